Source: an optimization exercise on an open RTL-to-GDS flow (aim: small area, a short achievable clock period and few clock cycles). Production flows keep margins and buffers that such runs may drop. At most, simulation tests tie the RTL to the original design; equivalence was not proved. Runs are listed by start time; runs that overlapped did not see each other's results, and the first one shown may already differ from the original design. The series may have gaps, and a smaller design here may also do less where the tests do not look. For runs 4 to 6, 10 to 18, 21, 27 to 31, 34 to 36, 38, 43 and 45, only the layout was checked, not whether the RTL still works. The clock cells of runs 14 to 45 come from the design's own scripts or RTL, not from TritonCTS. The clock port is modelled as an ideal driver, which makes a skipped or thinned clock tree look cheaper than it is; a real chip needs a root buffer or a tree.

<file path="flow/design.v">
module fifo_axi #(
    parameter DATA_WIDTH = 32,   
    parameter ADDR_WIDTH = 4     
)(
    input  wire                  clk,     
    input  wire                  rst_n,   
    input  wire [DATA_WIDTH-1:0] din,     
    input  wire                  wr_en,   
    output wire                  full,    
    output wire [DATA_WIDTH-1:0] dout,    
    input  wire                  rd_en,   
    output wire                  empty    
);
  localparam DEPTH = (1 << ADDR_WIDTH);
  reg [DATA_WIDTH-1:0] fifo_mem [0:DEPTH-1];
  reg [ADDR_WIDTH:0] wr_ptr; 
  reg [ADDR_WIDTH:0] rd_ptr;
  wire [ADDR_WIDTH-1:0] wr_addr = wr_ptr[ADDR_WIDTH-1:0];
  wire [ADDR_WIDTH-1:0] rd_addr = rd_ptr[ADDR_WIDTH-1:0];
  assign empty = (wr_ptr == rd_ptr);
  assign full  = ((wr_ptr[ADDR_WIDTH] != rd_ptr[ADDR_WIDTH]) &&
                  (wr_ptr[ADDR_WIDTH-1:0] == rd_ptr[ADDR_WIDTH-1:0]));
  assign dout = fifo_mem[rd_addr];
  always @(posedge clk or negedge rst_n) begin
    if (!rst_n) begin
      wr_ptr <= 0;
      rd_ptr <= 0;
    end else begin
      if (wr_en && !full) begin
        fifo_mem[wr_addr] <= din;
        wr_ptr <= wr_ptr + 1;
      end
      if (rd_en && !empty) begin
        rd_ptr <= rd_ptr + 1;
      end
    end
  end
endmodule
module axi_pcie_fifo_accel #(
    parameter DATA_WIDTH  = 32,
    parameter ADDR_WIDTH  = 4,
    parameter ADDR_LSB    = 2       
)(
    input  wire         s_axi_aclk,      
    input  wire         s_axi_aresetn,   
    input  wire [31:0]  s_axi_awaddr,
    input  wire         s_axi_awvalid,
    output reg          s_axi_awready,
    input  wire [31:0]  s_axi_wdata,
    input  wire [3:0]   s_axi_wstrb,
    input  wire         s_axi_wvalid,
    output reg          s_axi_wready,
    output reg [1:0]    s_axi_bresp,
    output reg          s_axi_bvalid,
    input  wire         s_axi_bready,
    input  wire [31:0]  s_axi_araddr,
    input  wire         s_axi_arvalid,
    output reg          s_axi_arready,
    output reg [31:0]   s_axi_rdata,
    output reg [1:0]    s_axi_rresp,
    output reg          s_axi_rvalid,
    input  wire         s_axi_rready
);
  wire fifo_full;
  wire fifo_empty;
  wire [DATA_WIDTH-1:0] fifo_dout;
  reg  [DATA_WIDTH-1:0] fifo_din;
  reg fifo_wr_en, fifo_rd_en;
  fifo_axi #(
      .DATA_WIDTH(DATA_WIDTH),
      .ADDR_WIDTH(ADDR_WIDTH)
  ) fifo_inst (
      .clk(s_axi_aclk),
      .rst_n(s_axi_aresetn),
      .din(fifo_din),
      .wr_en(fifo_wr_en),
      .full(fifo_full),
      .dout(fifo_dout),
      .rd_en(fifo_rd_en),
      .empty(fifo_empty)
  );
  reg [31:0] axi_awaddr_reg;
  reg        write_active;
  always @(posedge s_axi_aclk) begin
    if (!s_axi_aresetn) begin
      s_axi_awready   <= 0;
      s_axi_wready    <= 0;
      write_active    <= 0;
      axi_awaddr_reg  <= 32'd0;
      fifo_wr_en      <= 0;
      s_axi_bresp     <= 2'b00;
      s_axi_bvalid    <= 0;
    end else begin
      if (!write_active && s_axi_awvalid && s_axi_wvalid &&
          (!s_axi_bvalid || s_axi_bready)) begin
        axi_awaddr_reg <= s_axi_awaddr;
        s_axi_awready  <= 1;
        s_axi_wready   <= 1;
        write_active   <= 1;
      end else begin
        s_axi_awready  <= 0;
        s_axi_wready   <= 0;
      end
      if (write_active) begin
        case (axi_awaddr_reg[ADDR_LSB+1:ADDR_LSB])
          2'b00: begin
            if (!fifo_full) begin
              fifo_din  <= s_axi_wdata;
              fifo_wr_en <= 1;
            end else begin
              fifo_wr_en <= 0;
            end
          end
          default: begin
            fifo_wr_en <= 0;
          end
        endcase
      end else begin
        fifo_wr_en <= 0;
      end
      if (write_active) begin
        s_axi_bresp  <= 2'b00;
        s_axi_bvalid <= 1;
        write_active <= 0;   
      end else if (s_axi_bvalid && s_axi_bready) begin
        s_axi_bvalid <= 0;
      end
    end
  end
  always @(posedge s_axi_aclk) begin
    if (!s_axi_aresetn) begin
      s_axi_arready <= 0;
      s_axi_rvalid  <= 0;
      s_axi_rresp   <= 2'b00;
      fifo_rd_en    <= 0;
      s_axi_rdata   <= 32'd0;
    end else begin
      fifo_rd_en <= 0;
      if (s_axi_arvalid && !s_axi_arready &&
          (!s_axi_rvalid || s_axi_rready)) begin
        s_axi_arready <= 1;
      end else begin
        s_axi_arready <= 0;
      end
      if (s_axi_arready && s_axi_arvalid) begin
        case (s_axi_araddr[ADDR_LSB+1:ADDR_LSB])
          2'b01: begin
            if (!fifo_empty) begin
              fifo_rd_en  <= 1;
              s_axi_rdata <= fifo_dout;
            end else begin
              fifo_rd_en  <= 0;
              s_axi_rdata <= 32'hDEAD_DEAD;  
            end
          end
          2'b10: begin
            s_axi_rdata <= {30'd0, fifo_full, fifo_empty};
          end
          default: begin
            s_axi_rdata <= 32'd0;
          end
        endcase
        s_axi_rresp  <= 2'b00;   
        s_axi_rvalid <= 1;
      end else if (s_axi_rvalid && s_axi_rready) begin
        s_axi_rvalid <= 0;
      end
    end
  end
endmodule
module accelerator_mod #(
   parameter DATA_W = 32,
   parameter ADDR_W = 4
)(
   input  wire            pcie_clk,           
   input  wire            pcie_rstn,
   input  wire [31:0]     pcie_axi_awaddr,
   input  wire            pcie_axi_awvalid,
   output wire            pcie_axi_awready,
   input  wire [31:0]     pcie_axi_wdata,
   input  wire [3:0]      pcie_axi_wstrb,
   input  wire            pcie_axi_wvalid,
   output wire            pcie_axi_wready,
   output wire [1:0]      pcie_axi_bresp,
   output wire            pcie_axi_bvalid,
   input  wire            pcie_axi_bready,
   input  wire [31:0]     pcie_axi_araddr,
   input  wire            pcie_axi_arvalid,
   output wire            pcie_axi_arready,
   output wire [31:0]     pcie_axi_rdata,
   output wire [1:0]      pcie_axi_rresp,
   output wire            pcie_axi_rvalid,
   input  wire            pcie_axi_rready
);
   axi_pcie_fifo_accel #(
      .DATA_WIDTH (DATA_W),
      .ADDR_WIDTH (ADDR_W)
   ) u_fifo_accel (
      .s_axi_aclk   (pcie_clk),
      .s_axi_aresetn(pcie_rstn),
      .s_axi_awaddr (pcie_axi_awaddr),
      .s_axi_awvalid(pcie_axi_awvalid),
      .s_axi_awready(pcie_axi_awready),
      .s_axi_wdata  (pcie_axi_wdata),
      .s_axi_wstrb  (pcie_axi_wstrb),
      .s_axi_wvalid (pcie_axi_wvalid),
      .s_axi_wready (pcie_axi_wready),
      .s_axi_bresp  (pcie_axi_bresp),
      .s_axi_bvalid (pcie_axi_bvalid),
      .s_axi_bready (pcie_axi_bready),
      .s_axi_araddr (pcie_axi_araddr),
      .s_axi_arvalid(pcie_axi_arvalid),
      .s_axi_arready(pcie_axi_arready),
      .s_axi_rdata  (pcie_axi_rdata),
      .s_axi_rresp  (pcie_axi_rresp),
      .s_axi_rvalid (pcie_axi_rvalid),
      .s_axi_rready (pcie_axi_rready)
   );
endmodule
</file>
<file path="flow/run.sh">
#!/bin/bash
# synth_recipe.tcl (not shown) runs the flow's synth.tcl, then flattens the netlist and writes it again
# the make line also repeats each setting of config.mk as NAME=value (left out here)
make -C /OpenROAD-flow-scripts/flow DESIGN_CONFIG=/design/flow/config.mk WORK_HOME=/design/flow/orfs CLKGATE_MAP_FILE= SYNTH_SCRIPT=/design/flow/synth_recipe.tcl finish
</file>
<file path="flow/config.mk">
export PLATFORM = sky130hd
export DESIGN_NAME = accelerator_mod
export DESIGN_NICKNAME = accelerator_mod
export VERILOG_FILES = /design/flow/design.v
export SDC_FILE = /design/flow/constraint.sdc
export NUM_CORES = 4
export LEC_CHECK = 0
export CAP_MARGIN = 20
export CORE_MARGIN = 2
export CORE_UTILIZATION = 40
export PLACE_DENSITY = 0.6
export SLEW_MARGIN = 20
</file>
<file path="flow/constraint.sdc">
create_clock -name core_clock -period 2.8 [get_ports {pcie_clk}]
set_input_delay 0.5600 -clock core_clock [delete_from_list [all_inputs] [get_ports {pcie_clk}]]
set_output_delay 0.5600 -clock core_clock [all_outputs]
set_load 0.01 [all_outputs]
</file>
==> metrics.yaml, run 1 <==
worst_ep_arrival_time_ps: 3210
end_kind: "flop"
cts_resized: 0
drive_above_1_share_pct: 15.03
yosysWarnings: 3
postSynthCellCount: 1357
reg_top3: "u_fifo_accel.fifo_inst.fifo_mem x512, u_fifo_accel.fifo_din x32, u_fifo_accel.s_axi_rdata x32"
dpl_cell_area_um2: 25080
cts_buffers: 59
portBuffers: 79
io_pins: 148
finalCritPeriodShare_pct: 96.15
synth-seq-cells: 595
drc_errors: 0
holdBufCountCts: 0
fmax_ghz: 0.3714
synthToLayoutAreaGrowth_pct: 20.68
antenna_cells: 0
dp_hpwl_um: 35970
avgSynthCellArea_um2: 16.60
grt.total_usage_pct: 21.18
cts_tree: "yes"
wirelength_um: 61390
ant_nets: 0
path_clk_slew_ps: 60
ys.flop_type: "edfxtp_1"
critPathMaxFanout: 13
antenna_found_initial: 0
clockBufferDepth: 3
syn_area_um2: 22520
largest_reg_flops: 512
cp.required_ps: 3320
synthArstFlopShare_pct: 1.681
yosys.area.top_type_share_pct: 72.53
synth.distinct_cells: 62
setup_viol: 0
drv_slew: 0
synth-edff-count: 544
drt_iter0_drc: 1521
design_area_um2: 27180
start_util_pct: 40.64
yosysTopAreaCell: "edfxtp_1"
cap_violations: 0
yosys-top-cells-area: "edfxtp_1 73%, dfxtp_1 3.6%, a22oi_1 2.2%"
grt_pass1_wl_um: 88760
grt_max_degree: 42
hold_class: "in2async"
overflow: 0
tightest_slew_ps: 640.8
die_y_um: 241.3
finalHoldViolations: 0
core-area_um2: 55420
rsz0062_at_grt: "false"
vias: 13350
grt_pass1_vias: 13140
regMostFlops: "u_fifo_accel.fifo_inst.fifo_mem"
nets: 1618
dr.pass1.iters: 6
wl_per_cell_um: 26.71
insertion_delay_ps: 630
fin_skew_ps: 15.85
clock-sinks: 595
place_congestion: 0.7998
cts-root-buf: "clkbuf_16"
yosysSeqAreaShare_pct: 77.28
status: "timing/DRC/antenna clean"
period_needed_ps: 2692
cp-start-kind: "flop"
htree_levels: 2
path_class: "reg2reg"
relSlewSlack_pct: 57.28
die_w_um: 241.3
rows: 86
die_area_um2: 58220
viasPerCell: 5.808
worst max-delay path: stages (launching register included):
cell and delay, ps:
dfrtp_1 480, inv_1 190, ha_4 430, nor3_4 80, and2_1 300, a2111oi_0 550, nand3_1 330, o2bb2ai_1 210
stage by stage:
step / hold WS (ps) / utilization, % / cells / TNS, ps / setup WS [ps]
after floorplan: 264.4 / - / 1360 / -108820 / -245.8
after global placement: 469.9 / 45.26 / 2187 / 0 / 66.27
after detailed placement: 477.0 / 45.26 / 2187 / 0 / 59.86
after CTS: 322.2 / 49.02 / 2297 / 0 / 54.81
after global routing: 335.6 / 49.05 / 2298 / 0 / 4.452
final: 340.3 / 49.05 / 2298 / 0 / 107.7
layout by cell type, fill, tap and decap left out, types with 9 or more instances in the layout:
cell	instances
edfxtp_1	544
clkdlybuf4s50_1	79
nand2_1	74
buf_4	71
a22oi_1	65
a21oi_1	61
clkbuf_16	59
o21ai_0	46
dfxtp_1	41
nand3_1	39
a221oi_1	39
a22o_1	34
buf_12	32
a222oi_1	29
nor2_1	28
mux2i_1	23
o22ai_1	18
a31oi_1	14
clkinv_1	14
a32o_1	13
a32oi_1	13
bufinv_16	13
nor2_4	12
a211oi_1	12
clkbuf_1	10
inv_1	9
xnor2_1	9
logic make-up (layout without fill, tap and decap cells):
group | count (synthesis) | count (layout) | share of synthesized area, %
adders and majority gates | 10 | 10 | 0.5555
and+or+nand+nor | 205 | 205 | 4.350
AOI/OAI and AO/OA | 385 | 385 | 12.72
muxes | 34 | 34 | 1.822
xor gates and xnor gates | 14 | 14 | 0.5444
buffers and inverters | 113 | 303 | 2.711
other | 1 | 4 | 0.01665
DFF | 595 | 595 | 77.28
path summary, 6_finish.rpt:
check	startpoint	end	slack [ps]	cells after the start
worst max-delay path	u_fifo_accel.fifo_inst.rd_ptr[1]	u_fifo_accel.s_axi_rdata[0]	110	7
worst min-delay path	pcie_rstn	u_fifo_accel.fifo_inst.wr_ptr[4]	340	2
worst max register to register	u_fifo_accel.fifo_inst.rd_ptr[1]	u_fifo_accel.s_axi_rdata[0]	110	7
max in group asynchronous	pcie_rstn	u_fifo_accel.fifo_inst.rd_ptr[3]	2250	2
min in group core_clock	pcie_axi_wdata[23]	u_fifo_accel.fifo_din[23]	480	1
worst min register to register	u_fifo_accel.s_axi_rdata[11]	u_fifo_accel.s_axi_rdata[11]	490	1
cell usage after synthesis, types with 18 or more instances:
cell type / n
a222oi_1: 29
a21oi_1: 61
a221oi_1: 39
o22ai_1: 18
nand2_1: 74
a22o_1: 34
buf_2: 64
edfxtp_1: 544
nor2_1: 40
nand3_1: 39
a22oi_1: 65
dfxtp_1: 41
o21ai_0: 46
mux2i_1: 23
repair_timing:
item | CTS | global route
setup buffers | 0 | 1
setup endpoints to repair | 0 | 1
hold endpoints to repair | 0 | 0
layer usage:
layer / global-route usage, % / routed length [um] / vias to the layer above
li1: - / - / 5810
met5: 0 / 0 / -
met1: 29.65 / 25770 / 6840
met3: 4.239 / 5175 / 90
met4: 5.518 / 1235 / 0
met2: 34.01 / 29210 / 607
final cells by class:
class                   instances  area (um^2)
clock buffers                  70         1528
clock inverters                40        554.3
fillers                      4543        28240
inverters                      10        37.54
multi-input cells             652         4731
flip-flops and latches        595        17410
well taps                     748        935.9
repair buffers                183         1979
Testbench counts, summed over its fixed seeds: cycles 11,122.
Power of run 1 is not shown: the default activity estimate is doubtful for this run.
==> inputs of run 2 (changes only) <==
==> flow/design.v (replaced) <==
module fifo_axi #(
    parameter DATA_WIDTH = 32,   
    parameter ADDR_WIDTH = 4     
)(
    input  wire                  clk,
    input  wire                  rst_n,
    input  wire [DATA_WIDTH-1:0] din,       
    input  wire                  wr_stage,  
    input  wire                  push,      
    output reg                   full,
    output wire [DATA_WIDTH-1:0] dout,      
    input  wire                  pop,
    output reg                   empty
);
  localparam DEPTH = (1 << ADDR_WIDTH);
  reg [DATA_WIDTH-1:0] fifo_mem [0:DEPTH-1];
  reg [ADDR_WIDTH-1:0] wr_ptr;
  reg [ADDR_WIDTH-1:0] rd_ptr;
  wire do_push = push && !full;
  wire do_pop  = pop && !empty;
  wire [ADDR_WIDTH-1:0] wr_nxt = wr_ptr + 1'b1;
  wire [ADDR_WIDTH-1:0] rd_nxt = rd_ptr + 1'b1;
  assign dout = fifo_mem[rd_ptr];
  always @(posedge clk) begin
    if (wr_stage && !full)
      fifo_mem[wr_ptr] <= din;
  end
  always @(posedge clk or negedge rst_n) begin
    if (!rst_n) begin
      wr_ptr <= 0;
      rd_ptr <= 0;
      full   <= 1'b0;
      empty  <= 1'b1;
    end else begin
      if (do_push) wr_ptr <= wr_nxt;
      if (do_pop)  rd_ptr <= rd_nxt;
      if (do_push && !do_pop) begin
        empty <= 1'b0;
        full  <= (wr_nxt == rd_ptr);
      end else if (do_pop && !do_push) begin
        full  <= 1'b0;
        empty <= (rd_nxt == wr_ptr);
      end
    end
  end
endmodule
module axi_pcie_fifo_accel #(
    parameter DATA_WIDTH  = 32,
    parameter ADDR_WIDTH  = 4,
    parameter ADDR_LSB    = 2       
)(
    input  wire         s_axi_aclk,
    input  wire         s_axi_aresetn,
    input  wire [31:0]  s_axi_awaddr,
    input  wire         s_axi_awvalid,
    output reg          s_axi_awready,
    input  wire [31:0]  s_axi_wdata,
    input  wire [3:0]   s_axi_wstrb,
    input  wire         s_axi_wvalid,
    output reg          s_axi_wready,
    output wire [1:0]   s_axi_bresp,
    output reg          s_axi_bvalid,
    input  wire         s_axi_bready,
    input  wire [31:0]  s_axi_araddr,
    input  wire         s_axi_arvalid,
    output reg          s_axi_arready,
    output reg  [31:0]  s_axi_rdata,
    output wire [1:0]   s_axi_rresp,
    output reg          s_axi_rvalid,
    input  wire         s_axi_rready
);
  assign s_axi_bresp = 2'b00;
  assign s_axi_rresp = 2'b00;
  wire fifo_full;
  wire fifo_empty;
  wire [DATA_WIDTH-1:0] fifo_dout;
  reg aw_pend;      
  reg aw_push;      
  reg w_pend;       
  reg b_two;        
  wire aw_hs   = s_axi_awvalid && s_axi_awready;
  wire w_hs    = s_axi_wvalid && s_axi_wready;
  wire aw_have = aw_hs || aw_pend;
  wire w_have  = w_hs || w_pend;
  wire wr_done = aw_have && w_have;
  wire is_push = aw_hs ? (s_axi_awaddr[ADDR_LSB+1:ADDR_LSB] == 2'b00) : aw_push;
  wire b_hs    = s_axi_bvalid && s_axi_bready;
  wire aw_pend_n = aw_have && !w_have;
  wire w_pend_n  = w_have && !aw_have;
  wire b_one_n   = wr_done ? (!b_hs || s_axi_bvalid) : (s_axi_bvalid && !b_hs) || b_two;
  wire b_two_n   = wr_done ? (s_axi_bvalid && !b_hs) || b_two : (b_two && !b_hs);
  always @(posedge s_axi_aclk or negedge s_axi_aresetn) begin
    if (!s_axi_aresetn) begin
      aw_pend       <= 1'b0;
      aw_push       <= 1'b0;
      w_pend        <= 1'b0;
      b_two         <= 1'b0;
      s_axi_bvalid  <= 1'b0;
      s_axi_awready <= 1'b1;
      s_axi_wready  <= 1'b1;
    end else begin
      aw_pend       <= aw_pend_n;
      w_pend        <= w_pend_n;
      if (aw_hs) aw_push <= is_push;
      s_axi_bvalid  <= b_one_n;
      b_two         <= b_two_n;
      s_axi_awready <= !aw_pend_n && !b_two_n;
      s_axi_wready  <= !w_pend_n && !b_two_n;
    end
  end
  reg [1:0] skid_t;    
  wire ar_hs  = s_axi_arvalid && s_axi_arready;
  wire r_free = !s_axi_rvalid || s_axi_rready;
  wire skid_v = !s_axi_arready;
  wire r_load = r_free && (skid_v || ar_hs);
  wire [1:0] r_t = skid_v ? skid_t : s_axi_araddr[ADDR_LSB+1:ADDR_LSB];
  wire fifo_pop = r_load && (r_t == 2'b01);
  always @(posedge s_axi_aclk or negedge s_axi_aresetn) begin
    if (!s_axi_aresetn) begin
      s_axi_rvalid  <= 1'b0;
      s_axi_arready <= 1'b1;
      skid_t        <= 2'b00;
    end else begin
      s_axi_rvalid  <= r_load || !r_free;
      s_axi_arready <= skid_v ? r_free : !(ar_hs && !r_free);
      if (ar_hs) skid_t <= s_axi_araddr[ADDR_LSB+1:ADDR_LSB];
    end
  end
  always @(posedge s_axi_aclk) begin
    if (r_load) begin
      case (r_t)
        2'b01:   s_axi_rdata <= fifo_empty ? 32'hDEAD_DEAD : fifo_dout;
        2'b10:   s_axi_rdata <= {30'd0, fifo_full, fifo_empty};
        default: s_axi_rdata <= 32'd0;
      endcase
    end
  end
  fifo_axi #(
      .DATA_WIDTH(DATA_WIDTH),
      .ADDR_WIDTH(ADDR_WIDTH)
  ) fifo_inst (
      .clk(s_axi_aclk),
      .rst_n(s_axi_aresetn),
      .din(s_axi_wdata),
      .wr_stage(!w_pend),
      .push(wr_done && is_push),
      .full(fifo_full),
      .dout(fifo_dout),
      .pop(fifo_pop),
      .empty(fifo_empty)
  );
endmodule
module accelerator_mod #(
   parameter DATA_W = 32,
   parameter ADDR_W = 4
)(
   input  wire            pcie_clk,           
   input  wire            pcie_rstn,
   input  wire [31:0]     pcie_axi_awaddr,
   input  wire            pcie_axi_awvalid,
   output wire            pcie_axi_awready,
   input  wire [31:0]     pcie_axi_wdata,
   input  wire [3:0]      pcie_axi_wstrb,
   input  wire            pcie_axi_wvalid,
   output wire            pcie_axi_wready,
   output wire [1:0]      pcie_axi_bresp,
   output wire            pcie_axi_bvalid,
   input  wire            pcie_axi_bready,
   input  wire [31:0]     pcie_axi_araddr,
   input  wire            pcie_axi_arvalid,
   output wire            pcie_axi_arready,
   output wire [31:0]     pcie_axi_rdata,
   output wire [1:0]      pcie_axi_rresp,
   output wire            pcie_axi_rvalid,
   input  wire            pcie_axi_rready
);
   axi_pcie_fifo_accel #(
      .DATA_WIDTH (DATA_W),
      .ADDR_WIDTH (ADDR_W)
   ) u_fifo_accel (
      .s_axi_aclk   (pcie_clk),
      .s_axi_aresetn(pcie_rstn),
      .s_axi_awaddr (pcie_axi_awaddr),
      .s_axi_awvalid(pcie_axi_awvalid),
      .s_axi_awready(pcie_axi_awready),
      .s_axi_wdata  (pcie_axi_wdata),
      .s_axi_wstrb  (pcie_axi_wstrb),
      .s_axi_wvalid (pcie_axi_wvalid),
      .s_axi_wready (pcie_axi_wready),
      .s_axi_bresp  (pcie_axi_bresp),
      .s_axi_bvalid (pcie_axi_bvalid),
      .s_axi_bready (pcie_axi_bready),
      .s_axi_araddr (pcie_axi_araddr),
      .s_axi_arvalid(pcie_axi_arvalid),
      .s_axi_arready(pcie_axi_arready),
      .s_axi_rdata  (pcie_axi_rdata),
      .s_axi_rresp  (pcie_axi_rresp),
      .s_axi_rvalid (pcie_axi_rvalid),
      .s_axi_rready (pcie_axi_rready)
   );
endmodule
==> metrics.yaml, run 2 <==
path_clk_slew_ps: 60
setup_viol: 0
layout_commonest_cell: "edfxtp_1"
tightest_slew_ps: 682.1
cts_buffers: 57
met1_usage_pct: 23.38
synth.distinct_cells: 50
busiest_layer: "met2"
fmax_ghz: 0.3965
cts_resized: 0
design_area_um2: 25690
critPathMaxFanout: 5
nets: 1323
yosys.area.top_type_share_pct: 74.67
yosysTopAreaCell: "edfxtp_1"
place_congestion: 0.7574
setup_ws_ps: 277.9
synth-edff-count: 544
yosysMostFrequentCell: "edfxtp_1"
largest_reg_flops: 512
cpMostUsedCell: "ha_1"
netlist_top_cells_count: "544 x edfxtp_1, 112 x mux2i_1, 81 x mux4_2"
wirelength_um: 47720
holdBufCountCts: 0
crit_chain: "mux2i_1 -> ha_1 -> nand2b_1 -> or3_1 -> ha_1 -> nor4_1 -> a32o_1"
drc_errors: 0
rsz0062_at_grt: "false"
avgSynthCellArea_um2: 20.56
cts_setup_buffers: 0
synthArstFlopShare_pct: 3.717
dp_hpwl_um: 26370
drv_slew: 0
path_delay_family: "simple AND/OR/NAND/NOR gates"
cp.required_ps: 3350
start_util_pct: 40.58
die_w_um: 237.9
synth-seq-cells: 565
portBuffers: 79
status: "timing/DRC/antenna clean"
finalHoldViolations: 0
fin_skew_ps: 14.68
clock-sinks: 565
io_pins: 148
grt_use_met2_pct: 28.15
yosysSeqAreaShare_pct: 77.09
htree_levels: 2
grt_max_degree: 46
regMostFlops: "u_fifo_accel.fifo_inst.fifo_mem"
ys.flop_type: "edfxtp_1"
cpPeakStageDelay_ps: 580
crit_slowest_cell: "dfstp_2"
final_cell_mix: "544 x edfxtp_1, 112 x mux2i_1, 81 x mux4_2"
crit_buf_inv: 0
drive_above_1_share_pct: 21.02
die_area_um2: 56580
grt_pass1_wl_um: 70760
grt_pass1_vias: 10930
antenna_found_initial: 1
worst_ep_arrival_time_ps: 3070
grt.total_usage_pct: 17.08
reg_top3: "u_fifo_accel.fifo_inst.fifo_mem x512, u_fifo_accel.s_axi_rdata x32"
pre_cts_ws_ps: -108.5
period_needed_ps: 2522
ant_nets: 0
die_y_um: 237.9
vias: 10520
rows: 85
clockBufferDepth: 3
antenna_cells: 0
path_class: "reg2reg"
wl_per_cell_um: 24.51
end_kind: "flop"
overflow: 0
dpl_cell_area_um2: 23910
syn_area_um2: 21880
yosys-top-cells-area: "edfxtp_1 75%, mux4_2 8.3%, mux2i_1 5.1%"
cts-root-buf: "clkbuf_16"
ff2ff_setup_slack_ps: 280
viasPerCell: 5.403
cp-start-kind: "flop"
yosysWarnings: 2
finalCritPeriodShare_pct: 90.08
grt_util_met3_pct: 3.343
relSlewSlack_pct: 54.39
core-area_um2: 53920
cap_violations: 0
synthToLayoutAreaGrowth_pct: 17.43
nFillCells: 4438
dr.pass1.iters: 5
insertion_delay_ps: 610
hold_class: "in2async"
postSynthCellCount: 1064
cts_tree: "yes"
drt_iter0_drc: 889
## run 2: cell types whose count changed after synthesis, sizes merged, moves of 25 or more
cell | previous run | this run
nor2 | 40 | 15
a22o | 34 | 0
dfxtp | 41 | 0
a221oi | 39 | 1
nand2 | 74 | 10
mux2i | 23 | 112
nand3 | 39 | 3
buf | 90 | 35
a22oi | 65 | 24
mux4 | 5 | 81
## run 2: path summary, 6_finish.rpt
path	startpoint	endpoint	depth (start not counted)
max in group asynchronous	pcie_rstn	u_fifo_accel.s_axi_awready	2
min in group core_clock	u_fifo_accel.b_two	u_fifo_accel.s_axi_bvalid	2
max reg2reg	u_fifo_accel.s_axi_arready	u_fifo_accel.fifo_inst.empty	7
max	u_fifo_accel.s_axi_arready	u_fifo_accel.fifo_inst.empty	7
min reg2reg	u_fifo_accel.b_two	u_fifo_accel.s_axi_bvalid	2
min	pcie_rstn	u_fifo_accel.fifo_inst.rd_ptr[1]	1
## run 2: layer usage
metal | share of wire (%) | vias to the layer above
li1 | - | 4688
met5 | 0.027 | -
met2 | 49 | 240
met3 | 4.8 | 68
met4 | 2.1 | 2
met1 | 44 | 5521
## run 2: cells by family (layout without fill, tap and decap cells)
group	after synthesis	count (layout)	synth area share, %
buffers and inverters	70	254	2.167
and+or+nand+nor	70	70	1.790
muxes	196	196	13.62
other	1	4	0.01714
xor gates and xnor gates	15	15	0.6005
DFF	565	565	77.09
adders and majority gates	8	8	0.4575
AOI/OAI and AO/OA	139	139	4.261
## run 2: layout make-up
type	instances	area, um^2	area share [%]
multi-input combinational	432	4639	18.06
tap	696	870.8	3.390
timing repair buffer	145	1499	5.834
inverter	7	26.28	0.1023
clock buffer	74	1521	5.922
clock inverter	28	260.3	1.013
sequential	565	16870	65.68
## run 2: worst register-to-register path: stages (launching register included)
cell,delay (ps)
dfstp_2,580
mux2i_1,320
ha_1,240
nand2b_1,80
or3_1,430
ha_1,340
nor4_1,290
a32o_1,200
## run 2: through the flow
| step | hold WS, ps | instances | setup TNS, ps | util (%) |
|---|---|---|---|---|
| CTS | 363.8 | 1947 | 0 | 47.65 |
| finish | 369.9 | 1947 | 0 | 47.65 |
| floorplan | 264.4 | 1067 | -28840 | - |
| global placement | 482.0 | 1845 | -15.36 | 44.34 |
| detailed placement | 488.9 | 1845 | -160.3 | 44.34 |
| global route | 405.7 | 1947 | 0 | 47.65 |
Testbench counts for the RTL of run 2, summed over its fixed seeds: cycles 5,881.
Power of run 2 is not shown: the default activity estimate is doubtful for this run.
==> inputs of run 3 (changes only) <==
--- a/flow/config.mk
+++ b/flow/config.mk
@@ -11,2 +11,3 @@
 export PLACE_DENSITY = 0.6
+export SETUP_SLACK_MARGIN = 1.2
 export SLEW_MARGIN = 20
==> metrics.yaml, run 3 <==
worst_ep_arrival_time_ps: 2870
nets: 1466
crit_buf_inv: 4
period_needed_ps: 2455
netlist_top_cells_count: "544 x edfxtp_1, 112 x mux2i_1, 81 x mux4_2"
fmax_ghz: 0.4073
viasPerCell: 5.633
start_util_pct: 40.58
reg_top3: "u_fifo_accel.fifo_inst.fifo_mem x512, u_fifo_accel.s_axi_rdata x32"
clockBufferDepth: 3
rows: 85
die_area_um2: 56580
grt.total_usage_pct: 19.85
final_cell_mix: "544 x edfxtp_1, 108 x mux2i_1, 81 x mux4_2"
yosysWarnings: 2
yosysSeqAreaShare_pct: 77.09
drv_slew: 0
vias: 11790
rsz0062_at_grt: "true"
synth_xor_area_share_pct: 0.6005
cts-root-buf: "clkbuf_16"
dr.pass1.iters: 7
synth_fa_ha_area_share_pct: 0.4575
cp.required_ps: 3220
insertion_delay_ps: 620
grt_pass1_vias: 11770
core-area_um2: 53920
holdBufCountCts: 0
crit_chain: "buf_12 -> mux2i_4 -> ha_4 -> buf_6 -> nand3b_1 -> buf_6 -> clkbuf_16 -> a21oi_4 -> a21oi_2 -> o21ai_2"
wl_per_cell_um: 28.12
wirelength_um: 58860
syn_area_um2: 21880
synth_simple_gate_area_share_pct: 1.790
r2r_cells: 10
met1_usage_pct: 27.81
synthToLayoutAreaGrowth_pct: 30.47
ys.flop_type: "edfxtp_1"
setup_viol: 0
path_depth: 10
cts_tree: "yes"
cpPeakStageDelay_ps: 580
overflow: 0
drt_iter0_drc: 1302
finalHoldViolations: 0
die_y_um: 237.9
synthArstFlopShare_pct: 3.717
postSynthCellCount: 1064
place_congestion: 0.7307
fin_skew_ps: 15.13
hold_class: "in2async"
drive_above_1_share_pct: 37.94
grt_pass1_wl_um: 80530
cp-start-kind: "flop"
cpMostUsedCell: "buf_6"
drc_errors: 0
grt_use_met2_pct: 31.33
htree_levels: 2
layout_commonest_cell: "edfxtp_1"
status: "timing/DRC/antenna clean"
clock-sinks: 565
synth.distinct_cells: 50
grt_util_met3_pct: 4.246
tightest_slew_ps: 845.0
path_class: "reg2reg"
ant_nets: 0
cts_buffers: 56
finalCritPeriodShare_pct: 87.68
relSlewSlack_pct: 43.49
grt_max_degree: 62
end_kind: "flop"
synth-edff-count: 544
io_pins: 148
synth_compound_area_share_pct: 4.261
synth_mux_area_share_pct: 13.62
yosys.area.top_type_share_pct: 74.67
portBuffers: 79
path_clk_slew_ps: 60
antenna_found_initial: 1
cap_violations: 0
dp_hpwl_um: 25100
busiest_layer: "met2"
yosysMostFrequentCell: "edfxtp_1"
antenna_cells: 0
critPathMaxFanout: 6
die_w_um: 237.9
avgSynthCellArea_um2: 20.56
crit_slowest_cell: "dfstp_2"
path_delay_family: "buffers and inverters"
synth-seq-cells: 565
utilization_pct: 52.94
regMostFlops: "u_fifo_accel.fifo_inst.fifo_mem"
synth_top_family_by_area: "multiplexers"
yosysTopAreaCell: "edfxtp_1"
largest_reg_flops: 512
yosys-top-cells-area: "edfxtp_1 75%, mux4_2 8.3%, mux2i_1 5.1%"
[run 3: cell counts after synthesis]
No cell type changed its count.
[run 3: metrics by stage]
step                std cells  setup TNS (ps)  hold slack, ps  cell area (um^2)  setup slack [ps]
CTS                      2057               0           423.8             27730             425.7
detailed placement       1829          -94.64           493.6             23840            -57.22
global route             2093               0           474.6             28540             300.5
global placement         1829          -55.78           486.0             23840            -39.48
floorplan                1067               0           264.4             22110             501.9
finish                   2093               0           431.9             28540             344.9
[run 3: area by class of cell]
| type | instances | area [um^2] |
|---|---|---|
| clock buffer | 75 | 1525 |
| clock inverter | 29 | 275.3 |
| fill | 4067 | 25380 |
| inverter | 7 | 28.78 |
| multi-input combinational | 443 | 5386 |
| sequential | 565 | 16880 |
| tap | 696 | 870.8 |
| timing repair buffer | 278 | 3576 |
[run 3: logic make-up after synthesis]
| group | after synthesis |
|---|---|
| flip-flops | 565 |
| AO/OA/AOI/OAI | 139 |
| other | 1 |
| adder cells (fa/ha/maj) | 8 |
| AND/OR/NAND/NOR | 70 |
| XOR/XNOR | 15 |
| buffers and inverters | 70 |
| multiplexers | 196 |
[run 3: path summary, 6_finish.rpt]
kind,from,to,slack [ps]
hold reg to reg,u_fifo_accel.b_two,u_fifo_accel.s_axi_bvalid,530
max in group asynchronous,pcie_rstn,u_fifo_accel.s_axi_wready,1670
setup reg to reg,u_fifo_accel.s_axi_arready,u_fifo_accel.s_axi_rdata[30],340
min in group core_clock,pcie_axi_awvalid,u_fifo_accel.aw_push,480
hold / removal,pcie_rstn,u_fifo_accel.w_pend,430
setup / recovery,u_fifo_accel.s_axi_arready,u_fifo_accel.s_axi_rdata[30],340
[run 3: timing repair]
item	4_1_cts	5_1_grt
cloned	21	9
pin swaps	35	28
setup endpoints to repair	591	619
setup buffers	103	27
gates resized for setup	279	95
[run 3: per-layer routing]
| metal | part of all wire [%] | vias up |
|---|---|---|
| met5 | 0.014 | - |
| met4 | 2.8 | 2 |
| met3 | 7.0 | 98 |
| met2 | 48 | 431 |
| met1 | 42 | 6241 |
| li1 | - | 5017 |
Power of run 3 is not shown: the default activity estimate is doubtful for this run.
==> inputs of run 4 (changes only) <==
--- a/flow/design.v
+++ b/flow/design.v
@@ -22,2 +22,4 @@
   wire [ADDR_WIDTH-1:0] rd_nxt = rd_ptr + 1'b1;
+  wire one_left  = (rd_nxt == wr_ptr);
+  wire one_free  = (wr_nxt == rd_ptr);
   assign dout = fifo_mem[rd_ptr];
@@ -27,3 +29,3 @@
   end
-  always @(posedge clk or negedge rst_n) begin
+  always @(posedge clk) begin
     if (!rst_n) begin
@@ -38,6 +40,6 @@
         empty <= 1'b0;
-        full  <= (wr_nxt == rd_ptr);
+        full  <= one_free;
       end else if (do_pop && !do_push) begin
         full  <= 1'b0;
-        empty <= (rd_nxt == wr_ptr);
+        empty <= one_left;
       end
@@ -89,8 +91,7 @@
   wire w_pend_n  = w_have && !aw_have;
-  wire b_one_n   = wr_done ? (!b_hs || s_axi_bvalid) : (s_axi_bvalid && !b_hs) || b_two;
+  wire b_one_n   = wr_done || (s_axi_bvalid && !b_hs) || b_two;
   wire b_two_n   = wr_done ? (s_axi_bvalid && !b_hs) || b_two : (b_two && !b_hs);
-  always @(posedge s_axi_aclk or negedge s_axi_aresetn) begin
+  always @(posedge s_axi_aclk) begin
     if (!s_axi_aresetn) begin
       aw_pend       <= 1'b0;
-      aw_push       <= 1'b0;
       w_pend        <= 1'b0;
@@ -103,3 +104,2 @@
       w_pend        <= w_pend_n;
-      if (aw_hs) aw_push <= is_push;
       s_axi_bvalid  <= b_one_n;
@@ -110,10 +110,16 @@
   end
-  reg [1:0] skid_t;    
+  always @(posedge s_axi_aclk) begin
+    if (aw_hs) aw_push <= is_push;
+  end
+  reg       skid_v;    
+  reg [1:0] skid_t;
   wire ar_hs  = s_axi_arvalid && s_axi_arready;
   wire r_free = !s_axi_rvalid || s_axi_rready;
-  wire skid_v = !s_axi_arready;
   wire r_load = r_free && (skid_v || ar_hs);
   wire [1:0] r_t = skid_v ? skid_t : s_axi_araddr[ADDR_LSB+1:ADDR_LSB];
-  wire fifo_pop = r_load && (r_t == 2'b01);
-  always @(posedge s_axi_aclk or negedge s_axi_aresetn) begin
+  wire t_pop  = (r_t == 2'b01);
+  wire t_stat = (r_t == 2'b10);
+  wire fifo_pop = r_load && t_pop;
+  wire skid_v_n = skid_v ? !r_free : (ar_hs && !r_free);
+  always @(posedge s_axi_aclk) begin
     if (!s_axi_aresetn) begin
@@ -121,7 +127,7 @@
       s_axi_arready <= 1'b1;
-      skid_t        <= 2'b00;
+      skid_v        <= 1'b0;
     end else begin
       s_axi_rvalid  <= r_load || !r_free;
-      s_axi_arready <= skid_v ? r_free : !(ar_hs && !r_free);
-      if (ar_hs) skid_t <= s_axi_araddr[ADDR_LSB+1:ADDR_LSB];
+      s_axi_arready <= !skid_v_n;
+      skid_v        <= skid_v_n;
     end
@@ -129,9 +135,11 @@
   always @(posedge s_axi_aclk) begin
-    if (r_load) begin
-      case (r_t)
-        2'b01:   s_axi_rdata <= fifo_empty ? 32'hDEAD_DEAD : fifo_dout;
-        2'b10:   s_axi_rdata <= {30'd0, fifo_full, fifo_empty};
-        default: s_axi_rdata <= 32'd0;
-      endcase
-    end
+    if (ar_hs) skid_t <= s_axi_araddr[ADDR_LSB+1:ADDR_LSB];
+  end
+  wire sel_head = t_pop && !fifo_empty;
+  wire sel_dead = t_pop && fifo_empty;
+  wire [31:0] r_val = ({32{sel_head}} & fifo_dout)
+                    | ({32{sel_dead}} & 32'hDEAD_DEAD)
+                    | {30'd0, t_stat && fifo_full, t_stat && fifo_empty};
+  always @(posedge s_axi_aclk) begin
+    if (r_load) s_axi_rdata <= r_val;
   end
--- a/flow/config.mk
+++ b/flow/config.mk
@@ -11,3 +11,3 @@
 export PLACE_DENSITY = 0.6
-export SETUP_SLACK_MARGIN = 1.2
+export SETUP_SLACK_MARGIN = 0.8
 export SLEW_MARGIN = 20
==> metrics.yaml, run 4 <==
status: "timing/DRC/antenna clean"
yosys-top-cells-area: "edfxtp_1 76%, mux4_2 11%, mux2i_1 3.2%"
rsz0062_at_grt: "true"
finalCritPeriodShare_pct: 71.45
io_pins: 148
ys.flop_type: "edfxtp_1"
ant_nets: 0
yosysWarnings: 2
synth.distinct_cells: 50
cp.required_ps: 3100
synth-edff-count: 547
final_cell_mix: "547 x edfxtp_1, 106 x mux4_2, 70 x mux2i_1"
antenna_found_initial: 0
synthArstFlopShare_pct: 0
path_clk_slew_ps: 60
layout_commonest_cell: "edfxtp_1"
die_w_um: 237.1
cts_tree: "yes"
end_kind: "flop"
die_area_um2: 56200
synth_mux_area_share_pct: 14.21
cts-root-buf: "clkbuf_16"
drv_slew: 0
met2_length_um: 22780
hold_class: "in2reg"
start_util_pct: 40.45
hold-worst-slack_ps: 221.2
synthToLayoutAreaGrowth_pct: 18.84
grt_max_degree: 38
place_congestion: 0.7024
r2r_cells: 4
grt_pass1_vias: 10900
antenna_cells: 0
cp-start-kind: "flop"
cts_buffers: 56
yosysTopAreaCell: "edfxtp_1"
utilization_pct: 48.07
largest_reg_flops: 512
netlist_top_cells_count: "547 x edfxtp_1, 106 x mux4_2, 70 x mux2i_1"
clock-sinks: 570
fin_skew_ps: 14.05
min_path_cells: 1
portBuffers: 79
fmax_ghz: 0.4998
setup_tns_ps: 0
worst_ep_arrival_time_ps: 2310
wirelength_um: 47730
postSynthCellCount: 1024
synth_fa_ha_area_share_pct: 0.3455
htree_levels: 2
dr_wl_met3_um: 2145
yosysSeqAreaShare_pct: 77.72
overflow: 0
tightest_slew_ps: 819.1
path_class: "reg2reg"
grt.total_usage_pct: 17.14
synth-seq-cells: 570
highest_layer: "met4"
holdBufCountCts: 0
synth_simple_gate_area_share_pct: 2.154
core-area_um2: 53710
dp_hpwl_um: 25250
nets: 1298
dr.pass1.iters: 5
viasPerCell: 5.440
setup_viol: 0
clockBufferDepth: 3
yosysMostFrequentCell: "edfxtp_1"
synth_xor_area_share_pct: 0.4434
synth_compound_area_share_pct: 3.853
regMostFlops: "u_fifo_accel.fifo_inst.fifo_mem"
drive_above_1_share_pct: 23.77
drt_iter0_drc: 958
syn_area_um2: 21730
wl_met1_um: 21640
finalHoldViolations: 0
cap_violations: 0
insertion_delay_ps: 610
grt_pass1_wl_um: 70510
die_y_um: 237.1
wl_per_cell_um: 24.86
critPathMaxFanout: 17
avgSynthCellArea_um2: 21.22
synth_top_family_by_area: "multiplexers"
pre_cts_ws_ps: 194.5
rows: 85
reg_top3: "u_fifo_accel.fifo_inst.fifo_mem x512, u_fifo_accel.s_axi_rdata x32"
period_needed_ps: 2001
setup_ws_ps: 799.4
relSlewSlack_pct: 45.39
yosys.area.top_type_share_pct: 75.60
vias: 10440
drc_errors: 0
run 4: path summary, 6_finish.rpt:
path,startpoint,endpoint,slack (ps)
setup / recovery,flop,u_fifo_accel.s_axi_rdata[2],800
hold reg to reg,u_fifo_accel.fifo_inst.rd_ptr[3],u_fifo_accel.fifo_inst.rd_ptr[3],520
hold / removal,pcie_axi_araddr[2],u_fifo_accel.skid_t[0],220
setup reg to reg,flop,u_fifo_accel.s_axi_rdata[2],800
run 4: logic make-up after synthesis:
family | Yosys count
mux | 176
flops | 570
simple gates | 80
buf+inv | 61
fa+ha+maj | 6
xor+xnor | 11
compound gates | 119
other cells | 1
run 4: stage by stage:
step / std cells / area [um^2]
3_3_place_gp: 1802 / 23840
6_report: 1920 / 25820
4_1_cts: 1912 / 25680
5_1_grt: 1920 / 25820
3_5_place_dp: 1802 / 23840
2_1_floorplan: 1027 / 21770
run 4: area by class of cell:
cell class,instances,area (um^2)
fillers,4324,27890
flip-flops and latches,570,16900
multi-input cells,396,4697
repair buffers,155,1699
clock buffers,74,1469
well taps,696,870.8
clock inverters,23,163.9
inverters,6,22.52
run 4: routing by layer:
layer / track usage, % / vias up
li1: - / 4586
met1: 24.55 / 5524
met2: 27.41 / 259
met3: 2.343 / 75
met4: 5.451 / 0
met5: 0 / -
run 4: what timing repair did:
item                                    in CTS  in global routing
endpoints found under the setup margin     225                267
buffers inserted                            11                  6
resized for setup                           54                 15
hold endpoints to repair                     0                  0
pin swaps                                    0                  2
gates cloned                                 2                  2
run 4: critical path: stages, from the launching register on:
cell	delay, ps
dfxtp_4	480
buf_16	220
mux4_2	510
a211oi_1	340
a21oi_2	140
Power of run 4 is not shown: the default activity estimate is doubtful for this run.
==> inputs of run 5 (changes only) <==
--- a/flow/config.mk
+++ b/flow/config.mk
@@ -11,3 +11,2 @@
 export PLACE_DENSITY = 0.6
-export SETUP_SLACK_MARGIN = 0.8
 export SLEW_MARGIN = 20
==> metrics.yaml, run 5 <==
regMostFlops: "u_fifo_accel.fifo_inst.fifo_mem"
timing.rr.end: "u_fifo_accel.fifo_inst.fifo_mem[2][28]"
start_util_pct: 40.45
dpl_cell_area_um2: 23960
drc_errors: 0
ff2ff_setup_slack_ps: 560
cts_resized: 0
vias: 10450
die_area_um2: 56200
synthToLayoutAreaGrowth_pct: 18.54
grt.total_usage_pct: 17.21
ant_nets: 0
netlist_top_cells_count: "547 x edfxtp_1, 106 x mux4_2, 70 x mux2i_1"
portBuffers: 79
holdBufCountCts: 0
cap_violations: 0
finalCritPeriodShare_pct: 80.18
cts_setup_buffers: 0
layout_commonest_cell: "edfxtp_1"
synth.distinct_cells: 50
nets: 1288
cts_tree: "yes"
cts-root-buf: "clkbuf_16"
insertion_delay_ps: 630
yosysWarnings: 2
avgSynthCellArea_um2: 21.22
core-area_um2: 53710
finalHoldViolations: 0
synth-edff-count: 547
yosysSeqAreaShare_pct: 77.72
cp-start-kind: "flop"
final_cell_mix: "547 x edfxtp_1, 106 x mux4_2, 79 x clkdlybuf4s50_1"
grt_max_degree: 35
die_y_um: 237.1
yosysTopAreaCell: "edfxtp_1"
htree_levels: 2
worstSetupStartpoint: "u_fifo_accel.fifo_inst.full"
rsz0062_at_grt: "false"
synthArstFlopShare_pct: 0
multi_input_area_um2: 4612
relSlewSlack_pct: 48.00
antenna_found_initial: 0
ys.flop_type: "edfxtp_1"
hold_class: "reg2reg"
crit_path_end: "u_fifo_accel.fifo_inst.fifo_mem[2][28]"
drt_iter0_drc: 891
drive_above_1_share_pct: 22.28
yosysMostFrequentCell: "edfxtp_1"
dp_hpwl_um: 27810
grt_pass1_wl_um: 70760
wl_per_cell_um: 24.90
seq_area_um2: 16900
die_w_um: 237.1
clock-sinks: 570
grt_pass1_vias: 10750
synth-seq-cells: 570
critPathMaxFanout: 14
rows: 85
reg_top3: "u_fifo_accel.fifo_inst.fifo_mem x512, u_fifo_accel.s_axi_rdata x32"
cts_buffers: 59
setup_viol: 0
worst_ep_arrival_time_ps: 2530
viasPerCell: 5.453
drv_slew: 0
yosys-top-cells-area: "edfxtp_1 76%, mux4_2 11%, mux2i_1 3.2%"
dr.pass1.iters: 5
overflow: 0
crit_slowest_cell: "nor4_1"
antenna_cells: 0
timing.rr.start: "u_fifo_accel.fifo_inst.full"
yosys.area.top_type_share_pct: 75.60
cpPeakStageDelay_ps: 590
clockBufferDepth: 3
design_area_um2: 25750
largest_reg_flops: 512
status: "timing/DRC/antenna clean"
tightest_slew_ps: 777.6
cp.required_ps: 3080
period_needed_ps: 2245
wirelength_um: 47730
path_clk_slew_ps: 60
syn_area_um2: 21730
fmax_ghz: 0.4454
r2r_cells: 3
path_class: "reg2reg"
place_congestion: 0.7167
nFillCells: 4363
io_pins: 148
crit_chain: "nor4_1 -> and2_2 -> buf_4"
postSynthCellCount: 1024
fin_skew_ps: 29.79
end_kind: "flop"
[run 5: cell counts after synthesis]
Identical to the previous run, type by type.
[run 5: per-layer routing]
layer  track usage, %  wire, um  vias to the layer above
li1                 -         -                     4578
met1            24.23     21110                     5532
met2            28.08     23460                      273
met3            2.530      2183                       70
met4            5.012       975                        0
met5                0         0                        -
[run 5: kinds of logic after synthesis]
group	share of synthesized area [%]
muxes	14.21
buffers and inverters	1.250
AOI/OAI and AO/OA	3.853
and+or+nand+nor	2.154
xor gates and xnor gates	0.4435
DFF	77.72
other	0.01726
adders and majority gates	0.3455
[run 5: through the flow]
stage,util [%],worst slack (ps),TNS [ps],hold WS [ps],cells
2_1_floorplan,-,330.2,0,481.4,1027
6_report,47.95,555.0,0,526.6,1917
3_3_place_gp,44.58,-8.207,-74.17,495.9,1809
5_1_grt,47.95,388.0,0,561.1,1917
4_1_cts,47.95,496.4,0,524.9,1917
3_5_place_dp,44.62,-13.52,-13.52,513.2,1810
[run 5: cell type report]
class,instances,area share [%]
multi-input cells,396,17.91
repair buffers,142,6.073
clock inverters,27,0.8697
well taps,696,3.381
flip-flops and latches,570,65.60
inverters,6,0.08745
clock buffers,80,6.078
[run 5: how the worst min path moves through the flow]
stage                                     startpoint                               end  slack, ps  cells past startpoint
global placement    u_fifo_accel.fifo_inst.rd_ptr[3]  u_fifo_accel.fifo_inst.rd_ptr[3]        500                      2
CTS                 u_fifo_accel.fifo_inst.rd_ptr[3]                              flop        520                      2
global route        u_fifo_accel.fifo_inst.rd_ptr[3]  u_fifo_accel.fifo_inst.rd_ptr[3]        560                      2
detailed placement  u_fifo_accel.fifo_inst.rd_ptr[3]                              flop        510                      2
floorplan           u_fifo_accel.fifo_inst.rd_ptr[3]                              flop        480                      2
finish              u_fifo_accel.fifo_inst.rd_ptr[3]  u_fifo_accel.fifo_inst.rd_ptr[3]        530                      2
[run 5: critical path, delay by kind of cell (launching register included)]
kind / cells / cell delay (ps)
AND/OR/NAND/NOR: 2 / 1110
flip-flops: 1 / 420
buffers and inverters: 1 / 370
Power of run 5 is not shown: the default activity estimate is doubtful for this run.
==> inputs of run 6 (changes only) <==
--- a/flow/config.mk
+++ b/flow/config.mk
@@ -10,3 +10,6 @@
 export CORE_UTILIZATION = 40
+export CTS_CLUSTER_DIAMETER = 80
+export CTS_CLUSTER_SIZE = 30
 export PLACE_DENSITY = 0.6
+export SETUP_SLACK_MARGIN = 0.8
 export SLEW_MARGIN = 20
==> metrics.yaml, run 6 <==
tightest_slew_ps: 764.5
crit_chain: "buf_4 -> buf_8 -> or3_4 -> buf_4 -> o22ai_2 -> a211oi_2 -> a21oi_2"
insertion_delay_ps: 590
portBuffers: 79
fmax_ghz: 0.5042
nFillCells: 4359
crit_slowest_cell: "or3_4"
postSynthCellCount: 1024
wirelength_um: 47690
finalHoldViolations: 0
synthArstFlopShare_pct: 0
netlist_top_cells_count: "547 x edfxtp_1, 106 x mux4_2, 70 x mux2i_1"
drv_slew: 0
wl_per_cell_um: 25.41
setup_ws_ps: 816.6
final_cell_mix: "547 x edfxtp_1, 106 x mux4_2, 70 x mux2i_1"
grt_pass1_wl_um: 69150
grt.total_usage_pct: 16.69
synth.distinct_cells: 50
yosysTopAreaCell: "edfxtp_1"
cts_tree: "yes"
yosysWarnings: 2
pre_cts_ws_ps: 194.5
dp_hpwl_um: 25250
timing.rr.end: "u_fifo_accel.s_axi_rdata[2]"
reg_top3: "u_fifo_accel.fifo_inst.fifo_mem x512, u_fifo_accel.s_axi_rdata x32"
cp-start-kind: "flop"
hold_start: "pcie_axi_araddr[2]"
synth-seq-cells: 570
dp.cells: 1802
path_class: "reg2reg"
relSlewSlack_pct: 48.87
rows: 85
core-area_um2: 53710
finalCritPeriodShare_pct: 70.84
avgSynthCellArea_um2: 21.22
antenna_found_initial: 0
clockBufferDepth: 3
min_path_cells: 1
yosys-top-cells-area: "edfxtp_1 76%, mux4_2 11%, mux2i_1 3.2%"
setup_viol: 0
start_util_pct: 40.45
syn_area_um2: 21730
vias: 10350
critPathMaxFanout: 9
setup_tns_ps: 0
clock-sinks: 570
cpPeakStageDelay_ps: 480
ant_nets: 0
whs_endpoint: "u_fifo_accel.skid_t[0]"
die_y_um: 237.1
period_needed_ps: 1983
drt_iter0_drc: 1035
grt_max_degree: 38
status: "timing/DRC/antenna clean"
yosysMostFrequentCell: "edfxtp_1"
drive_above_1_share_pct: 24.39
nets: 1278
cts-root-buf: "clkbuf_16"
ff2ff_setup_slack_ps: 820
die_area_um2: 56200
ys.flop_type: "edfxtp_1"
antenna_cells: 0
r2r_cells: 7
cap_violations: 0
end_kind: "flop"
holdBufCountCts: 0
overflow: 0
layout.cells.non_filler: 1877
io_pins: 148
cts_buffers: 27
htree_levels: 1
path_delay_family: "buffers and inverters"
synthToLayoutAreaGrowth_pct: 16.47
synth-edff-count: 547
layout_commonest_cell: "edfxtp_1"
yosys.area.top_type_share_pct: 75.60
die_w_um: 237.1
dr.pass1.iters: 7
viasPerCell: 5.513
yosysSeqAreaShare_pct: 77.72
rsz0062_at_grt: "true"
path_clk_slew_ps: 110
crit_buf_inv: 3
grt_pass1_vias: 10540
regMostFlops: "u_fifo_accel.fifo_inst.fifo_mem"
fin_skew_ps: 20.59
worst_ep_arrival_time_ps: 2390
drc_errors: 0
cpMostUsedCell: "buf_4"
place_congestion: 0.7024
largest_reg_flops: 512
cp.required_ps: 3210
hold_class: "in2reg"
-- run 6: worst max-delay path by stage --
stage | cells after the start | slack (ps) | from | endpoint
detailed placement | 8 | 190 | pcie_axi_araddr[2] | u_fifo_accel.fifo_inst.full
global placement | 8 | 210 | pcie_axi_araddr[2] | u_fifo_accel.fifo_inst.full
global route | 7 | 730 | pcie_axi_awvalid | u_fifo_accel.fifo_inst.full
finish | 7 | 820 | flop | u_fifo_accel.s_axi_rdata[2]
floorplan | 7 | 660 | pcie_axi_araddr[3] | u_fifo_accel.fifo_inst.full
CTS | 4 | 770 | flop | u_fifo_accel.s_axi_rdata[21]
-- run 6: timing repair --
action / in CTS / in global routing
gates resized for setup: 57 / 33
cloned: 2 / 7
setup endpoints to repair: 189 / 235
setup buffers: 10 / 11
pin swaps: 1 / 4
-- run 6: cells by family (layout without fill, tap and decap cells) --
logic type / after synthesis / after routing / share of synthesized area [%]
compound gates: 119 / 119 / 3.853
xor+xnor: 11 / 11 / 0.4435
fa+ha+maj: 6 / 6 / 0.3455
buf+inv: 61 / 215 / 1.250
flops: 570 / 570 / 77.72
mux: 176 / 176 / 14.21
other cells: 1 / 4 / 0.01726
simple gates: 80 / 80 / 2.154
-- run 6: final cells by class --
cell class,instances,area (um^2),area share [%]
flip-flops and latches,570,16900,66.78
multi-input cells,396,4766,18.83
repair buffers,164,1876,7.412
well taps,696,870.8,3.441
clock buffers,28,679.4,2.685
clock inverters,17,192.7,0.7615
inverters,6,22.52,0.08900
-- run 6: per-layer routing --
layer  vias up  track usage (%)  wire [um]
li1       4518                -          -
met1      5482            24.63      21300
met2       306            27.11      22890
met3        42            1.772       2738
met4         0            3.488        758
met5         -                0          0
-- run 6: through the flow --
stage / hold slack [ps] / area (um^2) / util [%]
after floorplan: 481.4 / 21770 / -
after global placement: 500.6 / 23840 / 44.40
after detailed placement: 515.4 / 23840 / 44.40
after CTS: 531.0 / 24880 / 46.33
after global routing: 214.3 / 25300 / 47.11
final: 222.3 / 25300 / 47.11
Power of run 6 is not shown: the default activity estimate is doubtful for this run.
==> inputs of run 7 (changes only) <==
--- a/flow/design.v
+++ b/flow/design.v
@@ -7,3 +7,3 @@
     input  wire [DATA_WIDTH-1:0] din,       
-    input  wire                  wr_stage,  
+    input  wire                  hold,      
     input  wire                  push,      
@@ -16,24 +16,36 @@
   reg [DATA_WIDTH-1:0] fifo_mem [0:DEPTH-1];
-  reg [ADDR_WIDTH-1:0] wr_ptr;
-  reg [ADDR_WIDTH-1:0] rd_ptr;
+  reg [DEPTH-1:0] tail;    
+  reg [DEPTH-1:0] head;    
   wire do_push = push && !full;
   wire do_pop  = pop && !empty;
-  wire [ADDR_WIDTH-1:0] wr_nxt = wr_ptr + 1'b1;
-  wire [ADDR_WIDTH-1:0] rd_nxt = rd_ptr + 1'b1;
-  wire one_left  = (rd_nxt == wr_ptr);
-  wire one_free  = (wr_nxt == rd_ptr);
-  assign dout = fifo_mem[rd_ptr];
-  always @(posedge clk) begin
-    if (wr_stage && !full)
-      fifo_mem[wr_ptr] <= din;
-  end
+  wire [DEPTH-1:0] tail_nxt = {tail[DEPTH-2:0], tail[DEPTH-1]};
+  wire [DEPTH-1:0] head_nxt = {head[DEPTH-2:0], head[DEPTH-1]};
+  wire one_left = |(head_nxt & tail);
+  wire one_free = |(tail_nxt & head);
+  reg [DATA_WIDTH-1:0] rd_or;
+  integer i;
+  always @(*) begin
+    rd_or = {DATA_WIDTH{1'b0}};
+    for (i = 0; i < DEPTH; i = i + 1)
+      rd_or = rd_or | ({DATA_WIDTH{head[i]}} & fifo_mem[i]);
+  end
+  assign dout = rd_or;
+  genvar g;
+  generate
+    for (g = 0; g < DEPTH; g = g + 1) begin : g_row
+      always @(posedge clk) begin
+        if (tail[g] && !hold && !full)
+          fifo_mem[g] <= din;
+      end
+    end
+  endgenerate
   always @(posedge clk) begin
     if (!rst_n) begin
-      wr_ptr <= 0;
-      rd_ptr <= 0;
-      full   <= 1'b0;
-      empty  <= 1'b1;
+      tail  <= {{(DEPTH-1){1'b0}}, 1'b1};
+      head  <= {{(DEPTH-1){1'b0}}, 1'b1};
+      full  <= 1'b0;
+      empty <= 1'b1;
     end else begin
-      if (do_push) wr_ptr <= wr_nxt;
-      if (do_pop)  rd_ptr <= rd_nxt;
+      if (do_push) tail <= tail_nxt;
+      if (do_pop)  head <= head_nxt;
       if (do_push && !do_pop) begin
@@ -152,3 +164,3 @@
       .din(s_axi_wdata),
-      .wr_stage(!w_pend),
+      .hold(w_pend),
       .push(wr_done && is_push),
==> metrics.yaml, run 7 <==
largest_reg_flops: 512
crit_slowest_cell: "or3b_4"
hold_class: "in2reg"
hold-worst-slack_ps: 322.9
path_class: "reg2reg"
die_y_um: 234.5
finalHoldViolations: 0
ys.flop_type: "edfxtp_1"
yosys.area.top_type_share_pct: 77.29
path_clk_slew_ps: 100
crit_chain: "or3b_4 -> a2111oi_4 -> inv_2 -> ha_4 -> and3b_1 -> a32o_1"
netlist_top_cells_count: "547 x edfxtp_1, 152 x a22oi_1, 69 x clkbuf_1"
synth-edff-count: 547
met2_length_um: 26690
grt_pass1_wl_um: 80230
cts-root-buf: "clkbuf_16"
nets: 1375
portBuffers: 79
synthToLayoutAreaGrowth_pct: 14.21
syn_area_um2: 21250
synth.distinct_cells: 48
fmax_ghz: 0.5016
tightest_slew_ps: 817.3
grt_pass1_vias: 11430
rows: 84
die_w_um: 234.5
core-area_um2: 52550
htree_levels: 1
yosysWarnings: 3
final_cell_mix: "547 x edfxtp_1, 152 x a22oi_1, 45 x nand3_1"
yosysSeqAreaShare_pct: 81.34
fin_skew_ps: 27.47
relSlewSlack_pct: 45.52
die_area_um2: 54990
setup_viol: 0
r2r_cells: 6
rsz0062_at_grt: "true"
viasPerCell: 6.014
min_path_cells: 1
layout_commonest_cell: "edfxtp_1"
cpPeakStageDelay_ps: 400
highest_layer: "met4"
cts_tree: "yes"
finalCritPeriodShare_pct: 71.20
worst_ep_arrival_time_ps: 2490
clockBufferDepth: 3
io_pins: 148
grt.total_usage_pct: 20.33
avgSynthCellArea_um2: 17.92
vias: 11840
wl_met1_um: 24410
critPathMaxFanout: 6
drt_iter0_drc: 1590
timing.rr.start: "u_fifo_accel.skid_v"
dp_hpwl_um: 28020
wl_per_cell_um: 28.86
regMostFlops: "u_fifo_accel.fifo_inst.fifo_mem"
dr_wl_met3_um: 4666
antenna_found_initial: 2
yosysMostFrequentCell: "edfxtp_1"
utilization_pct: 46.19
cap_violations: 0
clock-sinks: 590
synth-seq-cells: 590
grt_max_degree: 49
path_delay_family: "simple AND/OR/NAND/NOR gates"
drc_errors: 0
hold_start: "pcie_axi_araddr[2]"
synthArstFlopShare_pct: 0
period_needed_ps: 1994
insertion_delay_ps: 610
setup_tns_ps: 0
reg_top3: "u_fifo_accel.fifo_inst.fifo_mem x512, u_fifo_accel.s_axi_rdata x32"
overflow: 0
end_kind: "flop"
timing.rr.end: "u_fifo_accel.fifo_inst.full"
status: "timing/DRC/antenna clean"
drv_slew: 0
cp.required_ps: 3290
ant_nets: 0
wirelength_um: 56830
yosysTopAreaCell: "edfxtp_1"
whs_endpoint: "u_fifo_accel.skid_t[0]"
crit_buf_inv: 1
ff2ff_setup_slack_ps: 810
dr.pass1.iters: 5
place_congestion: 0.8029
cts_buffers: 27
drive_above_1_share_pct: 11.41
postSynthCellCount: 1186
start_util_pct: 40.44
cp-start-kind: "flop"
yosys-top-cells-area: "edfxtp_1 77%, a22oi_1 5.4%, dfxtp_1 4.1%"
## run 7: what timing repair did
| action | CTS | global route |
|---|---|---|
| setup buffers | 2 | 3 |
| setup endpoints to repair | 58 | 18 |
| endpoints found under the hold margin | 0 | 0 |
| pin swaps | 1 | 2 |
| gates resized for setup | 61 | 11 |
| hold buffers | 0 | 0 |
## run 7: worst reg2reg max path: stages, from the launching register on
cell       delay [ps]
dfxtp_1           360
or3b_4            400
a2111oi_4         370
inv_2             100
ha_4              290
and3b_1           170
a32o_1            210
## run 7: routing by layer
| metal | vias to the layer above | GRT usage (%) |
|---|---|---|
| li1 | 5070 | - |
| met1 | 6180 | 29.22 |
| met2 | 523 | 33.21 |
| met3 | 69 | 3.064 |
| met4 | 0 | 3.911 |
| met5 | - | 0 |
## run 7: worst max-delay path by stage
| stage | start | depth (start not counted) | endpoint | slack (ps) |
|---|---|---|---|---|
| final | u_fifo_accel.skid_v | 6 | u_fifo_accel.fifo_inst.full | 810 |
| after CTS | u_fifo_accel.skid_v | 6 | u_fifo_accel.fifo_inst.full | 810 |
| after global routing | u_fifo_accel.skid_v | 6 | u_fifo_accel.fifo_inst.full | 720 |
| after floorplan | pcie_axi_araddr[3] | 6 | u_fifo_accel.fifo_inst.full | 530 |
| after detailed placement | pcie_axi_araddr[2] | 6 | u_fifo_accel.s_axi_rdata[17] | 60 |
| after global placement | pcie_axi_araddr[2] | 7 | u_fifo_accel.fifo_inst.full | 90 |
## run 7: final cells by class
type | instances | area [um^2]
inverter | 4 | 15.01
multi-input combinational | 508 | 3641
tap | 688 | 860.8
clock buffer | 27 | 675.6
sequential | 590 | 17350
antenna | 1 | 2.502
clock inverter | 15 | 251.5
timing repair buffer | 136 | 1479
fill | 4475 | 28280
## run 7: metrics by stage
| stage | std cells | setup WS (ps) | area (um^2) |
|---|---|---|---|
| finish | 1969 | 806.3 | 24270 |
| floorplan | 1189 | 527.7 | 21280 |
| global placement | 1921 | 92.38 | 23220 |
| global route | 1968 | 721.4 | 24270 |
| CTS | 1965 | 810.0 | 24170 |
| detailed placement | 1921 | 64.77 | 23220 |
## run 7: cell families after synthesis
family / Yosys count / synth area share (%)
flops: 590 / 81.34
buf+inv: 91 / 1.966
other cells: 1 / 0.01764
compound gates: 329 / 12.25
simple gates: 172 / 4.274
mux: 2 / 0.09420
fa+ha+maj: 1 / 0.05886
Testbench counts for the RTL of run 7, summed over its fixed seeds: cycles 5,881.
Power of run 7 is not shown: the default activity estimate is doubtful for this run.
==> inputs of run 8 (changes only) <==
--- a/flow/config.mk
+++ b/flow/config.mk
@@ -13,3 +13,3 @@
 export PLACE_DENSITY = 0.6
-export SETUP_SLACK_MARGIN = 0.8
+export SETUP_SLACK_MARGIN = 1.3
 export SLEW_MARGIN = 20
==> metrics.yaml, run 8 <==
status: "timing/DRC/antenna clean"
syn_area_um2: 21250
path_depth: 6
yosysWarnings: 3
overflow: 0
cts-root-buf: "clkbuf_16"
layout_commonest_cell: "edfxtp_1"
grt.total_usage_pct: 25.82
drc_errors: 0
yosysMostFrequentCell: "edfxtp_1"
crit_chain: "or3b_4 -> a2111oi_4 -> inv_2 -> ha_4 -> and3b_1 -> a32o_1"
largest_reg_flops: 512
cp-start-kind: "flop"
path_clk_slew_ps: 100
final_cell_mix: "547 x edfxtp_1, 129 x a22oi_1, 79 x buf_4"
regMostFlops: "u_fifo_accel.fifo_inst.fifo_mem"
yosys.area.top_type_share_pct: 77.29
synth-edff-count: 547
die_area_um2: 54990
end_kind: "flop"
rows: 84
synthArstFlopShare_pct: 0
nets: 1548
synth.distinct_cells: 48
clock-sinks: 590
drv_slew: 0
rsz0062_at_grt: "true"
cap_violations: 0
wirelength_um: 71310
crit_buf_inv: 1
setup_tns_ps: 0
cts_tree: "yes"
nFillCells: 4128
die_y_um: 234.5
yosys-top-cells-area: "edfxtp_1 77%, a22oi_1 5.4%, dfxtp_1 4.1%"
crit_slowest_cell: "or3b_4"
wl_per_cell_um: 33.27
setup_viol: 0
hold_class: "in2reg"
synthToLayoutAreaGrowth_pct: 29.61
dp_hpwl_um: 29390
cts_buffers: 29
yosysTopAreaCell: "edfxtp_1"
relSlewSlack_pct: 32.58
insertion_delay_ps: 620
min_path_cells: 1
grt_max_degree: 50
tightest_slew_ps: 1011
reg_top3: "u_fifo_accel.fifo_inst.fifo_mem x512, u_fifo_accel.s_axi_rdata x32"
avgSynthCellArea_um2: 17.92
postSynthCellCount: 1186
path_class: "reg2reg"
yosysSeqAreaShare_pct: 81.34
io_pins: 148
cp.required_ps: 3310
antenna_cells: 0
netlist_top_cells_count: "547 x edfxtp_1, 152 x a22oi_1, 69 x clkbuf_1"
antenna_found_initial: 3
vias: 13520
synth-seq-cells: 590
die_w_um: 234.5
path_delay_family: "simple AND/OR/NAND/NOR gates"
drt_iter0_drc: 2408
r2r_cells: 6
critPathMaxFanout: 3
portBuffers: 79
fin_skew_ps: 28.36
worst_ep_arrival_time_ps: 2450
core-area_um2: 52550
drive_above_1_share_pct: 32.10
start_util_pct: 40.44
clockBufferDepth: 3
fmax_ghz: 0.5169
cpPeakStageDelay_ps: 390
period_needed_ps: 1935
dr.pass1.iters: 6
viasPerCell: 6.310
grt_pass1_wl_um: 98680
finalHoldViolations: 0
grt_pass1_vias: 13090
holdBufCountCts: 0
place_congestion: 0.7370
htree_levels: 1
ys.flop_type: "edfxtp_1"
finalCritPeriodShare_pct: 69.10
ant_nets: 0
==> run 8: cell counts after synthesis <==
Identical to the previous run, type by type.
==> run 8: final cells by class <==
cell class,count,area (um^2),area share (%)
multi-input combinational,519,4522,16.42
sequential,590,17360,63.02
inverter,4,15.01,0.05451
tap,688,860.8,3.125
clock inverter,17,217.7,0.7903
timing repair buffer,296,3846,13.96
clock buffer,29,725.7,2.634
==> run 8: routing by layer <==
metal,routed length [um],track usage [%]
met1,26350,34.53
met2,33380,41.31
met3,8553,6.093
met4,2993,9.355
met5,31,0
==> run 8: path summary, 6_finish.rpt <==
path                             from  slack [ps]                          end
setup / recovery  u_fifo_accel.skid_v         870  u_fifo_accel.fifo_inst.full
hold / removal     pcie_axi_araddr[2]         290       u_fifo_accel.skid_t[0]
setup reg to reg  u_fifo_accel.skid_v         870  u_fifo_accel.fifo_inst.full
hold reg to reg    u_fifo_accel.b_two         490    u_fifo_accel.s_axi_bvalid
==> run 8: cell families (layout without fill, tap and decap cells) <==
logic type	after synthesis	after routing	synth area share (%)
and+or+nand+nor	172	183	4.274
AOI/OAI and AO/OA	329	329	12.25
DFF	590	590	81.34
other	1	4	0.01764
buffers and inverters	91	346	1.966
muxes	2	2	0.09420
adders and majority gates	1	1	0.05886
==> run 8: metrics by stage <==
stage               setup slack, ps  cell area [um^2]  hold WS [ps]  instances  util, %
floorplan                     527.7             21610         462.6       1189        -
global placement              96.36             23230         477.8       1915    44.20
detailed placement            97.84             23230         489.0       1915    44.20
CTS                           808.8             27150         271.6       2132    51.67
global route                  759.1             27550         284.6       2143    52.42
finish                        865.3             27550         294.4       2143    52.42
==> run 8: what timing repair did <==
action,CTS,global route
buffers inserted,149,10
pin swaps,73,64
gates cloned,22,1
resized for setup,337,54
setup endpoints to repair,601,390
Power of run 8 is not shown: the default activity estimate is doubtful for this run.
==> inputs of run 9 (changes only) <==
==> flow/flow/run.sh (new file) <==
#!/bin/bash
# Standard layout, with the port buffers made from plain buffers.
set -o pipefail
echo 'export BUFFER_PORTS_ARGS = -buffer_cell sky130_fd_sc_hd__buf_2' >> config.mk
bash standard.sh > standard.log 2>&1
==> flow/standard.sh (new file) <==
#!/bin/bash
# synth_recipe.tcl (not shown) runs the flow's synth.tcl, then flattens the netlist and writes it again
# the make line also repeats each setting of config.mk as NAME=value (left out here)
make -C /OpenROAD-flow-scripts/flow DESIGN_CONFIG=/design/flow/config.mk WORK_HOME=/design/flow/orfs CLKGATE_MAP_FILE= SYNTH_SCRIPT=/design/flow/synth_recipe.tcl "${@:-finish}"
--- a/flow/config.mk
+++ b/flow/config.mk
@@ -13,3 +13,4 @@
 export PLACE_DENSITY = 0.6
-export SETUP_SLACK_MARGIN = 1.3
+export SETUP_SLACK_MARGIN = 0.8
 export SLEW_MARGIN = 20
+export BUFFER_PORTS_ARGS = -buffer_cell sky130_fd_sc_hd__buf_2
removed: flow/run.sh
==> metrics.yaml, run 9 <==
yosys-top-cells-area: "edfxtp_1 77%, a22oi_1 5.4%, dfxtp_1 4.1%"
wirelength_um: 56300
syn_area_um2: 21250
yosys.area.top_type_share_pct: 77.29
cts-root-buf: "clkbuf_16"
vias: 11860
end_kind: "flop"
io_pins: 148
worstSetupStartpoint: "u_fifo_accel.fifo_inst.head[10]"
synth-seq-cells: 590
path_class: "reg2reg"
crit_slowest_cell: "dfxtp_2"
regMostFlops: "u_fifo_accel.fifo_inst.fifo_mem"
dr.pass1.iters: 8
clock-sinks: 590
yosysSeqAreaShare_pct: 81.34
synthArstFlopShare_pct: 0
insertion_delay_ps: 600
antenna_found_initial: 6
drc_errors: 0
overflow: 0
setup_viol: 0
tightest_slew_ps: 754.7
hold_class: "in2reg"
drv_slew: 0
largest_reg_flops: 512
synthToLayoutAreaGrowth_pct: 12.04
portBuffers: 79
place_congestion: 0.7768
clockBufferDepth: 3
avgSynthCellArea_um2: 17.92
nets: 1377
dp_hpwl_um: 28620
fmax_ghz: 0.5140
timing.rr.start: "u_fifo_accel.fifo_inst.head[10]"
start_util_pct: 40.44
status: "timing/DRC/antenna clean"
cp-start-kind: "flop"
htree_levels: 1
final_cell_mix: "547 x edfxtp_1, 152 x a22oi_1, 79 x buf_2"
ant_nets: 0
path_clk_slew_ps: 110
relSlewSlack_pct: 49.68
yosysMostFrequentCell: "edfxtp_1"
die_w_um: 234.5
cp.required_ps: 3140
ys.flop_type: "edfxtp_1"
core-area_um2: 52550
grt.total_usage_pct: 20.18
die_area_um2: 54990
layout_commonest_cell: "edfxtp_1"
worst_ep_arrival_time_ps: 2290
grt_pass1_wl_um: 79830
synth-edff-count: 547
finalCritPeriodShare_pct: 69.48
drive_above_1_share_pct: 17.57
crit_chain: "buf_12 -> a22oi_1 -> nand4_1 -> a2111oi_2 -> buf_4 -> nor2_1"
rows: 84
yosysWarnings: 3
cap_violations: 0
drt_iter0_drc: 1383
grt_max_degree: 35
fin_skew_ps: 24.64
cts_tree: "yes"
synth.distinct_cells: 48
wl_per_cell_um: 28.49
cpPeakStageDelay_ps: 470
setup_tns_ps: 0
grt_pass1_vias: 11450
finalHoldViolations: 0
yosysTopAreaCell: "edfxtp_1"
die_y_um: 234.5
period_needed_ps: 1946
postSynthCellCount: 1186
hold_start: "pcie_axi_araddr[2]"
netlist_top_cells_count: "547 x edfxtp_1, 152 x a22oi_1, 69 x clkbuf_1"
reg_top3: "u_fifo_accel.fifo_inst.fifo_mem x512, u_fifo_accel.s_axi_rdata x32"
rsz0062_at_grt: "true"
viasPerCell: 6.003
critPathMaxFanout: 26
cts_buffers: 27
## run 9: cell counts after synthesis
Identical to the previous run, type by type.
## run 9: cells by family after synthesis
group	after synthesis	synth area share, %
compound gates	329	12.25
fa+ha+maj	1	0.05886
buf+inv	91	1.966
flops	590	81.34
mux	2	0.09420
other cells	1	0.01764
simple gates	172	4.274
## run 9: final timing paths
kind / end / slack [ps] / depth (start not counted)
setup / recovery: u_fifo_accel.s_axi_rdata[10] / 850 / 6
setup reg to reg: u_fifo_accel.s_axi_rdata[10] / 850 / 6
hold / removal: u_fifo_accel.skid_t[0] / 170 / 1
hold reg to reg: u_fifo_accel.fifo_inst.tail[3] / 520 / 2
## run 9: timing repair
action,in CTS,in global routing
pin swaps,3,4
endpoints found under the setup margin,22,16
setup buffers,3,2
hold endpoints to repair,0,0
hold buffers,0,0
gates resized for setup,15,15
## run 9: metal layers
layer  vias to the layer above  wire length, um  GRT usage, %
li1                       5084                -             -
met1                      6197            24060         28.77
met2                       489            26970         33.04
met3                        84             3792         2.422
met4                         8             1430         5.228
met5                         -               52             0
## run 9: cell type report
cell class                 instances  area, um^2
fill                            4521       28740
sequential                       590       17340
multi-input combinational        508        3627
timing repair buffer             138        1107
tap                              688       860.8
clock buffer                      30       686.9
clock inverter                    16       166.4
inverter                           4       15.01
antenna                            2       5.005
## run 9: worst max-delay path, delay by kind of cell, from the launching register on
kind,cells,cell delay (ps)
AO/OA/AOI/OAI,2,600
AND/OR/NAND/NOR,2,170
flip-flops,1,470
buffers and inverters,2,430
## run 9: stage by stage
stage	util (%)	area, um^2	worst slack (ps)	std cells	hold slack [ps]
6_report	45.31	23810	854.5	1976	170.8
2_1_floorplan	-	21280	527.7	1189	465.4
4_1_cts	45.16	23730	712.2	1972	150.4
3_3_place_gp	43.43	22820	411.6	1923	474.5
3_5_place_dp	43.43	22820	408.1	1923	487.1
5_1_grt	45.31	23810	761.7	1975	155.4
Power of run 9 is not shown: the default activity estimate is doubtful for this run.
==> inputs of run 10 (changes only) <==
--- a/flow/design.v
+++ b/flow/design.v
@@ -50,9 +50,4 @@
       if (do_pop)  head <= head_nxt;
-      if (do_push && !do_pop) begin
-        empty <= 1'b0;
-        full  <= one_free;
-      end else if (do_pop && !do_push) begin
-        full  <= 1'b0;
-        empty <= one_left;
-      end
+      full  <= (full && !do_pop) || (do_push && !do_pop && one_free);
+      empty <= (empty && !do_push) || (do_pop && !do_push && one_left);
     end
@@ -99,3 +94,4 @@
   wire wr_done = aw_have && w_have;
-  wire is_push = aw_hs ? (s_axi_awaddr[ADDR_LSB+1:ADDR_LSB] == 2'b00) : aw_push;
+  wire aw_is0  = (s_axi_awaddr[ADDR_LSB+1:ADDR_LSB] == 2'b00);
+  wire push    = (aw_hs && aw_is0 && w_have) || (aw_pend && aw_push && w_hs);
   wire b_hs    = s_axi_bvalid && s_axi_bready;
@@ -123,13 +119,15 @@
   always @(posedge s_axi_aclk) begin
-    if (aw_hs) aw_push <= is_push;
-  end
-  reg       skid_v;    
-  reg [1:0] skid_t;
+    if (aw_hs) aw_push <= aw_is0;
+  end
+  reg skid_v;      
+  reg skid_pop;    
+  reg skid_stat;   
   wire ar_hs  = s_axi_arvalid && s_axi_arready;
+  wire ar_pop  = (s_axi_araddr[ADDR_LSB+1:ADDR_LSB] == 2'b01);
+  wire ar_stat = (s_axi_araddr[ADDR_LSB+1:ADDR_LSB] == 2'b10);
   wire r_free = !s_axi_rvalid || s_axi_rready;
   wire r_load = r_free && (skid_v || ar_hs);
-  wire [1:0] r_t = skid_v ? skid_t : s_axi_araddr[ADDR_LSB+1:ADDR_LSB];
-  wire t_pop  = (r_t == 2'b01);
-  wire t_stat = (r_t == 2'b10);
-  wire fifo_pop = r_load && t_pop;
+  wire t_pop  = skid_v ? skid_pop : ar_pop;
+  wire t_stat = skid_v ? skid_stat : ar_stat;
+  wire fifo_pop = r_free && (skid_v ? skid_pop : (ar_hs && ar_pop));
   wire skid_v_n = skid_v ? !r_free : (ar_hs && !r_free);
@@ -147,3 +145,6 @@
   always @(posedge s_axi_aclk) begin
-    if (ar_hs) skid_t <= s_axi_araddr[ADDR_LSB+1:ADDR_LSB];
+    if (ar_hs) begin
+      skid_pop  <= ar_pop;
+      skid_stat <= ar_stat;
+    end
   end
@@ -155,3 +156,3 @@
   always @(posedge s_axi_aclk) begin
-    if (r_load) s_axi_rdata <= r_val;
+    s_axi_rdata <= ({32{r_load}} & r_val) | ({32{!r_load}} & s_axi_rdata);
   end
@@ -165,3 +166,3 @@
       .hold(w_pend),
-      .push(wr_done && is_push),
+      .push(push),
       .full(fifo_full),
==> metrics.yaml, run 10 <==
setup_tns_ps: 0
finalHoldViolations: 0
reg_top3: "u_fifo_accel.fifo_inst.fifo_mem x512, u_fifo_accel.fifo_inst.head x16, u_fifo_accel.fifo_inst.tail x16"
grt_pass1_vias: 11870
viasPerCell: 6.017
antenna_found_initial: 3
worst_ep_arrival_time_ps: 2310
start_util_pct: 40.24
nets: 1395
drive_above_1_share_pct: 19.05
drt_iter0_drc: 1507
layout.cells.non_filler: 2005
wl_per_cell_um: 28.85
status: "timing/DRC/antenna clean"
dp_hpwl_um: 31450
cts_tree: "yes"
nFillCells: 4610
cts-root-buf: "clkbuf_16"
synth-edff-count: 547
synth.distinct_cells: 53
io_pins: 148
insertion_delay_ps: 610
utilization_pct: 44.95
dp.cells: 1953
yosysTopAreaCell: "edfxtp_1"
relSlewSlack_pct: 41.13
min_path_cells: 3
avgSynthCellArea_um2: 18.05
cp.required_ps: 3160
timing.rr.start: "u_fifo_accel.fifo_inst.head[6]"
setup_viol: 0
netlist_top_cells_count: "547 x edfxtp_1, 164 x a22oi_1, 43 x dfxtp_1"
finalCritPeriodShare_pct: 69.76
vias: 12060
overflow: 0
ff2ff_setup_slack_ps: 850
dr.pass1.iters: 5
fmax_ghz: 0.5120
synthArstFlopShare_pct: 0
clockBufferDepth: 3
crit_chain: "buf_4 -> a22oi_1 -> nand4_1 -> a2111oi_0 -> nor2_1"
hold_class: "in2reg"
period_needed_ps: 1953
ant_nets: 0
r2r_cells: 5
layout_commonest_cell: "edfxtp_1"
cpPeakStageDelay_ps: 520
yosys.area.top_type_share_pct: 76.15
die_w_um: 236.2
drv_slew: 0
yosysSeqAreaShare_pct: 80.14
tightest_slew_ps: 883.1
grt_pass1_wl_um: 83510
end_kind: "flop"
cp-start-kind: "flop"
holdBufCountCts: 0
crit_buf_inv: 1
die_y_um: 236.2
rows: 85
path_class: "reg2reg"
yosysWarnings: 3
synthToLayoutAreaGrowth_pct: 11.70
postSynthCellCount: 1195
grt.total_usage_pct: 20.39
place_congestion: 0.8201
portBuffers: 79
core-area_um2: 53600
crit_slowest_cell: "dfxtp_4"
clock-sinks: 590
wirelength_um: 57850
regMostFlops: "u_fifo_accel.fifo_inst.fifo_mem"
cap_violations: 0
whs_endpoint: "u_fifo_accel.s_axi_wready"
path_clk_slew_ps: 110
cts_buffers: 29
ys.flop_type: "edfxtp_1"
syn_area_um2: 21570
yosys-top-cells-area: "edfxtp_1 76%, a22oi_1 5.7%, dfxtp_1 4.0%"
final_cell_mix: "547 x edfxtp_1, 164 x a22oi_1, 79 x buf_2"
path_delay_family: "compound AO/OA/AOI/OAI gates"
die_area_um2: 55800
grt_max_degree: 38
htree_levels: 1
rsz0062_at_grt: "true"
drc_errors: 0
critPathMaxFanout: 28
yosysMostFrequentCell: "edfxtp_1"
cts_setup_buffers: 0
hold_start: "pcie_axi_bready"
fin_skew_ps: 19.30
synth-seq-cells: 590
largest_reg_flops: 512
==> run 10: cell types whose count changed in the layout (fill, tap and decap cells not counted), sizes merged, moves of 4 or more <==
| cell | before | now |
|---|---|---|
| o21ai | 30 | 21 |
| buf | 138 | 146 |
| nand3 | 45 | 40 |
| nand2 | 28 | 23 |
| nand3b | 8 | 0 |
| inv | 11 | 18 |
| a22oi | 152 | 164 |
| nand4 | 24 | 28 |
| mux2i | 2 | 17 |
| a21boi | 1 | 16 |
| a22o | 39 | 31 |
| a221oi | 39 | 31 |
==> run 10: worst max path at each step <==
| stage | slack (ps) | startpoint | to | depth (start not counted) |
|---|---|---|---|---|
| finish | 850 | u_fifo_accel.fifo_inst.head[6] | flop | 5 |
| global route | 770 | u_fifo_accel.fifo_inst.head[9] | flop | 4 |
| CTS | 720 | u_fifo_accel.fifo_inst.head[5] | flop | 5 |
| detailed placement | 600 | u_fifo_accel.fifo_inst.head[3] | flop | 5 |
| global placement | 660 | u_fifo_accel.fifo_inst.head[3] | flop | 5 |
| floorplan | 820 | u_fifo_accel.fifo_inst.full | u_fifo_accel.fifo_inst.fifo_mem[10][0] | 3 |
==> run 10: layout make-up <==
class / instances / area, um^2 / area share [%]
sequential: 590 / 17350 / 71.99
multi-input combinational: 513 / 3796 / 15.76
timing repair buffer: 146 / 1086 / 4.508
tap: 696 / 870.8 / 3.614
clock buffer: 29 / 725.7 / 3.012
clock inverter: 21 / 231.5 / 0.9607
inverter: 8 / 32.53 / 0.1350
antenna: 2 / 5.005 / 0.02077
==> run 10: timing repair <==
item | CTS | global route
endpoints found under the hold margin | 0 | 0
gates resized for setup | 17 | 8
setup endpoints to repair | 61 | 23
pin swaps | 1 | 0
==> run 10: per-stage QoR <==
stage                     worst slack [ps]  hold WS (ps)  instance area [um^2]
final                                846.8         229.3                 24090
after global routing                 770.3         231.9                 24090
after CTS                            715.8         213.4                 24070
after detailed placement             599.5         489.4                 23070
after global placement               657.6         488.5                 23070
after floorplan                      815.1         460.8                 21600
==> run 10: worst reg2reg max path, cell delays in order, from the launching register on <==
cell	delay, ps
dfxtp_4	520
buf_4	290
a22oi_1	190
nand4_1	100
a2111oi_0	510
nor2_1	90
==> run 10: routing by layer <==
metal  GRT usage, %  part of all wire [%]  up-vias
met5              0                 0.024        -
met4          3.606                   1.4        2
met3          3.183                   7.8       53
met2          34.50                    49      503
met1          28.28                    42     6371
li1               -                     -     5135
==> run 10: cells by family (layout without fill, tap and decap cells) <==
logic type / Yosys count / in the layout / share of synthesized area, %
AO/OA/AOI/OAI: 335 / 335 / 12.56
other: 1 / 6 / 0.01739
flip-flops: 590 / 590 / 80.14
AND/OR/NAND/NOR: 157 / 157 / 3.898
multiplexers: 17 / 17 / 0.7889
buffers and inverters: 95 / 204 / 2.587
Power of run 10 is not shown: the default activity estimate is doubtful for this run.
==> inputs of run 11 (changes only) <==
--- a/flow/config.mk
+++ b/flow/config.mk
@@ -9,6 +9,6 @@
 export CORE_MARGIN = 2
-export CORE_UTILIZATION = 40
+export CORE_UTILIZATION = 65
 export CTS_CLUSTER_DIAMETER = 80
 export CTS_CLUSTER_SIZE = 30
-export PLACE_DENSITY = 0.6
+export PLACE_DENSITY = 0.75
 export SETUP_SLACK_MARGIN = 0.8
==> metrics.yaml, run 11 <==
hold_class: "in2reg"
dpl_cell_area_um2: 22600
io_pins: 148
fmax_ghz: 0.4994
synthToLayoutAreaGrowth_pct: 9.003
yosysWarnings: 3
syn_area_um2: 21570
grt_max_degree: 37
cp.required_ps: 3100
grt.total_usage_pct: 31.02
nFillCells: 1953
synth_compound_area_share_pct: 12.56
yosysMostFrequentCell: "edfxtp_1"
die_w_um: 186.2
portBuffers: 79
netlist_top_cells_count: "547 x edfxtp_1, 164 x a22oi_1, 43 x dfxtp_1"
wl_per_cell_um: 30.98
design_area_um2: 23510
yosys-top-cells-area: "edfxtp_1 76%, a22oi_1 5.7%, dfxtp_1 4.0%"
synth-edff-count: 547
drc_errors: 0
synthArstFlopShare_pct: 0
relSlewSlack_pct: 38.31
grt_pass1_wl_um: 75850
rows: 66
nets: 1383
grt_pass1_vias: 11750
grt_util_met3_pct: 4.537
viasPerCell: 7.194
synth_simple_gate_area_share_pct: 3.898
core-area_um2: 32620
status: "timing/DRC/antenna clean"
cts_tree: "yes"
fin_skew_ps: 25.63
die_area_um2: 34660
critPathMaxFanout: 36
grt_use_met2_pct: 49.61
final_cell_mix: "547 x edfxtp_1, 164 x a22oi_1, 79 x buf_2"
synth_mux_area_share_pct: 0.7889
setup_viol: 0
rsz0062_at_grt: "true"
path_clk_slew_ps: 110
worst_ep_arrival_time_ps: 2300
yosysSeqAreaShare_pct: 80.14
pre_cts_ws_ps: 652.0
cts_buffers: 24
insertion_delay_ps: 570
drv_slew: 0
vias: 12500
die_y_um: 186.2
avgSynthCellArea_um2: 18.05
finalHoldViolations: 0
cap_violations: 0
synth_xor_area_share_pct: 0
drt_iter0_drc: 2143
postSynthCellCount: 1195
synth_fa_ha_area_share_pct: 0
overflow: 0
crit_slowest_cell: "dfxtp_4"
cpPeakStageDelay_ps: 560
synth-seq-cells: 590
met1_usage_pct: 45.10
regMostFlops: "u_fifo_accel.fifo_inst.fifo_mem"
yosys.area.top_type_share_pct: 76.15
layout_commonest_cell: "edfxtp_1"
cts-root-buf: "clkbuf_16"
setup_ws_ps: 797.5
ant_nets: 0
largest_reg_flops: 512
setup_tns_ps: 0
synth.distinct_cells: 53
start_util_pct: 66.13
antenna_found_initial: 3
clock-sinks: 590
period_needed_ps: 2003
drive_above_1_share_pct: 17.31
synth_top_family_by_area: "compound AO/OA/AOI/OAI gates"
tightest_slew_ps: 925.3
cp-start-kind: "flop"
crit_chain: "a222oi_1 -> nand3_1 -> a2111oi_1 -> nor2_1"
dr.pass1.iters: 6
busiest_layer: "met2"
end_kind: "flop"
wirelength_um: 53840
htree_levels: 1
clockBufferDepth: 3
finalCritPeriodShare_pct: 71.52
path_class: "reg2reg"
reg_top3: "u_fifo_accel.fifo_inst.fifo_mem x512, u_fifo_accel.fifo_inst.head x16, u_fifo_accel.fifo_inst.tail x16"
dp_hpwl_um: 28250
yosysTopAreaCell: "edfxtp_1"
place_congestion: 0.8655
ys.flop_type: "edfxtp_1"
run 11: cell counts after synthesis:
Identical to the previous run, type by type.
run 11: critical path: cells and delay by family, from the launching register on:
family,cells,cell delay [ps]
AOI/OAI and AO/OA,2,860
DFF,1,560
and+or+nand+nor,2,320
run 11: layout make-up:
type / instances / area [um^2] / area share [%]
inverter: 8 / 32.53 / 0.1384
timing repair buffer: 139 / 1033 / 4.396
clock inverter: 5 / 47.55 / 0.2022
antenna: 2 / 5.005 / 0.02129
sequential: 590 / 17350 / 73.79
clock buffer: 39 / 678.2 / 2.884
tap: 442 / 553.0 / 2.352
multi-input combinational: 513 / 3814 / 16.22
run 11: what timing repair did:
action | 4_1_cts | 5_1_grt
hold buffers | 0 | 0
setup buffers | 0 | 5
pin swaps | 0 | 1
gates resized for setup | 14 | 20
endpoints found under the setup margin | 44 | 53
run 11: through the flow:
stage                     util [%]  hold WS [ps]  cells
after CTS                    71.62         248.0   1731
after detailed placement     69.29         511.5   1687
after global routing         72.06         282.3   1736
final                        72.08         260.7   1738
after global placement       69.29         497.1   1687
after floorplan                  -         460.8   1198
run 11: metal layers:
layer	wire [um]	vias up
met5	21	-
met4	1710	4
met3	6881	137
met2	25760	979
met1	19460	6272
li1	-	5112
run 11: logic make-up after synthesis:
logic type | after synthesis
buffers and inverters | 95
AOI/OAI and AO/OA | 335
muxes | 17
other | 1
and+or+nand+nor | 157
DFF | 590
run 11: path summary, 6_finish.rpt:
kind / cells past startpoint / slack (ps) / startpoint / to
max: 4 / 800 / u_fifo_accel.fifo_inst.head[7] / flop
min: 3 / 260 / pcie_axi_bready / u_fifo_accel.s_axi_awready
max reg2reg: 4 / 800 / u_fifo_accel.fifo_inst.head[7] / flop
min reg2reg: 2 / 530 / u_fifo_accel.fifo_inst.tail[6] / u_fifo_accel.fifo_inst.tail[6]
Power of run 11 is not shown: the default activity estimate is doubtful for this run.
==> inputs of run 12 (changes only) <==
--- a/flow/design.v
+++ b/flow/design.v
@@ -44,3 +44,3 @@
       tail  <= {{(DEPTH-1){1'b0}}, 1'b1};
-      head  <= {{(DEPTH-1){1'b0}}, 1'b1};
+      head  <= {DEPTH{1'b0}};
       full  <= 1'b0;
@@ -49,3 +49,6 @@
       if (do_push) tail <= tail_nxt;
-      if (do_pop)  head <= head_nxt;
+      if (do_push && empty)
+        head <= tail;
+      else if (do_pop)
+        head <= (one_left && !do_push) ? {DEPTH{1'b0}} : head_nxt;
       full  <= (full && !do_pop) || (do_push && !do_pop && one_free);
@@ -150,9 +153,7 @@
   end
-  wire sel_head = t_pop && !fifo_empty;
-  wire sel_dead = t_pop && fifo_empty;
-  wire [31:0] r_val = ({32{sel_head}} & fifo_dout)
-                    | ({32{sel_dead}} & 32'hDEAD_DEAD)
-                    | {30'd0, t_stat && fifo_full, t_stat && fifo_empty};
-  always @(posedge s_axi_aclk) begin
-    s_axi_rdata <= ({32{r_load}} & r_val) | ({32{!r_load}} & s_axi_rdata);
+  wire [31:0] pop_val = fifo_dout | ({32{fifo_empty}} & 32'hDEAD_DEAD);
+  wire [31:0] r_val = t_pop ? pop_val
+                            : {30'd0, t_stat && fifo_full, t_stat && fifo_empty};
+  always @(posedge s_axi_aclk) begin
+    if (r_load) s_axi_rdata <= r_val;
   end
--- a/flow/config.mk
+++ b/flow/config.mk
@@ -9,6 +9,6 @@
 export CORE_MARGIN = 2
-export CORE_UTILIZATION = 65
+export CORE_UTILIZATION = 40
 export CTS_CLUSTER_DIAMETER = 80
 export CTS_CLUSTER_SIZE = 30
-export PLACE_DENSITY = 0.75
+export PLACE_DENSITY = 0.6
 export SETUP_SLACK_MARGIN = 0.8
==> metrics.yaml, run 12 <==
status: "timing/DRC/antenna clean"
cts_tree: "yes"
ys.flop_type: "edfxtp_1"
drive_above_1_share_pct: 20.47
overflow: 0
clockBufferDepth: 3
path_delay_family: "compound AO/OA/AOI/OAI gates"
antenna_found_initial: 5
cp-start-kind: "flop"
synth.distinct_cells: 40
die_w_um: 234.8
synthToLayoutAreaGrowth_pct: 14.43
r2r_cells: 6
portBuffers: 79
grt_pass1_vias: 12040
synthArstFlopShare_pct: 0
crit_chain: "a22o_1 -> a221oi_1 -> nand4_1 -> a211oi_4 -> buf_6 -> o2bb2ai_1"
yosysTopAreaCell: "edfxtp_1"
core-area_um2: 52660
grt.total_usage_pct: 20.38
timing.rr.end: "u_fifo_accel.fifo_inst.head[14]"
tightest_slew_ps: 596.5
finalHoldViolations: 0
grt_max_degree: 36
start_util_pct: 40.45
vias: 12300
synth-seq-cells: 590
yosys-top-cells-area: "edfxtp_1 77%, a22oi_1 6.0%, dfxtp_1 4.0%"
crit_buf_inv: 1
path_depth: 6
netlist_top_cells_count: "547 x edfxtp_1, 170 x a22oi_1, 73 x clkbuf_1"
syn_area_um2: 21300
finalCritPeriodShare_pct: 70.75
timing.rr.start: "u_fifo_accel.fifo_inst.head[12]"
hold_start: "pcie_rstn"
yosys.area.top_type_share_pct: 77.11
fmax_ghz: 0.5048
worst_ep_arrival_time_ps: 2490
rsz0062_at_grt: "false"
yosysWarnings: 3
insertion_delay_ps: 620
final_cell_mix: "547 x edfxtp_1, 170 x a22oi_1, 79 x buf_2"
path_clk_slew_ps: 100
reg_top3: "u_fifo_accel.fifo_inst.fifo_mem x512, u_fifo_accel.s_axi_rdata x32"
drt_iter0_drc: 1584
viasPerCell: 6.111
hold_class: "in2reg"
die_y_um: 234.8
setup_tns_ps: 0
avgSynthCellArea_um2: 18.05
fin_skew_ps: 36.04
synth-edff-count: 547
dr.pass1.iters: 7
place_congestion: 0.7902
io_pins: 148
rows: 84
postSynthCellCount: 1180
nets: 1419
path_class: "reg2reg"
htree_levels: 1
largest_reg_flops: 512
end_kind: "flop"
clock-sinks: 590
holdBufCountCts: 0
cts-root-buf: "clkbuf_16"
yosysMostFrequentCell: "edfxtp_1"
relSlewSlack_pct: 59.21
layout_commonest_cell: "edfxtp_1"
dp_hpwl_um: 30880
drc_errors: 0
yosysSeqAreaShare_pct: 81.16
setup_viol: 0
drv_slew: 0
critPathMaxFanout: 13
grt_pass1_wl_um: 83440
cap_violations: 0
crit_slowest_cell: "dfxtp_4"
period_needed_ps: 1981
ff2ff_setup_slack_ps: 820
die_area_um2: 55110
wl_per_cell_um: 29.21
cpPeakStageDelay_ps: 460
cp.required_ps: 3310
whs_endpoint: "u_fifo_accel.fifo_inst.tail[0]"
cts_buffers: 27
regMostFlops: "u_fifo_accel.fifo_inst.fifo_mem"
wirelength_um: 58810
ant_nets: 0
min_path_cells: 2
==> run 12: area by class of cell <==
class	instances	area (um^2)
timing repair buffer	184	1536
fill	4446	28280
clock buffer	27	675.6
tap	688	860.8
antenna	1	2.502
sequential	590	17350
inverter	3	11.26
clock inverter	14	188.9
multi-input combinational	506	3751
==> run 12: per-stage QoR <==
step                      hold slack, ps  setup slack (ps)  utilization (%)  cell area [um^2]  instances
after floorplan                    444.4             716.0                -             21330       1183
after global placement             462.0             625.9            43.69             23000       1938
after detailed placement           458.7             578.4            43.69             23000       1938
after CTS                          190.6             769.5            45.51             23960       1984
after global routing               225.2             749.9            46.29             24370       2012
final                              215.6             819.0            46.29             24370       2013
==> run 12: cell families after synthesis <==
kind of cell / after synthesis / synth area share, %
flip-flops: 590 / 81.16
AO/OA/AOI/OAI: 332 / 12.56
AND/OR/NAND/NOR: 153 / 3.777
buffers and inverters: 87 / 1.686
multiplexers: 17 / 0.8047
other: 1 / 0.01761
==> run 12: worst max path at each step <==
stage,startpoint,endpoint,slack [ps]
finish,u_fifo_accel.fifo_inst.head[12],u_fifo_accel.fifo_inst.head[14],820
global placement,pcie_axi_awaddr[2],u_fifo_accel.fifo_inst.head[6],630
global route,u_fifo_accel.fifo_inst.head[12],u_fifo_accel.fifo_inst.head[14],750
floorplan,pcie_axi_awaddr[2],u_fifo_accel.fifo_inst.head[12],720
CTS,u_fifo_accel.fifo_inst.head[9],u_fifo_accel.s_axi_rdata[11],770
detailed placement,u_fifo_accel.fifo_inst.head[5],u_fifo_accel.s_axi_rdata[11],580
==> run 12: repair_timing <==
| item | 4_1_cts | 5_1_grt |
|---|---|---|
| gates resized for setup | 19 | 20 |
| endpoints found under the hold margin | 0 | 0 |
| pin swaps | 0 | 5 |
| endpoints found under the setup margin | 40 | 33 |
| setup buffers | 5 | 27 |
| cloned | 0 | 1 |
==> run 12: worst register-to-register path: stages, from the launching register on <==
cell and delay (ps):
dfxtp_4 460, a22o_1 250, a221oi_1 240, nand4_1 260, a211oi_4 350, buf_6 210
o2bb2ai_1 140
==> run 12: layer usage <==
| metal | GRT usage [%] | up-vias | wire (um) |
|---|---|---|---|
| met5 | 0 | - | 29 |
| met4 | 4.104 | 4 | 1372 |
| met3 | 2.643 | 105 | 5173 |
| met2 | 33.85 | 630 | 27850 |
| met1 | 28.99 | 6380 | 24380 |
| li1 | - | 5182 | - |
Power of run 12 is not shown: the default activity estimate is doubtful for this run.
==> inputs of run 13 (changes only) <==
--- a/flow/design.v
+++ b/flow/design.v
@@ -10,3 +10,4 @@
     output reg                   full,
-    output wire [DATA_WIDTH-1:0] dout,      
+    output wire [DATA_WIDTH-1:0] dout_lo,   
+    output wire [DATA_WIDTH-1:0] dout_hi,   
     input  wire                  pop,
@@ -24,11 +25,16 @@
   wire one_free = |(tail_nxt & head);
-  reg [DATA_WIDTH-1:0] rd_or;
-  integer i;
-  always @(*) begin
-    rd_or = {DATA_WIDTH{1'b0}};
-    for (i = 0; i < DEPTH; i = i + 1)
-      rd_or = rd_or | ({DATA_WIDTH{head[i]}} & fifo_mem[i]);
-  end
-  assign dout = rd_or;
+  wire [DATA_WIDTH-1:0] pair_n [0:DEPTH/2-1];
   genvar g;
+  generate
+    for (g = 0; g < DEPTH/2; g = g + 1) begin : g_pair
+      fifo_aoi22 #(.W(DATA_WIDTH)) u_aoi (
+          .a(fifo_mem[2*g]), .sa(head[2*g]),
+          .b(fifo_mem[2*g+1]), .sb(head[2*g+1]),
+          .y(pair_n[g]));
+    end
+  endgenerate
+  fifo_nand4 #(.W(DATA_WIDTH)) u_lo (
+      .a(pair_n[0]), .b(pair_n[1]), .c(pair_n[2]), .d(pair_n[3]), .y(dout_lo));
+  fifo_nand4 #(.W(DATA_WIDTH)) u_hi (
+      .a(pair_n[4]), .b(pair_n[5]), .c(pair_n[6]), .d(pair_n[7]), .y(dout_hi));
   generate
@@ -58,2 +64,24 @@
 endmodule
+module fifo_aoi22 #(
+    parameter W = 32
+)(
+    input  wire [W-1:0] a,
+    input  wire         sa,
+    input  wire [W-1:0] b,
+    input  wire         sb,
+    output wire [W-1:0] y
+);
+  assign y = ~((a & {W{sa}}) | (b & {W{sb}}));
+endmodule
+module fifo_nand4 #(
+    parameter W = 32
+)(
+    input  wire [W-1:0] a,
+    input  wire [W-1:0] b,
+    input  wire [W-1:0] c,
+    input  wire [W-1:0] d,
+    output wire [W-1:0] y
+);
+  assign y = ~(a & b & c & d);
+endmodule
 module axi_pcie_fifo_accel #(
@@ -78,3 +106,3 @@
     output reg          s_axi_arready,
-    output reg  [31:0]  s_axi_rdata,
+    output wire [31:0]  s_axi_rdata,
     output wire [1:0]   s_axi_rresp,
@@ -87,3 +115,4 @@
   wire fifo_empty;
-  wire [DATA_WIDTH-1:0] fifo_dout;
+  wire [DATA_WIDTH-1:0] fifo_dout_lo;
+  wire [DATA_WIDTH-1:0] fifo_dout_hi;
   reg aw_pend;      
@@ -153,8 +182,10 @@
   end
-  wire [31:0] pop_val = fifo_dout | ({32{fifo_empty}} & 32'hDEAD_DEAD);
+  wire [31:0] pop_val = fifo_dout_lo | fifo_dout_hi | ({32{fifo_empty}} & 32'hDEAD_DEAD);
   wire [31:0] r_val = t_pop ? pop_val
                             : {30'd0, t_stat && fifo_full, t_stat && fifo_empty};
-  always @(posedge s_axi_aclk) begin
-    if (r_load) s_axi_rdata <= r_val;
-  end
+  axi_rdata_reg u_rdata (
+      .clk(s_axi_aclk),
+      .d(r_load ? r_val : s_axi_rdata),
+      .q(s_axi_rdata)
+  );
   fifo_axi #(
@@ -169,3 +200,4 @@
       .full(fifo_full),
-      .dout(fifo_dout),
+      .dout_lo(fifo_dout_lo),
+      .dout_hi(fifo_dout_hi),
       .pop(fifo_pop),
@@ -173,2 +205,9 @@
   );
+endmodule
+module axi_rdata_reg (
+    input  wire        clk,
+    input  wire [31:0] d,
+    output reg  [31:0] q
+);
+  always @(posedge clk) q <= d;
 endmodule
--- a/flow/config.mk
+++ b/flow/config.mk
@@ -15,2 +15,3 @@
 export SLEW_MARGIN = 20
+export SYNTH_HIERARCHICAL = 1
 export BUFFER_PORTS_ARGS = -buffer_cell sky130_fd_sc_hd__buf_2
==> metrics.yaml, run 13 <==
largest_reg_flops: 512
timing.rr.end: "u_fifo_accel.u_rdata.q[21]"
die_y_um: 238.3
dr.pass1.iters: 5
clock-sinks: 590
drc_errors: 0
min_path_cells: 2
ff2ff_setup_slack_ps: 860
yosysMostFrequentCell: "edfxtp_1"
cp.required_ps: 3290
wirelength_um: 55400
htree_levels: 1
utilization_pct: 45.21
cts_tree: "yes"
viasPerCell: 5.919
yosys-top-cells-area: "edfxtp_1 70%, a22oi_1 9.0%, dfxtp_1 6.8%"
nets: 1522
synth-edff-count: 515
yosys.area.top_type_share_pct: 70.46
period_needed_ps: 1936
relSlewSlack_pct: 46.27
grt_pass1_vias: 12520
regMostFlops: "u_fifo_accel.fifo_inst.fifo_mem"
yosysTopAreaCell: "edfxtp_1"
hold_class: "in2reg"
end_kind: "flop"
pre_cts_ws_ps: 264.4
synth.distinct_cells: 53
whs_endpoint: "u_fifo_accel.aw_push"
die_w_um: 238.3
status: "timing/DRC/antenna clean"
dp.cells: 2076
synth-seq-cells: 590
syn_area_um2: 21950
avgSynthCellArea_um2: 16.57
hold_start: "pcie_axi_awaddr[3]"
cp-start-kind: "flop"
finalCritPeriodShare_pct: 69.16
place_congestion: 0.7859
drt_iter0_drc: 1271
grt_pass1_wl_um: 81320
cts-root-buf: "clkbuf_16"
critPathMaxFanout: 21
die_area_um2: 56770
layout_commonest_cell: "edfxtp_1"
grt_max_degree: 65
antenna_found_initial: 3
setup_ws_ps: 863.5
path_class: "reg2reg"
nFillCells: 4719
r2r_cells: 5
postSynthCellCount: 1325
setup_tns_ps: 0
core-area_um2: 54030
dp_hpwl_um: 31600
insertion_delay_ps: 610
start_util_pct: 40.63
ant_nets: 0
rsz0062_at_grt: "true"
grt.total_usage_pct: 19.26
path_clk_slew_ps: 110
worst_ep_arrival_time_ps: 2430
layout.cells.non_filler: 2134
cap_violations: 0
fmax_ghz: 0.5164
finalHoldViolations: 0
timing.rr.start: "u_fifo_accel.fifo_inst.head[8]"
tightest_slew_ps: 806.0
netlist_top_cells_count: "515 x edfxtp_1, 262 x a22oi_1, 86 x nand2_1"
portBuffers: 79
fin_skew_ps: 29.94
drive_above_1_share_pct: 18.79
holdBufCountCts: 0
io_pins: 148
rows: 85
overflow: 0
cts_buffers: 28
clockBufferDepth: 3
reg_top3: "u_fifo_accel.fifo_inst.fifo_mem x512, u_fifo_accel.u_rdata.q x32"
setup_viol: 0
yosysSeqAreaShare_pct: 77.30
yosysWarnings: 11
drv_slew: 0
final_cell_mix: "515 x edfxtp_1, 262 x a22oi_1, 85 x nand2_1"
vias: 12630
synthArstFlopShare_pct: 0
ys.flop_type: "edfxtp_1"
wl_per_cell_um: 25.96
synthToLayoutAreaGrowth_pct: 11.27
run 13: cell types whose count changed in the layout (fill, tap and decap cells not counted), sizes merged, moves of 22 or more:
cell     previous run  this run
nor2               50        11
dfxtp              43        75
o21ai               6        56
a221oi             37         4
buf               183       139
o31ai               0        22
a2111oi            23         1
nand4              25        67
a22o               37         4
nand2              10        87
edfxtp            547       515
a22oi             170       262
run 13: cell families (layout without fill, tap and decap cells):
kind of cell / after synthesis / count (layout) / share of synthesized area, %
muxes: 2 / 2 / 0.1026
and+or+nand+nor: 251 / 252 / 6.230
DFF: 590 / 590 / 77.30
AOI/OAI and AO/OA: 396 / 396 / 13.58
other: 1 / 5 / 0.01708
buffers and inverters: 85 / 193 / 2.776
run 13: worst max-delay path by stage:
stage	startpoint	end	slack, ps
finish	u_fifo_accel.fifo_inst.head[8]	u_fifo_accel.u_rdata.q[21]	860
global route	u_fifo_accel.fifo_inst.head[8]	u_fifo_accel.u_rdata.q[29]	800
CTS	u_fifo_accel.fifo_inst.head[3]	u_fifo_accel.fifo_inst.empty	800
detailed placement	pcie_axi_awaddr[3]	u_fifo_accel.fifo_inst.head[11]	260
global placement	pcie_axi_awaddr[3]	u_fifo_accel.fifo_inst.head[10]	360
floorplan	pcie_axi_araddr[3]	u_fifo_accel.fifo_inst.head[1]	690
run 13: critical path, cell delays in order, from the launching register on:
cell and delay, ps:
dfxtp_2 550, buf_4 350, a22oi_1 210, nand4_1 110, o31ai_1 460, o21ai_1 100
run 13: timing repair:
item / CTS / global route
gates resized for setup: 7 / 9
gates cloned: 1 / 1
setup buffers: 1 / 2
pin swaps: 1 / 3
endpoints found under the setup margin: 17 / 18
run 13: per-stage QoR:
step / cell area, um^2 / hold slack (ps)
finish: 24420 / 250.7
detailed placement: 23320 / 439.3
CTS: 24340 / 222.4
global placement: 23320 / 434.4
global route: 24420 / 243.6
floorplan: 22040 / 469.5
run 13: final cells by class:
type | count | area [um^2] | share of cell area (%)
timing repair buffer | 140 | 1100 | 4.503
tap | 696 | 870.8 | 3.566
antenna | 1 | 2.502 | 0.01025
inverter | 1 | 3.754 | 0.01537
sequential | 590 | 16990 | 69.56
multi-input combinational | 654 | 4473 | 18.31
clock buffer | 39 | 794.5 | 3.253
clock inverter | 13 | 190.2 | 0.7787
run 13: layer usage:
| layer | share of wire [%] | track usage [%] | up-vias |
|---|---|---|---|
| met5 | 0.029 | 0 | - |
| met2 | 49 | 32.61 | 456 |
| met3 | 5.9 | 2.557 | 76 |
| met1 | 42 | 26.36 | 6555 |
| met4 | 2.2 | 4.924 | 2 |
| li1 | - | - | 5543 |
Power of run 13 is not shown: the default activity estimate is doubtful for this run.
==> inputs of run 14 (changes only) <==
--- a/flow/design.v
+++ b/flow/design.v
@@ -23,4 +23,9 @@
   wire [DEPTH-1:0] head_nxt = {head[DEPTH-2:0], head[DEPTH-1]};
-  wire one_left = |(head_nxt & tail);
-  wire one_free = |(tail_nxt & head);
+  reg [ADDR_WIDTH:0] count;
+  reg one_left;
+  reg one_free;
+  wire inc = do_push && !do_pop;
+  wire dec = do_pop && !do_push;
+  wire two_left = (count == 2);
+  wire two_free = (count == DEPTH-2);
   wire [DATA_WIDTH-1:0] pair_n [0:DEPTH/2-1];
@@ -49,6 +54,9 @@
     if (!rst_n) begin
-      tail  <= {{(DEPTH-1){1'b0}}, 1'b1};
-      head  <= {DEPTH{1'b0}};
-      full  <= 1'b0;
-      empty <= 1'b1;
+      tail     <= {{(DEPTH-1){1'b0}}, 1'b1};
+      head     <= {DEPTH{1'b0}};
+      count    <= 0;
+      full     <= 1'b0;
+      empty    <= 1'b1;
+      one_left <= 1'b0;
+      one_free <= 1'b0;
     end else begin
@@ -59,4 +67,15 @@
         head <= (one_left && !do_push) ? {DEPTH{1'b0}} : head_nxt;
-      full  <= (full && !do_pop) || (do_push && !do_pop && one_free);
-      empty <= (empty && !do_push) || (do_pop && !do_push && one_left);
+      if (inc) begin
+        count    <= count + 1'b1;
+        empty    <= 1'b0;
+        one_left <= empty;
+        one_free <= two_free;
+        full     <= one_free;
+      end else if (dec) begin
+        count    <= count - 1'b1;
+        full     <= 1'b0;
+        one_free <= full;
+        one_left <= two_left;
+        empty    <= one_left;
+      end
     end
==> flow/flow/run.sh (replaced) <==
#!/bin/bash
# Standard layout, with plain buffers on the ports and a two-level clock tree
# (flow/mycts.tcl) in place of TritonCTS.
set -o pipefail
here=$(pwd)
echo 'export BUFFER_PORTS_ARGS = -buffer_cell sky130_fd_sc_hd__buf_2' >> config.mk
echo "export PRE_CTS_TCL = $here/flow/pre_cts.tcl" >> config.mk
bash standard.sh > standard.log 2>&1
==> flow/flow/mycts.tcl (new file) <==
# Two-level clock tree: one root buffer fed by the clock port, driving one
# leaf buffer per cluster of flip-flops (clusters by k-means on position).
proc mycts_build {} {
  set block [ord::get_db_block]
  set db [ord::get_db]
  set clk_port [$block findBTerm pcie_clk]
  set clk_net [$clk_port getNet]
  set master [$db findMaster sky130_fd_sc_hd__clkbuf_16]
  set sinks {}
  foreach it [$clk_net getITerms] { lappend sinks $it }
  set n [llength $sinks]
  set csize [expr {[info exists ::env(MYCTS_CLUSTER)] ? $::env(MYCTS_CLUSTER) : 28}]
  set k [expr {int(ceil(double($n) / $csize))}]
  # positions
  set xs {}; set ys {}
  foreach it $sinks {
    set inst [$it getInst]
    set bb [$inst getBBox]
    lappend xs [expr {([$bb xMin] + [$bb xMax]) / 2.0}]
    lappend ys [expr {([$bb yMin] + [$bb yMax]) / 2.0}]
  }
  # init centers: grid over bounding box
  set xmin [tcl::mathfunc::min {*}$xs]; set xmax [tcl::mathfunc::max {*}$xs]
  set ymin [tcl::mathfunc::min {*}$ys]; set ymax [tcl::mathfunc::max {*}$ys]
  set g [expr {int(ceil(sqrt($k)))}]
  set cx {}; set cy {}
  for {set i 0} {$i < $k} {incr i} {
    set gx [expr {$i % $g}]; set gy [expr {$i / $g}]
    lappend cx [expr {$xmin + ($gx + 0.5) * ($xmax - $xmin) / $g}]
    lappend cy [expr {$ymin + ($gy + 0.5) * ($ymax - $ymin) / $g}]
  }
  # balanced k-means: capacity-limited greedy assignment
  set cap [expr {int(ceil(double($n) / $k)) + 2}]
  for {set iter 0} {$iter < 25} {incr iter} {
    set pairs {}
    for {set s 0} {$s < $n} {incr s} {
      set x [lindex $xs $s]; set y [lindex $ys $s]
      for {set c 0} {$c < $k} {incr c} {
        set d [expr {abs($x - [lindex $cx $c]) + abs($y - [lindex $cy $c])}]
        lappend pairs [list $d $s $c]
      }
    }
    set pairs [lsort -real -index 0 $pairs]
    set asg [lrepeat $n -1]
    set cnt [lrepeat $k 0]
    set left $n
    foreach p $pairs {
      lassign $p d s c
      if {[lindex $asg $s] >= 0} continue
      if {[lindex $cnt $c] >= $cap} continue
      lset asg $s $c
      lset cnt $c [expr {[lindex $cnt $c] + 1}]
      incr left -1
      if {$left == 0} break
    }
    set sx [lrepeat $k 0.0]; set sy [lrepeat $k 0.0]
    for {set s 0} {$s < $n} {incr s} {
      set c [lindex $asg $s]
      lset sx $c [expr {[lindex $sx $c] + [lindex $xs $s]}]
      lset sy $c [expr {[lindex $sy $c] + [lindex $ys $s]}]
    }
    for {set c 0} {$c < $k} {incr c} {
      if {[lindex $cnt $c] > 0} {
        lset cx $c [expr {[lindex $sx $c] / [lindex $cnt $c]}]
        lset cy $c [expr {[lindex $sy $c] / [lindex $cnt $c]}]
      }
    }
  }
  set nr [expr {[info exists ::env(MYCTS_ROOTS)] ? $::env(MYCTS_ROOTS) : 4}]
  set mx [expr {[tcl::mathop::+ {*}$cx] / $k}]
  set my [expr {[tcl::mathop::+ {*}$cy] / $k}]
  set rgrp {}
  for {set c 0} {$c < $k} {incr c} {
    if {$nr == 1} { lappend rgrp 0; continue }
    set q [expr {([lindex $cx $c] >= $mx ? 1 : 0) + ([lindex $cy $c] >= $my ? 2 : 0)}]
    if {$nr == 2} { set q [expr {$q & 1}] }
    lappend rgrp $q
  }
  set rnets {}
  for {set r 0} {$r < 4} {incr r} {
    set members {}
    for {set c 0} {$c < $k} {incr c} { if {[lindex $rgrp $c] == $r} { lappend members $c } }
    if {[llength $members] == 0} { lappend rnets {}; continue }
    set rx 0.0; set ry 0.0
    foreach c $members { set rx [expr {$rx + [lindex $cx $c]}]; set ry [expr {$ry + [lindex $cy $c]}] }
    set rx [expr {int($rx / [llength $members])}]; set ry [expr {int($ry / [llength $members])}]
    set root [odb::dbInst_create $block $master clkroot_$r]
    $root setLocation $rx $ry
    $root setPlacementStatus PLACED
    set rnet [odb::dbNet_create $block clknet_root_$r]
    $rnet setSigType CLOCK
    [$root findITerm A] connect $clk_net
    [$root findITerm X] connect $rnet
    lappend rnets $rnet
  }
  for {set c 0} {$c < $k} {incr c} {
    set b [odb::dbInst_create $block $master clkleaf_$c]
    $b setLocation [expr {int([lindex $cx $c])}] [expr {int([lindex $cy $c])}]
    $b setPlacementStatus PLACED
    set lnet [odb::dbNet_create $block clknet_leaf_$c]
    $lnet setSigType CLOCK
    [$b findITerm A] connect [lindex $rnets [lindex $rgrp $c]]
    [$b findITerm X] connect $lnet
    lappend leafnets $lnet
  }
  for {set s 0} {$s < $n} {incr s} {
    set it [lindex $sinks $s]
    $it disconnect
    $it connect [lindex $leafnets [lindex $asg $s]]
  }
  puts "mycts: $n sinks, $k leaf buffers, cluster cap $cap"
}
==> flow/flow/pre_cts.tcl (new file) <==
# Replaces TritonCTS with the two-level tree of mycts.tcl.
source [file join [file dirname [info script]] mycts.tcl]
proc clock_tree_synthesis {args} { mycts_build }
--- a/flow/config.mk
+++ b/flow/config.mk
@@ -10,4 +10,2 @@
 export CORE_UTILIZATION = 40
-export CTS_CLUSTER_DIAMETER = 80
-export CTS_CLUSTER_SIZE = 30
 export PLACE_DENSITY = 0.6
@@ -17 +15,2 @@
 export BUFFER_PORTS_ARGS = -buffer_cell sky130_fd_sc_hd__buf_2
+export PRE_CTS_TCL = /design/flow/flow/pre_cts.tcl
==> metrics.yaml, run 14 <==
status: "timing/DRC/antenna clean"
yosysTopAreaCell: "edfxtp_1"
timing.rr.start: "u_fifo_accel.skid_v"
relSlewSlack_pct: 41.12
drv_slew: 0
synth_xor_area_share_pct: 0.1190
synth-edff-count: 515
cp-start-kind: "primary input"
worst_ep_arrival_time_ps: 2720
postSynthCellCount: 1314
netlist_top_cells_count: "515 x edfxtp_1, 257 x a22oi_1, 82 x dfxtp_1"
synth_compound_area_share_pct: 13.00
antenna_found_initial: 3
wirelength_um: 54310
yosys-top-cells-area: "edfxtp_1 70%, a22oi_1 8.7%, dfxtp_1 7.4%"
synthToLayoutAreaGrowth_pct: 10.47
worstSetupStartpoint: "pcie_axi_araddr[3]"
yosys.area.top_type_share_pct: 70.07
crit_chain: "buf_6 -> or3b_4 -> and2_4 -> nor2_4 -> and2b_4 -> inv_4 -> ha_4 -> fa_2 -> nand3b_1 -> a211oi_2 -> a31oi_4 -> mux2i_1"
dr.pass1.iters: 5
die_w_um: 238.9
drive_above_1_share_pct: 20.06
grt_pass1_wl_um: 79700
die_area_um2: 57070
rows: 86
synth_top_family_by_area: "compound AO/OA/AOI/OAI gates"
setup_viol: 0
nets: 1531
period_needed_ps: 2518
synth.distinct_cells: 66
path_clk_slew_ps: 90
synth_fa_ha_area_share_pct: 0.3741
yosysWarnings: 11
hold_class: "reg2reg"
holdBufCountCts: 0
min_path_cells: 2
die_y_um: 238.9
regMostFlops: "u_fifo_accel.fifo_inst.fifo_mem"
cp.required_ps: 3000
grt_max_degree: 65
ant_nets: 0
avgSynthCellArea_um2: 16.80
drc_errors: 0
vias: 12320
fmax_ghz: 0.3972
overflow: 0
ys.flop_type: "edfxtp_1"
finalCritPeriodShare_pct: 89.92
ff2ff_setup_slack_ps: 300
layout_commonest_cell: "edfxtp_1"
crit_slowest_cell: "or3b_4"
cap_violations: 0
start_util_pct: 40.22
setup_tns_ps: 0
drt_iter0_drc: 1301
timing.rr.end: "u_fifo_accel.fifo_inst.count[4]"
synth_simple_gate_area_share_pct: 5.385
critPathMaxFanout: 3
final_cell_mix: "515 x edfxtp_1, 256 x a22oi_1, 78 x buf_2"
portBuffers: 79
core-area_um2: 54880
synth-seq-cells: 597
crit_path_end: "u_fifo_accel.fifo_inst.count[4]"
finalHoldViolations: 0
viasPerCell: 5.804
end_kind: "flop"
insertion_delay_ps: 370
fin_skew_ps: 59.40
rsz0062_at_grt: "true"
wl_per_cell_um: 25.58
path_class: "in2reg"
yosysSeqAreaShare_pct: 77.51
grt_pass1_vias: 12110
r2r_cells: 11
dp_hpwl_um: 30310
place_congestion: 0.7638
cpPeakStageDelay_ps: 380
synthArstFlopShare_pct: 0
largest_reg_flops: 512
grt.total_usage_pct: 18.76
reg_top3: "u_fifo_accel.fifo_inst.fifo_mem x512, u_fifo_accel.u_rdata.q x32"
yosysMostFrequentCell: "edfxtp_1"
syn_area_um2: 22070
io_pins: 148
synth_mux_area_share_pct: 0.6916
tightest_slew_ps: 883.2
## run 14: changes by cell type after synthesis, sizes merged, moves of 14 or more
cell	delta
nor2	+21
o211ai	-16
a21oi	+24
a21boi	-15
and2	-15
nor3b	-14
o21ai	-14
## run 14: metrics by stage
step           area, um^2  setup WS, ps  hold WS (ps)  cells  utilization [%]
2_1_floorplan       22140         59.51         445.0   1317                -
3_3_place_gp        23410         18.28         436.7   2079            42.66
3_5_place_dp        23410         22.59         435.9   2079            42.66
4_1_cts             24310         13.82         435.9   2117            44.31
5_1_grt             24380         223.0         467.6   2121            44.42
6_report            24380         282.2         450.8   2123            44.43
## run 14: worst min-delay path by stage
stage | from | end | slack, ps
after floorplan | u_fifo_accel.fifo_inst.tail[10] | u_fifo_accel.fifo_inst.tail[10] | 440
after global placement | u_fifo_accel.u_rdata.q[30] | u_fifo_accel.u_rdata.q[30] | 440
after detailed placement | u_fifo_accel.u_rdata.q[24] | u_fifo_accel.u_rdata.q[24] | 440
after CTS | u_fifo_accel.u_rdata.q[24] | u_fifo_accel.u_rdata.q[24] | 440
after global routing | u_fifo_accel.u_rdata.q[7] | u_fifo_accel.u_rdata.q[7] | 470
final | u_fifo_accel.u_rdata.q[9] | u_fifo_accel.u_rdata.q[9] | 450
## run 14: worst max-delay path, delay by kind of cell
kind | cells | cell delay (ps)
adder cells (fa/ha/maj) | 2 | 490
AO/OA/AOI/OAI | 2 | 400
AND/OR/NAND/NOR | 5 | 1000
buffers and inverters | 2 | 130
multiplexers | 1 | 120
## run 14: timing repair
action,in CTS,in global routing
setup endpoints to repair,36,12
gates resized for setup,24,11
gates cloned,1,0
buffers inserted,11,3
pin swaps,12,2
## run 14: cell type report
cell class / count / area [um^2]
Timing Repair Buffer: 151 / 1164
Inverter: 8 / 35.03
Multi-Input combinational cell: 634 / 4501
Buffer: 26 / 650.6
Antenna cell: 3 / 7.507
Tap cell: 704 / 880.8
Fill cell: 4765 / 30500
Sequential cell: 597 / 17140
## run 14: cell families after synthesis
group / Yosys count
flip-flops: 597
AO/OA/AOI/OAI: 383
AND/OR/NAND/NOR: 223
buffers and inverters: 86
multiplexers: 15
adder cells (fa/ha/maj): 6
XOR/XNOR: 3
other: 1
## run 14: layer usage
metal | track usage (%) | share of wire (%) | up-vias
met3 | 2.102 | 6.2 | 76
met1 | 25.44 | 42 | 6327
li1 | - | - | 5485
met4 | 4.186 | 2.4 | 2
met2 | 32.57 | 50 | 431
met5 | 0 | 0.028 | -
Power of run 14 is not shown: the default activity estimate is doubtful for this run.
==> inputs of run 15 (changes only) <==
--- a/flow/design.v
+++ b/flow/design.v
@@ -12,3 +12,3 @@
     output wire [DATA_WIDTH-1:0] dout_hi,   
-    input  wire                  pop,
+    input  wire                  pop,       
     output reg                   empty
@@ -19,7 +19,6 @@
   reg [DEPTH-1:0] head;    
-  wire do_push = push && !full;
-  wire do_pop  = pop && !empty;
+  wire do_push = push;
+  wire do_pop  = pop;
   wire [DEPTH-1:0] tail_nxt = {tail[DEPTH-2:0], tail[DEPTH-1]};
   wire [DEPTH-1:0] head_nxt = {head[DEPTH-2:0], head[DEPTH-1]};
-  reg [ADDR_WIDTH:0] count;
   reg one_left;
@@ -28,4 +27,6 @@
   wire dec = do_pop && !do_push;
-  wire two_left = (count == 2);
-  wire two_free = (count == DEPTH-2);
+  wire [DEPTH-1:0] head_nxt2 = {head[DEPTH-3:0], head[DEPTH-1:DEPTH-2]};
+  wire [DEPTH-1:0] tail_nxt2 = {tail[DEPTH-3:0], tail[DEPTH-1:DEPTH-2]};
+  wire two_left = |(head_nxt2 & tail);
+  wire two_free = |(tail_nxt2 & head);
   wire [DATA_WIDTH-1:0] pair_n [0:DEPTH/2-1];
@@ -56,3 +57,2 @@
       head     <= {DEPTH{1'b0}};
-      count    <= 0;
       full     <= 1'b0;
@@ -68,3 +68,2 @@
       if (inc) begin
-        count    <= count + 1'b1;
         empty    <= 1'b0;
@@ -74,3 +73,2 @@
       end else if (dec) begin
-        count    <= count - 1'b1;
         full     <= 1'b0;
@@ -146,3 +144,6 @@
   wire aw_is0  = (s_axi_awaddr[ADDR_LSB+1:ADDR_LSB] == 2'b00);
-  wire push    = (aw_hs && aw_is0 && w_have) || (aw_pend && aw_push && w_hs);
+  wire p_aw    = s_axi_awready && !fifo_full;
+  wire p_w     = aw_pend && aw_push && s_axi_wready && !fifo_full;
+  wire push    = (s_axi_awvalid && aw_is0 && p_aw && (w_pend || (s_axi_wvalid && s_axi_wready)))
+              || (s_axi_wvalid && p_w);
   wire b_hs    = s_axi_bvalid && s_axi_bready;
@@ -182,3 +183,6 @@
   wire t_stat = skid_v ? skid_stat : ar_stat;
-  wire fifo_pop = r_free && (skid_v ? skid_pop : (ar_hs && ar_pop));
+  wire q_skid  = skid_v && skid_pop && !fifo_empty;
+  wire q_ar    = !skid_v && !fifo_empty;
+  wire fifo_pop = (!s_axi_rvalid || s_axi_rready)
+               && (q_skid || (q_ar && s_axi_arvalid && ar_pop));
   wire skid_v_n = skid_v ? !r_free : (ar_hs && !r_free);
--- a/flow/config.mk
+++ b/flow/config.mk
@@ -11,3 +11,3 @@
 export PLACE_DENSITY = 0.6
-export SETUP_SLACK_MARGIN = 0.8
+export SETUP_SLACK_MARGIN = 1.3
 export SLEW_MARGIN = 20
==> metrics.yaml, run 15 <==
status: "timing/DRC/antenna clean"
drv_slew: 0
viasPerCell: 6.098
nets: 1611
overflow: 0
avgSynthCellArea_um2: 17.03
grt.total_usage_pct: 20.00
start_util_pct: 40.36
drt_iter0_drc: 1823
seq_area_um2: 17080
rows: 85
portBuffers: 79
yosysWarnings: 11
die_area_um2: 56070
yosys-top-cells-area: "edfxtp_1 71%, a22oi_1 9.1%, dfxtp_1 7.1%"
relSlewSlack_pct: 58.35
netlist_top_cells_count: "515 x edfxtp_1, 262 x a22oi_1, 77 x dfxtp_1"
fin_skew_ps: 86.89
grt_pass1_vias: 12110
insertion_delay_ps: 390
syn_area_um2: 21680
reg_top3: "u_fifo_accel.fifo_inst.fifo_mem x512, u_fifo_accel.u_rdata.q x32"
synthArstFlopShare_pct: 0
period_needed_ps: 2038
synth_compound_area_share_pct: 12.80
synthToLayoutAreaGrowth_pct: 20.65
drc_errors: 0
rsz0062_at_grt: "true"
critPathMaxFanout: 7
utilization_pct: 48.69
path_class: "reg2reg"
setup_tns_ps: 0
dr.pass1.iters: 6
cp.required_ps: 3100
ys.flop_type: "edfxtp_1"
setup_viol: 0
hold_class: "reg2reg"
cp-start-kind: "flop"
hold-worst-slack_ps: 445.8
core-area_um2: 53710
ant_nets: 0
worst_ep_arrival_time_ps: 2340
dp_hpwl_um: 28420
cap_violations: 0
die_w_um: 236.8
synth.distinct_cells: 48
nFillCells: 4412
dpl_cell_area_um2: 22820
yosysMostFrequentCell: "edfxtp_1"
vias: 13410
synth-edff-count: 515
synth_simple_gate_area_share_pct: 5.241
synth_top_family_by_area: "compound AO/OA/AOI/OAI gates"
wl_per_cell_um: 29.57
tightest_slew_ps: 623.1
design_area_um2: 26150
finalCritPeriodShare_pct: 72.80
fmax_ghz: 0.4906
drive_above_1_share_pct: 26.72
grt_pass1_wl_um: 83260
postSynthCellCount: 1273
io_pins: 148
synth-seq-cells: 592
end_kind: "flop"
path_clk_slew_ps: 100
layout_commonest_cell: "edfxtp_1"
yosys.area.top_type_share_pct: 71.35
die_y_um: 236.8
final_cell_mix: "515 x edfxtp_1, 261 x a22oi_1, 76 x buf_2"
place_congestion: 0.7672
finalHoldViolations: 0
regMostFlops: "u_fifo_accel.fifo_inst.fifo_mem"
yosysSeqAreaShare_pct: 78.46
synth_mux_area_share_pct: 0.7908
wirelength_um: 65030
yosysTopAreaCell: "edfxtp_1"
largest_reg_flops: 512
multi_input_area_um2: 4573
synth_fa_ha_area_share_pct: 0.05772
synth_xor_area_share_pct: 0
grt_max_degree: 38
antenna_found_initial: 3
==> run 15: cell types whose count changed in the layout (fill, tap and decap cells not counted), moves of 13 or more <==
| cell | delta |
|---|---|
| nor2_1 | +20 |
| a21oi_1 | -19 |
| buf_12 | +49 |
| and3_1 | +16 |
| buf_6 | +28 |
| a221oi_2 | +13 |
| nand2_1 | -39 |
| and2_4 | +27 |
| and2_2 | -14 |
==> run 15: area by class of cell <==
cell class                      count  area share [%]
Antenna cell                        2         0.01914
Buffer                             26           2.488
Inverter                            4         0.07177
Multi-Input combinational cell    619           17.49
Sequential cell                   592           65.31
Tap cell                          696           3.330
Timing Repair Buffer              259           11.27
Timing Repair inverter              1         0.01914
==> run 15: stage by stage <==
| step | setup WS [ps] | std cells |
|---|---|---|
| final | 761.5 | 2199 |
| after global routing | 681.2 | 2199 |
| after CTS | 373.4 | 2101 |
| after detailed placement | 354.5 | 2001 |
| after global placement | 367.4 | 2001 |
| after floorplan | 394.2 | 1276 |
==> run 15: logic make-up (layout without fill, tap and decap cells) <==
family	Yosys count	count (layout)
buf+inv	79	290
compound gates	372	373
simple gates	211	224
other cells	1	6
fa+ha+maj	1	1
flops	592	592
mux	17	17
==> run 15: worst max-delay path: stages, from the launching register on <==
cell and delay (ps):
dfxtp_4 390, or3b_4 380, and2_4 160, nor4_4 190
inv_2 90, ha_4 250, buf_6 130, a221oi_2 260
o21a_1 150
==> run 15: final timing paths <==
check | cells past startpoint | slack, ps | to | start
max | 8 | 760 | u_fifo_accel.fifo_inst.one_left | u_fifo_accel.skid_v
min | 2 | 450 | u_fifo_accel.u_rdata.q[17] | u_fifo_accel.u_rdata.q[17]
max reg2reg | 8 | 760 | u_fifo_accel.fifo_inst.one_left | u_fifo_accel.skid_v
min reg2reg | 2 | 450 | u_fifo_accel.u_rdata.q[17] | u_fifo_accel.u_rdata.q[17]
==> run 15: what timing repair did <==
action	4_1_cts	5_1_grt
endpoints found under the setup margin	583	299
pin swaps	5	28
gates resized for setup	82	71
hold buffers	0	0
cloned	16	7
endpoints found under the hold margin	0	0
buffers inserted	58	89
==> run 15: routing by layer <==
layer	up-vias	share of wire, %	track usage, %
li1	5669	-	-
met4	0	3.6	4.392
met2	766	46	32.27
met3	117	9.4	3.078
met1	6857	41	28.79
met5	-	0	0
Power of run 15 is not shown: the default activity estimate is doubtful for this run.
==> inputs of run 16 (changes only) <==
--- a/flow/config.mk
+++ b/flow/config.mk
@@ -11,3 +11,3 @@
 export PLACE_DENSITY = 0.6
-export SETUP_SLACK_MARGIN = 1.3
+export SETUP_SLACK_MARGIN = 0.8
 export SLEW_MARGIN = 20
==> metrics.yaml, run 16 <==
rows: 85
syn_area_um2: 21680
vias: 12110
path_clk_slew_ps: 110
ant_nets: 0
busiest_layer: "met2"
die_area_um2: 56070
setup_viol: 0
met1_usage_pct: 26.91
grt_pass1_vias: 11650
holdBufCountCts: 0
multi_input_area_um2: 4208
path_class: "reg2reg"
drive_above_1_share_pct: 15.55
grt_util_met3_pct: 1.935
finalCritPeriodShare_pct: 70.21
finalHoldViolations: 0
postSynthCellCount: 1273
final_cell_mix: "515 x edfxtp_1, 262 x a22oi_1, 77 x buf_2"
end_kind: "flop"
viasPerCell: 5.926
regMostFlops: "u_fifo_accel.fifo_inst.fifo_mem"
cap_violations: 0
yosysMostFrequentCell: "edfxtp_1"
worst_ep_arrival_time_ps: 2300
worstSetupStartpoint: "u_fifo_accel.skid_v"
rsz0062_at_grt: "true"
wl_per_cell_um: 25.45
drt_iter0_drc: 1181
yosys.area.top_type_share_pct: 71.35
synthArstFlopShare_pct: 0
reg_top3: "u_fifo_accel.fifo_inst.fifo_mem x512, u_fifo_accel.u_rdata.q x32"
dp_hpwl_um: 26930
netlist_top_cells_count: "515 x edfxtp_1, 262 x a22oi_1, 77 x dfxtp_1"
avgSynthCellArea_um2: 17.03
synth-seq-cells: 592
critPathMaxFanout: 6
grt.total_usage_pct: 17.90
dr.pass1.iters: 5
nFillCells: 4624
design_area_um2: 23690
portBuffers: 79
drc_errors: 0
fmax_ghz: 0.5087
synth.distinct_cells: 48
grt_max_degree: 40
place_congestion: 0.7548
antenna_found_initial: 1
core-area_um2: 53710
nets: 1454
yosys-top-cells-area: "edfxtp_1 71%, a22oi_1 9.1%, dfxtp_1 7.1%"
status: "timing/DRC/antenna clean"
grt_use_met2_pct: 28.66
yosysTopAreaCell: "edfxtp_1"
wirelength_um: 51990
synthToLayoutAreaGrowth_pct: 9.276
cp.required_ps: 3140
yosysSeqAreaShare_pct: 78.46
fin_skew_ps: 74.36
dpl_cell_area_um2: 22890
start_util_pct: 40.36
grt_pass1_wl_um: 76130
hold_start: "u_fifo_accel.u_rdata.q[27]"
yosysWarnings: 11
hold_class: "reg2reg"
insertion_delay_ps: 380
utilization_pct: 44.10
synth-edff-count: 515
die_w_um: 236.8
relSlewSlack_pct: 26.55
timing.rr.start: "u_fifo_accel.skid_v"
period_needed_ps: 1966
seq_area_um2: 17050
io_pins: 148
drv_slew: 0
layout_commonest_cell: "edfxtp_1"
tightest_slew_ps: 1102
overflow: 0
cp-start-kind: "flop"
die_y_um: 236.8
ys.flop_type: "edfxtp_1"
largest_reg_flops: 512
setup_tns_ps: 0
==> run 16: worst paths after layout <==
kind         slack [ps]  cells past startpoint                               to
max reg2reg         830                      8  u_fifo_accel.fifo_inst.one_left
min reg2reg         450                      2       u_fifo_accel.u_rdata.q[27]
min                 450                      2       u_fifo_accel.u_rdata.q[27]
max                 830                      8  u_fifo_accel.fifo_inst.one_left
==> run 16: layout make-up <==
cell class | count | area share, %
tap | 696 | 3.677
antenna | 3 | 0.03169
sequential | 592 | 71.98
multi-input combinational | 605 | 17.76
timing repair buffer | 117 | 3.735
inverter | 4 | 0.06339
buffer | 26 | 2.747
==> run 16: cell families after synthesis <==
family / count (synthesis) / synth area share [%]
flops: 592 / 78.46
compound gates: 372 / 12.80
simple gates: 211 / 5.241
buf+inv: 79 / 2.638
mux: 17 / 0.7908
fa+ha+maj: 1 / 0.05771
other cells: 1 / 0.01730
==> run 16: critical path: stages (launching register included) <==
cell and delay, ps:
dfxtp_4 370, or3b_4 370, and2_4 160, nor4_4 180, inv_2 100, ha_4 330
nor2_4 40, a221oi_2 240, o21a_1 140
==> run 16: layer usage <==
metal | wire (um) | vias up
met5 | 0 | -
met1 | 23030 | 6251
met3 | 3757 | 59
li1 | - | 5331
met2 | 24340 | 465
met4 | 857 | 0
==> run 16: metrics by stage <==
stage	hold WS [ps]	setup slack, ps	instances
2_1_floorplan	469.8	394.2	1276
3_3_place_gp	439.2	364.5	2007
3_5_place_dp	441.2	340.5	2007
4_1_cts	441.2	414.7	2037
5_1_grt	456.3	760.0	2040
6_report	449.6	834.1	2043
==> run 16: timing repair <==
action                                  in CTS  in global routing
resized for setup                            8                 16
pin swaps                                    3                  7
endpoints found under the setup margin      53                 31
setup buffers                                4                  3
Power of run 16 is not shown: the default activity estimate is doubtful for this run.
==> inputs of run 17 (changes only) <==
--- a/flow/design.v
+++ b/flow/design.v
@@ -19,10 +19,6 @@
   reg [DEPTH-1:0] head;    
-  wire do_push = push;
-  wire do_pop  = pop;
-  wire [DEPTH-1:0] tail_nxt = {tail[DEPTH-2:0], tail[DEPTH-1]};
-  wire [DEPTH-1:0] head_nxt = {head[DEPTH-2:0], head[DEPTH-1]};
-  reg one_left;
-  reg one_free;
-  wire inc = do_push && !do_pop;
-  wire dec = do_pop && !do_push;
+  reg one_left;            
+  reg one_free;            
+  wire [DEPTH-1:0] tail_nxt  = {tail[DEPTH-2:0], tail[DEPTH-1]};
+  wire [DEPTH-1:0] head_nxt  = {head[DEPTH-2:0], head[DEPTH-1]};
   wire [DEPTH-1:0] head_nxt2 = {head[DEPTH-3:0], head[DEPTH-1:DEPTH-2]};
@@ -31,2 +27,4 @@
   wire two_free = |(tail_nxt2 & head);
+  wire [DEPTH-1:0] head_push = empty ? tail : head;
+  wire [DEPTH-1:0] head_pop  = one_left ? {DEPTH{1'b0}} : head_nxt;
   wire [DATA_WIDTH-1:0] pair_n [0:DEPTH/2-1];
@@ -61,19 +59,15 @@
       one_free <= 1'b0;
-    end else begin
-      if (do_push) tail <= tail_nxt;
-      if (do_push && empty)
-        head <= tail;
-      else if (do_pop)
-        head <= (one_left && !do_push) ? {DEPTH{1'b0}} : head_nxt;
-      if (inc) begin
-        empty    <= 1'b0;
-        one_left <= empty;
-        one_free <= two_free;
-        full     <= one_free;
-      end else if (dec) begin
-        full     <= 1'b0;
-        one_free <= full;
-        one_left <= two_left;
-        empty    <= one_left;
-      end
+    end else if (push) begin
+      tail     <= tail_nxt;
+      head     <= head_push;
+      empty    <= 1'b0;
+      one_left <= empty;
+      one_free <= two_free;
+      full     <= one_free;
+    end else if (pop) begin
+      head     <= head_pop;
+      full     <= 1'b0;
+      one_free <= full;
+      one_left <= two_left;
+      empty    <= one_left;
     end
@@ -112,3 +106,3 @@
     input  wire         s_axi_awvalid,
-    output reg          s_axi_awready,
+    output wire         s_axi_awready,
     input  wire [31:0]  s_axi_wdata,
@@ -116,5 +110,5 @@
     input  wire         s_axi_wvalid,
-    output reg          s_axi_wready,
+    output wire         s_axi_wready,
     output wire [1:0]   s_axi_bresp,
-    output reg          s_axi_bvalid,
+    output wire         s_axi_bvalid,
     input  wire         s_axi_bready,
@@ -122,6 +116,6 @@
     input  wire         s_axi_arvalid,
-    output reg          s_axi_arready,
+    output wire         s_axi_arready,
     output wire [31:0]  s_axi_rdata,
     output wire [1:0]   s_axi_rresp,
-    output reg          s_axi_rvalid,
+    output wire         s_axi_rvalid,
     input  wire         s_axi_rready
@@ -134,2 +128,5 @@
   wire [DATA_WIDTH-1:0] fifo_dout_hi;
+  reg awready;      
+  reg wready;
+  reg bvalid;
   reg aw_pend;      
@@ -138,4 +135,4 @@
   reg b_two;        
-  wire aw_hs   = s_axi_awvalid && s_axi_awready;
-  wire w_hs    = s_axi_wvalid && s_axi_wready;
+  wire aw_hs   = s_axi_awvalid && awready;
+  wire w_hs    = s_axi_wvalid && wready;
   wire aw_have = aw_hs || aw_pend;
@@ -144,26 +141,28 @@
   wire aw_is0  = (s_axi_awaddr[ADDR_LSB+1:ADDR_LSB] == 2'b00);
-  wire p_aw    = s_axi_awready && !fifo_full;
-  wire p_w     = aw_pend && aw_push && s_axi_wready && !fifo_full;
-  wire push    = (s_axi_awvalid && aw_is0 && p_aw && (w_pend || (s_axi_wvalid && s_axi_wready)))
+  wire p_aw    = awready && !fifo_full;
+  wire p_w     = aw_pend && aw_push && wready && !fifo_full;
+  wire push    = (s_axi_awvalid && aw_is0 && p_aw && (w_pend || (s_axi_wvalid && wready)))
               || (s_axi_wvalid && p_w);
-  wire b_hs    = s_axi_bvalid && s_axi_bready;
+  wire b_hs    = bvalid && s_axi_bready;
   wire aw_pend_n = aw_have && !w_have;
   wire w_pend_n  = w_have && !aw_have;
-  wire b_one_n   = wr_done || (s_axi_bvalid && !b_hs) || b_two;
-  wire b_two_n   = wr_done ? (s_axi_bvalid && !b_hs) || b_two : (b_two && !b_hs);
+  wire b_one_n   = wr_done || (bvalid && !b_hs) || b_two;
+  wire b_two_n   = wr_done ? (bvalid && !b_hs) || b_two : (b_two && !b_hs);
+  wire awready_n = !aw_pend_n && !b_two_n;
+  wire wready_n  = !w_pend_n && !b_two_n;
   always @(posedge s_axi_aclk) begin
     if (!s_axi_aresetn) begin
-      aw_pend       <= 1'b0;
-      w_pend        <= 1'b0;
-      b_two         <= 1'b0;
-      s_axi_bvalid  <= 1'b0;
-      s_axi_awready <= 1'b1;
-      s_axi_wready  <= 1'b1;
+      aw_pend <= 1'b0;
+      w_pend  <= 1'b0;
+      b_two   <= 1'b0;
+      bvalid  <= 1'b0;
+      awready <= 1'b1;
+      wready  <= 1'b1;
     end else begin
-      aw_pend       <= aw_pend_n;
-      w_pend        <= w_pend_n;
-      s_axi_bvalid  <= b_one_n;
-      b_two         <= b_two_n;
-      s_axi_awready <= !aw_pend_n && !b_two_n;
-      s_axi_wready  <= !w_pend_n && !b_two_n;
+      aw_pend <= aw_pend_n;
+      w_pend  <= w_pend_n;
+      bvalid  <= b_one_n;
+      b_two   <= b_two_n;
+      awready <= awready_n;
+      wready  <= wready_n;
     end
@@ -173,2 +172,6 @@
   end
+  axi_reg1 #(.INIT(1'b1)) u_awready (.clk(s_axi_aclk), .rst_n(s_axi_aresetn), .d(awready_n), .q(s_axi_awready));
+  axi_reg1 #(.INIT(1'b1)) u_wready  (.clk(s_axi_aclk), .rst_n(s_axi_aresetn), .d(wready_n),  .q(s_axi_wready));
+  axi_reg1 #(.INIT(1'b0)) u_bvalid  (.clk(s_axi_aclk), .rst_n(s_axi_aresetn), .d(b_one_n),   .q(s_axi_bvalid));
+  reg rvalid;      
   reg skid_v;      
@@ -176,23 +179,21 @@
   reg skid_stat;   
-  wire ar_hs  = s_axi_arvalid && s_axi_arready;
+  wire ar_hs   = s_axi_arvalid && !skid_v;
   wire ar_pop  = (s_axi_araddr[ADDR_LSB+1:ADDR_LSB] == 2'b01);
   wire ar_stat = (s_axi_araddr[ADDR_LSB+1:ADDR_LSB] == 2'b10);
-  wire r_free = !s_axi_rvalid || s_axi_rready;
-  wire r_load = r_free && (skid_v || ar_hs);
-  wire t_pop  = skid_v ? skid_pop : ar_pop;
-  wire t_stat = skid_v ? skid_stat : ar_stat;
+  wire r_free  = !rvalid || s_axi_rready;
+  wire r_load  = r_free && (skid_v || ar_hs);
+  wire t_pop   = skid_v ? skid_pop : ar_pop;
+  wire t_stat  = skid_v ? skid_stat : ar_stat;
   wire q_skid  = skid_v && skid_pop && !fifo_empty;
   wire q_ar    = !skid_v && !fifo_empty;
-  wire fifo_pop = (!s_axi_rvalid || s_axi_rready)
-               && (q_skid || (q_ar && s_axi_arvalid && ar_pop));
+  wire fifo_pop = r_free && (q_skid || (q_ar && s_axi_arvalid && ar_pop));
   wire skid_v_n = skid_v ? !r_free : (ar_hs && !r_free);
+  wire rvalid_n = r_load || !r_free;
   always @(posedge s_axi_aclk) begin
     if (!s_axi_aresetn) begin
-      s_axi_rvalid  <= 1'b0;
-      s_axi_arready <= 1'b1;
-      skid_v        <= 1'b0;
+      rvalid <= 1'b0;
+      skid_v <= 1'b0;
     end else begin
-      s_axi_rvalid  <= r_load || !r_free;
-      s_axi_arready <= !skid_v_n;
-      skid_v        <= skid_v_n;
+      rvalid <= rvalid_n;
+      skid_v <= skid_v_n;
     end
@@ -205,10 +206,16 @@
   end
-  wire [31:0] pop_val = fifo_dout_lo | fifo_dout_hi | ({32{fifo_empty}} & 32'hDEAD_DEAD);
-  wire [31:0] r_val = t_pop ? pop_val
-                            : {30'd0, t_stat && fifo_full, t_stat && fifo_empty};
-  axi_rdata_reg u_rdata (
-      .clk(s_axi_aclk),
-      .d(r_load ? r_val : s_axi_rdata),
-      .q(s_axi_rdata)
-  );
+  axi_reg1 #(.INIT(1'b1)) u_arready (.clk(s_axi_aclk), .rst_n(s_axi_aresetn), .d(!skid_v_n), .q(s_axi_arready));
+  axi_reg1 #(.INIT(1'b0)) u_rvalid  (.clk(s_axi_aclk), .rst_n(s_axi_aresetn), .d(rvalid_n),  .q(s_axi_rvalid));
+  wire s_pop  = r_load && t_pop;
+  wire s_dead = r_load && t_pop && fifo_empty;
+  wire s_stat = r_load && t_stat;
+  wire [31:0] x_val = ({32{s_dead}} & 32'hDEAD_DEAD)
+                    | {30'd0, s_stat && fifo_full, s_stat && fifo_empty};
+  wire [31:0] n_lo, n_hi;
+  wire [31:0] n_qx = ~(({32{!r_load}} & s_axi_rdata) | x_val);
+  wire [31:0] rdata_d;
+  axi_nand2s u_nlo (.a(fifo_dout_lo), .s(s_pop), .y(n_lo));
+  axi_nand2s u_nhi (.a(fifo_dout_hi), .s(s_pop), .y(n_hi));
+  axi_nand3  u_d   (.a(n_lo), .b(n_hi), .c(n_qx), .y(rdata_d));
+  axi_rdata_reg u_rdata (.clk(s_axi_aclk), .d(rdata_d), .q(s_axi_rdata));
   fifo_axi #(
@@ -236,2 +243,27 @@
 endmodule
+module axi_reg1 #(
+    parameter INIT = 1'b0
+)(
+    input  wire clk,
+    input  wire rst_n,
+    input  wire d,
+    output reg  q
+);
+  always @(posedge clk) q <= rst_n ? d : INIT;
+endmodule
+module axi_nand2s (
+    input  wire [31:0] a,
+    input  wire        s,
+    output wire [31:0] y
+);
+  assign y = ~(a & {32{s}});
+endmodule
+module axi_nand3 (
+    input  wire [31:0] a,
+    input  wire [31:0] b,
+    input  wire [31:0] c,
+    output wire [31:0] y
+);
+  assign y = ~(a & b & c);
+endmodule
 module accelerator_mod #(
--- a/flow/config.mk
+++ b/flow/config.mk
@@ -11,3 +11,3 @@
 export PLACE_DENSITY = 0.6
-export SETUP_SLACK_MARGIN = 0.8
+export SETUP_SLACK_MARGIN = 1.1
 export SLEW_MARGIN = 20
==> metrics.yaml, run 17 <==
status: "timing/DRC/antenna clean"
grt_pass1_wl_um: 82360
ant_nets: 0
whs_endpoint: "u_fifo_accel.skid_pop"
tightest_slew_ps: 1071
end_kind: "flop"
setup_tns_ps: 0
hold_start: "pcie_axi_araddr[3]"
dr.pass1.iters: 5
seq_area_um2: 17110
grt_pass1_vias: 12270
synth-edff-count: 515
setup_viol: 0
postSynthCellCount: 1311
grt_util_met3_pct: 1.851
reg_top3: "u_fifo_accel.fifo_inst.fifo_mem x512, u_fifo_accel.u_rdata.q x32"
cpPeakStageDelay_ps: 380
insertion_delay_ps: 380
rows: 85
rsz0062_at_grt: "true"
dp_hpwl_um: 28890
busiest_layer: "met2"
io_pins: 148
die_w_um: 238.4
synthToLayoutAreaGrowth_pct: 15.82
drc_errors: 0
synth.distinct_cells: 47
timing.rr.start: "u_fifo_accel.skid_v"
finalCritPeriodShare_pct: 68.98
ys.flop_type: "edfxtp_1"
hold_class: "in2reg"
final_cell_mix: "515 x edfxtp_1, 262 x a22oi_1, 75 x buf_4"
wl_per_cell_um: 26.31
multi_input_area_um2: 4662
finalHoldViolations: 0
ff2ff_setup_slack_ps: 870
worst_ep_arrival_time_ps: 2220
holdBufCountCts: 0
antenna_cells: 0
yosys.area.top_type_share_pct: 70.39
syn_area_um2: 21970
grt.total_usage_pct: 19.41
place_congestion: 0.7572
overflow: 0
min_path_cells: 2
antenna_found_initial: 2
largest_reg_flops: 512
portBuffers: 79
drv_slew: 0
wirelength_um: 57120
worstSetupStartpoint: "u_fifo_accel.skid_v"
met1_usage_pct: 27.59
nFillCells: 4625
path_class: "reg2reg"
regMostFlops: "u_fifo_accel.fifo_inst.fifo_mem"
yosysSeqAreaShare_pct: 77.77
relSlewSlack_pct: 28.58
layout_commonest_cell: "edfxtp_1"
avgSynthCellArea_um2: 16.76
crit_slowest_cell: "or3b_4"
grt_use_met2_pct: 32.50
fmax_ghz: 0.5178
path_clk_slew_ps: 100
die_y_um: 238.4
drive_above_1_share_pct: 23.25
core-area_um2: 54030
grt_max_degree: 47
netlist_top_cells_count: "515 x edfxtp_1, 262 x a22oi_1, 81 x dfxtp_1, 81 x nand2_1, 67 x nand4_1"
fin_skew_ps: 40.44
cp.required_ps: 3090
cap_violations: 0
r2r_cells: 8
synthArstFlopShare_pct: 0
vias: 12680
period_needed_ps: 1931
die_area_um2: 56820
utilization_pct: 47.10
critPathMaxFanout: 6
timing.rr.end: "u_fifo_accel.u_rdata.q[23]"
crit_chain: "or3b_4 -> buf_6 -> a2111oi_4 -> buf_4 -> buf_8 -> buf_12 -> a21oi_2 -> nand3_1"
start_util_pct: 40.66
nets: 1584
synth-seq-cells: 596
cp-start-kind: "flop"
viasPerCell: 5.842
drt_iter0_drc: 1103
yosysTopAreaCell: "edfxtp_1"
yosys-top-cells-area: "edfxtp_1 70%, a22oi_1 9.0%, dfxtp_1 7.4%"
yosysWarnings: 13
yosysMostFrequentCell: "edfxtp_1"
-- run 17: cell types whose count changed after synthesis, moves of 19 or more --
cell,previous run,this run
nand2_1,39,81
o21ai_1,37,3
nand3_1,4,36
o31ai_1,22,0
nor2_1,43,24
-- run 17: what timing repair did --
action | 4_1_cts | 5_1_grt
pin swaps | 38 | 26
gates cloned | 13 | 2
gates resized for setup | 108 | 33
setup endpoints to repair | 382 | 348
buffers inserted | 19 | 56
-- run 17: per-module statistics from Yosys, one instance, submodules excluded, a selection --
| module | times used | cell area, um^2 |
|---|---|---|
| axi_rdata_reg | 1 | 640.6 |
| axi_nand3 | 1 | 160.2 |
| axi_nand2s | 2 | 153.9 |
-- run 17: how the worst max path moves through the flow --
| stage | to | slack, ps | cells past startpoint |
|---|---|---|---|
| finish | u_fifo_accel.u_rdata.q[23] | 870 | 8 |
| floorplan | u_fifo_accel.fifo_inst.head[11] | 710 | 8 |
| global placement | u_fifo_accel.fifo_inst.head[4] | 450 | 8 |
| detailed placement | u_fifo_accel.fifo_inst.head[4] | 420 | 8 |
| global route | u_fifo_accel.u_rdata.q[25] | 780 | 8 |
| CTS | u_fifo_accel.fifo_inst.head[4] | 560 | 9 |
-- run 17: layout make-up --
cell class / count / share of cell area, %
sequential: 596 / 67.26
timing repair buffer: 209 / 8.399
tap: 696 / 3.423
multi-input combinational: 641 / 18.32
inverter: 3 / 0.04426
buffer: 26 / 2.557
-- run 17: through the flow --
stage,worst slack [ps],instance area (um^2),hold slack (ps),std cells
6_report,868.6,25440,470.3,2171
5_1_grt,780.0,25440,453.0,2171
4_1_cts,555.8,24770,460.7,2112
3_5_place_dp,419.8,23180,469.8,2054
3_3_place_gp,450.1,23180,454.7,2054
2_1_floorplan,713.4,22020,474.9,1314
-- run 17: layer usage --
layer	part of all wire [%]	vias up
met5	0.032	-
met4	2.5	4
met3	5.7	60
met2	49	405
met1	43	6612
li1	-	5603
-- run 17: kinds of logic (layout without fill, tap and decap cells) --
group / count (synthesis) / in the layout / share of synthesized area [%]
multiplexers: 19 / 19 / 0.8713
AND/OR/NAND/NOR: 264 / 265 / 6.202
flip-flops: 596 / 596 / 77.77
buffers and inverters: 79 / 238 / 2.990
AO/OA/AOI/OAI: 352 / 353 / 12.15
other: 1 / 4 / 0.01707
-- run 17: worst max-delay path, delay by kind of cell, from the launching register on --
family	cells	cell delay [ps]
compound gates	2	400
buf+inv	4	610
flops	1	370
simple gates	2	470
Power of run 17 is not shown: the default activity estimate is doubtful for this run.
==> inputs of run 18 (changes only) <==
--- a/flow/config.mk
+++ b/flow/config.mk
@@ -11,3 +11,3 @@
 export PLACE_DENSITY = 0.6
-export SETUP_SLACK_MARGIN = 1.1
+export SETUP_SLACK_MARGIN = 0.8
 export SLEW_MARGIN = 20
==> metrics.yaml, run 18 <==
status: "timing/DRC/antenna clean"
die_w_um: 238.4
dp_hpwl_um: 30010
postSynthCellCount: 1311
fin_skew_ps: 64.17
dr.pass1.iters: 5
grt_pass1_vias: 12300
dp.cells: 2061
yosysTopAreaCell: "edfxtp_1"
finalCritPeriodShare_pct: 68.44
path_delay_family: "simple AND/OR/NAND/NOR gates"
seq_area_um2: 17110
overflow: 0
grt_max_degree: 47
worst_ep_arrival_time_ps: 2210
drt_iter0_drc: 1354
crit_slowest_cell: "or3b_4"
wl_per_cell_um: 26.88
drive_above_1_share_pct: 19.46
wirelength_um: 56850
synth-seq-cells: 596
grt_pass1_wl_um: 82920
crit_buf_inv: 5
crit_chain: "or3b_4 -> and2_4 -> buf_4 -> buf_6 -> nor2_4 -> buf_12 -> buf_12 -> buf_16 -> nand2_1 -> nand3_1"
cp.required_ps: 3100
regMostFlops: "u_fifo_accel.fifo_inst.fifo_mem"
antenna_found_initial: 5
path_class: "reg2reg"
period_needed_ps: 1916
vias: 12540
end_kind: "flop"
synthToLayoutAreaGrowth_pct: 11.90
setup_viol: 0
ant_nets: 0
largest_reg_flops: 512
portBuffers: 79
relSlewSlack_pct: 24.56
synth.distinct_cells: 47
synth-edff-count: 515
cpMostUsedCell: "buf_12"
viasPerCell: 5.927
tightest_slew_ps: 1132
rows: 85
finalHoldViolations: 0
drc_errors: 0
die_y_um: 238.4
path_clk_slew_ps: 100
multi_input_area_um2: 4519
syn_area_um2: 21970
rsz0062_at_grt: "false"
nFillCells: 4588
synthArstFlopShare_pct: 0
yosysMostFrequentCell: "edfxtp_1"
avgSynthCellArea_um2: 16.76
ff2ff_setup_slack_ps: 880
core-area_um2: 54030
die_area_um2: 56820
layout_commonest_cell: "edfxtp_1"
io_pins: 148
cpPeakStageDelay_ps: 370
layout.cells.non_filler: 2115
setup_tns_ps: 0
yosys.area.top_type_share_pct: 70.39
hold_class: "reg2reg"
nets: 1527
yosysWarnings: 13
final_cell_mix: "515 x edfxtp_1, 262 x a22oi_1, 77 x buf_2"
yosysSeqAreaShare_pct: 77.77
fmax_ghz: 0.5218
reg_top3: "u_fifo_accel.fifo_inst.fifo_mem x512, u_fifo_accel.u_rdata.q x32"
critPathMaxFanout: 10
ys.flop_type: "edfxtp_1"
cp-start-kind: "flop"
drv_slew: 0
place_congestion: 0.7400
cap_violations: 0
grt.total_usage_pct: 19.64
netlist_top_cells_count: "515 x edfxtp_1, 262 x a22oi_1, 81 x dfxtp_1, 81 x nand2_1, 67 x nand4_1"
yosys-top-cells-area: "edfxtp_1 70%, a22oi_1 9.0%, dfxtp_1 7.4%"
insertion_delay_ps: 390
start_util_pct: 40.66
## run 18: logic make-up after synthesis
| logic type | share of synthesized area [%] |
|---|---|
| mux | 0.8713 |
| compound gates | 12.15 |
| simple gates | 6.202 |
| flops | 77.77 |
| other cells | 0.01707 |
| buf+inv | 2.990 |
## run 18: area by class of cell
type,instances,area share [%]
Timing Repair Buffer,152,5.776
Antenna cell,1,0.01018
Sequential cell,596,69.60
Tap cell,696,3.542
Buffer,26,2.646
Multi-Input combinational cell,641,18.38
Inverter,3,0.04580
## run 18: through the flow
step | utilization [%] | setup WS, ps | area, um^2 | hold slack, ps
4_1_cts | 45.45 | 546.8 | 24550 | 456.1
6_report | 45.50 | 883.7 | 24580 | 476.9
3_3_place_gp | 42.98 | 434.7 | 23220 | 460.8
3_5_place_dp | 42.98 | 418.6 | 23220 | 452.3
5_1_grt | 45.50 | 809.3 | 24580 | 476.4
2_1_floorplan | - | 713.1 | 21990 | 474.9
## run 18: timing repair
action | in CTS | in global routing
buffers inserted | 15 | 2
pin swaps | 20 | 2
endpoints found under the setup margin | 66 | 43
hold buffers | 0 | 0
cloned | 10 | 0
gates resized for setup | 74 | 4
## run 18: modules after synthesis (local to each module, per instance), a selection
module         times used  cell area [um^2]  cells inside  flip-flops and latches
axi_nand3               1             160.2            32                       0
axi_nand2s              2             153.9            35                       0
axi_rdata_reg           1             640.6            32                      32
## run 18: final timing paths
kind / to / from / cells after the start
worst min register to register: u_fifo_accel.u_rdata.q[20] / u_fifo_accel.u_rdata.q[20] / 2
worst max-delay path: u_fifo_accel.u_rdata.q[30] / u_fifo_accel.skid_v / 10
worst min-delay path: u_fifo_accel.u_rdata.q[20] / u_fifo_accel.u_rdata.q[20] / 2
worst max register to register: u_fifo_accel.u_rdata.q[30] / u_fifo_accel.skid_v / 10
## run 18: layer usage
layer | part of all wire (%) | track usage [%] | vias to the layer above
met2 | 48 | 32.60 | 520
li1 | - | - | 5499
met1 | 42 | 27.91 | 6439
met3 | 7.5 | 2.603 | 72
met4 | 2.1 | 3.845 | 6
met5 | 0.063 | 0 | -
## run 18: worst register-to-register path: stages, from the launching register on
cell	delay (ps)
dfxtp_4	360
or3b_4	370
and2_4	180
buf_4	130
buf_6	110
nor2_4	140
buf_12	170
buf_12	140
buf_16	150
nand2_1	70
nand3_1	70
Power of run 18 is not shown: the default activity estimate is doubtful for this run.
==> inputs of run 19 (changes only) <==
--- a/flow/design.v
+++ b/flow/design.v
@@ -13,3 +13,5 @@
     input  wire                  pop,       
-    output reg                   empty
+    output reg                   empty,
+    output wire                  full_nx,
+    output wire                  empty_nx
 );
@@ -51,2 +53,8 @@
   endgenerate
+  assign full_nx  = rst_n && (push ? one_free : (!pop && full));
+  assign empty_nx = !rst_n || (push ? 1'b0 : (pop ? one_left : empty));
+  always @(posedge clk) begin
+    full  <= full_nx;
+    empty <= empty_nx;
+  end
   always @(posedge clk) begin
@@ -55,4 +63,2 @@
       head     <= {DEPTH{1'b0}};
-      full     <= 1'b0;
-      empty    <= 1'b1;
       one_left <= 1'b0;
@@ -62,12 +68,8 @@
       head     <= head_push;
-      empty    <= 1'b0;
       one_left <= empty;
       one_free <= two_free;
-      full     <= one_free;
     end else if (pop) begin
       head     <= head_pop;
-      full     <= 1'b0;
       one_free <= full;
       one_left <= two_left;
-      empty    <= one_left;
     end
@@ -126,2 +128,4 @@
   wire fifo_empty;
+  wire fifo_full_nx;
+  wire fifo_empty_nx;
   wire [DATA_WIDTH-1:0] fifo_dout_lo;
@@ -141,5 +145,6 @@
   wire aw_is0  = (s_axi_awaddr[ADDR_LSB+1:ADDR_LSB] == 2'b00);
-  wire p_aw    = awready && !fifo_full;
-  wire p_w     = aw_pend && aw_push && wready && !fifo_full;
-  wire push    = (s_axi_awvalid && aw_is0 && p_aw && (w_pend || (s_axi_wvalid && wready)))
+  reg p_aw_ws;      
+  reg p_aw_w;       
+  reg p_w;          
+  wire push    = (s_axi_awvalid && aw_is0 && (p_aw_ws || (s_axi_wvalid && p_aw_w)))
               || (s_axi_wvalid && p_w);
@@ -169,4 +174,16 @@
   end
+  wire aw_push_n = aw_hs ? aw_is0 : aw_push;
   always @(posedge s_axi_aclk) begin
-    if (aw_hs) aw_push <= aw_is0;
+    aw_push <= aw_push_n;
+  end
+  always @(posedge s_axi_aclk) begin
+    if (!s_axi_aresetn) begin
+      p_aw_ws <= 1'b0;
+      p_aw_w  <= 1'b1;
+      p_w     <= 1'b0;
+    end else begin
+      p_aw_ws <= awready_n && w_pend_n && !fifo_full_nx;
+      p_aw_w  <= awready_n && wready_n && !fifo_full_nx;
+      p_w     <= aw_pend_n && aw_push_n && wready_n && !fifo_full_nx;
+    end
   end
@@ -183,10 +200,9 @@
   wire r_free  = !rvalid || s_axi_rready;
-  wire r_load  = r_free && (skid_v || ar_hs);
   wire t_pop   = skid_v ? skid_pop : ar_pop;
   wire t_stat  = skid_v ? skid_stat : ar_stat;
-  wire q_skid  = skid_v && skid_pop && !fifo_empty;
-  wire q_ar    = !skid_v && !fifo_empty;
+  reg q_skid;       
+  reg q_ar;         
   wire fifo_pop = r_free && (q_skid || (q_ar && s_axi_arvalid && ar_pop));
   wire skid_v_n = skid_v ? !r_free : (ar_hs && !r_free);
-  wire rvalid_n = r_load || !r_free;
+  wire rvalid_n = !r_free || skid_v || s_axi_arvalid;
   always @(posedge s_axi_aclk) begin
@@ -200,6 +216,14 @@
   end
+  wire skid_pop_n = ar_hs ? ar_pop : skid_pop;
+  always @(posedge s_axi_aclk) begin
+    if (ar_hs) skid_stat <= ar_stat;
+    skid_pop <= skid_pop_n;
+  end
   always @(posedge s_axi_aclk) begin
-    if (ar_hs) begin
-      skid_pop  <= ar_pop;
-      skid_stat <= ar_stat;
+    if (!s_axi_aresetn) begin
+      q_skid <= 1'b0;
+      q_ar   <= 1'b0;
+    end else begin
+      q_skid <= skid_v_n && skid_pop_n && !fifo_empty_nx;
+      q_ar   <= !skid_v_n && !fifo_empty_nx;
     end
@@ -208,5 +232,6 @@
   axi_reg1 #(.INIT(1'b0)) u_rvalid  (.clk(s_axi_aclk), .rst_n(s_axi_aresetn), .d(rvalid_n),  .q(s_axi_rvalid));
-  wire s_pop  = r_load && t_pop;
-  wire s_dead = r_load && t_pop && fifo_empty;
-  wire s_stat = r_load && t_stat;
+  wire hold   = !r_free;
+  wire s_pop  = r_free && t_pop;
+  wire s_dead = r_free && t_pop && fifo_empty;
+  wire s_stat = r_free && t_stat;
   wire [31:0] x_val = ({32{s_dead}} & 32'hDEAD_DEAD)
@@ -214,3 +239,3 @@
   wire [31:0] n_lo, n_hi;
-  wire [31:0] n_qx = ~(({32{!r_load}} & s_axi_rdata) | x_val);
+  wire [31:0] n_qx = ~(({32{hold}} & s_axi_rdata) | x_val);
   wire [31:0] rdata_d;
@@ -233,3 +258,5 @@
       .pop(fifo_pop),
-      .empty(fifo_empty)
+      .empty(fifo_empty),
+      .full_nx(fifo_full_nx),
+      .empty_nx(fifo_empty_nx)
   );
==> metrics.yaml, run 19 <==
drv_slew: 0
grt_pass1_vias: 12180
cpPeakStageDelay_ps: 540
wl_per_cell_um: 26.23
yosysTopAreaCell: "edfxtp_1"
ant_nets: 0
die_y_um: 239.0
status: "timing/DRC/antenna clean"
yosys-top-cells-area: "edfxtp_1 70%, a22oi_1 9.0%, dfxtp_1 8.0%"
finalHoldViolations: 0
crit_slowest_cell: "and2_2"
crit_buf_inv: 2
yosysWarnings: 13
drive_above_1_share_pct: 16.55
layout_commonest_cell: "edfxtp_1"
synth_simple_gate_area_share_pct: 6.240
die_w_um: 239.0
rows: 86
dp_hpwl_um: 30610
fin_skew_ps: 69.82
rsz0062_at_grt: "false"
cp.required_ps: 2840
postSynthCellCount: 1322
drt_iter0_drc: 1078
reg_top3: "u_fifo_accel.fifo_inst.fifo_mem x512, u_fifo_accel.u_rdata.q x32"
wirelength_um: 55620
synth_xor_area_share_pct: 0
antenna_found_initial: 4
ys.flop_type: "edfxtp_1"
start_util_pct: 40.26
nets: 1523
io_pins: 148
grt.total_usage_pct: 19.13
end_kind: "flop"
fmax_ghz: 0.5537
path_class: "reg2reg"
setup_tns_ps: 0
tightest_slew_ps: 1104
portBuffers: 79
hold_class: "in2reg"
synth_fa_ha_area_share_pct: 0
drc_errors: 0
yosysSeqAreaShare_pct: 77.69
synth_top_family_by_area: "compound AO/OA/AOI/OAI gates"
netlist_top_cells_count: "513 x edfxtp_1, 264 x a22oi_1, 88 x dfxtp_1"
path_delay_family: "simple AND/OR/NAND/NOR gates"
relSlewSlack_pct: 26.41
avgSynthCellArea_um2: 16.71
finalCritPeriodShare_pct: 64.50
insertion_delay_ps: 390
setup_viol: 0
synthArstFlopShare_pct: 0
holdBufCountCts: 0
yosysMostFrequentCell: "edfxtp_1"
worst_ep_arrival_time_ps: 1850
grt_pass1_wl_um: 81050
largest_reg_flops: 512
final_cell_mix: "513 x edfxtp_1, 264 x a22oi_1, 82 x nand2_1"
period_needed_ps: 1806
cap_violations: 0
overflow: 0
synth-seq-cells: 601
synth.distinct_cells: 50
crit_chain: "nor2_1 -> buf_4 -> and2_2 -> buf_12"
syn_area_um2: 22090
regMostFlops: "u_fifo_accel.fifo_inst.fifo_mem"
critPathMaxFanout: 21
synth_mux_area_share_pct: 0.9740
cp-start-kind: "flop"
path_clk_slew_ps: 90
yosys.area.top_type_share_pct: 69.72
vias: 12360
grt_max_degree: 38
place_congestion: 0.7468
synth-edff-count: 513
dr.pass1.iters: 5
core-area_um2: 54880
synth_compound_area_share_pct: 12.18
die_area_um2: 57130
viasPerCell: 5.831
synthToLayoutAreaGrowth_pct: 9.695
## run 19: cell count changes after synthesis, moves of 3 or more
| cell | delta |
|---|---|
| a221oi_2 | +3 |
| dfxtp_1 | +7 |
| a31oi_1 | +3 |
| mux2_2 | +3 |
## run 19: worst register-to-register path, stage by stage (launching register included)
cell	delay, ps
dfxtp_1	350
nor2_1	110
buf_4	210
and2_2	540
buf_12	280
## run 19: kinds of logic after synthesis
kind of cell | Yosys count
buffers and inverters | 79
DFF | 601
and+or+nand+nor | 266
AOI/OAI and AO/OA | 354
other | 1
muxes | 21
## run 19: metrics by stage
step                area, um^2  hold WS, ps  cells  util (%)  setup slack (ps)
finish                   24240        488.6   2120     44.17             993.9
global route             24240        512.0   2120     44.17             902.2
CTS                      24230        476.8   2118     44.16             725.7
detailed placement       23410        474.0   2084     42.65             380.8
global placement         23410        465.5   2084     42.65             417.9
floorplan                22140        443.4   1325         -             679.5
## run 19: Yosys stat by module, one instance, submodules excluded, excerpt
module	cell area, um^2	cells	times used
axi_rdata_reg	640.6	32	1
axi_nand3	160.2	32	1
axi_nand2s	153.9	35	2
## run 19: routing by layer
| layer | track usage [%] | wire length (um) | up-vias |
|---|---|---|---|
| li1 | - | - | 5500 |
| met5 | 0 | 42 | - |
| met4 | 5.114 | 1682 | 6 |
| met1 | 26.41 | 23110 | 6308 |
| met3 | 2.425 | 3919 | 100 |
| met2 | 32.06 | 26860 | 447 |
## run 19: worst paths after layout
check                                                 start                                      to  slack [ps]  cells past startpoint
worst max-delay path            u_fifo_accel.fifo_inst.full  u_fifo_accel.fifo_inst.fifo_mem[11][9]         990                      4
worst min-delay path                              pcie_rstn                 u_fifo_accel.u_wready.q         490                      2
worst max register to register  u_fifo_accel.fifo_inst.full  u_fifo_accel.fifo_inst.fifo_mem[11][9]         990                      4
worst min register to register   u_fifo_accel.u_rdata.q[17]              u_fifo_accel.u_rdata.q[17]         490                      2
## run 19: layout make-up
class / count / area, um^2
Buffer: 26 / 650.6
Tap cell: 704 / 880.8
Multi-Input combinational cell: 645 / 4385
Fill cell: 4757 / 30640
Timing Repair Buffer: 139 / 1117
Inverter: 3 / 11.26
Antenna cell: 2 / 5.005
Sequential cell: 601 / 17190
## run 19: what timing repair did
item / in CTS / in global routing
setup endpoints to repair: 58 / 0
setup buffers: 7 / 0
resized for setup: 15 / 0
Testbench counts for the RTL of run 19, summed over its fixed seeds: cycles 5,881.
Power of run 19 is not shown: the default activity estimate is doubtful for this run.
==> inputs of run 20 (changes only) <==
--- a/flow/config.mk
+++ b/flow/config.mk
@@ -11,3 +11,3 @@
 export PLACE_DENSITY = 0.6
-export SETUP_SLACK_MARGIN = 0.8
+export SETUP_SLACK_MARGIN = 1.1
 export SLEW_MARGIN = 20
==> metrics.yaml, run 20 <==
synth_simple_gate_area_share_pct: 6.240
tightest_slew_ps: 836.1
rsz0062_at_grt: "true"
drv_slew: 0
ys.flop_type: "edfxtp_1"
relSlewSlack_pct: 44.26
path_class: "reg2reg"
yosysMostFrequentCell: "edfxtp_1"
period_needed_ps: 1725
finalCritPeriodShare_pct: 61.62
end_kind: "flop"
synthArstFlopShare_pct: 0
start_util_pct: 40.26
grt_pass1_wl_um: 85310
finalHoldViolations: 0
postSynthCellCount: 1322
portBuffers: 79
netlist_top_cells_count: "513 x edfxtp_1, 264 x a22oi_1, 88 x dfxtp_1"
critPathMaxFanout: 8
wl_per_cell_um: 27.49
synth-seq-cells: 601
multi_input_area_um2: 4896
die_w_um: 239.0
grt.total_usage_pct: 20.27
dp_hpwl_um: 30590
drive_above_1_share_pct: 24.46
viasPerCell: 6.018
hold_class: "reg2reg"
overflow: 0
die_y_um: 239.0
rows: 86
yosysWarnings: 13
nets: 1552
worst_ep_arrival_time_ps: 1990
synth_compound_area_share_pct: 12.18
synth.distinct_cells: 50
yosys.area.top_type_share_pct: 69.72
ff2ff_setup_slack_ps: 1070
regMostFlops: "u_fifo_accel.fifo_inst.fifo_mem"
drc_errors: 0
insertion_delay_ps: 380
cp-start-kind: "flop"
largest_reg_flops: 512
synth_fa_ha_area_share_pct: 0
yosys-top-cells-area: "edfxtp_1 70%, a22oi_1 9.0%, dfxtp_1 8.0%"
final_cell_mix: "513 x edfxtp_1, 263 x a22oi_1, 76 x buf_2"
nFillCells: 4716
synth_xor_area_share_pct: 0
synth-edff-count: 513
synth_mux_area_share_pct: 0.9740
status: "timing/DRC/antenna clean"
layout_commonest_cell: "edfxtp_1"
grt_pass1_vias: 12560
yosysSeqAreaShare_pct: 77.69
setup_tns_ps: 0
wirelength_um: 59020
yosysTopAreaCell: "edfxtp_1"
place_congestion: 0.7545
core-area_um2: 54880
path_clk_slew_ps: 100
fin_skew_ps: 52.18
dr.pass1.iters: 5
cap_violations: 0
avgSynthCellArea_um2: 16.71
syn_area_um2: 22090
grt_max_degree: 46
seq_area_um2: 17200
antenna_cells: 0
synthToLayoutAreaGrowth_pct: 14.87
antenna_found_initial: 3
io_pins: 148
setup_viol: 0
reg_top3: "u_fifo_accel.fifo_inst.fifo_mem x512, u_fifo_accel.u_rdata.q x32"
ant_nets: 0
synth_top_family_by_area: "compound AO/OA/AOI/OAI gates"
vias: 12920
cp.required_ps: 3060
die_area_um2: 57130
fmax_ghz: 0.5796
drt_iter0_drc: 1438
run 20: cell type report:
class                           count  share of cell area, %
Tap cell                          704                  3.471
Buffer                             26                  2.563
Multi-Input combinational cell    645                  19.29
Timing Repair Buffer              168                  6.862
Sequential cell                   601                  67.77
Inverter                            3                0.04437
run 20: timing repair:
action | 4_1_cts | 5_1_grt
cloned | 12 | 0
pin swaps | 39 | 4
resized for setup | 155 | 13
setup buffers | 22 | 1
endpoints found under the setup margin | 71 | 51
hold buffers | 0 | 0
run 20: layer usage:
metal	track usage (%)	wire length, um
met4	4.830	1564
met2	32.06	27310
met5	0	32
met1	29.44	25290
met3	3.268	4825
run 20: modules after synthesis (local to each module, per instance), a selection:
| module | flops+latches | cells inside | times used | area, um^2 |
|---|---|---|---|---|
| axi_rdata_reg | 32 | 32 | 1 | 640.6 |
| axi_nand3 | 0 | 32 | 1 | 160.2 |
| axi_nand2s | 0 | 35 | 2 | 153.9 |
run 20: per-stage QoR:
step | setup slack [ps] | cell area (um^2) | hold slack [ps] | cells | util [%]
floorplan | 679.9 | 22210 | 443.4 | 1325 | -
global placement | 516.8 | 23450 | 452.6 | 2086 | 42.74
detailed placement | 519.9 | 23450 | 451.0 | 2086 | 42.74
CTS | 761.5 | 25320 | 450.6 | 2146 | 46.13
global route | 1046 | 25380 | 500.7 | 2147 | 46.25
finish | 1075 | 25380 | 472.6 | 2147 | 46.25
run 20: kinds of logic (layout without fill, tap and decap cells):
logic type             count (synthesis)  count (layout)
AO/OA/AOI/OAI                        354             354
buffers and inverters                 79             197
flip-flops                           601             601
multiplexers                          21              21
other                                  1               4
AND/OR/NAND/NOR                      266             266
run 20: worst max-delay path: stages (launching register included):
cell and delay [ps]:
dfxtp_2 370, or3b_4 440, a21oi_4 180, buf_12 150, buf_12 120, buf_6 100, buf_16 130, nand2_4 50
nand3_2 70
run 20: final timing paths:
kind	to	startpoint	cells past startpoint
max reg2reg	u_fifo_accel.u_rdata.q[23]	u_fifo_accel.skid_v	8
max	u_fifo_accel.u_rdata.q[23]	u_fifo_accel.skid_v	8
min reg2reg	u_fifo_accel.u_rdata.q[29]	u_fifo_accel.u_rdata.q[29]	2
min	u_fifo_accel.u_rdata.q[29]	u_fifo_accel.u_rdata.q[29]	2
Power of run 20 is not shown: the default activity estimate is doubtful for this run.
==> inputs of run 21 (changes only) <==
--- a/flow/design.v
+++ b/flow/design.v
@@ -31,2 +31,9 @@
   wire [DEPTH-1:0] head_pop  = one_left ? {DEPTH{1'b0}} : head_nxt;
+  wire [DEPTH-1:0] head_d = !rst_n ? {DEPTH{1'b0}}
+                          : push   ? head_push
+                          : pop    ? head_pop
+                          : head;
+  wire [DEPTH-1:0] head_b;
+  fifo_sel_reg #(.W(DEPTH)) u_head_b (.clk(clk), .d(head_d), .q(head_b));
+  localparam HW = DATA_WIDTH / 2;
   wire [DATA_WIDTH-1:0] pair_n [0:DEPTH/2-1];
@@ -35,6 +42,10 @@
     for (g = 0; g < DEPTH/2; g = g + 1) begin : g_pair
-      fifo_aoi22 #(.W(DATA_WIDTH)) u_aoi (
-          .a(fifo_mem[2*g]), .sa(head[2*g]),
-          .b(fifo_mem[2*g+1]), .sb(head[2*g+1]),
-          .y(pair_n[g]));
+      fifo_aoi22 #(.W(HW)) u_aoi_l (
+          .a(fifo_mem[2*g][HW-1:0]), .sa(head[2*g]),
+          .b(fifo_mem[2*g+1][HW-1:0]), .sb(head[2*g+1]),
+          .y(pair_n[g][HW-1:0]));
+      fifo_aoi22 #(.W(DATA_WIDTH-HW)) u_aoi_h (
+          .a(fifo_mem[2*g][DATA_WIDTH-1:HW]), .sa(head_b[2*g]),
+          .b(fifo_mem[2*g+1][DATA_WIDTH-1:HW]), .sb(head_b[2*g+1]),
+          .y(pair_n[g][DATA_WIDTH-1:HW]));
     end
@@ -58,2 +69,3 @@
     empty <= empty_nx;
+    head  <= head_d;
   end
@@ -62,3 +74,2 @@
       tail     <= {{(DEPTH-1){1'b0}}, 1'b1};
-      head     <= {DEPTH{1'b0}};
       one_left <= 1'b0;
@@ -67,3 +78,2 @@
       tail     <= tail_nxt;
-      head     <= head_push;
       one_left <= empty;
@@ -71,3 +81,2 @@
     end else if (pop) begin
-      head     <= head_pop;
       one_free <= full;
@@ -99,2 +108,11 @@
 endmodule
+module fifo_sel_reg #(
+    parameter W = 16
+)(
+    input  wire         clk,
+    input  wire [W-1:0] d,
+    output reg  [W-1:0] q
+);
+  always @(posedge clk) q <= d;
+endmodule
 module axi_pcie_fifo_accel #(
==> metrics.yaml, run 21 <==
layout.cells.non_filler: 2255
viasPerCell: 5.657
synthArstFlopShare_pct: 0
largest_reg_flops: 512
die_area_um2: 61480
relSlewSlack_pct: 38.56
yosys-top-cells-area: "edfxtp_1 65%, dfxtp_1 8.7%, a22oi_2 7.6%"
synth-edff-count: 513
nets: 1590
core-area_um2: 58910
design_area_um2: 26410
yosysSeqAreaShare_pct: 73.45
fin_skew_ps: 40.25
ant_nets: 0
busiest_layer: "met2"
wirelength_um: 58270
synth.distinct_cells: 50
path_delay_family: "buffers and inverters"
setup_tns_ps: 0
place_congestion: 0.7688
critPathMaxFanout: 14
avgSynthCellArea_um2: 17.49
cp-start-kind: "primary input"
overflow: 0
vias: 12760
grt_max_degree: 33
yosys.area.top_type_share_pct: 64.71
ys.flop_type: "edfxtp_1"
die_y_um: 248.0
regMostFlops: "u_fifo_accel.fifo_inst.fifo_mem"
crit_buf_inv: 4
finalHoldViolations: 0
syn_area_um2: 23810
crit_chain: "buf_6 -> nor2_4 -> nand2_2 -> o21ai_4 -> buf_6 -> buf_4 -> buf_12 -> o21ai_1 -> nand2b_1 -> nor3b_1"
hold_class: "reg2reg"
grt_util_met3_pct: 2.011
grt_pass1_vias: 12870
dpl_cell_area_um2: 24940
status: "timing/DRC/antenna clean"
drt_iter0_drc: 1073
yosysWarnings: 14
yosysTopAreaCell: "edfxtp_1"
drc_errors: 0
worst_ep_arrival_time_ps: 1950
grt.total_usage_pct: 18.64
ff2ff_setup_slack_ps: 1150
dr.pass1.iters: 9
antenna_found_initial: 3
layout_commonest_cell: "edfxtp_1"
cpPeakStageDelay_ps: 190
dp_hpwl_um: 32840
wl_per_cell_um: 25.84
cp.required_ps: 3080
holdBufCountCts: 0
final_cell_mix: "513 x edfxtp_1, 144 x a22oi_2, 106 x a22oi_1"
setup_viol: 0
die_w_um: 248.0
synth-seq-cells: 617
drive_above_1_share_pct: 30.11
postSynthCellCount: 1361
crit_slowest_cell: "buf_4"
portBuffers: 79
met1_usage_pct: 26.61
cpMostUsedCell: "buf_6"
finalCritPeriodShare_pct: 59.76
rows: 89
fmax_ghz: 0.5976
grt_pass1_wl_um: 84690
dp.cells: 2195
tightest_slew_ps: 920.3
end_kind: "flop"
path_clk_slew_ps: 90
drv_slew: 0
path_class: "in2reg"
io_pins: 148
period_needed_ps: 1673
yosysMostFrequentCell: "edfxtp_1"
cap_violations: 0
rsz0062_at_grt: "true"
insertion_delay_ps: 370
grt_use_met2_pct: 31.26
reg_top3: "u_fifo_accel.fifo_inst.fifo_mem x512, u_fifo_accel.u_rdata.q x32"
netlist_top_cells_count: "513 x edfxtp_1, 144 x a22oi_2, 106 x a22oi_1"
start_util_pct: 40.41
synthToLayoutAreaGrowth_pct: 10.94
==> run 21: changes by cell type in the layout (fill, tap and decap cells not counted), sizes merged, moves of 2 or more <==
cell / delta
a221oi: -5
a211oi: +20
a22o: -3
inv: +2
nor2: +2
dfxtp: +16
buf: +17
o21ai: -17
a22oi: +2
nor3b: +3
mux2i: +16
nor2b: -17
==> run 21: cell families (layout without fill, tap and decap cells) <==
family,Yosys count,in the layout,synth area share (%)
multiplexers,37,37,1.577
other,1,5,0.01575
flip-flops,617,617,73.45
buffers and inverters,100,217,4.614
AO/OA/AOI/OAI,351,351,14.88
AND/OR/NAND/NOR,255,255,5.455
==> run 21: final timing paths <==
| path | from | endpoint | cells past startpoint |
|---|---|---|---|
| max | pcie_axi_awaddr[2] | u_fifo_accel.q_skid | 10 |
| min | u_fifo_accel.u_rdata.q[17] | u_fifo_accel.u_rdata.q[17] | 2 |
| max reg2reg | u_fifo_accel.skid_v | u_fifo_accel.u_rdata.q[12] | 7 |
| min reg2reg | u_fifo_accel.u_rdata.q[17] | u_fifo_accel.u_rdata.q[17] | 2 |
==> run 21: Yosys stat by module (local to each module, per instance), excerpt <==
module / cell area, um^2 / copies in the design / flip-flops and latches / cells inside
axi_nand2s: 153.9 / 2 / 0 / 35
axi_nand3: 160.2 / 1 / 0 / 32
axi_rdata_reg: 640.6 / 1 / 32 / 32
==> run 21: worst min-delay path: cells and delay by family, from the launching register on <==
kind | cells | cell delay (ps)
flops | 1 | 330
simple gates | 2 | 120
==> run 21: layout make-up <==
type | instances | area, um^2
fillers | 5071 | 32500
flip-flops and latches | 617 | 17500
multi-input cells | 647 | 5514
repair buffers | 185 | 1732
well taps | 773 | 967.2
plain buffers | 27 | 675.6
inverters | 5 | 21.27
diodes | 1 | 2.502
==> run 21: through the flow <==
step / worst slack [ps] / hold WS [ps] / utilization [%]
floorplan: 653.4 / 443.4 / -
global placement: 459.7 / 458.1 / 42.33
detailed placement: 451.9 / 457.5 / 42.33
CTS: 754.7 / 460.0 / 44.71
global route: 1038 / 505.1 / 44.83
finish: 1127 / 476.1 / 44.83
==> run 21: layer usage <==
layer  up-vias  share of wire (%)
li1       5685                  -
met3        69                5.7
met4         2                1.7
met5         -              0.027
met2       378                 49
met1      6623                 43
==> run 21: repair_timing <==
action,in CTS,in global routing
setup buffers,19,4
setup endpoints to repair,135,69
hold endpoints to repair,0,0
resized for setup,66,14
cloned,9,0
pin swaps,26,8
Power of run 21 is not shown: the default activity estimate is doubtful for this run.
==> inputs of run 22 (changes only) <==
--- a/flow/design.v
+++ b/flow/design.v
@@ -31,9 +31,2 @@
   wire [DEPTH-1:0] head_pop  = one_left ? {DEPTH{1'b0}} : head_nxt;
-  wire [DEPTH-1:0] head_d = !rst_n ? {DEPTH{1'b0}}
-                          : push   ? head_push
-                          : pop    ? head_pop
-                          : head;
-  wire [DEPTH-1:0] head_b;
-  fifo_sel_reg #(.W(DEPTH)) u_head_b (.clk(clk), .d(head_d), .q(head_b));
-  localparam HW = DATA_WIDTH / 2;
   wire [DATA_WIDTH-1:0] pair_n [0:DEPTH/2-1];
@@ -42,10 +35,6 @@
     for (g = 0; g < DEPTH/2; g = g + 1) begin : g_pair
-      fifo_aoi22 #(.W(HW)) u_aoi_l (
-          .a(fifo_mem[2*g][HW-1:0]), .sa(head[2*g]),
-          .b(fifo_mem[2*g+1][HW-1:0]), .sb(head[2*g+1]),
-          .y(pair_n[g][HW-1:0]));
-      fifo_aoi22 #(.W(DATA_WIDTH-HW)) u_aoi_h (
-          .a(fifo_mem[2*g][DATA_WIDTH-1:HW]), .sa(head_b[2*g]),
-          .b(fifo_mem[2*g+1][DATA_WIDTH-1:HW]), .sb(head_b[2*g+1]),
-          .y(pair_n[g][DATA_WIDTH-1:HW]));
+      fifo_aoi22 #(.W(DATA_WIDTH)) u_aoi (
+          .a(fifo_mem[2*g]), .sa(head[2*g]),
+          .b(fifo_mem[2*g+1]), .sb(head[2*g+1]),
+          .y(pair_n[g]));
     end
@@ -69,3 +58,2 @@
     empty <= empty_nx;
-    head  <= head_d;
   end
@@ -74,2 +62,3 @@
       tail     <= {{(DEPTH-1){1'b0}}, 1'b1};
+      head     <= {DEPTH{1'b0}};
       one_left <= 1'b0;
@@ -78,2 +67,3 @@
       tail     <= tail_nxt;
+      head     <= head_push;
       one_left <= empty;
@@ -81,2 +71,3 @@
     end else if (pop) begin
+      head     <= head_pop;
       one_free <= full;
@@ -108,11 +99,2 @@
 endmodule
-module fifo_sel_reg #(
-    parameter W = 16
-)(
-    input  wire         clk,
-    input  wire [W-1:0] d,
-    output reg  [W-1:0] q
-);
-  always @(posedge clk) q <= d;
-endmodule
 module axi_pcie_fifo_accel #(
--- a/flow/config.mk
+++ b/flow/config.mk
@@ -9,4 +9,4 @@
 export CORE_MARGIN = 2
-export CORE_UTILIZATION = 40
-export PLACE_DENSITY = 0.6
+export CORE_UTILIZATION = 75
+export PLACE_DENSITY = 0.82
 export SETUP_SLACK_MARGIN = 1.1
==> metrics.yaml, run 22 <==
io_pins: 148
synth-seq-cells: 601
dr.pass1.iters: 6
worstSetupStartpoint: "u_fifo_accel.skid_v"
final_cell_mix: "513 x edfxtp_1, 264 x a22oi_1, 76 x buf_2"
relSlewSlack_pct: 49.63
grt_max_degree: 37
regMostFlops: "u_fifo_accel.fifo_inst.fifo_mem"
grt_pass1_vias: 13770
place_congestion: 0.7781
period_needed_ps: 1692
yosysMostFrequentCell: "edfxtp_1"
synthArstFlopShare_pct: 0
dp_hpwl_um: 28020
path_class: "reg2reg"
whs_endpoint: "u_fifo_accel.skid_stat"
ys.flop_type: "edfxtp_1"
die_area_um2: 30850
grt_pass1_wl_um: 86320
hold_class: "in2reg"
worst_ep_arrival_time_ps: 1980
start_util_pct: 76.57
yosysWarnings: 13
largest_reg_flops: 512
insertion_delay_ps: 370
grt.total_usage_pct: 38.55
yosys-top-cells-area: "edfxtp_1 70%, a22oi_1 9.0%, dfxtp_1 8.0%"
nFillCells: 1147
r2r_cells: 7
drive_above_1_share_pct: 25.69
die_y_um: 175.6
core-area_um2: 28860
rsz0062_at_grt: "true"
synth.distinct_cells: 50
ff2ff_setup_slack_ps: 1110
cp-start-kind: "flop"
finalCritPeriodShare_pct: 60.43
layout_commonest_cell: "edfxtp_1"
yosysTopAreaCell: "edfxtp_1"
cap_violations: 0
antenna_cells: 0
multi_input_area_um2: 4985
fin_skew_ps: 49.32
hold_start: "pcie_axi_araddr[2]"
wirelength_um: 59910
rows: 62
timing.rr.start: "u_fifo_accel.skid_v"
postSynthCellCount: 1322
ant_nets: 0
antenna_found_initial: 1
fmax_ghz: 0.5910
synth-edff-count: 513
vias: 13990
path_clk_slew_ps: 110
drv_slew: 0
syn_area_um2: 22090
avgSynthCellArea_um2: 16.71
timing.rr.end: "u_fifo_accel.u_rdata.q[28]"
seq_area_um2: 17230
nets: 1561
setup_viol: 0
drt_iter0_drc: 2248
viasPerCell: 7.622
tightest_slew_ps: 755.6
yosysSeqAreaShare_pct: 77.69
setup_tns_ps: 0
drc_errors: 0
synthToLayoutAreaGrowth_pct: 13.49
cp.required_ps: 3090
end_kind: "flop"
min_path_cells: 2
die_w_um: 175.6
reg_top3: "u_fifo_accel.fifo_inst.fifo_mem x512, u_fifo_accel.u_rdata.q x32"
portBuffers: 79
wl_per_cell_um: 32.63
critPathMaxFanout: 8
status: "timing/DRC/antenna clean"
overflow: 0
yosys.area.top_type_share_pct: 69.72
finalHoldViolations: 0
netlist_top_cells_count: "513 x edfxtp_1, 264 x a22oi_1, 88 x dfxtp_1"
-- run 22: cell count changes after synthesis, sizes merged, moves of 2 or more --
cell    before  now
o21ai        6   23
a22o         2    5
a22oi      266  264
buf         89   71
inv          5    3
dfxtp      104   88
a221oi      16   21
a211oi      21    1
nor2        26   24
nor2b        4   21
mux2i       33   17
nor3b        5    2
-- run 22: critical path, cell delays in order (launching register included) --
cell	delay [ps]
dfxtp_4	370
or3b_4	410
a21oi_4	210
buf_6	140
buf_12	110
buf_16	180
nand2_1	100
nand3_2	80
-- run 22: what timing repair did --
action	CTS	global route
cloned	13	0
resized for setup	179	44
setup buffers	33	11
hold buffers	0	0
endpoints found under the setup margin	160	210
pin swaps	53	2
-- run 22: logic make-up (layout without fill, tap and decap cells) --
family	count (synthesis)	count (layout)	share of synthesized area, %
and+or+nand+nor	266	266	6.240
other	1	4	0.01697
muxes	21	21	0.9740
DFF	601	601	77.69
AOI/OAI and AO/OA	354	355	12.18
buffers and inverters	79	205	2.894
-- run 22: layout make-up --
class                           instances  area share (%)
Multi-Input combinational cell        646           19.88
Timing Repair Buffer                  176           6.866
Sequential cell                       601           68.70
Inverter                                3         0.04491
Buffer                                 26           2.595
Tap cell                              384           1.916
-- run 22: through the flow --
stage               setup slack (ps)  instance area (um^2)  instances  hold WS [ps]  util (%)
global route                    1035                 25080       1836         492.8     86.89
CTS                            749.0                 24880       1825         457.4     86.23
floorplan                      679.9                 22210       1325         443.4         -
detailed placement             324.9                 22900       1753         454.0     79.37
finish                          1108                 25080       1836         481.8     86.89
global placement               354.0                 22900       1753         447.9     79.37
-- run 22: Yosys stat by module (local to each module, per instance), excerpt --
module / times used / flops+latches / cells inside
axi_nand2s: 2 / 0 / 35
axi_nand3: 1 / 0 / 32
axi_rdata_reg: 1 / 32 / 32
-- run 22: how the worst max path moves through the flow --
stage	end	slack (ps)	depth (start not counted)
after CTS	u_fifo_accel.p_w	750	9
final	u_fifo_accel.u_rdata.q[28]	1110	7
after detailed placement	u_fifo_accel.u_rdata.q[12]	320	6
after floorplan	u_fifo_accel.p_w	680	9
after global routing	u_fifo_accel.fifo_inst.head[7]	1040	11
after global placement	u_fifo_accel.u_rdata.q[21]	350	6
-- run 22: routing by layer --
layer,track usage (%),vias up,wire [um]
met5,0,-,13
met4,18.46,2,2955
met3,9.113,241,8060
met2,60.74,1344,28500
met1,51.88,6836,20380
li1,-,5571,-
Testbench counts for the RTL of run 22, summed over its fixed seeds: cycles 5,881.
Power of run 22 is not shown: the default activity estimate is doubtful for this run.
==> inputs of run 23 (changes only) <==
==> flow/flow/run.sh (replaced) <==
#!/bin/bash
# Standard layout, with plain buffers on the ports, a two-level clock tree
# (flow/mycts.tcl) in place of TritonCTS, and gate sizing free to change a
# cell's footprint.
set -o pipefail
here=$(pwd)
echo 'export BUFFER_PORTS_ARGS = -buffer_cell sky130_fd_sc_hd__buf_2' >> config.mk
echo "export PRE_CTS_TCL = $here/flow/pre_cts.tcl" >> config.mk
bash standard.sh MATCH_CELL_FOOTPRINT=0 finish > standard.log 2>&1
--- a/flow/config.mk
+++ b/flow/config.mk
@@ -9,4 +9,4 @@
 export CORE_MARGIN = 2
-export CORE_UTILIZATION = 75
-export PLACE_DENSITY = 0.82
+export CORE_UTILIZATION = 60
+export PLACE_DENSITY = 0.7
 export SETUP_SLACK_MARGIN = 1.1
==> metrics.yaml, run 23 <==
status: "timing/DRC/antenna clean"
final_cell_mix: "513 x edfxtp_1, 264 x a22oi_1, 76 x buf_2"
die_area_um2: 38380
relSlewSlack_pct: 57.95
critPathMaxFanout: 23
finalCritPeriodShare_pct: 61.17
viasPerCell: 6.825
tightest_slew_ps: 630.7
overflow: 0
seq_area_um2: 17200
ys.flop_type: "edfxtp_1"
drive_above_1_share_pct: 22.43
path_clk_slew_ps: 100
netlist_top_cells_count: "513 x edfxtp_1, 264 x a22oi_1, 88 x dfxtp_1"
design_area_um2: 24610
wl_per_cell_um: 29.13
nets: 1540
rsz0062_at_grt: "true"
wirelength_um: 55350
holdBufCountCts: 0
synthArstFlopShare_pct: 0
antenna_found_initial: 2
regMostFlops: "u_fifo_accel.fifo_inst.fifo_mem"
finalHoldViolations: 0
reg_top3: "u_fifo_accel.fifo_inst.fifo_mem x512, u_fifo_accel.u_rdata.q x32"
synthToLayoutAreaGrowth_pct: 11.39
nFillCells: 2455
end_kind: "flop"
yosysWarnings: 13
cap_violations: 0
ant_nets: 0
die_w_um: 195.9
dr.pass1.iters: 5
grt_pass1_vias: 12710
postSynthCellCount: 1322
drc_errors: 0
largest_reg_flops: 512
fin_skew_ps: 49.97
drt_iter0_drc: 1493
dp_hpwl_um: 28930
period_needed_ps: 1713
syn_area_um2: 22090
yosysTopAreaCell: "edfxtp_1"
place_congestion: 0.7876
vias: 12970
cp.required_ps: 2830
grt_max_degree: 46
insertion_delay_ps: 380
rows: 70
setup_tns_ps: 0
grt_pass1_wl_um: 81520
fmax_ghz: 0.5839
drv_slew: 0
core-area_um2: 36430
cp-start-kind: "flop"
synth.distinct_cells: 50
setup_viol: 0
synth-seq-cells: 601
dpl_cell_area_um2: 23100
yosysMostFrequentCell: "edfxtp_1"
r2r_cells: 4
portBuffers: 79
yosys-top-cells-area: "edfxtp_1 70%, a22oi_1 9.0%, dfxtp_1 8.0%"
die_y_um: 195.9
synth-edff-count: 513
path_class: "reg2reg"
min_path_cells: 2
layout_commonest_cell: "edfxtp_1"
yosysSeqAreaShare_pct: 77.69
grt.total_usage_pct: 28.78
worst_ep_arrival_time_ps: 1740
hold_class: "reg2reg"
avgSynthCellArea_um2: 16.71
io_pins: 148
start_util_pct: 60.64
multi_input_area_um2: 4756
yosys.area.top_type_share_pct: 69.72
[run 23: kinds of logic (layout without fill, tap and decap cells)]
kind of cell    Yosys count  after routing  share of synthesized area [%]
flops                   601            601                          77.69
compound gates          354            354                          12.18
simple gates            266            266                          6.240
buf+inv                  79            185                          2.894
mux                      21             21                         0.9740
other cells               1              5                        0.01697
[run 23: cell type report]
| cell class | instances | share of cell area (%) |
|---|---|---|
| sequential | 601 | 69.90 |
| inverter | 3 | 0.04575 |
| timing repair buffer | 156 | 5.699 |
| multi-input combinational | 645 | 19.32 |
| buffer | 26 | 2.644 |
| antenna | 1 | 0.01017 |
| tap | 468 | 2.379 |
[run 23: per-module statistics from Yosys (local to each module, per instance), a selection]
module,copies in the design,cells
axi_nand2s,2,35
axi_nand3,1,32
axi_rdata_reg,1,32
[run 23: stage by stage]
step	cells	hold WS [ps]	utilization [%]	worst slack (ps)
6_report	1900	474.6	67.55	1087
3_5_place_dp	1846	455.4	63.41	537.6
5_1_grt	1900	490.5	67.55	1016
3_3_place_gp	1846	449.5	63.41	527.3
4_1_cts	1896	455.5	67.41	781.5
2_1_floorplan	1325	443.4	-	680.2
[run 23: per-layer routing]
metal	up-vias	share of wire (%)	track usage [%]
li1	5530	-	-
met1	6693	40	40.29
met2	648	49	48.44
met3	96	8.7	3.301
met4	0	3.1	8.418
met5	-	0	0
[run 23: path summary, 6_finish.rpt]
kind	slack, ps	endpoint	from
max reg2reg	1090	u_fifo_accel.fifo_inst.fifo_mem[7][14]	u_fifo_accel.fifo_inst.full
max	1090	u_fifo_accel.fifo_inst.fifo_mem[7][14]	u_fifo_accel.fifo_inst.full
min reg2reg	470	u_fifo_accel.u_rdata.q[17]	u_fifo_accel.u_rdata.q[17]
min	470	u_fifo_accel.u_rdata.q[17]	u_fifo_accel.u_rdata.q[17]
[run 23: timing repair]
item                                   in CTS  in global routing
setup endpoints to repair                 133                153
cloned                                     10                  0
buffers inserted                           14                  3
pin swaps                                  49                  2
endpoints found under the hold margin       0                  0
resized for setup                         118                 11
[run 23: critical path, stage by stage, from the launching register on]
cell and delay, ps:
dfxtp_1 340, nor2_1 120, buf_4 210, and2_2 420, buf_12 280
Power of run 23 is not shown: the default activity estimate is doubtful for this run.
==> inputs of run 24 (changes only) <==
==> flow/flow/run.sh (replaced) <==
#!/bin/bash
# Standard layout, with plain buffers on the ports and a two-level clock tree
# (flow/mycts.tcl) in place of TritonCTS.
set -o pipefail
here=$(pwd)
echo 'export BUFFER_PORTS_ARGS = -buffer_cell sky130_fd_sc_hd__buf_2' >> config.mk
echo "export PRE_CTS_TCL = $here/flow/pre_cts.tcl" >> config.mk
bash standard.sh > standard.log 2>&1
==> metrics.yaml, run 24 <==
drt_iter0_drc: 1271
grt_pass1_wl_um: 78440
critPathMaxFanout: 16
pre_cts_ws_ps: 389.2
synth_mux_area_share_pct: 0.9740
dpl_cell_area_um2: 23070
drv_slew: 0
status: "timing/DRC/antenna clean"
final_cell_mix: "513 x edfxtp_1, 263 x a22oi_1, 78 x nand2_1"
yosysWarnings: 13
utilization_pct: 67.08
hold_class: "reg2reg"
design_area_um2: 24440
netlist_top_cells_count: "513 x edfxtp_1, 264 x a22oi_1, 88 x dfxtp_1"
cp-start-kind: "flop"
dp_hpwl_um: 27590
portBuffers: 79
synth_top_family_by_area: "compound AO/OA/AOI/OAI gates"
fmax_ghz: 0.6046
avgSynthCellArea_um2: 16.71
synth_simple_gate_area_share_pct: 6.240
place_congestion: 0.7786
period_needed_ps: 1654
yosysTopAreaCell: "edfxtp_1"
yosysSeqAreaShare_pct: 77.69
cp.required_ps: 3100
vias: 12720
largest_reg_flops: 512
drc_errors: 0
yosys.area.top_type_share_pct: 69.72
grt_pass1_vias: 12380
crit_chain: "or3b_4 -> a21oi_4 -> buf_4 -> buf_12 -> buf_16 -> nand2_1 -> nand3_1"
nets: 1544
start_util_pct: 60.64
yosysMostFrequentCell: "edfxtp_1"
die_area_um2: 38380
nFillCells: 2434
path_class: "reg2reg"
regMostFlops: "u_fifo_accel.fifo_inst.fifo_mem"
end_kind: "flop"
setup_tns_ps: 0
worst_ep_arrival_time_ps: 1950
cap_violations: 0
finalHoldViolations: 0
insertion_delay_ps: 360
synth_compound_area_share_pct: 12.18
core-area_um2: 36430
finalCritPeriodShare_pct: 59.08
grt_max_degree: 37
crit_slowest_cell: "or3b_4"
synth-seq-cells: 601
setup_ws_ps: 1146
synthArstFlopShare_pct: 0
wirelength_um: 52960
setup_viol: 0
drive_above_1_share_pct: 19.09
rsz0062_at_grt: "true"
synthToLayoutAreaGrowth_pct: 10.62
postSynthCellCount: 1322
synth_xor_area_share_pct: 0
yosys-top-cells-area: "edfxtp_1 70%, a22oi_1 9.0%, dfxtp_1 8.0%"
die_w_um: 195.9
relSlewSlack_pct: 50.95
cpPeakStageDelay_ps: 420
antenna_found_initial: 1
tightest_slew_ps: 735.8
io_pins: 148
die_y_um: 195.9
dr.pass1.iters: 5
viasPerCell: 6.682
grt.total_usage_pct: 27.59
fin_skew_ps: 31.71
synth.distinct_cells: 50
overflow: 0
synth-edff-count: 513
reg_top3: "u_fifo_accel.fifo_inst.fifo_mem x512, u_fifo_accel.u_rdata.q x32"
path_clk_slew_ps: 100
synth_fa_ha_area_share_pct: 0
rows: 70
ant_nets: 0
layout_commonest_cell: "edfxtp_1"
ys.flop_type: "edfxtp_1"
holdBufCountCts: 0
wl_per_cell_um: 27.82
syn_area_um2: 22090
-- run 24: stage by stage --
step                      hold WS, ps  instances
final                           478.0       1904
after floorplan                 443.4       1325
after global placement          451.5       1845
after CTS                       454.0       1903
after global routing            498.9       1903
after detailed placement        456.6       1845
-- run 24: critical path: cells and delay by family, from the launching register on --
| family | cells | cell delay [ps] |
|---|---|---|
| AND/OR/NAND/NOR | 3 | 570 |
| buffers and inverters | 3 | 450 |
| flip-flops | 1 | 370 |
| AO/OA/AOI/OAI | 1 | 210 |
-- run 24: path summary, 6_finish.rpt --
kind                              start                         end  slack [ps]  cells past startpoint
max                 u_fifo_accel.skid_v  u_fifo_accel.u_rdata.q[22]        1150                      7
min          u_fifo_accel.u_rdata.q[17]  u_fifo_accel.u_rdata.q[17]         480                      2
max reg2reg         u_fifo_accel.skid_v  u_fifo_accel.u_rdata.q[22]        1150                      7
min reg2reg  u_fifo_accel.u_rdata.q[17]  u_fifo_accel.u_rdata.q[17]         480                      2
-- run 24: modules after synthesis, one instance, submodules excluded, a selection --
module / flops+latches / cell area, um^2 / cells
axi_nand3: 0 / 160.2 / 32
axi_rdata_reg: 32 / 640.6 / 32
axi_nand2s: 0 / 153.9 / 35
-- run 24: repair_timing --
item / in CTS / in global routing
buffers inserted: 24 / 0
hold endpoints to repair: 0 / 0
gates cloned: 8 / 0
pin swaps: 15 / 0
resized for setup: 62 / 10
setup endpoints to repair: 72 / 38
-- run 24: cell families after synthesis --
| group | Yosys count |
|---|---|
| multiplexers | 21 |
| other | 1 |
| buffers and inverters | 79 |
| AND/OR/NAND/NOR | 266 |
| AO/OA/AOI/OAI | 354 |
| flip-flops | 601 |
-- run 24: layer usage --
| layer | wire, um | vias up | track usage [%] |
|---|---|---|---|
| met5 | 0 | - | 0 |
| met4 | 1510 | 0 | 6.987 |
| met3 | 4056 | 103 | 3.369 |
| met2 | 26160 | 585 | 47.33 |
| met1 | 21230 | 6492 | 38.13 |
| li1 | - | 5542 | - |
-- run 24: final cells by class --
class,instances,area [um^2],area share [%]
Antenna cell,1,2.502,0.01024
Buffer,26,650.6,2.662
Inverter,3,11.26,0.04607
Multi-Input combinational cell,645,4507,18.44
Sequential cell,601,17200,70.38
Tap cell,468,585.6,2.396
Timing Repair Buffer,160,1483,6.066
Power of run 24 is not shown: the default activity estimate is doubtful for this run.
==> inputs of run 25 (changes only) <==
--- a/flow/config.mk
+++ b/flow/config.mk
@@ -11,3 +11,3 @@
 export PLACE_DENSITY = 0.7
-export SETUP_SLACK_MARGIN = 1.1
+export SETUP_SLACK_MARGIN = 1.3
 export SLEW_MARGIN = 20
==> metrics.yaml, run 25 <==
holdBufCountCts: 0
place_congestion: 0.7623
cap_violations: 0
postSynthCellCount: 1322
avgSynthCellArea_um2: 16.71
synthArstFlopShare_pct: 0
yosys-top-cells-area: "edfxtp_1 70%, a22oi_1 9.0%, dfxtp_1 8.0%"
ff2ff_setup_slack_ps: 1110
ys.flop_type: "edfxtp_1"
utilization_pct: 72.03
dr.pass1.iters: 6
synth.distinct_cells: 50
regMostFlops: "u_fifo_accel.fifo_inst.fifo_mem"
ant_nets: 0
drive_above_1_share_pct: 27.92
dp.cells: 1826
die_y_um: 195.9
tightest_slew_ps: 713.7
yosysTopAreaCell: "edfxtp_1"
r2r_cells: 6
yosysWarnings: 13
yosys.area.top_type_share_pct: 69.72
finalCritPeriodShare_pct: 61.10
met1_usage_pct: 40.73
antenna_found_initial: 2
finalHoldViolations: 0
hold_start: "u_fifo_accel.u_rdata.q[13]"
period_needed_ps: 1711
layout_commonest_cell: "edfxtp_1"
cp.required_ps: 3050
io_pins: 148
fin_skew_ps: 33.53
insertion_delay_ps: 360
drc_errors: 0
grt_pass1_wl_um: 82640
cp-start-kind: "primary input"
min_path_cells: 2
netlist_top_cells_count: "513 x edfxtp_1, 264 x a22oi_1, 88 x dfxtp_1"
drt_iter0_drc: 1753
critPathMaxFanout: 3
vias: 13710
yosysMostFrequentCell: "edfxtp_1"
grt.total_usage_pct: 29.34
nets: 1606
whs_endpoint: "u_fifo_accel.u_rdata.q[13]"
setup_viol: 0
grt_util_met3_pct: 4.848
grt_use_met2_pct: 47.46
yosysSeqAreaShare_pct: 77.69
start_util_pct: 60.64
cpMostUsedCell: "buf_4"
portBuffers: 79
wl_per_cell_um: 31.23
fmax_ghz: 0.5845
viasPerCell: 6.970
worst_ep_arrival_time_ps: 1960
grt_pass1_vias: 12650
final_cell_mix: "513 x edfxtp_1, 263 x a22oi_1, 76 x buf_2"
reg_top3: "u_fifo_accel.fifo_inst.fifo_mem x512, u_fifo_accel.u_rdata.q x32"
die_area_um2: 38380
synth-seq-cells: 601
dp_hpwl_um: 26540
core-area_um2: 36430
timing.rr.end: "u_fifo_accel.u_rdata.q[15]"
crit_chain: "buf_6 -> nor2b_4 -> a31oi_4 -> nor2_4 -> nor2_4 -> buf_4 -> buf_4 -> buf_4 -> a22o_1 -> o21ai_1 -> o21ba_1"
setup_tns_ps: 0
relSlewSlack_pct: 52.42
path_class: "in2reg"
status: "timing/DRC/antenna clean"
largest_reg_flops: 512
hold_class: "reg2reg"
path_clk_slew_ps: 100
busiest_layer: "met2"
die_w_um: 195.9
synth-edff-count: 513
worstSetupStartpoint: "pcie_axi_araddr[2]"
synthToLayoutAreaGrowth_pct: 18.78
crit_buf_inv: 4
wirelength_um: 61440
end_kind: "flop"
path_delay_family: "compound AO/OA/AOI/OAI gates"
crit_slowest_cell: "a22o_1"
timing.rr.start: "u_fifo_accel.skid_v"
cpPeakStageDelay_ps: 210
rsz0062_at_grt: "true"
layout.cells.non_filler: 1967
overflow: 0
drv_slew: 0
syn_area_um2: 22090
rows: 70
grt_max_degree: 46
## run 25: cell counts after synthesis
No cell type changed its count.
## run 25: cell families after synthesis
kind of cell | after synthesis | synth area share (%)
buffers and inverters | 79 | 2.894
DFF | 601 | 77.69
other | 1 | 0.01697
and+or+nand+nor | 266 | 6.240
muxes | 21 | 0.9740
AOI/OAI and AO/OA | 354 | 12.18
## run 25: worst max-delay path by stage
| stage | endpoint | slack [ps] | cells past startpoint |
|---|---|---|---|
| 2_1_floorplan | u_fifo_accel.p_w | 700 | 9 |
| 3_3_place_gp | u_fifo_accel.p_w | 490 | 9 |
| 3_5_place_dp | u_fifo_accel.p_w | 450 | 9 |
| 4_1_cts | u_fifo_accel.p_w | 830 | 9 |
| 5_1_grt | u_fifo_accel.p_w | 1050 | 9 |
| 6_report | u_fifo_accel.fifo_inst.one_left | 1090 | 11 |
## run 25: timing repair
| item | in CTS | in global routing |
|---|---|---|
| buffers inserted | 51 | 24 |
| setup endpoints to repair | 518 | 506 |
| resized for setup | 81 | 150 |
| gates cloned | 18 | 20 |
| pin swaps | 14 | 20 |
## run 25: cell type report
cell class,instances,area [um^2]
fill,2185,10190
buffer,26,650.6
tap,468,585.6
inverter,3,11.26
sequential,601,17230
timing repair buffer,212,2674
antenna,2,5.005
multi-input combinational,655,5091
## run 25: worst register-to-register path: stages (launching register included)
cell and delay (ps):
dfxtp_4 370, or3b_4 410, a211oi_4 310, buf_6 200, clkbuf_16 200, a21oi_2 50, nand3_2 70
## run 25: layer usage
metal  up-vias  wire length [um]  share of wire (%)
li1       5693                 -                  -
met1      6945             23120                 38
met2       909             29340                 48
met3       163              6369                 10
met4         0              2605                4.2
met5         -                 0                  0
## run 25: per-stage QoR
stage | hold slack [ps] | setup WS, ps | cell area (um^2)
global placement | 459.3 | 488.7 | 22910
CTS | 454.5 | 827.6 | 24970
floorplan | 443.4 | 695.8 | 22230
finish | 487.0 | 1089 | 26240
detailed placement | 456.5 | 446.0 | 22910
global route | 489.1 | 1048 | 26240
## run 25: modules after synthesis (local to each module, per instance), a selection
module	times used	area, um^2
axi_nand2s	2	153.9
axi_nand3	1	160.2
axi_rdata_reg	1	640.6
Power of run 25 is not shown: the default activity estimate is doubtful for this run.
==> inputs of run 26 (changes only) <==
==> flow/flow/pre_cts.tcl (replaced) <==
# Buffers high-fanout nets (at most 10 loads per driver), then replaces
# TritonCTS with the two-level tree of mycts.tcl.
source [file join [file dirname [info script]] mycts.tcl]
set_max_fanout 10 [current_design]
repair_design -verbose
proc clock_tree_synthesis {args} { mycts_build }
--- a/flow/config.mk
+++ b/flow/config.mk
@@ -11,3 +11,3 @@
 export PLACE_DENSITY = 0.7
-export SETUP_SLACK_MARGIN = 1.3
+export SETUP_SLACK_MARGIN = 1.1
 export SLEW_MARGIN = 20
==> metrics.yaml, run 26 <==
status: "timing/DRC/antenna clean"
period_needed_ps: 1816
drv_slew: 0
drive_above_1_share_pct: 30.06
pre_cts_ws_ps: 389.2
fmax_ghz: 0.5506
rows: 70
core-area_um2: 36430
final_cell_mix: "513 x edfxtp_1, 258 x a22oi_1, 101 x buf_2"
layout.cells.non_filler: 2130
wirelength_um: 64880
yosys.area.top_type_share_pct: 69.72
yosysTopAreaCell: "edfxtp_1"
timing.rr.start: "u_fifo_accel.skid_v"
grt.total_usage_pct: 32.98
portBuffers: 79
yosysSeqAreaShare_pct: 77.69
yosysWarnings: 13
antenna_found_initial: 3
dp_hpwl_um: 27590
yosysMostFrequentCell: "edfxtp_1"
reg_top3: "u_fifo_accel.fifo_inst.fifo_mem x512, u_fifo_accel.u_rdata.q x32"
dp.cells: 1845
ys.flop_type: "edfxtp_1"
synthArstFlopShare_pct: 0
insertion_delay_ps: 370
netlist_top_cells_count: "513 x edfxtp_1, 264 x a22oi_1, 88 x dfxtp_1"
hold_class: "reg2reg"
viasPerCell: 6.813
cp.required_ps: 3060
finalHoldViolations: 0
wl_per_cell_um: 30.46
die_area_um2: 38380
path_class: "in2reg"
drt_iter0_drc: 1651
die_w_um: 195.9
path_clk_slew_ps: 100
postSynthCellCount: 1322
synth.distinct_cells: 50
layout_commonest_cell: "edfxtp_1"
grt_pass1_vias: 13870
vias: 14510
drc_errors: 0
grt_pass1_wl_um: 91520
cap_violations: 0
rsz0062_at_grt: "true"
start_util_pct: 60.64
setup_viol: 0
synth-seq-cells: 601
largest_reg_flops: 512
grt_max_degree: 31
critPathMaxFanout: 4
worstSetupStartpoint: "pcie_axi_awaddr[2]"
syn_area_um2: 22090
avgSynthCellArea_um2: 16.71
worst_ep_arrival_time_ps: 2070
setup_ws_ps: 983.7
regMostFlops: "u_fifo_accel.fifo_inst.fifo_mem"
ant_nets: 0
fin_skew_ps: 34.92
overflow: 0
die_y_um: 195.9
io_pins: 148
hold_start: "u_fifo_accel.u_rdata.q[17]"
synthToLayoutAreaGrowth_pct: 22.36
dr.pass1.iters: 5
end_kind: "flop"
place_congestion: 0.7786
setup_tns_ps: 0
cp-start-kind: "primary input"
yosys-top-cells-area: "edfxtp_1 70%, a22oi_1 9.0%, dfxtp_1 8.0%"
nets: 1769
synth-edff-count: 513
finalCritPeriodShare_pct: 64.87
## run 26: cell type report
type	count	area (um^2)
flip-flops and latches	601	17200
well taps	468	585.6
repair buffers	385	3726
fillers	2183	9400
multi-input cells	645	4860
diodes	2	5.005
inverters	3	11.26
plain buffers	26	650.6
## run 26: worst max-delay path: stages
cell and delay [ps]:
buf_6 100, nor2_4 110, nand2_2 70, o21ai_4 240
buf_12 140, nor2_4 30, a22oi_2 130, nor2b_2 80
or3_4 400, nor4b_4 200
## run 26: per-module statistics from Yosys, one instance, submodules excluded, a selection
| module | cell area [um^2] | cells inside |
|---|---|---|
| axi_nand2s | 153.9 | 35 |
| axi_nand3 | 160.2 | 32 |
| axi_rdata_reg | 640.6 | 32 |
## run 26: worst paths after layout
| check | to | slack (ps) | depth (start not counted) |
|---|---|---|---|
| worst min-delay path | u_fifo_accel.u_rdata.q[17] | 480 | 2 |
| worst max register to register | u_fifo_accel.u_rdata.q[23] | 1000 | 10 |
| worst min register to register | u_fifo_accel.u_rdata.q[17] | 480 | 2 |
| worst max-delay path | u_fifo_accel.p_w | 980 | 10 |
## run 26: kinds of logic after synthesis
logic type	Yosys count	share of synthesized area [%]
buffers and inverters	79	2.894
AOI/OAI and AO/OA	354	12.18
other	1	0.01697
muxes	21	0.9740
and+or+nand+nor	266	6.240
DFF	601	77.69
## run 26: timing repair
action | 4_1_cts | 5_1_grt
buffers inserted | 31 | 11
cloned | 3 | 4
gates resized for setup | 753 | 285
hold buffers | 0 | 0
endpoints found under the setup margin | 593 | 300
pin swaps | 18 | 21
## run 26: per-layer routing
layer	track usage [%]	vias up	wire length, um
met5	0	-	9
met4	13.89	2	3325
met3	5.742	209	6896
met2	54.46	979	31180
met1	43.92	7312	23470
li1	-	6010	-
## run 26: metrics by stage
step                      hold WS, ps  area, um^2  util (%)
after floorplan                 443.4       22210         -
after global placement          451.5       23070     63.32
after detailed placement        456.6       23070     63.32
after CTS                       454.0       26620     73.07
after global routing            499.1       27030     74.19
final                           482.5       27030     74.20
Power of run 26 is not shown: the default activity estimate is doubtful for this run.
==> inputs of run 27 (changes only) <==
--- a/flow/design.v
+++ b/flow/design.v
@@ -13,5 +13,3 @@
     input  wire                  pop,       
-    output reg                   empty,
-    output wire                  full_nx,
-    output wire                  empty_nx
+    output reg                   empty
 );
@@ -23,2 +21,4 @@
   reg one_free;            
+  wire do_push = push && !full;
+  wire do_pop  = pop && !empty;
   wire [DEPTH-1:0] tail_nxt  = {tail[DEPTH-2:0], tail[DEPTH-1]};
@@ -53,4 +53,4 @@
   endgenerate
-  assign full_nx  = rst_n && (push ? one_free : (!pop && full));
-  assign empty_nx = !rst_n || (push ? 1'b0 : (pop ? one_left : empty));
+  wire full_nx  = rst_n && (do_push ? one_free : (!do_pop && full));
+  wire empty_nx = !rst_n || (do_push ? 1'b0 : (do_pop ? one_left : empty));
   always @(posedge clk) begin
@@ -65,3 +65,3 @@
       one_free <= 1'b0;
-    end else if (push) begin
+    end else if (do_push) begin
       tail     <= tail_nxt;
@@ -70,3 +70,3 @@
       one_free <= two_free;
-    end else if (pop) begin
+    end else if (do_pop) begin
       head     <= head_pop;
@@ -128,4 +128,2 @@
   wire fifo_empty;
-  wire fifo_full_nx;
-  wire fifo_empty_nx;
   wire [DATA_WIDTH-1:0] fifo_dout_lo;
@@ -184,5 +182,5 @@
     end else begin
-      p_aw_ws <= awready_n && w_pend_n && !fifo_full_nx;
-      p_aw_w  <= awready_n && wready_n && !fifo_full_nx;
-      p_w     <= aw_pend_n && aw_push_n && wready_n && !fifo_full_nx;
+      p_aw_ws <= awready_n && w_pend_n;
+      p_aw_w  <= awready_n && wready_n;
+      p_w     <= aw_pend_n && aw_push_n && wready_n;
     end
@@ -226,4 +224,4 @@
     end else begin
-      q_skid <= skid_v_n && skid_pop_n && !fifo_empty_nx;
-      q_ar   <= !skid_v_n && !fifo_empty_nx;
+      q_skid <= skid_v_n && skid_pop_n;
+      q_ar   <= !skid_v_n;
     end
@@ -258,5 +256,3 @@
       .pop(fifo_pop),
-      .empty(fifo_empty),
-      .full_nx(fifo_full_nx),
-      .empty_nx(fifo_empty_nx)
+      .empty(fifo_empty)
   );
==> flow/flow/pre_cts.tcl (replaced) <==
# Replaces TritonCTS with the two-level tree of mycts.tcl.
source [file join [file dirname [info script]] mycts.tcl]
proc clock_tree_synthesis {args} { mycts_build }
==> metrics.yaml, run 27 <==
status: "timing/DRC/antenna clean"
synth-seq-cells: 601
critPathMaxFanout: 16
end_kind: "flop"
final_cell_mix: "513 x edfxtp_1, 268 x a22oi_1, 94 x nand2_1"
die_area_um2: 38030
regMostFlops: "u_fifo_accel.fifo_inst.fifo_mem"
reg_top3: "u_fifo_accel.fifo_inst.fifo_mem x512, u_fifo_accel.u_rdata.q x32"
drv_slew: 0
multi_input_area_um2: 4756
overflow: 0
io_pins: 148
dp_hpwl_um: 28130
fmax_ghz: 0.5806
yosys-top-cells-area: "edfxtp_1 70%, a22oi_1 9.2%, dfxtp_1 8.0%"
postSynthCellCount: 1348
crit_buf_inv: 1
die_w_um: 195
cpPeakStageDelay_ps: 440
largest_reg_flops: 512
path_delay_family: "simple AND/OR/NAND/NOR gates"
dr.pass1.iters: 7
crit_slowest_cell: "and2_4"
worst_ep_arrival_time_ps: 1730
grt_pass1_wl_um: 81920
cp.required_ps: 2810
avgSynthCellArea_um2: 16.24
yosysMostFrequentCell: "edfxtp_1"
synthArstFlopShare_pct: 0
finalCritPeriodShare_pct: 61.52
viasPerCell: 6.847
synth.distinct_cells: 50
synth-edff-count: 513
finalHoldViolations: 0
cap_violations: 0
synthToLayoutAreaGrowth_pct: 13.12
relSlewSlack_pct: 49.54
yosysWarnings: 13
grt_max_degree: 36
portBuffers: 79
place_congestion: 0.8390
drive_above_1_share_pct: 22.82
nFillCells: 2292
setup_viol: 0
yosysSeqAreaShare_pct: 78.43
seq_area_um2: 17200
path_clk_slew_ps: 110
insertion_delay_ps: 360
grt.total_usage_pct: 29.41
layout_commonest_cell: "edfxtp_1"
path_class: "reg2reg"
antenna_found_initial: 3
wl_per_cell_um: 29.67
netlist_top_cells_count: "513 x edfxtp_1, 268 x a22oi_1, 135 x nand2_1"
drt_iter0_drc: 1741
grt_pass1_vias: 12730
yosysTopAreaCell: "edfxtp_1"
drc_errors: 0
crit_chain: "nor2_4 -> clkbuf_4 -> and2_4"
yosys.area.top_type_share_pct: 70.38
rsz0062_at_grt: "true"
ys.flop_type: "edfxtp_1"
vias: 13210
setup_tns_ps: 0
rows: 69
nets: 1577
hold_class: "in2reg"
ant_nets: 0
tightest_slew_ps: 756.9
fin_skew_ps: 25.91
die_y_um: 195
period_needed_ps: 1722
syn_area_um2: 21890
core-area_um2: 35740
wirelength_um: 57260
start_util_pct: 61.24
cp-start-kind: "flop"
## run 27: worst paths after layout
| path | startpoint | endpoint | slack (ps) | depth (start not counted) |
|---|---|---|---|---|
| min reg2reg | u_fifo_accel.u_rdata.q[17] | u_fifo_accel.u_rdata.q[17] | 470 | 2 |
| max reg2reg | u_fifo_accel.fifo_inst.full | u_fifo_accel.fifo_inst.fifo_mem[7][9] | 1080 | 3 |
| min | pcie_axi_araddr[2] | u_fifo_accel.skid_stat | 470 | 2 |
| max | u_fifo_accel.fifo_inst.full | u_fifo_accel.fifo_inst.fifo_mem[7][9] | 1080 | 3 |
## run 27: final cells by class
cell class	count	area share (%)
well taps	461	2.329
plain buffers	26	2.628
inverters	3	0.04548
repair buffers	156	6.311
multi-input cells	682	19.21
diodes	1	0.01011
flip-flops and latches	601	69.47
## run 27: cell families (layout without fill, tap and decap cells)
logic type,Yosys count,in the layout,share of synthesized area [%]
compound gates,372,372,12.00
buf+inv,79,185,2.795
flops,601,601,78.43
mux,3,3,0.1429
other cells,1,5,0.01713
simple gates,292,303,6.620
## run 27: modules after synthesis (local to each module, per instance), a selection
module	copies in the design	flip-flops and latches	cells
axi_nand2s	2	0	35
axi_nand3	1	0	32
axi_rdata_reg	1	32	32
## run 27: per-layer routing
metal	GRT usage (%)	share of wire, %	wire length [um]	vias up
met5	0	0.045	26	-
met3	5.406	11	6214	163
met2	46.90	47	26750	771
met4	10.21	3.8	2156	4
met1	41.43	39	22120	6655
li1	-	-	-	5621
## run 27: repair_timing
| action | in CTS | in global routing |
|---|---|---|
| cloned | 19 | 1 |
| endpoints found under the setup margin | 484 | 322 |
| setup buffers | 16 | 15 |
| gates resized for setup | 139 | 18 |
| hold buffers | 0 | 0 |
| pin swaps | 36 | 3 |
## run 27: per-stage QoR
| stage | hold WS [ps] | cells | area (um^2) | utilization (%) | setup slack, ps |
|---|---|---|---|---|---|
| global route | 476.1 | 1929 | 24760 | 69.27 | 1075 |
| finish | 465.7 | 1930 | 24760 | 69.28 | 1078 |
| detailed placement | 455.2 | 1852 | 22820 | 63.86 | 602.6 |
| global placement | 451.4 | 1852 | 22820 | 63.86 | 636.9 |
| CTS | 454.2 | 1913 | 24490 | 68.51 | 860.5 |
| floorplan | 441.1 | 1351 | 22080 | - | 1023 |
Power of run 27 is not shown: the default activity estimate is doubtful for this run.
==> inputs of run 28 (changes only) <==
--- a/flow/design.v
+++ b/flow/design.v
@@ -7,3 +7,3 @@
     input  wire [DATA_WIDTH-1:0] din,       
-    input  wire                  hold,      
+    input  wire                  hold_nx,   
     input  wire                  push,      
@@ -21,2 +21,3 @@
   reg one_free;            
+  reg stage;               
   wire do_push = push && !full;
@@ -31,2 +32,9 @@
   wire [DEPTH-1:0] head_pop  = one_left ? {DEPTH{1'b0}} : head_nxt;
+  wire [DEPTH-1:0] head_d = !rst_n  ? {DEPTH{1'b0}}
+                          : do_push ? head_push
+                          : do_pop  ? head_pop
+                          : head;
+  wire [DEPTH-1:0] head_b;
+  fifo_sel_reg #(.W(DEPTH)) u_head_b (.clk(clk), .d(head_d), .q(head_b));
+  localparam HW = DATA_WIDTH / 2;
   wire [DATA_WIDTH-1:0] pair_n [0:DEPTH/2-1];
@@ -35,6 +43,10 @@
     for (g = 0; g < DEPTH/2; g = g + 1) begin : g_pair
-      fifo_aoi22 #(.W(DATA_WIDTH)) u_aoi (
-          .a(fifo_mem[2*g]), .sa(head[2*g]),
-          .b(fifo_mem[2*g+1]), .sb(head[2*g+1]),
-          .y(pair_n[g]));
+      fifo_aoi22 #(.W(HW)) u_aoi_l (
+          .a(fifo_mem[2*g][HW-1:0]), .sa(head[2*g]),
+          .b(fifo_mem[2*g+1][HW-1:0]), .sb(head[2*g+1]),
+          .y(pair_n[g][HW-1:0]));
+      fifo_aoi22 #(.W(DATA_WIDTH-HW)) u_aoi_h (
+          .a(fifo_mem[2*g][DATA_WIDTH-1:HW]), .sa(head_b[2*g]),
+          .b(fifo_mem[2*g+1][DATA_WIDTH-1:HW]), .sb(head_b[2*g+1]),
+          .y(pair_n[g][DATA_WIDTH-1:HW]));
     end
@@ -48,3 +60,3 @@
       always @(posedge clk) begin
-        if (tail[g] && !hold && !full)
+        if (tail[g] && stage)
           fifo_mem[g] <= din;
@@ -58,2 +70,4 @@
     empty <= empty_nx;
+    stage <= !full_nx && !hold_nx;
+    head  <= head_d;
   end
@@ -62,3 +76,2 @@
       tail     <= {{(DEPTH-1){1'b0}}, 1'b1};
-      head     <= {DEPTH{1'b0}};
       one_left <= 1'b0;
@@ -67,3 +80,2 @@
       tail     <= tail_nxt;
-      head     <= head_push;
       one_left <= empty;
@@ -71,3 +83,2 @@
     end else if (do_pop) begin
-      head     <= head_pop;
       one_free <= full;
@@ -99,2 +110,11 @@
 endmodule
+module fifo_sel_reg #(
+    parameter W = 16
+)(
+    input  wire         clk,
+    input  wire [W-1:0] d,
+    output reg  [W-1:0] q
+);
+  always @(posedge clk) q <= d;
+endmodule
 module axi_pcie_fifo_accel #(
@@ -250,3 +270,3 @@
       .din(s_axi_wdata),
-      .hold(w_pend),
+      .hold_nx(w_pend_n && s_axi_aresetn),
       .push(push),
==> metrics.yaml, run 28 <==
hold_class: "reg2reg"
setup_viol: 0
grt_pass1_wl_um: 82380
die_y_um: 203.4
io_pins: 148
worst_ep_arrival_time_ps: 1960
crit_chain: "or3b_4 -> a21oi_4 -> buf_12 -> and2_4 -> buf_12 -> a21oi_2 -> nand3_1"
cp.required_ps: 3100
critPathMaxFanout: 6
antenna_found_initial: 0
vias: 13190
grt_max_degree: 38
synth.distinct_cells: 56
relSlewSlack_pct: 58.03
rsz0062_at_grt: "false"
end_kind: "flop"
die_w_um: 203.4
overflow: 0
grt.total_usage_pct: 26.93
yosysMostFrequentCell: "edfxtp_1"
status: "timing/DRC/antenna clean"
tightest_slew_ps: 628.6
postSynthCellCount: 1397
nets: 1607
netlist_top_cells_count: "513 x edfxtp_1, 144 x a22oi_2, 117 x nand2_1"
final_cell_mix: "513 x edfxtp_1, 144 x a22oi_2, 115 x nand2_1"
path_clk_slew_ps: 100
yosysTopAreaCell: "edfxtp_1"
start_util_pct: 60.44
dr.pass1.iters: 7
finalHoldViolations: 0
drc_errors: 0
yosys-top-cells-area: "edfxtp_1 65%, dfxtp_1 8.8%, a22oi_2 7.6%"
cap_violations: 0
grt_pass1_vias: 13020
synthArstFlopShare_pct: 0
ant_nets: 0
yosysSeqAreaShare_pct: 73.41
yosysWarnings: 14
drive_above_1_share_pct: 28.57
crit_slowest_cell: "or3b_4"
viasPerCell: 6.520
synth-seq-cells: 618
crit_buf_inv: 2
ys.flop_type: "edfxtp_1"
reg_top3: "u_fifo_accel.fifo_inst.fifo_mem x512, u_fifo_accel.u_rdata.q x32"
drv_slew: 0
yosys.area.top_type_share_pct: 64.60
die_area_um2: 41360
place_congestion: 0.8610
dp_hpwl_um: 31510
antenna_cells: 0
avgSynthCellArea_um2: 17.07
wirelength_um: 56330
holdBufCountCts: 0
core-area_um2: 39460
cp-start-kind: "flop"
wl_per_cell_um: 27.84
cpPeakStageDelay_ps: 420
cpMostUsedCell: "buf_12"
layout_commonest_cell: "edfxtp_1"
drt_iter0_drc: 1512
setup_tns_ps: 0
insertion_delay_ps: 370
syn_area_um2: 23850
rows: 73
utilization_pct: 65.54
period_needed_ps: 1666
fmax_ghz: 0.6003
portBuffers: 79
fin_skew_ps: 28.75
synthToLayoutAreaGrowth_pct: 8.442
synth-edff-count: 513
finalCritPeriodShare_pct: 59.50
path_class: "reg2reg"
path_delay_family: "simple AND/OR/NAND/NOR gates"
regMostFlops: "u_fifo_accel.fifo_inst.fifo_mem"
largest_reg_flops: 512
## run 28: timing repair
item / in CTS / in global routing
pin swaps: 20 / 1
endpoints found under the setup margin: 318 / 347
endpoints found under the hold margin: 0 / 0
resized for setup: 88 / 7
gates cloned: 9 / 1
buffers inserted: 20 / 0
## run 28: tightest hold or removal path, cell delays in order (launching register included)
cell	delay (ps)
dfxtp_1	350
a21oi_2	50
nand3_1	50
## run 28: kinds of logic (layout without fill, tap and decap cells)
| kind of cell | count (synthesis) | in the layout | share of synthesized area (%) |
|---|---|---|---|
| flip-flops | 618 | 618 | 73.41 |
| AO/OA/AOI/OAI | 371 | 372 | 15.37 |
| other | 1 | 4 | 0.01573 |
| multiplexers | 2 | 2 | 0.08920 |
| buffers and inverters | 96 | 188 | 4.554 |
| AND/OR/NAND/NOR | 309 | 314 | 6.559 |
## run 28: through the flow
| step | hold slack [ps] | cell area [um^2] | cells | setup WS [ps] |
|---|---|---|---|---|
| 2_1_floorplan | 441.1 | 23960 | 1400 | 1024 |
| 3_3_place_gp | 451.9 | 24520 | 1966 | 640.1 |
| 5_1_grt | 492.9 | 25860 | 2023 | 1099 |
| 3_5_place_dp | 454.9 | 24520 | 1966 | 658.6 |
| 4_1_cts | 453.1 | 25820 | 2022 | 877.1 |
| 6_report | 477.6 | 25860 | 2023 | 1134 |
## run 28: area by class of cell
type                    instances  area (um^2)
plain buffers                  27        675.6
fillers                      2725        13600
inverters                       2        7.507
multi-input cells             692         5599
flip-flops and latches        618        17510
well taps                     525        656.9
repair buffers                159         1406
## run 28: modules after synthesis, one instance, submodules excluded, a selection
module	cells inside	copies in the design	flops+latches
axi_rdata_reg	32	1	32
axi_nand2s	35	2	0
axi_nand3	32	1	0
## run 28: final timing paths
kind	from	endpoint	slack, ps	cells past startpoint
worst max-delay path	u_fifo_accel.skid_v	u_fifo_accel.u_rdata.q[2]	1130	7
worst min-delay path	u_fifo_accel.u_rdata.q[14]	u_fifo_accel.u_rdata.q[14]	480	2
worst max register to register	u_fifo_accel.skid_v	u_fifo_accel.u_rdata.q[2]	1130	7
worst min register to register	u_fifo_accel.u_rdata.q[14]	u_fifo_accel.u_rdata.q[14]	480	2
## run 28: per-layer routing
| metal | GRT usage [%] | share of wire (%) | vias up |
|---|---|---|---|
| met5 | 0 | 0 | - |
| met4 | 6.621 | 2.9 | 0 |
| li1 | - | - | 5721 |
| met3 | 3.531 | 8.0 | 106 |
| met2 | 44.82 | 48 | 575 |
| met1 | 38.18 | 41 | 6787 |
Power of run 28 is not shown: the default activity estimate is doubtful for this run.
==> inputs of run 29 (changes only) <==
--- a/flow/config.mk
+++ b/flow/config.mk
@@ -11,3 +11,3 @@
 export PLACE_DENSITY = 0.7
-export SETUP_SLACK_MARGIN = 1.1
+export SETUP_SLACK_MARGIN = 1.25
 export SLEW_MARGIN = 20
==> metrics.yaml, run 29 <==
setup_tns_ps: 0
path_clk_slew_ps: 110
hold_class: "reg2reg"
synthToLayoutAreaGrowth_pct: 10.87
worst_ep_arrival_time_ps: 1900
io_pins: 148
nets: 1637
hold-worst-slack_ps: 477.3
grt_max_degree: 35
setup_viol: 0
insertion_delay_ps: 400
syn_area_um2: 23850
finalCritPeriodShare_pct: 57.22
antenna_cells: 0
start_util_pct: 60.44
cap_violations: 0
synth-edff-count: 513
critPathMaxFanout: 6
wirelength_um: 54820
end_kind: "flop"
core-area_um2: 39460
die_w_um: 203.4
setup_ws_ps: 1198
drt_iter0_drc: 1415
worstSetupStartpoint: "pcie_axi_araddr[3]"
synth-seq-cells: 618
finalHoldViolations: 0
cp-start-kind: "primary input"
antenna_found_initial: 0
viasPerCell: 6.475
layout_commonest_cell: "edfxtp_1"
rows: 73
status: "timing/DRC/antenna clean"
reg_top3: "u_fifo_accel.fifo_inst.fifo_mem x512, u_fifo_accel.u_rdata.q x32"
wl_per_cell_um: 26.70
yosysTopAreaCell: "edfxtp_1"
r2r_cells: 7
yosysWarnings: 14
layout.cells.non_filler: 2053
synthArstFlopShare_pct: 0
die_y_um: 203.4
cp.required_ps: 3090
yosys-top-cells-area: "edfxtp_1 65%, dfxtp_1 8.8%, a22oi_2 7.6%"
synth.distinct_cells: 56
place_congestion: 0.8663
dp_hpwl_um: 31430
dp.cells: 1972
yosys.area.top_type_share_pct: 64.60
postSynthCellCount: 1397
timing.rr.end: "u_fifo_accel.u_rdata.q[23]"
regMostFlops: "u_fifo_accel.fifo_inst.fifo_mem"
rsz0062_at_grt: "true"
pre_cts_ws_ps: 684.9
timing.rr.start: "u_fifo_accel.skid_v"
portBuffers: 79
drv_slew: 0
netlist_top_cells_count: "513 x edfxtp_1, 144 x a22oi_2, 117 x nand2_1"
fin_skew_ps: 87.79
path_class: "in2reg"
nFillCells: 2627
yosysMostFrequentCell: "edfxtp_1"
largest_reg_flops: 512
dr.pass1.iters: 8
drc_errors: 0
period_needed_ps: 1602
grt_pass1_vias: 13020
fmax_ghz: 0.6241
avgSynthCellArea_um2: 17.07
vias: 13290
overflow: 0
crit_path_end: "u_fifo_accel.u_rdata.q[23]"
ff2ff_setup_slack_ps: 1200
grt.total_usage_pct: 25.48
final_cell_mix: "513 x edfxtp_1, 145 x a22oi_2, 103 x a22oi_1"
grt_pass1_wl_um: 79390
die_area_um2: 41360
drive_above_1_share_pct: 33.64
relSlewSlack_pct: 62.66
ys.flop_type: "edfxtp_1"
tightest_slew_ps: 559.4
ant_nets: 0
yosysSeqAreaShare_pct: 73.41
==> run 29: cell counts after synthesis <==
Identical to the previous run, type by type.
==> run 29: routing by layer <==
layer  up-vias  wire length (um)  track usage [%]
met3       106              3943            1.934
met2       590             26770            42.88
met4         0              1640            7.560
met1      6817             22470            36.13
li1       5781                 -                -
met5         -                 0                0
==> run 29: cell type report <==
cell class / count / area [um^2] / share of cell area (%)
Timing Repair Buffer: 187 / 1724 / 6.522
Sequential cell: 618 / 17530 / 66.32
Inverter: 2 / 7.507 / 0.02840
Tap cell: 525 / 656.9 / 2.485
Buffer: 27 / 675.6 / 2.556
Multi-Input combinational cell: 694 / 5839 / 22.09
==> run 29: cell families (layout without fill, tap and decap cells) <==
logic type	Yosys count	in the layout	share of synthesized area (%)
compound gates	371	372	15.37
buf+inv	96	216	4.554
flops	618	618	73.41
mux	2	2	0.08920
other cells	1	4	0.01573
simple gates	309	316	6.559
==> run 29: how the worst min path moves through the flow <==
| stage | startpoint | end | slack (ps) | cells after the start |
|---|---|---|---|---|
| CTS | u_fifo_accel.u_rdata.q[28] | u_fifo_accel.u_rdata.q[28] | 460 | 2 |
| detailed placement | u_fifo_accel.u_rdata.q[28] | u_fifo_accel.u_rdata.q[28] | 460 | 2 |
| global placement | u_fifo_accel.u_rdata.q[13] | u_fifo_accel.u_rdata.q[13] | 450 | 2 |
| finish | u_fifo_accel.u_rdata.q[28] | u_fifo_accel.u_rdata.q[28] | 480 | 2 |
| global route | u_fifo_accel.u_rdata.q[13] | u_fifo_accel.u_rdata.q[13] | 510 | 2 |
| floorplan | u_fifo_accel.skid_pop | u_fifo_accel.skid_pop | 440 | 2 |
==> run 29: per-stage QoR <==
stage               area [um^2]  util (%)
global route              26440     67.00
detailed placement        24550     62.23
CTS                       25870     65.56
floorplan                 24040         -
global placement          24550     62.23
finish                    26440     67.00
==> run 29: modules after synthesis, one instance, submodules excluded, a selection <==
module,area [um^2],cells inside
axi_nand2s,153.9,35
axi_rdata_reg,640.6,32
axi_nand3,160.2,32
==> run 29: what timing repair did <==
action,in CTS,in global routing
cloned,9,6
resized for setup,83,83
hold buffers,0,0
setup buffers,20,19
pin swaps,17,20
endpoints found under the setup margin,457,93
==> run 29: critical path: stages <==
cell and delay [ps]:
buf_8 100, or3b_4 410, a21oi_4 190, buf_12 180
buf_12 140, buf_16 160, nand2_1 70, nand3_1 70
Power of run 29 is not shown: the default activity estimate is doubtful for this run.
==> inputs of run 30 (changes only) <==
--- a/flow/design.v
+++ b/flow/design.v
@@ -222,2 +222,3 @@
   reg q_ar;         
+  reg q_skid_n;     
   wire fifo_pop = r_free && (q_skid || (q_ar && s_axi_arvalid && ar_pop));
@@ -241,7 +242,9 @@
     if (!s_axi_aresetn) begin
-      q_skid <= 1'b0;
-      q_ar   <= 1'b0;
+      q_skid   <= 1'b0;
+      q_skid_n <= 1'b1;
+      q_ar     <= 1'b1;
     end else begin
-      q_skid <= skid_v_n && skid_pop_n;
-      q_ar   <= !skid_v_n;
+      q_skid   <= skid_v_n && skid_pop_n;
+      q_skid_n <= !(skid_v_n && skid_pop_n);
+      q_ar     <= !skid_v_n;
     end
@@ -250,5 +253,12 @@
   axi_reg1 #(.INIT(1'b0)) u_rvalid  (.clk(s_axi_aclk), .rst_n(s_axi_aresetn), .d(rvalid_n),  .q(s_axi_rvalid));
-  wire hold   = !r_free;
-  wire s_pop  = r_free && t_pop;
-  wire s_dead = r_free && t_pop && fifo_empty;
+  wire rready_n, hold, a3_n, ar_npop, t_pop_n, s_pop;
+  axi_g_inv   u_g0 (.a(s_axi_rready), .y(rready_n));
+  axi_g_and2  u_g1 (.a(rvalid), .b(rready_n), .y(hold));
+  axi_g_inv   u_g2 (.a(s_axi_araddr[ADDR_LSB+1]), .y(a3_n));
+  axi_g_nand3 u_g3 (.a(q_ar), .b(s_axi_araddr[ADDR_LSB]), .c(a3_n), .y(ar_npop));
+  axi_g_and2  u_g4 (.a(q_skid_n), .b(ar_npop), .y(t_pop_n));
+  axi_g_nor2  u_g5 (.a(hold), .b(t_pop_n), .y(s_pop));
+  wire not_empty, s_dead;
+  axi_g_inv   u_g6 (.a(fifo_empty), .y(not_empty));
+  axi_g_nor3  u_g7 (.a(hold), .b(t_pop_n), .c(not_empty), .y(s_dead));
   wire s_stat = r_free && t_stat;
@@ -311,2 +321,17 @@
 endmodule
+module axi_g_inv (input wire a, output wire y);
+  assign y = ~a;
+endmodule
+module axi_g_and2 (input wire a, input wire b, output wire y);
+  assign y = a & b;
+endmodule
+module axi_g_nor2 (input wire a, input wire b, output wire y);
+  assign y = ~(a | b);
+endmodule
+module axi_g_nand3 (input wire a, input wire b, input wire c, output wire y);
+  assign y = ~(a & b & c);
+endmodule
+module axi_g_nor3 (input wire a, input wire b, input wire c, output wire y);
+  assign y = ~(a | b | c);
+endmodule
 module accelerator_mod #(
==> metrics.yaml, run 30 <==
cp.required_ps: 3030
yosysSeqAreaShare_pct: 73.40
start_util_pct: 60.38
drt_iter0_drc: 1306
drv_slew: 0
nets: 1649
setup_tns_ps: 0
netlist_top_cells_count: "513 x edfxtp_1, 144 x a22oi_2, 114 x nand2_1"
antenna_cells: 0
avgSynthCellArea_um2: 17.07
place_congestion: 0.8167
crit_path_end: "u_fifo_accel.fifo_inst.one_left"
worst_ep_arrival_time_ps: 1860
yosysTopAreaCell: "edfxtp_1"
timing.rr.start: "u_fifo_accel.fifo_inst.head[11]"
antenna_found_initial: 0
cp-start-kind: "flop"
grt_pass1_vias: 13160
relSlewSlack_pct: 61.01
synthArstFlopShare_pct: 0
tightest_slew_ps: 584.9
dp_hpwl_um: 31020
end_kind: "flop"
insertion_delay_ps: 380
status: "timing/DRC/antenna clean"
critPathMaxFanout: 20
dr.pass1.iters: 6
drc_errors: 0
largest_reg_flops: 512
drive_above_1_share_pct: 34.61
viasPerCell: 6.456
yosysMostFrequentCell: "edfxtp_1"
hold_class: "reg2reg"
crit_slowest_cell: "a2111oi_4"
holdBufCountCts: 0
overflow: 0
r2r_cells: 5
yosysWarnings: 14
path_clk_slew_ps: 90
synth-seq-cells: 619
ff2ff_setup_slack_ps: 1170
io_pins: 148
fin_skew_ps: 50.37
worstSetupStartpoint: "u_fifo_accel.fifo_inst.head[11]"
final_cell_mix: "513 x edfxtp_1, 144 x a22oi_2, 103 x a22oi_1"
crit_chain: "buf_4 -> a222oi_1 -> nand3_1 -> a2111oi_4 -> nor3_1"
grt_pass1_wl_um: 82320
synth.distinct_cells: 59
yosys-top-cells-area: "edfxtp_1 65%, dfxtp_1 8.9%, a22oi_2 7.5%"
vias: 13330
portBuffers: 79
rows: 73
fmax_ghz: 0.6138
grt.total_usage_pct: 26.79
wirelength_um: 56220
layout_commonest_cell: "edfxtp_1"
setup_viol: 0
regMostFlops: "u_fifo_accel.fifo_inst.fifo_mem"
design_area_um2: 26840
path_class: "reg2reg"
die_y_um: 203.5
die_w_um: 203.5
postSynthCellCount: 1399
reg_top3: "u_fifo_accel.fifo_inst.fifo_mem x512, u_fifo_accel.u_rdata.q x32"
finalHoldViolations: 0
yosys.area.top_type_share_pct: 64.51
grt_max_degree: 37
rsz0062_at_grt: "true"
timing.rr.end: "u_fifo_accel.fifo_inst.one_left"
cap_violations: 0
synthToLayoutAreaGrowth_pct: 12.42
finalCritPeriodShare_pct: 58.18
dpl_cell_area_um2: 24530
ant_nets: 0
synth-edff-count: 513
core-area_um2: 39550
wl_per_cell_um: 27.23
period_needed_ps: 1629
ys.flop_type: "edfxtp_1"
cpPeakStageDelay_ps: 370
syn_area_um2: 23880
die_area_um2: 41410
[run 30: cell count changes after synthesis, sizes merged, moves of 2 or more]
cell    previous run  this run
and3               0         4
buf               85        82
clkbuf             9        12
inv                2         6
nand2            117       114
nor3               7         3
o211ai             1         3
o21ai             10         8
[run 30: worst min-delay path by stage]
stage,start,end,slack [ps],cells after the start
floorplan,u_fifo_accel.skid_pop,u_fifo_accel.skid_pop,440,2
global placement,u_fifo_accel.aw_push,u_fifo_accel.aw_push,450,1
detailed placement,u_fifo_accel.u_rdata.q[20],u_fifo_accel.u_rdata.q[20],460,2
CTS,u_fifo_accel.aw_push,u_fifo_accel.aw_push,460,1
global route,u_fifo_accel.aw_push,u_fifo_accel.aw_push,520,1
finish,u_fifo_accel.aw_push,u_fifo_accel.aw_push,480,1
[run 30: kinds of logic after synthesis]
kind of cell	share of synthesized area [%]
AO/OA/AOI/OAI	15.44
buffers and inverters	4.553
flip-flops	73.40
multiplexers	0.08908
other	0.01570
AND/OR/NAND/NOR	6.503
[run 30: final cells by class]
cell class / instances / area [um^2]
sequential: 619 / 17540
fill: 2532 / 12700
multi-input combinational: 687 / 5917
timing repair buffer: 201 / 2031
buffer: 27 / 675.6
tap: 525 / 656.9
inverter: 6 / 22.52
[run 30: repair_timing]
action,in CTS,in global routing
setup endpoints to repair,556,97
buffers inserted,47,9
gates resized for setup,176,36
pin swaps,40,9
gates cloned,14,1
[run 30: critical path, delay by kind of cell, from the launching register on]
kind	cells	cell delay, ps
AO/OA/AOI/OAI	2	680
buffers and inverters	1	250
flip-flops	1	310
AND/OR/NAND/NOR	2	270
[run 30: metrics by stage]
step	hold WS [ps]	cells	setup slack (ps)	utilization, %
4_1_cts	459.8	2055	926.7	67.39
3_5_place_dp	458.0	1967	704.8	62.03
2_1_floorplan	437.2	1402	1127	-
6_report	481.0	2065	1171	67.88
5_1_grt	515.0	2065	1064	67.88
3_3_place_gp	453.7	1967	716.1	62.03
[run 30: per-layer routing]
layer | GRT usage [%] | vias up | wire length, um
met3 | 3.452 | 103 | 4360
met2 | 44.03 | 579 | 26890
met1 | 38.27 | 6838 | 23220
li1 | - | 5811 | -
met4 | 7.247 | 0 | 1752
met5 | 0 | - | 0
[run 30: modules after synthesis (local to each module, per instance), excerpt]
module / area, um^2 / cells inside
axi_nand2s: 153.9 / 35
axi_g_inv: 3.754 / 1
axi_g_nand3: 5.005 / 1
axi_g_nor3: 10.01 / 1
axi_g_nor2: 3.754 / 1
axi_nand3: 160.2 / 32
axi_rdata_reg: 640.6 / 32
axi_g_and2: 6.256 / 1
Power of run 30 is not shown: the default activity estimate is doubtful for this run.
==> inputs of run 31 (changes only) <==
--- a/flow/config.mk
+++ b/flow/config.mk
@@ -11,3 +11,3 @@
 export PLACE_DENSITY = 0.7
-export SETUP_SLACK_MARGIN = 1.25
+export SETUP_SLACK_MARGIN = 1.1
 export SLEW_MARGIN = 20
==> metrics.yaml, run 31 <==
synth-seq-cells: 619
grt.total_usage_pct: 27.12
regMostFlops: "u_fifo_accel.fifo_inst.fifo_mem"
wirelength_um: 56100
path_depth: 2
setup_viol: 0
nets: 1611
crit_slowest_cell: "and2_2"
dpl_cell_area_um2: 24520
cpPeakStageDelay_ps: 630
reg_top3: "u_fifo_accel.fifo_inst.fifo_mem x512, u_fifo_accel.u_rdata.q x32"
fin_skew_ps: 77.55
vias: 13240
r2r_cells: 2
final_cell_mix: "513 x edfxtp_1, 144 x a22oi_2, 113 x nand2_1"
largest_reg_flops: 512
path_delay_family: "simple AND/OR/NAND/NOR gates"
overflow: 0
die_area_um2: 41410
rows: 73
syn_area_um2: 23880
synth.distinct_cells: 59
ff2ff_setup_slack_ps: 1150
synthToLayoutAreaGrowth_pct: 8.657
yosysMostFrequentCell: "edfxtp_1"
status: "timing/DRC/antenna clean"
finalCritPeriodShare_pct: 58.93
end_kind: "flop"
drc_errors: 0
yosysTopAreaCell: "edfxtp_1"
wl_per_cell_um: 27.66
postSynthCellCount: 1399
grt_pass1_vias: 13340
whs_endpoint: "u_fifo_accel.aw_push"
crit_chain: "and2_2 -> buf_12"
drv_slew: 0
period_needed_ps: 1650
grt_max_degree: 39
start_util_pct: 60.38
relSlewSlack_pct: 48.18
design_area_um2: 25940
yosys.area.top_type_share_pct: 64.51
portBuffers: 79
ys.flop_type: "edfxtp_1"
utilization_pct: 65.60
dp_hpwl_um: 31740
synthArstFlopShare_pct: 0
layout_commonest_cell: "edfxtp_1"
timing.rr.start: "u_fifo_accel.fifo_inst.stage"
hold_class: "reg2reg"
dr.pass1.iters: 6
path_class: "reg2reg"
yosysWarnings: 14
grt_pass1_wl_um: 83560
io_pins: 148
setup_tns_ps: 0
place_congestion: 0.8259
cp.required_ps: 2870
avgSynthCellArea_um2: 17.07
hold_start: "u_fifo_accel.aw_push"
die_w_um: 203.5
die_y_um: 203.5
min_path_cells: 1
cap_violations: 0
path_clk_slew_ps: 90
tightest_slew_ps: 776.3
ant_nets: 0
crit_buf_inv: 1
drt_iter0_drc: 1681
worst_ep_arrival_time_ps: 1720
critPathMaxFanout: 17
synth-edff-count: 513
timing.rr.end: "u_fifo_accel.fifo_inst.fifo_mem[8][18]"
rsz0062_at_grt: "false"
yosys-top-cells-area: "edfxtp_1 65%, dfxtp_1 8.9%, a22oi_2 7.5%"
insertion_delay_ps: 380
hold-worst-slack_ps: 476.4
fmax_ghz: 0.6060
yosysSeqAreaShare_pct: 73.40
core-area_um2: 39550
finalHoldViolations: 0
viasPerCell: 6.529
drive_above_1_share_pct: 27.36
netlist_top_cells_count: "513 x edfxtp_1, 144 x a22oi_2, 114 x nand2_1"
antenna_found_initial: 1
cp-start-kind: "flop"
-- run 31: changes by cell type in the layout (fill, tap and decap cells not counted), sizes merged --
cell | previous run | this run
bufbuf | 0 | 1
o21ai | 9 | 8
buf | 201 | 162
nor2 | 25 | 24
diode | 0 | 1
nand3b | 2 | 4
-- run 31: logic make-up (layout without fill, tap and decap cells) --
kind of cell           Yosys count  count (layout)  synth area share [%]
flip-flops                     619             619                 73.40
AO/OA/AOI/OAI                  372             372                 15.44
multiplexers                     2               2               0.08908
buffers and inverters          100             196                 4.553
other                            1               5               0.01570
AND/OR/NAND/NOR                305             309                 6.503
-- run 31: worst max-delay path by stage --
stage                                 startpoint                                     end  slack, ps
CTS                           pcie_axi_araddr[2]   u_fifo_accel.fifo_inst.u_head_b.q[11]        920
global placement              pcie_axi_awaddr[3]         u_fifo_accel.fifo_inst.head[14]        640
floorplan                     pcie_axi_araddr[2]         u_fifo_accel.fifo_inst.head[10]       1110
global route        u_fifo_accel.fifo_inst.stage  u_fifo_accel.fifo_inst.fifo_mem[8][17]       1110
finish              u_fifo_accel.fifo_inst.stage  u_fifo_accel.fifo_inst.fifo_mem[8][18]       1150
detailed placement            pcie_axi_awaddr[3]         u_fifo_accel.fifo_inst.head[14]        620
-- run 31: per-module statistics from Yosys (local to each module, per instance), a selection --
module,cell area [um^2],flip-flops and latches
axi_g_and2,6.256,0
axi_g_inv,3.754,0
axi_g_nand3,5.005,0
axi_g_nor2,3.754,0
axi_g_nor3,10.01,0
axi_nand2s,153.9,0
axi_nand3,160.2,0
axi_rdata_reg,640.6,32
-- run 31: per-stage QoR --
stage,setup slack [ps],std cells
global route,1113,2028
detailed placement,618.1,1968
CTS,918.9,2027
floorplan,1106,1402
global placement,639.5,1968
finish,1150,2028
-- run 31: final cells by class --
type,count,area [um^2]
inverters,6,22.52
multi-input cells,687,5488
flip-flops and latches,619,17530
plain buffers,27,675.6
well taps,525,656.9
repair buffers,163,1567
diodes,1,2.502
fillers,2691,13600
-- run 31: timing repair --
item,CTS,global route
pin swaps,20,0
endpoints found under the setup margin,390,18
gates resized for setup,66,5
cloned,14,0
setup buffers,18,0
hold buffers,0,0
-- run 31: metal layers --
| metal | track usage, % | vias up | wire length, um |
|---|---|---|---|
| met5 | 0 | - | 0 |
| met4 | 8.394 | 0 | 1948 |
| met3 | 5.018 | 108 | 5148 |
| met2 | 42.82 | 670 | 26400 |
| met1 | 38.81 | 6738 | 22600 |
| li1 | - | 5724 | - |
Power of run 31 is not shown: the default activity estimate is doubtful for this run.
==> inputs of run 32 (changes only) <==
==> flow/design.v: back to that of run 19 <==
--- a/flow/config.mk
+++ b/flow/config.mk
@@ -11,3 +11,3 @@
 export PLACE_DENSITY = 0.7
-export SETUP_SLACK_MARGIN = 1.1
+export SETUP_SLACK_MARGIN = 1.25
 export SLEW_MARGIN = 20
==> metrics.yaml, run 32 <==
status: "timing/DRC/antenna clean"
final_cell_mix: "513 x edfxtp_1, 263 x a22oi_1, 75 x buf_2"
yosysTopAreaCell: "edfxtp_1"
vias: 13250
yosysSeqAreaShare_pct: 77.69
cp.required_ps: 3110
path_clk_slew_ps: 110
viasPerCell: 6.823
end_kind: "flop"
cpPeakStageDelay_ps: 410
synth-edff-count: 513
yosys.area.top_type_share_pct: 69.72
fin_skew_ps: 62.23
layout_commonest_cell: "edfxtp_1"
fmax_ghz: 0.5779
worst_ep_arrival_time_ps: 2040
cp-start-kind: "flop"
io_pins: 148
drt_iter0_drc: 1601
yosys-top-cells-area: "edfxtp_1 70%, a22oi_1 9.0%, dfxtp_1 8.0%"
hold_class: "in2reg"
synth.distinct_cells: 50
drv_slew: 0
path_delay_family: "simple AND/OR/NAND/NOR gates"
core-area_um2: 36430
cpMostUsedCell: "buf_6"
synthArstFlopShare_pct: 0
tightest_slew_ps: 675.7
synth-seq-cells: 601
nFillCells: 2237
avgSynthCellArea_um2: 16.71
portBuffers: 79
ant_nets: 0
place_congestion: 0.7502
drive_above_1_share_pct: 26.59
grt_max_degree: 43
die_area_um2: 38380
ys.flop_type: "edfxtp_1"
cap_violations: 0
holdBufCountCts: 0
grt_pass1_wl_um: 83300
rows: 70
finalCritPeriodShare_pct: 61.80
rsz0062_at_grt: "true"
wirelength_um: 59140
yosysWarnings: 13
start_util_pct: 60.64
regMostFlops: "u_fifo_accel.fifo_inst.fifo_mem"
setup_tns_ps: 0
grt.total_usage_pct: 29.86
wl_per_cell_um: 30.45
crit_buf_inv: 3
crit_slowest_cell: "or3b_4"
overflow: 0
yosysMostFrequentCell: "edfxtp_1"
relSlewSlack_pct: 54.95
grt_pass1_vias: 12770
die_y_um: 195.9
antenna_cells: 0
syn_area_um2: 22090
synthToLayoutAreaGrowth_pct: 16.76
netlist_top_cells_count: "513 x edfxtp_1, 264 x a22oi_1, 88 x dfxtp_1"
dp_hpwl_um: 26670
path_class: "reg2reg"
reg_top3: "u_fifo_accel.fifo_inst.fifo_mem x512, u_fifo_accel.u_rdata.q x32"
insertion_delay_ps: 380
largest_reg_flops: 512
nets: 1583
critPathMaxFanout: 7
finalHoldViolations: 0
antenna_found_initial: 1
postSynthCellCount: 1322
drc_errors: 0
period_needed_ps: 1730
dr.pass1.iters: 5
setup_viol: 0
die_w_um: 195.9
crit_chain: "or3b_4 -> a211oi_4 -> buf_6 -> buf_6 -> buf_16 -> a21oi_1 -> nand3_1"
run 32: cell count changes after synthesis, sizes merged, moves of 4 or more:
cell    previous run  this run
o211a             14         0
a221oi             5        21
nor2b              8        21
dfxtp            106        88
nand2            114        83
a21boi            19         1
and3               4         0
o21ai              8        23
nand2b            20         5
a21oi             41        26
buf               82        71
clkbuf            12         5
mux2i              1        17
run 32: layout make-up:
class,instances,area (um^2),area share (%)
plain buffers,26,650.6,2.522
inverters,3,11.26,0.04365
well taps,468,585.6,2.270
flip-flops and latches,601,17220,66.75
multi-input cells,655,5085,19.71
repair buffers,189,2246,8.706
run 32: worst paths after layout:
kind,startpoint,endpoint,slack (ps),depth (start not counted)
setup reg to reg,u_fifo_accel.skid_v,u_fifo_accel.u_rdata.q[25],1070,7
setup / recovery,u_fifo_accel.skid_v,u_fifo_accel.u_rdata.q[25],1070,7
hold / removal,pcie_rstn,u_fifo_accel.u_arready.q,410,2
hold reg to reg,u_fifo_accel.u_rdata.q[12],u_fifo_accel.u_rdata.q[12],480,2
run 32: kinds of logic after synthesis:
kind of cell,after synthesis,synth area share [%]
and+or+nand+nor,266,6.240
other,1,0.01697
muxes,21,0.9740
AOI/OAI and AO/OA,354,12.18
DFF,601,77.69
buffers and inverters,79,2.894
run 32: through the flow:
step / setup WS (ps) / utilization [%] / cell area, um^2 / hold slack (ps) / instances
2_1_floorplan: 695.8 / - / 22230 / 443.4 / 1325
3_3_place_gp: 411.3 / 62.85 / 22900 / 451.6 / 1824
3_5_place_dp: 410.3 / 62.85 / 22900 / 453.9 / 1824
4_1_cts: 780.3 / 68.87 / 25090 / 456.9 / 1915
5_1_grt: 1015 / 70.80 / 25800 / 404.9 / 1942
6_report: 1070 / 70.80 / 25800 / 407.0 / 1942
run 32: routing by layer:
layer	part of all wire, %	up-vias	GRT usage, %
met4	3.7	2	10.75
li1	-	5629	-
met5	0.014	-	0
met1	39	6717	41.87
met3	9.8	108	4.452
met2	48	794	48.50
run 32: timing repair:
action	CTS	global route
cloned	22	5
pin swaps	49	26
gates resized for setup	155	64
setup endpoints to repair	550	544
buffers inserted	43	22
run 32: per-module statistics from Yosys, one instance, submodules excluded, a selection:
module	times used	flip-flops and latches	cells inside
axi_nand2s	2	0	35
axi_nand3	1	0	32
axi_rdata_reg	1	32	32
Testbench counts for the RTL of run 32, summed over its fixed seeds: cycles 5,881.
Power of run 32 is not shown: the default activity estimate is doubtful for this run.
==> inputs of run 33 (changes only) <==
--- a/flow/config.mk
+++ b/flow/config.mk
@@ -9,5 +9,5 @@
 export CORE_MARGIN = 2
-export CORE_UTILIZATION = 60
-export PLACE_DENSITY = 0.7
-export SETUP_SLACK_MARGIN = 1.25
+export CORE_UTILIZATION = 65
+export PLACE_DENSITY = 0.75
+export SETUP_SLACK_MARGIN = 1.1
 export SLEW_MARGIN = 20
==> metrics.yaml, run 33 <==
status: "timing/DRC/antenna clean"
nFillCells: 1932
relSlewSlack_pct: 43.47
drt_iter0_drc: 1762
fin_skew_ps: 32.02
multi_input_area_um2: 4997
grt_use_met2_pct: 51.63
worst_ep_arrival_time_ps: 2030
dr.pass1.iters: 6
yosys-top-cells-area: "edfxtp_1 70%, a22oi_1 9.0%, dfxtp_1 8.0%"
wl_per_cell_um: 30.10
grt_pass1_vias: 12970
portBuffers: 79
ant_nets: 0
pre_cts_ws_ps: 403.6
rows: 67
die_w_um: 188.4
start_util_pct: 65.89
rsz0062_at_grt: "true"
end_kind: "flop"
viasPerCell: 7.013
period_needed_ps: 1758
dp_hpwl_um: 27790
grt_pass1_wl_um: 82660
synth-edff-count: 513
netlist_top_cells_count: "513 x edfxtp_1, 264 x a22oi_1, 88 x dfxtp_1"
yosysTopAreaCell: "edfxtp_1"
synthToLayoutAreaGrowth_pct: 13.62
wirelength_um: 56710
synth.distinct_cells: 50
drc_errors: 0
path_class: "reg2reg"
seq_area_um2: 17220
hold_class: "reg2reg"
grt.total_usage_pct: 31.54
reg_top3: "u_fifo_accel.fifo_inst.fifo_mem x512, u_fifo_accel.u_rdata.q x32"
fmax_ghz: 0.5688
die_area_um2: 35480
yosys.area.top_type_share_pct: 69.72
vias: 13210
ys.flop_type: "edfxtp_1"
die_y_um: 188.4
tightest_slew_ps: 848.0
place_congestion: 0.7793
postSynthCellCount: 1322
io_pins: 148
drv_slew: 0
largest_reg_flops: 512
finalCritPeriodShare_pct: 62.79
busiest_layer: "met2"
setup_tns_ps: 0
overflow: 0
drive_above_1_share_pct: 24.55
finalHoldViolations: 0
nets: 1543
grt_util_met3_pct: 5.457
setup_ws_ps: 1042
cp-start-kind: "flop"
insertion_delay_ps: 360
grt_max_degree: 37
regMostFlops: "u_fifo_accel.fifo_inst.fifo_mem"
path_clk_slew_ps: 90
holdBufCountCts: 0
yosysSeqAreaShare_pct: 77.69
cp.required_ps: 3070
setup_viol: 0
core-area_um2: 33530
layout_commonest_cell: "edfxtp_1"
avgSynthCellArea_um2: 16.71
yosysMostFrequentCell: "edfxtp_1"
final_cell_mix: "513 x edfxtp_1, 263 x a22oi_1, 75 x buf_2"
synth-seq-cells: 601
synthArstFlopShare_pct: 0
antenna_found_initial: 2
critPathMaxFanout: 27
met1_usage_pct: 43.09
yosysWarnings: 13
cap_violations: 0
syn_area_um2: 22090
==> run 33: changes by cell type in the layout (fill, tap and decap cells not counted), moves of 6 or more <==
cell     change
buf_12      -21
and2_4      -17
buf_6        -9
nand2_1      -7
and2_2       +6
==> run 33: Yosys stat by module, one instance, submodules excluded, a selection <==
module         cells inside  flip-flops and latches  cell area [um^2]  times used
axi_nand2s               35                       0             153.9           2
axi_rdata_reg            32                      32             640.6           1
axi_nand3                32                       0             160.2           1
==> run 33: metrics by stage <==
step	cell area [um^2]	instances	hold WS (ps)	util (%)
6_report	25100	1884	481.6	74.87
5_1_grt	25100	1883	497.5	74.86
4_1_cts	24780	1872	457.5	73.90
3_5_place_dp	23020	1815	455.8	68.65
3_3_place_gp	23020	1815	451.4	68.65
2_1_floorplan	22210	1325	443.4	-
==> run 33: logic make-up after synthesis <==
family / share of synthesized area [%]
simple gates: 6.240
flops: 77.69
compound gates: 12.18
buf+inv: 2.894
other cells: 0.01697
mux: 0.9740
==> run 33: routing by layer <==
layer	wire, um	up-vias
li1	-	5545
met1	21150	6695
met2	27450	845
met3	6119	128
met4	1989	0
met5	0	-
==> run 33: repair_timing <==
action / 4_1_cts / 5_1_grt
pin swaps: 37 / 16
cloned: 12 / 0
gates resized for setup: 141 / 55
buffers inserted: 19 / 10
endpoints found under the setup margin: 141 / 278
==> run 33: final timing paths <==
| path | startpoint | endpoint | slack [ps] | cells past startpoint |
|---|---|---|---|---|
| max | u_fifo_accel.fifo_inst.head[11] | u_fifo_accel.u_rdata.q[4] | 1040 | 5 |
| min | u_fifo_accel.u_rdata.q[24] | u_fifo_accel.u_rdata.q[24] | 480 | 2 |
| max reg2reg | u_fifo_accel.fifo_inst.head[11] | u_fifo_accel.u_rdata.q[4] | 1040 | 5 |
| min reg2reg | u_fifo_accel.u_rdata.q[24] | u_fifo_accel.u_rdata.q[24] | 480 | 2 |
==> run 33: cell type report <==
cell class / count / area share [%]
flip-flops and latches: 601 / 68.58
multi-input cells: 645 / 19.91
plain buffers: 26 / 2.592
inverters: 3 / 0.04486
diodes: 2 / 0.01994
well taps: 448 / 2.233
repair buffers: 159 / 6.629
==> run 33: critical path: stages, from the launching register on <==
cell and delay [ps]:
dfxtp_2 870, buf_4 340, a22oi_1 130, nand4_1 180
nand2_4 70, nand3_2 90
Power of run 33 is not shown: the default activity estimate is doubtful for this run.
==> inputs of run 34 (changes only) <==
--- a/flow/design.v
+++ b/flow/design.v
@@ -21,10 +21,7 @@
   reg [DEPTH-1:0] head;    
-  reg one_left;            
-  reg one_free;            
+  reg [DEPTH:0]   cnt;     
+  wire one_left = cnt[1];
+  wire one_free = cnt[DEPTH-1];
   wire [DEPTH-1:0] tail_nxt  = {tail[DEPTH-2:0], tail[DEPTH-1]};
   wire [DEPTH-1:0] head_nxt  = {head[DEPTH-2:0], head[DEPTH-1]};
-  wire [DEPTH-1:0] head_nxt2 = {head[DEPTH-3:0], head[DEPTH-1:DEPTH-2]};
-  wire [DEPTH-1:0] tail_nxt2 = {tail[DEPTH-3:0], tail[DEPTH-1:DEPTH-2]};
-  wire two_left = |(head_nxt2 & tail);
-  wire two_free = |(tail_nxt2 & head);
   wire [DEPTH-1:0] head_push = empty ? tail : head;
@@ -53,5 +50,10 @@
   endgenerate
-  assign full_nx  = rst_n && (push ? one_free : (!pop && full));
-  assign empty_nx = !rst_n || (push ? 1'b0 : (pop ? one_left : empty));
+  wire [DEPTH:0] cnt_nx = !rst_n ? {{DEPTH{1'b0}}, 1'b1}
+                       : push   ? {cnt[DEPTH-1:0], 1'b0}
+                       : pop    ? {1'b0, cnt[DEPTH:1]}
+                       : cnt;
+  assign full_nx  = cnt_nx[DEPTH];
+  assign empty_nx = cnt_nx[0];
   always @(posedge clk) begin
+    cnt   <= cnt_nx;
     full  <= full_nx;
@@ -61,15 +63,9 @@
     if (!rst_n) begin
-      tail     <= {{(DEPTH-1){1'b0}}, 1'b1};
-      head     <= {DEPTH{1'b0}};
-      one_left <= 1'b0;
-      one_free <= 1'b0;
+      tail <= {{(DEPTH-1){1'b0}}, 1'b1};
+      head <= {DEPTH{1'b0}};
     end else if (push) begin
-      tail     <= tail_nxt;
-      head     <= head_push;
-      one_left <= empty;
-      one_free <= two_free;
+      tail <= tail_nxt;
+      head <= head_push;
     end else if (pop) begin
-      head     <= head_pop;
-      one_free <= full;
-      one_left <= two_left;
+      head <= head_pop;
     end
--- a/flow/config.mk
+++ b/flow/config.mk
@@ -9,4 +9,4 @@
 export CORE_MARGIN = 2
-export CORE_UTILIZATION = 65
-export PLACE_DENSITY = 0.75
+export CORE_UTILIZATION = 60
+export PLACE_DENSITY = 0.7
 export SETUP_SLACK_MARGIN = 1.1
==> metrics.yaml, run 34 <==
status: "timing/DRC/antenna clean"
viasPerCell: 6.594
netlist_top_cells_count: "513 x edfxtp_1, 258 x a22oi_1, 101 x dfxtp_1"
yosysWarnings: 13
die_area_um2: 39150
cp-start-kind: "primary input"
end_kind: "flop"
die_y_um: 197.9
synth-seq-cells: 614
finalCritPeriodShare_pct: 61.16
ant_nets: 0
rsz0062_at_grt: "true"
setup_viol: 0
grt_pass1_vias: 12570
yosysTopAreaCell: "edfxtp_1"
synthToLayoutAreaGrowth_pct: 12.25
synth-edff-count: 513
vias: 12960
tightest_slew_ps: 1011
grt_pass1_wl_um: 79070
yosys.area.top_type_share_pct: 68.31
drv_slew: 0
core-area_um2: 37310
antenna_found_initial: 1
dp_hpwl_um: 28850
yosysSeqAreaShare_pct: 77.28
design_area_um2: 25310
dpl_cell_area_um2: 23490
holdBufCountCts: 0
largest_reg_flops: 512
critPathMaxFanout: 4
synth.distinct_cells: 45
period_needed_ps: 1713
final_cell_mix: "513 x edfxtp_1, 257 x a22oi_1, 83 x dfxtp_1"
path_class: "in2reg"
layout_commonest_cell: "edfxtp_1"
io_pins: 148
portBuffers: 79
place_congestion: 0.7596
postSynthCellCount: 1375
wl_per_cell_um: 27.74
worst_ep_arrival_time_ps: 1980
regMostFlops: "u_fifo_accel.fifo_inst.fifo_mem"
path_clk_slew_ps: 100
grt_max_degree: 51
drc_errors: 0
nets: 1599
wirelength_um: 54550
reg_top3: "u_fifo_accel.fifo_inst.fifo_mem x512, u_fifo_accel.u_rdata.q x32"
rows: 71
overflow: 0
finalHoldViolations: 0
fin_skew_ps: 20.07
drt_iter0_drc: 1354
start_util_pct: 60.44
setup_tns_ps: 0
fmax_ghz: 0.5839
yosysMostFrequentCell: "edfxtp_1"
drive_above_1_share_pct: 22.62
ys.flop_type: "edfxtp_1"
dr.pass1.iters: 5
cap_violations: 0
die_w_um: 197.9
hold_class: "reg2reg"
grt.total_usage_pct: 27.62
cp.required_ps: 3070
insertion_delay_ps: 360
synthArstFlopShare_pct: 0
yosys-top-cells-area: "edfxtp_1 68%, dfxtp_1 9.0%, a22oi_1 8.6%"
avgSynthCellArea_um2: 16.40
syn_area_um2: 22550
nFillCells: 2476
relSlewSlack_pct: 32.58
-- run 34: changes by cell type after synthesis, moves of 6 or more --
cell     change
a22oi_1      -6
and2_1      +15
dfxtp_1     +13
mux2i_1     +15
nand2_1     +14
o21ai_0     +14
-- run 34: layout make-up --
type                    instances  area [um^2]  share of cell area, %
diodes                          2        5.005                0.01977
plain buffers                  26        650.6                  2.570
inverters                       3        11.26                0.04449
multi-input cells             679         5001                  19.76
flip-flops and latches        614        17460                  68.99
well taps                     474        593.1                  2.343
repair buffers                168         1588                  6.273
-- run 34: Yosys stat by module (local to each module, per instance), excerpt --
module | area, um^2 | cells | copies in the design
axi_nand3 | 160.2 | 32 | 1
axi_nand2s | 153.9 | 35 | 2
axi_rdata_reg | 640.6 | 32 | 1
-- run 34: timing repair --
item / CTS / global route
hold endpoints to repair: 0 / 0
setup endpoints to repair: 89 / 87
gates resized for setup: 147 / 20
cloned: 11 / 0
pin swaps: 45 / 7
buffers inserted: 22 / 3
-- run 34: worst paths after layout --
path                                                  from                          to  slack, ps  depth (start not counted)
worst max-delay path                       pcie_axi_wvalid            u_fifo_accel.p_w       1090                          8
worst min-delay path            u_fifo_accel.u_rdata.q[31]  u_fifo_accel.u_rdata.q[31]        470                          2
worst max register to register         u_fifo_accel.p_aw_w            u_fifo_accel.p_w       1100                          7
worst min register to register  u_fifo_accel.u_rdata.q[31]  u_fifo_accel.u_rdata.q[31]        470                          2
-- run 34: per-stage QoR --
| step | setup slack [ps] | instances | utilization, % | hold WS (ps) |
|---|---|---|---|---|
| 2_1_floorplan | 424.4 | 1378 | - | 443.4 |
| 6_report | 1087 | 1966 | 67.84 | 472.9 |
| 4_1_cts | 744.8 | 1961 | 67.60 | 453.6 |
| 3_5_place_dp | 352.4 | 1902 | 62.97 | 459.5 |
| 5_1_grt | 1028 | 1965 | 67.84 | 492.6 |
| 3_3_place_gp | 471.1 | 1902 | 62.97 | 451.4 |
-- run 34: logic make-up after synthesis --
group / after synthesis / synth area share, %
simple gates: 290 / 6.608
flops: 614 / 77.28
buf+inv: 86 / 3.024
other cells: 1 / 0.01663
mux: 37 / 1.737
compound gates: 347 / 11.34
-- run 34: per-layer routing --
layer | wire length [um] | GRT usage [%] | share of wire, % | vias to the layer above
met4 | 1564 | 7.630 | 2.9 | 0
met1 | 21800 | 37.52 | 40 | 6632
met2 | 26610 | 46.50 | 49 | 562
met3 | 4574 | 4.854 | 8.4 | 85
li1 | - | - | - | 5684
met5 | 0 | 0 | 0 | -
-- run 34: worst max-delay path: stages --
cell and delay (ps):
buf_2 130, a21oi_2 170, o21ai_4 110, buf_6 130, a22oi_2 160, nor2b_2 70, or3_4 390, nor4b_4 260
Power of run 34 is not shown: the default activity estimate is doubtful for this run.
==> inputs of run 35 (changes only) <==
--- a/flow/design.v
+++ b/flow/design.v
@@ -7,3 +7,3 @@
     input  wire [DATA_WIDTH-1:0] din,       
-    input  wire                  hold,      
+    input  wire                  hold_nx,   
     input  wire                  push,      
@@ -22,2 +22,3 @@
   reg [DEPTH:0]   cnt;     
+  reg [DEPTH-1:0] wen;     
   wire one_left = cnt[1];
@@ -45,3 +46,3 @@
       always @(posedge clk) begin
-        if (tail[g] && !hold && !full)
+        if (wen[g])
           fifo_mem[g] <= din;
@@ -61,2 +62,8 @@
   end
+  wire [DEPTH-1:0] tail_nx = !rst_n ? {{(DEPTH-1){1'b0}}, 1'b1}
+                           : push   ? tail_nxt
+                           : tail;
+  always @(posedge clk) begin
+    wen <= tail_nx & {DEPTH{!full_nx && !(hold_nx && rst_n)}};
+  end
   always @(posedge clk) begin
@@ -196,3 +203,2 @@
   wire r_free  = !rvalid || s_axi_rready;
-  wire t_pop   = skid_v ? skid_pop : ar_pop;
   wire t_stat  = skid_v ? skid_stat : ar_stat;
@@ -200,2 +206,4 @@
   reg q_ar;         
+  reg t_skid_n;     
+  reg t_ar;         
   wire fifo_pop = r_free && (q_skid || (q_ar && s_axi_arvalid && ar_pop));
@@ -219,7 +227,11 @@
     if (!s_axi_aresetn) begin
-      q_skid <= 1'b0;
-      q_ar   <= 1'b0;
+      q_skid   <= 1'b0;
+      q_ar     <= 1'b0;
+      t_skid_n <= 1'b1;
+      t_ar     <= 1'b1;
     end else begin
-      q_skid <= skid_v_n && skid_pop_n && !fifo_empty_nx;
-      q_ar   <= !skid_v_n && !fifo_empty_nx;
+      q_skid   <= skid_v_n && skid_pop_n && !fifo_empty_nx;
+      q_ar     <= !skid_v_n && !fifo_empty_nx;
+      t_skid_n <= !(skid_v_n && skid_pop_n);
+      t_ar     <= !skid_v_n;
     end
@@ -228,5 +240,11 @@
   axi_reg1 #(.INIT(1'b0)) u_rvalid  (.clk(s_axi_aclk), .rst_n(s_axi_aresetn), .d(rvalid_n),  .q(s_axi_rvalid));
-  wire hold   = !r_free;
-  wire s_pop  = r_free && t_pop;
-  wire s_dead = r_free && t_pop && fifo_empty;
+  wire rready_n, hold, a3_n, ar_npop, t_pop_n, s_pop, not_empty, s_dead;
+  axi_g_inv   u_g0 (.a(s_axi_rready), .y(rready_n));
+  axi_g_and2  u_g1 (.a(rvalid), .b(rready_n), .y(hold));
+  axi_g_inv   u_g2 (.a(s_axi_araddr[ADDR_LSB+1]), .y(a3_n));
+  axi_g_nand3 u_g3 (.a(t_ar), .b(s_axi_araddr[ADDR_LSB]), .c(a3_n), .y(ar_npop));
+  axi_g_and2  u_g4 (.a(t_skid_n), .b(ar_npop), .y(t_pop_n));
+  axi_g_nor2  u_g5 (.a(hold), .b(t_pop_n), .y(s_pop));
+  axi_g_inv   u_g6 (.a(fifo_empty), .y(not_empty));
+  axi_g_nor3  u_g7 (.a(hold), .b(t_pop_n), .c(not_empty), .y(s_dead));
   wire s_stat = r_free && t_stat;
@@ -248,3 +266,3 @@
       .din(s_axi_wdata),
-      .hold(w_pend),
+      .hold_nx(w_pend_n),
       .push(push),
@@ -291,2 +309,17 @@
 endmodule
+module axi_g_inv (input wire a, output wire y);
+  assign y = ~a;
+endmodule
+module axi_g_and2 (input wire a, input wire b, output wire y);
+  assign y = a & b;
+endmodule
+module axi_g_nor2 (input wire a, input wire b, output wire y);
+  assign y = ~(a | b);
+endmodule
+module axi_g_nand3 (input wire a, input wire b, input wire c, output wire y);
+  assign y = ~(a & b & c);
+endmodule
+module axi_g_nor3 (input wire a, input wire b, input wire c, output wire y);
+  assign y = ~(a | b | c);
+endmodule
 module accelerator_mod #(
==> metrics.yaml, run 35 <==
overflow: 0
antenna_cells: 0
insertion_delay_ps: 390
synth_mux_area_share_pct: 1.556
setup_viol: 0
portBuffers: 79
drc_errors: 0
ys.flop_type: "edfxtp_1"
die_area_um2: 39780
yosysSeqAreaShare_pct: 77.61
yosysTopAreaCell: "edfxtp_1"
nets: 1637
regMostFlops: "u_fifo_accel.fifo_inst.fifo_mem"
cp.required_ps: 3080
yosys-top-cells-area: "edfxtp_1 67%, dfxtp_1 10%, a22oi_1 8.4%"
setup_tns_ps: 0
synth-edff-count: 513
end_kind: "flop"
grt.total_usage_pct: 28.61
status: "timing/DRC/antenna clean"
ant_nets: 0
largest_reg_flops: 512
io_pins: 148
cpPeakStageDelay_ps: 440
synth_fa_ha_area_share_pct: 0
drt_iter0_drc: 1689
syn_area_um2: 22920
path_clk_slew_ps: 110
start_util_pct: 60.85
antenna_found_initial: 2
reg_top3: "u_fifo_accel.fifo_inst.fifo_mem x512, u_fifo_accel.u_rdata.q x32"
rsz0062_at_grt: "true"
synth.distinct_cells: 43
place_congestion: 0.7982
core-area_um2: 37670
viasPerCell: 6.539
fin_skew_ps: 68.72
die_y_um: 199.4
netlist_top_cells_count: "513 x edfxtp_1, 257 x a22oi_1, 119 x dfxtp_1"
crit_chain: "buf_6 -> nor2_4 -> nand2_2 -> o21ai_4 -> nor3b_2 -> a21oi_2 -> nor2b_2 -> nor2_2 -> or4b_1 -> nand4_1"
vias: 13330
finalHoldViolations: 0
yosysWarnings: 13
worst_ep_arrival_time_ps: 1960
yosysMostFrequentCell: "edfxtp_1"
layout_commonest_cell: "edfxtp_1"
relSlewSlack_pct: 30.61
holdBufCountCts: 0
rows: 71
layout.cells.non_filler: 2039
grt_pass1_wl_um: 82500
crit_slowest_cell: "or4b_1"
grt_pass1_vias: 12940
dr.pass1.iters: 6
tightest_slew_ps: 1041
synth_xor_area_share_pct: 0
cp-start-kind: "primary input"
final_cell_mix: "513 x edfxtp_1, 257 x a22oi_1, 87 x dfxtp_1"
postSynthCellCount: 1407
period_needed_ps: 1683
drive_above_1_share_pct: 21.20
dp_hpwl_um: 30260
cap_violations: 0
avgSynthCellArea_um2: 16.29
die_w_um: 199.4
synth_top_family_by_area: "compound AO/OA/AOI/OAI gates"
synth_simple_gate_area_share_pct: 6.982
wirelength_um: 56850
grt_max_degree: 54
finalCritPeriodShare_pct: 60.11
critPathMaxFanout: 4
drv_slew: 0
nFillCells: 2556
yosys.area.top_type_share_pct: 67.21
synth_compound_area_share_pct: 11.00
synthToLayoutAreaGrowth_pct: 12.03
synth-seq-cells: 632
synthArstFlopShare_pct: 0
dp.cells: 1969
fmax_ghz: 0.5941
path_class: "in2reg"
hold_class: "reg2reg"
wl_per_cell_um: 27.88
[run 35: changes by cell type after synthesis, sizes merged, moves of 4 or more]
cell    delta
dfxtp     +18
nor3b     +14
and2      -13
clkbuf    +10
buf        -7
nand3      +4
[run 35: cells by family after synthesis]
logic type | count (synthesis)
buffers and inverters | 91
flip-flops | 632
AO/OA/AOI/OAI | 350
other | 1
multiplexers | 35
AND/OR/NAND/NOR | 298
[run 35: layer usage]
metal  GRT usage [%]  up-vias  share of wire (%)
li1                -     5798                  -
met1           41.11     6775                 40
met2           45.99      654                 47
met3           4.439      102                9.4
met4           8.395        4                3.4
met5               0        -              0.037
[run 35: worst paths after layout]
kind | start | end | slack (ps) | depth (start not counted)
max | pcie_axi_awaddr[2] | u_fifo_accel.p_aw_w | 1120 | 10
min | u_fifo_accel.u_rdata.q[23] | u_fifo_accel.u_rdata.q[23] | 490 | 2
max reg2reg | u_fifo_accel.fifo_inst.head[6] | u_fifo_accel.u_rdata.q[15] | 1160 | 5
min reg2reg | u_fifo_accel.u_rdata.q[23] | u_fifo_accel.u_rdata.q[23] | 490 | 2
[run 35: worst max-delay path, delay by kind of cell]
kind	cells	cell delay, ps
compound gates	2	350
simple gates	7	960
buf+inv	1	100
[run 35: timing repair]
action	4_1_cts	5_1_grt
resized for setup	140	11
endpoints found under the setup margin	103	15
hold endpoints to repair	0	0
setup buffers	28	1
cloned	14	0
pin swaps	43	1
[run 35: area by class of cell]
type	instances	area, um^2	area share, %
inverter	5	18.77	0.07309
buffer	27	675.6	2.631
multi-input combinational	688	4857	18.92
tap	511	639.4	2.490
timing repair buffer	176	1649	6.422
sequential	632	17840	69.47
[run 35: per-module statistics from Yosys, one instance, submodules excluded, excerpt]
| module | cells inside | flops+latches | cell area [um^2] |
|---|---|---|---|
| axi_g_inv | 1 | 0 | 3.754 |
| axi_g_and2 | 1 | 0 | 6.256 |
| axi_g_nand3 | 1 | 0 | 5.005 |
| axi_nand2s | 35 | 0 | 153.9 |
| axi_g_nor3 | 1 | 0 | 10.01 |
| axi_rdata_reg | 32 | 32 | 640.6 |
| axi_g_nor2 | 1 | 0 | 3.754 |
| axi_nand3 | 32 | 0 | 160.2 |
[run 35: stage by stage]
step                      cell area (um^2)  util, %  hold slack, ps  setup slack, ps
after floorplan                      23000        -           445.2            834.9
after global placement               23860    63.35           460.2            199.7
after detailed placement             23890    63.43           458.0            313.9
after CTS                            25630    68.06           453.9            764.2
after global routing                 25680    68.17           506.8             1055
final                                25680    68.17           485.2             1117
Power of run 35 is not shown: the default activity estimate is doubtful for this run.
==> inputs of run 36 (changes only) <==
--- a/flow/config.mk
+++ b/flow/config.mk
@@ -11,3 +11,3 @@
 export PLACE_DENSITY = 0.7
-export SETUP_SLACK_MARGIN = 1.1
+export SETUP_SLACK_MARGIN = 1.0
 export SLEW_MARGIN = 20
==> metrics.yaml, run 36 <==
status: "timing/DRC/antenna clean"
start_util_pct: 60.85
drv_slew: 0
grt_max_degree: 70
ys.flop_type: "edfxtp_1"
cp-start-kind: "flop"
path_depth: 9
layout_commonest_cell: "edfxtp_1"
period_needed_ps: 1733
fin_skew_ps: 54.48
grt_pass1_wl_um: 76670
ff2ff_setup_slack_ps: 1070
regMostFlops: "u_fifo_accel.fifo_inst.fifo_mem"
dr.pass1.iters: 7
cp.required_ps: 3080
reg_top3: "u_fifo_accel.fifo_inst.fifo_mem x512, u_fifo_accel.u_rdata.q x32"
nFillCells: 2599
rsz0062_at_grt: "true"
yosysTopAreaCell: "edfxtp_1"
worst_ep_arrival_time_ps: 2020
die_area_um2: 39780
yosysSeqAreaShare_pct: 77.61
netlist_top_cells_count: "513 x edfxtp_1, 257 x a22oi_1, 119 x dfxtp_1"
io_pins: 148
path_delay_family: "simple AND/OR/NAND/NOR gates"
viasPerCell: 6.489
place_congestion: 0.7778
synth-edff-count: 513
final_cell_mix: "513 x edfxtp_1, 257 x a22oi_1, 97 x nand2_1"
synth.distinct_cells: 43
path_class: "reg2reg"
r2r_cells: 9
ant_nets: 0
finalCritPeriodShare_pct: 61.88
largest_reg_flops: 512
drt_iter0_drc: 1581
path_clk_slew_ps: 90
yosys-top-cells-area: "edfxtp_1 67%, dfxtp_1 10%, a22oi_1 8.4%"
cap_violations: 0
holdBufCountCts: 0
overflow: 0
relSlewSlack_pct: 23.19
yosysWarnings: 13
wl_per_cell_um: 25.78
dp_hpwl_um: 27130
crit_slowest_cell: "or4b_1"
die_y_um: 199.4
timing.rr.start: "u_fifo_accel.p_aw_w"
drive_above_1_share_pct: 15.96
avgSynthCellArea_um2: 16.29
fmax_ghz: 0.5771
tightest_slew_ps: 1152
crit_chain: "a21oi_4 -> o21ai_4 -> buf_12 -> buf_8 -> a21oi_2 -> nor2b_2 -> nor2_1 -> or4b_1 -> nand4_1"
syn_area_um2: 22920
worstSetupStartpoint: "u_fifo_accel.p_aw_w"
synth-seq-cells: 632
grt_pass1_vias: 12380
grt.total_usage_pct: 26.01
antenna_found_initial: 2
insertion_delay_ps: 380
nets: 1594
setup_tns_ps: 0
wirelength_um: 51530
portBuffers: 79
critPathMaxFanout: 5
min_path_cells: 2
die_w_um: 199.4
setup_viol: 0
synthArstFlopShare_pct: 0
yosysMostFrequentCell: "edfxtp_1"
end_kind: "flop"
finalHoldViolations: 0
vias: 12970
drc_errors: 0
synthToLayoutAreaGrowth_pct: 8.593
hold_start: "u_fifo_accel.u_rdata.q[17]"
hold_class: "reg2reg"
core-area_um2: 37670
crit_buf_inv: 2
postSynthCellCount: 1407
yosys.area.top_type_share_pct: 67.21
rows: 71
cpPeakStageDelay_ps: 440
==> run 36: final cells by class <==
| class | count | area (um^2) | share of cell area [%] |
|---|---|---|---|
| Timing Repair Buffer | 133 | 1030 | 4.137 |
| Multi-Input combinational cell | 688 | 4691 | 18.85 |
| Buffer | 27 | 675.6 | 2.715 |
| Inverter | 5 | 18.77 | 0.07541 |
| Tap cell | 511 | 639.4 | 2.569 |
| Antenna cell | 3 | 7.507 | 0.03016 |
| Sequential cell | 632 | 17830 | 71.63 |
==> run 36: worst register-to-register path: stages (launching register included) <==
cell and delay [ps]:
dfxtp_1 340, a21oi_4 150, o21ai_4 90, buf_12 140, buf_8 120, a21oi_2 130, nor2b_2 60, nor2_1 110
or4b_1 440, nand4_1 100
==> run 36: metal layers <==
layer	vias to the layer above	track usage, %	share of wire [%]
li1	5720	-	-
met1	6623	38.65	42
met2	550	42.15	47
met3	78	3.139	8.4
met4	0	5.405	2.3
met5	-	0	0
==> run 36: final timing paths <==
check,end
max,u_fifo_accel.p_aw_w
min,u_fifo_accel.u_rdata.q[17]
max reg2reg,u_fifo_accel.p_aw_w
min reg2reg,u_fifo_accel.u_rdata.q[17]
==> run 36: cells by family after synthesis <==
logic type,after synthesis,share of synthesized area [%]
flip-flops,632,77.61
AO/OA/AOI/OAI,350,11.00
AND/OR/NAND/NOR,298,6.982
buffers and inverters,91,2.839
multiplexers,35,1.556
other,1,0.01636
==> run 36: through the flow <==
stage | utilization (%) | cells | instance area (um^2) | setup WS (ps) | hold slack (ps)
after floorplan | - | 1410 | 22960 | 834.9 | 445.2
after global placement | 62.89 | 1947 | 23690 | 473.9 | 464.6
after detailed placement | 62.89 | 1947 | 23690 | 456.0 | 458.0
after CTS | 66.02 | 1996 | 24870 | 717.7 | 461.1
after global routing | 66.06 | 1996 | 24880 | 968.8 | 508.8
final | 66.08 | 1999 | 24890 | 1067 | 478.8
==> run 36: what timing repair did <==
action,CTS,global route
hold endpoints to repair,0,0
cloned,5,0
pin swaps,14,0
resized for setup,60,3
setup endpoints to repair,101,9
setup buffers,17,0
==> run 36: Yosys stat by module (local to each module, per instance), a selection <==
| module | copies in the design | cells inside |
|---|---|---|
| axi_nand3 | 1 | 32 |
| axi_nand2s | 2 | 35 |
| axi_g_nor3 | 1 | 1 |
| axi_g_nor2 | 1 | 1 |
| axi_rdata_reg | 1 | 32 |
| axi_g_and2 | 2 | 1 |
Power of run 36 is not shown: the default activity estimate is doubtful for this run.
==> inputs of run 37 (changes only) <==
==> flow/design.v: back to that of run 19 <==
==> flow/flow/run.sh (replaced) <==
#!/bin/bash
# Standard layout, with plain buffers on the ports and a two-level clock tree
# (flow/mycts.tcl: clkbuf_16 roots, clkbuf_8 leaves of about 20 flip-flops)
# in place of TritonCTS.
set -o pipefail
here=$(pwd)
echo 'export BUFFER_PORTS_ARGS = -buffer_cell sky130_fd_sc_hd__buf_2' >> config.mk
echo "export PRE_CTS_TCL = $here/flow/pre_cts.tcl" >> config.mk
export MYCTS_LEAF=sky130_fd_sc_hd__clkbuf_8
export MYCTS_CLUSTER=20
bash standard.sh > standard.log 2>&1
--- a/flow/flow/mycts.tcl
+++ b/flow/flow/mycts.tcl
@@ -8,2 +8,4 @@
   set master [$db findMaster sky130_fd_sc_hd__clkbuf_16]
+  set leaf_cell [expr {[info exists ::env(MYCTS_LEAF)] ? $::env(MYCTS_LEAF) : "sky130_fd_sc_hd__clkbuf_16"}]
+  set leaf_master [$db findMaster $leaf_cell]
   set sinks {}
@@ -96,3 +98,3 @@
   for {set c 0} {$c < $k} {incr c} {
-    set b [odb::dbInst_create $block $master clkleaf_$c]
+    set b [odb::dbInst_create $block $leaf_master clkleaf_$c]
     $b setLocation [expr {int([lindex $cx $c])}] [expr {int([lindex $cy $c])}]
--- a/flow/config.mk
+++ b/flow/config.mk
@@ -11,3 +11,3 @@
 export PLACE_DENSITY = 0.7
-export SETUP_SLACK_MARGIN = 1.0
+export SETUP_SLACK_MARGIN = 1.1
 export SLEW_MARGIN = 20
==> metrics.yaml, run 37 <==
vias: 12800
finalCritPeriodShare_pct: 60.39
path_clk_slew_ps: 110
dr.pass1.iters: 6
reg_top3: "u_fifo_accel.fifo_inst.fifo_mem x512, u_fifo_accel.u_rdata.q x32"
wl_per_cell_um: 27.82
yosysTopAreaCell: "edfxtp_1"
seq_area_um2: 17200
die_y_um: 195.9
drt_iter0_drc: 1269
synthArstFlopShare_pct: 0
core-area_um2: 36430
drive_above_1_share_pct: 23.79
cp.required_ps: 3080
yosysWarnings: 13
largest_reg_flops: 512
start_util_pct: 60.64
worst_ep_arrival_time_ps: 1980
period_needed_ps: 1691
path_class: "reg2reg"
relSlewSlack_pct: 51.02
finalHoldViolations: 0
portBuffers: 79
postSynthCellCount: 1322
die_area_um2: 38380
netlist_top_cells_count: "513 x edfxtp_1, 264 x a22oi_1, 88 x dfxtp_1"
cpPeakStageDelay_ps: 430
hold_class: "reg2reg"
avgSynthCellArea_um2: 16.71
yosys.area.top_type_share_pct: 69.72
synth-seq-cells: 601
fin_skew_ps: 31.28
cap_violations: 0
place_congestion: 0.7786
drv_slew: 0
regMostFlops: "u_fifo_accel.fifo_inst.fifo_mem"
ys.flop_type: "edfxtp_1"
viasPerCell: 6.669
insertion_delay_ps: 360
final_cell_mix: "513 x edfxtp_1, 263 x a22oi_1, 75 x buf_2"
cp-start-kind: "flop"
yosys-top-cells-area: "edfxtp_1 70%, a22oi_1 9.0%, dfxtp_1 8.0%"
status: "timing/DRC/antenna clean"
synth.distinct_cells: 50
tightest_slew_ps: 734.6
multi_input_area_um2: 4783
grt_pass1_vias: 12450
crit_slowest_cell: "or3b_4"
end_kind: "flop"
drc_errors: 0
grt_pass1_wl_um: 78800
ant_nets: 0
die_w_um: 195.9
nFillCells: 2420
crit_chain: "or3b_4 -> a21oi_4 -> buf_8 -> buf_6 -> buf_16 -> nand2_2 -> nand3_2"
grt_max_degree: 37
grt.total_usage_pct: 27.79
rsz0062_at_grt: "true"
io_pins: 148
holdBufCountCts: 0
yosysMostFrequentCell: "edfxtp_1"
antenna_found_initial: 1
dp_hpwl_um: 27590
layout_commonest_cell: "edfxtp_1"
setup_viol: 0
fmax_ghz: 0.5914
yosysSeqAreaShare_pct: 77.69
syn_area_um2: 22090
wirelength_um: 53380
overflow: 0
synthToLayoutAreaGrowth_pct: 11.86
rows: 70
synth-edff-count: 513
setup_tns_ps: 0
critPathMaxFanout: 8
nets: 1559
==> run 37: cell types whose count changed after synthesis, moves of 4 or more <==
| cell | change |
|---|---|
| a221oi_1 | -8 |
| a221oi_2 | +13 |
| a22o_1 | +5 |
| a22oi_1 | +7 |
| clkbuf_1 | -13 |
| dfxtp_1 | -31 |
| mux2i_1 | -15 |
| nand2_1 | -15 |
| nor3_1 | +4 |
| nor3b_1 | -4 |
| nor3b_2 | -10 |
| o21ai_0 | -12 |
==> run 37: timing repair <==
action	CTS	global route
gates cloned	10	0
setup buffers	25	3
pin swaps	21	3
setup endpoints to repair	72	40
resized for setup	108	39
==> run 37: worst paths after layout <==
path	to	slack, ps	start	cells after the start
worst max-delay path	u_fifo_accel.u_rdata.q[24]	1110	u_fifo_accel.skid_v	7
worst min-delay path	u_fifo_accel.u_rdata.q[17]	480	u_fifo_accel.u_rdata.q[17]	2
worst max register to register	u_fifo_accel.u_rdata.q[24]	1110	u_fifo_accel.skid_v	7
worst min register to register	u_fifo_accel.u_rdata.q[17]	480	u_fifo_accel.u_rdata.q[17]	2
==> run 37: critical path, delay by kind of cell, from the launching register on <==
family          cells  cell delay [ps]
simple gates        3              570
buf+inv             3              450
flops               1              380
compound gates      1              210
==> run 37: final cells by class <==
class                   count  share of cell area [%]
multi-input cells         645                   19.35
plain buffers              35                   2.131
inverters                   3                 0.04556
diodes                      1                 0.01013
flip-flops and latches    601                   69.61
well taps                 468                   2.369
repair buffers            166                   6.480
==> run 37: kinds of logic after synthesis <==
family	after synthesis	synth area share, %
compound gates	354	12.18
buf+inv	79	2.894
flops	601	77.69
mux	21	0.9740
other cells	1	0.01697
simple gates	266	6.240
==> run 37: metal layers <==
metal  GRT usage, %  part of all wire, %  up-vias
met1          39.03                   40     6530
met2          46.83                   50      589
li1               -                    -     5566
met5              0                    0        -
met3          2.751                  7.6      112
met4          8.502                  3.0        0
==> run 37: per-stage QoR <==
step,util (%),hold WS [ps],cell area (um^2),setup slack [ps],cells
final,67.83,483.9,24720,1109,1919
after global routing,67.83,507.8,24710,1072,1918
after CTS,67.38,454.0,24550,818.2,1915
after detailed placement,63.32,456.6,23070,389.2,1845
after global placement,63.32,451.5,23070,448.0,1845
after floorplan,-,443.4,22210,679.9,1325
==> run 37: Yosys stat by module (local to each module, per instance), a selection <==
| module | area (um^2) | flip-flops and latches |
|---|---|---|
| axi_nand3 | 160.2 | 0 |
| axi_nand2s | 153.9 | 0 |
| axi_rdata_reg | 640.6 | 32 |
Testbench counts for the RTL of run 37, summed over its fixed seeds: cycles 5,881.
Power of run 37 is not shown: the default activity estimate is doubtful for this run.
==> inputs of run 38 (changes only) <==
--- a/flow/design.v
+++ b/flow/design.v
@@ -189,5 +189,5 @@
   end
-  axi_reg1 #(.INIT(1'b1)) u_awready (.clk(s_axi_aclk), .rst_n(s_axi_aresetn), .d(awready_n), .q(s_axi_awready));
-  axi_reg1 #(.INIT(1'b1)) u_wready  (.clk(s_axi_aclk), .rst_n(s_axi_aresetn), .d(wready_n),  .q(s_axi_wready));
-  axi_reg1 #(.INIT(1'b0)) u_bvalid  (.clk(s_axi_aclk), .rst_n(s_axi_aresetn), .d(b_one_n),   .q(s_axi_bvalid));
+  assign s_axi_awready = awready;
+  assign s_axi_wready  = wready;
+  assign s_axi_bvalid  = bvalid;
   reg rvalid;      
@@ -231,3 +231,3 @@
   axi_reg1 #(.INIT(1'b1)) u_arready (.clk(s_axi_aclk), .rst_n(s_axi_aresetn), .d(!skid_v_n), .q(s_axi_arready));
-  axi_reg1 #(.INIT(1'b0)) u_rvalid  (.clk(s_axi_aclk), .rst_n(s_axi_aresetn), .d(rvalid_n),  .q(s_axi_rvalid));
+  assign s_axi_rvalid = rvalid;
   wire hold   = !r_free;
==> flow/flow/run.sh (replaced) <==
#!/bin/bash
# Standard layout, with plain buffers on the ports and a two-level clock tree
# (flow/mycts.tcl) in place of TritonCTS.
set -o pipefail
here=$(pwd)
echo 'export BUFFER_PORTS_ARGS = -buffer_cell sky130_fd_sc_hd__buf_2' >> config.mk
echo "export PRE_CTS_TCL = $here/flow/pre_cts.tcl" >> config.mk
bash standard.sh > standard.log 2>&1
--- a/flow/flow/mycts.tcl
+++ b/flow/flow/mycts.tcl
@@ -8,4 +8,2 @@
   set master [$db findMaster sky130_fd_sc_hd__clkbuf_16]
-  set leaf_cell [expr {[info exists ::env(MYCTS_LEAF)] ? $::env(MYCTS_LEAF) : "sky130_fd_sc_hd__clkbuf_16"}]
-  set leaf_master [$db findMaster $leaf_cell]
   set sinks {}
@@ -98,3 +96,3 @@
   for {set c 0} {$c < $k} {incr c} {
-    set b [odb::dbInst_create $block $leaf_master clkleaf_$c]
+    set b [odb::dbInst_create $block $master clkleaf_$c]
     $b setLocation [expr {int([lindex $cx $c])}] [expr {int([lindex $cy $c])}]
==> metrics.yaml, run 38 <==
status: "timing/DRC/antenna clean"
avgSynthCellArea_um2: 16.75
core-area_um2: 36350
fmax_ghz: 0.6074
portBuffers: 79
grt.total_usage_pct: 28.16
syn_area_um2: 21960
timing.rr.start: "u_fifo_accel.fifo_inst.head[6]"
yosysWarnings: 12
finalHoldViolations: 0
wirelength_um: 54930
reg_top3: "u_fifo_accel.fifo_inst.fifo_mem x512, u_fifo_accel.u_rdata.q x32"
cap_violations: 0
start_util_pct: 60.41
whs_endpoint: "u_fifo_accel.awready"
path_delay_family: "flip-flops"
synth-edff-count: 513
hold_class: "in2reg"
nets: 1559
tightest_slew_ps: 706.0
setup_viol: 0
worst_ep_arrival_time_ps: 1930
dp_hpwl_um: 27770
drv_slew: 0
setup_tns_ps: 0
crit_buf_inv: 1
io_pins: 148
end_kind: "flop"
cp.required_ps: 3090
largest_reg_flops: 512
finalCritPeriodShare_pct: 58.80
cpPeakStageDelay_ps: 690
insertion_delay_ps: 380
yosysTopAreaCell: "edfxtp_1"
viasPerCell: 6.727
r2r_cells: 5
hold_start: "pcie_axi_bready"
cp-start-kind: "flop"
die_y_um: 195.3
ff2ff_setup_slack_ps: 1150
synthArstFlopShare_pct: 0
wl_per_cell_um: 28.62
place_congestion: 0.7595
die_area_um2: 38140
yosys-top-cells-area: "edfxtp_1 70%, a22oi_1 9.0%, dfxtp_1 7.7%"
grt_pass1_wl_um: 79160
seq_area_um2: 17120
path_class: "reg2reg"
yosys.area.top_type_share_pct: 70.16
path_clk_slew_ps: 100
holdBufCountCts: 0
ant_nets: 0
ys.flop_type: "edfxtp_1"
period_needed_ps: 1646
timing.rr.end: "u_fifo_accel.u_rdata.q[9]"
worstSetupStartpoint: "u_fifo_accel.fifo_inst.head[6]"
drt_iter0_drc: 1805
critPathMaxFanout: 19
postSynthCellCount: 1311
regMostFlops: "u_fifo_accel.fifo_inst.fifo_mem"
final_cell_mix: "513 x edfxtp_1, 263 x a22oi_1, 76 x buf_2"
multi_input_area_um2: 4638
rows: 70
yosysMostFrequentCell: "edfxtp_1"
synth-seq-cells: 597
rsz0062_at_grt: "true"
dr.pass1.iters: 7
synth.distinct_cells: 44
crit_chain: "buf_4 -> a22oi_1 -> nand4_1 -> nand2_1 -> nand3_1"
layout_commonest_cell: "edfxtp_1"
drive_above_1_share_pct: 23.31
die_w_um: 195.3
antenna_found_initial: 2
yosysSeqAreaShare_pct: 77.82
overflow: 0
nFillCells: 2337
vias: 12910
grt_pass1_vias: 12370
netlist_top_cells_count: "513 x edfxtp_1, 264 x a22oi_1, 84 x dfxtp_1"
drc_errors: 0
min_path_cells: 2
fin_skew_ps: 54.17
grt_max_degree: 42
relSlewSlack_pct: 52.93
crit_slowest_cell: "dfxtp_2"
synthToLayoutAreaGrowth_pct: 13.09
==> run 38: Yosys stat by module, one instance, submodules excluded, a selection <==
module	flops+latches	cells inside	times used	area, um^2
axi_nand2s	0	35	2	153.9
axi_nand3	0	32	1	160.2
axi_rdata_reg	32	32	1	640.6
==> run 38: worst max path at each step <==
stage | endpoint | cells past startpoint
2_1_floorplan | u_fifo_accel.u_rdata.q[10] | 6
3_3_place_gp | u_fifo_accel.p_w | 9
3_5_place_dp | u_fifo_accel.fifo_inst.head[1] | 8
4_1_cts | u_fifo_accel.u_rdata.q[14] | 7
5_1_grt | u_fifo_accel.fifo_inst.fifo_mem[9][15] | 4
6_report | u_fifo_accel.u_rdata.q[9] | 5
==> run 38: routing by layer <==
| layer | track usage [%] | wire, um | up-vias |
|---|---|---|---|
| met5 | 0 | 13 | - |
| met4 | 8.651 | 1994 | 2 |
| met3 | 4.352 | 4693 | 104 |
| met2 | 45.78 | 26050 | 631 |
| met1 | 39.91 | 22180 | 6597 |
| li1 | - | - | 5575 |
==> run 38: layout make-up <==
class | count | share of cell area [%]
inverter | 2 | 0.03023
multi-input combinational | 641 | 18.68
tap | 468 | 2.358
buffer | 26 | 2.620
antenna | 1 | 0.01008
timing repair buffer | 184 | 7.351
sequential | 597 | 68.95
==> run 38: cells by family (layout without fill, tap and decap cells) <==
logic type | Yosys count | after routing | synth area share, %
AND/OR/NAND/NOR | 259 | 260 | 6.029
flip-flops | 597 | 597 | 77.82
other | 1 | 5 | 0.01708
AO/OA/AOI/OAI | 355 | 356 | 12.27
buffers and inverters | 78 | 212 | 2.895
multiplexers | 21 | 21 | 0.9744
==> run 38: timing repair <==
action,CTS,global route
setup buffers,20,35
pin swaps,28,1
gates resized for setup,96,16
cloned,11,0
setup endpoints to repair,307,267
==> run 38: through the flow <==
step,setup slack [ps],cell area (um^2),cells,hold WS (ps),util (%)
floorplan,1025,22150,1314,442.9,-
global placement,680.6,22990,1826,454.4,63.24
detailed placement,677.8,22990,1826,456.0,63.24
CTS,887.2,24460,1883,457.5,67.30
global route,1087,24830,1918,486.1,68.31
finish,1154,24830,1919,462.3,68.32
Power of run 38 is not shown: the default activity estimate is doubtful for this run.
==> inputs of run 39 (changes only) <==
--- a/flow/design.v
+++ b/flow/design.v
@@ -189,5 +189,5 @@
   end
-  assign s_axi_awready = awready;
-  assign s_axi_wready  = wready;
-  assign s_axi_bvalid  = bvalid;
+  axi_reg1 #(.INIT(1'b1)) u_awready (.clk(s_axi_aclk), .rst_n(s_axi_aresetn), .d(awready_n), .q(s_axi_awready));
+  axi_reg1 #(.INIT(1'b1)) u_wready  (.clk(s_axi_aclk), .rst_n(s_axi_aresetn), .d(wready_n),  .q(s_axi_wready));
+  axi_reg1 #(.INIT(1'b0)) u_bvalid  (.clk(s_axi_aclk), .rst_n(s_axi_aresetn), .d(b_one_n),   .q(s_axi_bvalid));
   reg rvalid;      
@@ -231,3 +231,3 @@
   axi_reg1 #(.INIT(1'b1)) u_arready (.clk(s_axi_aclk), .rst_n(s_axi_aresetn), .d(!skid_v_n), .q(s_axi_arready));
-  assign s_axi_rvalid = rvalid;
+  axi_reg1 #(.INIT(1'b0)) u_rvalid  (.clk(s_axi_aclk), .rst_n(s_axi_aresetn), .d(rvalid_n),  .q(s_axi_rvalid));
   wire hold   = !r_free;
--- a/flow/config.mk
+++ b/flow/config.mk
@@ -7,3 +7,3 @@
 export LEC_CHECK = 0
-export CAP_MARGIN = 20
+export CAP_MARGIN = 0
 export CORE_MARGIN = 2
@@ -12,3 +12,3 @@
 export SETUP_SLACK_MARGIN = 1.1
-export SLEW_MARGIN = 20
+export SLEW_MARGIN = 0
 export SYNTH_HIERARCHICAL = 1
==> metrics.yaml, run 39 <==
status: "timing/DRC/antenna clean"
cp-start-kind: "flop"
die_area_um2: 38380
vias: 12720
grt_pass1_wl_um: 78440
dr.pass1.iters: 5
largest_reg_flops: 512
synthToLayoutAreaGrowth_pct: 10.62
wl_per_cell_um: 27.82
nets: 1544
overflow: 0
setup_viol: 0
worst_ep_arrival_time_ps: 1950
fmax_ghz: 0.6046
yosysMostFrequentCell: "edfxtp_1"
reg_top3: "u_fifo_accel.fifo_inst.fifo_mem x512, u_fifo_accel.u_rdata.q x32"
rsz0062_at_grt: "true"
finalCritPeriodShare_pct: 59.08
insertion_delay_ps: 360
regMostFlops: "u_fifo_accel.fifo_inst.fifo_mem"
hold_class: "reg2reg"
layout_commonest_cell: "edfxtp_1"
portBuffers: 79
drive_above_1_share_pct: 19.09
yosys-top-cells-area: "edfxtp_1 70%, a22oi_1 9.0%, dfxtp_1 8.0%"
yosysTopAreaCell: "edfxtp_1"
path_class: "reg2reg"
ff2ff_setup_slack_ps: 1150
die_w_um: 195.9
dp_hpwl_um: 27590
holdBufCountCts: 0
drv_slew: 0
nFillCells: 2434
critPathMaxFanout: 16
place_congestion: 0.7786
netlist_top_cells_count: "513 x edfxtp_1, 264 x a22oi_1, 88 x dfxtp_1"
avgSynthCellArea_um2: 16.71
setup_tns_ps: 0
grt_max_degree: 37
synth.distinct_cells: 50
min_path_cells: 2
start_util_pct: 60.64
synth-edff-count: 513
end_kind: "flop"
multi_input_area_um2: 4507
seq_area_um2: 17200
relSlewSlack_pct: 50.95
yosysSeqAreaShare_pct: 77.69
core-area_um2: 36430
cap_violations: 0
viasPerCell: 6.682
r2r_cells: 7
finalHoldViolations: 0
path_clk_slew_ps: 100
rows: 70
final_cell_mix: "513 x edfxtp_1, 263 x a22oi_1, 78 x nand2_1"
io_pins: 148
synthArstFlopShare_pct: 0
grt_pass1_vias: 12380
ys.flop_type: "edfxtp_1"
timing.rr.start: "u_fifo_accel.skid_v"
postSynthCellCount: 1322
syn_area_um2: 22090
die_y_um: 195.9
drc_errors: 0
hold_start: "u_fifo_accel.u_rdata.q[17]"
whs_endpoint: "u_fifo_accel.u_rdata.q[17]"
drt_iter0_drc: 1271
grt.total_usage_pct: 27.59
antenna_found_initial: 1
yosys.area.top_type_share_pct: 69.72
tightest_slew_ps: 735.8
timing.rr.end: "u_fifo_accel.u_rdata.q[22]"
cp.required_ps: 3100
ant_nets: 0
period_needed_ps: 1654
synth-seq-cells: 601
fin_skew_ps: 31.71
yosysWarnings: 13
wirelength_um: 52960
## run 39: cell count changes in the layout (fill, tap and decap cells not counted), moves of 8 or more
cell,previous run,this run
nand2_2,12,1
and2_2,4,16
nand2_1,64,78
buf_12,28,19
a21oi_2,23,1
and2_4,14,0
o21ai_0,5,13
a21oi_1,1,22
## run 39: per-module statistics from Yosys (local to each module, per instance), excerpt
| module | copies in the design | flops+latches | area [um^2] |
|---|---|---|---|
| axi_nand3 | 1 | 0 | 160.2 |
| axi_nand2s | 2 | 0 | 153.9 |
| axi_rdata_reg | 1 | 32 | 640.6 |
## run 39: routing by layer
metal	part of all wire [%]	track usage [%]	wire, um
met1	40	38.13	21230
met2	49	47.33	26160
met3	7.7	3.369	4056
met4	2.9	6.987	1510
met5	0	0	0
## run 39: metrics by stage
step / cell area (um^2) / util (%) / hold slack [ps] / worst slack, ps / std cells
floorplan: 22210 / - / 443.4 / 679.9 / 1325
global placement: 23070 / 63.32 / 451.5 / 448.0 / 1845
detailed placement: 23070 / 63.32 / 456.6 / 389.2 / 1845
CTS: 24420 / 67.03 / 454.0 / 818.2 / 1903
global route: 24440 / 67.08 / 498.9 / 1087 / 1903
finish: 24440 / 67.08 / 478.0 / 1146 / 1904
## run 39: layout make-up
cell class                 count  share of cell area, %
sequential                   601                  70.38
multi-input combinational    645                  18.44
timing repair buffer         160                  6.066
buffer                        26                  2.662
tap                          468                  2.396
inverter                       3                0.04607
antenna                        1                0.01024
## run 39: critical path: stages, from the launching register on
cell and delay (ps):
dfxtp_2 370, or3b_4 420, a21oi_4 210, buf_4 150, buf_12 120, buf_16 180
nand2_1 70, nand3_1 80
## run 39: worst max path at each step
stage | end | slack, ps | start | cells after the start
floorplan | u_fifo_accel.p_w | 680 | pcie_axi_rready | 9
global placement | u_fifo_accel.p_w | 450 | pcie_axi_awaddr[3] | 9
detailed placement | u_fifo_accel.p_w | 390 | pcie_axi_awaddr[3] | 9
CTS | u_fifo_accel.p_w | 820 | pcie_axi_araddr[3] | 9
global route | u_fifo_accel.p_w | 1090 | pcie_axi_awaddr[3] | 9
finish | u_fifo_accel.u_rdata.q[22] | 1150 | u_fifo_accel.skid_v | 7
## run 39: timing repair
item                                    CTS  global route
pin swaps                                15             0
resized for setup                        62            10
endpoints found under the setup margin   72            38
setup buffers                            24             0
cloned                                    8             0
## run 39: logic make-up after synthesis
kind of cell / synth area share (%)
compound gates: 12.18
mux: 0.9740
other cells: 0.01697
simple gates: 6.240
buf+inv: 2.894
flops: 77.69
Testbench counts for the RTL of run 39, summed over its fixed seeds: cycles 5,881.
Power of run 39 is not shown: the default activity estimate is doubtful for this run.
==> inputs of run 40 (changes only) <==
--- a/flow/config.mk
+++ b/flow/config.mk
@@ -7,3 +7,3 @@
 export LEC_CHECK = 0
-export CAP_MARGIN = 0
+export CAP_MARGIN = 20
 export CORE_MARGIN = 2
@@ -12,4 +12,5 @@
 export SETUP_SLACK_MARGIN = 1.1
-export SLEW_MARGIN = 0
+export SLEW_MARGIN = 20
 export SYNTH_HIERARCHICAL = 1
+export TNS_END_PERCENT = 20
 export BUFFER_PORTS_ARGS = -buffer_cell sky130_fd_sc_hd__buf_2
==> metrics.yaml, run 40 <==
path_clk_slew_ps: 90
crit_slowest_cell: "and2_2"
synth.distinct_cells: 50
wl_per_cell_um: 27.99
finalHoldViolations: 0
crit_chain: "nor2_1 -> buf_4 -> and2_2 -> buf_12"
yosysTopAreaCell: "edfxtp_1"
drc_errors: 0
design_area_um2: 24710
regMostFlops: "u_fifo_accel.fifo_inst.fifo_mem"
overflow: 0
yosysMostFrequentCell: "edfxtp_1"
nets: 1550
yosysWarnings: 13
die_w_um: 195.9
status: "timing/DRC/antenna clean"
antenna_found_initial: 1
drive_above_1_share_pct: 20.47
period_needed_ps: 1770
yosysSeqAreaShare_pct: 77.69
final_cell_mix: "513 x edfxtp_1, 264 x a22oi_1, 76 x buf_2"
place_congestion: 0.7542
hold-worst-slack_ps: 446.6
portBuffers: 79
die_y_um: 195.9
grt_pass1_wl_um: 78050
die_area_um2: 38380
min_path_cells: 2
grt.total_usage_pct: 27.57
start_util_pct: 60.64
timing.rr.end: "u_fifo_accel.fifo_inst.fifo_mem[10][19]"
core-area_um2: 36430
whs_endpoint: "u_fifo_accel.u_arready.q"
timing.rr.start: "u_fifo_accel.fifo_inst.full"
rows: 70
drv_slew: 0
synthArstFlopShare_pct: 0
worst_ep_arrival_time_ps: 1800
path_class: "reg2reg"
yosys.area.top_type_share_pct: 69.72
ys.flop_type: "edfxtp_1"
ff2ff_setup_slack_ps: 1030
io_pins: 148
layout_commonest_cell: "edfxtp_1"
cap_violations: 0
hold_start: "pcie_rstn"
cp.required_ps: 2830
ant_nets: 0
grt_pass1_vias: 12290
netlist_top_cells_count: "513 x edfxtp_1, 264 x a22oi_1, 88 x dfxtp_1"
finalCritPeriodShare_pct: 63.20
grt_max_degree: 43
viasPerCell: 6.707
setup_viol: 0
vias: 12800
setup_tns_ps: 0
seq_area_um2: 17190
tightest_slew_ps: 805.9
synth-seq-cells: 601
fmax_ghz: 0.5651
cp-start-kind: "flop"
fin_skew_ps: 27.28
hold_class: "in2reg"
yosys-top-cells-area: "edfxtp_1 70%, a22oi_1 9.0%, dfxtp_1 8.0%"
largest_reg_flops: 512
nFillCells: 2408
synthToLayoutAreaGrowth_pct: 11.84
cpPeakStageDelay_ps: 450
postSynthCellCount: 1322
end_kind: "flop"
critPathMaxFanout: 22
dr.pass1.iters: 6
avgSynthCellArea_um2: 16.71
multi_input_area_um2: 4583
wirelength_um: 53430
relSlewSlack_pct: 46.28
syn_area_um2: 22090
insertion_delay_ps: 360
dpl_cell_area_um2: 23170
drt_iter0_drc: 1549
utilization_pct: 67.82
antenna_cells: 0
reg_top3: "u_fifo_accel.fifo_inst.fifo_mem x512, u_fifo_accel.u_rdata.q x32"
rsz0062_at_grt: "true"
dp_hpwl_um: 29050
synth-edff-count: 513
r2r_cells: 4
[run 40: per-stage QoR]
| stage | setup WS [ps] | instances |
|---|---|---|
| 3_5_place_dp | 402.4 | 1845 |
| 6_report | 1030 | 1909 |
| 4_1_cts | 725.7 | 1906 |
| 5_1_grt | 962.2 | 1909 |
| 3_3_place_gp | 430.9 | 1845 |
| 2_1_floorplan | 679.9 | 1325 |
[run 40: layer usage]
| metal | wire length, um | track usage, % | up-vias |
|---|---|---|---|
| li1 | - | - | 5549 |
| met1 | 21820 | 39.88 | 6527 |
| met2 | 25840 | 45.95 | 645 |
| met3 | 4557 | 3.576 | 81 |
| met4 | 1198 | 5.415 | 2 |
| met5 | 7 | 0 | - |
[run 40: how the worst max path moves through the flow]
stage / end / cells past startpoint / slack (ps) / start
2_1_floorplan: u_fifo_accel.p_w / 9 / 680 / pcie_axi_rready
3_3_place_gp: u_fifo_accel.fifo_inst.head[11] / 9 / 430 / pcie_axi_awaddr[3]
3_5_place_dp: u_fifo_accel.fifo_inst.head[1] / 9 / 400 / pcie_axi_awaddr[3]
4_1_cts: u_fifo_accel.p_w / 9 / 730 / pcie_axi_awaddr[2]
5_1_grt: u_fifo_accel.fifo_inst.fifo_mem[10][19] / 4 / 960 / u_fifo_accel.fifo_inst.full
6_report: u_fifo_accel.fifo_inst.fifo_mem[10][19] / 4 / 1030 / u_fifo_accel.fifo_inst.full
[run 40: what timing repair did]
action                     CTS  global route
pin swaps                   23             0
setup endpoints to repair  166           216
setup buffers               25             3
hold buffers                 0             0
gates resized for setup     74             6
cloned                      10             0
[run 40: Yosys stat by module (local to each module, per instance), excerpt]
module         times used  flip-flops and latches
axi_rdata_reg           1                      32
axi_nand2s              2                       0
axi_nand3               1                       0
[run 40: cell type report]
cell class,count,share of cell area (%)
Tap cell,468,2.370
Timing Repair Buffer,166,6.835
Inverter,3,0.04557
Buffer,26,2.633
Sequential cell,601,69.57
Multi-Input combinational cell,645,18.55
[run 40: logic make-up after synthesis]
group	Yosys count	share of synthesized area [%]
simple gates	266	6.240
flops	601	77.69
compound gates	354	12.18
mux	21	0.9740
buf+inv	79	2.894
other cells	1	0.01697
[run 40: critical path: cells and delay by family (launching register included)]
family,cells,cell delay [ps]
flops,1,370
simple gates,2,570
buf+inv,2,480
Power of run 40 is not shown: the default activity estimate is doubtful for this run.
==> inputs of run 41 (changes only) <==
--- a/flow/config.mk
+++ b/flow/config.mk
@@ -11,6 +11,5 @@
 export PLACE_DENSITY = 0.7
-export SETUP_SLACK_MARGIN = 1.1
+export SETUP_SLACK_MARGIN = 1.15
 export SLEW_MARGIN = 20
 export SYNTH_HIERARCHICAL = 1
-export TNS_END_PERCENT = 20
 export BUFFER_PORTS_ARGS = -buffer_cell sky130_fd_sc_hd__buf_2
==> metrics.yaml, run 41 <==
end_kind: "flop"
rsz0062_at_grt: "true"
syn_area_um2: 22090
final_cell_mix: "513 x edfxtp_1, 263 x a22oi_1, 74 x buf_2"
cp-start-kind: "flop"
hold_class: "reg2reg"
grt_max_degree: 37
yosysSeqAreaShare_pct: 77.69
die_w_um: 195.9
yosysWarnings: 13
fin_skew_ps: 58.86
utilization_pct: 68.36
rows: 70
finalHoldViolations: 0
antenna_found_initial: 2
core-area_um2: 36430
finalCritPeriodShare_pct: 59.30
r2r_cells: 7
path_class: "reg2reg"
ys.flop_type: "edfxtp_1"
io_pins: 148
timing.rr.start: "u_fifo_accel.skid_v"
whs_endpoint: "u_fifo_accel.u_rdata.q[8]"
die_area_um2: 38380
hold-worst-slack_ps: 475.1
synthToLayoutAreaGrowth_pct: 12.72
period_needed_ps: 1660
grt_pass1_wl_um: 78000
drt_iter0_drc: 1472
yosys.area.top_type_share_pct: 69.72
dp_hpwl_um: 28720
overflow: 0
netlist_top_cells_count: "513 x edfxtp_1, 264 x a22oi_1, 88 x dfxtp_1"
synth-edff-count: 513
wirelength_um: 53680
drv_slew: 0
relSlewSlack_pct: 49.35
dpl_cell_area_um2: 23110
ff2ff_setup_slack_ps: 1140
min_path_cells: 2
status: "timing/DRC/antenna clean"
portBuffers: 79
drive_above_1_share_pct: 21.44
dr.pass1.iters: 7
largest_reg_flops: 512
worst_ep_arrival_time_ps: 1930
ant_nets: 0
wl_per_cell_um: 27.90
vias: 12850
postSynthCellCount: 1322
hold_start: "u_fifo_accel.u_rdata.q[8]"
synth.distinct_cells: 50
design_area_um2: 24910
synthArstFlopShare_pct: 0
cap_violations: 0
reg_top3: "u_fifo_accel.fifo_inst.fifo_mem x512, u_fifo_accel.u_rdata.q x32"
viasPerCell: 6.680
place_congestion: 0.7694
synth-seq-cells: 601
tightest_slew_ps: 759.7
setup_viol: 0
nets: 1564
yosysTopAreaCell: "edfxtp_1"
path_clk_slew_ps: 100
setup_tns_ps: 0
yosysMostFrequentCell: "edfxtp_1"
grt_pass1_vias: 12380
insertion_delay_ps: 380
regMostFlops: "u_fifo_accel.fifo_inst.fifo_mem"
holdBufCountCts: 0
die_y_um: 195.9
fmax_ghz: 0.6023
nFillCells: 2411
critPathMaxFanout: 8
start_util_pct: 60.64
drc_errors: 0
timing.rr.end: "u_fifo_accel.u_rdata.q[15]"
layout_commonest_cell: "edfxtp_1"
yosys-top-cells-area: "edfxtp_1 70%, a22oi_1 9.0%, dfxtp_1 8.0%"
avgSynthCellArea_um2: 16.71
grt.total_usage_pct: 27.52
cp.required_ps: 3070
[run 41: cell counts after synthesis]
No cell type changed its count.
[run 41: worst max path at each step]
stage / from / end / slack, ps
2_1_floorplan: pcie_axi_rready / u_fifo_accel.p_w / 680
3_3_place_gp: pcie_axi_araddr[2] / u_fifo_accel.p_w / 530
3_5_place_dp: pcie_axi_araddr[3] / u_fifo_accel.p_w / 520
4_1_cts: pcie_axi_awaddr[2] / u_fifo_accel.p_w / 820
5_1_grt: pcie_axi_awaddr[3] / u_fifo_accel.p_w / 1040
6_report: u_fifo_accel.skid_v / u_fifo_accel.u_rdata.q[15] / 1140
[run 41: Yosys stat by module, one instance, submodules excluded, excerpt]
module / area (um^2) / cells inside / flip-flops and latches
axi_rdata_reg: 640.6 / 32 / 32
axi_nand3: 160.2 / 32 / 0
axi_nand2s: 153.9 / 35 / 0
[run 41: area by class of cell]
class,instances,area [um^2],share of cell area [%]
diodes,1,2.502,0.01005
plain buffers,26,650.6,2.612
inverters,3,11.26,0.04521
multi-input cells,645,4616,18.53
flip-flops and latches,601,17210,69.11
well taps,468,585.6,2.351
repair buffers,180,1827,7.335
[run 41: critical path: stages, from the launching register on]
cell	delay, ps
dfxtp_2	370
or3b_4	420
a21oi_4	160
buf_12	150
buf_12	130
buf_16	180
nand2_1	80
nand3_1	80
[run 41: what timing repair did]
action / CTS / global route
endpoints found under the setup margin: 249 / 358
pin swaps: 26 / 0
cloned: 8 / 3
hold endpoints to repair: 0 / 0
gates resized for setup: 102 / 24
buffers inserted: 26 / 17
[run 41: routing by layer]
metal | share of wire (%) | vias up | track usage [%]
met5 | 0.013 | - | 0
met4 | 2.9 | 2 | 7.099
met3 | 8.0 | 90 | 2.974
met2 | 49 | 599 | 46.90
met1 | 40 | 6576 | 38.56
li1 | - | 5586 | -
[run 41: cell families after synthesis]
logic type      after synthesis  share of synthesized area, %
mux                          21                        0.9740
simple gates                266                         6.240
buf+inv                      79                         2.894
other cells                   1                       0.01697
flops                       601                         77.69
compound gates              354                         12.18
[run 41: per-stage QoR]
stage,std cells,setup slack [ps]
floorplan,1325,679.9
finish,1924,1140
detailed placement,1843,518.8
global placement,1843,533.4
global route,1924,1042
CTS,1903,824.9
Power of run 41 is not shown: the default activity estimate is doubtful for this run.
==> inputs of run 42 (changes only) <==
--- a/flow/config.mk
+++ b/flow/config.mk
@@ -11,3 +11,3 @@
 export PLACE_DENSITY = 0.7
-export SETUP_SLACK_MARGIN = 1.15
+export SETUP_SLACK_MARGIN = 1.0
 export SLEW_MARGIN = 20
==> metrics.yaml, run 42 <==
tightest_slew_ps: 1083
yosys-top-cells-area: "edfxtp_1 70%, a22oi_1 9.0%, dfxtp_1 8.0%"
worst_ep_arrival_time_ps: 2070
final_cell_mix: "513 x edfxtp_1, 263 x a22oi_1, 75 x buf_2"
wl_per_cell_um: 29.85
io_pins: 148
drt_iter0_drc: 1633
design_area_um2: 24980
cp.required_ps: 3100
drive_above_1_share_pct: 23.57
netlist_top_cells_count: "513 x edfxtp_1, 264 x a22oi_1, 88 x dfxtp_1"
grt_pass1_vias: 12660
utilization_pct: 68.55
grt_pass1_wl_um: 82460
drc_errors: 0
largest_reg_flops: 512
ant_nets: 0
core-area_um2: 36430
synthToLayoutAreaGrowth_pct: 13.04
end_kind: "flop"
dpl_cell_area_um2: 23140
synth.distinct_cells: 50
dp_hpwl_um: 28510
grt.total_usage_pct: 29.21
layout_commonest_cell: "edfxtp_1"
postSynthCellCount: 1322
synthArstFlopShare_pct: 0
viasPerCell: 6.831
status: "timing/DRC/antenna clean"
finalHoldViolations: 0
insertion_delay_ps: 380
relSlewSlack_pct: 27.79
cp-start-kind: "flop"
antenna_found_initial: 2
synth-edff-count: 513
yosysTopAreaCell: "edfxtp_1"
die_y_um: 195.9
hold_class: "reg2reg"
fmax_ghz: 0.5619
place_congestion: 0.7616
portBuffers: 79
die_area_um2: 38380
ys.flop_type: "edfxtp_1"
cap_violations: 0
rsz0062_at_grt: "true"
vias: 13010
overflow: 0
drv_slew: 0
die_w_um: 195.9
regMostFlops: "u_fifo_accel.fifo_inst.fifo_mem"
nets: 1543
rows: 70
dr.pass1.iters: 5
reg_top3: "u_fifo_accel.fifo_inst.fifo_mem x512, u_fifo_accel.u_rdata.q x32"
avgSynthCellArea_um2: 16.71
wirelength_um: 56830
nFillCells: 2376
yosysSeqAreaShare_pct: 77.69
setup_viol: 0
finalCritPeriodShare_pct: 63.56
hold-worst-slack_ps: 475.0
period_needed_ps: 1780
path_class: "reg2reg"
critPathMaxFanout: 36
start_util_pct: 60.64
yosysMostFrequentCell: "edfxtp_1"
setup_tns_ps: 0
fin_skew_ps: 69.14
synth-seq-cells: 601
syn_area_um2: 22090
grt_max_degree: 37
yosys.area.top_type_share_pct: 69.72
path_clk_slew_ps: 100
yosysWarnings: 13
run 42: changes by cell type in the layout (fill, tap and decap cells not counted), sizes merged:
cell / change
clkbuf: -3
bufbuf: +1
diode: +1
buf: -19
run 42: cell type report:
type / count / area (um^2) / area share [%]
timing repair buffer: 159 / 1675 / 6.708
tap: 468 / 585.6 / 2.344
antenna: 2 / 5.005 / 0.02004
sequential: 601 / 17190 / 68.81
buffer: 26 / 650.6 / 2.605
multi-input combinational: 645 / 4862 / 19.47
inverter: 3 / 11.26 / 0.04509
run 42: modules after synthesis, one instance, submodules excluded, excerpt:
module / cells inside / cell area (um^2) / flops+latches
axi_nand2s: 35 / 153.9 / 0
axi_rdata_reg: 32 / 640.6 / 32
axi_nand3: 32 / 160.2 / 0
run 42: layer usage:
layer  vias up  part of all wire [%]  track usage (%)
li1       5544                     -                -
met1      6617                    41            43.27
met2       755                    47            47.70
met3        91                   9.4            3.713
met4         0                   2.0            5.724
met5         -                     0                0
run 42: cells by family after synthesis:
logic type / synth area share, %
AND/OR/NAND/NOR: 6.240
flip-flops: 77.69
buffers and inverters: 2.894
multiplexers: 0.9740
AO/OA/AOI/OAI: 12.18
other: 0.01697
run 42: worst paths after layout:
check | start | end | slack, ps | cells after the start
setup / recovery | u_fifo_accel.fifo_inst.head[4] | u_fifo_accel.u_rdata.q[6] | 1020 | 4
hold / removal | u_fifo_accel.aw_push | u_fifo_accel.aw_push | 470 | 1
setup reg to reg | u_fifo_accel.fifo_inst.head[4] | u_fifo_accel.u_rdata.q[6] | 1020 | 4
hold reg to reg | u_fifo_accel.aw_push | u_fifo_accel.aw_push | 470 | 1
run 42: worst max-delay path, cell delays in order, from the launching register on:
cell and delay [ps]:
dfxtp_2 1060, a22oi_1 230, nand4_1 260, nand2_2 80, nand3_1 80
run 42: repair_timing:
| action | CTS | global route |
|---|---|---|
| endpoints found under the setup margin | 74 | 20 |
| setup buffers | 20 | 0 |
| pin swaps | 32 | 0 |
| hold buffers | 0 | 0 |
| cloned | 12 | 0 |
| gates resized for setup | 163 | 1 |
run 42: metrics by stage:
| stage | setup slack [ps] | cells |
|---|---|---|
| 2_1_floorplan | 679.5 | 1325 |
| 5_1_grt | 998.8 | 1903 |
| 3_5_place_dp | 520.9 | 1844 |
| 6_report | 1020 | 1904 |
| 3_3_place_gp | 564.0 | 1844 |
| 4_1_cts | 771.4 | 1902 |
Power of run 42 is not shown: the default activity estimate is doubtful for this run.
==> inputs of run 43 (changes only) <==
--- a/flow/design.v
+++ b/flow/design.v
@@ -13,5 +13,3 @@
     input  wire                  pop,       
-    output reg                   empty,
-    output wire                  full_nx,
-    output wire                  empty_nx
+    output reg                   empty
 );
@@ -53,4 +51,4 @@
   endgenerate
-  assign full_nx  = rst_n && (push ? one_free : (!pop && full));
-  assign empty_nx = !rst_n || (push ? 1'b0 : (pop ? one_left : empty));
+  wire full_nx  = rst_n && (push ? one_free : (!pop && full));
+  wire empty_nx = !rst_n || (push ? 1'b0 : (pop ? one_left : empty));
   always @(posedge clk) begin
@@ -128,4 +126,2 @@
   wire fifo_empty;
-  wire fifo_full_nx;
-  wire fifo_empty_nx;
   wire [DATA_WIDTH-1:0] fifo_dout_lo;
@@ -148,4 +144,7 @@
   reg p_w;          
-  wire push    = (s_axi_awvalid && aw_is0 && (p_aw_ws || (s_axi_wvalid && p_aw_w)))
-              || (s_axi_wvalid && p_w);
+  wire f_aw_ws = p_aw_ws && !fifo_full;
+  wire f_aw_w  = p_aw_w && !fifo_full;
+  wire f_w     = p_w && !fifo_full;
+  wire push    = (s_axi_awvalid && aw_is0 && (f_aw_ws || (s_axi_wvalid && f_aw_w)))
+              || (s_axi_wvalid && f_w);
   wire b_hs    = bvalid && s_axi_bready;
@@ -184,10 +183,10 @@
     end else begin
-      p_aw_ws <= awready_n && w_pend_n && !fifo_full_nx;
-      p_aw_w  <= awready_n && wready_n && !fifo_full_nx;
-      p_w     <= aw_pend_n && aw_push_n && wready_n && !fifo_full_nx;
+      p_aw_ws <= awready_n && w_pend_n;
+      p_aw_w  <= awready_n && wready_n;
+      p_w     <= aw_pend_n && aw_push_n && wready_n;
     end
   end
-  axi_reg1 #(.INIT(1'b1)) u_awready (.clk(s_axi_aclk), .rst_n(s_axi_aresetn), .d(awready_n), .q(s_axi_awready));
-  axi_reg1 #(.INIT(1'b1)) u_wready  (.clk(s_axi_aclk), .rst_n(s_axi_aresetn), .d(wready_n),  .q(s_axi_wready));
-  axi_reg1 #(.INIT(1'b0)) u_bvalid  (.clk(s_axi_aclk), .rst_n(s_axi_aresetn), .d(b_one_n),   .q(s_axi_bvalid));
+  assign s_axi_awready = awready;
+  assign s_axi_wready  = wready;
+  assign s_axi_bvalid  = bvalid;
   reg rvalid;      
@@ -204,3 +203,5 @@
   reg q_ar;         
-  wire fifo_pop = r_free && (q_skid || (q_ar && s_axi_arvalid && ar_pop));
+  wire e_skid   = q_skid && !fifo_empty;
+  wire e_ar     = q_ar && !fifo_empty;
+  wire fifo_pop = r_free && (e_skid || (e_ar && s_axi_arvalid && ar_pop));
   wire skid_v_n = skid_v ? !r_free : (ar_hs && !r_free);
@@ -224,6 +225,6 @@
       q_skid <= 1'b0;
-      q_ar   <= 1'b0;
+      q_ar   <= 1'b1;
     end else begin
-      q_skid <= skid_v_n && skid_pop_n && !fifo_empty_nx;
-      q_ar   <= !skid_v_n && !fifo_empty_nx;
+      q_skid <= skid_v_n && skid_pop_n;
+      q_ar   <= !skid_v_n;
     end
@@ -231,3 +232,3 @@
   axi_reg1 #(.INIT(1'b1)) u_arready (.clk(s_axi_aclk), .rst_n(s_axi_aresetn), .d(!skid_v_n), .q(s_axi_arready));
-  axi_reg1 #(.INIT(1'b0)) u_rvalid  (.clk(s_axi_aclk), .rst_n(s_axi_aresetn), .d(rvalid_n),  .q(s_axi_rvalid));
+  assign s_axi_rvalid = rvalid;
   wire hold   = !r_free;
@@ -258,5 +259,3 @@
       .pop(fifo_pop),
-      .empty(fifo_empty),
-      .full_nx(fifo_full_nx),
-      .empty_nx(fifo_empty_nx)
+      .empty(fifo_empty)
   );
--- a/flow/config.mk
+++ b/flow/config.mk
@@ -11,3 +11,3 @@
 export PLACE_DENSITY = 0.7
-export SETUP_SLACK_MARGIN = 1.0
+export SETUP_SLACK_MARGIN = 1.1
 export SLEW_MARGIN = 20
==> metrics.yaml, run 43 <==
status: "timing/DRC/antenna clean"
viasPerCell: 6.676
antenna_found_initial: 6
multi_input_area_um2: 4712
core-area_um2: 36350
crit_slowest_cell: "a221oi_2"
critPathMaxFanout: 6
portBuffers: 79
cap_violations: 0
yosysSeqAreaShare_pct: 77.79
tightest_slew_ps: 768.5
insertion_delay_ps: 380
cpPeakStageDelay_ps: 250
crit_chain: "buf_8 -> a21oi_4 -> nor4b_4 -> a21oi_2 -> nor2_4 -> buf_12 -> buf_4 -> buf_8 -> buf_16 -> a221oi_2 -> nor2_1"
grt.total_usage_pct: 27.64
fin_skew_ps: 49.05
min_path_cells: 2
r2r_cells: 10
synth-seq-cells: 597
die_w_um: 195.3
finalCritPeriodShare_pct: 61.05
grt_pass1_wl_um: 77890
design_area_um2: 24760
synthToLayoutAreaGrowth_pct: 12.75
layout_commonest_cell: "edfxtp_1"
yosysMostFrequentCell: "edfxtp_1"
synth-edff-count: 513
ant_nets: 0
overflow: 0
rows: 70
cp-start-kind: "primary input"
place_congestion: 0.7740
reg_top3: "u_fifo_accel.fifo_inst.fifo_mem x512, u_fifo_accel.u_rdata.q x32"
path_clk_slew_ps: 100
dp_hpwl_um: 28240
cpMostUsedCell: "buf_8"
final_cell_mix: "513 x edfxtp_1, 265 x a22oi_1, 75 x buf_2"
yosys.area.top_type_share_pct: 70.14
largest_reg_flops: 512
netlist_top_cells_count: "513 x edfxtp_1, 265 x a22oi_1, 84 x dfxtp_1, 84 x nand2_1, 66 x nand4_1"
nFillCells: 2379
finalHoldViolations: 0
utilization_pct: 68.13
setup_tns_ps: 0
io_pins: 148
setup_viol: 0
hold_class: "in2reg"
period_needed_ps: 1709
ys.flop_type: "edfxtp_1"
start_util_pct: 60.43
seq_area_um2: 17130
grt_pass1_vias: 12420
drive_above_1_share_pct: 22.33
synthArstFlopShare_pct: 0
postSynthCellCount: 1317
syn_area_um2: 21960
nets: 1542
relSlewSlack_pct: 48.77
worst_ep_arrival_time_ps: 1950
regMostFlops: "u_fifo_accel.fifo_inst.fifo_mem"
yosysWarnings: 12
end_kind: "flop"
dr.pass1.iters: 7
yosysTopAreaCell: "edfxtp_1"
wl_per_cell_um: 27.91
cp.required_ps: 3040
path_class: "in2reg"
drv_slew: 0
fmax_ghz: 0.5850
yosys-top-cells-area: "edfxtp_1 70%, a22oi_1 9.1%, dfxtp_1 7.7%"
vias: 12700
drc_errors: 0
synth.distinct_cells: 49
drt_iter0_drc: 1462
die_area_um2: 38150
wirelength_um: 53110
die_y_um: 195.3
rsz0062_at_grt: "true"
holdBufCountCts: 0
avgSynthCellArea_um2: 16.68
dpl_cell_area_um2: 23160
grt_max_degree: 49
-- run 43: cell types whose count changed after synthesis, moves of 3 or more --
cell	before	now
a21oi_1	24	27
dfxtp_1	88	84
mux2_2	4	1
nand2b_1	5	1
nor2_1	23	29
nor3_1	4	1
-- run 43: logic make-up (layout without fill, tap and decap cells) --
group / after synthesis / in the layout / synth area share (%)
buffers and inverters: 82 / 195 / 2.962
AOI/OAI and AO/OA: 357 / 357 / 12.29
DFF: 597 / 597 / 77.79
muxes: 19 / 19 / 0.8716
and+or+nand+nor: 261 / 261 / 6.067
other: 1 / 6 / 0.01707
-- run 43: layer usage --
layer  wire [um]  track usage, %
met1       21570           39.00
met2       25060           44.55
met3        4757           4.853
met4        1696           8.849
met5          23               0
-- run 43: worst paths after layout --
check,start,endpoint,slack (ps)
worst max register to register,u_fifo_accel.p_aw_w,u_fifo_accel.fifo_inst.head[8],1090
worst min register to register,u_fifo_accel.skid_pop,u_fifo_accel.skid_pop,480
worst max-delay path,pcie_axi_wvalid,u_fifo_accel.fifo_inst.head[8],1090
worst min-delay path,pcie_axi_awaddr[2],u_fifo_accel.aw_push,440
-- run 43: area by class of cell --
cell class,instances,share of cell area [%]
sequential,597,69.15
multi-input combinational,641,19.03
timing repair buffer,165,6.745
buffer,26,2.627
tap,468,2.365
inverter,4,0.06063
antenna,2,0.02021
-- run 43: per-module statistics from Yosys, one instance, submodules excluded, excerpt --
module	cells inside	flops+latches	cell area, um^2	times used
axi_rdata_reg	32	32	640.6	1
axi_nand3	32	0	160.2	1
axi_nand2s	35	0	153.9	2
-- run 43: timing repair --
item / 4_1_cts / 5_1_grt
resized for setup: 109 / 21
pin swaps: 16 / 4
gates cloned: 9 / 0
setup buffers: 19 / 4
setup endpoints to repair: 92 / 156
-- run 43: stage by stage --
| stage | hold slack [ps] | setup slack (ps) | instances |
|---|---|---|---|
| after floorplan | 415.6 | 995.3 | 1320 |
| after global placement | 444.6 | 616.2 | 1843 |
| after detailed placement | 463.8 | 594.4 | 1843 |
| after CTS | 460.1 | 784.0 | 1897 |
| after global routing | 432.0 | 992.1 | 1903 |
| final | 438.0 | 1091 | 1903 |
-- run 43: critical path, delay by kind of cell --
family	cells	cell delay, ps
compound gates	3	590
buf+inv	5	620
simple gates	3	170
Power of run 43 is not shown: the default activity estimate is doubtful for this run.
==> inputs of run 44 (changes only) <==
==> flow/design.v: back to that of run 19 <==
--- a/flow/config.mk
+++ b/flow/config.mk
@@ -10,2 +10,3 @@
 export CORE_UTILIZATION = 60
+export GPL_TIMING_DRIVEN = 0
 export PLACE_DENSITY = 0.7
==> metrics.yaml, run 44 <==
portBuffers: 79
setup_ws_ps: 923.9
die_area_um2: 38380
nFillCells: 2315
finalCritPeriodShare_pct: 67.01
setup_viol: 0
largest_reg_flops: 512
grt_pass1_wl_um: 81240
yosys.area.top_type_share_pct: 69.72
end_kind: "flop"
syn_area_um2: 22090
relSlewSlack_pct: 57.09
drt_iter0_drc: 1561
fmax_ghz: 0.5330
ant_nets: 0
die_y_um: 195.9
crit_slowest_cell: "dfxtp_2"
avgSynthCellArea_um2: 16.71
yosysMostFrequentCell: "edfxtp_1"
hold_class: "reg2reg"
synthToLayoutAreaGrowth_pct: 15.61
reg_top3: "u_fifo_accel.fifo_inst.fifo_mem x512, u_fifo_accel.u_rdata.q x32"
yosysTopAreaCell: "edfxtp_1"
fin_skew_ps: 67.54
crit_buf_inv: 8
synth.distinct_cells: 50
regMostFlops: "u_fifo_accel.fifo_inst.fifo_mem"
drive_above_1_share_pct: 25.72
overflow: 0
setup_tns_ps: 0
crit_chain: "and2b_2 -> buf_8 -> buf_12 -> buf_6 -> clkbuf_16 -> a21oi_4 -> buf_12 -> buf_16 -> buf_12 -> buf_16 -> nand2_4 -> nand3_2"
worst_ep_arrival_time_ps: 2190
dpl_cell_area_um2: 23190
place_congestion: 0.8122
cp.required_ps: 3110
viasPerCell: 6.751
layout_commonest_cell: "edfxtp_1"
synth-edff-count: 513
core-area_um2: 36430
wl_per_cell_um: 28.59
dp.cells: 1872
drc_errors: 0
path_clk_slew_ps: 100
path_delay_family: "buffers and inverters"
drv_slew: 0
insertion_delay_ps: 380
cpMostUsedCell: "buf_12"
vias: 13290
grt_max_degree: 33
cap_violations: 0
start_util_pct: 60.64
finalHoldViolations: 0
yosysWarnings: 13
yosysSeqAreaShare_pct: 77.69
grt.total_usage_pct: 28.81
dp_hpwl_um: 29590
ys.flop_type: "edfxtp_1"
yosys-top-cells-area: "edfxtp_1 70%, a22oi_1 9.0%, dfxtp_1 8.0%"
critPathMaxFanout: 5
synthArstFlopShare_pct: 0
antenna_found_initial: 0
synth-seq-cells: 601
wirelength_um: 56300
io_pins: 148
postSynthCellCount: 1322
dr.pass1.iters: 5
rsz0062_at_grt: "true"
path_class: "reg2reg"
rows: 70
cp-start-kind: "flop"
antenna_cells: 0
tightest_slew_ps: 642.7
netlist_top_cells_count: "513 x edfxtp_1, 264 x a22oi_1, 88 x dfxtp_1"
status: "timing/DRC/antenna clean"
holdBufCountCts: 0
design_area_um2: 25540
pre_cts_ws_ps: 320.5
final_cell_mix: "513 x edfxtp_1, 263 x a22oi_1, 101 x buf_2"
layout.cells.non_filler: 1969
cpPeakStageDelay_ps: 320
die_w_um: 195.9
period_needed_ps: 1876
nets: 1610
grt_pass1_vias: 12730
==> run 44: cell count changes after synthesis, sizes merged, moves of 3 or more <==
cell,change
a21oi,-4
dfxtp,+4
mux2,+3
nand2b,+4
nor2,-6
nor3,+3
==> run 44: metal layers <==
metal  wire, um  GRT usage, %  share of wire (%)
met1      21990         40.87                 39
met2      27720         47.36                 49
met3       4822         3.662                8.6
met4       1764         9.035                3.1
met5          0             0                  0
==> run 44: per-module statistics from Yosys (local to each module, per instance), excerpt <==
module	area, um^2	copies in the design	cells
axi_nand2s	153.9	2	35
axi_rdata_reg	640.6	1	32
axi_nand3	160.2	1	32
==> run 44: per-stage QoR <==
step | util, % | hold slack (ps)
2_1_floorplan | - | 443.4
3_3_place_gp | 63.64 | 450.5
3_5_place_dp | 63.64 | 459.0
4_1_cts | 68.96 | 458.9
5_1_grt | 70.11 | 497.9
6_report | 70.11 | 490.9
==> run 44: worst paths after layout <==
| check | from | to | slack (ps) | depth (start not counted) |
|---|---|---|---|---|
| setup / recovery | u_fifo_accel.rvalid | u_fifo_accel.u_rdata.q[27] | 920 | 12 |
| hold / removal | u_fifo_accel.aw_push | u_fifo_accel.aw_push | 490 | 1 |
| setup reg to reg | u_fifo_accel.rvalid | u_fifo_accel.u_rdata.q[27] | 920 | 12 |
| hold reg to reg | u_fifo_accel.aw_push | u_fifo_accel.aw_push | 490 | 1 |
==> run 44: repair_timing <==
item / in CTS / in global routing
setup endpoints to repair: 585 / 512
buffers inserted: 43 / 9
gates resized for setup: 148 / 60
pin swaps: 28 / 17
cloned: 18 / 1
==> run 44: area by class of cell <==
| type | count | area, um^2 | share of cell area [%] |
|---|---|---|---|
| plain buffers | 102 | 1416 | 5.545 |
| inverters | 3 | 11.26 | 0.04408 |
| multi-input cells | 657 | 5070 | 19.85 |
| flip-flops and latches | 601 | 17170 | 67.21 |
| well taps | 468 | 585.6 | 2.292 |
| repair buffers | 138 | 1292 | 5.060 |
==> run 44: worst register-to-register path, cell delays in order, from the launching register on <==
cell	delay, ps
dfxtp_2	320
and2b_2	210
buf_8	130
buf_12	120
buf_6	110
clkbuf_16	130
a21oi_4	180
buf_12	140
buf_16	130
buf_12	110
buf_16	130
nand2_4	50
nand3_2	50
==> run 44: cells by family (layout without fill, tap and decap cells) <==
logic type / after synthesis / count (layout) / share of synthesized area, %
flip-flops: 601 / 601 / 77.69
buffers and inverters: 79 / 243 / 2.894
AO/OA/AOI/OAI: 354 / 354 / 12.18
multiplexers: 21 / 21 / 0.9740
other: 1 / 4 / 0.01697
AND/OR/NAND/NOR: 266 / 278 / 6.240
Testbench counts for the RTL of run 44, summed over its fixed seeds: cycles 5,881.
Power of run 44 is not shown: the default activity estimate is doubtful for this run.
==> inputs of run 45 (changes only) <==
--- a/flow/design.v
+++ b/flow/design.v
@@ -189,5 +189,5 @@
   end
-  axi_reg1 #(.INIT(1'b1)) u_awready (.clk(s_axi_aclk), .rst_n(s_axi_aresetn), .d(awready_n), .q(s_axi_awready));
-  axi_reg1 #(.INIT(1'b1)) u_wready  (.clk(s_axi_aclk), .rst_n(s_axi_aresetn), .d(wready_n),  .q(s_axi_wready));
-  axi_reg1 #(.INIT(1'b0)) u_bvalid  (.clk(s_axi_aclk), .rst_n(s_axi_aresetn), .d(b_one_n),   .q(s_axi_bvalid));
+  assign s_axi_awready = awready;
+  assign s_axi_wready  = wready;
+  assign s_axi_bvalid  = bvalid;
   reg rvalid;      
@@ -231,3 +231,3 @@
   axi_reg1 #(.INIT(1'b1)) u_arready (.clk(s_axi_aclk), .rst_n(s_axi_aresetn), .d(!skid_v_n), .q(s_axi_arready));
-  axi_reg1 #(.INIT(1'b0)) u_rvalid  (.clk(s_axi_aclk), .rst_n(s_axi_aresetn), .d(rvalid_n),  .q(s_axi_rvalid));
+  assign s_axi_rvalid = rvalid;
   wire hold   = !r_free;
--- a/flow/config.mk
+++ b/flow/config.mk
@@ -9,5 +9,4 @@
 export CORE_MARGIN = 2
-export CORE_UTILIZATION = 60
-export GPL_TIMING_DRIVEN = 0
-export PLACE_DENSITY = 0.7
+export CORE_UTILIZATION = 55
+export PLACE_DENSITY = 0.68
 export SETUP_SLACK_MARGIN = 1.1
==> metrics.yaml, run 45 <==
synthArstFlopShare_pct: 0
largest_reg_flops: 512
fin_skew_ps: 49.42
setup_viol: 0
r2r_cells: 4
min_path_cells: 2
die_w_um: 203.8
dp.cells: 1892
die_y_um: 203.8
worst_ep_arrival_time_ps: 1700
cpMostUsedCell: "buf_4"
critPathMaxFanout: 14
finalCritPeriodShare_pct: 59.77
cpPeakStageDelay_ps: 400
ff2ff_setup_slack_ps: 1130
period_needed_ps: 1673
rsz0062_at_grt: "true"
overflow: 0
yosysWarnings: 12
avgSynthCellArea_um2: 16.75
path_clk_slew_ps: 100
drv_slew: 0
grt_pass1_vias: 12320
grt_pass1_wl_um: 78560
insertion_delay_ps: 390
drive_above_1_share_pct: 19.51
core-area_um2: 39550
final_cell_mix: "513 x edfxtp_1, 263 x a22oi_1, 82 x nand2_1"
crit_chain: "nor2_4 -> buf_4 -> and2_2 -> buf_4"
grt.total_usage_pct: 25.48
setup_tns_ps: 0
hold_start: "u_fifo_accel.u_rdata.q[14]"
finalHoldViolations: 0
fmax_ghz: 0.5976
place_congestion: 0.7722
relSlewSlack_pct: 37.35
holdBufCountCts: 0
yosys-top-cells-area: "edfxtp_1 70%, a22oi_1 9.0%, dfxtp_1 7.7%"
drc_errors: 0
wirelength_um: 52980
status: "timing/DRC/antenna clean"
layout_commonest_cell: "edfxtp_1"
cp-start-kind: "flop"
timing.rr.end: "u_fifo_accel.fifo_inst.fifo_mem[3][15]"
reg_top3: "u_fifo_accel.fifo_inst.fifo_mem x512, u_fifo_accel.u_rdata.q x32"
dp_hpwl_um: 27930
end_kind: "flop"
synth.distinct_cells: 44
io_pins: 148
synth-edff-count: 513
netlist_top_cells_count: "513 x edfxtp_1, 264 x a22oi_1, 84 x dfxtp_1"
synth-seq-cells: 597
postSynthCellCount: 1311
timing.rr.start: "u_fifo_accel.fifo_inst.full"
worstSetupStartpoint: "u_fifo_accel.fifo_inst.full"
grt_max_degree: 37
utilization_pct: 61.36
hold_class: "reg2reg"
ys.flop_type: "edfxtp_1"
wl_per_cell_um: 27.30
regMostFlops: "u_fifo_accel.fifo_inst.fifo_mem"
start_util_pct: 55.52
tightest_slew_ps: 939.8
cp.required_ps: 2820
yosysTopAreaCell: "edfxtp_1"
vias: 12630
yosys.area.top_type_share_pct: 70.16
portBuffers: 79
yosysMostFrequentCell: "edfxtp_1"
ant_nets: 0
drt_iter0_drc: 1752
syn_area_um2: 21960
path_class: "reg2reg"
rows: 73
cap_violations: 0
viasPerCell: 6.507
die_area_um2: 41540
crit_slowest_cell: "dfxtp_1"
nets: 1524
whs_endpoint: "u_fifo_accel.u_rdata.q[14]"
dr.pass1.iters: 5
layout.cells.non_filler: 1941
antenna_found_initial: 2
yosysSeqAreaShare_pct: 77.82
synthToLayoutAreaGrowth_pct: 10.51
-- run 45: how the worst max path moves through the flow --
stage | endpoint | slack (ps) | depth (start not counted)
CTS | u_fifo_accel.u_rdata.q[9] | 890 | 8
global route | u_fifo_accel.fifo_inst.fifo_mem[8][4] | 1090 | 4
floorplan | u_fifo_accel.u_rdata.q[10] | 1030 | 6
global placement | u_fifo_accel.fifo_inst.head[2] | 690 | 8
detailed placement | u_fifo_accel.fifo_inst.head[2] | 690 | 8
finish | u_fifo_accel.fifo_inst.fifo_mem[3][15] | 1130 | 4
-- run 45: routing by layer --
metal	GRT usage (%)	part of all wire [%]	routed length, um
met5	0	0.013	7
met4	5.553	2.7	1455
met3	3.595	8.1	4272
met2	42.06	48	25350
met1	36.46	41	21900
-- run 45: modules after synthesis, one instance, submodules excluded, a selection --
module | flip-flops and latches | copies in the design | cells inside
axi_rdata_reg | 32 | 1 | 32
axi_nand2s | 0 | 2 | 35
axi_nand3 | 0 | 1 | 32
-- run 45: critical path: cells and delay by family, from the launching register on --
kind                   cells  cell delay (ps)
AND/OR/NAND/NOR            2              440
flip-flops                 1              400
buffers and inverters      2              500
-- run 45: stage by stage --
step                hold slack, ps  cell area [um^2]  setup slack, ps
global route                 494.2             24270             1094
finish                       477.6             24270             1127
detailed placement           459.9             23060            687.0
global placement             455.3             23060            685.1
CTS                          461.3             24200            889.6
floorplan                    442.9             22150             1025
-- run 45: layout make-up --
cell class | count | area [um^2]
sequential | 597 | 17130
buffer | 26 | 650.6
tap | 525 | 656.9
timing repair buffer | 149 | 1314
antenna | 1 | 2.502
inverter | 2 | 7.507
fill | 2867 | 15280
multi-input combinational | 641 | 4507
-- run 45: logic make-up (layout without fill, tap and decap cells) --
group / Yosys count / count (layout) / share of synthesized area [%]
buffers and inverters: 78 / 177 / 2.895
AND/OR/NAND/NOR: 259 / 260 / 6.029
AO/OA/AOI/OAI: 355 / 356 / 12.27
multiplexers: 21 / 21 / 0.9744
other: 1 / 5 / 0.01708
flip-flops: 597 / 597 / 77.82
-- run 45: what timing repair did --
action                                  CTS  global route
setup buffers                            15             0
gates resized for setup                  49            19
pin swaps                                17             1
endpoints found under the setup margin  583           107
cloned                                    7             0
Power of run 45 is not shown: the default activity estimate is doubtful for this run.

[afterwards: timing with drivers on the ports]
How much do the figures lean on ideal ports? The routed layouts below were timed once more, with nothing changed but the port constraints. Step 1 sets driving cells, clkbuf_16 on the clock port and buf_2 on the other inputs (assumed; they add their load-dependent delay and slew). Step 2 moves the port delays by t, midway between the first and last clock arrival at a register: inputs arrive t later, outputs are due t later. That takes back most of the time a late clock gives input paths. Slacks: no drivers / after step 1 / after step 2; pairs: no drivers / after step 1.
run	t, ns	slack for setup (ns)	hold slack, ns	latest minus earliest clock arrival (ns)	worst slew at a driven data input, ns
run 1	0.681	0.108 / 0.108 / 0.065	0.340 / 0.314 / 0.493	0.020 / 0.021	0.05
run 2	0.653	0.278 / 0.278 / -0.123	0.370 / 0.336 / 0.499	0.017 / 0.018	0.09
run 3	0.667	0.345 / 0.345 / -0.055	0.432 / 0.397 / 0.534	0.016 / 0.016	0.08
run 4	0.657	0.799 / 0.759 / 0.282	0.221 / 0.199 / 0.520	0.016 / 0.015	0.08
run 5	0.666	0.555 / 0.546 / -0.033	0.527 / 0.527 / 0.527	0.036 / 0.036	0.08
run 6	0.645	0.817 / 0.809 / 0.226	0.222 / 0.200 / 0.526	0.023 / 0.023	0.09
run 7	0.643	0.806 / 0.790 / 0.239	0.323 / 0.292 / 0.517	0.031 / 0.031	0.10
run 8	0.665	0.865 / 0.865 / 0.348	0.294 / 0.258 / 0.490	0.028 / 0.028	0.12
run 9	0.644	0.854 / 0.854 / 0.487	0.171 / 0.138 / 0.522	0.028 / 0.028	0.09
run 10	0.652	0.847 / 0.847 / 0.768	0.229 / 0.197 / 0.511	0.028 / 0.028	0.11
run 11	0.613	0.797 / 0.797 / 0.635	0.261 / 0.230 / 0.532	0.028 / 0.029	0.08
run 12	0.659	0.819 / 0.819 / 0.508	0.216 / 0.179 / 0.474	0.036 / 0.037	0.11
run 13	0.657	0.864 / 0.864 / 0.570	0.251 / 0.214 / 0.452	0.033 / 0.033	0.09
run 14	0.454	0.282 / 0.300 / -0.089	0.451 / 0.410 / 0.451	0.060 / 0.060	0.11
run 15	0.462	0.762 / 0.762 / 0.458	0.446 / 0.388 / 0.446	0.101 / 0.102	0.11
run 16	0.454	0.834 / 0.834 / 0.533	0.450 / 0.371 / 0.450	0.077 / 0.076	0.10
run 17	0.472	0.869 / 0.869 / 0.529	0.470 / 0.398 / 0.482	0.044 / 0.045	0.10
run 18	0.469	0.884 / 0.884 / 0.507	0.477 / 0.420 / 0.477	0.066 / 0.066	0.10
run 19	0.476	0.994 / 0.994 / 0.685	0.489 / 0.392 / 0.490	0.070 / 0.070	0.09
run 20	0.468	1.075 / 1.049 / 0.754	0.473 / 0.424 / 0.473	0.074 / 0.074	0.09
run 21	0.471	1.127 / 1.150 / 0.741	0.476 / 0.423 / 0.476	0.046 / 0.045	0.09
run 22	0.463	1.108 / 1.108 / 0.724	0.482 / 0.413 / 0.484	0.050 / 0.049	0.08
run 23	0.460	1.087 / 1.088 / 0.722	0.475 / 0.426 / 0.475	0.056 / 0.056	0.09
run 24	0.464	1.146 / 1.146 / 0.774	0.478 / 0.437 / 0.478	0.033 / 0.033	0.08
run 25	0.468	1.089 / 1.110 / 0.700	0.487 / 0.416 / 0.487	0.039 / 0.039	0.07
run 26	0.473	0.984 / 0.997 / 0.601	0.483 / 0.409 / 0.483	0.038 / 0.038	0.09
run 27	0.469	1.078 / 1.078 / 0.777	0.466 / 0.382 / 0.475	0.028 / 0.028	0.10
run 28	0.474	1.134 / 1.128 / 0.822	0.478 / 0.408 / 0.478	0.032 / 0.033	0.06
run 29	0.471	1.198 / 1.161 / 0.802	0.477 / 0.428 / 0.477	0.093 / 0.093	0.06
run 30	0.463	1.171 / 1.171 / 0.825	0.481 / 0.454 / 0.481	0.054 / 0.053	0.07
run 31	0.466	1.150 / 1.140 / 0.864	0.476 / 0.446 / 0.476	0.079 / 0.079	0.07
run 32	0.461	1.070 / 1.070 / 0.722	0.407 / 0.322 / 0.481	0.063 / 0.063	0.09
run 33	0.457	1.042 / 1.042 / 0.715	0.482 / 0.422 / 0.482	0.034 / 0.034	0.10
run 34	0.464	1.087 / 1.096 / 0.721	0.473 / 0.390 / 0.473	0.028 / 0.028	0.08
run 35	0.464	1.117 / 1.123 / 0.731	0.485 / 0.406 / 0.485	0.075 / 0.075	0.08
run 36	0.464	1.067 / 1.067 / 0.678	0.479 / 0.411 / 0.479	0.068 / 0.067	0.08
run 37	0.454	1.109 / 1.109 / 0.794	0.484 / 0.433 / 0.484	0.034 / 0.035	0.07
run 38	0.464	1.154 / 1.119 / 0.864	0.462 / 0.374 / 0.475	0.056 / 0.055	0.09
run 39	0.464	1.146 / 1.146 / 0.774	0.478 / 0.437 / 0.478	0.033 / 0.033	0.08
run 40	0.460	1.030 / 1.030 / 0.695	0.447 / 0.352 / 0.472	0.034 / 0.035	0.09
run 41	0.461	1.140 / 1.119 / 0.759	0.475 / 0.428 / 0.475	0.066 / 0.066	0.08
run 42	0.474	1.020 / 1.021 / 0.720	0.475 / 0.428 / 0.475	0.080 / 0.080	0.08
run 43	0.470	1.091 / 1.092 / 0.689	0.438 / 0.367 / 0.478	0.051 / 0.051	0.09
run 44	0.459	0.924 / 0.924 / 0.587	0.491 / 0.406 / 0.491	0.070 / 0.070	0.04
run 45	0.469	1.127 / 1.126 / 0.841	0.478 / 0.404 / 0.478	0.069 / 0.068	0.10
With both steps, setup timing fails in run 2, run 3, run 5 and run 14, where it was met with ideal ports. The setup slack of run 6, which loses most, moves by -0.008 ns with the drivers and by -0.591 ns with both steps.
